Source: an optimization exercise on an open RTL-to-GDS flow (aim: small area, a short achievable clock period and few clock cycles). Production flows keep margins and buffers that such runs may drop.
Where RTL was checked, it was by simulation tests only, not by an equivalence proof against the original.
Order is by start time. A run may have started before the one above it ended, and the first run may already hold edits.
Some runs may be left out. An edit can pass the tests and still lose a function that they never use.
For runs 6, 7, 17, 18, 23, 24 and 32, only the layout was checked, not whether the RTL still works.

==> flow/design.v <==
`timescale 1 ns / 100 ps
module mult1(clk, rst, start, ack, multiplicand, multiplier, product, done);
	input clk;
	input rst;
	input start;
	input ack;
	input [31:0] multiplicand;
	input [31:0] multiplier;
	output [63:0] product;
	output done;
localparam IDLE = 2'd0;
localparam ITER = 2'd1;
localparam FIN  = 2'd2;
localparam DONE = 2'd3;
reg [1:0]  state;
reg [2:0]  cnt;
reg [31:0] a_q;      
reg [31:0] b_q;      
reg [31:0] s_q;      
reg [31:0] c_q;      
reg [3:0]  sl_q;     
reg [3:0]  cl_q;     
reg        cy_q;     
assign done    = (state == DONE);
assign product = {s_q, b_q};
wire [35:0] p0 = {4'b0, a_q & {32{b_q[0]}}};
wire [35:0] p1 = {3'b0, a_q & {32{b_q[1]}}, 1'b0};
wire [35:0] p2 = {2'b0, a_q & {32{b_q[2]}}, 2'b0};
wire [35:0] p3 = {1'b0, a_q & {32{b_q[3]}}, 3'b0};
wire [35:0] sw = {4'b0, s_q};
wire [35:0] cw = {4'b0, c_q};
wire [35:0] s1 = sw ^ cw ^ p0;
wire [35:0] c1 = {(sw[34:0] & cw[34:0]) | (sw[34:0] & p0[34:0]) | (cw[34:0] & p0[34:0]), 1'b0};
wire [35:0] s2 = p1 ^ p2 ^ p3;
wire [35:0] c2 = {(p1[34:0] & p2[34:0]) | (p1[34:0] & p3[34:0]) | (p2[34:0] & p3[34:0]), 1'b0};
wire [35:0] s3 = s1 ^ c1 ^ s2;
wire [35:0] c3 = {(s1[34:0] & c1[34:0]) | (s1[34:0] & s2[34:0]) | (c1[34:0] & s2[34:0]), 1'b0};
wire [35:0] st = s3 ^ c3 ^ c2;
wire [35:0] ct = {(s3[34:0] & c3[34:0]) | (s3[34:0] & c2[34:0]) | (c3[34:0] & c2[34:0]), 1'b0};
wire [36:0] sum = {1'b0, s_q, sl_q} + {1'b0, c_q, cl_q} + {36'b0, cy_q};
wire [4:0]  lo  = {1'b0, sl_q} + {1'b0, cl_q} + {4'b0, cy_q};
always @(posedge clk or posedge rst)
	if (rst) begin
		state <= IDLE;
		cnt   <= 3'd0;
	end else begin
		case (state)
			IDLE: if (start) state <= ITER;
			ITER: if (cnt == 3'd7) state <= FIN;
			FIN:  state <= DONE;
			DONE: if (ack) state <= IDLE;
		endcase
		cnt <= (state == ITER) ? cnt + 3'd1 : 3'd0;
	end
always @(posedge clk or posedge rst)
	if (rst) begin
		s_q  <= 32'b0;
		c_q  <= 32'b0;
		sl_q <= 4'b0;
		cl_q <= 4'b0;
		cy_q <= 1'b0;
	end else begin
		case (state)
			IDLE: begin
				s_q  <= 32'b0;
				c_q  <= 32'b0;
				sl_q <= 4'b0;
				cl_q <= 4'b0;
				cy_q <= 1'b0;
			end
			ITER: begin
				s_q  <= st[35:4];
				c_q  <= ct[35:4];
				sl_q <= st[3:0];
				cl_q <= ct[3:0];
				cy_q <= lo[4];
			end
			default: begin
				s_q  <= sum[35:4];
				c_q  <= 32'b0;
				sl_q <= 4'b0;
				cl_q <= 4'b0;
				cy_q <= 1'b0;
			end
		endcase
	end
always @(posedge clk)
	case (state)
		IDLE: begin
			a_q <= multiplicand;
			b_q <= multiplier;
		end
		ITER, FIN: b_q <= {lo[3:0], b_q[31:4]};
		default: ;
	endcase
endmodule
==> flow/run.sh <==
#!/bin/bash
# synth_recipe.tcl (not shown) runs the flow's synth.tcl, then flattens the netlist and writes it again
# the make line also repeats each setting of config.mk as NAME=value (left out here)
make -C /OpenROAD-flow-scripts/flow DESIGN_CONFIG=/design/flow/config.mk WORK_HOME=/design/flow/orfs CLKGATE_MAP_FILE= SYNTH_SCRIPT=/design/flow/synth_recipe.tcl finish
==> flow/config.mk <==
export PLATFORM = sky130hd
export DESIGN_NAME = mult1
export DESIGN_NICKNAME = mult1
export VERILOG_FILES = /design/flow/design.v
export SDC_FILE = /design/flow/constraint.sdc
export NUM_CORES = 4
export LEC_CHECK = 0
export CAP_MARGIN = 20
export CORE_MARGIN = 2
export CORE_UTILIZATION = 40
export SLEW_MARGIN = 20
==> flow/constraint.sdc <==
create_clock -name core_clock -period 5.0 [get_ports {clk}]
set_input_delay 1.0000 -clock core_clock [delete_from_list [all_inputs] [get_ports {clk}]]
set_output_delay 1.0000 -clock core_clock [all_outputs]
set_load 0.01 [all_outputs]
==> results of run 1 <==
layout make-up:
class,instances,area [sq um]
Fill cell,2326,12700
Multi-Input combinational cell,657,5990
Sequential cell,139,3800
Timing Repair Buffer,141,1390
Clock buffer,17,425
Tap cell,330,413
Inverter,99,373
Clock inverter,15,185
Antenna cell,1,2.50
Yosys cell counts, types with 19 or more instances:
cell and instances:
o21ai_0 19, a21oi_1 26, mux2_2 30, dfrtp_1 75, nand2_1 113, ha_1 47
o22ai_1 22, clkbuf_1 28, fa_1 124, edfxtp_1 64, inv_1 98, and2_1 51
nor2_1 55
critical path: stages, from the launching register on:
cell and delay (ns):
edfxtp_1 0.81, buf_4 0.39, nand2_1 0.10, fa_1 0.49, inv_1 0.06, fa_1 0.52
inv_1 0.05, fa_1 0.47, inv_1 0.04, a221o_1 0.33
path summary, 6_finish.rpt:
| kind | slack, ns | start | to | cells after the start |
|---|---|---|---|---|
| max | 1.61 | b_q[1]$_DFFE_PP_ | s_q[25]$_DFF_PP0_ | 9 |
| min | 0.43 | cnt[0]$_DFF_PP0_ | cnt[0]$_DFF_PP0_ | 1 |
| max reg2reg | 1.61 | b_q[1]$_DFFE_PP_ | s_q[25]$_DFF_PP0_ | 9 |
| min reg2reg | 0.43 | cnt[0]$_DFF_PP0_ | cnt[0]$_DFF_PP0_ | 1 |
| max in group asynchronous | 2.99 | rst | cnt[1]$_DFF_PP0_ | 3 |
| min in group asynchronous | 1.04 | rst | s_q[11]$_DFF_PP0_ | 2 |
layer usage:
| layer | share of wire [%] | vias to the layer above | track usage [%] |
|---|---|---|---|
| li1 | - | 3380 | - |
| met1 | 45 | 3738 | 28.0 |
| met2 | 47 | 240 | 33.7 |
| met3 | 6.7 | 38 | 6.05 |
| met4 | 1.9 | 0 | 5.69 |
| met5 | 0 | - | 0 |
cell families after synthesis:
family | after synthesis | share of synthesized area, %
simple gates | 291 | 13.5
fa+ha+maj | 171 | 29.7
compound gates | 140 | 9.34
flops | 139 | 36.7
buf+inv | 135 | 5.43
mux | 32 | 3.46
xor+xnor | 23 | 1.95
flip-flops by register name (all words and copies together) (netlist names):
name,count
cnt,3
b_q,32
a_q,32
c_q,32
s_q,32
sl_q,4
cl_q,1
cy_q,1
state,2
through the flow:
step	util [%]	hold slack, ns	cell area, sq um	setup slack [ns]
2_1_floorplan	-	0.403	10400	2.09
3_3_place_gp	47.3	0.419	12000	1.76
3_5_place_dp	47.3	0.427	12000	1.68
4_1_cts	49.7	0.438	12600	1.66
5_1_grt	49.7	0.460	12600	1.52
6_report	49.7	0.435	12600	1.61
==> flow_summary_export.csv, run 1 <==
group,metric,value,unit
outcome,outcome,"no timing/DRC/antenna violations",
logic_synthesis,synthDominantCellAreaShare,24.0,%
setup_path,worstPathArrival,3.70,ns
global_routing,gr-total-overflow,0,
sta,drv_slew,0,
cts,ctsHoldBuffers,0,
sta,finalHoldViolations,0,
global_routing,antenna_found_initial,1,
floorplanning,initial_core_util,40.9,%
floorplanning,dieArea,27200,sq um
cts,cts_tree,"built",
place,io_buffers,132,
logic_synthesis,synth_top_area_cell,"fa_1",
drt,wl_per_cell,19.2,um
logic_synthesis,ys_ff_latch,139,
drt,vias_per_cell,5.29,
floorplanning,io_pins,133,
logic_synthesis,postSynthAreaPerCell,11.1,sq um
finish,areaGrowthSynthToFinish,21.5,%
sta,worst_pin_slew,1.10,ns
setup_path,start_kind,"flip-flop",
logic_synthesis,async_flop_share,54.0,%
finish,finalNonFillerCells,1399,
sta,tns,0,ns
drt,wl,26800,um
setup_path,critPathKind,"reg2reg",
cts,cts_buffers,17,
flow_run,cap_violations,0,
floorplanning,coreArea,25300,sq um
finish,nets,1294,
setup_path,crit_fanout,18,
sta,rsz0062_at_grt,"no",
cts,clockBufferDepth,2,
floorplanning,std_cell_rows,58,
drt,drc,0,
setup_path,endpoint_kind,"flip-flop",
setup_path,cp.required,5.31,ns
drt,ant_nets,0,
logic_synthesis,synth_edf_count,64,
cts,clk_latency,0.43,ns
drt,vias,7396,
finish,drive_above_1_share,8.15,%
drt,drt_iter0_markers,420,
logic_synthesis,ys_types,68,
logic_synthesis,synth_cells,931,
place,dp_hpwl,19900,um
cts,cts-htree-levels,4,
floorplanning,dieHeight,165,um
drt,firstDrtPassIters,4,
global_routing,gr-usage-all-layers,21.0,%
place,place_congestion,0.859,
cts,ctsResizeCount,0,
cts,path_clk_slew,0.07,ns
logic_synthesis,yosysWarnings,1,
sta,relSlewSlack,26.7,%
sta,skew,0.0109,ns
sta,fmax,295,MHz
sta,finalSetupViolCount,0,
logic_synthesis,synth_area_leaders,"fa_1, edfxtp_1, dfrtp_1",
cts,cts_root_buf,"clkbuf_16",
global_routing,grt_pass1_wl,43400,um
global_routing,grt_max_degree,45,
floorplanning,die_w,165,um
place,dp.cells,1366,
finish,layout_commonest_cell,"clkdlybuf4s50_1",
logic_synthesis,yosysSeqAreaShare,36.7,%
sta,period_share,67.7,%
worst_hold_path,min_path_type,"reg2reg",
logic_synthesis,synthesis.area,10400,sq um
sta,fin_crit,3.39,ns
cts,post_cts_buffers,0,
finish,final_cell_mix,"clkdlybuf4s50_1, fa_1, nand2_1, inv_1, dfrtp_1",
global_routing,grt_pass1_vias,7937,
cts,clock_sinks,139,
logic_synthesis,ys.flop_type,"dfrtp_1",
Testbench counts, summed over its fixed seeds: cycles 5,632.
Power of run 1 is not shown: the default activity estimate is doubtful for this run.
==> run 2, diff against run 1 <==
==> flow/design.v (replaced) <==
`timescale 1 ns / 100 ps
module mult1(clk, rst, start, ack, multiplicand, multiplier, product, done);
	input clk;
	input rst;
	input start;
	input ack;
	input [31:0] multiplicand;
	input [31:0] multiplier;
	output [63:0] product;
	output done;
reg        idle_q;   
reg        iter_q;   
reg        fin_q;    
reg        done_q;   
reg        first_q;  
reg [2:0]  cnt;
reg [31:0] a_q;      
reg [31:0] b_q;      
reg [31:0] s_q;      
reg [31:0] c_q;      
reg [3:0]  sl_q;     
reg [3:0]  cl_q;     
reg        cy_q;     
assign done    = done_q;
assign product = {a_q, b_q};
wire [31:0] sg = s_q & {32{~first_q}};
wire [31:0] cg = c_q & {32{~first_q}};
wire [35:0] p0 = {4'b0, a_q & {32{b_q[0]}}};
wire [35:0] p1 = {3'b0, a_q & {32{b_q[1]}}, 1'b0};
wire [35:0] p2 = {2'b0, a_q & {32{b_q[2]}}, 2'b0};
wire [35:0] p3 = {1'b0, a_q & {32{b_q[3]}}, 3'b0};
wire [35:0] sw = {4'b0, sg};
wire [35:0] cw = {4'b0, cg};
wire [35:0] s1 = sw ^ cw ^ p0;
wire [35:0] c1 = {(sw[34:0] & cw[34:0]) | (sw[34:0] & p0[34:0]) | (cw[34:0] & p0[34:0]), 1'b0};
wire [35:0] s2 = p1 ^ p2 ^ p3;
wire [35:0] c2 = {(p1[34:0] & p2[34:0]) | (p1[34:0] & p3[34:0]) | (p2[34:0] & p3[34:0]), 1'b0};
wire [35:0] s3 = s1 ^ c1 ^ s2;
wire [35:0] c3 = {(s1[34:0] & c1[34:0]) | (s1[34:0] & s2[34:0]) | (c1[34:0] & s2[34:0]), 1'b0};
wire [35:0] st = s3 ^ c3 ^ c2;
wire [35:0] ct = {(s3[34:0] & c3[34:0]) | (s3[34:0] & c2[34:0]) | (c3[34:0] & c2[34:0]), 1'b0};
wire [4:0]  lo  = {1'b0, sl_q} + {1'b0, cl_q} + {4'b0, cy_q};
wire [36:0] sum = {1'b0, s_q, sl_q} + {1'b0, c_q, cl_q} + {36'b0, cy_q};
wire a_nz = |multiplicand;
wire b_nz = |multiplier;
always @(posedge clk or posedge rst)
	if (rst) begin
		idle_q  <= 1'b1;
		iter_q  <= 1'b0;
		fin_q   <= 1'b0;
		done_q  <= 1'b0;
		first_q <= 1'b1;
		cnt     <= 3'd0;
	end else begin
		idle_q  <= (idle_q & ~start) | (done_q & ack);
		iter_q  <= (idle_q & start & a_nz & b_nz) | (iter_q & (cnt != 3'd7));
		fin_q   <= iter_q & (cnt == 3'd7);
		done_q  <= fin_q | (idle_q & start & ~(a_nz & b_nz)) | (done_q & ~ack);
		first_q <= idle_q;
		cnt     <= iter_q ? cnt + 3'd1 : 3'd0;
	end
always @(posedge clk) begin
	s_q  <= st[35:4];
	c_q  <= ct[35:4];
	sl_q <= st[3:0];
	cl_q <= ct[3:0];
	cy_q <= lo[4] & ~first_q;
end
always @(posedge clk)
	if (idle_q) begin
		a_q <= multiplicand & {32{b_nz}};
		b_q <= multiplier & {32{a_nz}};
	end else if (iter_q | fin_q) begin
		b_q <= {lo[3:0], b_q[31:4]};
		if (fin_q)
			a_q <= sum[35:4];
	end
endmodule
==> flow_summary_export.csv, run 2 <==
group,metric,value,unit
outcome,outcome,"no timing/DRC/antenna violations",
setup_path,critPathBufInv,2,
logic_synthesis,synth_cells,1080,
cts,clock_sinks,141,
setup_path,worstPathArrival,2.24,ns
logic_synthesis,yosysWarnings,1,
cts,ctsHoldBuffers,0,
sta,finalHoldViolations,0,
floorplanning,die_w,168,um
logic_synthesis,synth_common_cells,"inv_1, and2_1, fa_1",
logic_synthesis,synthesis.area,10800,sq um
floorplanning,dieArea,28200,sq um
setup_path,slowest_stage,"edfxtp_1",
global_routing,antenna_found_initial,0,
drt,vias,7985,
sta,relSlewSlack,34.0,%
setup_path,r2r_end,"s_q[0]$_DFF_P_",
finish,diodes,0,
setup_path,endpoint_kind,"output pin",
logic_synthesis,synth_top_area_cell,"fa_1",
setup_path,critical_path.endpoint,"product[3]",
setup_path,critPathKind,"reg2out",
logic_synthesis,ys_types,70,
setup_path,ff2ff_path_depth,7,
drt,wl,26900,um
setup_path,crit_fanout,19,
global_routing,grt_pass1_vias,8413,
finish,final_cell_mix,"inv_1, clkdlybuf4s50_1, and2_1, fa_1, nand2_1",
finish,drive_above_1_share,5.69,%
logic_synthesis,synth_area_leaders,"fa_1, edfxtp_1, dfxtp_1",
global_routing,grt_max_degree,88,
logic_synthesis,yosysSeqAreaShare,32.6,%
finish,reg_top3,"a_q x32, b_q x32, c_q x32",
cts,path_clk_slew,0.07,ns
sta,fin_crit,3.24,ns
cts,cts-htree-levels,4,
worst_hold_path,min_path_type,"reg2reg",
finish,nets,1432,
setup_path,crit_family,"buffers and inverters",
drt,drc,0,
floorplanning,dieHeight,168,um
place,place_congestion,0.825,
sta,fmax,309,MHz
global_routing,grt_pass1_wl,44100,um
floorplanning,coreArea,26700,sq um
cts,clk_latency,0.43,ns
place,io_buffers,132,
cts,cts_tree,"built",
floorplanning,io_pins,133,
logic_synthesis,synth_edf_count,64,
logic_synthesis,synthDominantCellAreaShare,22.9,%
place,dp_hpwl,20300,um
drt,wl_per_cell,17.3,um
sta,skew,0.0130,ns
setup_path,r2r_setup_slack,1.96,ns
cts,ctsResizeCount,0,
cts,post_cts_buffers,0,
drt,drt_iter0_markers,451,
setup_path,crit_chain,"buf_4 > clkdlybuf4s50_1",
setup_path,path_depth,2,
setup_path,cp.required,4.00,ns
cts,cts_root_buf,"clkbuf_16",
logic_synthesis,yosysMostFrequentCell,"inv_1",
global_routing,gr-usage-all-layers,19.9,%
finish,areaGrowthSynthToFinish,21.7,%
sta,rsz0062_at_grt,"no",
drt,ant_nets,0,
logic_synthesis,ys.flop_type,"dfxtp_1",
sta,period_share,64.7,%
floorplanning,initial_core_util,40.4,%
cts,cts_buffers,17,
global_routing,gr-total-overflow,0,
floorplanning,std_cell_rows,60,
cts,clockBufferDepth,2,
flow_run,cap_violations,0,
logic_synthesis,async_flop_share,5.67,%
worst_hold_path,min_from,"cnt[0]$_DFF_PP0_",
sta,tns,0,ns
logic_synthesis,postSynthAreaPerCell,9.96,sq um
sta,finalSetupViolCount,0,
sta,drv_slew,0,
setup_path,startpoint,"b_q[3]$_DFFE_PP_",
sta,worst_pin_slew,0.990,ns
logic_synthesis,ys_ff_latch,141,
setup_path,start_kind,"flip-flop",
setup_path,critPathMaxStageDelay,0.86,ns
drt,firstDrtPassIters,5,
finish,nFillCells,2471,
setup_path,r2r-start,"b_q[3]$_DFFE_PP_",
finish,layout_commonest_cell,"inv_1",
drt,vias_per_cell,5.14,
run 2: changes by cell type in the layout (fill, tap and decap cells not counted), moves of 31 or more:
cell	before	now
dfxtp_1	0	69
inv_1	97	155
dfrtp_1	75	6
o2bb2ai_1	0	31
nor2b_1	4	62
and2_1	51	129
run 2: worst min path at each step:
stage,to,slack [ns],cells past startpoint
after global placement,cnt[0]$_DFF_PP0_,0.42,1
after global routing,cnt[0]$_DFF_PP0_,0.46,1
after CTS,cnt[0]$_DFF_PP0_,0.44,1
final,cnt[0]$_DFF_PP0_,0.44,1
after detailed placement,cnt[0]$_DFF_PP0_,0.43,1
after floorplan,first_q$_DFF_PP1_,0.35,0
run 2: per-stage QoR:
| step | util [%] | instance area, sq um | std cells | setup slack, ns | hold slack (ns) |
|---|---|---|---|---|---|
| global placement | 46.7 | 12400 | 1521 | 1.36 | 0.423 |
| global route | 49.1 | 13100 | 1553 | 1.67 | 0.457 |
| finish | 49.1 | 13100 | 1553 | 1.76 | 0.438 |
| CTS | 49.1 | 13100 | 1553 | 1.71 | 0.436 |
| floorplan | - | 10800 | 1080 | 2.27 | 0.352 |
| detailed placement | 46.7 | 12400 | 1521 | 1.37 | 0.426 |
run 2: cell families (layout without fill, tap and decap cells):
kind of cell,Yosys count,in the layout,share of synthesized area (%)
flip-flops,141,141,32.6
AND/OR/NAND/NOR,373,373,19.0
multiplexers,1,1,0.0930
AO/OA/AOI/OAI,175,175,11.5
adder cells (fa/ha/maj),165,165,27.8
buffers and inverters,200,332,7.02
XOR/XNOR,25,25,2.03
run 2: cell type report:
type / instances / area [sq um] / share of cell area (%)
Clock inverter: 15 / 223 / 1.70
Tap cell: 341 / 427 / 3.26
Inverter: 156 / 586 / 4.47
Multi-Input combinational cell: 739 / 6510 / 49.7
Clock buffer: 17 / 425 / 3.25
Timing Repair Buffer: 144 / 1410 / 10.8
Sequential cell: 141 / 3510 / 26.8
run 2: routing by layer:
layer	up-vias	share of wire (%)	global-route usage, %
met5	-	0	0
met3	24	3.9	3.17
li1	3798	-	-
met4	0	1.3	5.10
met2	187	48	33.4
met1	3976	47	27.0
Testbench counts for the RTL of run 2, summed over its fixed seeds: cycles 5,119.
Power of run 2 is not shown: the default activity estimate is doubtful for this run.
==> run 3, diff against run 2 <==
--- a/flow/config.mk
+++ b/flow/config.mk
@@ -5,7 +5,9 @@
 export SDC_FILE = /design/flow/constraint.sdc
 export NUM_CORES = 4
 export LEC_CHECK = 0
+export ABC_CLOCK_PERIOD_IN_PS = 2500
 export CAP_MARGIN = 20
 export CORE_MARGIN = 2
 export CORE_UTILIZATION = 40
+export SETUP_SLACK_MARGIN = 2.5
 export SLEW_MARGIN = 20
==> flow_summary_export.csv, run 3 <==
group,metric,value,unit
sta,finalSetupViolCount,0,
global_routing,grt_pass1_vias,8715,
cts,ctsHoldBuffers,0,
floorplanning,die_w,168,um
global_routing,grt_max_degree,54,
logic_synthesis,synthDominantCellAreaShare,22.9,%
logic_synthesis,yosysWarnings,1,
drt,drt_iter0_markers,503,
setup_path,critPathBufInv,4,
sta,skew,0.0112,ns
setup_path,r2r-start,"first_q$_DFF_PP1_",
logic_synthesis,synth_common_cells,"inv_1, and2_1, fa_1",
outcome,outcome,"no timing/DRC/antenna violations",
logic_synthesis,synth_top_area_cell,"fa_1",
drt,ant_nets,0,
floorplanning,io_pins,133,
cts,clk_latency,0.45,ns
finish,areaGrowthSynthToFinish,35.0,%
finish,final_cell_mix,"inv_1, and2_1, fa_1, clkdlybuf4s50_1, nand2_1",
setup_path,critPathKind,"reg2reg",
sta,period_share,54.7,%
cts,cts-htree-levels,4,
finish,fin_area,14500,sq um
drt,vias,8408,
floorplanning,dieHeight,168,um
place,placed_area,12500,sq um
logic_synthesis,postSynthAreaPerCell,9.96,sq um
logic_synthesis,synth_edf_count,64,
finish,postLayoutCoreUtil,54.5,%
finish,reg_top3,"a_q x32, b_q x32, c_q x32",
sta,rsz0062_at_grt,"yes",
drt,wl,30800,um
sta,fin_ws,2.27,ns
sta,fmax,366,MHz
drt,wl_met2,14900,um
setup_path,crit_fanout,7,
global_routing,antenna_found_initial,1,
floorplanning,initial_core_util,40.4,%
logic_synthesis,ys_types,70,
logic_synthesis,yosysMostFrequentCell,"inv_1",
setup_path,startpoint,"first_q$_DFF_PP1_",
drt,met1Wirelength,14000,um
worst_hold_path,min_path_type,"reg2reg",
drt,drc,0,
setup_path,start_kind,"flip-flop",
logic_synthesis,async_flop_share,5.67,%
drt,met3WireLength,1390,um
logic_synthesis,synth_cells,1080,
place,place_congestion,0.814,
drt,top_layer,"met4",
global_routing,gr-usage-all-layers,21.6,%
place,io_buffers,132,
sta,tns,0,ns
worst_hold_path,min_from,"cnt[0]$_DFF_PP0_",
place,dp_hpwl,20300,um
setup_path,worstPathArrival,3.13,ns
finish,diodes,0,
cts,cts_root_buf,"clkbuf_16",
logic_synthesis,synthesis.area,10800,sq um
drt,firstDrtPassIters,6,
floorplanning,dieArea,28200,sq um
setup_path,crit_chain,"buf_12 > clkbuf_16 > nor2b_4 > fa_1 > inv_2 > fa_2 > inv_2 > fa_2",
sta,fin_crit,2.73,ns
logic_synthesis,ys.flop_type,"dfxtp_1",
finish,nFillCells,2328,
global_routing,gr-total-overflow,0,
finish,nets,1488,
finish,drive_above_1_share,20.3,%
drt,wl_per_cell,19.1,um
logic_synthesis,synth_area_leaders,"fa_1, edfxtp_1, dfxtp_1",
setup_path,slowest_stage,"dfstp_4",
sta,finalHoldViolations,0,
sta,worst_pin_slew,0.997,ns
setup_path,cp.required,5.39,ns
setup_path,crit_family,"adder cells",
logic_synthesis,yosysSeqAreaShare,32.6,%
drt,vias_per_cell,5.23,
cts,clock_sinks,141,
cts,cts_buffers,17,
setup_path,critPathMaxStageDelay,0.69,ns
finish,layout_commonest_cell,"inv_1",
logic_synthesis,ys_ff_latch,141,
cts,cts_tree,"built",
setup_path,endpoint_kind,"flip-flop",
cts,clockBufferDepth,2,
floorplanning,coreArea,26700,sq um
place,pre_cts_ws,1.36,ns
flow_run,cap_violations,0,
sta,drv_slew,0,
finish,multi_input_area,7160,sq um
cts,path_clk_slew,0.08,ns
finish,final-seq-area,3530,sq um
floorplanning,std_cell_rows,60,
sta,relSlewSlack,33.5,%
global_routing,grt_pass1_wl,47300,um
==> run 3: changes by cell type in the layout (fill, tap and decap cells not counted), sizes merged <==
cell and change:
buf +50, clkdlybuf4s50 -32, dlymetal6s2s +23, dlygate4sd2 +9
clkinv +5, clkbuf +4, bufinv -3, inv -2
nor2 +2
==> run 3: metal layers <==
layer	up-vias	track usage [%]
li1	3925	-
met1	4217	29.8
met2	233	35.8
met3	33	3.53
met4	0	5.22
met5	-	0
==> run 3: worst paths after layout <==
kind / slack (ns) / endpoint / cells past startpoint
min: 0.44 / cnt[0]$_DFF_PP0_ / 1
max in group asynchronous: 3.91 / first_q$_DFF_PP1_ / 2
min in group asynchronous: 0.80 / done_q$_DFF_PP0_ / 2
max: 2.27 / s_q[26]$_DFF_P_ / 8
min reg2reg: 0.44 / cnt[0]$_DFF_PP0_ / 1
max reg2reg: 2.27 / s_q[26]$_DFF_P_ / 8
==> run 3: timing repair <==
item | 4_1_cts | 5_1_grt
gates cloned | 5 | 5
endpoints found under the setup margin | 126 | 146
gates resized for setup | 93 | 129
pin swaps | 39 | 35
setup buffers | 31 | 16
==> run 3: per-stage QoR <==
stage,std cells,hold WS [ns]
3_5_place_dp,1520,0.429
6_report,1609,0.437
2_1_floorplan,1080,0.352
5_1_grt,1609,0.466
4_1_cts,1588,0.440
3_3_place_gp,1520,0.428
==> run 3: worst register-to-register path: cells and delay by family (launching register included) <==
kind	cells	cell delay, ns
adders and majority gates	3	1.54
and+or+nand+nor	1	0.05
DFF	1	0.69
buffers and inverters	4	0.40
==> run 3: cell families after synthesis <==
| kind of cell | count (synthesis) | share of synthesized area (%) |
|---|---|---|
| simple gates | 373 | 19.0 |
| buf+inv | 200 | 7.02 |
| compound gates | 175 | 11.5 |
| fa+ha+maj | 165 | 27.8 |
| flops | 141 | 32.6 |
| xor+xnor | 25 | 2.03 |
| mux | 1 | 0.0930 |
==> run 3: layout make-up <==
class / instances / share of cell area [%]
inverters: 156 / 4.03
repair buffers: 198 / 15.1
multi-input cells: 741 / 49.3
flip-flops and latches: 141 / 24.3
well taps: 341 / 2.94
clock inverters: 15 / 1.30
clock buffers: 17 / 2.93
Power of run 3 is not shown: the default activity estimate is doubtful for this run.
==> run 4, diff against run 3 <==
==> flow/config.mk (replaced) <==
export PLATFORM = sky130hd
export DESIGN_NAME = mult1
export DESIGN_NICKNAME = mult1
export VERILOG_FILES = /design/flow/design.v
export SDC_FILE = /design/flow/constraint.sdc
export NUM_CORES = 4
export LEC_CHECK = 0
export CAP_MARGIN = 20
export CORE_MARGIN = 2
export CORE_UTILIZATION = 40
export SETUP_SLACK_MARGIN = 1.5
export SLEW_MARGIN = 20
==> flow_summary_export.csv, run 4 <==
group,metric,value,unit
finish,areaGrowthSynthToFinish,21.7,%
setup_path,worstPathArrival,2.24,ns
cts,ctsResizeCount,0,
logic_synthesis,synth_edf_count,64,
floorplanning,io_pins,133,
finish,diodes,0,
worst_hold_path,min_path_type,"reg2reg",
logic_synthesis,ys.flop_type,"dfxtp_1",
setup_path,r2r-start,"b_q[3]$_DFFE_PP_",
setup_path,r2r_setup_slack,1.96,ns
finish,layout_commonest_cell,"inv_1",
cts,clockBufferDepth,2,
setup_path,cp.required,4.00,ns
global_routing,grt_pass1_vias,8413,
setup_path,endpoint_kind,"output pin",
logic_synthesis,yosysWarnings,1,
sta,fin_crit,3.24,ns
finish,nFillCells,2471,
outcome,outcome,"no timing/DRC/antenna violations",
global_routing,grt_max_degree,88,
cts,cts-htree-levels,4,
logic_synthesis,yosysMostFrequentCell,"inv_1",
cts,ctsHoldBuffers,0,
sta,fmax,309,MHz
floorplanning,std_cell_rows,60,
finish,nets,1432,
flow_run,cap_violations,0,
worst_hold_path,min_from,"cnt[0]$_DFF_PP0_",
finish,drive_above_1_share,5.69,%
cts,clk_latency,0.43,ns
floorplanning,dieArea,28200,sq um
setup_path,critPathKind,"reg2out",
cts,clock_sinks,141,
cts,cts_tree,"built",
finish,reg_top3,"a_q x32, b_q x32, c_q x32",
logic_synthesis,synthDominantCellAreaShare,22.9,%
cts,cts_root_buf,"clkbuf_16",
logic_synthesis,postSynthAreaPerCell,9.96,sq um
setup_path,startpoint,"b_q[3]$_DFFE_PP_",
logic_synthesis,ys_types,70,
cts,post_cts_buffers,0,
place,dp_hpwl,20300,um
floorplanning,initial_core_util,40.4,%
sta,relSlewSlack,34.0,%
setup_path,start_kind,"flip-flop",
logic_synthesis,ys_ff_latch,141,
sta,worst_pin_slew,0.990,ns
floorplanning,coreArea,26700,sq um
drt,ant_nets,0,
drt,wl_per_cell,17.3,um
sta,period_share,64.7,%
sta,drv_slew,0,
logic_synthesis,synth_top_area_cell,"fa_1",
drt,wl,26900,um
place,io_buffers,132,
logic_synthesis,synth_common_cells,"inv_1, and2_1, fa_1",
drt,vias,7985,
setup_path,crit_fanout,19,
global_routing,grt_pass1_wl,44100,um
logic_synthesis,synth_cells,1080,
cts,path_clk_slew,0.07,ns
drt,drt_iter0_markers,451,
logic_synthesis,synth_area_leaders,"fa_1, edfxtp_1, dfxtp_1",
sta,finalSetupViolCount,0,
floorplanning,die_w,168,um
logic_synthesis,async_flop_share,5.67,%
sta,tns,0,ns
sta,skew,0.0130,ns
sta,finalHoldViolations,0,
sta,rsz0062_at_grt,"no",
global_routing,gr-usage-all-layers,19.9,%
floorplanning,dieHeight,168,um
logic_synthesis,synthesis.area,10800,sq um
cts,cts_buffers,17,
drt,drc,0,
global_routing,antenna_found_initial,0,
drt,vias_per_cell,5.14,
drt,firstDrtPassIters,5,
finish,final_cell_mix,"inv_1, clkdlybuf4s50_1, and2_1, fa_1, nand2_1",
place,place_congestion,0.825,
logic_synthesis,yosysSeqAreaShare,32.6,%
global_routing,gr-total-overflow,0,
-- run 4: cell count changes in the layout (fill, tap and decap cells not counted), moves of 20 or more --
cell	delta
clkdlybuf4s50_1	+32
buf_4	-23
fa_2	-22
fa_1	+22
dlymetal6s2s_1	-23
nor2b_1	+20
-- run 4: area by class of cell --
| cell class | count | area, sq um | share of cell area (%) |
|---|---|---|---|
| multi-input cells | 739 | 6510 | 49.7 |
| flip-flops and latches | 141 | 3510 | 26.8 |
| repair buffers | 144 | 1410 | 10.8 |
| inverters | 156 | 586 | 4.47 |
| well taps | 341 | 427 | 3.26 |
| clock buffers | 17 | 425 | 3.25 |
| clock inverters | 15 | 223 | 1.70 |
-- run 4: final timing paths --
| path | to | depth (start not counted) |
|---|---|---|
| worst max-delay path | product[3] | 2 |
| worst min-delay path | cnt[0]$_DFF_PP0_ | 1 |
| worst max register to register | s_q[0]$_DFF_P_ | 7 |
| worst min register to register | cnt[0]$_DFF_PP0_ | 1 |
| max in group asynchronous | idle_q$_DFF_PP1_ | 2 |
| min in group asynchronous | iter_q$_DFF_PP0_ | 2 |
-- run 4: stage by stage --
stage	util [%]	hold WS, ns	std cells	setup slack, ns	instance area, sq um
floorplan	-	0.352	1080	2.27	10800
global placement	46.7	0.423	1521	1.36	12400
detailed placement	46.7	0.426	1521	1.37	12400
CTS	49.1	0.436	1553	1.71	13100
global route	49.1	0.457	1553	1.67	13100
finish	49.1	0.438	1553	1.76	13100
-- run 4: critical path, stage by stage (launching register included) --
cell and delay [ns]:
edfxtp_1 0.86, buf_4 0.36, clkdlybuf4s50_1 0.57
-- run 4: routing by layer --
layer  routed length, um  track usage [%]
met5                   0                0
met4                 355             5.10
met3                1050             3.17
met2               13000             33.4
met1               12500             27.0
-- run 4: logic make-up after synthesis --
group / synth area share [%]
mux: 0.0930
fa+ha+maj: 27.8
compound gates: 11.5
flops: 32.6
buf+inv: 7.02
xor+xnor: 2.03
simple gates: 19.0
Power of run 4 is not shown: the default activity estimate is doubtful for this run.
==> run 5, diff against run 4 <==
--- a/flow/config.mk
+++ b/flow/config.mk
@@ -8,5 +8,5 @@
 export CAP_MARGIN = 20
 export CORE_MARGIN = 2
 export CORE_UTILIZATION = 40
-export SETUP_SLACK_MARGIN = 1.5
+export SETUP_SLACK_MARGIN = 3.5
 export SLEW_MARGIN = 20
==> flow_summary_export.csv, run 5 <==
group,metric,value,unit
drt,vias_per_cell,5.23,
place,io_buffers,132,
floorplanning,dieArea,28200,sq um
finish,final_cell_mix,"inv_1, fa_1, nand2_1, and2_1",
global_routing,gr-total-overflow,0,
finish,areaGrowthSynthToFinish,48.2,%
setup_path,r2r_end,"s_q[20]$_DFF_P_",
outcome,outcome,"no timing/DRC/antenna violations",
floorplanning,io_pins,133,
logic_synthesis,synth_common_cells,"inv_1, and2_1, fa_1",
drt,ant_nets,0,
sta,finalSetupViolCount,0,
cts,cts_buffers,17,
global_routing,grt_pass1_vias,9255,
drt,firstDrtPassIters,4,
setup_path,critPathMaxStageDelay,0.69,ns
setup_path,slowest_stage,"dfstp_4",
finish,nFillCells,2210,
logic_synthesis,synth_area_leaders,"fa_1, edfxtp_1, dfxtp_1",
global_routing,grtUsageMet2,39.8,%
global_routing,grt_pass1_wl,52200,um
setup_path,startpoint,"first_q$_DFF_PP1_",
sta,period_share,53.8,%
global_routing,grt_max_degree,38,
setup_path,cp.required,5.38,ns
logic_synthesis,ys_ff_latch,141,
global_routing,antenna_found_initial,0,
finish,finalNonFillerCells,1713,
sta,skew,0.0120,ns
flow_run,cap_violations,0,
place,dp.cells,1520,
sta,timing.hold.ws,0.475,ns
logic_synthesis,yosysWarnings,1,
logic_synthesis,synth_edf_count,64,
worst_hold_path,holdPathStages,1,
logic_synthesis,ys.flop_type,"dfxtp_1",
setup_path,crit_fanout,7,
floorplanning,initial_core_util,40.4,%
logic_synthesis,postSynthAreaPerCell,9.96,sq um
finish,nets,1592,
drt,wl_per_cell,19.5,um
logic_synthesis,synthDominantCellAreaShare,22.9,%
logic_synthesis,ys_types,70,
setup_path,crit_chain,"buf_12 > clkbuf_16 > nor2b_4 > fa_1 > inv_1 > fa_1 > inv_1 > fa_2",
cts,cts_tree,"built",
floorplanning,std_cell_rows,60,
setup_path,critPathKind,"reg2reg",
sta,fmax,372,MHz
drt,drc,0,
place,place_congestion,0.817,
cts,cts-htree-levels,4,
setup_path,r2r_setup_slack,2.31,ns
sta,finalHoldViolations,0,
logic_synthesis,async_flop_share,5.67,%
setup_path,start_kind,"flip-flop",
logic_synthesis,yosysSeqAreaShare,32.6,%
place,dp_hpwl,20800,um
place,placed_area,13000,sq um
sta,worst_pin_slew,0.769,ns
finish,layout_commonest_cell,"inv_1",
cts,clk_latency,0.44,ns
drt,vias,8967,
setup_path,r2r-start,"first_q$_DFF_PP1_",
logic_synthesis,yosysMostFrequentCell,"inv_1",
cts,clockBufferDepth,2,
logic_synthesis,synthesis.area,10800,sq um
sta,drv_slew,0,
global_routing,grt_busiest_layer,"met2",
finish,fin_area,15900,sq um
floorplanning,die_w,168,um
sta,fin_crit,2.69,ns
floorplanning,dieHeight,168,um
setup_path,critical_path.endpoint,"s_q[20]$_DFF_P_",
global_routing,gr-usage-met1,32.3,%
sta,tns,0,ns
cts,cts_root_buf,"clkbuf_16",
global_routing,gr-usage-all-layers,24.2,%
floorplanning,coreArea,26700,sq um
finish,diodes,0,
setup_path,worstPathArrival,3.07,ns
drt,drt_iter0_markers,661,
finish,reg_top3,"a_q x32, b_q x32, c_q x32",
logic_synthesis,synth_cells,1080,
setup_path,ff2ff_path_depth,8,
cts,clock_sinks,141,
worst_hold_path,min_path_type,"reg2reg",
setup_path,endpoint_kind,"flip-flop",
finish,drive_above_1_share,41.5,%
drt,wl,33500,um
sta,rsz0062_at_grt,"yes",
global_routing,met3_usage,5.24,%
logic_synthesis,synth_top_area_cell,"fa_1",
sta,relSlewSlack,48.7,%
cts,path_clk_slew,0.07,ns
[run 5: stage by stage]
stage	worst slack [ns]	util, %
finish	2.31	59.8
detailed placement	1.26	48.8
global placement	1.26	48.8
global route	2.25	59.8
CTS	2.33	56.8
floorplan	2.50	-
[run 5: worst min-delay path by stage]
| stage | start | to | slack [ns] |
|---|---|---|---|
| detailed placement | cnt[0]$_DFF_PP0_ | cnt[0]$_DFF_PP0_ | 0.43 |
| floorplan | idle_q$_DFF_PP1_ | first_q$_DFF_PP1_ | 0.35 |
| global placement | cnt[0]$_DFF_PP0_ | cnt[0]$_DFF_PP0_ | 0.43 |
| CTS | cnt[0]$_DFF_PP0_ | cnt[0]$_DFF_PP0_ | 0.44 |
| finish | cnt[0]$_DFF_PP0_ | cnt[0]$_DFF_PP0_ | 0.48 |
| global route | cnt[0]$_DFF_PP0_ | cnt[0]$_DFF_PP0_ | 0.47 |
[run 5: routing by layer]
metal | up-vias | wire, um
li1 | 4135 | -
met2 | 288 | 16100
met5 | - | 0
met3 | 50 | 2120
met4 | 0 | 707
met1 | 4494 | 14500
[run 5: final cells by class]
cell class / instances / area, sq um / area share, %
well taps: 341 / 427 / 2.68
inverters: 156 / 588 / 3.69
repair buffers: 299 / 2880 / 18.1
multi-input cells: 744 / 7900 / 49.6
flip-flops and latches: 141 / 3540 / 22.2
clock inverters: 15 / 180 / 1.13
clock buffers: 17 / 425 / 2.67
[run 5: cell families (layout without fill, tap and decap cells)]
logic type               after synthesis  after routing  synth area share [%]
buffers and inverters                200            487                  7.02
AND/OR/NAND/NOR                      373            378                  19.0
multiplexers                           1              1                0.0930
flip-flops                           141            141                  32.6
XOR/XNOR                              25             25                  2.03
adder cells (fa/ha/maj)              165            165                  27.8
AO/OA/AOI/OAI                        175            175                  11.5
[run 5: worst max-delay path, delay by kind of cell (launching register included)]
| kind | cells | cell delay (ns) |
|---|---|---|
| fa+ha+maj | 3 | 1.46 |
| flops | 1 | 0.69 |
| buf+inv | 4 | 0.43 |
| simple gates | 1 | 0.05 |
[run 5: what timing repair did]
action | in CTS | in global routing
pin swaps | 79 | 59
setup endpoints to repair | 264 | 231
resized for setup | 591 | 159
gates cloned | 10 | 1
hold buffers | 0 | 0
hold endpoints to repair | 0 | 0
buffers inserted | 112 | 38
Power of run 5 is not shown: the default activity estimate is doubtful for this run.
==> run 6, diff against run 5 <==
--- a/flow/design.v
+++ b/flow/design.v
@@ -1,4 +1,10 @@
 `timescale 1 ns / 100 ps
+module mult1_fa(a, b, ci, s, co);
+	input a, b, ci;
+	output s, co;
+	assign s  = a ^ b ^ ci;
+	assign co = (a & b) | (a & ci) | (b & ci);
+endmodule
 module mult1(clk, rst, start, ack, multiplicand, multiplier, product, done);
 	input clk;
 	input rst;
@@ -25,20 +31,141 @@
 assign product = {a_q, b_q};
 wire [31:0] sg = s_q & {32{~first_q}};
 wire [31:0] cg = c_q & {32{~first_q}};
-wire [35:0] p0 = {4'b0, a_q & {32{b_q[0]}}};
-wire [35:0] p1 = {3'b0, a_q & {32{b_q[1]}}, 1'b0};
-wire [35:0] p2 = {2'b0, a_q & {32{b_q[2]}}, 2'b0};
-wire [35:0] p3 = {1'b0, a_q & {32{b_q[3]}}, 3'b0};
-wire [35:0] sw = {4'b0, sg};
-wire [35:0] cw = {4'b0, cg};
-wire [35:0] s1 = sw ^ cw ^ p0;
-wire [35:0] c1 = {(sw[34:0] & cw[34:0]) | (sw[34:0] & p0[34:0]) | (cw[34:0] & p0[34:0]), 1'b0};
-wire [35:0] s2 = p1 ^ p2 ^ p3;
-wire [35:0] c2 = {(p1[34:0] & p2[34:0]) | (p1[34:0] & p3[34:0]) | (p2[34:0] & p3[34:0]), 1'b0};
-wire [35:0] s3 = s1 ^ c1 ^ s2;
-wire [35:0] c3 = {(s1[34:0] & c1[34:0]) | (s1[34:0] & s2[34:0]) | (c1[34:0] & s2[34:0]), 1'b0};
-wire [35:0] st = s3 ^ c3 ^ c2;
-wire [35:0] ct = {(s3[34:0] & c3[34:0]) | (s3[34:0] & c2[34:0]) | (c3[34:0] & c2[34:0]), 1'b0};
+wire [31:0] pp0 = a_q & {32{b_q[0]}};
+wire [31:0] pp1 = a_q & {32{b_q[1]}};
+wire [31:0] pp2 = a_q & {32{b_q[2]}};
+wire [31:0] pp3 = a_q & {32{b_q[3]}};
+wire s1, k2, s3, k4, s5, k6, s7, k8, s9, k10, s11, k12, s13, k14, s15, k16, s17, k18, s19, k20, s21, k22, s23, k24, s25, k26, s27, k28, s29, k30, s31, k32, s33, k34, s35, k36, s37, k38, s39, k40, s41, k42, s43, k44, s45, k46, s47, k48, s49, k50, s51, k52, s53, k54, s55, k56, s57, k58, s59, k60, s61, k62, s63, k64, s65, k66, s67, k68, s69, k70, s71, k72, s73, k74, s75, k76, s77, k78, s79, k80, s81, k82, s83, k84, s85, k86, s87, k88, s89, k90, s91, k92, s93, k94, s95, k96, s97, k98, s99, k100, s101, k102, s103, k104, s105, k106, s107, k108, s109, k110, s111, k112, s113, k114, s115, k116, s117, k118, s119, k120, s121, k122, s123, k124, s125, k126, s127, k128, s129, k130, s131, k132, s133, k134, s135, k136, s137, k138, s139, k140, s141, k142, s143, k144, s145, k146, s147, k148, s149, k150, s151, k152, s153, k154, s155, k156, s157, k158, s159, k160, s161, k162, s163, k164, s165, k166, s167, k168, s169, k170, s171, k172, s173, k174, s175, k176, s177, k178, s179, k180, s181, k182, s183, k184, s185, k186, s187, k188, s189, k190, s191, k192, s193, k194, s195, k196, s197, k198, s199, k200, s201, k202, s203, k204, s205, k206, s207, k208, s209, k210, s211, k212, s213, k214, s215, k216, s217, k218, s219, k220, s221, k222, s223, k224, s225, k226, s227, k228, s229, k230, s231, k232, s233, k234, s235, k236, s237, k238, s239, k240, s241, k242, s243, k244, s245, k246, s247, k248, s249, k250, s251, k252, s253, k254, s255, k256;
+mult1_fa f2 (.a(cg[0]), .b(sg[0]), .ci(pp0[0]), .s(s1), .co(k2));
+mult1_fa f4 (.a(cg[1]), .b(sg[1]), .ci(pp0[1]), .s(s3), .co(k4));
+mult1_fa f6 (.a(pp1[0]), .b(k2), .ci(s3), .s(s5), .co(k6));
+mult1_fa f8 (.a(cg[2]), .b(sg[2]), .ci(pp0[2]), .s(s7), .co(k8));
+mult1_fa f10 (.a(pp1[1]), .b(pp2[0]), .ci(k4), .s(s9), .co(k10));
+mult1_fa f12 (.a(s7), .b(k6), .ci(s9), .s(s11), .co(k12));
+mult1_fa f14 (.a(cg[3]), .b(sg[3]), .ci(pp0[3]), .s(s13), .co(k14));
+mult1_fa f16 (.a(pp1[2]), .b(pp2[1]), .ci(pp3[0]), .s(s15), .co(k16));
+mult1_fa f18 (.a(k8), .b(s13), .ci(s15), .s(s17), .co(k18));
+mult1_fa f20 (.a(k10), .b(s17), .ci(k12), .s(s19), .co(k20));
+mult1_fa f22 (.a(cg[4]), .b(sg[4]), .ci(pp0[4]), .s(s21), .co(k22));
+mult1_fa f24 (.a(pp1[3]), .b(pp2[2]), .ci(pp3[1]), .s(s23), .co(k24));
+mult1_fa f26 (.a(k14), .b(k16), .ci(s21), .s(s25), .co(k26));
+mult1_fa f28 (.a(s23), .b(k18), .ci(s25), .s(s27), .co(k28));
+mult1_fa f30 (.a(cg[5]), .b(sg[5]), .ci(pp0[5]), .s(s29), .co(k30));
+mult1_fa f32 (.a(pp1[4]), .b(pp2[3]), .ci(pp3[2]), .s(s31), .co(k32));
+mult1_fa f34 (.a(k22), .b(k24), .ci(s29), .s(s33), .co(k34));
+mult1_fa f36 (.a(s31), .b(k26), .ci(s33), .s(s35), .co(k36));
+mult1_fa f38 (.a(cg[6]), .b(sg[6]), .ci(pp0[6]), .s(s37), .co(k38));
+mult1_fa f40 (.a(pp1[5]), .b(pp2[4]), .ci(pp3[3]), .s(s39), .co(k40));
+mult1_fa f42 (.a(k30), .b(k32), .ci(s37), .s(s41), .co(k42));
+mult1_fa f44 (.a(s39), .b(k34), .ci(s41), .s(s43), .co(k44));
+mult1_fa f46 (.a(cg[7]), .b(sg[7]), .ci(pp0[7]), .s(s45), .co(k46));
+mult1_fa f48 (.a(pp1[6]), .b(pp2[5]), .ci(pp3[4]), .s(s47), .co(k48));
+mult1_fa f50 (.a(k38), .b(k40), .ci(s45), .s(s49), .co(k50));
+mult1_fa f52 (.a(s47), .b(k42), .ci(s49), .s(s51), .co(k52));
+mult1_fa f54 (.a(cg[8]), .b(sg[8]), .ci(pp0[8]), .s(s53), .co(k54));
+mult1_fa f56 (.a(pp1[7]), .b(pp2[6]), .ci(pp3[5]), .s(s55), .co(k56));
+mult1_fa f58 (.a(k46), .b(k48), .ci(s53), .s(s57), .co(k58));
+mult1_fa f60 (.a(s55), .b(k50), .ci(s57), .s(s59), .co(k60));
+mult1_fa f62 (.a(cg[9]), .b(sg[9]), .ci(pp0[9]), .s(s61), .co(k62));
+mult1_fa f64 (.a(pp1[8]), .b(pp2[7]), .ci(pp3[6]), .s(s63), .co(k64));
+mult1_fa f66 (.a(k54), .b(k56), .ci(s61), .s(s65), .co(k66));
+mult1_fa f68 (.a(s63), .b(k58), .ci(s65), .s(s67), .co(k68));
+mult1_fa f70 (.a(cg[10]), .b(sg[10]), .ci(pp0[10]), .s(s69), .co(k70));
+mult1_fa f72 (.a(pp1[9]), .b(pp2[8]), .ci(pp3[7]), .s(s71), .co(k72));
+mult1_fa f74 (.a(k62), .b(k64), .ci(s69), .s(s73), .co(k74));
+mult1_fa f76 (.a(s71), .b(k66), .ci(s73), .s(s75), .co(k76));
+mult1_fa f78 (.a(cg[11]), .b(sg[11]), .ci(pp0[11]), .s(s77), .co(k78));
+mult1_fa f80 (.a(pp1[10]), .b(pp2[9]), .ci(pp3[8]), .s(s79), .co(k80));
+mult1_fa f82 (.a(k70), .b(k72), .ci(s77), .s(s81), .co(k82));
+mult1_fa f84 (.a(s79), .b(k74), .ci(s81), .s(s83), .co(k84));
+mult1_fa f86 (.a(cg[12]), .b(sg[12]), .ci(pp0[12]), .s(s85), .co(k86));
+mult1_fa f88 (.a(pp1[11]), .b(pp2[10]), .ci(pp3[9]), .s(s87), .co(k88));
+mult1_fa f90 (.a(k78), .b(k80), .ci(s85), .s(s89), .co(k90));
+mult1_fa f92 (.a(s87), .b(k82), .ci(s89), .s(s91), .co(k92));
+mult1_fa f94 (.a(cg[13]), .b(sg[13]), .ci(pp0[13]), .s(s93), .co(k94));
+mult1_fa f96 (.a(pp1[12]), .b(pp2[11]), .ci(pp3[10]), .s(s95), .co(k96));
+mult1_fa f98 (.a(k86), .b(k88), .ci(s93), .s(s97), .co(k98));
+mult1_fa f100 (.a(s95), .b(k90), .ci(s97), .s(s99), .co(k100));
+mult1_fa f102 (.a(cg[14]), .b(sg[14]), .ci(pp0[14]), .s(s101), .co(k102));
+mult1_fa f104 (.a(pp1[13]), .b(pp2[12]), .ci(pp3[11]), .s(s103), .co(k104));
+mult1_fa f106 (.a(k94), .b(k96), .ci(s101), .s(s105), .co(k106));
+mult1_fa f108 (.a(s103), .b(k98), .ci(s105), .s(s107), .co(k108));
+mult1_fa f110 (.a(cg[15]), .b(sg[15]), .ci(pp0[15]), .s(s109), .co(k110));
+mult1_fa f112 (.a(pp1[14]), .b(pp2[13]), .ci(pp3[12]), .s(s111), .co(k112));
+mult1_fa f114 (.a(k102), .b(k104), .ci(s109), .s(s113), .co(k114));
+mult1_fa f116 (.a(s111), .b(k106), .ci(s113), .s(s115), .co(k116));
+mult1_fa f118 (.a(cg[16]), .b(sg[16]), .ci(pp0[16]), .s(s117), .co(k118));
+mult1_fa f120 (.a(pp1[15]), .b(pp2[14]), .ci(pp3[13]), .s(s119), .co(k120));
+mult1_fa f122 (.a(k110), .b(k112), .ci(s117), .s(s121), .co(k122));
+mult1_fa f124 (.a(s119), .b(k114), .ci(s121), .s(s123), .co(k124));
+mult1_fa f126 (.a(cg[17]), .b(sg[17]), .ci(pp0[17]), .s(s125), .co(k126));
+mult1_fa f128 (.a(pp1[16]), .b(pp2[15]), .ci(pp3[14]), .s(s127), .co(k128));
+mult1_fa f130 (.a(k118), .b(k120), .ci(s125), .s(s129), .co(k130));
+mult1_fa f132 (.a(s127), .b(k122), .ci(s129), .s(s131), .co(k132));
+mult1_fa f134 (.a(cg[18]), .b(sg[18]), .ci(pp0[18]), .s(s133), .co(k134));
+mult1_fa f136 (.a(pp1[17]), .b(pp2[16]), .ci(pp3[15]), .s(s135), .co(k136));
+mult1_fa f138 (.a(k126), .b(k128), .ci(s133), .s(s137), .co(k138));
+mult1_fa f140 (.a(s135), .b(k130), .ci(s137), .s(s139), .co(k140));
+mult1_fa f142 (.a(cg[19]), .b(sg[19]), .ci(pp0[19]), .s(s141), .co(k142));
+mult1_fa f144 (.a(pp1[18]), .b(pp2[17]), .ci(pp3[16]), .s(s143), .co(k144));
+mult1_fa f146 (.a(k134), .b(k136), .ci(s141), .s(s145), .co(k146));
+mult1_fa f148 (.a(s143), .b(k138), .ci(s145), .s(s147), .co(k148));
+mult1_fa f150 (.a(cg[20]), .b(sg[20]), .ci(pp0[20]), .s(s149), .co(k150));
+mult1_fa f152 (.a(pp1[19]), .b(pp2[18]), .ci(pp3[17]), .s(s151), .co(k152));
+mult1_fa f154 (.a(k142), .b(k144), .ci(s149), .s(s153), .co(k154));
+mult1_fa f156 (.a(s151), .b(k146), .ci(s153), .s(s155), .co(k156));
+mult1_fa f158 (.a(cg[21]), .b(sg[21]), .ci(pp0[21]), .s(s157), .co(k158));
+mult1_fa f160 (.a(pp1[20]), .b(pp2[19]), .ci(pp3[18]), .s(s159), .co(k160));
+mult1_fa f162 (.a(k150), .b(k152), .ci(s157), .s(s161), .co(k162));
+mult1_fa f164 (.a(s159), .b(k154), .ci(s161), .s(s163), .co(k164));
+mult1_fa f166 (.a(cg[22]), .b(sg[22]), .ci(pp0[22]), .s(s165), .co(k166));
+mult1_fa f168 (.a(pp1[21]), .b(pp2[20]), .ci(pp3[19]), .s(s167), .co(k168));
+mult1_fa f170 (.a(k158), .b(k160), .ci(s165), .s(s169), .co(k170));
+mult1_fa f172 (.a(s167), .b(k162), .ci(s169), .s(s171), .co(k172));
+mult1_fa f174 (.a(cg[23]), .b(sg[23]), .ci(pp0[23]), .s(s173), .co(k174));
+mult1_fa f176 (.a(pp1[22]), .b(pp2[21]), .ci(pp3[20]), .s(s175), .co(k176));
+mult1_fa f178 (.a(k166), .b(k168), .ci(s173), .s(s177), .co(k178));
+mult1_fa f180 (.a(s175), .b(k170), .ci(s177), .s(s179), .co(k180));
+mult1_fa f182 (.a(cg[24]), .b(sg[24]), .ci(pp0[24]), .s(s181), .co(k182));
+mult1_fa f184 (.a(pp1[23]), .b(pp2[22]), .ci(pp3[21]), .s(s183), .co(k184));
+mult1_fa f186 (.a(k174), .b(k176), .ci(s181), .s(s185), .co(k186));
+mult1_fa f188 (.a(s183), .b(k178), .ci(s185), .s(s187), .co(k188));
+mult1_fa f190 (.a(cg[25]), .b(sg[25]), .ci(pp0[25]), .s(s189), .co(k190));
+mult1_fa f192 (.a(pp1[24]), .b(pp2[23]), .ci(pp3[22]), .s(s191), .co(k192));
+mult1_fa f194 (.a(k182), .b(k184), .ci(s189), .s(s193), .co(k194));
+mult1_fa f196 (.a(s191), .b(k186), .ci(s193), .s(s195), .co(k196));
+mult1_fa f198 (.a(cg[26]), .b(sg[26]), .ci(pp0[26]), .s(s197), .co(k198));
+mult1_fa f200 (.a(pp1[25]), .b(pp2[24]), .ci(pp3[23]), .s(s199), .co(k200));
+mult1_fa f202 (.a(k190), .b(k192), .ci(s197), .s(s201), .co(k202));
+mult1_fa f204 (.a(s199), .b(k194), .ci(s201), .s(s203), .co(k204));
+mult1_fa f206 (.a(cg[27]), .b(sg[27]), .ci(pp0[27]), .s(s205), .co(k206));
+mult1_fa f208 (.a(pp1[26]), .b(pp2[25]), .ci(pp3[24]), .s(s207), .co(k208));
+mult1_fa f210 (.a(k198), .b(k200), .ci(s205), .s(s209), .co(k210));
+mult1_fa f212 (.a(s207), .b(k202), .ci(s209), .s(s211), .co(k212));
+mult1_fa f214 (.a(cg[28]), .b(sg[28]), .ci(pp0[28]), .s(s213), .co(k214));
+mult1_fa f216 (.a(pp1[27]), .b(pp2[26]), .ci(pp3[25]), .s(s215), .co(k216));
+mult1_fa f218 (.a(k206), .b(k208), .ci(s213), .s(s217), .co(k218));
+mult1_fa f220 (.a(s215), .b(k210), .ci(s217), .s(s219), .co(k220));
+mult1_fa f222 (.a(cg[29]), .b(sg[29]), .ci(pp0[29]), .s(s221), .co(k222));
+mult1_fa f224 (.a(pp1[28]), .b(pp2[27]), .ci(pp3[26]), .s(s223), .co(k224));
+mult1_fa f226 (.a(k214), .b(k216), .ci(s221), .s(s225), .co(k226));
+mult1_fa f228 (.a(s223), .b(k218), .ci(s225), .s(s227), .co(k228));
+mult1_fa f230 (.a(cg[30]), .b(sg[30]), .ci(pp0[30]), .s(s229), .co(k230));
+mult1_fa f232 (.a(pp1[29]), .b(pp2[28]), .ci(pp3[27]), .s(s231), .co(k232));
+mult1_fa f234 (.a(k222), .b(k224), .ci(s229), .s(s233), .co(k234));
+mult1_fa f236 (.a(s231), .b(k226), .ci(s233), .s(s235), .co(k236));
+mult1_fa f238 (.a(cg[31]), .b(sg[31]), .ci(pp0[31]), .s(s237), .co(k238));
+mult1_fa f240 (.a(pp1[30]), .b(pp2[29]), .ci(pp3[28]), .s(s239), .co(k240));
+mult1_fa f242 (.a(k230), .b(k232), .ci(s237), .s(s241), .co(k242));
+mult1_fa f244 (.a(s239), .b(k234), .ci(s241), .s(s243), .co(k244));
+mult1_fa f246 (.a(pp1[31]), .b(pp2[30]), .ci(pp3[29]), .s(s245), .co(k246));
+mult1_fa f248 (.a(k238), .b(k240), .ci(s245), .s(s247), .co(k248));
+mult1_fa f250 (.a(k242), .b(s247), .ci(k244), .s(s249), .co(k250));
+mult1_fa f252 (.a(pp2[31]), .b(pp3[30]), .ci(k246), .s(s251), .co(k252));
+mult1_fa f254 (.a(k248), .b(s251), .ci(k250), .s(s253), .co(k254));
+mult1_fa f256 (.a(pp3[31]), .b(k252), .ci(k254), .s(s255), .co(k256));
+wire [35:0] st = {k256, s255, s253, s249, k236, k228, k220, k212, k204, k196, k188, k180, k172, k164, k156, k148, k140, k132, k124, k116, k108, k100, k92, k84, k76, k68, k60, k52, k44, k36, k28, k20, s19, s11, s5, s1};
+wire [35:0] ct = {1'b0, 1'b0, 1'b0, 1'b0, s243, s235, s227, s219, s211, s203, s195, s187, s179, s171, s163, s155, s147, s139, s131, s123, s115, s107, s99, s91, s83, s75, s67, s59, s51, s43, s35, s27, 1'b0, 1'b0, 1'b0, 1'b0};
 wire [4:0]  lo  = {1'b0, sl_q} + {1'b0, cl_q} + {4'b0, cy_q};
 wire [36:0] sum = {1'b0, s_q, sl_q} + {1'b0, c_q, cl_q} + {36'b0, cy_q};
 wire a_nz = |multiplicand;
--- a/flow/config.mk
+++ b/flow/config.mk
@@ -8,5 +8,7 @@
 export CAP_MARGIN = 20
 export CORE_MARGIN = 2
 export CORE_UTILIZATION = 40
-export SETUP_SLACK_MARGIN = 3.5
+export SETUP_SLACK_MARGIN = 2.5
 export SLEW_MARGIN = 20
+export SYNTH_HIERARCHICAL = 1
+export SYNTH_MINIMUM_KEEP_SIZE = 0
==> flow_summary_export.csv, run 6 <==
group,metric,value,unit
outcome,outcome,"no timing/DRC/antenna violations",
finish,nets,1343,
place,io_buffers,132,
logic_synthesis,ys.flop_type,"dfxtp_1",
logic_synthesis,synth_top_area_cell,"fa_1",
logic_synthesis,yosysMostFrequentCell,"and2_1",
logic_synthesis,yosysSeqAreaShare,33.7,%
floorplanning,dieArea,26700,sq um
setup_path,crit_chain,"nor2b_4 > fa_1 > fa_1 > fa_2 > fa_2 > fa_2 > fa_1",
logic_synthesis,synthDominantCellAreaShare,25.2,%
flow_run,cap_violations,0,
floorplanning,die_w,163,um
place,dp_hpwl,20800,um
logic_synthesis,yosys.area_share.simple,20.4,%
global_routing,gr-usage-all-layers,23.5,%
logic_synthesis,postSynthAreaPerCell,10.8,sq um
global_routing,grt_pass1_vias,8254,
finish,diodes,0,
logic_synthesis,synthMuxAreaShare,0.197,%
cts,cts_root_buf,"clkbuf_16",
setup_path,start_kind,"flip-flop",
drt,wl,30300,um
floorplanning,dieHeight,163,um
finish,reg_top3,"a_q x32, b_q x32, s_q x32",
sta,worst_pin_slew,0.976,ns
logic_synthesis,synth_xor_xnor_area_share,2.07,%
sta,fin_crit,3.26,ns
sta,period_share,65.3,%
cts,cts_buffers,17,
setup_path,cp.required,5.31,ns
logic_synthesis,synth_common_cells,"and2_1, fa_1, nand2_1",
finish,areaGrowthSynthToFinish,34.7,%
cts,clock_sinks,137,
drt,firstDrtPassIters,6,
finish,nFillCells,2182,
drt,ant_nets,0,
setup_path,critPathKind,"reg2reg",
logic_synthesis,synth_area_leaders,"fa_1, edfxtp_1, dfxtp_1",
worst_hold_path,min_path_type,"reg2reg",
setup_path,endpoint_kind,"flip-flop",
finish,drive_above_1_share,21.6,%
cts,clk_latency,0.43,ns
logic_synthesis,ys_ff_latch,137,
setup_path,slowest_stage,"dfstp_4",
place,place_congestion,0.888,
drt,drc,0,
global_routing,grt_pass1_wl,47200,um
cts,path_clk_slew,0.07,ns
sta,finalHoldViolations,0,
cts,cts-htree-levels,4,
global_routing,grt_max_degree,70,
logic_synthesis,synth_edf_count,64,
logic_synthesis,async_flop_share,5.84,%
logic_synthesis,yosysWarnings,7,
logic_synthesis,synth_top_family_by_area,"adder cells",
global_routing,gr-total-overflow,0,
drt,vias,7903,
sta,rsz0062_at_grt,"yes",
sta,tns,0,ns
setup_path,crit_fanout,5,
sta,relSlewSlack,34.9,%
setup_path,critPathMaxStageDelay,0.66,ns
finish,layout_commonest_cell,"and2_1",
cts,cts_tree,"built",
floorplanning,initial_core_util,40.6,%
logic_synthesis,synthesis.area,10200,sq um
sta,skew,0.0105,ns
logic_synthesis,ys_types,63,
cts,ctsHoldBuffers,0,
floorplanning,std_cell_rows,58,
logic_synthesis,synthAdderAreaFrac,29.1,%
cts,clockBufferDepth,2,
finish,final_cell_mix,"and2_1, clkdlybuf4s50_1, nand2_1, fa_1",
sta,finalSetupViolCount,0,
logic_synthesis,synth_cells,938,
finish,multi_input_area,7100,sq um
floorplanning,coreArea,25000,sq um
setup_path,worstPathArrival,3.57,ns
sta,drv_slew,0,
sta,fmax,306,MHz
drt,drt_iter0_markers,575,
drt,wl_per_cell,20.8,um
global_routing,antenna_found_initial,0,
finish,final-seq-area,3430,sq um
logic_synthesis,synth_compound_area_share,12.2,%
drt,vias_per_cell,5.42,
floorplanning,io_pins,133,
==> run 6: cell count changes in the layout (fill, tap and decap cells not counted), sizes merged, moves of 7 or more <==
cell	before	now
buf	253	65
a21oi	37	48
a21o	9	2
xor2	13	4
ha	42	32
o22ai	14	2
inv	168	26
xnor2	12	20
clkdlybuf4s50	4	90
a22o	0	8
==> run 6: cell type report <==
type	instances	area share, %
flip-flops and latches	137	25.1
well taps	330	3.02
multi-input cells	746	51.8
inverters	15	0.411
repair buffers	198	15.2
clock inverters	15	1.43
clock buffers	17	3.11
==> run 6: path summary, 6_finish.rpt <==
path | from | endpoint | slack (ns) | cells after the start
worst max-delay path | first_q$_DFF_PP1_ | s_q[30]$_DFF_P_ | 1.74 | 7
worst min-delay path | cnt[0]$_DFF_PP0_ | cnt[0]$_DFF_PP0_ | 0.42 | 1
worst max register to register | first_q$_DFF_PP1_ | s_q[30]$_DFF_P_ | 1.74 | 7
worst min register to register | cnt[0]$_DFF_PP0_ | cnt[0]$_DFF_PP0_ | 0.42 | 1
min in group asynchronous | rst | cnt[2]$_DFF_PP0_ | 0.82 | 2
max in group asynchronous | rst | idle_q$_DFF_PP1_ | 3.89 | 2
==> run 6: metrics by stage <==
stage | hold slack (ns) | setup WS [ns] | cell area (sq um) | util (%) | std cells
floorplan | 0.383 | 1.72 | 10200 | - | 941
global placement | 0.416 | 1.23 | 11800 | 47.2 | 1368
detailed placement | 0.422 | 1.14 | 11800 | 47.2 | 1368
CTS | 0.429 | 1.74 | 13200 | 52.9 | 1442
global route | 0.455 | 1.67 | 13700 | 54.7 | 1458
finish | 0.425 | 1.74 | 13700 | 54.7 | 1458
==> run 6: timing repair <==
action                                  4_1_cts  5_1_grt
endpoints found under the setup margin      135      135
buffers inserted                             36       16
gates resized for setup                     140      104
pin swaps                                    36       58
cloned                                        6        0
==> run 6: cells by family after synthesis <==
group	after synthesis
buffers and inverters	58
and+or+nand+nor	377
other	1
muxes	2
adders and majority gates	160
xor gates and xnor gates	24
DFF	137
AOI/OAI and AO/OA	179
==> run 6: critical path: cells and delay by family (launching register included) <==
kind / cells / cell delay (ns)
flip-flops: 1 / 0.66
adder cells (fa/ha/maj): 6 / 2.42
AND/OR/NAND/NOR: 1 / 0.05
==> run 6: modules after synthesis (local to each module, per instance) <==
module / cells inside / cell area (sq um)
mult1_fa: 1 / 20.0
mult1: 810 / 7600
==> run 6: per-layer routing <==
layer | GRT usage [%] | up-vias | share of wire (%)
met2 | 37.9 | 257 | 47
met5 | 0 | - | 0
met4 | 4.87 | 0 | 1.4
met1 | 33.1 | 3995 | 45
li1 | - | 3616 | -
met3 | 4.72 | 35 | 6.1
Power of run 6 is not shown: the default activity estimate is doubtful for this run.
==> run 7, diff against run 6 <==
--- a/flow/config.mk
+++ b/flow/config.mk
@@ -8,7 +8,7 @@
 export CAP_MARGIN = 20
 export CORE_MARGIN = 2
 export CORE_UTILIZATION = 40
-export SETUP_SLACK_MARGIN = 2.5
+export SETUP_SLACK_MARGIN = 2.0
 export SLEW_MARGIN = 20
 export SYNTH_HIERARCHICAL = 1
 export SYNTH_MINIMUM_KEEP_SIZE = 0
==> flow_summary_export.csv, run 7 <==
group,metric,value,unit
outcome,outcome,"no timing/DRC/antenna violations",
sta,rsz0062_at_grt,"yes",
cts,cts_buffers,17,
floorplanning,io_pins,133,
sta,worst_pin_slew,0.984,ns
drt,wl_per_cell,20.0,um
sta,skew,0.0119,ns
floorplanning,die_w,163,um
place,dp_hpwl,20800,um
logic_synthesis,synth_common_cells,"and2_1, fa_1, nand2_1",
worst_hold_path,holdPathStages,1,
logic_synthesis,ys_types,63,
sta,drv_slew,0,
global_routing,grt_pass1_wl,45000,um
logic_synthesis,yosysSeqAreaShare,33.7,%
logic_synthesis,ys_ff_latch,137,
sta,fmax,308,MHz
place,pre_cts_ws,1.14,ns
global_routing,grt_max_degree,70,
finish,reg_top3,"a_q x32, b_q x32, s_q x32",
sta,fin_ws,1.75,ns
global_routing,gr-total-overflow,0,
sta,fin_crit,3.25,ns
sta,finalSetupViolCount,0,
drt,vias_per_cell,5.41,
global_routing,antenna_found_initial,0,
setup_path,r2r-start,"first_q$_DFF_PP1_",
setup_path,slowest_stage,"dfstp_4",
setup_path,cp.required,5.30,ns
logic_synthesis,synthesis.area,10200,sq um
logic_synthesis,synth_edf_count,64,
cts,cts-htree-levels,4,
setup_path,endpoint_kind,"flip-flop",
setup_path,ff2ff_path_depth,7,
drt,drt_iter0_markers,501,
setup_path,worstPathArrival,3.55,ns
worst_hold_path,worstHoldEndpoint,"cnt[0]$_DFF_PP0_",
setup_path,critPathKind,"reg2reg",
global_routing,gr-usage-all-layers,22.3,%
drt,top_layer,"met4",
drt,wl_met2,13200,um
floorplanning,coreArea,25000,sq um
drt,met3WireLength,1630,um
sta,finalHoldViolations,0,
setup_path,r2r_setup_slack,1.75,ns
finish,final_cell_mix,"and2_1, clkdlybuf4s50_1, fa_1, nand2_1, dfxtp_1",
floorplanning,initial_core_util,40.6,%
drt,met1Wirelength,13000,um
finish,drive_above_1_share,7.80,%
setup_path,crit_chain,"nor2b_2 > fa_1 > fa_1 > fa_2 > fa_2 > fa_2 > fa_1",
sta,period_share,65.0,%
cts,clk_latency,0.43,ns
logic_synthesis,async_flop_share,5.84,%
logic_synthesis,synth_area_leaders,"fa_1, edfxtp_1, dfxtp_1",
place,placed_area,11800,sq um
cts,clockBufferDepth,2,
cts,cts_root_buf,"clkbuf_16",
sta,relSlewSlack,34.4,%
place,place_congestion,0.888,
setup_path,critPathMaxStageDelay,0.65,ns
global_routing,grt_pass1_vias,8057,
cts,path_clk_slew,0.07,ns
logic_synthesis,yosysWarnings,7,
flow_run,cap_violations,0,
worst_hold_path,min_path_type,"reg2reg",
floorplanning,std_cell_rows,58,
drt,ant_nets,0,
worst_hold_path,min_from,"cnt[0]$_DFF_PP0_",
sta,tns,0,ns
drt,wl,28300,um
finish,diodes,0,
finish,nets,1305,
finish,fin_area,12700,sq um
finish,layout_commonest_cell,"and2_1",
cts,cts_tree,"built",
logic_synthesis,postSynthAreaPerCell,10.8,sq um
logic_synthesis,synth_cells,938,
cts,clock_sinks,137,
drt,firstDrtPassIters,5,
floorplanning,dieArea,26700,sq um
setup_path,crit_fanout,5,
finish,areaGrowthSynthToFinish,24.4,%
logic_synthesis,yosysMostFrequentCell,"and2_1",
place,io_buffers,132,
logic_synthesis,ys.flop_type,"dfxtp_1",
drt,vias,7678,
logic_synthesis,synthDominantCellAreaShare,25.2,%
setup_path,r2r_end,"s_q[30]$_DFF_P_",
logic_synthesis,synth_top_area_cell,"fa_1",
floorplanning,dieHeight,163,um
drt,drc,0,
setup_path,start_kind,"flip-flop",
-- run 7: Yosys stat by module, one instance, submodules excluded --
module    cells  flip-flops and latches  cell area (sq um)  times used
mult1_fa      1                       0               20.0         128
mult1       810                     137               7600           1
-- run 7: layout make-up --
type	instances	area (sq um)
Multi-Input combinational cell	746	6570
Inverter	15	56.3
Tap cell	330	413
Sequential cell	137	3430
Fill cell	2297	12400
Clock inverter	15	195
Timing Repair Buffer	160	1560
Clock buffer	17	425
-- run 7: worst max-delay path by stage --
stage / slack [ns] / end / from
2_1_floorplan: 1.72 / s_q[30]$_DFF_P_ / first_q$_DFF_PP1_
6_report: 1.75 / s_q[30]$_DFF_P_ / first_q$_DFF_PP1_
3_3_place_gp: 1.23 / s_q[30]$_DFF_P_ / b_q[0]$_DFFE_PP_
4_1_cts: 1.74 / s_q[30]$_DFF_P_ / first_q$_DFF_PP1_
3_5_place_dp: 1.14 / s_q[30]$_DFF_P_ / b_q[0]$_DFFE_PP_
5_1_grt: 1.68 / s_q[30]$_DFF_P_ / a_q[29]$_DFFE_PP_
-- run 7: stage by stage --
step / hold WS, ns / instances / util, %
after detailed placement: 0.422 / 1368 / 47.2
after CTS: 0.429 / 1417 / 50.3
after floorplan: 0.383 / 941 / -
after global placement: 0.416 / 1368 / 47.2
after global routing: 0.455 / 1420 / 50.5
final: 0.424 / 1420 / 50.5
-- run 7: repair_timing --
action	in CTS	in global routing
resized for setup	3	8
buffers inserted	17	3
hold buffers	0	0
pin swaps	2	2
setup endpoints to repair	33	5
-- run 7: logic make-up after synthesis --
kind of cell | after synthesis | share of synthesized area [%]
XOR/XNOR | 24 | 2.07
buffers and inverters | 58 | 2.22
AO/OA/AOI/OAI | 179 | 12.2
other | 1 | 0.0369
flip-flops | 137 | 33.7
adder cells (fa/ha/maj) | 160 | 29.1
AND/OR/NAND/NOR | 377 | 20.4
multiplexers | 2 | 0.197
-- run 7: routing by layer --
metal / GRT usage, % / vias to the layer above
met3: 4.70 / 24
met4: 5.99 / 0
li1: - / 3535
met5: 0 / -
met1: 31.3 / 3895
met2: 35.2 / 224
-- run 7: worst max-delay path, delay by kind of cell (launching register included) --
kind | cells | cell delay (ns)
adders and majority gates | 6 | 2.42
DFF | 1 | 0.65
and+or+nand+nor | 1 | 0.05
Power of run 7 is not shown: the default activity estimate is doubtful for this run.
==> run 8, diff against run 7 <==
==> flow/design.v (replaced) <==
`timescale 1 ns / 100 ps
module mult1_fa(a, b, ci, s, co);
	input a, b, ci;
	output s, co;
	assign s  = a ^ b ^ ci;
	assign co = (a & b) | (a & ci) | (b & ci);
endmodule
module mult1_ha(a, b, s, co);
	input a, b;
	output s, co;
	assign s  = ~(a ^ b);
	assign co = a | b;
endmodule
module mult1(clk, rst, start, ack, multiplicand, multiplier, product, done);
	input clk;
	input rst;
	input start;
	input ack;
	input [31:0] multiplicand;
	input [31:0] multiplier;
	output [63:0] product;
	output done;
reg        idle_q;   
reg        iter_q;   
reg        fin_q;    
reg        done_q;   
reg        first_q;  
reg [2:0]  cnt;
reg [31:0] a_q;      
reg [31:0] b_q;      
reg [31:0] s_n;      
reg [31:0] c_n;      
reg [3:0]  sl_n;     
reg [3:0]  cl_n;     
reg        cy_q;     
assign done    = done_q;
assign product = {a_q, b_q};
wire [31:0] sg = s_n | {32{first_q}};
wire [31:0] cg = c_n | {32{first_q}};
wire [31:0] pp0 = ~(a_q & {32{b_q[0]}});
wire [31:0] pp1 = ~(a_q & {32{b_q[1]}});
wire [31:0] pp2 = ~(a_q & {32{b_q[2]}});
wire [31:0] pp3 = ~(a_q & {32{b_q[3]}});
wire s1, k2, s3, k4, s5, k6, s7, k8, s9, k10, s11, k12, s13, k14, s15, k16, s17, k18, s19, k20, s21, k22, s23, k24, s25, k26, s27, k28, s29, k30, s31, k32, s33, k34, s35, k36, s37, k38, s39, k40, s41, k42, s43, k44, s45, k46, s47, k48, s49, k50, s51, k52, s53, k54, s55, k56, s57, k58, s59, k60, s61, k62, s63, k64, s65, k66, s67, k68, s69, k70, s71, k72, s73, k74, s75, k76, s77, k78, s79, k80, s81, k82, s83, k84, s85, k86, s87, k88, s89, k90, s91, k92, s93, k94, s95, k96, s97, k98, s99, k100, s101, k102, s103, k104, s105, k106, s107, k108, s109, k110, s111, k112, s113, k114, s115, k116, s117, k118, s119, k120, s121, k122, s123, k124, s125, k126, s127, k128, s129, k130, s131, k132, s133, k134, s135, k136, s137, k138, s139, k140, s141, k142, s143, k144, s145, k146, s147, k148, s149, k150, s151, k152, s153, k154, s155, k156, s157, k158, s159, k160, s161, k162, s163, k164, s165, k166, s167, k168, s169, k170, s171, k172, s173, k174, s175, k176, s177, k178, s179, k180, s181, k182, s183, k184, s185, k186, s187, k188, s189, k190, s191, k192, s193, k194, s195, k196, s197, k198, s199, k200, s201, k202, s203, k204, s205, k206, s207, k208, s209, k210, s211, k212, s213, k214, s215, k216, s217, k218, s219, k220, s221, k222, s223, k224, s225, k226, s227, k228, s229, k230, s231, k232, s233, k234, s235, k236, s237, k238, s239, k240, s241, k242, s243, k244, s245, k246, s247, k248, s249, k250, s251, k252, s253, k254, s255, k256;
mult1_ha h2 (.a(sg[2]), .b(cg[2]), .s(s1), .co(k2));
mult1_fa f4 (.a(sg[3]), .b(cg[3]), .ci(pp0[3]), .s(s3), .co(k4));
mult1_ha h6 (.a(pp1[2]), .b(pp2[1]), .s(s5), .co(k6));
mult1_fa f8 (.a(sg[4]), .b(cg[4]), .ci(pp0[4]), .s(s7), .co(k8));
mult1_fa f10 (.a(pp1[3]), .b(pp2[2]), .ci(pp3[1]), .s(s9), .co(k10));
mult1_fa f12 (.a(sg[5]), .b(cg[5]), .ci(pp0[5]), .s(s11), .co(k12));
mult1_fa f14 (.a(pp1[4]), .b(pp2[3]), .ci(pp3[2]), .s(s13), .co(k14));
mult1_fa f16 (.a(sg[6]), .b(cg[6]), .ci(pp0[6]), .s(s15), .co(k16));
mult1_fa f18 (.a(pp1[5]), .b(pp2[4]), .ci(pp3[3]), .s(s17), .co(k18));
mult1_fa f20 (.a(sg[7]), .b(cg[7]), .ci(pp0[7]), .s(s19), .co(k20));
mult1_fa f22 (.a(pp1[6]), .b(pp2[5]), .ci(pp3[4]), .s(s21), .co(k22));
mult1_fa f24 (.a(sg[8]), .b(cg[8]), .ci(pp0[8]), .s(s23), .co(k24));
mult1_fa f26 (.a(pp1[7]), .b(pp2[6]), .ci(pp3[5]), .s(s25), .co(k26));
mult1_fa f28 (.a(sg[9]), .b(cg[9]), .ci(pp0[9]), .s(s27), .co(k28));
mult1_fa f30 (.a(pp1[8]), .b(pp2[7]), .ci(pp3[6]), .s(s29), .co(k30));
mult1_fa f32 (.a(sg[10]), .b(cg[10]), .ci(pp0[10]), .s(s31), .co(k32));
mult1_fa f34 (.a(pp1[9]), .b(pp2[8]), .ci(pp3[7]), .s(s33), .co(k34));
mult1_fa f36 (.a(sg[11]), .b(cg[11]), .ci(pp0[11]), .s(s35), .co(k36));
mult1_fa f38 (.a(pp1[10]), .b(pp2[9]), .ci(pp3[8]), .s(s37), .co(k38));
mult1_fa f40 (.a(sg[12]), .b(cg[12]), .ci(pp0[12]), .s(s39), .co(k40));
mult1_fa f42 (.a(pp1[11]), .b(pp2[10]), .ci(pp3[9]), .s(s41), .co(k42));
mult1_fa f44 (.a(sg[13]), .b(cg[13]), .ci(pp0[13]), .s(s43), .co(k44));
mult1_fa f46 (.a(pp1[12]), .b(pp2[11]), .ci(pp3[10]), .s(s45), .co(k46));
mult1_fa f48 (.a(sg[14]), .b(cg[14]), .ci(pp0[14]), .s(s47), .co(k48));
mult1_fa f50 (.a(pp1[13]), .b(pp2[12]), .ci(pp3[11]), .s(s49), .co(k50));
mult1_fa f52 (.a(sg[15]), .b(cg[15]), .ci(pp0[15]), .s(s51), .co(k52));
mult1_fa f54 (.a(pp1[14]), .b(pp2[13]), .ci(pp3[12]), .s(s53), .co(k54));
mult1_fa f56 (.a(sg[16]), .b(cg[16]), .ci(pp0[16]), .s(s55), .co(k56));
mult1_fa f58 (.a(pp1[15]), .b(pp2[14]), .ci(pp3[13]), .s(s57), .co(k58));
mult1_fa f60 (.a(sg[17]), .b(cg[17]), .ci(pp0[17]), .s(s59), .co(k60));
mult1_fa f62 (.a(pp1[16]), .b(pp2[15]), .ci(pp3[14]), .s(s61), .co(k62));
mult1_fa f64 (.a(sg[18]), .b(cg[18]), .ci(pp0[18]), .s(s63), .co(k64));
mult1_fa f66 (.a(pp1[17]), .b(pp2[16]), .ci(pp3[15]), .s(s65), .co(k66));
mult1_fa f68 (.a(sg[19]), .b(cg[19]), .ci(pp0[19]), .s(s67), .co(k68));
mult1_fa f70 (.a(pp1[18]), .b(pp2[17]), .ci(pp3[16]), .s(s69), .co(k70));
mult1_fa f72 (.a(sg[20]), .b(cg[20]), .ci(pp0[20]), .s(s71), .co(k72));
mult1_fa f74 (.a(pp1[19]), .b(pp2[18]), .ci(pp3[17]), .s(s73), .co(k74));
mult1_fa f76 (.a(sg[21]), .b(cg[21]), .ci(pp0[21]), .s(s75), .co(k76));
mult1_fa f78 (.a(pp1[20]), .b(pp2[19]), .ci(pp3[18]), .s(s77), .co(k78));
mult1_fa f80 (.a(sg[22]), .b(cg[22]), .ci(pp0[22]), .s(s79), .co(k80));
mult1_fa f82 (.a(pp1[21]), .b(pp2[20]), .ci(pp3[19]), .s(s81), .co(k82));
mult1_fa f84 (.a(sg[23]), .b(cg[23]), .ci(pp0[23]), .s(s83), .co(k84));
mult1_fa f86 (.a(pp1[22]), .b(pp2[21]), .ci(pp3[20]), .s(s85), .co(k86));
mult1_fa f88 (.a(sg[24]), .b(cg[24]), .ci(pp0[24]), .s(s87), .co(k88));
mult1_fa f90 (.a(pp1[23]), .b(pp2[22]), .ci(pp3[21]), .s(s89), .co(k90));
mult1_fa f92 (.a(sg[25]), .b(cg[25]), .ci(pp0[25]), .s(s91), .co(k92));
mult1_fa f94 (.a(pp1[24]), .b(pp2[23]), .ci(pp3[22]), .s(s93), .co(k94));
mult1_fa f96 (.a(sg[26]), .b(cg[26]), .ci(pp0[26]), .s(s95), .co(k96));
mult1_fa f98 (.a(pp1[25]), .b(pp2[24]), .ci(pp3[23]), .s(s97), .co(k98));
mult1_fa f100 (.a(sg[27]), .b(cg[27]), .ci(pp0[27]), .s(s99), .co(k100));
mult1_fa f102 (.a(pp1[26]), .b(pp2[25]), .ci(pp3[24]), .s(s101), .co(k102));
mult1_fa f104 (.a(sg[28]), .b(cg[28]), .ci(pp0[28]), .s(s103), .co(k104));
mult1_fa f106 (.a(pp1[27]), .b(pp2[26]), .ci(pp3[25]), .s(s105), .co(k106));
mult1_fa f108 (.a(sg[29]), .b(cg[29]), .ci(pp0[29]), .s(s107), .co(k108));
mult1_fa f110 (.a(pp1[28]), .b(pp2[27]), .ci(pp3[26]), .s(s109), .co(k110));
mult1_fa f112 (.a(sg[30]), .b(cg[30]), .ci(pp0[30]), .s(s111), .co(k112));
mult1_fa f114 (.a(pp1[29]), .b(pp2[28]), .ci(pp3[27]), .s(s113), .co(k114));
mult1_fa f116 (.a(sg[31]), .b(cg[31]), .ci(pp0[31]), .s(s115), .co(k116));
mult1_fa f118 (.a(pp1[30]), .b(pp2[29]), .ci(pp3[28]), .s(s117), .co(k118));
mult1_ha h120 (.a(pp1[31]), .b(pp2[30]), .s(s119), .co(k120));
mult1_ha h122 (.a(sg[1]), .b(cg[1]), .s(s121), .co(k122));
mult1_fa f124 (.a(s1), .b(pp0[2]), .ci(pp1[1]), .s(s123), .co(k124));
mult1_fa f126 (.a(k2), .b(s3), .ci(s5), .s(s125), .co(k126));
mult1_fa f128 (.a(k4), .b(k6), .ci(s7), .s(s127), .co(k128));
mult1_fa f130 (.a(k8), .b(k10), .ci(s11), .s(s129), .co(k130));
mult1_fa f132 (.a(k12), .b(k14), .ci(s15), .s(s131), .co(k132));
mult1_fa f134 (.a(k16), .b(k18), .ci(s19), .s(s133), .co(k134));
mult1_fa f136 (.a(k20), .b(k22), .ci(s23), .s(s135), .co(k136));
mult1_fa f138 (.a(k24), .b(k26), .ci(s27), .s(s137), .co(k138));
mult1_fa f140 (.a(k28), .b(k30), .ci(s31), .s(s139), .co(k140));
mult1_fa f142 (.a(k32), .b(k34), .ci(s35), .s(s141), .co(k142));
mult1_fa f144 (.a(k36), .b(k38), .ci(s39), .s(s143), .co(k144));
mult1_fa f146 (.a(k40), .b(k42), .ci(s43), .s(s145), .co(k146));
mult1_fa f148 (.a(k44), .b(k46), .ci(s47), .s(s147), .co(k148));
mult1_fa f150 (.a(k48), .b(k50), .ci(s51), .s(s149), .co(k150));
mult1_fa f152 (.a(k52), .b(k54), .ci(s55), .s(s151), .co(k152));
mult1_fa f154 (.a(k56), .b(k58), .ci(s59), .s(s153), .co(k154));
mult1_fa f156 (.a(k60), .b(k62), .ci(s63), .s(s155), .co(k156));
mult1_fa f158 (.a(k64), .b(k66), .ci(s67), .s(s157), .co(k158));
mult1_fa f160 (.a(k68), .b(k70), .ci(s71), .s(s159), .co(k160));
mult1_fa f162 (.a(k72), .b(k74), .ci(s75), .s(s161), .co(k162));
mult1_fa f164 (.a(k76), .b(k78), .ci(s79), .s(s163), .co(k164));
mult1_fa f166 (.a(k80), .b(k82), .ci(s83), .s(s165), .co(k166));
mult1_fa f168 (.a(k84), .b(k86), .ci(s87), .s(s167), .co(k168));
mult1_fa f170 (.a(k88), .b(k90), .ci(s91), .s(s169), .co(k170));
mult1_fa f172 (.a(k92), .b(k94), .ci(s95), .s(s171), .co(k172));
mult1_fa f174 (.a(k96), .b(k98), .ci(s99), .s(s173), .co(k174));
mult1_fa f176 (.a(k100), .b(k102), .ci(s103), .s(s175), .co(k176));
mult1_fa f178 (.a(k104), .b(k106), .ci(s107), .s(s177), .co(k178));
mult1_fa f180 (.a(k108), .b(k110), .ci(s111), .s(s179), .co(k180));
mult1_fa f182 (.a(k112), .b(k114), .ci(s115), .s(s181), .co(k182));
mult1_fa f184 (.a(k116), .b(k118), .ci(s119), .s(s183), .co(k184));
mult1_ha h186 (.a(k120), .b(pp2[31]), .s(s185), .co(k186));
mult1_ha h188 (.a(sg[0]), .b(cg[0]), .s(s187), .co(k188));
mult1_fa f190 (.a(s121), .b(pp0[1]), .ci(pp1[0]), .s(s189), .co(k190));
mult1_fa f192 (.a(k122), .b(s123), .ci(pp2[0]), .s(s191), .co(k192));
mult1_fa f194 (.a(k124), .b(s125), .ci(pp3[0]), .s(s193), .co(k194));
mult1_fa f196 (.a(k126), .b(s127), .ci(s9), .s(s195), .co(k196));
mult1_fa f198 (.a(k128), .b(s129), .ci(s13), .s(s197), .co(k198));
mult1_fa f200 (.a(k130), .b(s131), .ci(s17), .s(s199), .co(k200));
mult1_fa f202 (.a(k132), .b(s133), .ci(s21), .s(s201), .co(k202));
mult1_fa f204 (.a(k134), .b(s135), .ci(s25), .s(s203), .co(k204));
mult1_fa f206 (.a(k136), .b(s137), .ci(s29), .s(s205), .co(k206));
mult1_fa f208 (.a(k138), .b(s139), .ci(s33), .s(s207), .co(k208));
mult1_fa f210 (.a(k140), .b(s141), .ci(s37), .s(s209), .co(k210));
mult1_fa f212 (.a(k142), .b(s143), .ci(s41), .s(s211), .co(k212));
mult1_fa f214 (.a(k144), .b(s145), .ci(s45), .s(s213), .co(k214));
mult1_fa f216 (.a(k146), .b(s147), .ci(s49), .s(s215), .co(k216));
mult1_fa f218 (.a(k148), .b(s149), .ci(s53), .s(s217), .co(k218));
mult1_fa f220 (.a(k150), .b(s151), .ci(s57), .s(s219), .co(k220));
mult1_fa f222 (.a(k152), .b(s153), .ci(s61), .s(s221), .co(k222));
mult1_fa f224 (.a(k154), .b(s155), .ci(s65), .s(s223), .co(k224));
mult1_fa f226 (.a(k156), .b(s157), .ci(s69), .s(s225), .co(k226));
mult1_fa f228 (.a(k158), .b(s159), .ci(s73), .s(s227), .co(k228));
mult1_fa f230 (.a(k160), .b(s161), .ci(s77), .s(s229), .co(k230));
mult1_fa f232 (.a(k162), .b(s163), .ci(s81), .s(s231), .co(k232));
mult1_fa f234 (.a(k164), .b(s165), .ci(s85), .s(s233), .co(k234));
mult1_fa f236 (.a(k166), .b(s167), .ci(s89), .s(s235), .co(k236));
mult1_fa f238 (.a(k168), .b(s169), .ci(s93), .s(s237), .co(k238));
mult1_fa f240 (.a(k170), .b(s171), .ci(s97), .s(s239), .co(k240));
mult1_fa f242 (.a(k172), .b(s173), .ci(s101), .s(s241), .co(k242));
mult1_fa f244 (.a(k174), .b(s175), .ci(s105), .s(s243), .co(k244));
mult1_fa f246 (.a(k176), .b(s177), .ci(s109), .s(s245), .co(k246));
mult1_fa f248 (.a(k178), .b(s179), .ci(s113), .s(s247), .co(k248));
mult1_fa f250 (.a(k180), .b(s181), .ci(s117), .s(s249), .co(k250));
mult1_fa f252 (.a(k182), .b(s183), .ci(pp3[29]), .s(s251), .co(k252));
mult1_fa f254 (.a(k184), .b(s185), .ci(pp3[30]), .s(s253), .co(k254));
mult1_ha h256 (.a(k186), .b(pp3[31]), .s(s255), .co(k256));
wire [35:0] st = {k256, k254, k252, k250, k248, k246, k244, k242, k240, k238, k236, k234, k232, k230, k228, k226, k224, k222, k220, k218, k216, k214, k212, k210, k208, k206, k204, k202, k200, k198, k196, k194, k192, k190, k188, s187};
wire [35:0] ct = {1'b1, s255, s253, s251, s249, s247, s245, s243, s241, s239, s237, s235, s233, s231, s229, s227, s225, s223, s221, s219, s217, s215, s213, s211, s209, s207, s205, s203, s201, s199, s197, s195, s193, s191, s189, pp0[0]};
wire [4:0]  lo  = {1'b0, ~sl_n} + {1'b0, ~cl_n} + {4'b0, cy_q};
wire [36:0] sum = {1'b0, ~s_n, ~sl_n} + {1'b0, ~c_n, ~cl_n} + {36'b0, cy_q};
wire a_nz = |multiplicand;
wire b_nz = |multiplier;
always @(posedge clk or posedge rst)
	if (rst) begin
		idle_q  <= 1'b1;
		iter_q  <= 1'b0;
		fin_q   <= 1'b0;
		done_q  <= 1'b0;
		first_q <= 1'b1;
		cnt     <= 3'd0;
	end else begin
		idle_q  <= (idle_q & ~start) | (done_q & ack);
		iter_q  <= (idle_q & start & a_nz & b_nz) | (iter_q & (cnt != 3'd7));
		fin_q   <= iter_q & (cnt == 3'd7);
		done_q  <= fin_q | (idle_q & start & ~(a_nz & b_nz)) | (done_q & ~ack);
		first_q <= idle_q;
		cnt     <= iter_q ? cnt + 3'd1 : 3'd0;
	end
always @(posedge clk) begin
	s_n  <= st[35:4];
	c_n  <= ct[35:4];
	sl_n <= st[3:0];
	cl_n <= ct[3:0];
	cy_q <= lo[4] & ~first_q;
end
always @(posedge clk)
	if (idle_q) begin
		a_q <= multiplicand & {32{b_nz}};
		b_q <= multiplier & {32{a_nz}};
	end else if (iter_q | fin_q) begin
		b_q <= {lo[3:0], b_q[31:4]};
		if (fin_q)
			a_q <= sum[35:4];
	end
endmodule
==> flow_summary_export.csv, run 8 <==
group,metric,value,unit
floorplanning,die_w,166,um
global_routing,gr-total-overflow,0,
global_routing,grt_max_degree,70,
finish,layout_commonest_cell,"nand2_1",
drt,firstDrtPassIters,4,
drt,drt_iter0_markers,499,
place,dp.cells,1474,
logic_synthesis,synthDominantCellAreaShare,23.6,%
sta,skew,0.0150,ns
logic_synthesis,postSynthAreaPerCell,9.99,sq um
setup_path,slowest_stage,"fa_2",
logic_synthesis,synthesis.area,10400,sq um
logic_synthesis,synth_top_area_cell,"fa_1",
logic_synthesis,ys.flop_type,"dfxtp_1",
sta,relSlewSlack,39.1,%
global_routing,grt_pass1_wl,44100,um
sta,fin_crit,2.95,ns
place,io_buffers,132,
cts,cts_root_buf,"clkbuf_16",
outcome,outcome,"no timing/DRC/antenna violations",
worst_hold_path,min_path_type,"reg2reg",
drt,vias_per_cell,5.20,
setup_path,start_kind,"flip-flop",
setup_path,crit_family,"compound AO/OA/AOI/OAI gates",
setup_path,critPathMaxStageDelay,0.36,ns
setup_path,worstPathArrival,3.16,ns
sta,finalSetupViolCount,0,
logic_synthesis,async_flop_share,5.56,%
cts,cts-htree-levels,4,
setup_path,critPathKind,"reg2reg",
setup_path,crit_fanout,4,
sta,fmax,339,MHz
cts,path_clk_slew,0.07,ns
floorplanning,dieHeight,166,um
place,dp_hpwl,20500,um
sta,period_share,59.0,%
global_routing,antenna_found_initial,0,
setup_path,crit_chain,"inv_2 > fa_2 > inv_2 > fa_2 > nor2b_2 > o31a_1 > o31ai_4 > a21oi_4 > a311oi_4 > o41ai_4 > a21o_2 > a221o_1",
sta,rsz0062_at_grt,"yes",
global_routing,grt_pass1_vias,8367,
finish,final_cell_mix,"nand2_1, clkdlybuf4s50_1, fa_1, inv_1, dfxtp_1",
logic_synthesis,synth_common_cells,"nand2_1, fa_1, inv_1",
logic_synthesis,synth_edf_count,64,
finish,nFillCells,2455,
setup_path,endpoint_kind,"flip-flop",
setup_path,cp.required,5.20,ns
finish,areaGrowthSynthToFinish,22.9,%
floorplanning,std_cell_rows,59,
cts,clk_latency,0.45,ns
logic_synthesis,yosysMostFrequentCell,"nand2_1",
logic_synthesis,synth_area_leaders,"fa_1, edfxtp_1, dfxtp_1",
place,place_congestion,0.851,
sta,tns,0,ns
finish,reg_top3,"a_q x32, b_q x32, s_n x32",
finish,drive_above_1_share,11.9,%
drt,vias,7887,
finish,nets,1402,
cts,cts_tree,"built",
logic_synthesis,yosysWarnings,7,
cts,clockBufferDepth,2,
finish,finalNonFillerCells,1516,
finish,diodes,0,
floorplanning,initial_core_util,40.4,%
flow_run,cap_violations,0,
global_routing,gr-usage-all-layers,21.1,%
drt,wl,27200,um
drt,ant_nets,0,
sta,finalHoldViolations,0,
drt,drc,0,
sta,timing.hold.ws,0.461,ns
setup_path,critPathBufInv,2,
drt,wl_per_cell,17.9,um
logic_synthesis,ys_types,64,
worst_hold_path,holdPathStages,1,
logic_synthesis,synth_cells,1045,
cts,cts_buffers,17,
logic_synthesis,ys_ff_latch,144,
setup_path,ff2ff_path_depth,12,
floorplanning,coreArea,25800,sq um
logic_synthesis,yosysSeqAreaShare,34.2,%
sta,drv_slew,0,
cts,clock_sinks,144,
floorplanning,io_pins,133,
sta,worst_pin_slew,0.913,ns
setup_path,path_depth,12,
floorplanning,dieArea,27400,sq um
-- run 8: changes by cell type after synthesis, sizes merged, moves of 12 or more --
| cell | delta |
|---|---|
| nor2b | -59 |
| nand2 | +126 |
| and2 | -130 |
| a21oi | -12 |
| a21o | +27 |
| inv | +96 |
| or2 | +65 |
-- run 8: layer usage --
layer	routed length [um]	track usage, %	up-vias	share of wire [%]
met5	0	0	-	0
met4	296	5.41	0	1.1
met3	1270	4.07	24	4.7
met2	13100	34.6	202	48
met1	12600	28.9	3928	46
li1	-	-	3733	-
-- run 8: cell families (layout without fill, tap and decap cells) --
| group | after synthesis | count (layout) | synth area share, % |
|---|---|---|---|
| compound gates | 184 | 184 | 12.6 |
| xor+xnor | 28 | 28 | 2.35 |
| fa+ha+maj | 166 | 166 | 28.7 |
| buf+inv | 159 | 295 | 5.77 |
| flops | 144 | 144 | 34.2 |
| mux | 3 | 3 | 0.288 |
| other cells | 1 | 1 | 0.0359 |
| simple gates | 360 | 360 | 16.1 |
-- run 8: worst paths after layout --
path                                  start                end  slack [ns]
min                        cnt[0]$_DFF_PP0_   cnt[0]$_DFF_PP0_        0.46
max reg2reg                 cl_n[0]$_DFF_P_  a_q[30]$_DFFE_PP_        2.05
max                         cl_n[0]$_DFF_P_  a_q[30]$_DFFE_PP_        2.05
max in group asynchronous               rst   idle_q$_DFF_PP1_        3.90
min in group asynchronous               rst   cnt[2]$_DFF_PP0_        0.80
min reg2reg                cnt[0]$_DFF_PP0_   cnt[0]$_DFF_PP0_        0.46
-- run 8: final cells by class --
| type | instances | area (sq um) | area share, % |
|---|---|---|---|
| flip-flops and latches | 144 | 3570 | 27.8 |
| inverters | 112 | 420 | 3.28 |
| clock buffers | 17 | 425 | 3.32 |
| well taps | 335 | 419 | 3.27 |
| repair buffers | 151 | 1460 | 11.4 |
| clock inverters | 15 | 201 | 1.57 |
| multi-input cells | 742 | 6330 | 49.3 |
-- run 8: stage by stage --
step / util [%] / area, sq um / setup slack [ns]
final: 49.7 / 12800 / 2.05
after global routing: 49.7 / 12800 / 1.92
after CTS: 49.4 / 12800 / 1.91
after detailed placement: 46.7 / 12100 / 1.62
after global placement: 46.7 / 12100 / 1.59
after floorplan: - / 10400 / 2.11
-- run 8: per-module statistics from Yosys, one instance, submodules excluded --
module,cell area [sq um],cells,copies in the design,flops+latches
mult1_fa,20.0,1,121,0
mult1,7820,889,1,144
mult1_ha,27.5,5,7,0
-- run 8: timing repair --
| item | 4_1_cts | 5_1_grt |
|---|---|---|
| pin swaps | 9 | 9 |
| buffers inserted | 6 | 4 |
| resized for setup | 8 | 8 |
| setup endpoints to repair | 10 | 17 |
| hold buffers | 0 | 0 |
| cloned | 0 | 0 |
Testbench counts for the RTL of run 8, summed over its fixed seeds: cycles 5,119.
Power of run 8 is not shown: the default activity estimate is doubtful for this run.
==> run 9, diff against run 8 <==
--- a/flow/config.mk
+++ b/flow/config.mk
@@ -8,7 +8,7 @@
 export CAP_MARGIN = 20
 export CORE_MARGIN = 2
 export CORE_UTILIZATION = 40
-export SETUP_SLACK_MARGIN = 2.0
+export SETUP_SLACK_MARGIN = 2.5
 export SLEW_MARGIN = 20
 export SYNTH_HIERARCHICAL = 1
 export SYNTH_MINIMUM_KEEP_SIZE = 0
==> flow_summary_export.csv, run 9 <==
group,metric,value,unit
global_routing,grt_max_degree,50,
sta,fin_ws,1.95,ns
finish,reg_top3,"a_q x32, b_q x32, s_n x32",
global_routing,grt_pass1_vias,8700,
logic_synthesis,postSynthAreaPerCell,9.99,sq um
logic_synthesis,synth_edf_count,64,
finish,fin_area,14200,sq um
drt,drc,0,
setup_path,r2r_setup_slack,1.95,ns
finish,drive_above_1_share,24.6,%
finish,diodes,0,
sta,period_share,61.0,%
logic_synthesis,yosysWarnings,7,
drt,wl_per_cell,19.2,um
floorplanning,initial_core_util,40.4,%
floorplanning,dieArea,27400,sq um
global_routing,gr-usage-all-layers,22.9,%
worst_hold_path,min_path_type,"reg2reg",
setup_path,critPathMaxStageDelay,0.42,ns
setup_path,endpoint_kind,"flip-flop",
worst_hold_path,holdPathStages,1,
place,place_congestion,0.829,
drt,firstDrtPassIters,5,
global_routing,gr-total-overflow,0,
worst_hold_path,worstHoldEndpoint,"cnt[0]$_DFF_PP0_",
cts,clock_sinks,144,
setup_path,ff2ff_path_depth,12,
cts,cts_tree,"built",
worst_hold_path,min_from,"cnt[0]$_DFF_PP0_",
sta,finalSetupViolCount,0,
cts,clk_latency,0.44,ns
cts,cts_root_buf,"clkbuf_16",
sta,relSlewSlack,35.0,%
setup_path,start_kind,"flip-flop",
sta,drv_slew,0,
logic_synthesis,ys_ff_latch,144,
place,dp_hpwl,20300,um
floorplanning,io_pins,133,
finish,nets,1463,
sta,finalHoldViolations,0,
logic_synthesis,synthDominantCellAreaShare,23.6,%
global_routing,antenna_found_initial,0,
setup_path,crit_fanout,4,
setup_path,worstPathArrival,3.24,ns
drt,wl,30300,um
finish,layout_commonest_cell,"nand2_1",
cts,cts-htree-levels,4,
place,io_buffers,132,
logic_synthesis,yosysSeqAreaShare,34.2,%
global_routing,grt_pass1_wl,47600,um
floorplanning,coreArea,25800,sq um
sta,fmax,328,MHz
sta,worst_pin_slew,0.964,ns
logic_synthesis,synth_cells,1045,
outcome,outcome,"no timing/DRC/antenna violations",
cts,path_clk_slew,0.07,ns
sta,rsz0062_at_grt,"yes",
floorplanning,std_cell_rows,59,
logic_synthesis,yosysMostFrequentCell,"nand2_1",
place,pre_cts_ws,1.62,ns
cts,clockBufferDepth,2,
logic_synthesis,ys.flop_type,"dfxtp_1",
finish,areaGrowthSynthToFinish,36.0,%
drt,vias_per_cell,5.26,
place,placed_area,12100,sq um
setup_path,critPathKind,"reg2reg",
logic_synthesis,async_flop_share,5.56,%
logic_synthesis,synth_common_cells,"nand2_1, fa_1, inv_1",
sta,skew,0.0131,ns
finish,final_cell_mix,"nand2_1, clkdlybuf4s50_1, inv_1, fa_2, dfxtp_1",
flow_run,cap_violations,0,
finish,finalNonFillerCells,1577,
drt,vias,8298,
setup_path,cp.required,5.19,ns
logic_synthesis,synth_top_area_cell,"fa_1",
setup_path,r2r-start,"sl_n[0]$_DFF_P_",
setup_path,r2r_end,"a_q[26]$_DFFE_PP_",
sta,fin_crit,3.05,ns
floorplanning,die_w,166,um
logic_synthesis,ys_types,64,
sta,tns,0,ns
logic_synthesis,synth_area_leaders,"fa_1, edfxtp_1, dfxtp_1",
logic_synthesis,synthesis.area,10400,sq um
setup_path,slowest_stage,"o41a_1",
drt,drt_iter0_markers,648,
cts,cts_buffers,17,
place,dp.cells,1474,
setup_path,crit_chain,"inv_2 > fa_2 > inv_2 > fa_2 > nor2b_2 > o31a_1 > o31ai_4 > a21oi_4 > a311oi_4 > o41ai_4 > mux2i_1 > o41a_1",
drt,ant_nets,0,
floorplanning,dieHeight,166,um
==> run 9: layout make-up <==
type                            instances  area, sq um
Clock inverter                         15          196
Clock buffer                           17          425
Timing Repair Buffer                  212         2240
Sequential cell                       144         3570
Inverter                              112          420
Tap cell                              335          419
Multi-Input combinational cell        742         6920
Fill cell                            2294        11600
==> run 9: metrics by stage <==
stage / utilization, % / hold WS [ns]
global route: 54.9 / 0.461
CTS: 52.8 / 0.439
floorplan: - / 0.353
finish: 54.9 / 0.442
global placement: 46.7 / 0.422
detailed placement: 46.7 / 0.428
==> run 9: worst max-delay path by stage <==
| stage | from | endpoint | depth (start not counted) |
|---|---|---|---|
| final | sl_n[0]$_DFF_P_ | a_q[26]$_DFFE_PP_ | 12 |
| after global routing | sl_n[0]$_DFF_P_ | a_q[26]$_DFFE_PP_ | 12 |
| after CTS | sl_n[0]$_DFF_P_ | a_q[26]$_DFFE_PP_ | 12 |
| after detailed placement | multiplicand[13] | b_q[30]$_DFFE_PP_ | 6 |
| after global placement | multiplicand[13] | b_q[30]$_DFFE_PP_ | 6 |
| after floorplan | sl_n[0]$_DFF_P_ | a_q[26]$_DFFE_PP_ | 12 |
==> run 9: kinds of logic (layout without fill, tap and decap cells) <==
kind of cell               count (synthesis)  count (layout)  synth area share [%]
DFF                                      144             144                  34.2
adders and majority gates                166             166                  28.7
AOI/OAI and AO/OA                        184             184                  12.6
xor gates and xnor gates                  28              28                  2.35
muxes                                      3               3                 0.288
buffers and inverters                    159             356                  5.77
other                                      1               1                0.0359
and+or+nand+nor                          360             360                  16.1
==> run 9: repair_timing <==
item,CTS,global route
setup buffers,33,30
pin swaps,94,78
resized for setup,176,58
endpoints found under the setup margin,135,143
cloned,5,3
hold buffers,0,0
==> run 9: worst max-delay path, delay by kind of cell (launching register included) <==
family                     cells  cell delay [ns]
AOI/OAI and AO/OA              6             1.55
adders and majority gates      2             0.62
DFF                            1             0.32
muxes                          1             0.15
buffers and inverters          2             0.11
and+or+nand+nor                1             0.05
==> run 9: Yosys stat by module (local to each module, per instance) <==
| module | flops+latches | area [sq um] | cells inside | copies in the design |
|---|---|---|---|---|
| mult1_ha | 0 | 27.5 | 5 | 7 |
| mult1 | 144 | 7820 | 889 | 1 |
| mult1_fa | 0 | 20.0 | 1 | 121 |
==> run 9: layer usage <==
| metal | GRT usage [%] | wire (um) | vias up |
|---|---|---|---|
| met5 | 0 | 0 | - |
| met4 | 4.98 | 382 | 0 |
| met3 | 3.82 | 1470 | 31 |
| met2 | 38.5 | 14900 | 228 |
| met1 | 31.3 | 13600 | 4181 |
| li1 | - | - | 3858 |
Power of run 9 is not shown: the default activity estimate is doubtful for this run.
==> run 10, diff against run 9 <==
==> flow/flow/run.sh (new file) <==
#!/bin/bash
# The standard layout (standard.sh: the ORFS synthesis and flow), with one change:
# the port buffers that ORFS's buffer_ports inserts are the small sky130_fd_sc_hd__buf_1
# instead of the delay-cell buffer it picks by default. Every port still gets a buffer.
set -euo pipefail
export BUFFER_PORTS_ARGS="-buffer_cell sky130_fd_sc_hd__buf_1"
bash standard.sh finish > standard.log 2>&1
==> flow/standard.sh (new file) <==
#!/bin/bash
# synth_recipe.tcl (not shown) runs the flow's synth.tcl, then flattens the netlist and writes it again
# the make line also repeats each setting of config.mk as NAME=value (left out here)
make -C /OpenROAD-flow-scripts/flow DESIGN_CONFIG=/design/flow/config.mk WORK_HOME=/design/flow/orfs CLKGATE_MAP_FILE= SYNTH_SCRIPT=/design/flow/synth_recipe.tcl "${@:-finish}"
removed: flow/run.sh
==> flow_summary_export.csv, run 10 <==
group,metric,value,unit
drt,vias_per_cell,5.33,
finish,final_cell_mix,"nand2_1, buf_1, inv_1, fa_2, dfxtp_1",
setup_path,start_kind,"flip-flop",
outcome,outcome,"no timing/DRC/antenna violations",
floorplanning,coreArea,25800,sq um
drt,firstDrtPassIters,5,
global_routing,gr-usage-all-layers,22.7,%
finish,drive_above_1_share,22.4,%
logic_synthesis,yosysWarnings,7,
setup_path,cp.required,5.20,ns
logic_synthesis,synth_top_family_by_area,"adder cells",
floorplanning,dieArea,27400,sq um
logic_synthesis,synth_area_leaders,"fa_1, edfxtp_1, dfxtp_1",
finish,layout_commonest_cell,"nand2_1",
cts,clock_sinks,144,
logic_synthesis,postSynthAreaPerCell,9.99,sq um
setup_path,ff2ff_path_depth,12,
setup_path,r2r_end,"a_q[28]$_DFFE_PP_",
logic_synthesis,yosys.area_share.simple,16.1,%
setup_path,critPathKind,"reg2reg",
drt,ant_nets,0,
logic_synthesis,synth_common_cells,"nand2_1, fa_1, inv_1",
setup_path,r2r-start,"sl_n[0]$_DFF_P_",
sta,period_share,59.4,%
place,placed_area,11200,sq um
finish,nFillCells,2410,
logic_synthesis,ys.flop_type,"dfxtp_1",
global_routing,grt_pass1_wl,46600,um
worst_hold_path,min_path_type,"reg2reg",
setup_path,endpoint_kind,"flip-flop",
finish,reg_top3,"a_q x32, b_q x32, s_n x32",
sta,relSlewSlack,26.4,%
cts,cts-htree-levels,4,
global_routing,grt_max_degree,83,
global_routing,antenna_found_initial,0,
drt,wl,29600,um
setup_path,critical_path.endpoint,"a_q[28]$_DFFE_PP_",
finish,diodes,0,
place,place_congestion,0.883,
drt,drc,0,
flow_run,cap_violations,0,
sta,skew,0.0108,ns
setup_path,crit_fanout,3,
setup_path,r2r_setup_slack,2.03,ns
logic_synthesis,synth_compound_area_share,12.6,%
finish,multi_input_area,6820,sq um
floorplanning,initial_core_util,40.4,%
drt,drt_iter0_markers,696,
cts,clockBufferDepth,2,
sta,tns,0,ns
cts,clk_latency,0.44,ns
finish,nets,1425,
logic_synthesis,yosysMostFrequentCell,"nand2_1",
logic_synthesis,synth_xor_xnor_area_share,2.35,%
finish,areaGrowthSynthToFinish,23.0,%
logic_synthesis,synth_cells,1045,
setup_path,startpoint,"sl_n[0]$_DFF_P_",
logic_synthesis,ys_ff_latch,144,
floorplanning,std_cell_rows,59,
logic_synthesis,synth_edf_count,64,
worst_hold_path,min_from,"cnt[0]$_DFF_PP0_",
sta,finalHoldViolations,0,
finish,final-seq-area,3570,sq um
drt,wl_per_cell,19.2,um
global_routing,grt_pass1_vias,8405,
logic_synthesis,yosysSeqAreaShare,34.2,%
global_routing,gr-total-overflow,0,
floorplanning,io_pins,133,
logic_synthesis,async_flop_share,5.56,%
cts,cts_tree,"built",
logic_synthesis,synth_top_area_cell,"fa_1",
logic_synthesis,synthMuxAreaShare,0.288,%
logic_synthesis,synthDominantCellAreaShare,23.6,%
sta,finalSetupViolCount,0,
floorplanning,die_w,166,um
cts,cts_buffers,17,
sta,worst_pin_slew,1.10,ns
logic_synthesis,synthAdderAreaFrac,28.7,%
drt,vias,8196,
place,dp_hpwl,19900,um
sta,fin_crit,2.97,ns
sta,rsz0062_at_grt,"yes",
logic_synthesis,ys_types,64,
sta,drv_slew,0,
setup_path,worstPathArrival,3.17,ns
place,io_buffers,132,
cts,cts_root_buf,"clkbuf_16",
cts,path_clk_slew,0.07,ns
floorplanning,dieHeight,166,um
logic_synthesis,synthesis.area,10400,sq um
finish,postLayoutCoreUtil,49.7,%
finish,fin_area,12800,sq um
sta,fmax,337,MHz
-- run 10: per-module statistics from Yosys (local to each module, per instance) --
module / cells inside / flops+latches / area [sq um] / times used
mult1_ha: 5 / 0 / 27.5 / 7
mult1_fa: 1 / 0 / 20.0 / 121
mult1: 889 / 144 / 7820 / 1
-- run 10: metrics by stage --
step                setup slack [ns]  hold WS [ns]  cells
floorplan                       2.16         0.353   1045
global placement                2.03         0.420   1474
detailed placement              2.03         0.423   1474
CTS                             2.05         0.434   1531
global route                    1.92         0.460   1539
finish                          2.03         0.434   1539
-- run 10: worst min-delay path by stage --
stage | end | slack (ns) | depth (start not counted)
after floorplan | first_q$_DFF_PP1_ | 0.35 | 0
after global placement | cnt[0]$_DFF_PP0_ | 0.42 | 1
after detailed placement | cnt[0]$_DFF_PP0_ | 0.42 | 1
after CTS | cnt[0]$_DFF_PP0_ | 0.43 | 1
after global routing | cnt[0]$_DFF_PP0_ | 0.46 | 1
final | cnt[0]$_DFF_PP0_ | 0.43 | 1
-- run 10: cell families after synthesis --
family                   count (synthesis)
adder cells (fa/ha/maj)                166
AND/OR/NAND/NOR                        360
AO/OA/AOI/OAI                          184
multiplexers                             3
other                                    1
flip-flops                             144
XOR/XNOR                                28
buffers and inverters                  159
-- run 10: cell type report --
type	instances	share of cell area [%]
timing repair buffer	174	7.79
sequential	144	27.8
clock buffer	17	3.31
multi-input combinational	742	53.1
clock inverter	15	1.46
tap	335	3.26
inverter	112	3.27
-- run 10: critical path, cell delays in order (launching register included) --
cell      delay [ns]
dfxtp_2         0.32
inv_2           0.03
fa_2            0.39
inv_2           0.06
fa_2            0.20
nor2b_2         0.05
o31a_1          0.28
o31ai_4         0.24
o41ai_1         0.17
o211ai_1        0.30
a21oi_1         0.13
or3_1           0.32
a32o_1          0.24
-- run 10: timing repair --
item                                    CTS  global route
gates resized for setup                 150            47
hold buffers                              0             0
pin swaps                                94            63
setup buffers                            21             8
gates cloned                              4             0
endpoints found under the setup margin   86           117
-- run 10: layer usage --
metal / up-vias / routed length, um / track usage (%)
met5: - / 0 / 0
met4: 0 / 598 / 6.86
met3: 33 / 1570 / 3.92
met2: 255 / 14300 / 37.1
met1: 4127 / 13100 / 30.9
li1: 3781 / - / -
Power of run 10 is not shown: the default activity estimate is doubtful for this run.
==> run 11, diff against run 10 <==
--- a/flow/config.mk
+++ b/flow/config.mk
@@ -8,7 +8,7 @@
 export CAP_MARGIN = 20
 export CORE_MARGIN = 2
 export CORE_UTILIZATION = 40
-export SETUP_SLACK_MARGIN = 2.5
+export SETUP_SLACK_MARGIN = 2.0
 export SLEW_MARGIN = 20
 export SYNTH_HIERARCHICAL = 1
 export SYNTH_MINIMUM_KEEP_SIZE = 0
==> flow_summary_export.csv, run 11 <==
group,metric,value,unit
logic_synthesis,ys_types,64,
finish,reg_top3,"a_q x32, b_q x32, s_n x32",
outcome,outcome,"no timing/DRC/antenna violations",
cts,clk_latency,0.44,ns
place,place_congestion,0.849,
floorplanning,dieHeight,166,um
drt,vias_per_cell,5.23,
floorplanning,std_cell_rows,59,
logic_synthesis,synth_area_leaders,"fa_1, edfxtp_1, dfxtp_1",
logic_synthesis,synthesis.area,10400,sq um
floorplanning,die_w,166,um
cts,cts_buffers,17,
finish,final_cell_mix,"nand2_1, buf_1, fa_1, inv_1, dfxtp_1",
place,dp_hpwl,20000,um
finish,nFillCells,2496,
sta,period_share,59.1,%
finish,layout_commonest_cell,"nand2_1",
sta,fin_crit,2.95,ns
cts,clockBufferDepth,2,
sta,tns,0,ns
setup_path,crit_family,"compound AO/OA/AOI/OAI gates",
logic_synthesis,yosysWarnings,7,
cts,path_clk_slew,0.07,ns
logic_synthesis,ys_ff_latch,144,
floorplanning,dieArea,27400,sq um
setup_path,worstPathArrival,3.15,ns
floorplanning,io_pins,133,
logic_synthesis,async_flop_share,5.56,%
global_routing,grt_max_degree,65,
floorplanning,coreArea,25800,sq um
sta,timing.hold.ws,0.438,ns
place,pre_cts_ws,1.92,ns
logic_synthesis,postSynthAreaPerCell,9.99,sq um
finish,diodes,0,
floorplanning,initial_core_util,40.4,%
finish,areaGrowthSynthToFinish,14.5,%
finish,fin_area,11900,sq um
global_routing,gr-usage-all-layers,20.8,%
sta,skew,0.0153,ns
drt,wl_per_cell,17.6,um
setup_path,path_common_cell,"fa_2",
sta,relSlewSlack,31.7,%
setup_path,critPathBufInv,1,
sta,finalSetupViolCount,0,
logic_synthesis,synth_top_area_cell,"fa_1",
logic_synthesis,yosysMostFrequentCell,"nand2_1",
setup_path,cp.required,5.20,ns
global_routing,grt_pass1_wl,43600,um
drt,wl_met2,12500,um
drt,wl,26600,um
setup_path,start_kind,"flip-flop",
sta,drv_slew,0,
finish,nets,1397,
logic_synthesis,synth_cells,1045,
drt,top_layer,"met4",
drt,met1Wirelength,12300,um
setup_path,crit_fanout,3,
sta,fmax,338,MHz
cts,clock_sinks,144,
cts,cts_root_buf,"clkbuf_16",
drt,vias,7902,
cts,cts-htree-levels,4,
flow_run,cap_violations,0,
setup_path,critPathMaxStageDelay,0.39,ns
sta,worst_pin_slew,1.02,ns
logic_synthesis,synthDominantCellAreaShare,23.6,%
drt,drc,0,
logic_synthesis,synth_edf_count,64,
drt,firstDrtPassIters,5,
setup_path,slowest_stage,"fa_2",
setup_path,critPathKind,"reg2reg",
worst_hold_path,min_path_type,"reg2reg",
global_routing,grt_pass1_vias,8239,
logic_synthesis,ys.flop_type,"dfxtp_1",
logic_synthesis,yosysSeqAreaShare,34.2,%
sta,finalHoldViolations,0,
sta,fin_ws,2.05,ns
finish,drive_above_1_share,11.5,%
drt,met3WireLength,1430,um
global_routing,gr-total-overflow,0,
logic_synthesis,synth_common_cells,"nand2_1, fa_1, inv_1",
setup_path,endpoint_kind,"flip-flop",
place,io_buffers,132,
drt,drt_iter0_markers,521,
drt,ant_nets,0,
cts,cts_tree,"built",
global_routing,antenna_found_initial,0,
sta,rsz0062_at_grt,"yes",
setup_path,crit_chain,"fa_2 > inv_2 > fa_2 > nor2b_2 > o31a_1 > o31ai_4 > o41ai_4 > o211ai_1 > a21oi_1 > or3_1 > a32o_1",
place,placed_area,11200,sq um
cts,ctsHoldBuffers,0,
-- run 11: cell type report --
cell class / count / area, sq um / area share, %
clock buffers: 17 / 425 / 3.56
clock inverters: 15 / 194 / 1.62
inverters: 112 / 420 / 3.52
multi-input cells: 742 / 6310 / 52.9
flip-flops and latches: 144 / 3570 / 29.9
well taps: 335 / 419 / 3.51
repair buffers: 146 / 601 / 5.03
-- run 11: modules after synthesis, one instance, submodules excluded --
module	times used	cell area, sq um	flip-flops and latches	cells inside
mult1	1	7820	144	889
mult1_ha	7	27.5	0	5
mult1_fa	121	20.0	0	1
-- run 11: final timing paths --
| kind | slack [ns] | startpoint | depth (start not counted) | to |
|---|---|---|---|---|
| worst min register to register | 0.44 | cnt[0]$_DFF_PP0_ | 1 | cnt[0]$_DFF_PP0_ |
| worst max-delay path | 2.05 | cy_q$_DFF_P_ | 11 | a_q[28]$_DFFE_PP_ |
| worst min-delay path | 0.44 | cnt[0]$_DFF_PP0_ | 1 | cnt[0]$_DFF_PP0_ |
| min in group asynchronous | 0.47 | rst | 2 | done_q$_DFF_PP0_ |
| max in group asynchronous | 4.24 | rst | 2 | idle_q$_DFF_PP1_ |
| worst max register to register | 2.05 | cy_q$_DFF_P_ | 11 | a_q[28]$_DFFE_PP_ |
-- run 11: metrics by stage --
| stage | util, % | std cells |
|---|---|---|
| after floorplan | - | 1045 |
| after global placement | 43.5 | 1474 |
| after detailed placement | 43.5 | 1474 |
| after CTS | 46.1 | 1510 |
| after global routing | 46.2 | 1511 |
| final | 46.2 | 1511 |
-- run 11: worst register-to-register path, cell delays in order, from the launching register on --
cell and delay [ns]:
dfxtp_2 0.33, fa_2 0.39, inv_2 0.06, fa_2 0.20, nor2b_2 0.05, o31a_1 0.28
o31ai_4 0.29, o41ai_4 0.10, o211ai_1 0.29, a21oi_1 0.14, or3_1 0.32, a32o_1 0.25
-- run 11: layer usage --
metal | track usage, % | up-vias
li1 | - | 3718
met1 | 28.8 | 3927
met2 | 33.5 | 225
met3 | 3.75 | 32
met4 | 5.76 | 0
met5 | 0 | -
-- run 11: kinds of logic (layout without fill, tap and decap cells) --
logic type,count (synthesis),count (layout),synth area share (%)
xor+xnor,28,28,2.35
other cells,1,1,0.0359
mux,3,3,0.288
compound gates,184,184,12.6
simple gates,360,360,16.1
buf+inv,159,290,5.77
fa+ha+maj,166,166,28.7
flops,144,144,34.2
-- run 11: repair_timing --
| action | in CTS | in global routing |
|---|---|---|
| gates resized for setup | 8 | 6 |
| hold endpoints to repair | 0 | 0 |
| setup buffers | 4 | 1 |
| endpoints found under the setup margin | 6 | 47 |
| pin swaps | 8 | 10 |
Power of run 11 is not shown: the default activity estimate is doubtful for this run.
==> run 12, diff against run 11 <==
--- a/flow/config.mk
+++ b/flow/config.mk
@@ -7,7 +7,7 @@
 export LEC_CHECK = 0
 export CAP_MARGIN = 20
 export CORE_MARGIN = 2
-export CORE_UTILIZATION = 40
+export CORE_UTILIZATION = 55
 export SETUP_SLACK_MARGIN = 2.0
 export SLEW_MARGIN = 20
 export SYNTH_HIERARCHICAL = 1
==> flow_summary_export.csv, run 12 <==
group,metric,value,unit
cts,clk_latency,0.43,ns
setup_path,start_kind,"flip-flop",
finish,reg_top3,"a_q x32, b_q x32, s_n x32",
finish,nets,1402,
worst_hold_path,min_path_type,"reg2reg",
sta,fin_crit,3.03,ns
global_routing,grt_pass1_vias,8171,
finish,finalNonFillerCells,1415,
logic_synthesis,synth_common_cells,"nand2_1, fa_1, inv_1",
worst_hold_path,worstHoldEndpoint,"cnt[0]$_DFF_PP0_",
finish,diodes,0,
sta,relSlewSlack,33.2,%
setup_path,r2r-start,"cy_q$_DFF_P_",
logic_synthesis,ys.flop_type,"dfxtp_1",
cts,ctsHoldBuffers,0,
setup_path,critPathKind,"reg2reg",
logic_synthesis,yosysMostFrequentCell,"nand2_1",
cts,cts-htree-levels,4,
finish,areaGrowthSynthToFinish,13.7,%
sta,worst_pin_slew,1.00,ns
drt,drt_iter0_markers,490,
setup_path,r2r_setup_slack,1.97,ns
floorplanning,coreArea,18600,sq um
drt,drc,0,
cts,cts_root_buf,"clkbuf_16",
cts,cts_buffers,17,
logic_synthesis,postSynthAreaPerCell,9.99,sq um
logic_synthesis,ys_ff_latch,144,
finish,drive_above_1_share,12.2,%
finish,layout_commonest_cell,"nand2_1",
setup_path,worstPathArrival,3.21,ns
floorplanning,io_pins,133,
place,dp_hpwl,19300,um
cts,clockBufferDepth,2,
global_routing,grt_max_degree,83,
drt,firstDrtPassIters,5,
setup_path,crit_fanout,3,
sta,drv_slew,0,
logic_synthesis,synth_edf_count,64,
logic_synthesis,yosysSeqAreaShare,34.2,%
setup_path,cp.required,5.18,ns
drt,vias_per_cell,5.62,
sta,period_share,60.5,%
sta,skew,0.0105,ns
floorplanning,dieHeight,142,um
drt,ant_nets,0,
logic_synthesis,synth_top_area_cell,"fa_1",
sta,finalHoldViolations,0,
logic_synthesis,ys_types,64,
finish,final_cell_mix,"nand2_1, buf_1, fa_1, inv_1, dfxtp_1",
global_routing,gr-total-overflow,0,
logic_synthesis,synthesis.area,10400,sq um
logic_synthesis,yosysWarnings,7,
drt,vias,7955,
sta,rsz0062_at_grt,"yes",
logic_synthesis,async_flop_share,5.56,%
outcome,outcome,"no timing/DRC/antenna violations",
sta,tns,0,ns
logic_synthesis,synth_area_leaders,"fa_1, edfxtp_1, dfxtp_1",
global_routing,antenna_found_initial,0,
cts,path_clk_slew,0.07,ns
drt,wl,26700,um
floorplanning,std_cell_rows,50,
place,dp.cells,1373,
floorplanning,initial_core_util,56.0,%
cts,cts_tree,"built",
cts,clock_sinks,144,
sta,fmax,330,MHz
floorplanning,dieArea,20100,sq um
place,io_buffers,132,
setup_path,endpoint_kind,"flip-flop",
drt,wl_per_cell,18.9,um
worst_hold_path,min_from,"cnt[0]$_DFF_PP0_",
sta,finalSetupViolCount,0,
logic_synthesis,synthDominantCellAreaShare,23.6,%
setup_path,ff2ff_path_depth,11,
place,place_congestion,0.873,
setup_path,r2r_end,"a_q[28]$_DFFE_PP_",
global_routing,grt_pass1_wl,43400,um
logic_synthesis,synth_cells,1045,
flow_run,cap_violations,0,
floorplanning,die_w,142,um
global_routing,gr-usage-all-layers,28.2,%
worst_hold_path,holdPathStages,1,
## run 12: cell counts after synthesis
No cell type changed its count.
## run 12: cell families after synthesis
| kind of cell | after synthesis | synth area share [%] |
|---|---|---|
| other | 1 | 0.0359 |
| xor gates and xnor gates | 28 | 2.35 |
| AOI/OAI and AO/OA | 184 | 12.6 |
| buffers and inverters | 159 | 5.77 |
| adders and majority gates | 166 | 28.7 |
| and+or+nand+nor | 360 | 16.1 |
| DFF | 144 | 34.2 |
| muxes | 3 | 0.288 |
## run 12: worst max-delay path by stage
stage / slack (ns) / to / from
global route: 1.82 / a_q[28]$_DFFE_PP_ / cl_n[0]$_DFF_P_
floorplan: 2.11 / a_q[26]$_DFFE_PP_ / sl_n[0]$_DFF_P_
detailed placement: 1.90 / a_q[26]$_DFFE_PP_ / sl_n[0]$_DFF_P_
CTS: 1.87 / a_q[30]$_DFFE_PP_ / cy_q$_DFF_P_
global placement: 1.89 / a_q[26]$_DFFE_PP_ / sl_n[0]$_DFF_P_
finish: 1.97 / a_q[28]$_DFFE_PP_ / cy_q$_DFF_P_
## run 12: routing by layer
| layer | GRT usage [%] | vias to the layer above | part of all wire (%) |
|---|---|---|---|
| met2 | 45.7 | 222 | 48 |
| met5 | 0 | - | 0 |
| met4 | 8.26 | 0 | 2.1 |
| li1 | - | 3730 | - |
| met3 | 5.87 | 36 | 5.0 |
| met1 | 38.7 | 3967 | 45 |
## run 12: repair_timing
item / CTS / global route
pin swaps: 11 / 10
gates resized for setup: 12 / 7
setup endpoints to repair: 15 / 11
buffers inserted: 6 / 4
## run 12: area by class of cell
class / instances / area, sq um
Multi-Input combinational cell: 742 / 6340
Inverter: 112 / 420
Clock buffer: 17 / 425
Sequential cell: 144 / 3570
Clock inverter: 15 / 175
Tap cell: 234 / 293
Timing Repair Buffer: 151 / 642
Fill cell: 1639 / 6770
## run 12: Yosys stat by module (local to each module, per instance)
module / flops+latches / cells inside
mult1: 144 / 889
mult1_fa: 0 / 1
mult1_ha: 0 / 5
## run 12: per-stage QoR
stage                     util, %  hold slack, ns  worst slack [ns]  instance area, sq um
final                        63.7           0.437              1.97                 11900
after global routing         63.7           0.463              1.82                 11900
after CTS                    63.3           0.438              1.87                 11800
after detailed placement     59.6           0.428              1.90                 11100
after global placement       59.6           0.424              1.89                 11100
after floorplan                 -           0.353              2.11                 10400
## run 12: critical path: stages (launching register included)
cell and delay (ns):
dfxtp_2 0.32, fa_2 0.39, inv_2 0.08, fa_2 0.23, nor2b_2 0.05, o31a_1 0.29
o31ai_4 0.28, o41ai_2 0.12, o211ai_1 0.33, a21oi_2 0.11, or3_1 0.33, a32o_1 0.25
Power of run 12 is not shown: the default activity estimate is doubtful for this run.
==> run 13, diff against run 12 <==
==> flow/design.v (replaced) <==
`timescale 1 ns / 100 ps
module mult1_fa(a, b, ci, s, co);
	input a, b, ci;
	output s, co;
	assign s  = a ^ b ^ ci;
	assign co = (a & b) | (a & ci) | (b & ci);
endmodule
module mult1_ha(a, b, s, co);
	input a, b;
	output s, co;
	assign s  = a ^ b;
	assign co = a & b;
endmodule
module mult1_ha1(a, b, s, co);
	input a, b;
	output s, co;
	assign s  = ~(a ^ b);
	assign co = a | b;
endmodule
module mult1_row(a, one, two, neg, r);
	input [31:0] a;
	input one, two, neg;
	output [33:0] r;
	wire [32:0] m = ({1'b0, a} & {33{one}}) | ({a, 1'b0} & {33{two}});
	assign r = {~neg, m ^ {33{neg}}};
endmodule
module mult1_enc(b, one, two, neg);
	input [2:0] b;
	output one, two, neg;
	assign one = b[1] ^ b[0];
	assign two = (b[2] & ~b[1] & ~b[0]) | (~b[2] & b[1] & b[0]);
	assign neg = b[2];
endmodule
module mult1_add(a, b, ci, s, c8);
	input [39:0] a, b;
	input ci;
	output [39:0] s;
	output c8;
	wire [39:0] p0 = a ^ b;
	wire [39:0] g0 = a & b;
	wire gg1 = g0[1] | (p0[1] & g0[0]);
	wire pp1 = p0[1] & p0[0];
	wire gg2 = g0[3] | (p0[3] & g0[2]);
	wire pp2 = p0[3] & p0[2];
	wire gg3 = g0[5] | (p0[5] & g0[4]);
	wire pp3 = p0[5] & p0[4];
	wire gg4 = g0[7] | (p0[7] & g0[6]);
	wire pp4 = p0[7] & p0[6];
	wire gg5 = g0[9] | (p0[9] & g0[8]);
	wire pp5 = p0[9] & p0[8];
	wire gg6 = g0[11] | (p0[11] & g0[10]);
	wire pp6 = p0[11] & p0[10];
	wire gg7 = g0[13] | (p0[13] & g0[12]);
	wire pp7 = p0[13] & p0[12];
	wire gg8 = g0[15] | (p0[15] & g0[14]);
	wire pp8 = p0[15] & p0[14];
	wire gg9 = g0[17] | (p0[17] & g0[16]);
	wire pp9 = p0[17] & p0[16];
	wire gg10 = g0[19] | (p0[19] & g0[18]);
	wire pp10 = p0[19] & p0[18];
	wire gg11 = g0[21] | (p0[21] & g0[20]);
	wire pp11 = p0[21] & p0[20];
	wire gg12 = g0[23] | (p0[23] & g0[22]);
	wire pp12 = p0[23] & p0[22];
	wire gg13 = g0[25] | (p0[25] & g0[24]);
	wire pp13 = p0[25] & p0[24];
	wire gg14 = g0[27] | (p0[27] & g0[26]);
	wire pp14 = p0[27] & p0[26];
	wire gg15 = g0[29] | (p0[29] & g0[28]);
	wire pp15 = p0[29] & p0[28];
	wire gg16 = g0[31] | (p0[31] & g0[30]);
	wire pp16 = p0[31] & p0[30];
	wire gg17 = g0[33] | (p0[33] & g0[32]);
	wire pp17 = p0[33] & p0[32];
	wire gg18 = g0[35] | (p0[35] & g0[34]);
	wire pp18 = p0[35] & p0[34];
	wire gg19 = g0[37] | (p0[37] & g0[36]);
	wire pp19 = p0[37] & p0[36];
	wire gg20 = g0[39] | (p0[39] & g0[38]);
	wire pp20 = p0[39] & p0[38];
	wire gg21 = g0[2] | (p0[2] & gg1);
	wire pp21 = p0[2] & pp1;
	wire gg22 = gg2 | (pp2 & gg1);
	wire pp22 = pp2 & pp1;
	wire gg23 = g0[6] | (p0[6] & gg3);
	wire pp23 = p0[6] & pp3;
	wire gg24 = gg4 | (pp4 & gg3);
	wire pp24 = pp4 & pp3;
	wire gg25 = g0[10] | (p0[10] & gg5);
	wire pp25 = p0[10] & pp5;
	wire gg26 = gg6 | (pp6 & gg5);
	wire pp26 = pp6 & pp5;
	wire gg27 = g0[14] | (p0[14] & gg7);
	wire pp27 = p0[14] & pp7;
	wire gg28 = gg8 | (pp8 & gg7);
	wire pp28 = pp8 & pp7;
	wire gg29 = g0[18] | (p0[18] & gg9);
	wire pp29 = p0[18] & pp9;
	wire gg30 = gg10 | (pp10 & gg9);
	wire pp30 = pp10 & pp9;
	wire gg31 = g0[22] | (p0[22] & gg11);
	wire pp31 = p0[22] & pp11;
	wire gg32 = gg12 | (pp12 & gg11);
	wire pp32 = pp12 & pp11;
	wire gg33 = g0[26] | (p0[26] & gg13);
	wire pp33 = p0[26] & pp13;
	wire gg34 = gg14 | (pp14 & gg13);
	wire pp34 = pp14 & pp13;
	wire gg35 = g0[30] | (p0[30] & gg15);
	wire pp35 = p0[30] & pp15;
	wire gg36 = gg16 | (pp16 & gg15);
	wire pp36 = pp16 & pp15;
	wire gg37 = g0[34] | (p0[34] & gg17);
	wire pp37 = p0[34] & pp17;
	wire gg38 = gg18 | (pp18 & gg17);
	wire pp38 = pp18 & pp17;
	wire gg39 = g0[38] | (p0[38] & gg19);
	wire pp39 = p0[38] & pp19;
	wire gg40 = gg20 | (pp20 & gg19);
	wire pp40 = pp20 & pp19;
	wire gg41 = g0[4] | (p0[4] & gg22);
	wire pp41 = p0[4] & pp22;
	wire gg42 = gg3 | (pp3 & gg22);
	wire pp42 = pp3 & pp22;
	wire gg43 = gg23 | (pp23 & gg22);
	wire pp43 = pp23 & pp22;
	wire gg44 = gg24 | (pp24 & gg22);
	wire pp44 = pp24 & pp22;
	wire gg45 = g0[12] | (p0[12] & gg26);
	wire pp45 = p0[12] & pp26;
	wire gg46 = gg7 | (pp7 & gg26);
	wire pp46 = pp7 & pp26;
	wire gg47 = gg27 | (pp27 & gg26);
	wire pp47 = pp27 & pp26;
	wire gg48 = gg28 | (pp28 & gg26);
	wire pp48 = pp28 & pp26;
	wire gg49 = g0[20] | (p0[20] & gg30);
	wire pp49 = p0[20] & pp30;
	wire gg50 = gg11 | (pp11 & gg30);
	wire pp50 = pp11 & pp30;
	wire gg51 = gg31 | (pp31 & gg30);
	wire pp51 = pp31 & pp30;
	wire gg52 = gg32 | (pp32 & gg30);
	wire pp52 = pp32 & pp30;
	wire gg53 = g0[28] | (p0[28] & gg34);
	wire pp53 = p0[28] & pp34;
	wire gg54 = gg15 | (pp15 & gg34);
	wire pp54 = pp15 & pp34;
	wire gg55 = gg35 | (pp35 & gg34);
	wire pp55 = pp35 & pp34;
	wire gg56 = gg36 | (pp36 & gg34);
	wire pp56 = pp36 & pp34;
	wire gg57 = g0[36] | (p0[36] & gg38);
	wire pp57 = p0[36] & pp38;
	wire gg58 = gg19 | (pp19 & gg38);
	wire pp58 = pp19 & pp38;
	wire gg59 = gg39 | (pp39 & gg38);
	wire pp59 = pp39 & pp38;
	wire gg60 = gg40 | (pp40 & gg38);
	wire pp60 = pp40 & pp38;
	wire gg61 = g0[8] | (p0[8] & gg44);
	wire pp61 = p0[8] & pp44;
	wire gg62 = gg5 | (pp5 & gg44);
	wire pp62 = pp5 & pp44;
	wire gg63 = gg25 | (pp25 & gg44);
	wire pp63 = pp25 & pp44;
	wire gg64 = gg26 | (pp26 & gg44);
	wire pp64 = pp26 & pp44;
	wire gg65 = gg45 | (pp45 & gg44);
	wire pp65 = pp45 & pp44;
	wire gg66 = gg46 | (pp46 & gg44);
	wire pp66 = pp46 & pp44;
	wire gg67 = gg47 | (pp47 & gg44);
	wire pp67 = pp47 & pp44;
	wire gg68 = gg48 | (pp48 & gg44);
	wire pp68 = pp48 & pp44;
	wire gg69 = g0[24] | (p0[24] & gg52);
	wire pp69 = p0[24] & pp52;
	wire gg70 = gg13 | (pp13 & gg52);
	wire pp70 = pp13 & pp52;
	wire gg71 = gg33 | (pp33 & gg52);
	wire pp71 = pp33 & pp52;
	wire gg72 = gg34 | (pp34 & gg52);
	wire pp72 = pp34 & pp52;
	wire gg73 = gg53 | (pp53 & gg52);
	wire pp73 = pp53 & pp52;
	wire gg74 = gg54 | (pp54 & gg52);
	wire pp74 = pp54 & pp52;
	wire gg75 = gg55 | (pp55 & gg52);
	wire pp75 = pp55 & pp52;
	wire gg76 = gg56 | (pp56 & gg52);
	wire pp76 = pp56 & pp52;
	wire gg77 = g0[16] | (p0[16] & gg68);
	wire pp77 = p0[16] & pp68;
	wire gg78 = gg9 | (pp9 & gg68);
	wire pp78 = pp9 & pp68;
	wire gg79 = gg29 | (pp29 & gg68);
	wire pp79 = pp29 & pp68;
	wire gg80 = gg30 | (pp30 & gg68);
	wire pp80 = pp30 & pp68;
	wire gg81 = gg49 | (pp49 & gg68);
	wire pp81 = pp49 & pp68;
	wire gg82 = gg50 | (pp50 & gg68);
	wire pp82 = pp50 & pp68;
	wire gg83 = gg51 | (pp51 & gg68);
	wire pp83 = pp51 & pp68;
	wire gg84 = gg52 | (pp52 & gg68);
	wire pp84 = pp52 & pp68;
	wire gg85 = gg69 | (pp69 & gg68);
	wire pp85 = pp69 & pp68;
	wire gg86 = gg70 | (pp70 & gg68);
	wire pp86 = pp70 & pp68;
	wire gg87 = gg71 | (pp71 & gg68);
	wire pp87 = pp71 & pp68;
	wire gg88 = gg72 | (pp72 & gg68);
	wire pp88 = pp72 & pp68;
	wire gg89 = gg73 | (pp73 & gg68);
	wire pp89 = pp73 & pp68;
	wire gg90 = gg74 | (pp74 & gg68);
	wire pp90 = pp74 & pp68;
	wire gg91 = gg75 | (pp75 & gg68);
	wire pp91 = pp75 & pp68;
	wire gg92 = gg76 | (pp76 & gg68);
	wire pp92 = pp76 & pp68;
	wire gg93 = g0[32] | (p0[32] & gg92);
	wire pp93 = p0[32] & pp92;
	wire gg94 = gg17 | (pp17 & gg92);
	wire pp94 = pp17 & pp92;
	wire gg95 = gg37 | (pp37 & gg92);
	wire pp95 = pp37 & pp92;
	wire gg96 = gg38 | (pp38 & gg92);
	wire pp96 = pp38 & pp92;
	wire gg97 = gg57 | (pp57 & gg92);
	wire pp97 = pp57 & pp92;
	wire gg98 = gg58 | (pp58 & gg92);
	wire pp98 = pp58 & pp92;
	wire gg99 = gg59 | (pp59 & gg92);
	wire pp99 = pp59 & pp92;
	wire gg100 = gg60 | (pp60 & gg92);
	wire pp100 = pp60 & pp92;
	assign s = p0 ^ {(gg99 | (pp99 & ci)), (gg98 | (pp98 & ci)), (gg97 | (pp97 & ci)), (gg96 | (pp96 & ci)), (gg95 | (pp95 & ci)), (gg94 | (pp94 & ci)), (gg93 | (pp93 & ci)), (gg92 | (pp92 & ci)), (gg91 | (pp91 & ci)), (gg90 | (pp90 & ci)), (gg89 | (pp89 & ci)), (gg88 | (pp88 & ci)), (gg87 | (pp87 & ci)), (gg86 | (pp86 & ci)), (gg85 | (pp85 & ci)), (gg84 | (pp84 & ci)), (gg83 | (pp83 & ci)), (gg82 | (pp82 & ci)), (gg81 | (pp81 & ci)), (gg80 | (pp80 & ci)), (gg79 | (pp79 & ci)), (gg78 | (pp78 & ci)), (gg77 | (pp77 & ci)), (gg68 | (pp68 & ci)), (gg67 | (pp67 & ci)), (gg66 | (pp66 & ci)), (gg65 | (pp65 & ci)), (gg64 | (pp64 & ci)), (gg63 | (pp63 & ci)), (gg62 | (pp62 & ci)), (gg61 | (pp61 & ci)), (gg44 | (pp44 & ci)), (gg43 | (pp43 & ci)), (gg42 | (pp42 & ci)), (gg41 | (pp41 & ci)), (gg22 | (pp22 & ci)), (gg21 | (pp21 & ci)), (gg1 | (pp1 & ci)), (g0[0] | (p0[0] & ci)), ci};
	assign c8 = (gg44 | (pp44 & ci));
endmodule
module mult1(clk, rst, start, ack, multiplicand, multiplier, product, done);
	input clk;
	input rst;
	input start;
	input ack;
	input [31:0] multiplicand;
	input [31:0] multiplier;
	output [63:0] product;
	output done;
reg        idle_q;   
reg        iter_q;   
reg        fin_q;    
reg        done_q;   
reg        first_q;  
reg [1:0]  cnt;
reg [31:0] a_q;      
reg [31:0] b_q;      
reg [34:0] s_q;      
reg [33:0] c_q;      
reg [7:0]  sl_q;     
reg [7:0]  cl_q;     
reg        cy_q;     
reg        ng_q;     
assign done    = done_q;
assign product = {a_q, b_q};
wire last = (cnt == 2'd3);
wire [9:0] nb = idle_q ? {multiplier[9:2], 2'b00} : {b_q[17:16] & {2{cnt != 2'd2}}, b_q[15:9], 1'b0};
wire [3:0] one_d, two_d, neg_d;
mult1_enc e1 (.b(nb[3:1]), .one(one_d[0]), .two(two_d[0]), .neg(neg_d[0]));
mult1_enc e2 (.b(nb[5:3]), .one(one_d[1]), .two(two_d[1]), .neg(neg_d[1]));
mult1_enc e3 (.b(nb[7:5]), .one(one_d[2]), .two(two_d[2]), .neg(neg_d[2]));
mult1_enc e4 (.b(nb[9:7]), .one(one_d[3]), .two(two_d[3]), .neg(neg_d[3]));
reg [3:0] one_q, two_q, neg_q;
always @(posedge clk) begin
	one_q <= one_d;
	two_q <= two_d;
	neg_q <= neg_d;
end
wire neg1 = neg_q[0], neg2 = neg_q[1], neg3 = neg_q[2], neg4 = neg_q[3];
wire [33:0] r1, r2, r3, r4;
mult1_row w1 (.a(a_q), .one(one_q[0]), .two(two_q[0]), .neg(neg_q[0]), .r(r1));
mult1_row w2 (.a(a_q), .one(one_q[1]), .two(two_q[1]), .neg(neg_q[1]), .r(r2));
mult1_row w3 (.a(a_q), .one(one_q[2]), .two(two_q[2]), .neg(neg_q[2]), .r(r3));
mult1_row w4 (.a(a_q), .one(one_q[3]), .two(two_q[3]), .neg(neg_q[3]), .r(r4));
reg f0_q, f1_q, nf_q;
always @(posedge clk) begin
	f0_q <= idle_q & multiplier[0];
	f1_q <= idle_q & multiplier[1];
	nf_q <= ~idle_q;
end
wire [34:0] sx = {s_q[34] | ~nf_q, s_q[33:32] & {2{nf_q}}, (a_q & {32{f0_q}}) | (s_q[31:0] & {32{nf_q}})};
wire [33:0] cx = {c_q[33] & nf_q, (a_q & {32{f1_q}}) | (c_q[32:1] & {32{nf_q}}), c_q[0] & nf_q};
wire        n0 = ng_q & nf_q;
wire s1, k2, s3, k4, s5, k6, s7, k8, s9, k10, s11, k12, s13, k14, s15, k16, s17, k18, s19, k20, s21, k22, s23, k24, s25, k26, s27, k28, s29, k30, s31, k32, s33, k34, s35, k36, s37, k38, s39, k40, s41, k42, s43, k44, s45, k46, s47, k48, s49, k50, s51, k52, s53, k54, s55, k56, s57, k58, s59, k60, s61, k62, s63, k64, s65, k66, s67, k68, s69, k70, s71, k72, s73, k74, s75, k76, s77, k78, s79, k80, s81, k82, s83, k84, s85, k86, s87, k88, s89, k90, s91, k92, s93, k94, s95, k96, s97, k98, s99, k100, s101, k102, s103, k104, s105, k106, s107, k108, s109, k110, s111, k112, s113, k114, s115, k116, s117, k118, s119, k120, s121, k122, s123, k124, s125, k126, s127, k128, s129, k130, s131, k132, s133, k134, s135, k136, s137, k138, s139, k140, s141, k142, s143, k144, s145, k146, s147, k148, s149, k150, s151, k152, s153, k154, s155, k156, s157, k158, s159, k160, s161, k162, s163, k164, s165, k166, s167, k168, s169, k170, s171, k172, s173, k174, s175, k176, s177, k178, s179, k180, s181, k182, s183, k184, s185, k186, s187, k188, s189, k190, s191, k192, s193, k194, s195, k196, s197, k198, s199, k200, s201, k202, s203, k204, s205, k206, s207, k208, s209, k210, s211, k212, s213, k214, s215, k216, s217, k218, s219, k220, s221, k222, s223, k224, s225, k226, s227, k228, s229, k230, s231, k232, s233, k234, s235, k236, s237, k238, s239, k240, s241, k242, s243, k244, s245, k246, s247, k248, s249, k250, s251, k252, s253, k254, s255, k256, s257, k258, s259, k260, s261, k262, s263, k264, s265, k266, s267, k268, s269, k270, s271, k272, s273, k274, s275, k276, s277, k278, s279;
mult1_ha h2 (.a(neg2), .b(sx[4]), .s(s1), .co(k2));
mult1_ha h4 (.a(sx[5]), .b(cx[5]), .s(s3), .co(k4));
mult1_fa f6 (.a(neg3), .b(sx[6]), .ci(cx[6]), .s(s5), .co(k6));
mult1_ha h8 (.a(r1[4]), .b(r2[2]), .s(s7), .co(k8));
mult1_fa f10 (.a(sx[7]), .b(cx[7]), .ci(r1[5]), .s(s9), .co(k10));
mult1_ha h12 (.a(r2[3]), .b(r3[1]), .s(s11), .co(k12));
mult1_fa f14 (.a(sx[8]), .b(cx[8]), .ci(r1[6]), .s(s13), .co(k14));
mult1_fa f16 (.a(r2[4]), .b(r3[2]), .ci(r4[0]), .s(s15), .co(k16));
mult1_fa f18 (.a(sx[9]), .b(cx[9]), .ci(r1[7]), .s(s17), .co(k18));
mult1_fa f20 (.a(r2[5]), .b(r3[3]), .ci(r4[1]), .s(s19), .co(k20));
mult1_fa f22 (.a(sx[10]), .b(cx[10]), .ci(r1[8]), .s(s21), .co(k22));
mult1_fa f24 (.a(r2[6]), .b(r3[4]), .ci(r4[2]), .s(s23), .co(k24));
mult1_fa f26 (.a(sx[11]), .b(cx[11]), .ci(r1[9]), .s(s25), .co(k26));
mult1_fa f28 (.a(r2[7]), .b(r3[5]), .ci(r4[3]), .s(s27), .co(k28));
mult1_fa f30 (.a(sx[12]), .b(cx[12]), .ci(r1[10]), .s(s29), .co(k30));
mult1_fa f32 (.a(r2[8]), .b(r3[6]), .ci(r4[4]), .s(s31), .co(k32));
mult1_fa f34 (.a(sx[13]), .b(cx[13]), .ci(r1[11]), .s(s33), .co(k34));
mult1_fa f36 (.a(r2[9]), .b(r3[7]), .ci(r4[5]), .s(s35), .co(k36));
mult1_fa f38 (.a(sx[14]), .b(cx[14]), .ci(r1[12]), .s(s37), .co(k38));
mult1_fa f40 (.a(r2[10]), .b(r3[8]), .ci(r4[6]), .s(s39), .co(k40));
mult1_fa f42 (.a(sx[15]), .b(cx[15]), .ci(r1[13]), .s(s41), .co(k42));
mult1_fa f44 (.a(r2[11]), .b(r3[9]), .ci(r4[7]), .s(s43), .co(k44));
mult1_fa f46 (.a(sx[16]), .b(cx[16]), .ci(r1[14]), .s(s45), .co(k46));
mult1_fa f48 (.a(r2[12]), .b(r3[10]), .ci(r4[8]), .s(s47), .co(k48));
mult1_fa f50 (.a(sx[17]), .b(cx[17]), .ci(r1[15]), .s(s49), .co(k50));
mult1_fa f52 (.a(r2[13]), .b(r3[11]), .ci(r4[9]), .s(s51), .co(k52));
mult1_fa f54 (.a(sx[18]), .b(cx[18]), .ci(r1[16]), .s(s53), .co(k54));
mult1_fa f56 (.a(r2[14]), .b(r3[12]), .ci(r4[10]), .s(s55), .co(k56));
mult1_fa f58 (.a(sx[19]), .b(cx[19]), .ci(r1[17]), .s(s57), .co(k58));
mult1_fa f60 (.a(r2[15]), .b(r3[13]), .ci(r4[11]), .s(s59), .co(k60));
mult1_fa f62 (.a(sx[20]), .b(cx[20]), .ci(r1[18]), .s(s61), .co(k62));
mult1_fa f64 (.a(r2[16]), .b(r3[14]), .ci(r4[12]), .s(s63), .co(k64));
mult1_fa f66 (.a(sx[21]), .b(cx[21]), .ci(r1[19]), .s(s65), .co(k66));
mult1_fa f68 (.a(r2[17]), .b(r3[15]), .ci(r4[13]), .s(s67), .co(k68));
mult1_fa f70 (.a(sx[22]), .b(cx[22]), .ci(r1[20]), .s(s69), .co(k70));
mult1_fa f72 (.a(r2[18]), .b(r3[16]), .ci(r4[14]), .s(s71), .co(k72));
mult1_fa f74 (.a(sx[23]), .b(cx[23]), .ci(r1[21]), .s(s73), .co(k74));
mult1_fa f76 (.a(r2[19]), .b(r3[17]), .ci(r4[15]), .s(s75), .co(k76));
mult1_fa f78 (.a(sx[24]), .b(cx[24]), .ci(r1[22]), .s(s77), .co(k78));
mult1_fa f80 (.a(r2[20]), .b(r3[18]), .ci(r4[16]), .s(s79), .co(k80));
mult1_fa f82 (.a(sx[25]), .b(cx[25]), .ci(r1[23]), .s(s81), .co(k82));
mult1_fa f84 (.a(r2[21]), .b(r3[19]), .ci(r4[17]), .s(s83), .co(k84));
mult1_fa f86 (.a(sx[26]), .b(cx[26]), .ci(r1[24]), .s(s85), .co(k86));
mult1_fa f88 (.a(r2[22]), .b(r3[20]), .ci(r4[18]), .s(s87), .co(k88));
mult1_fa f90 (.a(sx[27]), .b(cx[27]), .ci(r1[25]), .s(s89), .co(k90));
mult1_fa f92 (.a(r2[23]), .b(r3[21]), .ci(r4[19]), .s(s91), .co(k92));
mult1_fa f94 (.a(sx[28]), .b(cx[28]), .ci(r1[26]), .s(s93), .co(k94));
mult1_fa f96 (.a(r2[24]), .b(r3[22]), .ci(r4[20]), .s(s95), .co(k96));
mult1_fa f98 (.a(sx[29]), .b(cx[29]), .ci(r1[27]), .s(s97), .co(k98));
mult1_fa f100 (.a(r2[25]), .b(r3[23]), .ci(r4[21]), .s(s99), .co(k100));
mult1_fa f102 (.a(sx[30]), .b(cx[30]), .ci(r1[28]), .s(s101), .co(k102));
mult1_fa f104 (.a(r2[26]), .b(r3[24]), .ci(r4[22]), .s(s103), .co(k104));
mult1_fa f106 (.a(sx[31]), .b(cx[31]), .ci(r1[29]), .s(s105), .co(k106));
mult1_fa f108 (.a(r2[27]), .b(r3[25]), .ci(r4[23]), .s(s107), .co(k108));
mult1_fa f110 (.a(sx[32]), .b(cx[32]), .ci(r1[30]), .s(s109), .co(k110));
mult1_fa f112 (.a(r2[28]), .b(r3[26]), .ci(r4[24]), .s(s111), .co(k112));
mult1_fa f114 (.a(sx[33]), .b(cx[33]), .ci(r1[31]), .s(s113), .co(k114));
mult1_fa f116 (.a(r2[29]), .b(r3[27]), .ci(r4[25]), .s(s115), .co(k116));
mult1_fa f118 (.a(sx[34]), .b(r1[32]), .ci(r2[30]), .s(s117), .co(k118));
mult1_ha1 g120 (.a(r3[28]), .b(r4[26]), .s(s119), .co(k120));
mult1_fa f122 (.a(r1[33]), .b(r2[31]), .ci(r3[29]), .s(s121), .co(k122));
mult1_ha h124 (.a(r2[32]), .b(r3[30]), .s(s123), .co(k124));
mult1_ha h126 (.a(neg1), .b(sx[2]), .s(s125), .co(k126));
mult1_ha h128 (.a(sx[3]), .b(cx[3]), .s(s127), .co(k128));
mult1_fa f130 (.a(cx[4]), .b(r1[2]), .ci(r2[0]), .s(s129), .co(k130));
mult1_fa f132 (.a(r1[3]), .b(r2[1]), .ci(k2), .s(s131), .co(k132));
mult1_fa f134 (.a(r3[0]), .b(k4), .ci(s5), .s(s133), .co(k134));
mult1_fa f136 (.a(k6), .b(k8), .ci(s11), .s(s135), .co(k136));
mult1_fa f138 (.a(k12), .b(k10), .ci(s13), .s(s137), .co(k138));
mult1_fa f140 (.a(k14), .b(s17), .ci(k16), .s(s139), .co(k140));
mult1_fa f142 (.a(k18), .b(s21), .ci(k20), .s(s141), .co(k142));
mult1_fa f144 (.a(k22), .b(s25), .ci(k24), .s(s143), .co(k144));
mult1_fa f146 (.a(k26), .b(s29), .ci(k28), .s(s145), .co(k146));
mult1_fa f148 (.a(k30), .b(s33), .ci(k32), .s(s147), .co(k148));
mult1_fa f150 (.a(k34), .b(s37), .ci(k36), .s(s149), .co(k150));
mult1_fa f152 (.a(k38), .b(s41), .ci(k40), .s(s151), .co(k152));
mult1_fa f154 (.a(k42), .b(s45), .ci(k44), .s(s153), .co(k154));
mult1_fa f156 (.a(k46), .b(s49), .ci(k48), .s(s155), .co(k156));
mult1_fa f158 (.a(k50), .b(s53), .ci(k52), .s(s157), .co(k158));
mult1_fa f160 (.a(k54), .b(s57), .ci(k56), .s(s159), .co(k160));
mult1_fa f162 (.a(k58), .b(s61), .ci(k60), .s(s161), .co(k162));
mult1_fa f164 (.a(k62), .b(s65), .ci(k64), .s(s163), .co(k164));
mult1_fa f166 (.a(k66), .b(s69), .ci(k68), .s(s165), .co(k166));
mult1_fa f168 (.a(k70), .b(s73), .ci(k72), .s(s167), .co(k168));
mult1_fa f170 (.a(k74), .b(s77), .ci(k76), .s(s169), .co(k170));
mult1_fa f172 (.a(k78), .b(s81), .ci(k80), .s(s171), .co(k172));
mult1_fa f174 (.a(k82), .b(s85), .ci(k84), .s(s173), .co(k174));
mult1_fa f176 (.a(k86), .b(s89), .ci(k88), .s(s175), .co(k176));
mult1_fa f178 (.a(k90), .b(s93), .ci(k92), .s(s177), .co(k178));
mult1_fa f180 (.a(k94), .b(s97), .ci(k96), .s(s179), .co(k180));
mult1_fa f182 (.a(k98), .b(s101), .ci(k100), .s(s181), .co(k182));
mult1_fa f184 (.a(k102), .b(s105), .ci(k104), .s(s183), .co(k184));
mult1_fa f186 (.a(k106), .b(s109), .ci(k108), .s(s185), .co(k186));
mult1_fa f188 (.a(k110), .b(s113), .ci(k112), .s(s187), .co(k188));
mult1_fa f190 (.a(k114), .b(s117), .ci(s119), .s(s189), .co(k190));
mult1_fa f192 (.a(r4[27]), .b(k118), .ci(k120), .s(s191), .co(k192));
mult1_fa f194 (.a(r4[28]), .b(s123), .ci(k122), .s(s193), .co(k194));
mult1_fa f196 (.a(r2[33]), .b(r3[31]), .ci(r4[29]), .s(s195), .co(k196));
mult1_ha h198 (.a(r3[32]), .b(r4[30]), .s(s197), .co(k198));
mult1_ha h200 (.a(n0), .b(sx[0]), .s(s199), .co(k200));
mult1_ha h202 (.a(sx[1]), .b(cx[1]), .s(s201), .co(k202));
mult1_fa f204 (.a(cx[2]), .b(r1[0]), .ci(s125), .s(s203), .co(k204));
mult1_fa f206 (.a(r1[1]), .b(k126), .ci(s127), .s(s205), .co(k206));
mult1_fa f208 (.a(k128), .b(s1), .ci(s129), .s(s207), .co(k208));
mult1_fa f210 (.a(s3), .b(k130), .ci(s131), .s(s209), .co(k210));
mult1_fa f212 (.a(s7), .b(k132), .ci(s133), .s(s211), .co(k212));
mult1_fa f214 (.a(s9), .b(k134), .ci(s135), .s(s213), .co(k214));
mult1_fa f216 (.a(s15), .b(k136), .ci(s137), .s(s215), .co(k216));
mult1_fa f218 (.a(s19), .b(k138), .ci(s139), .s(s217), .co(k218));
mult1_fa f220 (.a(s23), .b(k140), .ci(s141), .s(s219), .co(k220));
mult1_fa f222 (.a(s27), .b(k142), .ci(s143), .s(s221), .co(k222));
mult1_fa f224 (.a(s31), .b(k144), .ci(s145), .s(s223), .co(k224));
mult1_fa f226 (.a(s35), .b(k146), .ci(s147), .s(s225), .co(k226));
mult1_fa f228 (.a(s39), .b(k148), .ci(s149), .s(s227), .co(k228));
mult1_fa f230 (.a(s43), .b(k150), .ci(s151), .s(s229), .co(k230));
mult1_fa f232 (.a(s47), .b(k152), .ci(s153), .s(s231), .co(k232));
mult1_fa f234 (.a(s51), .b(k154), .ci(s155), .s(s233), .co(k234));
mult1_fa f236 (.a(s55), .b(k156), .ci(s157), .s(s235), .co(k236));
mult1_fa f238 (.a(s59), .b(k158), .ci(s159), .s(s237), .co(k238));
mult1_fa f240 (.a(s63), .b(k160), .ci(s161), .s(s239), .co(k240));
mult1_fa f242 (.a(s67), .b(k162), .ci(s163), .s(s241), .co(k242));
mult1_fa f244 (.a(s71), .b(k164), .ci(s165), .s(s243), .co(k244));
mult1_fa f246 (.a(s75), .b(k166), .ci(s167), .s(s245), .co(k246));
mult1_fa f248 (.a(s79), .b(k168), .ci(s169), .s(s247), .co(k248));
mult1_fa f250 (.a(s83), .b(k170), .ci(s171), .s(s249), .co(k250));
mult1_fa f252 (.a(s87), .b(k172), .ci(s173), .s(s251), .co(k252));
mult1_fa f254 (.a(s91), .b(k174), .ci(s175), .s(s253), .co(k254));
mult1_fa f256 (.a(s95), .b(k176), .ci(s177), .s(s255), .co(k256));
mult1_fa f258 (.a(s99), .b(k178), .ci(s179), .s(s257), .co(k258));
mult1_fa f260 (.a(s103), .b(k180), .ci(s181), .s(s259), .co(k260));
mult1_fa f262 (.a(s107), .b(k182), .ci(s183), .s(s261), .co(k262));
mult1_fa f264 (.a(s111), .b(k184), .ci(s185), .s(s263), .co(k264));
mult1_fa f266 (.a(s115), .b(k186), .ci(s187), .s(s265), .co(k266));
mult1_fa f268 (.a(k116), .b(k188), .ci(s189), .s(s267), .co(k268));
mult1_fa f270 (.a(s121), .b(k190), .ci(s191), .s(s269), .co(k270));
mult1_ha1 g272 (.a(s193), .b(k192), .s(s271), .co(k272));
mult1_fa f274 (.a(k124), .b(s195), .ci(k194), .s(s273), .co(k274));
mult1_ha1 g276 (.a(s197), .b(k196), .s(s275), .co(k276));
mult1_fa f278 (.a(r3[33]), .b(r4[31]), .ci(k198), .s(s277), .co(k278));
assign s279 = ~r4[32];
wire [42:0] st = {1'b0, r4[32], k278, k276, k274, k272, k270, k268, k266, k264, k262, k260, k258, k256, k254, k252, k250, k248, k246, k244, k242, k240, k238, k236, k234, k232, k230, k228, k226, k224, k222, k220, k218, k216, k214, k212, k210, k208, k206, k204, k202, k200, s199};
wire [42:0] ct = {1'b0, r4[33], s279, s277, s275, s273, s271, s269, s267, s265, s263, s261, s259, s257, s255, s253, s251, s249, s247, s245, s243, s241, s239, s237, s235, s233, s231, s229, s227, s225, s223, s221, s219, s217, s215, s213, s211, s209, s207, s205, s203, s201, cx[0]};
wire [39:0] sum;
wire        lo8;
mult1_add ad (.a({s_q[31:0], sl_q}), .b({c_q[31:0], cl_q}), .ci(cy_q), .s(sum), .c8(lo8));
wire [8:0]  lo  = {lo8, sum[7:0]};
wire a_nz = |multiplicand;
wire b_nz = |multiplier;
always @(posedge clk or posedge rst)
	if (rst) begin
		idle_q  <= 1'b1;
		iter_q  <= 1'b0;
		fin_q   <= 1'b0;
		done_q  <= 1'b0;
		first_q <= 1'b1;
		cnt     <= 2'd0;
	end else begin
		idle_q  <= (idle_q & ~start) | (done_q & ack);
		iter_q  <= (idle_q & start & a_nz & b_nz) | (iter_q & ~last);
		fin_q   <= iter_q & last;
		done_q  <= fin_q | (idle_q & start & ~(a_nz & b_nz)) | (done_q & ~ack);
		first_q <= idle_q;
		cnt     <= iter_q ? cnt + 2'd1 : 2'd0;
	end
always @(posedge clk) begin
	s_q  <= st[42:8];
	c_q  <= ct[41:8];
	sl_q <= st[7:0];
	cl_q <= ct[7:0];
	cy_q <= lo[8] & ~first_q;
	ng_q <= neg4;
end
always @(posedge clk)
	if (idle_q) begin
		a_q <= multiplicand & {32{b_nz}};
		b_q <= multiplier & {32{a_nz}};
	end else if (iter_q | fin_q) begin
		b_q <= {lo[7:0], b_q[31:8]};
		if (fin_q)
			a_q <= sum[39:8];
	end
endmodule
==> flow_summary_export.csv, run 13 <==
group,metric,value,unit
finish,fin_area,14200,sq um
cts,cts_tree,"built",
cts,clockBufferDepth,2,
finish,nets,1488,
logic_synthesis,synthAdderAreaFrac,25.0,%
setup_path,start_kind,"flip-flop",
finish,nFillCells,2042,
finish,layout_commonest_cell,"xnor2_1",
logic_synthesis,synth_top_family_by_area,"adder cells",
floorplanning,coreArea,23300,sq um
sta,tns,0,ns
sta,finalSetupViolCount,0,
cts,clk_latency,0.44,ns
setup_path,cp.required,5.32,ns
drt,ant_nets,0,
floorplanning,initial_core_util,55.4,%
sta,drv_slew,0,
place,placed_area,13500,sq um
finish,final_cell_mix,"xnor2_1, buf_1, fa_1, a22oi_1, nand2_1",
setup_path,r2r_setup_slack,2.10,ns
logic_synthesis,ys_types,55,
logic_synthesis,ys_ff_latch,172,
global_routing,gr-usage-all-layers,30.4,%
cts,cts_root_buf,"clkbuf_16",
drt,drt_iter0_markers,703,
place,place_congestion,0.875,
drt,wl_per_cell,23.1,um
setup_path,r2r-start,"two_q[2]$_DFF_P_",
logic_synthesis,yosysWarnings,7,
logic_synthesis,synth_cells,1146,
setup_path,crit_family,"adder cells",
logic_synthesis,yosysSeqAreaShare,32.0,%
flow_run,cap_violations,0,
cts,cts-htree-levels,4,
global_routing,gr-total-overflow,0,
floorplanning,dieHeight,157,um
floorplanning,dieArea,24700,sq um
setup_path,worstPathArrival,3.22,ns
sta,worst_pin_slew,1.01,ns
setup_path,critPathKind,"reg2reg",
outcome,outcome,"no timing/DRC/antenna violations",
setup_path,crit_chain,"a22oi_1 > xnor2_1 > fa_1 > fa_1 > fa_1",
finish,reg_top3,"c_q x34, s_q x34",
finish,drive_above_1_share,6.79,%
setup_path,critical_path.endpoint,"c_q[16]$_DFF_P_",
logic_synthesis,synth_top_area_cell,"fa_1",
setup_path,startpoint,"two_q[2]$_DFF_P_",
sta,fin_crit,2.90,ns
sta,period_share,58.0,%
setup_path,r2r_end,"c_q[16]$_DFF_P_",
drt,drc,0,
cts,path_clk_slew,0.08,ns
sta,relSlewSlack,33.0,%
logic_synthesis,synthMuxAreaShare,0,%
worst_hold_path,holdPathStages,1,
floorplanning,die_w,157,um
floorplanning,std_cell_rows,56,
logic_synthesis,synth_common_cells,"xnor2_1, fa_1, a22oi_1",
logic_synthesis,synth_compound_area_share,20.5,%
logic_synthesis,synth_edf_count,64,
worst_hold_path,min_path_type,"reg2reg",
global_routing,antenna_found_initial,1,
sta,fmax,345,MHz
logic_synthesis,yosysMostFrequentCell,"xnor2_1",
drt,vias,9622,
logic_synthesis,postSynthAreaPerCell,11.2,sq um
logic_synthesis,async_flop_share,4.07,%
floorplanning,io_pins,133,
drt,wl,36200,um
logic_synthesis,ys.flop_type,"dfxtp_1",
finish,diodes,0,
setup_path,endpoint_kind,"flip-flop",
place,dp_hpwl,25400,um
place,io_buffers,132,
cts,cts_buffers,17,
setup_path,ff2ff_path_depth,5,
global_routing,grt_pass1_wl,56200,um
setup_path,crit_fanout,32,
drt,firstDrtPassIters,5,
drt,vias_per_cell,6.12,
setup_path,critPathMaxStageDelay,0.93,ns
sta,rsz0062_at_grt,"no",
logic_synthesis,yosys.area_share.simple,6.40,%
sta,finalHoldViolations,0,
finish,areaGrowthSynthToFinish,10.1,%
cts,clock_sinks,172,
global_routing,grt_pass1_vias,9720,
logic_synthesis,synth_area_leaders,"fa_1, dfxtp_1, edfxtp_1",
logic_synthesis,synthesis.area,12900,sq um
logic_synthesis,synth_xor_xnor_area_share,11.5,%
logic_synthesis,synthDominantCellAreaShare,19.7,%
setup_path,path_common_cell,"fa_1",
setup_path,critPathBufInv,0,
setup_path,slowest_stage,"dfxtp_2",
setup_path,path_depth,5,
cts,ctsHoldBuffers,0,
sta,skew,0.0170,ns
global_routing,grt_max_degree,53,
==> run 13: changes by cell type in the layout (fill, tap and decap cells not counted), sizes merged, moves of 16 or more <==
cell,before,now
xnor2,20,153
a21o,29,13
o2bb2ai,29,55
dfxtp,72,101
o21ai,37,21
a22oi,1,124
or2,66,1
nand2,209,103
a22o,1,64
inv,118,35
==> run 13: metal layers <==
layer | vias to the layer above | share of wire [%] | global-route usage, %
li1 | 4354 | - | -
met1 | 4845 | 44 | 41.8
met2 | 381 | 48 | 50.3
met3 | 42 | 6.7 | 5.45
met4 | 0 | 1.6 | 7.53
met5 | - | 0 | 0
==> run 13: cell families after synthesis <==
family,after synthesis
AO/OA/AOI/OAI,336
XOR/XNOR,169
AND/OR/NAND/NOR,180
flip-flops,172
buffers and inverters,108
adder cells (fa/ha/maj),181
==> run 13: layout make-up <==
type                    count  area [sq um]  share of cell area, %
clock inverters            15           218                   1.53
repair buffers            153           691                   4.86
well taps                 319           399                   2.81
multi-input cells         866          8210                   57.8
clock buffers              17           425                   3.00
flip-flops and latches    172          4150                   29.2
inverters                  29           109                  0.767
==> run 13: repair_timing <==
action	CTS	global route
endpoints found under the setup margin	34	20
gates resized for setup	5	9
buffers inserted	1	2
pin swaps	1	2
==> run 13: metrics by stage <==
step	setup slack [ns]	util (%)	hold slack (ns)	std cells
finish	2.10	61.0	0.464	1571
global route	2.01	61.0	0.481	1571
floorplan	2.41	-	0.326	1146
detailed placement	1.74	57.8	0.456	1536
global placement	1.72	57.8	0.443	1535
CTS	2.01	60.7	0.468	1569
==> run 13: Yosys stat by module (local to each module, per instance) <==
| module | cells | flops+latches | area, sq um |
|---|---|---|---|
| mult1_ha1 | 5 | 0 | 27.5 |
| mult1_ha | 1 | 0 | 12.5 |
| mult1_fa | 1 | 0 | 20.0 |
| mult1_row | 77 | 0 | 609 |
| mult1_enc | 5 | 0 | 38.8 |
| mult1 | 469 | 172 | 5990 |
| mult1_add | 198 | 0 | 1580 |
==> run 13: worst min path at each step <==
stage,start,to,slack [ns]
finish,cnt[0]$_DFF_PP0_,cnt[0]$_DFF_PP0_,0.46
global route,rst,cnt[1]$_DFF_PP0_,0.48
CTS,rst,cnt[1]$_DFF_PP0_,0.47
detailed placement,cnt[0]$_DFF_PP0_,cnt[0]$_DFF_PP0_,0.46
global placement,cnt[0]$_DFF_PP0_,cnt[0]$_DFF_PP0_,0.44
floorplan,neg_q[3]$_DFF_P_,ng_q$_DFF_P_,0.33
Testbench counts for the RTL of run 13, summed over its fixed seeds: cycles 3,299.
Power of run 13 is not shown: default switching activity piles up to over one toggle a cycle in this logic, so the estimate is an artifact.
==> run 14, diff against run 13 <==
--- a/flow/config.mk
+++ b/flow/config.mk
@@ -8,7 +8,7 @@
 export CAP_MARGIN = 20
 export CORE_MARGIN = 2
 export CORE_UTILIZATION = 55
-export SETUP_SLACK_MARGIN = 2.0
+export SETUP_SLACK_MARGIN = 2.5
 export SLEW_MARGIN = 20
 export SYNTH_HIERARCHICAL = 1
 export SYNTH_MINIMUM_KEEP_SIZE = 0
==> flow_summary_export.csv, run 14 <==
group,metric,value,unit
outcome,outcome,"no timing/DRC/antenna violations",
cts,clk_latency,0.45,ns
logic_synthesis,yosys.area_share.simple,6.40,%
place,dp_hpwl,25900,um
global_routing,grt_pass1_vias,10500,
logic_synthesis,synth_top_area_cell,"fa_1",
sta,fmax,365,MHz
sta,skew,0.0151,ns
drt,ant_nets,0,
drt,drc,0,
cts,ctsHoldBuffers,0,
floorplanning,dieHeight,157,um
cts,cts-htree-levels,4,
setup_path,startpoint,"cl_q[5]$_DFF_P_",
sta,period_share,54.8,%
place,place_congestion,0.898,
logic_synthesis,postSynthAreaPerCell,11.2,sq um
finish,multi_input_area,9130,sq um
finish,final-seq-area,4190,sq um
cts,cts_root_buf,"clkbuf_16",
global_routing,grt_pass1_wl,62100,um
cts,clock_sinks,172,
place,io_buffers,132,
logic_synthesis,synth_edf_count,64,
sta,rsz0062_at_grt,"yes",
drt,firstDrtPassIters,7,
setup_path,r2r-start,"cl_q[5]$_DFF_P_",
finish,layout_commonest_cell,"buf_1",
logic_synthesis,synth_common_cells,"xnor2_1, fa_1, a22oi_1",
drt,vias_per_cell,6.18,
cts,cts_buffers,17,
finish,nets,1631,
sta,fin_crit,2.74,ns
logic_synthesis,synthMuxAreaShare,0,%
drt,wl_met2,20600,um
logic_synthesis,synth_area_leaders,"fa_1, dfxtp_1, edfxtp_1",
global_routing,antenna_found_initial,0,
drt,wl,41900,um
logic_synthesis,synthesis.area,12900,sq um
flow_run,cap_violations,0,
logic_synthesis,yosysMostFrequentCell,"xnor2_1",
logic_synthesis,synth_compound_area_share,20.5,%
logic_synthesis,synth_cells,1146,
global_routing,gr-usage-all-layers,34.1,%
drt,met1Wirelength,17500,um
global_routing,gr-total-overflow,0,
finish,drive_above_1_share,29.0,%
floorplanning,dieArea,24700,sq um
floorplanning,io_pins,133,
sta,finalHoldViolations,0,
logic_synthesis,ys_ff_latch,172,
drt,top_layer,"met4",
logic_synthesis,yosysWarnings,7,
global_routing,grt_max_degree,50,
setup_path,crit_fanout,5,
logic_synthesis,ys.flop_type,"dfxtp_1",
finish,nFillCells,1717,
logic_synthesis,synth_xor_xnor_area_share,11.5,%
cts,path_clk_slew,0.08,ns
logic_synthesis,synth_top_family_by_area,"adder cells",
drt,vias,10600,
sta,tns,0,ns
cts,cts_tree,"built",
setup_path,critPathKind,"reg2reg",
setup_path,start_kind,"flip-flop",
floorplanning,initial_core_util,55.4,%
cts,clockBufferDepth,2,
worst_hold_path,min_from,"cnt[0]$_DFF_PP0_",
logic_synthesis,ys_types,55,
floorplanning,coreArea,23300,sq um
drt,wl_per_cell,24.4,um
logic_synthesis,synthAdderAreaFrac,25.0,%
sta,relSlewSlack,30.7,%
floorplanning,die_w,157,um
logic_synthesis,synthDominantCellAreaShare,19.7,%
sta,finalSetupViolCount,0,
sta,worst_pin_slew,1.04,ns
floorplanning,std_cell_rows,56,
logic_synthesis,yosysSeqAreaShare,32.0,%
setup_path,worstPathArrival,2.94,ns
setup_path,cp.required,5.20,ns
finish,final_cell_mix,"buf_1, xnor2_1, nand2_1, buf_4, fa_1",
drt,drt_iter0_markers,863,
worst_hold_path,min_path_type,"reg2reg",
setup_path,endpoint_kind,"flip-flop",
finish,reg_top3,"c_q x34, s_q x34",
drt,met3WireLength,2630,um
sta,drv_slew,0,
finish,areaGrowthSynthToFinish,29.2,%
logic_synthesis,async_flop_share,4.07,%
run 14: cell counts after synthesis:
No cell type changed its count.
run 14: path summary, 6_finish.rpt:
check,to,slack [ns],cells past startpoint
hold reg to reg,cnt[0]$_DFF_PP0_,0.46,1
min in group asynchronous,cnt[0]$_DFF_PP0_,0.47,2
setup / recovery,a_q[29]$_DFFE_PP_,2.26,13
setup reg to reg,a_q[29]$_DFFE_PP_,2.26,13
hold / removal,cnt[0]$_DFF_PP0_,0.46,1
max in group asynchronous,first_q$_DFF_PP1_,4.22,2
run 14: repair_timing:
| action | in CTS | in global routing |
|---|---|---|
| pin swaps | 54 | 114 |
| setup buffers | 116 | 24 |
| endpoints found under the setup margin | 130 | 84 |
| resized for setup | 112 | 167 |
| cloned | 1 | 2 |
run 14: layout make-up:
class,instances,area share (%)
diodes,1,0.0150
clock buffers,17,2.55
clock inverters,15,1.27
inverters,29,0.668
multi-input cells,866,54.8
flip-flops and latches,172,25.1
well taps,319,2.40
repair buffers,296,13.2
run 14: cells by family after synthesis:
family | count (synthesis)
AO/OA/AOI/OAI | 336
XOR/XNOR | 169
adder cells (fa/ha/maj) | 181
buffers and inverters | 108
flip-flops | 172
AND/OR/NAND/NOR | 180
run 14: per-module statistics from Yosys (local to each module, per instance):
module / copies in the design / flip-flops and latches / cells / area (sq um)
mult1_row: 4 / 0 / 77 / 609
mult1: 1 / 172 / 469 / 5990
mult1_add: 1 / 0 / 198 / 1580
mult1_fa: 126 / 0 / 1 / 20.0
mult1_enc: 4 / 0 / 5 / 38.8
mult1_ha: 10 / 0 / 1 / 12.5
mult1_ha1: 3 / 0 / 5 / 27.5
run 14: metrics by stage:
stage | utilization (%) | std cells | setup slack [ns] | instance area, sq um | hold slack [ns]
after floorplan | - | 1146 | 2.52 | 12900 | 0.326
after global placement | 57.9 | 1539 | 1.66 | 13500 | 0.443
after CTS | 67.5 | 1688 | 2.27 | 15700 | 0.462
after detailed placement | 57.9 | 1539 | 1.72 | 13500 | 0.451
final | 71.6 | 1715 | 2.26 | 16700 | 0.464
after global routing | 71.6 | 1714 | 2.19 | 16700 | 0.492
run 14: worst max-delay path, stage by stage (launching register included):
cell	delay (ns)
dfxtp_1	0.38
ha_4	0.22
a21oi_1	0.17
o21ai_2	0.10
a31oi_2	0.24
o31ai_4	0.12
buf_6	0.16
a32oi_4	0.32
o31ai_4	0.08
buf_4	0.15
buf_12	0.13
a31oi_4	0.18
xnor2_1	0.10
o2bb2ai_1	0.13
run 14: per-layer routing:
layer | track usage (%) | vias up
li1 | - | 4657
met1 | 45.0 | 5372
met2 | 56.7 | 477
met3 | 6.91 | 90
met4 | 11.4 | 0
met5 | 0 | -
Power of run 14 is left out for the same reason.
==> run 15, diff against run 14 <==
--- a/flow/config.mk
+++ b/flow/config.mk
@@ -7,8 +7,8 @@
 export LEC_CHECK = 0
 export CAP_MARGIN = 20
 export CORE_MARGIN = 2
-export CORE_UTILIZATION = 55
-export SETUP_SLACK_MARGIN = 2.5
+export CORE_UTILIZATION = 65
+export SETUP_SLACK_MARGIN = 2.0
 export SLEW_MARGIN = 20
 export SYNTH_HIERARCHICAL = 1
 export SYNTH_MINIMUM_KEEP_SIZE = 0
==> flow_summary_export.csv, run 15 <==
group,metric,value,unit
cts,cts_buffers,17,
setup_path,slowest_stage,"dfxtp_2",
setup_path,critPathMaxStageDelay,0.91,ns
logic_synthesis,ys_ff_latch,172,
setup_path,cp.required,5.30,ns
cts,clockBufferDepth,2,
cts,path_clk_slew,0.07,ns
outcome,outcome,"no timing/DRC/antenna violations",
global_routing,gr-total-overflow,0,
sta,fin_crit,2.89,ns
sta,tns,0,ns
sta,period_share,57.8,%
global_routing,antenna_found_initial,0,
sta,finalHoldViolations,0,
place,place_congestion,0.937,
logic_synthesis,yosysMostFrequentCell,"xnor2_1",
setup_path,worstPathArrival,3.19,ns
drt,vias,9807,
finish,layout_commonest_cell,"xnor2_1",
setup_path,crit_chain,"a22oi_1 > xnor2_1 > fa_1 > fa_1 > fa_1",
logic_synthesis,async_flop_share,4.07,%
sta,worst_pin_slew,0.980,ns
flow_run,cap_violations,0,
finish,diodes,0,
logic_synthesis,postSynthAreaPerCell,11.2,sq um
drt,drt_iter0_markers,939,
logic_synthesis,yosysSeqAreaShare,32.0,%
sta,fmax,346,MHz
global_routing,grt_max_degree,69,
drt,ant_nets,0,
drt,firstDrtPassIters,7,
floorplanning,dieArea,21000,sq um
setup_path,path_common_cell,"fa_1",
cts,clock_sinks,172,
setup_path,critPathKind,"reg2reg",
cts,cts_root_buf,"clkbuf_16",
logic_synthesis,synth_cells,1146,
logic_synthesis,synth_area_leaders,"fa_1, dfxtp_1, edfxtp_1",
sta,drv_slew,0,
floorplanning,std_cell_rows,51,
drt,drc,0,
finish,final_cell_mix,"xnor2_1, buf_1, fa_1, a22oi_1, nand2_1",
floorplanning,die_w,145,um
floorplanning,initial_core_util,66.2,%
finish,drive_above_1_share,6.27,%
floorplanning,dieHeight,145,um
drt,wl_per_cell,23.8,um
cts,clk_latency,0.43,ns
place,dp_hpwl,24400,um
logic_synthesis,synth_common_cells,"xnor2_1, fa_1, a22oi_1",
sta,rsz0062_at_grt,"yes",
setup_path,crit_fanout,32,
logic_synthesis,ys.flop_type,"dfxtp_1",
sta,skew,0.0113,ns
setup_path,endpoint_kind,"flip-flop",
sta,fin_ws,2.11,ns
sta,relSlewSlack,34.5,%
cts,cts-htree-levels,4,
cts,cts_tree,"built",
setup_path,start_kind,"flip-flop",
global_routing,gr-usage-all-layers,35.2,%
drt,wl,35900,um
floorplanning,coreArea,19500,sq um
cts,ctsHoldBuffers,0,
sta,finalSetupViolCount,0,
global_routing,grt_pass1_wl,54800,um
drt,vias_per_cell,6.49,
global_routing,grt_pass1_vias,9731,
logic_synthesis,synth_edf_count,64,
place,io_buffers,132,
logic_synthesis,synthesis.area,12900,sq um
logic_synthesis,synth_top_area_cell,"fa_1",
worst_hold_path,min_path_type,"reg2reg",
logic_synthesis,ys_types,55,
logic_synthesis,synthDominantCellAreaShare,19.7,%
place,pre_cts_ws,1.84,ns
floorplanning,io_pins,133,
finish,areaGrowthSynthToFinish,8.86,%
logic_synthesis,yosysWarnings,7,
finish,postLayoutCoreUtil,72.1,%
finish,reg_top3,"c_q x34, s_q x34",
finish,nets,1482,
run 15: changes by cell type in the layout (fill, tap and decap cells not counted), moves of 12 or more:
cell,previous run,this run
buf_4,94,13
a22oi_1,67,124
a22oi_2,57,0
buf_6,42,0
fa_1,87,127
fa_2,40,0
xnor2_1,127,153
xnor2_2,26,0
buf_12,14,2
dfxtp_4,16,4
ha_1,42,54
run 15: area by class of cell:
type / count / area, sq um
clock buffer: 17 / 425
clock inverter: 14 / 183
fill: 1448 / 5430
inverter: 29 / 109
multi-input combinational: 866 / 8200
sequential: 172 / 4150
tap: 265 / 332
timing repair buffer: 147 / 633
run 15: worst paths after layout:
path,start,endpoint,slack [ns],cells after the start
setup / recovery,one_q[2]$_DFF_P_,c_q[19]$_DFF_P_,2.11,5
hold / removal,cnt[0]$_DFF_PP0_,cnt[0]$_DFF_PP0_,0.46,1
setup reg to reg,one_q[2]$_DFF_P_,c_q[19]$_DFF_P_,2.11,5
hold reg to reg,cnt[0]$_DFF_PP0_,cnt[0]$_DFF_PP0_,0.46,1
max in group asynchronous,rst,first_q$_DFF_PP1_,4.25,2
min in group asynchronous,rst,cnt[1]$_DFF_PP0_,0.47,2
run 15: kinds of logic after synthesis:
| family | after synthesis | synth area share (%) |
|---|---|---|
| flip-flops | 172 | 32.0 |
| buffers and inverters | 108 | 4.67 |
| AO/OA/AOI/OAI | 336 | 20.5 |
| adder cells (fa/ha/maj) | 181 | 25.0 |
| XOR/XNOR | 169 | 11.5 |
| AND/OR/NAND/NOR | 180 | 6.40 |
run 15: per-module statistics from Yosys (local to each module, per instance):
module	copies in the design	cell area [sq um]
mult1_ha1	3	27.5
mult1	1	5990
mult1_ha	10	12.5
mult1_fa	126	20.0
mult1_add	1	1580
mult1_row	4	609
mult1_enc	4	38.8
run 15: per-stage QoR:
| stage | instance area, sq um | instances | hold slack [ns] |
|---|---|---|---|
| floorplan | 12900 | 1146 | 0.326 |
| global placement | 13300 | 1476 | 0.446 |
| detailed placement | 13300 | 1476 | 0.449 |
| CTS | 14000 | 1508 | 0.460 |
| global route | 14000 | 1510 | 0.474 |
| finish | 14000 | 1510 | 0.457 |
run 15: routing by layer:
metal / GRT usage, % / vias up / part of all wire (%)
met4: 9.45 / 0 / 2.1
li1: - / 4350 / -
met5: 0 / - / 0
met2: 57.1 / 520 / 49
met3: 8.39 / 58 / 9.2
met1: 47.8 / 4879 / 40
run 15: timing repair:
| item | 4_1_cts | 5_1_grt |
|---|---|---|
| endpoints found under the setup margin | 43 | 25 |
| cloned | 0 | 0 |
| gates resized for setup | 5 | 6 |
| pin swaps | 1 | 4 |
| setup buffers | 1 | 2 |
run 15: worst max-delay path, delay by kind of cell (launching register included):
kind                     cells  cell delay (ns)
flip-flops                   1             0.91
adder cells (fa/ha/maj)      3             1.41
AO/OA/AOI/OAI                1             0.25
XOR/XNOR                     1             0.20
Power of run 15 is left out for the same reason.
==> run 16, diff against run 15 <==
--- a/flow/config.mk
+++ b/flow/config.mk
@@ -8,7 +8,7 @@
 export CAP_MARGIN = 20
 export CORE_MARGIN = 2
 export CORE_UTILIZATION = 65
-export SETUP_SLACK_MARGIN = 2.0
+export SETUP_SLACK_MARGIN = 1.7
 export SLEW_MARGIN = 20
 export SYNTH_HIERARCHICAL = 1
 export SYNTH_MINIMUM_KEEP_SIZE = 0
==> flow_summary_export.csv, run 16 <==
group,metric,value,unit
finish,final_cell_mix,"xnor2_1, buf_1, fa_1, a22oi_1, nand2_1",
logic_synthesis,yosysMostFrequentCell,"xnor2_1",
floorplanning,dieHeight,145,um
drt,firstDrtPassIters,6,
finish,nFillCells,1456,
sta,fmax,315,MHz
worst_hold_path,min_path_type,"reg2reg",
floorplanning,coreArea,19500,sq um
logic_synthesis,synthDominantCellAreaShare,19.7,%
place,place_congestion,0.937,
logic_synthesis,synth_common_cells,"xnor2_1, fa_1, a22oi_1",
sta,fin_crit,3.18,ns
logic_synthesis,synth_top_area_cell,"fa_1",
cts,clk_latency,0.43,ns
global_routing,gr-usage-all-layers,35.2,%
setup_path,crit_chain,"ha_1 > a211oi_2 > o21bai_2 > a21oi_2 > o31ai_4 > a32oi_2 > o31ai_4 > a41oi_1 > xnor2_1 > o2bb2ai_1",
setup_path,endpoint_kind,"flip-flop",
place,pre_cts_ws,1.84,ns
logic_synthesis,postSynthAreaPerCell,11.2,sq um
logic_synthesis,synth_area_leaders,"fa_1, dfxtp_1, edfxtp_1",
logic_synthesis,yosysSeqAreaShare,32.0,%
sta,drv_slew,0,
drt,wl_per_cell,23.7,um
setup_path,start_kind,"flip-flop",
finish,final-seq-area,4140,sq um
setup_path,critPathKind,"reg2reg",
logic_synthesis,async_flop_share,4.07,%
logic_synthesis,synth_cells,1146,
finish,reg_top3,"c_q x34, s_q x34",
sta,finalHoldViolations,0,
setup_path,critPathBufInv,0,
drt,ant_nets,0,
logic_synthesis,ys_ff_latch,172,
finish,drive_above_1_share,5.88,%
logic_synthesis,yosysWarnings,7,
setup_path,critPathMaxStageDelay,0.53,ns
setup_path,cp.required,5.15,ns
global_routing,grt_max_degree,69,
outcome,outcome,"no timing/DRC/antenna violations",
setup_path,worstPathArrival,3.33,ns
floorplanning,std_cell_rows,51,
global_routing,grt_pass1_vias,9738,
sta,period_share,63.6,%
place,io_buffers,132,
cts,post_cts_buffers,0,
flow_run,cap_violations,0,
setup_path,crit_family,"compound AO/OA/AOI/OAI gates",
setup_path,crit_fanout,9,
place,dp_hpwl,24400,um
logic_synthesis,ys_types,55,
drt,vias,9865,
sta,skew,0.0122,ns
global_routing,grt_pass1_wl,54800,um
cts,cts-htree-levels,4,
sta,fin_ws,1.82,ns
cts,clockBufferDepth,2,
finish,diodes,0,
finish,multi_input_area,8180,sq um
setup_path,slowest_stage,"o31ai_4",
logic_synthesis,synthesis.area,12900,sq um
sta,worst_pin_slew,1.16,ns
sta,rsz0062_at_grt,"no",
floorplanning,io_pins,133,
cts,clock_sinks,172,
cts,path_clk_slew,0.07,ns
logic_synthesis,synth_edf_count,64,
drt,vias_per_cell,6.55,
logic_synthesis,ys.flop_type,"dfxtp_1",
finish,nets,1479,
drt,drc,0,
sta,relSlewSlack,22.7,%
cts,cts_root_buf,"clkbuf_16",
global_routing,antenna_found_initial,0,
global_routing,gr-total-overflow,0,
drt,wl,35800,um
floorplanning,die_w,145,um
cts,cts_tree,"built",
setup_path,path_common_cell,"o31ai_4",
sta,finalSetupViolCount,0,
finish,areaGrowthSynthToFinish,8.20,%
sta,tns,0,ns
floorplanning,initial_core_util,66.2,%
cts,cts_buffers,17,
finish,layout_commonest_cell,"xnor2_1",
drt,drt_iter0_markers,855,
floorplanning,dieArea,21000,sq um
run 16: cell counts after synthesis:
No cell type changed its count.
run 16: layout make-up:
| type | count | area share [%] |
|---|---|---|
| Clock buffer | 17 | 3.05 |
| Clock inverter | 14 | 1.31 |
| Inverter | 29 | 0.780 |
| Multi-Input combinational cell | 866 | 58.6 |
| Sequential cell | 172 | 29.7 |
| Tap cell | 265 | 2.38 |
| Timing Repair Buffer | 144 | 4.20 |
run 16: cells by family (layout without fill, tap and decap cells):
kind of cell    count (synthesis)  after routing  share of synthesized area [%]
simple gates                  180            180                           6.40
flops                         172            172                           32.0
xor+xnor                      169            169                           11.5
fa+ha+maj                     181            181                           25.0
compound gates                336            336                           20.5
buf+inv                       108            204                           4.67
run 16: timing repair:
item	in CTS	in global routing
hold buffers	0	0
endpoints found under the hold margin	0	0
gates resized for setup	0	2
endpoints found under the setup margin	0	8
run 16: through the flow:
stage | hold WS (ns) | util (%) | std cells | area (sq um)
after CTS | 0.460 | 71.7 | 1507 | 13900
after floorplan | 0.326 | - | 1146 | 12900
after detailed placement | 0.449 | 68.5 | 1476 | 13300
final | 0.457 | 71.7 | 1507 | 13900
after global routing | 0.474 | 71.7 | 1507 | 13900
after global placement | 0.446 | 68.5 | 1476 | 13300
run 16: final timing paths:
path,startpoint,endpoint,slack [ns],cells after the start
min in group asynchronous,rst,cnt[1]$_DFF_PP0_,0.47,2
setup reg to reg,sl_q[0]$_DFF_P_,a_q[30]$_DFFE_PP_,1.82,10
setup / recovery,sl_q[0]$_DFF_P_,a_q[30]$_DFFE_PP_,1.82,10
hold reg to reg,cnt[0]$_DFF_PP0_,cnt[0]$_DFF_PP0_,0.46,1
hold / removal,cnt[0]$_DFF_PP0_,cnt[0]$_DFF_PP0_,0.46,1
max in group asynchronous,rst,first_q$_DFF_PP1_,4.25,2
run 16: Yosys stat by module, one instance, submodules excluded, a selection:
module	cell area [sq um]	cells inside
mult1	5990	469
mult1_add	1580	198
mult1_row	609	77
mult1_enc	38.8	5
mult1_fa	20.0	1
mult1_ha	12.5	1
run 16: per-layer routing:
metal  track usage [%]  share of wire [%]  vias up
met5                 0                  0        -
met2              57.1                 49      502
met4              9.35                2.0        0
met1              47.8                 40     4969
met3              8.39                9.1       53
li1                  -                  -     4341
Power of run 16 is left out for the same reason.
==> run 17, diff against run 16 <==
--- a/flow/design.v
+++ b/flow/design.v
@@ -264,9 +264,10 @@
 reg [7:0]  cl_q;     
 reg        cy_q;     
 reg        ng_q;     
+reg        sm_q;     
 assign done    = done_q;
 assign product = {a_q, b_q};
-wire last = (cnt == 2'd3);
+wire last = (cnt == 2'd3) | sm_q;
 wire [9:0] nb = idle_q ? {multiplier[9:2], 2'b00} : {b_q[17:16] & {2{cnt != 2'd2}}, b_q[15:9], 1'b0};
 wire [3:0] one_d, two_d, neg_d;
 mult1_enc e1 (.b(nb[3:1]), .one(one_d[0]), .two(two_d[0]), .neg(neg_d[0]));
@@ -451,9 +452,12 @@
 		done_q  <= 1'b0;
 		first_q <= 1'b1;
 		cnt     <= 2'd0;
+		sm_q    <= 1'b0;
 	end else begin
 		idle_q  <= (idle_q & ~start) | (done_q & ack);
 		iter_q  <= (idle_q & start & a_nz & b_nz) | (iter_q & ~last);
+		if (idle_q)
+			sm_q <= ~|multiplier[31:8];
 		fin_q   <= iter_q & last;
 		done_q  <= fin_q | (idle_q & start & ~(a_nz & b_nz)) | (done_q & ~ack);
 		first_q <= idle_q;
@@ -471,6 +475,9 @@
 	if (idle_q) begin
 		a_q <= multiplicand & {32{b_nz}};
 		b_q <= multiplier & {32{a_nz}};
+	end else if (fin_q & sm_q) begin
+		a_q <= {24'b0, sum[39:32]};
+		b_q <= sum[31:0];
 	end else if (iter_q | fin_q) begin
 		b_q <= {lo[7:0], b_q[31:8]};
 		if (fin_q)
--- a/flow/config.mk
+++ b/flow/config.mk
@@ -8,7 +8,7 @@
 export CAP_MARGIN = 20
 export CORE_MARGIN = 2
 export CORE_UTILIZATION = 65
-export SETUP_SLACK_MARGIN = 1.7
+export SETUP_SLACK_MARGIN = 2.0
 export SLEW_MARGIN = 20
 export SYNTH_HIERARCHICAL = 1
 export SYNTH_MINIMUM_KEEP_SIZE = 0
==> flow_summary_export.csv, run 17 <==
group,metric,value,unit
setup_path,critPathKind,"reg2reg",
drt,wl_per_cell,25.8,um
global_routing,grt_pass1_vias,10200,
setup_path,slowest_stage,"o31ai_4",
finish,areaGrowthSynthToFinish,11.0,%
sta,skew,0.0148,ns
setup_path,worstPathArrival,3.17,ns
sta,finalHoldViolations,0,
logic_synthesis,synthesis.area,13200,sq um
cts,clockBufferDepth,2,
cts,clock_sinks,173,
cts,ctsHoldBuffers,0,
logic_synthesis,ys_ff_latch,173,
setup_path,crit_fanout,8,
global_routing,grt_max_degree,64,
floorplanning,dieHeight,147,um
cts,clk_latency,0.45,ns
global_routing,gr-usage-all-layers,37.3,%
cts,cts_tree,"built",
logic_synthesis,yosysMostFrequentCell,"xnor2_1",
logic_synthesis,synth_top_area_cell,"fa_1",
worst_hold_path,min_path_type,"reg2reg",
sta,rsz0062_at_grt,"yes",
drt,vias_per_cell,6.64,
outcome,outcome,"no timing/DRC/antenna violations",
logic_synthesis,synth_area_leaders,"fa_1, dfxtp_1, edfxtp_1",
logic_synthesis,yosysWarnings,7,
floorplanning,dieArea,21500,sq um
setup_path,endpoint_kind,"flip-flop",
setup_path,crit_family,"compound AO/OA/AOI/OAI gates",
cts,cts-htree-levels,4,
sta,worst_pin_slew,1.14,ns
sta,relSlewSlack,24.3,%
setup_path,critPathBufInv,1,
place,dp_hpwl,27900,um
drt,wl,39800,um
global_routing,gr-total-overflow,0,
setup_path,cp.required,5.17,ns
sta,tns,0,ns
logic_synthesis,async_flop_share,4.62,%
sta,fin_crit,3.00,ns
cts,path_clk_slew,0.08,ns
flow_run,cap_violations,0,
finish,diodes,0,
logic_synthesis,synthDominantCellAreaShare,19.3,%
drt,firstDrtPassIters,5,
drt,vias,10200,
place,place_congestion,0.940,
logic_synthesis,synth_edf_count,64,
sta,period_share,59.9,%
floorplanning,coreArea,20100,sq um
floorplanning,initial_core_util,65.7,%
finish,layout_commonest_cell,"xnor2_1",
floorplanning,io_pins,133,
sta,fmax,334,MHz
global_routing,antenna_found_initial,1,
logic_synthesis,postSynthAreaPerCell,11.3,sq um
sta,finalSetupViolCount,0,
setup_path,crit_chain,"ha_4 > o21ai_4 > o21bai_2 > a21oi_4 > o31ai_4 > a32oi_4 > o31ai_4 > buf_12 > a31oi_1 > xnor2_2 > mux2i_1 > o22ai_1",
finish,final_cell_mix,"xnor2_1, buf_1, fa_1, a22oi_1, a22o_1",
drt,drc,0,
cts,cts_root_buf,"clkbuf_16",
finish,reg_top3,"c_q x34, s_q x34",
logic_synthesis,ys_types,59,
cts,cts_buffers,17,
logic_synthesis,synth_common_cells,"xnor2_1, fa_1, a22oi_1",
place,io_buffers,132,
logic_synthesis,ys.flop_type,"dfxtp_1",
finish,drive_above_1_share,9.20,%
setup_path,critPathMaxStageDelay,0.41,ns
setup_path,start_kind,"flip-flop",
floorplanning,die_w,147,um
logic_synthesis,synth_cells,1165,
floorplanning,std_cell_rows,52,
drt,drt_iter0_markers,1017,
finish,nets,1508,
global_routing,grt_pass1_wl,60200,um
logic_synthesis,yosysSeqAreaShare,31.4,%
setup_path,path_common_cell,"o31ai_4",
sta,drv_slew,0,
drt,ant_nets,0,
[run 17: cell count changes in the layout (fill, tap and decap cells not counted), sizes merged, moves of 2 or more]
| cell | delta |
|---|---|
| a22o | +24 |
| mux2i | +40 |
| o2bb2ai | -53 |
| bufinv | -2 |
| nand2 | -39 |
| buf | +10 |
| o22ai | +38 |
| nor3 | +2 |
| nor2b | +3 |
| o21ai | -3 |
| inv | +7 |
[run 17: area by class of cell]
type | count | area, sq um
fillers | 1521 | 5450
multi-input cells | 880 | 8720
inverters | 33 | 124
well taps | 270 | 338
flip-flops and latches | 173 | 4190
clock inverters | 15 | 188
clock buffers | 17 | 425
repair buffers | 154 | 677
[run 17: worst paths after layout]
check	cells after the start	slack (ns)	to	from
worst max-delay path	12	2.00	a_q[7]$_DFFE_PP_	sl_q[1]$_DFF_P_
worst min-delay path	1	0.46	cnt[0]$_DFF_PP0_	cnt[0]$_DFF_PP0_
worst max register to register	12	2.00	a_q[7]$_DFFE_PP_	sl_q[1]$_DFF_P_
worst min register to register	1	0.46	cnt[0]$_DFF_PP0_	cnt[0]$_DFF_PP0_
max in group asynchronous	2	4.23	first_q$_DFF_PP1_	rst
min in group asynchronous	2	0.47	cnt[0]$_DFF_PP0_	rst
[run 17: cell families (layout without fill, tap and decap cells)]
kind of cell	Yosys count	after routing	share of synthesized area (%)
AO/OA/AOI/OAI	344	344	19.9
XOR/XNOR	169	169	11.2
adder cells (fa/ha/maj)	181	181	24.4
buffers and inverters	112	219	4.60
flip-flops	173	173	31.4
multiplexers	40	40	3.03
AND/OR/NAND/NOR	146	146	5.45
[run 17: metrics by stage]
step / util, % / setup slack (ns) / hold WS (ns) / cell area [sq um] / instances
CTS: 71.5 / 2.00 / 0.462 / 14400 / 1538
detailed placement: 68.1 / 1.66 / 0.452 / 13700 / 1503
floorplan: - / 2.29 / 0.326 / 13200 / 1165
global route: 72.9 / 1.91 / 0.480 / 14700 / 1542
finish: 72.9 / 2.00 / 0.462 / 14700 / 1542
global placement: 68.0 / 1.69 / 0.448 / 13700 / 1502
[run 17: modules after synthesis, one instance, submodules excluded]
module / area [sq um] / flops+latches / cells inside
mult1_row: 609 / 0 / 77
mult1_add: 1580 / 0 / 198
mult1: 6300 / 173 / 488
mult1_enc: 38.8 / 0 / 5
mult1_ha: 12.5 / 0 / 1
mult1_fa: 20.0 / 0 / 1
mult1_ha1: 27.5 / 0 / 5
[run 17: metal layers]
layer  routed length, um  GRT usage [%]  share of wire [%]
met2               18200           57.5                 46
met3                4310           7.69                 11
met5                  11              0              0.028
met1               15800           52.7                 40
met4                1400           13.6                3.5
[run 17: worst reg2reg max path, delay by kind of cell, from the launching register on]
| family | cells | cell delay, ns |
|---|---|---|
| AOI/OAI and AO/OA | 8 | 1.52 |
| xor gates and xnor gates | 1 | 0.21 |
| adders and majority gates | 1 | 0.29 |
| buffers and inverters | 1 | 0.17 |
| DFF | 1 | 0.34 |
| muxes | 1 | 0.19 |
[run 17: what timing repair did]
action                     4_1_cts  5_1_grt
cloned                           0        0
setup endpoints to repair       34       44
pin swaps                        4       15
buffers inserted                 3        4
gates resized for setup          8       41
Power of run 17 is left out for the same reason.
==> run 18, diff against run 17 <==
--- a/flow/config.mk
+++ b/flow/config.mk
@@ -8,7 +8,7 @@
 export CAP_MARGIN = 20
 export CORE_MARGIN = 2
 export CORE_UTILIZATION = 65
-export SETUP_SLACK_MARGIN = 2.0
+export SETUP_SLACK_MARGIN = 2.2
 export SLEW_MARGIN = 20
 export SYNTH_HIERARCHICAL = 1
 export SYNTH_MINIMUM_KEEP_SIZE = 0
==> flow_summary_export.csv, run 18 <==
group,metric,value,unit
floorplanning,die_w,147,um
global_routing,grt_max_degree,64,
setup_path,ff2ff_path_depth,13,
logic_synthesis,yosys.area_share.simple,5.45,%
cts,cts-htree-levels,4,
setup_path,worstPathArrival,3.05,ns
sta,timing.hold.ws,0.462,ns
outcome,outcome,"no timing/DRC/antenna violations",
setup_path,cp.required,5.16,ns
logic_synthesis,synthDominantCellAreaShare,19.3,%
setup_path,path_common_cell,"o31ai_4",
logic_synthesis,ys_ff_latch,173,
drt,drt_iter0_markers,1058,
finish,nFillCells,1491,
logic_synthesis,synthesis.area,13200,sq um
logic_synthesis,synth_top_family_by_area,"adder cells",
global_routing,grt_pass1_wl,61000,um
logic_synthesis,yosysSeqAreaShare,31.4,%
setup_path,startpoint,"c_q[3]$_DFF_P_",
logic_synthesis,async_flop_share,4.62,%
cts,clk_latency,0.45,ns
logic_synthesis,synth_top_area_cell,"fa_1",
logic_synthesis,synth_cells,1165,
sta,rsz0062_at_grt,"yes",
sta,relSlewSlack,34.6,%
finish,layout_commonest_cell,"xnor2_1",
cts,ctsHoldBuffers,0,
drt,drc,0,
logic_synthesis,synthAdderAreaFrac,24.4,%
setup_path,start_kind,"flip-flop",
finish,multi_input_area,8810,sq um
cts,cts_root_buf,"clkbuf_16",
setup_path,slowest_stage,"dfxtp_2",
global_routing,gr-usage-met1,53.4,%
drt,wl_per_cell,26.1,um
setup_path,r2r_setup_slack,2.11,ns
drt,vias_per_cell,6.76,
global_routing,gr-total-overflow,0,
sta,finalSetupViolCount,0,
finish,diodes,0,
global_routing,grt_busiest_layer,"met2",
finish,final-seq-area,4200,sq um
floorplanning,dieHeight,147,um
setup_path,crit_fanout,8,
cts,cts_buffers,17,
global_routing,met3_usage,7.38,%
sta,drv_slew,0,
logic_synthesis,ys_types,59,
sta,fin_ws,2.11,ns
drt,ant_nets,0,
cts,path_clk_slew,0.08,ns
flow_run,cap_violations,0,
worst_hold_path,min_path_type,"reg2reg",
place,place_congestion,0.940,
logic_synthesis,synth_edf_count,64,
logic_synthesis,synthMuxAreaShare,3.03,%
floorplanning,dieArea,21500,sq um
finish,areaGrowthSynthToFinish,12.4,%
logic_synthesis,synth_common_cells,"xnor2_1, fa_1, a22oi_1",
logic_synthesis,yosysWarnings,7,
finish,nets,1512,
setup_path,crit_chain,"ha_4 > a21oi_1 > o21ai_0 > a31oi_2 > o31ai_4 > buf_6 > a32oi_4 > o31ai_4 > buf_12 > a41oi_4 > xnor2_2 > mux2i_1 > o22ai_1",
global_routing,grt_pass1_vias,10300,
floorplanning,std_cell_rows,52,
cts,clock_sinks,173,
cts,cts_tree,"built",
global_routing,gr-usage-all-layers,37.8,%
place,dp_hpwl,27900,um
setup_path,critPathKind,"reg2reg",
global_routing,antenna_found_initial,1,
sta,fmax,346,MHz
sta,worst_pin_slew,0.971,ns
logic_synthesis,synth_compound_area_share,19.9,%
global_routing,grtUsageMet2,58.7,%
setup_path,endpoint_kind,"flip-flop",
finish,postLayoutCoreUtil,73.8,%
sta,tns,0,ns
cts,clockBufferDepth,2,
sta,fin_crit,2.89,ns
logic_synthesis,yosysMostFrequentCell,"xnor2_1",
floorplanning,io_pins,133,
setup_path,critPathMaxStageDelay,0.38,ns
logic_synthesis,synth_area_leaders,"fa_1, dfxtp_1, edfxtp_1",
logic_synthesis,synth_xor_xnor_area_share,11.2,%
finish,final_cell_mix,"xnor2_1, buf_1, fa_1, a22oi_1, a22o_1",
place,pre_cts_ws,1.66,ns
place,io_buffers,132,
setup_path,r2r-start,"c_q[3]$_DFF_P_",
setup_path,critical_path.endpoint,"a_q[6]$_DFFE_PP_",
drt,vias,10500,
finish,drive_above_1_share,11.4,%
drt,wl,40400,um
drt,firstDrtPassIters,5,
sta,skew,0.0155,ns
floorplanning,initial_core_util,65.7,%
logic_synthesis,postSynthAreaPerCell,11.3,sq um
logic_synthesis,ys.flop_type,"dfxtp_1",
floorplanning,coreArea,20100,sq um
setup_path,r2r_end,"a_q[6]$_DFFE_PP_",
sta,period_share,57.8,%
finish,reg_top3,"c_q x34, s_q x34",
sta,finalHoldViolations,0,
[run 18: cell counts after synthesis]
No cell type changed its count.
[run 18: worst min-delay path by stage]
stage,from,to,slack [ns],cells after the start
2_1_floorplan,neg_q[3]$_DFF_P_,ng_q$_DFF_P_,0.33,0
3_3_place_gp,cnt[0]$_DFF_PP0_,cnt[0]$_DFF_PP0_,0.45,1
3_5_place_dp,cnt[0]$_DFF_PP0_,cnt[0]$_DFF_PP0_,0.45,1
4_1_cts,rst,cnt[0]$_DFF_PP0_,0.46,2
5_1_grt,cnt[0]$_DFF_PP0_,cnt[0]$_DFF_PP0_,0.48,1
6_report,cnt[0]$_DFF_PP0_,cnt[0]$_DFF_PP0_,0.46,1
[run 18: cells by family (layout without fill, tap and decap cells)]
| kind of cell | after synthesis | count (layout) |
|---|---|---|
| compound gates | 344 | 344 |
| xor+xnor | 169 | 169 |
| fa+ha+maj | 181 | 181 |
| buf+inv | 112 | 223 |
| flops | 173 | 173 |
| mux | 40 | 40 |
| simple gates | 146 | 146 |
[run 18: area by class of cell]
class                      count  share of cell area [%]
multi-input combinational    880                    59.4
sequential                   173                    28.3
timing repair buffer         158                    5.05
clock buffer                  17                    2.87
tap                          270                    2.28
clock inverter                15                    1.26
inverter                      33                   0.835
[run 18: stage by stage]
step           std cells  instance area (sq um)
2_1_floorplan       1165                  13200
3_3_place_gp        1502                  13700
3_5_place_dp        1503                  13700
4_1_cts             1541                  14700
5_1_grt             1546                  14800
6_report            1546                  14800
[run 18: layer usage]
layer / vias to the layer above / share of wire [%] / routed length [um]
li1: 4484 / - / -
met1: 5166 / 39 / 15700
met2: 708 / 46 / 18800
met3: 96 / 11 / 4510
met4: 2 / 3.5 / 1430
met5: - / 0.030 / 12
[run 18: timing repair]
action | 4_1_cts | 5_1_grt
pin swaps | 12 | 9
setup endpoints to repair | 102 | 60
hold endpoints to repair | 0 | 0
gates resized for setup | 54 | 32
buffers inserted | 6 | 5
[run 18: worst max-delay path: cells and delay by family, from the launching register on]
family          cells  cell delay (ns)
fa+ha+maj           1             0.23
xor+xnor            1             0.11
compound gates      8             1.37
mux                 1             0.18
buf+inv             2             0.31
flops               1             0.38
[run 18: per-module statistics from Yosys (local to each module, per instance), excerpt]
| module | cell area (sq um) | flip-flops and latches |
|---|---|---|
| mult1 | 6300 | 173 |
| mult1_add | 1580 | 0 |
| mult1_fa | 20.0 | 0 |
| mult1_ha | 12.5 | 0 |
| mult1_ha1 | 27.5 | 0 |
| mult1_row | 609 | 0 |
Power of run 18 is left out for the same reason.
==> run 19, diff against run 18 <==
--- a/flow/design.v
+++ b/flow/design.v
@@ -264,10 +264,9 @@
 reg [7:0]  cl_q;     
 reg        cy_q;     
 reg        ng_q;     
-reg        sm_q;     
 assign done    = done_q;
 assign product = {a_q, b_q};
-wire last = (cnt == 2'd3) | sm_q;
+wire last = (cnt == 2'd3);
 wire [9:0] nb = idle_q ? {multiplier[9:2], 2'b00} : {b_q[17:16] & {2{cnt != 2'd2}}, b_q[15:9], 1'b0};
 wire [3:0] one_d, two_d, neg_d;
 mult1_enc e1 (.b(nb[3:1]), .one(one_d[0]), .two(two_d[0]), .neg(neg_d[0]));
@@ -452,12 +451,9 @@
 		done_q  <= 1'b0;
 		first_q <= 1'b1;
 		cnt     <= 2'd0;
-		sm_q    <= 1'b0;
 	end else begin
 		idle_q  <= (idle_q & ~start) | (done_q & ack);
 		iter_q  <= (idle_q & start & a_nz & b_nz) | (iter_q & ~last);
-		if (idle_q)
-			sm_q <= ~|multiplier[31:8];
 		fin_q   <= iter_q & last;
 		done_q  <= fin_q | (idle_q & start & ~(a_nz & b_nz)) | (done_q & ~ack);
 		first_q <= idle_q;
@@ -475,9 +471,6 @@
 	if (idle_q) begin
 		a_q <= multiplicand & {32{b_nz}};
 		b_q <= multiplier & {32{a_nz}};
-	end else if (fin_q & sm_q) begin
-		a_q <= {24'b0, sum[39:32]};
-		b_q <= sum[31:0];
 	end else if (iter_q | fin_q) begin
 		b_q <= {lo[7:0], b_q[31:8]};
 		if (fin_q)
==> flow/flow/run.sh (replaced) <==
#!/bin/bash
# The standard layout (standard.sh: the ORFS synthesis and flow), with two changes:
# the port buffers that ORFS's buffer_ports inserts are the small sky130_fd_sc_hd__buf_1
# instead of the delay-cell buffer it picks by default (every port still gets a buffer),
# and after timing repair ORFS's power recovery downsizes cells off the critical paths.
set -euo pipefail
export BUFFER_PORTS_ARGS="-buffer_cell sky130_fd_sc_hd__buf_1"
export RECOVER_POWER=100
bash standard.sh finish > standard.log 2>&1
--- a/flow/config.mk
+++ b/flow/config.mk
@@ -8,7 +8,7 @@
 export CAP_MARGIN = 20
 export CORE_MARGIN = 2
 export CORE_UTILIZATION = 65
-export SETUP_SLACK_MARGIN = 2.2
+export SETUP_SLACK_MARGIN = 2.0
 export SLEW_MARGIN = 20
 export SYNTH_HIERARCHICAL = 1
 export SYNTH_MINIMUM_KEEP_SIZE = 0
==> flow_summary_export.csv, run 19 <==
group,metric,value,unit
logic_synthesis,synth_common_cells,"xnor2_1, fa_1, a22oi_1",
floorplanning,die_w,145,um
global_routing,antenna_found_initial,0,
floorplanning,dieArea,21000,sq um
setup_path,r2r_end,"a_q[23]$_DFFE_PP_",
finish,final_cell_mix,"xnor2_1, buf_1, fa_1, a22oi_1, nand2_1",
sta,drv_slew,181,
drt,drt_iter0_markers,878,
setup_path,critPathKind,"reg2reg",
drt,vias_per_cell,6.50,
place,place_congestion,0.937,
finish,finalNonFillerCells,1510,
floorplanning,std_cell_rows,51,
logic_synthesis,synth_area_leaders,"fa_1, dfxtp_1, edfxtp_1",
drt,drc,0,
cts,clk_latency,0.43,ns
global_routing,gr-total-overflow,0,
setup_path,worstPathArrival,3.98,ns
logic_synthesis,ys_ff_latch,172,
global_routing,grt_pass1_vias,9731,
setup_path,r2r_setup_slack,1.17,ns
cts,clockBufferDepth,2,
finish,layout_commonest_cell,"xnor2_1",
finish,diodes,0,
logic_synthesis,synth_edf_count,64,
logic_synthesis,postSynthAreaPerCell,11.2,sq um
finish,drive_above_1_share,4.82,%
drt,wl_per_cell,23.8,um
sta,tns,0,ns
sta,finalHoldViolations,0,
sta,fin_crit,3.83,ns
setup_path,ff2ff_path_depth,11,
global_routing,grt_pass1_wl,54800,um
sta,fmax,261,MHz
setup_path,start_kind,"flip-flop",
cts,ctsHoldBuffers,0,
cts,cts-htree-levels,4,
sta,worst_pin_slew,2.70,ns
place,dp.cells,1476,
logic_synthesis,ys_types,55,
cts,path_clk_slew,0.07,ns
sta,period_share,76.7,%
outcome,outcome,"finished with violations",
drt,wl,36000,um
setup_path,startpoint,"sl_q[0]$_DFF_P_",
finish,reg_top3,"c_q x34, s_q x34",
floorplanning,dieHeight,145,um
floorplanning,coreArea,19500,sq um
sta,skew,0.00980,ns
flow_run,cap_violations,5,
logic_synthesis,async_flop_share,4.07,%
logic_synthesis,yosysWarnings,7,
logic_synthesis,synthesis.area,12900,sq um
place,dp_hpwl,24400,um
global_routing,grt_max_degree,69,
outcome,so_faults,"capacitance limit, slew limit",
setup_path,cp.required,5.15,ns
sta,finalSetupViolCount,0,
logic_synthesis,synth_top_area_cell,"fa_1",
setup_path,endpoint_kind,"flip-flop",
floorplanning,io_pins,133,
global_routing,gr-usage-all-layers,35.2,%
drt,firstDrtPassIters,6,
floorplanning,initial_core_util,66.2,%
logic_synthesis,yosysMostFrequentCell,"xnor2_1",
logic_synthesis,synth_cells,1146,
setup_path,crit_fanout,6,
setup_path,critical_path.endpoint,"a_q[23]$_DFFE_PP_",
drt,ant_nets,0,
worst_hold_path,min_path_type,"reg2reg",
setup_path,r2r-start,"sl_q[0]$_DFF_P_",
cts,clock_sinks,172,
cts,cts_buffers,17,
sta,relSlewSlack,-80.1,%
cts,cts_root_buf,"clkbuf_16",
place,io_buffers,132,
logic_synthesis,ys.flop_type,"dfxtp_1",
logic_synthesis,synthDominantCellAreaShare,19.7,%
drt,vias,9819,
finish,areaGrowthSynthToFinish,8.00,%
logic_synthesis,yosysSeqAreaShare,32.0,%
sta,rsz0062_at_grt,"yes",
cts,cts_tree,"built",
finish,nets,1482,
[run 19: cell types whose count changed in the layout (fill, tap and decap cells not counted), sizes merged, moves of 3 or more]
cell and change:
nand2 +39, a22o -24, o2bb2ai +53, o21ai +3
o22ai -38, mux2i -40, buf -17, clkbuf +6
nor2b -3, inv -7
[run 19: area by class of cell]
| class | count | area [sq um] |
|---|---|---|
| inverters | 29 | 109 |
| repair buffers | 147 | 586 |
| flip-flops and latches | 172 | 4150 |
| clock buffers | 17 | 425 |
| fillers | 1462 | 5540 |
| well taps | 265 | 332 |
| clock inverters | 14 | 183 |
| multi-input cells | 866 | 8140 |
[run 19: repair_timing]
action	CTS	global route
endpoints found under the setup margin	43	25
buffers inserted	1	2
resized for setup	5	6
pin swaps	1	4
[run 19: metrics by stage]
step	hold WS (ns)	setup slack (ns)	utilization, %	cell area, sq um
after floorplan	0.326	2.41	-	12900
after global placement	0.446	1.78	68.5	13300
after detailed placement	0.449	1.84	68.5	13300
after CTS	0.460	2.03	71.9	14000
after global routing	0.474	1.00	71.5	13900
final	0.456	1.17	71.5	13900
[run 19: per-module statistics from Yosys (local to each module, per instance)]
module | cell area (sq um) | copies in the design | flip-flops and latches
mult1_fa | 20.0 | 126 | 0
mult1_ha1 | 27.5 | 3 | 0
mult1 | 5990 | 1 | 172
mult1_row | 609 | 4 | 0
mult1_enc | 38.8 | 4 | 0
mult1_add | 1580 | 1 | 0
mult1_ha | 12.5 | 10 | 0
[run 19: how the worst min path moves through the flow]
stage                     slack [ns]          endpoint              from  depth (start not counted)
after floorplan                 0.33      ng_q$_DFF_P_  neg_q[3]$_DFF_P_                          0
after global placement          0.45  cnt[0]$_DFF_PP0_  cnt[0]$_DFF_PP0_                          1
after detailed placement        0.45  cnt[0]$_DFF_PP0_  cnt[0]$_DFF_PP0_                          1
after CTS                       0.46  cnt[0]$_DFF_PP0_               rst                          2
after global routing            0.47  cnt[0]$_DFF_PP0_  cnt[0]$_DFF_PP0_                          1
final                           0.46  cnt[0]$_DFF_PP0_  cnt[0]$_DFF_PP0_                          1
[run 19: routing by layer]
layer  GRT usage, %  vias to the layer above  routed length (um)
met5              0                        -                   0
met4           9.45                        0                 716
met3           8.39                       49                3210
met2           57.1                      496               17500
met1           47.8                     4925               14600
li1               -                     4349                   -
[run 19: cell families (layout without fill, tap and decap cells)]
group | Yosys count | count (layout) | synth area share (%)
AO/OA/AOI/OAI | 336 | 336 | 20.5
adder cells (fa/ha/maj) | 181 | 181 | 25.0
AND/OR/NAND/NOR | 180 | 180 | 6.40
flip-flops | 172 | 172 | 32.0
XOR/XNOR | 169 | 169 | 11.5
buffers and inverters | 108 | 207 | 4.67
[run 19: worst max-delay path, cell delays in order, from the launching register on]
cell and delay [ns]:
dfxtp_1 0.33, ha_1 0.33, a211oi_1 0.38, o21bai_2 0.11, a21oi_1 0.45, o31ai_4 0.11
clkbuf_1 0.29, a32oi_1 0.60, o21ai_0 0.38, a41oi_1 0.33, xnor2_1 0.12, o2bb2ai_1 0.13
Testbench counts for the RTL of run 19, summed over its fixed seeds: cycles 3,299.
Power of run 19 is left out for the same reason.
==> run 20, diff against run 19 <==
--- a/flow/config.mk
+++ b/flow/config.mk
@@ -8,7 +8,7 @@
 export CAP_MARGIN = 20
 export CORE_MARGIN = 2
 export CORE_UTILIZATION = 65
-export SETUP_SLACK_MARGIN = 2.0
+export SETUP_SLACK_MARGIN = 2.3
 export SLEW_MARGIN = 20
 export SYNTH_HIERARCHICAL = 1
 export SYNTH_MINIMUM_KEEP_SIZE = 0
==> flow_summary_export.csv, run 20 <==
group,metric,value,unit
outcome,outcome,"finished with violations",
outcome,so_faults,"capacitance limit, slew limit",
setup_path,r2r_setup_slack,1.32,ns
worst_hold_path,worstHoldEndpoint,"cnt[0]$_DFF_PP0_",
global_routing,gr-usage-all-layers,35.8,%
floorplanning,dieHeight,145,um
logic_synthesis,ys.flop_type,"dfxtp_1",
cts,clockBufferDepth,2,
logic_synthesis,ys_ff_latch,172,
place,dp_hpwl,24400,um
sta,relSlewSlack,-76.9,%
worst_hold_path,min_from,"cnt[0]$_DFF_PP0_",
global_routing,grt_pass1_vias,9812,
cts,cts_tree,"built",
finish,final_cell_mix,"xnor2_1, buf_1, fa_1, a22oi_1, nand2_1",
logic_synthesis,synthesis.area,12900,sq um
drt,vias_per_cell,6.51,
finish,nets,1522,
logic_synthesis,yosysSeqAreaShare,32.0,%
logic_synthesis,synth_cells,1146,
floorplanning,coreArea,19500,sq um
logic_synthesis,synth_compound_area_share,20.5,%
sta,skew,0.0110,ns
floorplanning,io_pins,133,
drt,ant_nets,0,
logic_synthesis,postSynthAreaPerCell,11.2,sq um
sta,rsz0062_at_grt,"yes",
logic_synthesis,yosysWarnings,7,
setup_path,crit_fanout,6,
setup_path,r2r-start,"sl_q[0]$_DFF_P_",
sta,fmax,272,MHz
cts,path_clk_slew,0.07,ns
setup_path,ff2ff_path_depth,11,
logic_synthesis,synthMuxAreaShare,0,%
logic_synthesis,synth_edf_count,64,
worst_hold_path,holdPathStages,1,
flow_run,cap_violations,3,
finish,diodes,0,
logic_synthesis,yosys.area_share.simple,6.40,%
floorplanning,std_cell_rows,51,
finish,drive_above_1_share,8.79,%
sta,tns,0,ns
logic_synthesis,async_flop_share,4.07,%
logic_synthesis,synthAdderAreaFrac,25.0,%
drt,drt_iter0_markers,869,
floorplanning,die_w,145,um
place,place_congestion,0.937,
drt,firstDrtPassIters,8,
global_routing,grt_max_degree,69,
setup_path,critPathKind,"reg2reg",
logic_synthesis,synth_top_family_by_area,"adder cells",
finish,reg_top3,"c_q x34, s_q x34",
place,io_buffers,132,
sta,period_share,73.5,%
finish,layout_commonest_cell,"xnor2_1",
sta,finalSetupViolCount,0,
cts,cts_buffers,17,
logic_synthesis,synthDominantCellAreaShare,19.7,%
floorplanning,dieArea,21000,sq um
logic_synthesis,yosysMostFrequentCell,"xnor2_1",
cts,cts_root_buf,"clkbuf_16",
setup_path,cp.required,5.28,ns
global_routing,gr-total-overflow,0,
logic_synthesis,synth_xor_xnor_area_share,11.5,%
floorplanning,initial_core_util,66.2,%
logic_synthesis,synth_top_area_cell,"fa_1",
setup_path,endpoint_kind,"flip-flop",
drt,vias,10100,
global_routing,antenna_found_initial,0,
cts,cts-htree-levels,4,
sta,worst_pin_slew,2.65,ns
setup_path,r2r_end,"a_q[22]$_DFFE_PP_",
cts,clk_latency,0.43,ns
finish,areaGrowthSynthToFinish,11.7,%
logic_synthesis,ys_types,55,
global_routing,grt_pass1_wl,55600,um
worst_hold_path,min_path_type,"reg2reg",
logic_synthesis,synth_common_cells,"xnor2_1, fa_1, a22oi_1",
sta,fin_crit,3.68,ns
drt,drc,0,
logic_synthesis,synth_area_leaders,"fa_1, dfxtp_1, edfxtp_1",
sta,drv_slew,100,
setup_path,start_kind,"flip-flop",
drt,wl_per_cell,24.3,um
sta,finalHoldViolations,0,
setup_path,worstPathArrival,3.96,ns
cts,clock_sinks,172,
drt,wl,37600,um
## run 20: worst max path at each step
stage / from / to / slack, ns
floorplan: sl_q[0]$_DFF_P_ / a_q[30]$_DFFE_PP_ / 2.41
global placement: one_q[0]$_DFF_P_ / c_q[20]$_DFF_P_ / 1.78
CTS: cl_q[0]$_DFF_P_ / a_q[30]$_DFFE_PP_ / 2.29
detailed placement: one_q[1]$_DFF_P_ / c_q[26]$_DFF_P_ / 1.84
finish: sl_q[0]$_DFF_P_ / a_q[22]$_DFFE_PP_ / 1.32
global route: sl_q[0]$_DFF_P_ / a_q[30]$_DFFE_PP_ / 1.23
## run 20: layout make-up
class	instances	area [sq um]
sequential	172	4170
tap	265	332
clock inverter	14	183
inverter	29	109
timing repair buffer	187	945
clock buffer	17	425
multi-input combinational	866	8230
fill	1411	5070
## run 20: cells by family after synthesis
| kind of cell | Yosys count |
|---|---|
| adder cells (fa/ha/maj) | 181 |
| XOR/XNOR | 169 |
| buffers and inverters | 108 |
| AND/OR/NAND/NOR | 180 |
| flip-flops | 172 |
| AO/OA/AOI/OAI | 336 |
## run 20: through the flow
stage	cells	area (sq um)	utilization [%]	setup WS, ns	hold WS, ns
CTS	1511	14100	72.6	2.29	0.460
floorplan	1146	12900	-	2.41	0.326
global placement	1476	13300	68.5	1.78	0.446
detailed placement	1476	13300	68.5	1.84	0.449
global route	1550	14400	74.0	1.23	0.474
finish	1550	14400	74.0	1.32	0.456
## run 20: worst max-delay path, stage by stage (launching register included)
cell and delay [ns]:
dfxtp_1 0.33, ha_1 0.35, a211oi_1 0.43, o21bai_2 0.08, a21oi_1 0.25, o31ai_1 0.11
clkbuf_1 0.27, a32oi_1 0.64, o21ai_0 0.38, a2111o_1 0.48, nand3_1 0.09, o2bb2ai_1 0.11
## run 20: metal layers
metal | GRT usage, % | vias to the layer above | routed length [um]
li1 | - | 4431 | -
met1 | 48.1 | 5059 | 14900
met2 | 57.9 | 528 | 18300
met3 | 9.02 | 73 | 3460
met4 | 10.2 | 0 | 991
met5 | 0 | - | 0
## run 20: Yosys stat by module (local to each module, per instance)
module,times used,cells inside
mult1_add,1,198
mult1_ha,10,1
mult1_ha1,3,5
mult1_fa,126,1
mult1,1,469
mult1_row,4,77
mult1_enc,4,5
## run 20: what timing repair did
item	CTS	global route
pin swaps	6	8
cloned	0	0
gates resized for setup	30	25
setup buffers	4	39
setup endpoints to repair	84	43
hold buffers	0	0
Power of run 20 is left out for the same reason.
==> run 21, diff against run 20 <==
==> flow/flow/run.sh (replaced) <==
#!/bin/bash
# The standard layout (standard.sh: the ORFS synthesis and flow), with one change:
# the port buffers that ORFS's buffer_ports inserts are the small sky130_fd_sc_hd__buf_1
# instead of the delay-cell buffer it picks by default. Every port still gets a buffer.
set -euo pipefail
export BUFFER_PORTS_ARGS="-buffer_cell sky130_fd_sc_hd__buf_1"
bash standard.sh finish > standard.log 2>&1
--- a/flow/config.mk
+++ b/flow/config.mk
@@ -7,8 +7,8 @@
 export LEC_CHECK = 0
 export CAP_MARGIN = 20
 export CORE_MARGIN = 2
-export CORE_UTILIZATION = 65
-export SETUP_SLACK_MARGIN = 2.3
+export CORE_UTILIZATION = 75
+export SETUP_SLACK_MARGIN = 2.0
 export SLEW_MARGIN = 20
 export SYNTH_HIERARCHICAL = 1
 export SYNTH_MINIMUM_KEEP_SIZE = 0
==> flow_summary_export.csv, run 21 <==
group,metric,value,unit
outcome,outcome,"no timing/DRC/antenna violations",
finish,nets,1487,
global_routing,met3_usage,9.12,%
finish,drive_above_1_share,6.63,%
finish,reg_top3,"c_q x34, s_q x34",
floorplanning,dieHeight,135,um
floorplanning,io_pins,133,
global_routing,grt_pass1_vias,10100,
sta,fin_crit,2.95,ns
logic_synthesis,yosysWarnings,7,
drt,wl_per_cell,24.5,um
worst_hold_path,min_path_type,"reg2reg",
finish,fin_area,14000,sq um
sta,worst_pin_slew,1.00,ns
logic_synthesis,synth_top_area_cell,"fa_1",
sta,tns,0,ns
worst_hold_path,min_from,"cnt[0]$_DFF_PP0_",
cts,clk_latency,0.44,ns
cts,ctsHoldBuffers,0,
floorplanning,coreArea,16700,sq um
cts,cts_root_buf,"clkbuf_16",
worst_hold_path,holdPathStages,1,
drt,drt_iter0_markers,1206,
worst_hold_path,worstHoldEndpoint,"cnt[0]$_DFF_PP0_",
global_routing,gr-usage-met1,55.6,%
setup_path,r2r-start,"two_q[0]$_DFF_P_",
drt,wl,36100,um
sta,skew,0.00978,ns
place,dp_hpwl,24200,um
cts,path_clk_slew,0.07,ns
logic_synthesis,yosysMostFrequentCell,"xnor2_1",
setup_path,critPathKind,"reg2reg",
floorplanning,die_w,135,um
global_routing,antenna_found_initial,0,
drt,vias_per_cell,6.92,
global_routing,gr-total-overflow,0,
logic_synthesis,postSynthAreaPerCell,11.2,sq um
logic_synthesis,synth_edf_count,64,
drt,drc,0,
global_routing,grtUsageMet2,61.8,%
setup_path,start_kind,"flip-flop",
drt,firstDrtPassIters,7,
sta,rsz0062_at_grt,"yes",
sta,drv_slew,0,
cts,clock_sinks,172,
cts,cts_tree,"built",
setup_path,worstPathArrival,3.26,ns
sta,finalHoldViolations,0,
global_routing,grt_busiest_layer,"met2",
global_routing,gr-usage-all-layers,40.4,%
setup_path,cp.required,5.31,ns
global_routing,grt_max_degree,70,
setup_path,ff2ff_path_depth,5,
floorplanning,initial_core_util,77.2,%
drt,ant_nets,0,
setup_path,crit_fanout,32,
finish,nFillCells,992,
setup_path,r2r_end,"c_q[13]$_DFF_P_",
logic_synthesis,synthesis.area,12900,sq um
logic_synthesis,synthDominantCellAreaShare,19.7,%
place,io_buffers,132,
setup_path,r2r_setup_slack,2.05,ns
finish,areaGrowthSynthToFinish,8.37,%
drt,vias,10200,
place,placed_area,13300,sq um
logic_synthesis,synth_area_leaders,"fa_1, dfxtp_1, edfxtp_1",
logic_synthesis,ys.flop_type,"dfxtp_1",
logic_synthesis,ys_types,55,
sta,relSlewSlack,33.2,%
setup_path,endpoint_kind,"flip-flop",
floorplanning,dieArea,18300,sq um
logic_synthesis,ys_ff_latch,172,
flow_run,cap_violations,0,
logic_synthesis,synth_common_cells,"xnor2_1, fa_1, a22oi_1",
cts,cts_buffers,17,
place,place_congestion,0.954,
floorplanning,std_cell_rows,47,
finish,final_cell_mix,"xnor2_1, buf_1, fa_1, a22oi_1, nand2_1",
cts,clockBufferDepth,2,
finish,diodes,0,
sta,period_share,58.9,%
sta,finalSetupViolCount,0,
logic_synthesis,synth_cells,1146,
logic_synthesis,yosysSeqAreaShare,32.0,%
logic_synthesis,async_flop_share,4.07,%
sta,fmax,339,MHz
global_routing,grt_pass1_wl,55800,um
finish,layout_commonest_cell,"xnor2_1",
cts,cts-htree-levels,4,
-- run 21: cell types whose count changed in the layout (fill, tap and decap cells not counted), sizes merged --
cell and delta:
bufinv -2, buf -18, clkinv -1, clkbuf -13, clkinvlp +1, inv -1
-- run 21: worst max-delay path by stage --
| stage | to | cells after the start | from |
|---|---|---|---|
| after floorplan | a_q[30]$_DFFE_PP_ | 10 | sl_q[0]$_DFF_P_ |
| after global placement | c_q[6]$_DFF_P_ | 5 | one_q[0]$_DFF_P_ |
| after detailed placement | c_q[1]$_DFF_P_ | 5 | one_q[1]$_DFF_P_ |
| after CTS | c_q[1]$_DFF_P_ | 4 | neg_q[1]$_DFF_P_ |
| after global routing | a_q[30]$_DFFE_PP_ | 11 | sl_q[7]$_DFF_P_ |
| final | c_q[13]$_DFF_P_ | 5 | two_q[0]$_DFF_P_ |
-- run 21: per-module statistics from Yosys, one instance, submodules excluded --
module     area (sq um)  flip-flops and latches
mult1              5990                     172
mult1_add          1580                       0
mult1_row           609                       0
mult1_enc          38.8                       0
mult1_ha1          27.5                       0
mult1_fa           20.0                       0
mult1_ha           12.5                       0
-- run 21: routing by layer --
layer	wire, um	share of wire [%]	up-vias
met2	16600	46	774
met4	1550	4.3	0
li1	-	-	4351
met3	4250	12	130
met5	0	0	-
met1	13700	38	4925
-- run 21: area by class of cell --
cell class	instances	area [sq um]	area share, %
clock buffer	21	460	3.30
multi-input combinational	866	8210	58.7
sequential	172	4150	29.7
inverter	29	109	0.779
clock inverter	11	124	0.887
tap	220	275	1.97
timing repair buffer	152	646	4.62
-- run 21: timing repair --
| item | 4_1_cts | 5_1_grt |
|---|---|---|
| gates resized for setup | 7 | 11 |
| pin swaps | 2 | 4 |
| setup endpoints to repair | 68 | 36 |
| cloned | 0 | 0 |
| buffers inserted | 3 | 2 |
-- run 21: worst max-delay path: stages (launching register included) --
cell and delay [ns]:
dfxtp_2 0.84, a22oi_1 0.22, xnor2_1 0.26, fa_1 0.49, fa_1 0.57, fa_1 0.41
-- run 21: metrics by stage --
stage / hold slack [ns] / cells / util, % / setup WS (ns)
finish: 0.471 / 1471 / 83.7 / 2.05
floorplan: 0.326 / 1146 / - / 2.41
CTS: 0.470 / 1469 / 83.3 / 2.04
global route: 0.491 / 1471 / 83.7 / 1.98
global placement: 0.441 / 1434 / 79.6 / 1.72
detailed placement: 0.474 / 1434 / 79.6 / 1.79
-- run 21: kinds of logic after synthesis --
group,after synthesis,share of synthesized area [%]
AO/OA/AOI/OAI,336,20.5
buffers and inverters,108,4.67
XOR/XNOR,169,11.5
flip-flops,172,32.0
adder cells (fa/ha/maj),181,25.0
AND/OR/NAND/NOR,180,6.40
Power of run 21 is left out for the same reason.
==> run 22, diff against run 21 <==
--- a/flow/config.mk
+++ b/flow/config.mk
@@ -7,8 +7,8 @@
 export LEC_CHECK = 0
 export CAP_MARGIN = 20
 export CORE_MARGIN = 2
-export CORE_UTILIZATION = 75
-export SETUP_SLACK_MARGIN = 2.0
+export CORE_UTILIZATION = 65
+export SETUP_SLACK_MARGIN = 2.1
 export SLEW_MARGIN = 20
 export SYNTH_HIERARCHICAL = 1
 export SYNTH_MINIMUM_KEEP_SIZE = 0
==> flow_summary_export.csv, run 22 <==
group,metric,value,unit
logic_synthesis,synth_edf_count,64,
sta,timing.hold.ws,0.457,ns
cts,cts-htree-levels,4,
global_routing,gr-total-overflow,0,
logic_synthesis,ys_types,55,
cts,cts_tree,"built",
global_routing,gr-usage-all-layers,35.3,%
sta,drv_slew,0,
finish,nFillCells,1443,
logic_synthesis,synthDominantCellAreaShare,19.7,%
place,place_congestion,0.937,
finish,final_cell_mix,"xnor2_1, buf_1, fa_1, a22oi_1, nand2_1",
global_routing,antenna_found_initial,0,
setup_path,r2r_setup_slack,2.15,ns
logic_synthesis,synth_cells,1146,
floorplanning,dieHeight,145,um
setup_path,start_kind,"flip-flop",
floorplanning,std_cell_rows,51,
sta,fin_crit,2.85,ns
drt,wl_per_cell,23.7,um
logic_synthesis,ys.flop_type,"dfxtp_1",
logic_synthesis,postSynthAreaPerCell,11.2,sq um
flow_run,cap_violations,0,
drt,ant_nets,0,
worst_hold_path,worstHoldEndpoint,"cnt[0]$_DFF_PP0_",
drt,vias_per_cell,6.47,
setup_path,r2r-start,"neg_q[3]$_DFF_P_",
setup_path,crit_family,"adder cells",
setup_path,r2r_end,"c_q[4]$_DFF_P_",
finish,layout_commonest_cell,"xnor2_1",
global_routing,grt_pass1_vias,9722,
finish,areaGrowthSynthToFinish,9.10,%
sta,relSlewSlack,34.2,%
sta,tns,0,ns
floorplanning,initial_core_util,66.2,%
cts,path_clk_slew,0.07,ns
setup_path,slowest_stage,"dfxtp_2",
setup_path,crit_chain,"buf_4 > xnor2_1 > fa_1 > fa_1 > fa_1",
logic_synthesis,yosysMostFrequentCell,"xnor2_1",
drt,vias,9769,
sta,period_share,57.1,%
logic_synthesis,synth_top_area_cell,"fa_1",
sta,fmax,351,MHz
setup_path,endpoint_kind,"flip-flop",
drt,wl,35800,um
setup_path,critPathKind,"reg2reg",
place,dp_hpwl,24400,um
logic_synthesis,yosysWarnings,7,
worst_hold_path,min_from,"cnt[0]$_DFF_PP0_",
cts,clock_sinks,172,
place,io_buffers,132,
drt,drt_iter0_markers,891,
sta,rsz0062_at_grt,"yes",
sta,finalHoldViolations,0,
logic_synthesis,async_flop_share,4.07,%
logic_synthesis,ys_ff_latch,172,
drt,firstDrtPassIters,5,
outcome,outcome,"no timing/DRC/antenna violations",
cts,cts_buffers,17,
floorplanning,die_w,145,um
sta,finalSetupViolCount,0,
floorplanning,io_pins,133,
cts,clockBufferDepth,2,
finish,postLayoutCoreUtil,72.3,%
setup_path,cp.required,5.30,ns
logic_synthesis,synthesis.area,12900,sq um
setup_path,path_common_cell,"fa_1",
finish,diodes,0,
global_routing,grt_max_degree,69,
finish,nets,1483,
logic_synthesis,yosysSeqAreaShare,32.0,%
finish,reg_top3,"c_q x34, s_q x34",
setup_path,crit_fanout,20,
setup_path,worstPathArrival,3.16,ns
worst_hold_path,holdPathStages,1,
cts,clk_latency,0.43,ns
setup_path,critPathBufInv,1,
floorplanning,dieArea,21000,sq um
cts,cts_root_buf,"clkbuf_16",
global_routing,grt_pass1_wl,54900,um
sta,skew,0.0103,ns
worst_hold_path,min_path_type,"reg2reg",
setup_path,critPathMaxStageDelay,0.67,ns
floorplanning,coreArea,19500,sq um
logic_synthesis,synth_common_cells,"xnor2_1, fa_1, a22oi_1",
finish,drive_above_1_share,6.50,%
logic_synthesis,synth_area_leaders,"fa_1, dfxtp_1, edfxtp_1",
setup_path,startpoint,"neg_q[3]$_DFF_P_",
drt,drc,0,
sta,worst_pin_slew,0.984,ns
setup_path,ff2ff_path_depth,5,
## run 22: modules after synthesis (local to each module, per instance), excerpt
module / flops+latches / copies in the design / cells
mult1_ha1: 0 / 3 / 5
mult1_ha: 0 / 10 / 1
mult1_row: 0 / 4 / 77
mult1: 172 / 1 / 469
mult1_add: 0 / 1 / 198
mult1_fa: 0 / 126 / 1
## run 22: timing repair
item,4_1_cts,5_1_grt
buffers inserted,1,3
pin swaps,2,5
endpoints found under the setup margin,67,32
hold buffers,0,0
resized for setup,9,13
## run 22: kinds of logic (layout without fill, tap and decap cells)
logic type	count (synthesis)	count (layout)	share of synthesized area, %
DFF	172	172	32.0
xor gates and xnor gates	169	169	11.5
adders and majority gates	181	181	25.0
AOI/OAI and AO/OA	336	336	20.5
and+or+nand+nor	180	180	6.40
buffers and inverters	108	208	4.67
## run 22: area by class of cell
type | count | area [sq um] | share of cell area, %
Timing Repair Buffer | 148 | 641 | 4.55
Sequential cell | 172 | 4170 | 29.6
Inverter | 29 | 109 | 0.774
Tap cell | 265 | 332 | 2.36
Multi-Input combinational cell | 866 | 8210 | 58.4
Clock buffer | 17 | 425 | 3.02
Clock inverter | 14 | 183 | 1.30
## run 22: worst max path at each step
stage                     slack [ns]  depth (start not counted)           endpoint
after global placement          1.78                          5    c_q[20]$_DFF_P_
after global routing            2.04                         12  a_q[30]$_DFFE_PP_
after detailed placement        1.84                          6    c_q[26]$_DFF_P_
after floorplan                 2.41                         10  a_q[30]$_DFFE_PP_
final                           2.15                          5     c_q[4]$_DFF_P_
after CTS                       2.09                         11  a_q[30]$_DFFE_PP_
## run 22: stage by stage
| step | setup slack (ns) | cells | instance area (sq um) |
|---|---|---|---|
| 4_1_cts | 2.09 | 1508 | 14000 |
| 6_report | 2.15 | 1511 | 14100 |
| 5_1_grt | 2.04 | 1511 | 14100 |
| 3_5_place_dp | 1.84 | 1476 | 13300 |
| 2_1_floorplan | 2.41 | 1146 | 12900 |
| 3_3_place_gp | 1.78 | 1476 | 13300 |
## run 22: layer usage
layer	up-vias	global-route usage, %	share of wire (%)
met4	0	9.45	2.1
met1	4853	48.0	40
li1	4345	-	-
met2	511	57.1	49
met5	-	0	0
met3	60	8.39	9.3
## run 22: worst register-to-register path, cell delays in order, from the launching register on
cell and delay [ns]:
dfxtp_2 0.67, buf_4 0.50, xnor2_1 0.19, fa_1 0.41, fa_1 0.54, fa_1 0.43
Power of run 22 is left out for the same reason.
==> run 23, diff against run 22 <==
--- a/flow/design.v
+++ b/flow/design.v
@@ -17,12 +17,15 @@
 	assign s  = ~(a ^ b);
 	assign co = a | b;
 endmodule
-module mult1_row(a, one, two, neg, r);
+module mult1_row(a, onel, twol, negl, oneh, twoh, negh, r);
 	input [31:0] a;
-	input one, two, neg;
+	input onel, twol, negl, oneh, twoh, negh;
 	output [33:0] r;
-	wire [32:0] m = ({1'b0, a} & {33{one}}) | ({a, 1'b0} & {33{two}});
-	assign r = {~neg, m ^ {33{neg}}};
+	wire [32:0] one = {{16{oneh}}, {17{onel}}};
+	wire [32:0] two = {{16{twoh}}, {17{twol}}};
+	wire [32:0] neg = {{16{negh}}, {17{negl}}};
+	wire [32:0] m = ({1'b0, a} & one) | ({a, 1'b0} & two);
+	assign r = {~negh, m ^ neg};
 endmodule
 module mult1_enc(b, one, two, neg);
 	input [2:0] b;
@@ -274,17 +277,28 @@
 mult1_enc e3 (.b(nb[7:5]), .one(one_d[2]), .two(two_d[2]), .neg(neg_d[2]));
 mult1_enc e4 (.b(nb[9:7]), .one(one_d[3]), .two(two_d[3]), .neg(neg_d[3]));
 reg [3:0] one_q, two_q, neg_q;
+reg [3:0] one_r, two_r, neg_r;
 always @(posedge clk) begin
 	one_q <= one_d;
 	two_q <= two_d;
 	neg_q <= neg_d;
 end
+always @(posedge clk or posedge rst)
+	if (rst) begin
+		one_r <= 4'b0;
+		two_r <= 4'b0;
+		neg_r <= 4'b0;
+	end else begin
+		one_r <= one_d;
+		two_r <= two_d;
+		neg_r <= neg_d;
+	end
 wire neg1 = neg_q[0], neg2 = neg_q[1], neg3 = neg_q[2], neg4 = neg_q[3];
 wire [33:0] r1, r2, r3, r4;
-mult1_row w1 (.a(a_q), .one(one_q[0]), .two(two_q[0]), .neg(neg_q[0]), .r(r1));
-mult1_row w2 (.a(a_q), .one(one_q[1]), .two(two_q[1]), .neg(neg_q[1]), .r(r2));
-mult1_row w3 (.a(a_q), .one(one_q[2]), .two(two_q[2]), .neg(neg_q[2]), .r(r3));
-mult1_row w4 (.a(a_q), .one(one_q[3]), .two(two_q[3]), .neg(neg_q[3]), .r(r4));
+mult1_row w1 (.a(a_q), .onel(one_q[0]), .twol(two_q[0]), .negl(neg_q[0]), .oneh(one_r[0]), .twoh(two_r[0]), .negh(neg_r[0]), .r(r1));
+mult1_row w2 (.a(a_q), .onel(one_q[1]), .twol(two_q[1]), .negl(neg_q[1]), .oneh(one_r[1]), .twoh(two_r[1]), .negh(neg_r[1]), .r(r2));
+mult1_row w3 (.a(a_q), .onel(one_q[2]), .twol(two_q[2]), .negl(neg_q[2]), .oneh(one_r[2]), .twoh(two_r[2]), .negh(neg_r[2]), .r(r3));
+mult1_row w4 (.a(a_q), .onel(one_q[3]), .twol(two_q[3]), .negl(neg_q[3]), .oneh(one_r[3]), .twoh(two_r[3]), .negh(neg_r[3]), .r(r4));
 reg f0_q, f1_q, nf_q;
 always @(posedge clk) begin
 	f0_q <= idle_q & multiplier[0];
--- a/flow/config.mk
+++ b/flow/config.mk
@@ -8,7 +8,7 @@
 export CAP_MARGIN = 20
 export CORE_MARGIN = 2
 export CORE_UTILIZATION = 65
-export SETUP_SLACK_MARGIN = 2.1
+export SETUP_SLACK_MARGIN = 2.0
 export SLEW_MARGIN = 20
 export SYNTH_HIERARCHICAL = 1
 export SYNTH_MINIMUM_KEEP_SIZE = 0
==> flow_summary_export.csv, run 23 <==
group,metric,value,unit
global_routing,grt_pass1_vias,10300,
floorplanning,dieArea,22400,sq um
worst_hold_path,min_from,"cnt[0]$_DFF_PP0_",
finish,nets,1495,
outcome,outcome,"no timing/DRC/antenna violations",
logic_synthesis,postSynthAreaPerCell,11.9,sq um
sta,tns,0,ns
logic_synthesis,synthMuxAreaShare,0,%
logic_synthesis,synth_edf_count,64,
place,dp_hpwl,26100,um
logic_synthesis,yosysWarnings,7,
worst_hold_path,holdPathStages,1,
cts,path_clk_slew,0.08,ns
sta,fin_crit,2.95,ns
logic_synthesis,yosysSeqAreaShare,32.1,%
logic_synthesis,yosysMostFrequentCell,"xnor2_1",
drt,firstDrtPassIters,5,
logic_synthesis,synthDominantCellAreaShare,18.4,%
cts,cts-htree-levels,4,
logic_synthesis,synth_area_leaders,"fa_1, dfxtp_1, edfxtp_1",
sta,drv_slew,0,
sta,skew,0.0151,ns
finish,layout_commonest_cell,"xnor2_1",
cts,clock_sinks,184,
global_routing,antenna_found_initial,0,
setup_path,r2r_setup_slack,2.05,ns
logic_synthesis,yosys.area_share.simple,5.98,%
finish,final-seq-area,4440,sq um
setup_path,worstPathArrival,3.26,ns
global_routing,gr-total-overflow,0,
sta,rsz0062_at_grt,"yes",
place,place_congestion,0.914,
drt,vias_per_cell,6.48,
finish,reg_top3,"c_q x34, s_q x34",
finish,final_cell_mix,"xnor2_1, buf_1, fa_1, nand2_1, dfxtp_1",
drt,drt_iter0_markers,789,
sta,period_share,59.0,%
logic_synthesis,synth_common_cells,"xnor2_1, fa_1, nand2_1",
logic_synthesis,async_flop_share,10.3,%
setup_path,r2r-start,"one_r[2]$_DFF_PP0_",
sta,finalSetupViolCount,0,
logic_synthesis,synth_top_area_cell,"fa_1",
drt,wl_per_cell,24.2,um
floorplanning,die_w,150,um
sta,worst_pin_slew,1.10,ns
cts,cts_buffers,17,
floorplanning,dieHeight,150,um
worst_hold_path,min_path_type,"reg2reg",
cts,clockBufferDepth,2,
global_routing,gr-usage-all-layers,34.4,%
floorplanning,std_cell_rows,53,
finish,areaGrowthSynthToFinish,7.31,%
floorplanning,initial_core_util,66.0,%
setup_path,crit_fanout,15,
global_routing,grt_pass1_wl,57700,um
setup_path,endpoint_kind,"flip-flop",
setup_path,start_kind,"flip-flop",
cts,cts_tree,"built",
drt,vias,9939,
finish,nFillCells,1595,
logic_synthesis,synth_top_family_by_area,"adder cells",
setup_path,cp.required,5.31,ns
logic_synthesis,synth_compound_area_share,22.2,%
setup_path,ff2ff_path_depth,5,
setup_path,critPathKind,"reg2reg",
logic_synthesis,synth_xor_xnor_area_share,10.7,%
logic_synthesis,synth_cells,1162,
drt,ant_nets,0,
drt,drc,0,
setup_path,r2r_end,"c_q[19]$_DFF_P_",
worst_hold_path,worstHoldEndpoint,"cnt[0]$_DFF_PP0_",
logic_synthesis,synthesis.area,13800,sq um
global_routing,grt_max_degree,70,
sta,relSlewSlack,26.6,%
logic_synthesis,ys.flop_type,"dfxtp_1",
finish,multi_input_area,8610,sq um
finish,diodes,0,
floorplanning,io_pins,133,
logic_synthesis,synthAdderAreaFrac,23.3,%
flow_run,cap_violations,0,
logic_synthesis,ys_ff_latch,184,
floorplanning,coreArea,20900,sq um
sta,finalHoldViolations,0,
drt,wl,37100,um
finish,drive_above_1_share,12.8,%
logic_synthesis,ys_types,56,
cts,cts_root_buf,"clkbuf_16",
place,io_buffers,132,
sta,fmax,339,MHz
cts,clk_latency,0.44,ns
run 23: changes by cell type after synthesis, sizes merged:
cell | previous run | this run
dfrtp | 5 | 17
buf | 48 | 60
clkbuf | 31 | 23
run 23: stage by stage:
stage	setup slack (ns)	utilization [%]	instances	hold slack, ns	instance area (sq um)
4_1_cts	1.99	70.5	1531	0.462	14700
5_1_grt	1.98	70.8	1534	0.480	14800
6_report	2.05	70.8	1534	0.461	14800
2_1_floorplan	2.41	-	1162	0.326	13800
3_3_place_gp	1.73	67.2	1497	0.442	14000
3_5_place_dp	1.71	67.2	1497	0.449	14000
run 23: per-module statistics from Yosys, one instance, submodules excluded, excerpt:
| module | times used | flip-flops and latches | cells | area, sq um |
|---|---|---|---|---|
| mult1 | 1 | 184 | 481 | 6290 |
| mult1_add | 1 | 0 | 198 | 1580 |
| mult1_enc | 4 | 0 | 5 | 38.8 |
| mult1_fa | 126 | 0 | 1 | 20.0 |
| mult1_ha1 | 3 | 0 | 5 | 27.5 |
| mult1_row | 4 | 0 | 78 | 757 |
run 23: repair_timing:
action | in CTS | in global routing
hold buffers | 0 | 0
gates resized for setup | 5 | 10
buffers inserted | 2 | 2
endpoints found under the setup margin | 28 | 18
pin swaps | 1 | 3
run 23: logic make-up after synthesis:
kind of cell	count (synthesis)
AOI/OAI and AO/OA	336
DFF	184
adders and majority gates	181
and+or+nand+nor	180
xor gates and xnor gates	169
buffers and inverters	112
run 23: per-layer routing:
metal	global-route usage, %	share of wire, %	vias to the layer above
met5	0	0	-
met3	4.30	6.6	71
met4	12.2	2.9	0
met2	57.2	49	447
li1	-	-	4377
met1	46.9	42	5044
run 23: final cells by class:
type                       instances  share of cell area (%)
timing repair buffer             148                    4.36
clock buffer                      17                    2.88
sequential                       184                    30.0
tap                              275                    2.33
multi-input combinational        866                    58.2
clock inverter                    15                    1.48
inverter                          29                   0.736
run 23: worst max-delay path by stage:
stage                                    to  slack [ns]                from  cells past startpoint
final                       c_q[19]$_DFF_P_        2.05  one_r[2]$_DFF_PP0_                      5
after global routing      a_q[27]$_DFFE_PP_        1.98     sl_q[0]$_DFF_P_                     13
after CTS                 a_q[30]$_DFFE_PP_        1.99     sl_q[0]$_DFF_P_                     11
after detailed placement  b_q[28]$_DFFE_PP_        1.71    multiplicand[13]                      6
after global placement     b_q[0]$_DFFE_PP_        1.73    multiplicand[13]                      6
after floorplan           a_q[30]$_DFFE_PP_        2.41     sl_q[0]$_DFF_P_                     10
run 23: critical path: stages, from the launching register on:
cell and delay (ns):
dfrtp_1 0.95, a22oi_1 0.23, xnor2_1 0.20, fa_1 0.46, fa_1 0.52, fa_1 0.45
Power of run 23 is left out for the same reason.
==> run 24, diff against run 23 <==
--- a/flow/config.mk
+++ b/flow/config.mk
@@ -8,7 +8,7 @@
 export CAP_MARGIN = 20
 export CORE_MARGIN = 2
 export CORE_UTILIZATION = 65
-export SETUP_SLACK_MARGIN = 2.0
+export SETUP_SLACK_MARGIN = 2.4
 export SLEW_MARGIN = 20
 export SYNTH_HIERARCHICAL = 1
 export SYNTH_MINIMUM_KEEP_SIZE = 0
==> flow_summary_export.csv, run 24 <==
group,metric,value,unit
outcome,outcome,"no timing/DRC/antenna violations",
drt,wl,41000,um
global_routing,grt_max_degree,70,
logic_synthesis,synth_edf_count,64,
sta,fin_crit,2.80,ns
setup_path,crit_fanout,8,
logic_synthesis,ys_types,56,
place,place_congestion,0.914,
global_routing,gr-total-overflow,0,
drt,drt_iter0_markers,1058,
setup_path,start_kind,"flip-flop",
finish,nets,1600,
floorplanning,dieArea,22400,sq um
setup_path,r2r-start,"c_q[2]$_DFF_P_",
place,dp.cells,1497,
worst_hold_path,min_path_type,"reg2reg",
logic_synthesis,synthDominantCellAreaShare,18.4,%
finish,diodes,0,
logic_synthesis,yosysWarnings,7,
logic_synthesis,yosysSeqAreaShare,32.1,%
floorplanning,coreArea,20900,sq um
setup_path,crit_chain,"ha_4 > and3_1 > nand2_1 > o31ai_4 > buf_12 > a32oi_4 > o31ai_4 > buf_12 > a21oi_1 > xnor2_1 > o2bb2ai_1",
sta,fmax,358,MHz
logic_synthesis,ys_ff_latch,184,
cts,ctsHoldBuffers,0,
drt,wl_per_cell,25.0,um
drt,drc,0,
floorplanning,io_pins,133,
logic_synthesis,postSynthAreaPerCell,11.9,sq um
logic_synthesis,ys.flop_type,"dfxtp_1",
drt,met3WireLength,2950,um
cts,cts-htree-levels,4,
place,dp_hpwl,26100,um
floorplanning,std_cell_rows,53,
global_routing,antenna_found_initial,0,
sta,drv_slew,0,
worst_hold_path,min_from,"cnt[0]$_DFF_PP0_",
drt,firstDrtPassIters,5,
global_routing,grt_pass1_vias,10800,
finish,drive_above_1_share,26.8,%
setup_path,critPathMaxStageDelay,0.35,ns
setup_path,worstPathArrival,3.04,ns
drt,vias_per_cell,6.51,
setup_path,critPathKind,"reg2reg",
logic_synthesis,synth_common_cells,"xnor2_1, fa_1, nand2_1",
finish,finalNonFillerCells,1639,
floorplanning,die_w,150,um
sta,relSlewSlack,34.7,%
place,io_buffers,132,
logic_synthesis,synthesis.area,13800,sq um
global_routing,gr-usage-all-layers,36.2,%
setup_path,cp.required,5.25,ns
cts,clk_latency,0.44,ns
cts,cts_tree,"built",
logic_synthesis,synth_cells,1162,
logic_synthesis,yosysMostFrequentCell,"xnor2_1",
floorplanning,initial_core_util,66.0,%
drt,top_layer,"met4",
sta,finalSetupViolCount,0,
logic_synthesis,async_flop_share,10.3,%
setup_path,startpoint,"c_q[2]$_DFF_P_",
drt,wl_met2,20100,um
drt,met1Wirelength,16300,um
logic_synthesis,synth_top_area_cell,"fa_1",
drt,ant_nets,0,
sta,tns,0,ns
logic_synthesis,synth_area_leaders,"fa_1, dfxtp_1, edfxtp_1",
sta,period_share,55.9,%
cts,cts_buffers,17,
cts,path_clk_slew,0.08,ns
setup_path,slowest_stage,"dfxtp_1",
finish,nFillCells,1348,
sta,finalHoldViolations,0,
global_routing,grt_pass1_wl,60400,um
drt,vias,10700,
setup_path,endpoint_kind,"flip-flop",
cts,cts_root_buf,"clkbuf_16",
finish,final_cell_mix,"xnor2_1, buf_1, fa_1, nand2_1, buf_4",
finish,areaGrowthSynthToFinish,18.6,%
flow_run,cap_violations,0,
finish,layout_commonest_cell,"xnor2_1",
finish,reg_top3,"c_q x34, s_q x34",
cts,clock_sinks,184,
sta,skew,0.0168,ns
sta,worst_pin_slew,0.979,ns
sta,rsz0062_at_grt,"yes",
cts,clockBufferDepth,2,
floorplanning,dieHeight,150,um
[run 24: cell counts after synthesis]
No cell type changed its count.
[run 24: final timing paths]
check,end,slack [ns],depth (start not counted)
setup / recovery,a_q[25]$_DFFE_PP_,2.20,11
hold / removal,cnt[0]$_DFF_PP0_,0.46,1
setup reg to reg,a_q[25]$_DFFE_PP_,2.20,11
hold reg to reg,cnt[0]$_DFF_PP0_,0.46,1
max in group asynchronous,one_r[0]$_DFF_PP0_,3.80,2
min in group asynchronous,cnt[1]$_DFF_PP0_,0.64,2
[run 24: cells by family after synthesis]
kind of cell / Yosys count / synth area share [%]
xor+xnor: 169 / 10.7
flops: 184 / 32.1
buf+inv: 112 / 5.60
fa+ha+maj: 181 / 23.3
compound gates: 336 / 22.2
simple gates: 180 / 5.98
[run 24: stage by stage]
step	hold WS (ns)	instance area (sq um)	util [%]	setup slack [ns]
global placement	0.442	14000	67.2	1.73
floorplan	0.326	13800	-	2.41
global route	0.480	16300	78.3	2.07
CTS	0.462	15700	75.2	2.32
finish	0.457	16300	78.3	2.20
detailed placement	0.449	14000	67.2	1.71
[run 24: what timing repair did]
item	CTS	global route
buffers inserted	77	32
endpoints found under the hold margin	0	0
setup endpoints to repair	109	49
gates cloned	1	0
resized for setup	70	93
pin swaps	13	52
[run 24: per-module statistics from Yosys (local to each module, per instance)]
module / copies in the design / cells / flops+latches
mult1_ha1: 3 / 5 / 0
mult1_fa: 126 / 1 / 0
mult1_ha: 10 / 1 / 0
mult1_enc: 4 / 5 / 0
mult1_add: 1 / 198 / 0
mult1: 1 / 481 / 184
mult1_row: 4 / 78 / 0
[run 24: layer usage]
layer  track usage, %  vias up
met4             14.6        0
met5                0        -
met1             47.6     5362
li1                 -     4595
met3             5.03      137
met2             60.6      574
[run 24: worst max-delay path: cells and delay by family, from the launching register on]
| family | cells | cell delay, ns |
|---|---|---|
| AO/OA/AOI/OAI | 5 | 1.03 |
| flip-flops | 1 | 0.35 |
| buffers and inverters | 2 | 0.34 |
| AND/OR/NAND/NOR | 2 | 0.31 |
| adder cells (fa/ha/maj) | 1 | 0.30 |
| XOR/XNOR | 1 | 0.28 |
[run 24: area by class of cell]
cell class / instances / area, sq um / share of cell area [%]
flip-flops and latches: 184 / 4520 / 27.6
multi-input cells: 867 / 9110 / 55.7
clock buffers: 17 / 425 / 2.60
well taps: 275 / 344 / 2.10
repair buffers: 252 / 1630 / 9.96
clock inverters: 15 / 219 / 1.34
inverters: 29 / 109 / 0.666
Power of run 24 is left out for the same reason.
==> run 25, diff against run 24 <==
--- a/flow/design.v
+++ b/flow/design.v
@@ -17,15 +17,12 @@
 	assign s  = ~(a ^ b);
 	assign co = a | b;
 endmodule
-module mult1_row(a, onel, twol, negl, oneh, twoh, negh, r);
+module mult1_row(a, one, two, neg, r);
 	input [31:0] a;
-	input onel, twol, negl, oneh, twoh, negh;
+	input one, two, neg;
 	output [33:0] r;
-	wire [32:0] one = {{16{oneh}}, {17{onel}}};
-	wire [32:0] two = {{16{twoh}}, {17{twol}}};
-	wire [32:0] neg = {{16{negh}}, {17{negl}}};
-	wire [32:0] m = ({1'b0, a} & one) | ({a, 1'b0} & two);
-	assign r = {~negh, m ^ neg};
+	wire [32:0] m = ({1'b0, a} & {33{one}}) | ({a, 1'b0} & {33{two}});
+	assign r = {~neg, m ^ {33{neg}}};
 endmodule
 module mult1_enc(b, one, two, neg);
 	input [2:0] b;
@@ -277,28 +274,17 @@
 mult1_enc e3 (.b(nb[7:5]), .one(one_d[2]), .two(two_d[2]), .neg(neg_d[2]));
 mult1_enc e4 (.b(nb[9:7]), .one(one_d[3]), .two(two_d[3]), .neg(neg_d[3]));
 reg [3:0] one_q, two_q, neg_q;
-reg [3:0] one_r, two_r, neg_r;
 always @(posedge clk) begin
 	one_q <= one_d;
 	two_q <= two_d;
 	neg_q <= neg_d;
 end
-always @(posedge clk or posedge rst)
-	if (rst) begin
-		one_r <= 4'b0;
-		two_r <= 4'b0;
-		neg_r <= 4'b0;
-	end else begin
-		one_r <= one_d;
-		two_r <= two_d;
-		neg_r <= neg_d;
-	end
 wire neg1 = neg_q[0], neg2 = neg_q[1], neg3 = neg_q[2], neg4 = neg_q[3];
 wire [33:0] r1, r2, r3, r4;
-mult1_row w1 (.a(a_q), .onel(one_q[0]), .twol(two_q[0]), .negl(neg_q[0]), .oneh(one_r[0]), .twoh(two_r[0]), .negh(neg_r[0]), .r(r1));
-mult1_row w2 (.a(a_q), .onel(one_q[1]), .twol(two_q[1]), .negl(neg_q[1]), .oneh(one_r[1]), .twoh(two_r[1]), .negh(neg_r[1]), .r(r2));
-mult1_row w3 (.a(a_q), .onel(one_q[2]), .twol(two_q[2]), .negl(neg_q[2]), .oneh(one_r[2]), .twoh(two_r[2]), .negh(neg_r[2]), .r(r3));
-mult1_row w4 (.a(a_q), .onel(one_q[3]), .twol(two_q[3]), .negl(neg_q[3]), .oneh(one_r[3]), .twoh(two_r[3]), .negh(neg_r[3]), .r(r4));
+mult1_row w1 (.a(a_q), .one(one_q[0]), .two(two_q[0]), .neg(neg_q[0]), .r(r1));
+mult1_row w2 (.a(a_q), .one(one_q[1]), .two(two_q[1]), .neg(neg_q[1]), .r(r2));
+mult1_row w3 (.a(a_q), .one(one_q[2]), .two(two_q[2]), .neg(neg_q[2]), .r(r3));
+mult1_row w4 (.a(a_q), .one(one_q[3]), .two(two_q[3]), .neg(neg_q[3]), .r(r4));
 reg f0_q, f1_q, nf_q;
 always @(posedge clk) begin
 	f0_q <= idle_q & multiplier[0];
--- a/flow/config.mk
+++ b/flow/config.mk
@@ -8,7 +8,8 @@
 export CAP_MARGIN = 20
 export CORE_MARGIN = 2
 export CORE_UTILIZATION = 65
-export SETUP_SLACK_MARGIN = 2.4
+export CTS_BUF_LIST = sky130_fd_sc_hd__clkbuf_4 sky130_fd_sc_hd__clkbuf_8
+export SETUP_SLACK_MARGIN = 2.0
 export SLEW_MARGIN = 20
 export SYNTH_HIERARCHICAL = 1
 export SYNTH_MINIMUM_KEEP_SIZE = 0
==> flow_summary_export.csv, run 25 <==
group,metric,value,unit
logic_synthesis,ys.flop_type,"dfxtp_1",
logic_synthesis,synthesis.area,12900,sq um
floorplanning,coreArea,19500,sq um
logic_synthesis,synth_area_leaders,"fa_1, dfxtp_1, edfxtp_1",
setup_path,slowest_stage,"ha_1",
logic_synthesis,yosysWarnings,7,
setup_path,critPathKind,"reg2reg",
sta,finalHoldViolations,0,
place,dp_hpwl,24400,um
global_routing,gr-total-overflow,0,
finish,drive_above_1_share,6.19,%
floorplanning,std_cell_rows,51,
floorplanning,dieHeight,145,um
setup_path,crit_fanout,9,
global_routing,grt_busiest_layer,"met2",
sta,fmax,341,MHz
drt,drt_iter0_markers,975,
floorplanning,die_w,145,um
logic_synthesis,postSynthAreaPerCell,11.2,sq um
floorplanning,io_pins,133,
global_routing,grt_pass1_wl,54500,um
setup_path,crit_chain,"ha_1 > a211oi_2 > o21bai_2 > a21oi_4 > o31ai_4 > buf_12 > a32oi_4 > o31ai_4 > buf_12 > a41oi_1 > xnor2_1 > o2bb2ai_1",
finish,diodes,0,
setup_path,worstPathArrival,3.13,ns
drt,wl,35500,um
logic_synthesis,synth_edf_count,64,
setup_path,r2r-start,"sl_q[0]$_DFF_P_",
global_routing,grt_pass1_vias,9616,
finish,final_cell_mix,"xnor2_1, buf_1, fa_1, a22oi_1, nand2_1",
drt,wl_per_cell,23.6,um
global_routing,met3_usage,7.93,%
cts,cts_root_buf,"clkbuf_8",
outcome,outcome,"no timing/DRC/antenna violations",
worst_hold_path,min_path_type,"in2async",
setup_path,crit_family,"compound AO/OA/AOI/OAI gates",
place,io_buffers,132,
setup_path,endpoint_kind,"flip-flop",
drt,vias,9784,
global_routing,grt_max_degree,69,
logic_synthesis,ys_types,55,
global_routing,antenna_found_initial,0,
logic_synthesis,yosysSeqAreaShare,32.0,%
setup_path,critPathBufInv,2,
cts,cts_buffers,17,
sta,tns,0,ns
drt,vias_per_cell,6.48,
floorplanning,initial_core_util,66.2,%
cts,cts-htree-levels,4,
place,place_congestion,0.937,
finish,layout_commonest_cell,"xnor2_1",
logic_synthesis,synth_top_family_by_area,"adder cells",
logic_synthesis,synthMuxAreaShare,0,%
logic_synthesis,async_flop_share,4.07,%
sta,timing.hold.ws,0.423,ns
logic_synthesis,synth_common_cells,"xnor2_1, fa_1, a22oi_1",
setup_path,cp.required,5.20,ns
sta,period_share,58.6,%
global_routing,gr-usage-all-layers,35.0,%
logic_synthesis,synth_xor_xnor_area_share,11.5,%
global_routing,gr-usage-met1,48.2,%
logic_synthesis,synth_compound_area_share,20.5,%
cts,clk_latency,0.47,ns
logic_synthesis,synth_cells,1146,
logic_synthesis,ys_ff_latch,172,
flow_run,cap_violations,0,
cts,clock_sinks,172,
logic_synthesis,synthAdderAreaFrac,25.0,%
cts,clockBufferDepth,2,
sta,skew,0.0127,ns
logic_synthesis,synthDominantCellAreaShare,19.7,%
setup_path,startpoint,"sl_q[0]$_DFF_P_",
sta,fin_ws,2.07,ns
sta,rsz0062_at_grt,"yes",
setup_path,critPathMaxStageDelay,0.35,ns
drt,ant_nets,0,
finish,nFillCells,1480,
logic_synthesis,yosysMostFrequentCell,"xnor2_1",
sta,finalSetupViolCount,0,
cts,cts_tree,"built",
sta,relSlewSlack,33.2,%
logic_synthesis,yosys.area_share.simple,6.40,%
sta,worst_pin_slew,1.00,ns
sta,drv_slew,0,
cts,ctsHoldBuffers,0,
sta,fin_crit,2.93,ns
setup_path,start_kind,"flip-flop",
global_routing,grtUsageMet2,55.6,%
setup_path,path_depth,12,
place,pre_cts_ws,1.84,ns
cts,path_clk_slew,0.10,ns
floorplanning,dieArea,21000,sq um
drt,drc,0,
setup_path,ff2ff_path_depth,12,
finish,nets,1481,
finish,reg_top3,"c_q x34, s_q x34",
finish,areaGrowthSynthToFinish,7.32,%
drt,firstDrtPassIters,5,
logic_synthesis,synth_top_area_cell,"fa_1",
run 25: cell types whose count changed in the layout (fill, tap and decap cells not counted), sizes merged:
cell / delta
buf: -105
clkbuf: -1
inv: +1
clkinv: -3
clkinvlp: -1
dfrtp: -12
bufinv: +2
nor4: -1
run 25: repair_timing:
action,in CTS,in global routing
pin swaps,1,4
setup endpoints to repair,41,22
hold endpoints to repair,0,0
gates resized for setup,4,8
setup buffers,1,1
run 25: Yosys stat by module (local to each module, per instance):
module | copies in the design | cells | area (sq um) | flops+latches
mult1_ha | 10 | 1 | 12.5 | 0
mult1_add | 1 | 198 | 1580 | 0
mult1_fa | 126 | 1 | 20.0 | 0
mult1_enc | 4 | 5 | 38.8 | 0
mult1 | 1 | 469 | 5990 | 172
mult1_ha1 | 3 | 5 | 27.5 | 0
mult1_row | 4 | 77 | 609 | 0
run 25: layout make-up:
class                      instances  area (sq um)  share of cell area, %
multi-input combinational        866          8200                   59.3
sequential                       172          4150                   30.0
timing repair buffer             146           626                   4.52
tap                              265           332                   2.40
clock buffer                      17           234                   1.69
clock inverter                    14           183                   1.32
inverter                          29           109                  0.787
run 25: final timing paths:
kind | end | slack (ns)
max | a_q[30]$_DFFE_PP_ | 2.07
max in group asynchronous | first_q$_DFF_PP1_ | 4.30
min reg2reg | cnt[0]$_DFF_PP0_ | 0.46
max reg2reg | a_q[30]$_DFFE_PP_ | 2.07
min in group core_clock | cnt[0]$_DFF_PP0_ | 0.46
min | cnt[1]$_DFF_PP0_ | 0.42
run 25: stage by stage:
step                      std cells  utilization (%)  area (sq um)
after floorplan                1146                -         12900
after global placement         1476             68.5         13300
after detailed placement       1476             68.5         13300
after CTS                      1508             70.8         13800
after global routing           1509             71.1         13800
final                          1509             71.1         13800
run 25: kinds of logic (layout without fill, tap and decap cells):
| logic type | Yosys count | in the layout |
|---|---|---|
| fa+ha+maj | 181 | 181 |
| xor+xnor | 169 | 169 |
| buf+inv | 108 | 206 |
| compound gates | 336 | 336 |
| simple gates | 180 | 180 |
| flops | 172 | 172 |
run 25: metal layers:
| metal | wire (um) | vias up | part of all wire, % |
|---|---|---|---|
| met5 | 0 | - | 0 |
| met4 | 937 | 0 | 2.6 |
| met3 | 3010 | 61 | 8.5 |
| met2 | 17100 | 489 | 48 |
| met1 | 14500 | 4902 | 41 |
| li1 | - | 4332 | - |
Testbench counts for the RTL of run 25, summed over its fixed seeds: cycles 3,299.
Power of run 25 is left out for the same reason.
==> run 26, diff against run 25 <==
--- a/flow/config.mk
+++ b/flow/config.mk
@@ -9,7 +9,7 @@
 export CORE_MARGIN = 2
 export CORE_UTILIZATION = 65
 export CTS_BUF_LIST = sky130_fd_sc_hd__clkbuf_4 sky130_fd_sc_hd__clkbuf_8
-export SETUP_SLACK_MARGIN = 2.0
+export SETUP_SLACK_MARGIN = 2.2
 export SLEW_MARGIN = 20
 export SYNTH_HIERARCHICAL = 1
 export SYNTH_MINIMUM_KEEP_SIZE = 0
==> flow_summary_export.csv, run 26 <==
group,metric,value,unit
outcome,outcome,"no timing/DRC/antenna violations",
sta,relSlewSlack,33.8,%
floorplanning,io_pins,133,
logic_synthesis,yosysSeqAreaShare,32.0,%
floorplanning,std_cell_rows,51,
drt,drc,0,
finish,reg_top3,"c_q x34, s_q x34",
cts,cts_tree,"built",
logic_synthesis,ys_types,55,
global_routing,grt_pass1_wl,54600,um
finish,areaGrowthSynthToFinish,8.52,%
logic_synthesis,synth_top_family_by_area,"adder cells",
logic_synthesis,synthAdderAreaFrac,25.0,%
sta,drv_slew,0,
flow_run,cap_violations,0,
setup_path,critPathKind,"reg2reg",
sta,rsz0062_at_grt,"no",
floorplanning,initial_core_util,66.2,%
cts,clk_latency,0.47,ns
logic_synthesis,synth_xor_xnor_area_share,11.5,%
global_routing,grt_pass1_vias,9645,
drt,ant_nets,0,
drt,drt_iter0_markers,971,
global_routing,antenna_found_initial,0,
sta,skew,0.0155,ns
logic_synthesis,synthesis.area,12900,sq um
drt,vias,9834,
logic_synthesis,ys_ff_latch,172,
logic_synthesis,synth_area_leaders,"fa_1, dfxtp_1, edfxtp_1",
finish,layout_commonest_cell,"xnor2_1",
logic_synthesis,synthMuxAreaShare,0,%
drt,vias_per_cell,6.50,
logic_synthesis,yosysWarnings,7,
global_routing,grt_max_degree,69,
logic_synthesis,yosys.area_share.simple,6.40,%
logic_synthesis,yosysMostFrequentCell,"xnor2_1",
cts,cts_buffers,17,
logic_synthesis,async_flop_share,4.07,%
sta,finalSetupViolCount,0,
logic_synthesis,synthDominantCellAreaShare,19.7,%
sta,fin_crit,2.76,ns
place,io_buffers,132,
logic_synthesis,ys.flop_type,"dfxtp_1",
global_routing,gr-usage-all-layers,35.1,%
finish,drive_above_1_share,7.77,%
logic_synthesis,postSynthAreaPerCell,11.2,sq um
cts,clockBufferDepth,2,
sta,tns,0,ns
finish,diodes,0,
logic_synthesis,synth_common_cells,"xnor2_1, fa_1, a22oi_1",
setup_path,cp.required,5.19,ns
drt,firstDrtPassIters,5,
sta,fmax,362,MHz
cts,clock_sinks,172,
sta,period_share,55.3,%
floorplanning,die_w,145,um
floorplanning,coreArea,19500,sq um
place,place_congestion,0.937,
finish,nets,1485,
setup_path,start_kind,"flip-flop",
finish,final_cell_mix,"xnor2_1, buf_1, fa_1, a22oi_1, nand2_1",
floorplanning,dieHeight,145,um
drt,wl_per_cell,23.5,um
logic_synthesis,synth_top_area_cell,"fa_1",
logic_synthesis,synth_compound_area_share,20.5,%
setup_path,worstPathArrival,2.95,ns
setup_path,crit_fanout,9,
cts,cts_root_buf,"clkbuf_8",
setup_path,endpoint_kind,"flip-flop",
cts,cts-htree-levels,4,
logic_synthesis,synth_edf_count,64,
cts,ctsHoldBuffers,0,
sta,worst_pin_slew,0.990,ns
cts,path_clk_slew,0.10,ns
global_routing,gr-total-overflow,0,
drt,wl,35600,um
worst_hold_path,min_path_type,"in2async",
floorplanning,dieArea,21000,sq um
logic_synthesis,synth_cells,1146,
sta,finalHoldViolations,0,
place,dp_hpwl,24400,um
run 26: cells by family after synthesis:
| family | count (synthesis) |
|---|---|
| DFF | 172 |
| xor gates and xnor gates | 169 |
| AOI/OAI and AO/OA | 336 |
| and+or+nand+nor | 180 |
| buffers and inverters | 108 |
| adders and majority gates | 181 |
run 26: per-stage QoR:
stage	hold slack (ns)	instances	util, %	setup slack (ns)	instance area [sq um]
floorplan	0.326	1146	-	2.41	12900
global placement	0.446	1476	68.5	1.78	13300
finish	0.428	1513	71.9	2.24	14000
detailed placement	0.449	1476	68.5	1.84	13300
global route	0.435	1513	71.9	2.15	14000
CTS	0.406	1510	71.2	2.20	13900
run 26: worst max-delay path, stage by stage (launching register included):
cell and delay [ns]:
dfxtp_1 0.33, ha_1 0.33, nand2_1 0.10, nor2_1 0.41, and3_1 0.31, a32oi_4 0.17
o31ai_4 0.25, buf_12 0.16, a41oi_2 0.12, xnor2_1 0.15, o2bb2ai_1 0.13
run 26: per-layer routing:
layer	global-route usage (%)	vias up	wire length, um
met3	8.09	59	3070
met2	55.9	486	17400
met1	48.1	4947	14300
met4	10.7	0	830
li1	-	4342	-
met5	0	-	0
run 26: worst paths after layout:
kind / start / slack (ns) / to / cells past startpoint
worst max-delay path: s_q[7]$_DFF_P_ / 2.24 / a_q[30]$_DFFE_PP_ / 10
worst min-delay path: rst / 0.43 / cnt[1]$_DFF_PP0_ / 2
worst max register to register: s_q[7]$_DFF_P_ / 2.24 / a_q[30]$_DFFE_PP_ / 10
worst min register to register: cnt[0]$_DFF_PP0_ / 0.46 / cnt[0]$_DFF_PP0_ / 1
max in group asynchronous: rst / 4.29 / first_q$_DFF_PP1_ / 2
min in group core_clock: cnt[0]$_DFF_PP0_ / 0.46 / cnt[0]$_DFF_PP0_ / 1
run 26: modules after synthesis, one instance, submodules excluded:
| module | times used | cell area [sq um] | flops+latches | cells |
|---|---|---|---|---|
| mult1_ha | 10 | 12.5 | 0 | 1 |
| mult1_fa | 126 | 20.0 | 0 | 1 |
| mult1 | 1 | 5990 | 172 | 469 |
| mult1_row | 4 | 609 | 0 | 77 |
| mult1_ha1 | 3 | 27.5 | 0 | 5 |
| mult1_enc | 4 | 38.8 | 0 | 5 |
| mult1_add | 1 | 1580 | 0 | 198 |
run 26: cell type report:
| type | instances | area (sq um) |
|---|---|---|
| Fill cell | 1453 | 5470 |
| Clock buffer | 17 | 234 |
| Tap cell | 265 | 332 |
| Multi-Input combinational cell | 866 | 8300 |
| Clock inverter | 14 | 183 |
| Timing Repair Buffer | 150 | 659 |
| Sequential cell | 172 | 4180 |
| Inverter | 29 | 109 |
run 26: repair_timing:
action,in CTS,in global routing
gates cloned,0,0
pin swaps,6,4
setup buffers,3,3
resized for setup,19,21
setup endpoints to repair,76,48
Power of run 26 is left out for the same reason.
==> run 27, diff against run 26 <==
--- a/flow/config.mk
+++ b/flow/config.mk
@@ -9,7 +9,7 @@
 export CORE_MARGIN = 2
 export CORE_UTILIZATION = 65
 export CTS_BUF_LIST = sky130_fd_sc_hd__clkbuf_4 sky130_fd_sc_hd__clkbuf_8
-export SETUP_SLACK_MARGIN = 2.2
+export SETUP_SLACK_MARGIN = 2.1
 export SLEW_MARGIN = 20
 export SYNTH_HIERARCHICAL = 1
 export SYNTH_MINIMUM_KEEP_SIZE = 0
==> flow_summary_export.csv, run 27 <==
group,metric,value,unit
finish,reg_top3,"c_q x34, s_q x34",
cts,cts_tree,"built",
global_routing,antenna_found_initial,0,
finish,final-seq-area,4170,sq um
sta,relSlewSlack,34.6,%
sta,skew,0.0132,ns
sta,tns,0,ns
logic_synthesis,synthDominantCellAreaShare,19.7,%
sta,rsz0062_at_grt,"yes",
finish,diodes,0,
logic_synthesis,synthesis.area,12900,sq um
setup_path,r2r_setup_slack,2.16,ns
sta,finalSetupViolCount,0,
drt,drc,0,
setup_path,r2r_end,"a_q[30]$_DFFE_PP_",
global_routing,grt_pass1_vias,9620,
logic_synthesis,ys_ff_latch,172,
cts,path_clk_slew,0.10,ns
logic_synthesis,synth_common_cells,"xnor2_1, fa_1, a22oi_1",
floorplanning,io_pins,133,
drt,vias,9791,
finish,final_cell_mix,"xnor2_1, buf_1, fa_1, a22oi_1, nand2_1",
setup_path,start_kind,"flip-flop",
floorplanning,std_cell_rows,51,
finish,nFillCells,1473,
cts,cts-htree-levels,4,
cts,clk_latency,0.46,ns
cts,clockBufferDepth,2,
logic_synthesis,synth_edf_count,64,
finish,layout_commonest_cell,"xnor2_1",
logic_synthesis,yosysWarnings,7,
setup_path,r2r-start,"sl_q[0]$_DFF_P_",
global_routing,gr-total-overflow,0,
logic_synthesis,yosysSeqAreaShare,32.0,%
floorplanning,dieHeight,145,um
place,place_congestion,0.937,
logic_synthesis,synth_top_area_cell,"fa_1",
setup_path,endpoint_kind,"flip-flop",
floorplanning,coreArea,19500,sq um
logic_synthesis,async_flop_share,4.07,%
setup_path,slowest_stage,"dfxtp_1",
global_routing,gr-usage-all-layers,35.0,%
floorplanning,initial_core_util,66.2,%
global_routing,grt_pass1_wl,54500,um
logic_synthesis,synth_area_leaders,"fa_1, dfxtp_1, edfxtp_1",
sta,fin_crit,2.84,ns
place,dp_hpwl,24400,um
setup_path,critPathKind,"reg2reg",
finish,areaGrowthSynthToFinish,7.77,%
sta,finalHoldViolations,0,
cts,cts_root_buf,"clkbuf_8",
drt,vias_per_cell,6.48,
sta,worst_pin_slew,0.979,ns
drt,wl,35500,um
floorplanning,die_w,145,um
setup_path,worstPathArrival,3.04,ns
floorplanning,dieArea,21000,sq um
outcome,outcome,"no timing/DRC/antenna violations",
setup_path,critPathMaxStageDelay,0.34,ns
logic_synthesis,ys_types,55,
setup_path,crit_chain,"ha_1 > a211oi_2 > o21bai_2 > a21oi_4 > o31ai_4 > buf_12 > a32oi_4 > o31ai_4 > buf_12 > a41oi_1 > xnor2_1 > o2bb2ai_1",
drt,ant_nets,0,
sta,drv_slew,0,
cts,clock_sinks,172,
setup_path,cp.required,5.19,ns
place,io_buffers,132,
global_routing,grt_max_degree,69,
sta,fmax,352,MHz
drt,drt_iter0_markers,1100,
setup_path,ff2ff_path_depth,12,
cts,cts_buffers,17,
setup_path,crit_fanout,9,
worst_hold_path,min_path_type,"in2async",
sta,period_share,56.9,%
logic_synthesis,synth_cells,1146,
flow_run,cap_violations,0,
finish,multi_input_area,8220,sq um
logic_synthesis,postSynthAreaPerCell,11.2,sq um
drt,wl_per_cell,23.5,um
finish,nets,1484,
drt,firstDrtPassIters,5,
finish,drive_above_1_share,6.66,%
logic_synthesis,yosysMostFrequentCell,"xnor2_1",
logic_synthesis,ys.flop_type,"dfxtp_1",
[run 27: timing repair]
| item | CTS | global route |
|---|---|---|
| pin swaps | 2 | 5 |
| setup buffers | 1 | 4 |
| setup endpoints to repair | 66 | 33 |
| gates cloned | 0 | 0 |
| resized for setup | 8 | 16 |
| endpoints found under the hold margin | 0 | 0 |
| hold buffers | 0 | 0 |
[run 27: how the worst max path moves through the flow]
stage	depth (start not counted)	from	slack, ns	to
after floorplan	10	sl_q[0]$_DFF_P_	2.41	a_q[30]$_DFFE_PP_
after global placement	5	one_q[0]$_DFF_P_	1.78	c_q[20]$_DFF_P_
after detailed placement	6	one_q[1]$_DFF_P_	1.84	c_q[26]$_DFF_P_
after CTS	10	sl_q[0]$_DFF_P_	2.12	a_q[15]$_DFFE_PP_
after global routing	12	sl_q[0]$_DFF_P_	2.02	a_q[30]$_DFFE_PP_
final	12	sl_q[0]$_DFF_P_	2.16	a_q[30]$_DFFE_PP_
[run 27: per-stage QoR]
stage	utilization (%)	setup WS, ns	area [sq um]	std cells	hold WS (ns)
finish	71.4	2.16	13900	1512	0.426
global route	71.4	2.02	13900	1512	0.435
CTS	70.9	2.12	13800	1508	0.406
detailed placement	68.5	1.84	13300	1476	0.449
global placement	68.5	1.78	13300	1476	0.446
floorplan	-	2.41	12900	1146	0.326
[run 27: per-module statistics from Yosys, one instance, submodules excluded, a selection]
module	flops+latches	cells	copies in the design	cell area (sq um)
mult1	172	469	1	5990
mult1_add	0	198	1	1580
mult1_row	0	77	4	609
mult1_enc	0	5	4	38.8
mult1_ha1	0	5	3	27.5
mult1_ha	0	1	10	12.5
[run 27: cells by family (layout without fill, tap and decap cells)]
family                     Yosys count  count (layout)  synth area share [%]
AOI/OAI and AO/OA                  336             336                  20.5
xor gates and xnor gates           169             169                  11.5
adders and majority gates          181             181                  25.0
buffers and inverters              108             209                  4.67
DFF                                172             172                  32.0
and+or+nand+nor                    180             180                  6.40
[run 27: per-layer routing]
layer | vias to the layer above | share of wire [%] | GRT usage [%]
li1 | 4339 | - | -
met1 | 4900 | 40 | 48.2
met2 | 499 | 48 | 55.5
met3 | 53 | 9.0 | 8.09
met4 | 0 | 2.4 | 10.8
met5 | - | 0 | 0
[run 27: critical path: cells and delay by family, from the launching register on]
kind | cells | cell delay [ns]
adders and majority gates | 1 | 0.34
AOI/OAI and AO/OA | 8 | 1.49
buffers and inverters | 2 | 0.33
xor gates and xnor gates | 1 | 0.09
DFF | 1 | 0.34
[run 27: layout make-up]
class                   count  area share, %
multi-input cells         866           59.2
flip-flops and latches    172           30.0
repair buffers            149           4.66
well taps                 265           2.39
clock buffers              17           1.68
clock inverters            14           1.31
inverters                  29          0.783
Power of run 27 is left out for the same reason.
==> run 28, diff against run 27 <==
--- a/flow/config.mk
+++ b/flow/config.mk
@@ -9,7 +9,7 @@
 export CORE_MARGIN = 2
 export CORE_UTILIZATION = 65
 export CTS_BUF_LIST = sky130_fd_sc_hd__clkbuf_4 sky130_fd_sc_hd__clkbuf_8
-export SETUP_SLACK_MARGIN = 2.1
+export SETUP_SLACK_MARGIN = 2.3
 export SLEW_MARGIN = 20
 export SYNTH_HIERARCHICAL = 1
 export SYNTH_MINIMUM_KEEP_SIZE = 0
==> flow_summary_export.csv, run 28 <==
group,metric,value,unit
sta,finalHoldViolations,0,
logic_synthesis,ys_ff_latch,172,
worst_hold_path,min_path_type,"in2async",
cts,cts_root_buf,"clkbuf_8",
drt,vias_per_cell,6.48,
sta,relSlewSlack,33.5,%
cts,clockBufferDepth,2,
drt,firstDrtPassIters,5,
place,io_buffers,132,
global_routing,gr-total-overflow,0,
floorplanning,initial_core_util,66.2,%
setup_path,cp.required,5.32,ns
floorplanning,dieArea,21000,sq um
finish,layout_commonest_cell,"xnor2_1",
logic_synthesis,ys_types,55,
sta,drv_slew,0,
logic_synthesis,synthDominantCellAreaShare,19.7,%
logic_synthesis,synth_cells,1146,
drt,wl,36800,um
outcome,outcome,"no timing/DRC/antenna violations",
logic_synthesis,yosysSeqAreaShare,32.0,%
logic_synthesis,synthesis.area,12900,sq um
cts,cts_buffers,17,
finish,final_cell_mix,"xnor2_1, buf_1, fa_1, a22oi_1, nand2_1",
finish,reg_top3,"c_q x34, s_q x34",
sta,skew,0.0163,ns
logic_synthesis,async_flop_share,4.07,%
floorplanning,io_pins,133,
logic_synthesis,synth_area_leaders,"fa_1, dfxtp_1, edfxtp_1",
sta,fin_crit,2.77,ns
floorplanning,coreArea,19500,sq um
setup_path,crit_chain,"ha_4 > a211oi_4 > o21bai_2 > a21oi_4 > o31ai_4 > buf_12 > a32oi_4 > o31ai_4 > buf_12 > a311o_1 > nand3_1 > o2bb2ai_1",
setup_path,critPathMaxStageDelay,0.36,ns
global_routing,grt_pass1_vias,9721,
cts,cts-htree-levels,4,
global_routing,grt_pass1_wl,55000,um
setup_path,critPathKind,"reg2reg",
sta,worst_pin_slew,0.995,ns
drt,wl_per_cell,23.7,um
drt,ant_nets,0,
floorplanning,die_w,145,um
cts,clk_latency,0.47,ns
setup_path,crit_family,"compound AO/OA/AOI/OAI gates",
setup_path,slowest_stage,"dfxtp_4",
finish,nets,1523,
place,place_congestion,0.937,
sta,fmax,361,MHz
flow_run,cap_violations,0,
global_routing,gr-usage-all-layers,35.3,%
finish,areaGrowthSynthToFinish,11.6,%
global_routing,antenna_found_initial,0,
drt,drt_iter0_markers,959,
logic_synthesis,yosysMostFrequentCell,"xnor2_1",
floorplanning,std_cell_rows,51,
logic_synthesis,synth_edf_count,64,
logic_synthesis,ys.flop_type,"dfxtp_1",
logic_synthesis,postSynthAreaPerCell,11.2,sq um
setup_path,start_kind,"flip-flop",
logic_synthesis,synth_common_cells,"xnor2_1, fa_1, a22oi_1",
cts,ctsHoldBuffers,0,
cts,path_clk_slew,0.10,ns
sta,rsz0062_at_grt,"yes",
cts,clock_sinks,172,
sta,period_share,55.4,%
floorplanning,dieHeight,145,um
finish,diodes,0,
drt,drc,0,
setup_path,worstPathArrival,3.09,ns
setup_path,crit_fanout,9,
sta,finalSetupViolCount,0,
sta,tns,0,ns
drt,vias,10000,
setup_path,endpoint_kind,"flip-flop",
sta,timing.hold.ws,0.424,ns
global_routing,grt_max_degree,69,
finish,drive_above_1_share,11.3,%
cts,cts_tree,"built",
logic_synthesis,synth_top_area_cell,"fa_1",
place,dp_hpwl,24400,um
setup_path,critPathBufInv,2,
logic_synthesis,yosysWarnings,7,
run 28: cell counts after synthesis:
Identical to the previous run, type by type.
run 28: through the flow:
stage | setup slack [ns] | instances | util, % | instance area [sq um]
6_report | 2.23 | 1551 | 73.9 | 14400
3_3_place_gp | 1.78 | 1476 | 68.5 | 13300
4_1_cts | 2.31 | 1513 | 71.6 | 13900
3_5_place_dp | 1.84 | 1476 | 68.5 | 13300
2_1_floorplan | 2.41 | 1146 | - | 12900
5_1_grt | 2.16 | 1551 | 73.9 | 14400
run 28: final timing paths:
path / startpoint / to / slack, ns / cells past startpoint
setup reg to reg: cl_q[0]$_DFF_P_ / a_q[27]$_DFFE_PP_ / 2.23 / 12
max in group asynchronous: rst / first_q$_DFF_PP1_ / 4.29 / 2
min in group core_clock: cnt[0]$_DFF_PP0_ / cnt[0]$_DFF_PP0_ / 0.46 / 1
setup / recovery: cl_q[0]$_DFF_P_ / a_q[27]$_DFFE_PP_ / 2.23 / 12
hold reg to reg: cnt[0]$_DFF_PP0_ / cnt[0]$_DFF_PP0_ / 0.46 / 1
hold / removal: rst / cnt[1]$_DFF_PP0_ / 0.42 / 2
run 28: cell type report:
| cell class | count | area [sq um] |
|---|---|---|
| clock inverter | 14 | 183 |
| fill | 1405 | 5070 |
| clock buffer | 17 | 234 |
| sequential | 172 | 4180 |
| multi-input combinational | 866 | 8370 |
| tap | 265 | 332 |
| timing repair buffer | 188 | 988 |
| inverter | 29 | 109 |
run 28: cells by family after synthesis:
logic type | Yosys count | synth area share, %
compound gates | 336 | 20.5
fa+ha+maj | 181 | 25.0
simple gates | 180 | 6.40
flops | 172 | 32.0
xor+xnor | 169 | 11.5
buf+inv | 108 | 4.67
run 28: Yosys stat by module, one instance, submodules excluded:
module	cell area [sq um]	flops+latches	cells	copies in the design
mult1	5990	172	469	1
mult1_add	1580	0	198	1
mult1_row	609	0	77	4
mult1_enc	38.8	0	5	4
mult1_ha1	27.5	0	5	3
mult1_fa	20.0	0	1	126
mult1_ha	12.5	0	1	10
run 28: layer usage:
metal  vias to the layer above  track usage, %  share of wire (%)
li1                       4420               -                  -
met3                        78            8.13                9.1
met4                         0            11.4                2.9
met2                       546            56.5                 48
met5                         -               0                  0
met1                      4999            48.0                 40
run 28: timing repair:
item / in CTS / in global routing
pin swaps: 7 / 9
cloned: 0 / 0
resized for setup: 29 / 27
endpoints found under the setup margin: 82 / 40
setup buffers: 6 / 38
Power of run 28 is left out for the same reason.
==> run 29, diff against run 28 <==
--- a/flow/config.mk
+++ b/flow/config.mk
@@ -9,7 +9,7 @@
 export CORE_MARGIN = 2
 export CORE_UTILIZATION = 65
 export CTS_BUF_LIST = sky130_fd_sc_hd__clkbuf_4 sky130_fd_sc_hd__clkbuf_8
-export SETUP_SLACK_MARGIN = 2.3
+export SETUP_SLACK_MARGIN = 2.4
 export SLEW_MARGIN = 20
 export SYNTH_HIERARCHICAL = 1
 export SYNTH_MINIMUM_KEEP_SIZE = 0
==> flow_summary_export.csv, run 29 <==
group,metric,value,unit
floorplanning,die_w,145,um
sta,finalHoldViolations,0,
logic_synthesis,ys_ff_latch,172,
logic_synthesis,synthDominantCellAreaShare,19.7,%
drt,firstDrtPassIters,6,
worst_hold_path,min_path_type,"in2async",
global_routing,grt_max_degree,69,
logic_synthesis,synth_xor_xnor_area_share,11.5,%
setup_path,critPathMaxStageDelay,0.38,ns
setup_path,cp.required,5.21,ns
setup_path,critPathKind,"reg2reg",
outcome,outcome,"no timing/DRC/antenna violations",
setup_path,endpoint_kind,"flip-flop",
flow_run,cap_violations,0,
cts,ctsHoldBuffers,0,
sta,drv_slew,0,
logic_synthesis,synthesis.area,12900,sq um
setup_path,worstPathArrival,2.94,ns
logic_synthesis,postSynthAreaPerCell,11.2,sq um
logic_synthesis,synth_edf_count,64,
sta,worst_pin_slew,0.911,ns
place,place_congestion,0.937,
logic_synthesis,async_flop_share,4.07,%
sta,fin_crit,2.73,ns
finish,areaGrowthSynthToFinish,21.1,%
finish,nets,1607,
global_routing,grt_pass1_wl,58100,um
logic_synthesis,synth_top_area_cell,"fa_1",
finish,nFillCells,1201,
sta,fin_ws,2.27,ns
cts,cts_tree,"built",
setup_path,crit_fanout,5,
floorplanning,dieHeight,145,um
logic_synthesis,synthMuxAreaShare,0,%
logic_synthesis,synth_area_leaders,"fa_1, dfxtp_1, edfxtp_1",
sta,tns,0,ns
sta,skew,0.0128,ns
logic_synthesis,yosysMostFrequentCell,"xnor2_1",
logic_synthesis,ys_types,55,
setup_path,r2r_setup_slack,2.27,ns
floorplanning,coreArea,19500,sq um
finish,reg_top3,"c_q x34, s_q x34",
logic_synthesis,synth_common_cells,"xnor2_1, fa_1, a22oi_1",
drt,vias,10900,
setup_path,r2r-start,"s_q[0]$_DFF_P_",
cts,clk_latency,0.47,ns
global_routing,grt_pass1_vias,10200,
logic_synthesis,synth_top_family_by_area,"adder cells",
logic_synthesis,yosys.area_share.simple,6.40,%
place,dp_hpwl,24400,um
global_routing,antenna_found_initial,1,
logic_synthesis,ys.flop_type,"dfxtp_1",
drt,vias_per_cell,6.64,
sta,rsz0062_at_grt,"yes",
sta,fmax,366,MHz
sta,relSlewSlack,39.3,%
cts,cts-htree-levels,4,
sta,finalSetupViolCount,0,
setup_path,crit_chain,"ha_1 > a21oi_1 > o21ai_1 > a31oi_2 > o31ai_4 > buf_12 > a32oi_4 > o31ai_4 > buf_4 > buf_12 > a31oi_2 > xnor2_1 > o2bb2ai_1",
cts,cts_root_buf,"clkbuf_8",
finish,drive_above_1_share,21.2,%
floorplanning,io_pins,133,
finish,diodes,0,
drt,wl,42500,um
sta,period_share,54.7,%
place,dp.cells,1476,
floorplanning,dieArea,21000,sq um
place,pre_cts_ws,1.84,ns
logic_synthesis,synth_compound_area_share,20.5,%
setup_path,startpoint,"s_q[0]$_DFF_P_",
floorplanning,initial_core_util,66.2,%
drt,drt_iter0_markers,1178,
drt,wl_per_cell,26.0,um
setup_path,ff2ff_path_depth,13,
place,io_buffers,132,
setup_path,slowest_stage,"dfxtp_1",
global_routing,gr-total-overflow,0,
cts,path_clk_slew,0.10,ns
cts,clockBufferDepth,2,
floorplanning,std_cell_rows,51,
setup_path,start_kind,"flip-flop",
logic_synthesis,yosysWarnings,7,
finish,finalNonFillerCells,1635,
setup_path,r2r_end,"a_q[29]$_DFFE_PP_",
finish,layout_commonest_cell,"xnor2_1",
logic_synthesis,yosysSeqAreaShare,32.0,%
logic_synthesis,synthAdderAreaFrac,25.0,%
finish,final_cell_mix,"xnor2_1, buf_1, fa_1, a22oi_1, nand2_1",
cts,cts_buffers,17,
global_routing,gr-usage-all-layers,37.3,%
drt,ant_nets,0,
cts,clock_sinks,172,
logic_synthesis,synth_cells,1146,
drt,drc,0,
sta,timing.hold.ws,0.420,ns
-- run 29: cell counts after synthesis --
Identical to the previous run, type by type.
-- run 29: Yosys stat by module, one instance, submodules excluded --
module | cells | flip-flops and latches | area (sq um) | copies in the design
mult1_ha | 1 | 0 | 12.5 | 10
mult1_ha1 | 5 | 0 | 27.5 | 3
mult1_add | 198 | 0 | 1580 | 1
mult1 | 469 | 172 | 5990 | 1
mult1_row | 77 | 0 | 609 | 4
mult1_fa | 1 | 0 | 20.0 | 126
mult1_enc | 5 | 0 | 38.8 | 4
-- run 29: area by class of cell --
cell class	count	area, sq um	share of cell area, %
flip-flops and latches	172	4190	26.9
clock inverters	14	183	1.17
multi-input cells	867	8700	55.8
repair buffers	271	1860	11.9
well taps	265	332	2.12
inverters	29	109	0.697
clock buffers	17	234	1.50
-- run 29: logic make-up after synthesis --
kind of cell / after synthesis
adder cells (fa/ha/maj): 181
buffers and inverters: 108
flip-flops: 172
AO/OA/AOI/OAI: 336
AND/OR/NAND/NOR: 180
XOR/XNOR: 169
-- run 29: stage by stage --
stage | utilization [%] | instance area, sq um
finish | 80.2 | 15600
global route | 80.2 | 15600
CTS | 74.9 | 14600
detailed placement | 68.5 | 13300
global placement | 68.5 | 13300
floorplan | - | 12900
-- run 29: worst max-delay path by stage --
stage / endpoint / slack, ns
6_report: a_q[29]$_DFFE_PP_ / 2.27
2_1_floorplan: a_q[30]$_DFFE_PP_ / 2.41
5_1_grt: a_q[29]$_DFFE_PP_ / 2.21
3_5_place_dp: c_q[26]$_DFF_P_ / 1.84
4_1_cts: a_q[29]$_DFFE_PP_ / 2.35
3_3_place_gp: c_q[20]$_DFF_P_ / 1.78
-- run 29: metal layers --
metal / track usage [%] / part of all wire (%)
met1: 50.5 / 36
met2: 59.1 / 48
met3: 8.26 / 11
met4: 14.5 / 3.9
met5: 0 / 0.033
-- run 29: critical path: cells and delay by family (launching register included) --
family / cells / cell delay, ns
xor gates and xnor gates: 1 / 0.09
adders and majority gates: 1 / 0.24
DFF: 1 / 0.38
buffers and inverters: 3 / 0.44
AOI/OAI and AO/OA: 8 / 1.32
-- run 29: repair_timing --
item,CTS,global route
pin swaps,24,23
resized for setup,77,63
cloned,1,1
endpoints found under the setup margin,87,66
buffers inserted,46,80
Power of run 29 is left out for the same reason.
==> run 30, diff against run 29 <==
==> flow/flow/run.sh (replaced) <==
#!/bin/bash
# The standard layout (standard.sh: the ORFS synthesis and flow), with two changes:
# the port buffers that ORFS's buffer_ports inserts are the small sky130_fd_sc_hd__buf_1
# instead of the delay-cell buffer it picks by default (every port still gets a buffer),
# and clock tree synthesis adds no dummy load cells at the leaves.
set -euo pipefail
export BUFFER_PORTS_ARGS="-buffer_cell sky130_fd_sc_hd__buf_1"
export CTS_ARGS="-sink_clustering_enable -repair_clock_nets -dont_use_dummy_load -buf_list {sky130_fd_sc_hd__clkbuf_4 sky130_fd_sc_hd__clkbuf_8}"
bash standard.sh finish > standard.log 2>&1
--- a/flow/config.mk
+++ b/flow/config.mk
@@ -9,7 +9,7 @@
 export CORE_MARGIN = 2
 export CORE_UTILIZATION = 65
 export CTS_BUF_LIST = sky130_fd_sc_hd__clkbuf_4 sky130_fd_sc_hd__clkbuf_8
-export SETUP_SLACK_MARGIN = 2.4
+export SETUP_SLACK_MARGIN = 2.2
 export SLEW_MARGIN = 20
 export SYNTH_HIERARCHICAL = 1
 export SYNTH_MINIMUM_KEEP_SIZE = 0
==> flow_summary_export.csv, run 30 <==
group,metric,value,unit
logic_synthesis,synth_edf_count,64,
logic_synthesis,synth_common_cells,"xnor2_1, fa_1, a22oi_1",
setup_path,critPathKind,"reg2reg",
logic_synthesis,yosysSeqAreaShare,32.0,%
drt,drc,0,
cts,path_clk_slew,0.09,ns
logic_synthesis,synth_top_area_cell,"fa_1",
cts,cts_buffers,17,
setup_path,worstPathArrival,3.03,ns
logic_synthesis,yosysWarnings,7,
drt,drt_iter0_markers,944,
sta,fin_crit,2.73,ns
setup_path,start_kind,"flip-flop",
sta,relSlewSlack,34.3,%
floorplanning,dieHeight,145,um
setup_path,r2r_setup_slack,2.27,ns
finish,nFillCells,1480,
drt,vias_per_cell,6.57,
logic_synthesis,ys_ff_latch,172,
outcome,outcome,"no timing/DRC/antenna violations",
finish,final_cell_mix,"xnor2_1, buf_1, fa_1, a22oi_1, nand2_1",
global_routing,grt_max_degree,69,
sta,worst_pin_slew,0.983,ns
cts,cts_root_buf,"clkbuf_8",
drt,firstDrtPassIters,5,
drt,top_layer,"met4",
drt,vias,9842,
cts,clock_sinks,172,
sta,drv_slew,0,
place,dp_hpwl,24400,um
floorplanning,io_pins,133,
cts,clk_latency,0.46,ns
sta,rsz0062_at_grt,"no",
flow_run,cap_violations,0,
cts,clockBufferDepth,2,
floorplanning,dieArea,21000,sq um
sta,period_share,54.7,%
cts,ctsHoldBuffers,0,
place,place_congestion,0.937,
finish,diodes,0,
drt,ant_nets,0,
cts,cts_tree,"built",
logic_synthesis,synth_area_leaders,"fa_1, dfxtp_1, edfxtp_1",
drt,met1Wirelength,14300,um
drt,wl_met2,17000,um
logic_synthesis,async_flop_share,4.07,%
floorplanning,die_w,145,um
global_routing,grt_pass1_wl,54000,um
finish,layout_commonest_cell,"xnor2_1",
drt,wl,35600,um
sta,fmax,366,MHz
sta,skew,0.0345,ns
floorplanning,coreArea,19500,sq um
worst_hold_path,min_path_type,"in2async",
sta,finalSetupViolCount,0,
logic_synthesis,ys.flop_type,"dfxtp_1",
sta,tns,0,ns
logic_synthesis,postSynthAreaPerCell,11.2,sq um
place,io_buffers,132,
floorplanning,initial_core_util,66.2,%
global_routing,grt_pass1_vias,9610,
logic_synthesis,yosysMostFrequentCell,"xnor2_1",
finish,drive_above_1_share,6.97,%
global_routing,gr-usage-all-layers,34.7,%
cts,cts-htree-levels,4,
setup_path,crit_fanout,20,
drt,wl_per_cell,23.7,um
drt,met3WireLength,3290,um
floorplanning,std_cell_rows,51,
finish,nets,1485,
logic_synthesis,ys_types,55,
finish,multi_input_area,8320,sq um
setup_path,cp.required,5.30,ns
finish,final-seq-area,4180,sq um
logic_synthesis,synthDominantCellAreaShare,19.7,%
logic_synthesis,synthesis.area,12900,sq um
global_routing,antenna_found_initial,0,
logic_synthesis,synth_cells,1146,
setup_path,endpoint_kind,"flip-flop",
finish,areaGrowthSynthToFinish,7.47,%
sta,finalHoldViolations,0,
finish,reg_top3,"c_q x34, s_q x34",
global_routing,gr-total-overflow,0,
## run 30: changes by cell type in the layout (fill, tap and decap cells not counted), moves of 10 or more
| cell | change |
|---|---|
| a22oi_1 | +18 |
| buf_4 | -86 |
| a22oi_2 | -18 |
| buf_12 | -10 |
| fa_2 | -10 |
| fa_1 | +10 |
| dfxtp_1 | +10 |
## run 30: final timing paths
| path | from | to | depth (start not counted) |
|---|---|---|---|
| worst max-delay path | neg_q[3]$_DFF_P_ | c_q[2]$_DFF_P_ | 5 |
| worst min-delay path | rst | cnt[1]$_DFF_PP0_ | 2 |
| worst max register to register | neg_q[3]$_DFF_P_ | c_q[2]$_DFF_P_ | 5 |
| worst min register to register | cnt[0]$_DFF_PP0_ | cnt[0]$_DFF_PP0_ | 1 |
| max in group asynchronous | rst | first_q$_DFF_PP1_ | 2 |
| min in group core_clock | cnt[0]$_DFF_PP0_ | cnt[0]$_DFF_PP0_ | 1 |
## run 30: per-layer routing
metal	global-route usage (%)	vias up
li1	-	4325
met1	46.9	4947
met2	56.1	498
met3	8.62	72
met4	9.45	0
met5	0	-
## run 30: final cells by class
class                      instances  share of cell area, %
clock buffer                      17                   1.69
inverter                          29                  0.786
multi-input combinational        866                   60.1
sequential                       172                   30.1
tap                              265                   2.39
timing repair buffer             150                   4.93
## run 30: Yosys stat by module, one instance, submodules excluded
module	cell area, sq um	cells	times used
mult1	5990	469	1
mult1_add	1580	198	1
mult1_row	609	77	4
mult1_enc	38.8	5	4
mult1_ha1	27.5	5	3
mult1_fa	20.0	1	126
mult1_ha	12.5	1	10
## run 30: critical path, stage by stage (launching register included)
cell and delay (ns):
dfxtp_2 0.67, buf_6 0.37, xnor2_1 0.15, fa_1 0.43, fa_1 0.51, fa_1 0.43
## run 30: kinds of logic after synthesis
logic type | Yosys count | synth area share (%)
AOI/OAI and AO/OA | 336 | 20.5
and+or+nand+nor | 180 | 6.40
xor gates and xnor gates | 169 | 11.5
DFF | 172 | 32.0
adders and majority gates | 181 | 25.0
buffers and inverters | 108 | 4.67
## run 30: metrics by stage
step | instances | worst slack, ns | hold slack, ns | utilization (%) | instance area [sq um]
3_5_place_dp | 1476 | 1.84 | 0.449 | 68.5 | 13300
2_1_floorplan | 1146 | 2.41 | 0.326 | - | 12900
5_1_grt | 1499 | 2.17 | 0.451 | 71.2 | 13900
6_report | 1499 | 2.27 | 0.445 | 71.2 | 13900
4_1_cts | 1496 | 2.22 | 0.427 | 70.3 | 13700
3_3_place_gp | 1476 | 1.78 | 0.446 | 68.5 | 13300
## run 30: timing repair
item,CTS,global route
endpoints found under the setup margin,77,21
pin swaps,5,7
endpoints found under the hold margin,0,0
setup buffers,3,3
resized for setup,21,23
Power of run 30 is left out for the same reason.
==> run 31, diff against run 30 <==
--- a/flow/config.mk
+++ b/flow/config.mk
@@ -8,8 +8,7 @@
 export CAP_MARGIN = 20
 export CORE_MARGIN = 2
 export CORE_UTILIZATION = 65
-export CTS_BUF_LIST = sky130_fd_sc_hd__clkbuf_4 sky130_fd_sc_hd__clkbuf_8
-export SETUP_SLACK_MARGIN = 2.2
+export SETUP_SLACK_MARGIN = 2.3
 export SLEW_MARGIN = 20
 export SYNTH_HIERARCHICAL = 1
 export SYNTH_MINIMUM_KEEP_SIZE = 0
==> flow_summary_export.csv, run 31 <==
group,metric,value,unit
outcome,outcome,"no timing/DRC/antenna violations",
logic_synthesis,ys.flop_type,"dfxtp_1",
place,dp.cells,1476,
setup_path,slowest_stage,"dfxtp_4",
sta,drv_slew,0,
logic_synthesis,ys_ff_latch,172,
place,pre_cts_ws,1.84,ns
logic_synthesis,synth_compound_area_share,20.5,%
floorplanning,io_pins,133,
setup_path,critPathMaxStageDelay,0.37,ns
finish,diodes,0,
drt,wl_per_cell,23.8,um
finish,drive_above_1_share,10.3,%
setup_path,r2r-start,"sl_q[0]$_DFF_P_",
sta,rsz0062_at_grt,"yes",
logic_synthesis,synth_common_cells,"xnor2_1, fa_1, a22oi_1",
finish,areaGrowthSynthToFinish,10.5,%
cts,cts-htree-levels,4,
setup_path,critPathKind,"reg2reg",
global_routing,antenna_found_initial,0,
logic_synthesis,yosysWarnings,7,
drt,met3WireLength,3370,um
finish,reg_top3,"c_q x34, s_q x34",
place,place_congestion,0.937,
drt,firstDrtPassIters,6,
setup_path,crit_fanout,9,
drt,vias,9972,
setup_path,crit_chain,"ha_4 > a211oi_4 > o21bai_2 > a21oi_4 > o31ai_4 > buf_12 > a32oi_4 > o31ai_4 > buf_12 > a31oi_1 > xnor2_1 > o2bb2ai_1",
drt,wl,36700,um
sta,fmax,367,MHz
drt,ant_nets,0,
global_routing,grt_pass1_vias,9648,
global_routing,grt_max_degree,69,
setup_path,r2r_setup_slack,2.27,ns
logic_synthesis,synthAdderAreaFrac,25.0,%
logic_synthesis,async_flop_share,4.07,%
cts,clock_sinks,172,
logic_synthesis,postSynthAreaPerCell,11.2,sq um
setup_path,worstPathArrival,2.91,ns
logic_synthesis,synth_area_leaders,"fa_1, dfxtp_1, edfxtp_1",
cts,cts_tree,"built",
finish,final_cell_mix,"xnor2_1, buf_1, fa_1, a22oi_1, nand2_1",
logic_synthesis,synth_top_area_cell,"fa_1",
setup_path,cp.required,5.18,ns
floorplanning,dieHeight,145,um
finish,layout_commonest_cell,"xnor2_1",
logic_synthesis,synth_xor_xnor_area_share,11.5,%
setup_path,endpoint_kind,"flip-flop",
sta,fin_ws,2.27,ns
place,io_buffers,132,
worst_hold_path,min_path_type,"in2async",
cts,cts_root_buf,"clkbuf_8",
finish,nets,1524,
floorplanning,dieArea,21000,sq um
logic_synthesis,synthesis.area,12900,sq um
flow_run,cap_violations,0,
logic_synthesis,synth_edf_count,64,
drt,wl_met2,17600,um
logic_synthesis,synth_top_family_by_area,"adder cells",
sta,tns,0,ns
cts,clk_latency,0.47,ns
place,dp_hpwl,24400,um
logic_synthesis,synthMuxAreaShare,0,%
sta,fin_crit,2.73,ns
setup_path,r2r_end,"a_q[29]$_DFFE_PP_",
setup_path,ff2ff_path_depth,12,
global_routing,grt_pass1_wl,54300,um
floorplanning,die_w,145,um
logic_synthesis,yosysMostFrequentCell,"xnor2_1",
drt,drc,0,
drt,vias_per_cell,6.48,
drt,drt_iter0_markers,997,
sta,finalHoldViolations,0,
floorplanning,coreArea,19500,sq um
floorplanning,std_cell_rows,51,
global_routing,gr-total-overflow,0,
cts,cts_buffers,17,
sta,skew,0.0364,ns
logic_synthesis,yosysSeqAreaShare,32.0,%
cts,clockBufferDepth,2,
finish,postLayoutCoreUtil,73.2,%
drt,met1Wirelength,14700,um
floorplanning,initial_core_util,66.2,%
logic_synthesis,yosys.area_share.simple,6.40,%
sta,relSlewSlack,34.0,%
logic_synthesis,synthDominantCellAreaShare,19.7,%
sta,period_share,54.6,%
finish,finalNonFillerCells,1538,
sta,finalSetupViolCount,0,
drt,top_layer,"met4",
global_routing,gr-usage-all-layers,35.0,%
setup_path,start_kind,"flip-flop",
logic_synthesis,synth_cells,1146,
logic_synthesis,ys_types,55,
cts,path_clk_slew,0.09,ns
sta,worst_pin_slew,0.988,ns
==> run 31: cell count changes in the layout (fill, tap and decap cells not counted), moves of 2 or more <==
| cell | change |
|---|---|
| buf_4 | +35 |
| a21oi_1 | -2 |
| a21oi_2 | +2 |
| buf_12 | +2 |
| buf_8 | +2 |
| dfxtp_2 | -2 |
| dfxtp_4 | +2 |
| ha_1 | -2 |
| ha_4 | +2 |
==> run 31: cells by family (layout without fill, tap and decap cells) <==
logic type | Yosys count | count (layout)
AO/OA/AOI/OAI | 336 | 336
AND/OR/NAND/NOR | 180 | 180
flip-flops | 172 | 172
buffers and inverters | 108 | 235
adder cells (fa/ha/maj) | 181 | 181
XOR/XNOR | 169 | 169
==> run 31: layout make-up <==
cell class,count,area (sq um)
multi-input combinational,866,8390
fill,1422,5220
sequential,172,4180
timing repair buffer,189,1000
tap,265,332
clock buffer,17,234
inverter,29,109
==> run 31: critical path, delay by kind of cell, from the launching register on <==
kind / cells / cell delay, ns
flops: 1 / 0.37
fa+ha+maj: 1 / 0.25
compound gates: 8 / 1.42
buf+inv: 2 / 0.31
xor+xnor: 1 / 0.09
==> run 31: per-module statistics from Yosys (local to each module, per instance), a selection <==
| module | cells | flops+latches |
|---|---|---|
| mult1_ha | 1 | 0 |
| mult1_ha1 | 5 | 0 |
| mult1 | 469 | 172 |
| mult1_add | 198 | 0 |
| mult1_row | 77 | 0 |
| mult1_enc | 5 | 0 |
==> run 31: what timing repair did <==
action / CTS / global route
hold buffers: 0 / 0
pin swaps: 7 / 10
resized for setup: 27 / 30
buffers inserted: 6 / 39
setup endpoints to repair: 82 / 40
==> run 31: layer usage <==
metal	GRT usage [%]	up-vias
met5	0	-
met4	9.66	0
met3	7.90	71
met2	56.5	530
met1	47.8	4971
li1	-	4400
==> run 31: worst max-delay path by stage <==
| stage | to | slack, ns | cells past startpoint | startpoint |
|---|---|---|---|---|
| finish | a_q[29]$_DFFE_PP_ | 2.27 | 12 | sl_q[0]$_DFF_P_ |
| global route | a_q[27]$_DFFE_PP_ | 2.20 | 12 | sl_q[7]$_DFF_P_ |
| CTS | a_q[23]$_DFFE_PP_ | 2.30 | 11 | cl_q[0]$_DFF_P_ |
| detailed placement | c_q[26]$_DFF_P_ | 1.84 | 6 | one_q[1]$_DFF_P_ |
| global placement | c_q[20]$_DFF_P_ | 1.78 | 5 | one_q[0]$_DFF_P_ |
| floorplan | a_q[30]$_DFFE_PP_ | 2.41 | 10 | sl_q[0]$_DFF_P_ |
==> run 31: through the flow <==
step / instance area [sq um] / hold slack [ns]
after floorplan: 12900 / 0.326
after global placement: 13300 / 0.446
after detailed placement: 13300 / 0.449
after CTS: 13700 / 0.427
after global routing: 14200 / 0.451
final: 14200 / 0.438
Power of run 31 is left out for the same reason.
==> run 32, diff against run 31 <==
--- a/flow/design.v
+++ b/flow/design.v
@@ -264,9 +264,10 @@
 reg [7:0]  cl_q;     
 reg        cy_q;     
 reg        ng_q;     
+reg        sm_q;     
 assign done    = done_q;
 assign product = {a_q, b_q};
-wire last = (cnt == 2'd3);
+wire last = (cnt == 2'd3) | sm_q;
 wire [9:0] nb = idle_q ? {multiplier[9:2], 2'b00} : {b_q[17:16] & {2{cnt != 2'd2}}, b_q[15:9], 1'b0};
 wire [3:0] one_d, two_d, neg_d;
 mult1_enc e1 (.b(nb[3:1]), .one(one_d[0]), .two(two_d[0]), .neg(neg_d[0]));
@@ -451,9 +452,12 @@
 		done_q  <= 1'b0;
 		first_q <= 1'b1;
 		cnt     <= 2'd0;
+		sm_q    <= 1'b0;
 	end else begin
 		idle_q  <= (idle_q & ~start) | (done_q & ack);
 		iter_q  <= (idle_q & start & a_nz & b_nz) | (iter_q & ~last);
+		if (idle_q)
+			sm_q <= ~|multiplier[31:8];
 		fin_q   <= iter_q & last;
 		done_q  <= fin_q | (idle_q & start & ~(a_nz & b_nz)) | (done_q & ~ack);
 		first_q <= idle_q;
@@ -471,6 +475,9 @@
 	if (idle_q) begin
 		a_q <= multiplicand & {32{b_nz}};
 		b_q <= multiplier & {32{a_nz}};
+	end else if (fin_q & sm_q) begin
+		a_q <= {24'b0, sum[39:32]};
+		b_q <= sum[31:0];
 	end else if (iter_q | fin_q) begin
 		b_q <= {lo[7:0], b_q[31:8]};
 		if (fin_q)
--- a/flow/config.mk
+++ b/flow/config.mk
@@ -8,7 +8,7 @@
 export CAP_MARGIN = 20
 export CORE_MARGIN = 2
 export CORE_UTILIZATION = 65
-export SETUP_SLACK_MARGIN = 2.3
+export SETUP_SLACK_MARGIN = 2.2
 export SLEW_MARGIN = 20
 export SYNTH_HIERARCHICAL = 1
 export SYNTH_MINIMUM_KEEP_SIZE = 0
==> flow_summary_export.csv, run 32 <==
group,metric,value,unit
outcome,outcome,"no timing/DRC/antenna violations",
floorplanning,std_cell_rows,52,
logic_synthesis,synth_cells,1165,
drt,vias_per_cell,6.74,
setup_path,critPathKind,"reg2reg",
place,place_congestion,0.940,
cts,cts-htree-levels,4,
finish,reg_top3,"c_q x34, s_q x34",
floorplanning,io_pins,133,
logic_synthesis,synth_edf_count,64,
global_routing,gr-usage-all-layers,37.3,%
cts,clockBufferDepth,2,
sta,fin_crit,2.89,ns
cts,clock_sinks,173,
setup_path,worstPathArrival,3.06,ns
floorplanning,initial_core_util,65.7,%
setup_path,crit_fanout,5,
logic_synthesis,yosysSeqAreaShare,31.4,%
finish,nFillCells,1557,
logic_synthesis,synthesis.area,13200,sq um
global_routing,grt_pass1_vias,10200,
place,dp_hpwl,27900,um
global_routing,gr-total-overflow,0,
sta,timing.hold.ws,0.427,ns
sta,finalSetupViolCount,0,
logic_synthesis,ys_ff_latch,173,
cts,ctsHoldBuffers,0,
worst_hold_path,min_path_type,"in2async",
global_routing,grt_max_degree,64,
global_routing,grt_pass1_wl,60100,um
logic_synthesis,async_flop_share,4.62,%
floorplanning,coreArea,20100,sq um
sta,worst_pin_slew,0.987,ns
cts,cts_root_buf,"clkbuf_8",
logic_synthesis,postSynthAreaPerCell,11.3,sq um
drt,drc,0,
setup_path,ff2ff_path_depth,13,
cts,path_clk_slew,0.11,ns
logic_synthesis,synth_common_cells,"xnor2_1, fa_1, a22oi_1",
logic_synthesis,yosysWarnings,7,
logic_synthesis,synthDominantCellAreaShare,19.3,%
place,io_buffers,132,
drt,drt_iter0_markers,1028,
finish,areaGrowthSynthToFinish,9.88,%
logic_synthesis,synth_area_leaders,"fa_1, dfxtp_1, edfxtp_1",
finish,drive_above_1_share,10.5,%
floorplanning,dieArea,21500,sq um
logic_synthesis,yosysMostFrequentCell,"xnor2_1",
flow_run,cap_violations,0,
finish,layout_commonest_cell,"xnor2_1",
floorplanning,die_w,147,um
finish,nets,1515,
finish,final_cell_mix,"xnor2_1, buf_1, fa_1, a22oi_1, a22o_1",
sta,tns,0,ns
sta,fmax,347,MHz
cts,clk_latency,0.48,ns
logic_synthesis,ys.flop_type,"dfxtp_1",
sta,finalHoldViolations,0,
drt,wl,40200,um
drt,vias,10300,
setup_path,r2r-start,"sl_q[7]$_DFF_P_",
finish,diodes,0,
sta,skew,0.0402,ns
cts,cts_buffers,17,
setup_path,endpoint_kind,"flip-flop",
sta,relSlewSlack,33.5,%
setup_path,start_kind,"flip-flop",
cts,cts_tree,"built",
global_routing,antenna_found_initial,0,
drt,ant_nets,0,
finish,postLayoutCoreUtil,72.1,%
logic_synthesis,ys_types,59,
setup_path,startpoint,"sl_q[7]$_DFF_P_",
sta,drv_slew,0,
floorplanning,dieHeight,147,um
drt,firstDrtPassIters,5,
logic_synthesis,synth_top_area_cell,"fa_1",
sta,rsz0062_at_grt,"yes",
drt,wl_per_cell,26.2,um
sta,period_share,57.7,%
setup_path,cp.required,5.17,ns
-- run 32: changes by cell type after synthesis, sizes merged, moves of 6 or more --
| cell | delta |
|---|---|
| o2bb2ai | -53 |
| mux2i | +40 |
| clkbuf | +6 |
| buf | -6 |
| o22ai | +38 |
| a22o | +24 |
| nand2 | -39 |
-- run 32: through the flow --
stage                     setup WS [ns]  std cells  cell area [sq um]
after detailed placement           1.66       1503              13700
after global routing               2.08       1534              14500
final                              2.11       1534              14500
after CTS                          2.21       1525              14300
after global placement             1.69       1502              13700
after floorplan                    2.29       1165              13200
-- run 32: layout make-up --
type	instances	area, sq um	area share (%)
Clock buffer	17	234	1.61
Inverter	33	124	0.854
Multi-Input combinational cell	880	8830	60.9
Sequential cell	173	4210	29.0
Tap cell	270	338	2.33
Timing Repair Buffer	161	771	5.31
-- run 32: worst paths after layout --
kind                       slack [ns]                end
setup / recovery                 2.11  b_q[21]$_DFFE_PP_
hold / removal                   0.43   cnt[0]$_DFF_PP0_
setup reg to reg                 2.11  b_q[21]$_DFFE_PP_
hold reg to reg                  0.47   cnt[0]$_DFF_PP0_
max in group asynchronous        4.24  first_q$_DFF_PP1_
min in group core_clock          0.47   cnt[0]$_DFF_PP0_
-- run 32: Yosys stat by module, one instance, submodules excluded --
module | times used | cells | cell area, sq um
mult1_row | 4 | 77 | 609
mult1_ha | 10 | 1 | 12.5
mult1_ha1 | 3 | 5 | 27.5
mult1_add | 1 | 198 | 1580
mult1 | 1 | 488 | 6300
mult1_fa | 126 | 1 | 20.0
mult1_enc | 4 | 5 | 38.8
-- run 32: repair_timing --
action	CTS	global route
gates resized for setup	58	34
buffers inserted	5	9
setup endpoints to repair	101	84
pin swaps	10	14
-- run 32: routing by layer --
metal | global-route usage, % | vias to the layer above | share of wire, %
li1 | - | 4465 | -
met1 | 53.7 | 5153 | 40
met2 | 57.4 | 651 | 46
met3 | 7.19 | 70 | 11
met4 | 12.3 | 0 | 2.9
met5 | 0 | - | 0
-- run 32: cell families (layout without fill, tap and decap cells) --
| family | count (synthesis) | count (layout) | share of synthesized area (%) |
|---|---|---|---|
| AO/OA/AOI/OAI | 344 | 344 | 19.9 |
| adder cells (fa/ha/maj) | 181 | 181 | 24.4 |
| flip-flops | 173 | 173 | 31.4 |
| XOR/XNOR | 169 | 169 | 11.2 |
| AND/OR/NAND/NOR | 146 | 146 | 5.45 |
| buffers and inverters | 112 | 211 | 4.60 |
| multiplexers | 40 | 40 | 3.03 |
-- run 32: critical path: stages (launching register included) --
cell,delay [ns]
dfxtp_1,0.37
ha_4,0.23
a21oi_1,0.18
o21ai_2,0.10
a31oi_2,0.24
o31ai_4,0.10
buf_6,0.14
buf_4,0.13
a31oi_4,0.25
o21bai_1,0.14
a21oi_1,0.24
xnor2_2,0.16
mux2i_1,0.19
o22ai_1,0.13
Power of run 32 is left out for the same reason.
==> run 33, diff against run 32 <==
--- a/flow/design.v
+++ b/flow/design.v
@@ -264,10 +264,9 @@
 reg [7:0]  cl_q;     
 reg        cy_q;     
 reg        ng_q;     
-reg        sm_q;     
 assign done    = done_q;
 assign product = {a_q, b_q};
-wire last = (cnt == 2'd3) | sm_q;
+wire last = (cnt == 2'd3);
 wire [9:0] nb = idle_q ? {multiplier[9:2], 2'b00} : {b_q[17:16] & {2{cnt != 2'd2}}, b_q[15:9], 1'b0};
 wire [3:0] one_d, two_d, neg_d;
 mult1_enc e1 (.b(nb[3:1]), .one(one_d[0]), .two(two_d[0]), .neg(neg_d[0]));
@@ -452,12 +451,9 @@
 		done_q  <= 1'b0;
 		first_q <= 1'b1;
 		cnt     <= 2'd0;
-		sm_q    <= 1'b0;
 	end else begin
 		idle_q  <= (idle_q & ~start) | (done_q & ack);
 		iter_q  <= (idle_q & start & a_nz & b_nz) | (iter_q & ~last);
-		if (idle_q)
-			sm_q <= ~|multiplier[31:8];
 		fin_q   <= iter_q & last;
 		done_q  <= fin_q | (idle_q & start & ~(a_nz & b_nz)) | (done_q & ~ack);
 		first_q <= idle_q;
@@ -475,9 +471,6 @@
 	if (idle_q) begin
 		a_q <= multiplicand & {32{b_nz}};
 		b_q <= multiplier & {32{a_nz}};
-	end else if (fin_q & sm_q) begin
-		a_q <= {24'b0, sum[39:32]};
-		b_q <= sum[31:0];
 	end else if (iter_q | fin_q) begin
 		b_q <= {lo[7:0], b_q[31:8]};
 		if (fin_q)
--- a/flow/config.mk
+++ b/flow/config.mk
@@ -7,7 +7,7 @@
 export LEC_CHECK = 0
 export CAP_MARGIN = 20
 export CORE_MARGIN = 2
-export CORE_UTILIZATION = 65
+export CORE_UTILIZATION = 60
 export SETUP_SLACK_MARGIN = 2.2
 export SLEW_MARGIN = 20
 export SYNTH_HIERARCHICAL = 1
==> flow_summary_export.csv, run 33 <==
group,metric,value,unit
finish,drive_above_1_share,7.40,%
logic_synthesis,yosysMostFrequentCell,"xnor2_1",
logic_synthesis,ys.flop_type,"dfxtp_1",
setup_path,r2r_end,"a_q[27]$_DFFE_PP_",
sta,rsz0062_at_grt,"yes",
logic_synthesis,synthesis.area,12900,sq um
logic_synthesis,ys_ff_latch,172,
global_routing,antenna_found_initial,0,
drt,vias,9781,
finish,diodes,0,
setup_path,endpoint_kind,"flip-flop",
logic_synthesis,async_flop_share,4.07,%
drt,drc,0,
logic_synthesis,synth_common_cells,"xnor2_1, fa_1, a22oi_1",
logic_synthesis,synth_top_area_cell,"fa_1",
setup_path,critPathBufInv,2,
setup_path,worstPathArrival,3.03,ns
setup_path,cp.required,5.31,ns
sta,fmax,368,MHz
drt,wl_per_cell,24.1,um
cts,path_clk_slew,0.09,ns
floorplanning,dieArea,22700,sq um
sta,drv_slew,0,
cts,cts_buffers,17,
outcome,outcome,"no timing/DRC/antenna violations",
flow_run,cap_violations,0,
global_routing,gr-total-overflow,0,
place,io_buffers,132,
cts,ctsHoldBuffers,0,
setup_path,crit_chain,"ha_1 > a21oi_1 > o21ai_1 > a31oi_2 > o31ai_4 > buf_12 > a32oi_4 > o31ai_4 > buf_12 > a311o_1 > nand3_1 > o2bb2ai_1",
setup_path,r2r_setup_slack,2.28,ns
setup_path,start_kind,"flip-flop",
floorplanning,std_cell_rows,53,
sta,fin_crit,2.72,ns
drt,vias_per_cell,6.44,
finish,nets,1495,
cts,cts_root_buf,"clkbuf_8",
logic_synthesis,synth_cells,1146,
cts,clk_latency,0.48,ns
worst_hold_path,min_path_type,"in2async",
drt,firstDrtPassIters,6,
global_routing,grt_pass1_wl,55600,um
finish,reg_top3,"c_q x34, s_q x34",
setup_path,critPathMaxStageDelay,0.35,ns
sta,relSlewSlack,32.2,%
floorplanning,io_pins,133,
drt,drt_iter0_markers,977,
logic_synthesis,ys_types,55,
sta,finalSetupViolCount,0,
floorplanning,initial_core_util,61.1,%
setup_path,slowest_stage,"a32oi_4",
logic_synthesis,yosysWarnings,7,
global_routing,grt_pass1_vias,9692,
finish,layout_commonest_cell,"xnor2_1",
drt,ant_nets,0,
logic_synthesis,synthDominantCellAreaShare,19.7,%
setup_path,crit_fanout,9,
setup_path,r2r-start,"sl_q[5]$_DFF_P_",
global_routing,grt_max_degree,59,
floorplanning,dieHeight,151,um
sta,tns,0,ns
cts,clock_sinks,172,
cts,cts-htree-levels,4,
place,dp_hpwl,25400,um
finish,areaGrowthSynthToFinish,8.12,%
cts,cts_tree,"built",
sta,finalHoldViolations,0,
finish,final_cell_mix,"xnor2_1, buf_1, fa_1, a22oi_1, nand2_1",
floorplanning,die_w,151,um
setup_path,crit_family,"compound AO/OA/AOI/OAI gates",
sta,skew,0.0572,ns
sta,period_share,54.4,%
place,place_congestion,0.872,
logic_synthesis,yosysSeqAreaShare,32.0,%
setup_path,ff2ff_path_depth,12,
logic_synthesis,postSynthAreaPerCell,11.2,sq um
global_routing,gr-usage-all-layers,33.0,%
setup_path,critPathKind,"reg2reg",
finish,nFillCells,1696,
logic_synthesis,synth_edf_count,64,
floorplanning,coreArea,21100,sq um
sta,worst_pin_slew,1.02,ns
drt,wl,36600,um
logic_synthesis,synth_area_leaders,"fa_1, dfxtp_1, edfxtp_1",
cts,clockBufferDepth,2,
-- run 33: worst max-delay path by stage --
| stage | start | end | slack, ns | cells past startpoint |
|---|---|---|---|---|
| after CTS | two_q[1]$_DFF_P_ | c_q[1]$_DFF_P_ | 2.19 | 6 |
| after floorplan | sl_q[0]$_DFF_P_ | a_q[30]$_DFFE_PP_ | 2.41 | 10 |
| after global placement | multiplicand[13] | b_q[1]$_DFFE_PP_ | 1.74 | 6 |
| after detailed placement | multiplicand[14] | b_q[22]$_DFFE_PP_ | 1.65 | 6 |
| after global routing | sl_q[1]$_DFF_P_ | a_q[30]$_DFFE_PP_ | 2.19 | 12 |
| final | sl_q[5]$_DFF_P_ | a_q[27]$_DFFE_PP_ | 2.28 | 12 |
-- run 33: per-module statistics from Yosys, one instance, submodules excluded --
module | area [sq um] | flip-flops and latches
mult1 | 5990 | 172
mult1_add | 1580 | 0
mult1_row | 609 | 0
mult1_enc | 38.8 | 0
mult1_ha1 | 27.5 | 0
mult1_fa | 20.0 | 0
mult1_ha | 12.5 | 0
-- run 33: kinds of logic after synthesis --
group	Yosys count	synth area share, %
buffers and inverters	108	4.67
AOI/OAI and AO/OA	336	20.5
DFF	172	32.0
adders and majority gates	181	25.0
and+or+nand+nor	180	6.40
xor gates and xnor gates	169	11.5
-- run 33: through the flow --
stage	area [sq um]	std cells	hold slack (ns)	setup slack (ns)	util (%)
after CTS	13800	1515	0.436	2.19	65.2
final	13900	1519	0.447	2.28	66.1
after floorplan	12900	1146	0.326	2.41	-
after global placement	13400	1493	0.437	1.74	63.5
after detailed placement	13400	1493	0.441	1.65	63.5
after global routing	13900	1519	0.441	2.19	66.1
-- run 33: worst reg2reg max path, stage by stage (launching register included) --
cell and delay, ns:
dfxtp_1 0.32, ha_1 0.34, a21oi_1 0.14, o21ai_1 0.11, a31oi_2 0.26, o31ai_4 0.12, buf_12 0.15, a32oi_4 0.36
o31ai_4 0.10, buf_12 0.16, a311o_1 0.34, nand3_1 0.08, o2bb2ai_1 0.11
-- run 33: area by class of cell --
| type | instances | area, sq um | area share, % |
|---|---|---|---|
| Multi-Input combinational cell | 867 | 8340 | 59.8 |
| Sequential cell | 172 | 4180 | 30.0 |
| Timing Repair Buffer | 159 | 742 | 5.32 |
| Tap cell | 275 | 344 | 2.47 |
| Clock buffer | 17 | 234 | 1.68 |
| Inverter | 29 | 109 | 0.781 |
-- run 33: what timing repair did --
action,CTS,global route
endpoints found under the setup margin,77,62
buffers inserted,4,4
pin swaps,6,8
endpoints found under the hold margin,0,0
gates resized for setup,20,29
gates cloned,1,0
-- run 33: metal layers --
metal | vias to the layer above | track usage (%) | wire length, um
li1 | 4362 | - | -
met1 | 4924 | 44.6 | 15000
met2 | 444 | 55.1 | 18100
met3 | 51 | 6.09 | 2770
met4 | 0 | 8.41 | 670
met5 | - | 0 | 0
Testbench counts for the RTL of run 33, summed over its fixed seeds: cycles 3,299.
Power of run 33 is left out for the same reason.
==> run 34, diff against run 33 <==
--- a/flow/config.mk
+++ b/flow/config.mk
@@ -7,7 +7,8 @@
 export LEC_CHECK = 0
 export CAP_MARGIN = 20
 export CORE_MARGIN = 2
-export CORE_UTILIZATION = 60
+export CORE_UTILIZATION = 65
+export PLACE_DENSITY = 0.75
 export SETUP_SLACK_MARGIN = 2.2
 export SLEW_MARGIN = 20
 export SYNTH_HIERARCHICAL = 1
==> flow_summary_export.csv, run 34 <==
group,metric,value,unit
logic_synthesis,synth_edf_count,64,
logic_synthesis,synthMuxAreaShare,0,%
setup_path,startpoint,"s_q[10]$_DFF_P_",
drt,vias_per_cell,6.71,
setup_path,cp.required,5.19,ns
setup_path,critPathKind,"reg2reg",
finish,layout_commonest_cell,"xnor2_1",
setup_path,start_kind,"flip-flop",
finish,nets,1520,
cts,cts_tree,"built",
global_routing,grt_max_degree,58,
flow_run,cap_violations,0,
cts,clock_sinks,172,
finish,final_cell_mix,"xnor2_1, buf_1, fa_1, a22oi_1, nand2_1",
logic_synthesis,synth_common_cells,"xnor2_1, fa_1, a22oi_1",
floorplanning,io_pins,133,
global_routing,grt_pass1_vias,10100,
setup_path,r2r_end,"a_q[27]$_DFFE_PP_",
setup_path,r2r_setup_slack,2.17,ns
logic_synthesis,yosysSeqAreaShare,32.0,%
setup_path,crit_chain,"ha_1 > nand2_1 > o21ai_2 > a21oi_1 > o21ai_2 > a32oi_4 > buf_12 > o31ai_4 > buf_12 > buf_6 > a311o_1 > nand3_2 > o2bb2ai_2",
logic_synthesis,synth_top_family_by_area,"adder cells",
outcome,outcome,"no timing/DRC/antenna violations",
logic_synthesis,synth_area_leaders,"fa_1, dfxtp_1, edfxtp_1",
cts,cts_buffers,17,
finish,postLayoutCoreUtil,73.6,%
sta,skew,0.0515,ns
finish,final-seq-area,4180,sq um
global_routing,grt_pass1_wl,56200,um
sta,rsz0062_at_grt,"yes",
drt,wl_per_cell,24.6,um
floorplanning,dieArea,21000,sq um
global_routing,antenna_found_initial,0,
sta,fin_ws,2.17,ns
cts,clockBufferDepth,2,
logic_synthesis,yosys.area_share.simple,6.40,%
finish,reg_top3,"c_q x34, s_q x34",
setup_path,ff2ff_path_depth,13,
logic_synthesis,async_flop_share,4.07,%
setup_path,crit_fanout,7,
setup_path,endpoint_kind,"flip-flop",
logic_synthesis,ys_ff_latch,172,
setup_path,slowest_stage,"ha_1",
drt,vias,10300,
sta,worst_pin_slew,1.05,ns
cts,cts-htree-levels,4,
sta,drv_slew,0,
sta,tns,0,ns
logic_synthesis,synth_compound_area_share,20.5,%
logic_synthesis,ys_types,55,
logic_synthesis,ys.flop_type,"dfxtp_1",
floorplanning,std_cell_rows,51,
finish,areaGrowthSynthToFinish,11.1,%
drt,firstDrtPassIters,6,
global_routing,gr-usage-all-layers,35.8,%
place,dp_hpwl,24800,um
global_routing,gr-total-overflow,0,
logic_synthesis,synthDominantCellAreaShare,19.7,%
place,pre_cts_ws,1.41,ns
logic_synthesis,synth_cells,1146,
logic_synthesis,yosysMostFrequentCell,"xnor2_1",
place,io_buffers,132,
logic_synthesis,synth_top_area_cell,"fa_1",
floorplanning,initial_core_util,66.2,%
logic_synthesis,synthesis.area,12900,sq um
floorplanning,dieHeight,145,um
logic_synthesis,postSynthAreaPerCell,11.2,sq um
drt,ant_nets,0,
cts,cts_root_buf,"clkbuf_8",
drt,drc,0,
setup_path,worstPathArrival,3.02,ns
finish,drive_above_1_share,11.1,%
drt,drt_iter0_markers,1212,
logic_synthesis,synth_xor_xnor_area_share,11.5,%
setup_path,critPathMaxStageDelay,0.37,ns
logic_synthesis,synthAdderAreaFrac,25.0,%
sta,fin_crit,2.83,ns
floorplanning,coreArea,19500,sq um
sta,relSlewSlack,30.1,%
finish,nFillCells,1400,
cts,clk_latency,0.48,ns
setup_path,critical_path.endpoint,"a_q[27]$_DFFE_PP_",
sta,period_share,56.6,%
sta,finalHoldViolations,0,
drt,wl,37700,um
logic_synthesis,yosysWarnings,7,
finish,multi_input_area,8510,sq um
cts,path_clk_slew,0.11,ns
floorplanning,die_w,145,um
setup_path,r2r-start,"s_q[10]$_DFF_P_",
sta,fmax,354,MHz
place,place_congestion,0.891,
finish,diodes,0,
worst_hold_path,min_path_type,"in2async",
sta,finalSetupViolCount,0,
run 34: final cells by class:
type / count / area share [%]
Inverter: 29 / 0.760
Multi-Input combinational cell: 867 / 59.4
Tap cell: 265 / 2.31
Sequential cell: 172 / 29.2
Clock buffer: 17 / 1.63
Timing Repair Buffer: 184 / 6.76
run 34: kinds of logic after synthesis:
family	after synthesis
flip-flops	172
AND/OR/NAND/NOR	180
AO/OA/AOI/OAI	336
XOR/XNOR	169
buffers and inverters	108
adder cells (fa/ha/maj)	181
run 34: worst min path at each step:
stage                           from          endpoint  slack [ns]  depth (start not counted)
floorplan           neg_q[3]$_DFF_P_      ng_q$_DFF_P_        0.33                          0
global placement    cnt[0]$_DFF_PP0_  cnt[0]$_DFF_PP0_        0.44                          1
detailed placement  cnt[0]$_DFF_PP0_  cnt[0]$_DFF_PP0_        0.46                          1
CTS                              rst   fin_q$_DFF_PP0_        0.39                          2
global route                     rst  done_q$_DFF_PP0_        0.41                          2
finish                           rst  iter_q$_DFF_PP0_        0.40                          2
run 34: critical path: cells and delay by family, from the launching register on:
family                     cells  cell delay (ns)
DFF                            1             0.35
buffers and inverters          3             0.43
AOI/OAI and AO/OA              7             1.20
adders and majority gates      1             0.37
and+or+nand+nor                2             0.20
run 34: routing by layer:
layer / GRT usage, % / up-vias / routed length [um]
met5: 0 / - / 0
met4: 13.2 / 0 / 1160
met3: 7.90 / 87 / 3920
met2: 55.7 / 632 / 18100
met1: 49.5 / 5168 / 14500
li1: - / 4410 / -
run 34: through the flow:
step / hold slack (ns) / cells / cell area [sq um]
after floorplan: 0.326 / 1146 / 12900
after global placement: 0.440 / 1486 / 13400
after detailed placement: 0.465 / 1486 / 13400
after CTS: 0.391 / 1513 / 13800
after global routing: 0.414 / 1534 / 14300
final: 0.400 / 1534 / 14300
run 34: Yosys stat by module (local to each module, per instance):
module,flip-flops and latches,cell area (sq um)
mult1_fa,0,20.0
mult1,172,5990
mult1_ha,0,12.5
mult1_ha1,0,27.5
mult1_add,0,1580
mult1_enc,0,38.8
mult1_row,0,609
run 34: what timing repair did:
item,CTS,global route
hold buffers,0,0
gates cloned,1,0
resized for setup,24,54
pin swaps,7,20
setup buffers,9,21
setup endpoints to repair,108,52
Power of run 34 is left out for the same reason.
==> run 35, diff against run 34 <==
--- a/flow/config.mk
+++ b/flow/config.mk
@@ -8,7 +8,7 @@
 export CAP_MARGIN = 20
 export CORE_MARGIN = 2
 export CORE_UTILIZATION = 65
-export PLACE_DENSITY = 0.75
+export PLACE_DENSITY = 0.5
 export SETUP_SLACK_MARGIN = 2.2
 export SLEW_MARGIN = 20
 export SYNTH_HIERARCHICAL = 1
==> flow_summary_export.csv, run 35 <==
group,metric,value,unit
setup_path,cp.required,5.30,ns
drt,top_layer,"met4",
floorplanning,dieHeight,145,um
cts,cts_buffers,17,
logic_synthesis,synth_edf_count,64,
cts,clock_sinks,172,
logic_synthesis,synthesis.area,12900,sq um
sta,finalHoldViolations,0,
sta,relSlewSlack,34.3,%
finish,diodes,0,
logic_synthesis,synth_compound_area_share,20.5,%
global_routing,grt_pass1_wl,54000,um
setup_path,r2r-start,"neg_q[3]$_DFF_P_",
sta,skew,0.0345,ns
logic_synthesis,synth_top_family_by_area,"adder cells",
finish,final_cell_mix,"xnor2_1, buf_1, fa_1, a22oi_1, nand2_1",
sta,fmax,366,MHz
drt,drc,0,
place,place_congestion,0.937,
logic_synthesis,ys_ff_latch,172,
setup_path,slowest_stage,"dfxtp_2",
floorplanning,io_pins,133,
drt,firstDrtPassIters,5,
setup_path,ff2ff_path_depth,5,
finish,layout_commonest_cell,"xnor2_1",
sta,tns,0,ns
drt,ant_nets,0,
sta,timing.hold.ws,0.445,ns
place,dp_hpwl,24400,um
place,io_buffers,132,
floorplanning,coreArea,19500,sq um
cts,cts_tree,"built",
finish,areaGrowthSynthToFinish,7.47,%
cts,cts-htree-levels,4,
logic_synthesis,yosys.area_share.simple,6.40,%
drt,wl,35600,um
setup_path,critPathMaxStageDelay,0.67,ns
setup_path,startpoint,"neg_q[3]$_DFF_P_",
sta,rsz0062_at_grt,"no",
logic_synthesis,synthAdderAreaFrac,25.0,%
floorplanning,die_w,145,um
logic_synthesis,ys.flop_type,"dfxtp_1",
logic_synthesis,synthMuxAreaShare,0,%
flow_run,cap_violations,0,
setup_path,crit_chain,"buf_6 > xnor2_1 > fa_1 > fa_1 > fa_1",
drt,met3WireLength,3290,um
setup_path,critPathKind,"reg2reg",
sta,finalSetupViolCount,0,
drt,drt_iter0_markers,944,
finish,reg_top3,"c_q x34, s_q x34",
finish,nets,1485,
setup_path,crit_fanout,20,
sta,drv_slew,0,
outcome,outcome,"no timing/DRC/antenna violations",
floorplanning,std_cell_rows,51,
global_routing,grt_pass1_vias,9610,
floorplanning,initial_core_util,66.2,%
cts,clk_latency,0.46,ns
drt,wl_per_cell,23.7,um
floorplanning,dieArea,21000,sq um
global_routing,gr-usage-all-layers,34.7,%
logic_synthesis,synth_cells,1146,
logic_synthesis,synth_area_leaders,"fa_1, dfxtp_1, edfxtp_1",
cts,cts_root_buf,"clkbuf_8",
cts,path_clk_slew,0.09,ns
logic_synthesis,synthDominantCellAreaShare,19.7,%
logic_synthesis,synth_xor_xnor_area_share,11.5,%
logic_synthesis,yosysWarnings,7,
setup_path,worstPathArrival,3.03,ns
drt,wl_met2,17000,um
sta,worst_pin_slew,0.983,ns
setup_path,path_common_cell,"fa_1",
logic_synthesis,synth_common_cells,"xnor2_1, fa_1, a22oi_1",
sta,fin_crit,2.73,ns
logic_synthesis,yosysMostFrequentCell,"xnor2_1",
global_routing,gr-total-overflow,0,
global_routing,grt_max_degree,69,
setup_path,endpoint_kind,"flip-flop",
logic_synthesis,postSynthAreaPerCell,11.2,sq um
logic_synthesis,yosysSeqAreaShare,32.0,%
logic_synthesis,async_flop_share,4.07,%
setup_path,start_kind,"flip-flop",
drt,met1Wirelength,14300,um
logic_synthesis,ys_types,55,
drt,vias_per_cell,6.57,
cts,ctsHoldBuffers,0,
setup_path,r2r_end,"c_q[2]$_DFF_P_",
sta,period_share,54.7,%
setup_path,r2r_setup_slack,2.27,ns
global_routing,antenna_found_initial,0,
drt,vias,9842,
finish,postLayoutCoreUtil,71.2,%
finish,drive_above_1_share,6.97,%
logic_synthesis,synth_top_area_cell,"fa_1",
cts,clockBufferDepth,2,
worst_hold_path,min_path_type,"in2async",
[run 35: cell types whose count changed in the layout (fill, tap and decap cells not counted), moves of 2 or more]
cell	previous run	this run
ha_4	12	5
buf_8	2	0
o21ai_1	2	4
buf_4	41	13
buf_6	6	2
a21oi_2	5	2
ha_1	42	48
a21oi_1	19	22
o21ai_2	5	3
[run 35: cells by family after synthesis]
| family | after synthesis |
|---|---|
| and+or+nand+nor | 180 |
| xor gates and xnor gates | 169 |
| buffers and inverters | 108 |
| DFF | 172 |
| AOI/OAI and AO/OA | 336 |
| adders and majority gates | 181 |
[run 35: final cells by class]
| cell class | count | area, sq um |
|---|---|---|
| inverters | 29 | 109 |
| repair buffers | 150 | 683 |
| fillers | 1480 | 5610 |
| clock buffers | 17 | 234 |
| multi-input cells | 866 | 8320 |
| flip-flops and latches | 172 | 4180 |
| well taps | 265 | 332 |
[run 35: stage by stage]
stage	area, sq um	std cells	setup WS, ns
2_1_floorplan	12900	1146	2.41
3_3_place_gp	13300	1476	1.78
3_5_place_dp	13300	1476	1.84
4_1_cts	13700	1496	2.22
5_1_grt	13900	1499	2.17
6_report	13900	1499	2.27
[run 35: worst max path at each step]
stage	endpoint	slack, ns	cells after the start
after global routing	a_q[30]$_DFFE_PP_	2.17	12
after floorplan	a_q[30]$_DFFE_PP_	2.41	10
after detailed placement	c_q[26]$_DFF_P_	1.84	6
after CTS	c_q[4]$_DFF_P_	2.22	5
after global placement	c_q[20]$_DFF_P_	1.78	5
final	c_q[2]$_DFF_P_	2.27	5
[run 35: worst max-delay path, delay by kind of cell, from the launching register on]
kind	cells	cell delay, ns
adders and majority gates	3	1.37
DFF	1	0.67
buffers and inverters	1	0.37
xor gates and xnor gates	1	0.15
[run 35: per-layer routing]
layer | up-vias | global-route usage, %
met2 | 498 | 56.1
met3 | 72 | 8.62
li1 | 4325 | -
met5 | - | 0
met4 | 0 | 9.45
met1 | 4947 | 46.9
[run 35: Yosys stat by module, one instance, submodules excluded]
module	cells	area (sq um)	flops+latches	copies in the design
mult1_row	77	609	0	4
mult1_fa	1	20.0	0	126
mult1_enc	5	38.8	0	4
mult1_add	198	1580	0	1
mult1_ha1	5	27.5	0	3
mult1_ha	1	12.5	0	10
mult1	469	5990	172	1
[run 35: timing repair]
action / CTS / global route
hold endpoints to repair: 0 / 0
setup endpoints to repair: 77 / 21
pin swaps: 5 / 7
resized for setup: 21 / 23
buffers inserted: 3 / 3
Power of run 35 is left out for the same reason.
==> run 36, diff against run 35 <==
--- a/flow/config.mk
+++ b/flow/config.mk
@@ -8,8 +8,8 @@
 export CAP_MARGIN = 20
 export CORE_MARGIN = 2
 export CORE_UTILIZATION = 65
-export PLACE_DENSITY = 0.5
 export SETUP_SLACK_MARGIN = 2.2
 export SLEW_MARGIN = 20
 export SYNTH_HIERARCHICAL = 1
 export SYNTH_MINIMUM_KEEP_SIZE = 0
+export TNS_END_PERCENT = 20
==> flow_summary_export.csv, run 36 <==
group,metric,value,unit
outcome,outcome,"no timing/DRC/antenna violations",
setup_path,critPathBufInv,1,
finish,nFillCells,1489,
flow_run,cap_violations,0,
logic_synthesis,async_flop_share,4.07,%
sta,rsz0062_at_grt,"yes",
drt,wl_per_cell,23.6,um
sta,worst_pin_slew,0.988,ns
setup_path,slowest_stage,"dfxtp_2",
place,io_buffers,132,
drt,drc,0,
sta,finalHoldViolations,0,
floorplanning,die_w,145,um
cts,path_clk_slew,0.10,ns
finish,finalNonFillerCells,1498,
logic_synthesis,yosysWarnings,7,
drt,met3WireLength,3190,um
cts,cts_buffers,17,
finish,areaGrowthSynthToFinish,7.03,%
logic_synthesis,ys_types,55,
sta,skew,0.0356,ns
floorplanning,dieArea,21000,sq um
drt,top_layer,"met4",
cts,ctsHoldBuffers,0,
setup_path,crit_chain,"buf_4 > a22o_1 > fa_1 > fa_1 > fa_1",
sta,fmax,359,MHz
setup_path,endpoint_kind,"flip-flop",
cts,clock_sinks,172,
logic_synthesis,synth_common_cells,"xnor2_1, fa_1, a22oi_1",
logic_synthesis,synth_cells,1146,
sta,period_share,55.8,%
place,pre_cts_ws,1.84,ns
cts,clk_latency,0.46,ns
cts,cts_tree,"built",
sta,timing.hold.ws,0.444,ns
worst_hold_path,min_path_type,"in2async",
place,dp_hpwl,24400,um
setup_path,cp.required,5.32,ns
finish,diodes,0,
finish,layout_commonest_cell,"xnor2_1",
sta,drv_slew,0,
global_routing,grt_max_degree,69,
sta,finalSetupViolCount,0,
logic_synthesis,ys.flop_type,"dfxtp_1",
floorplanning,dieHeight,145,um
logic_synthesis,synth_top_area_cell,"fa_1",
floorplanning,initial_core_util,66.2,%
setup_path,start_kind,"flip-flop",
global_routing,gr-usage-all-layers,34.7,%
setup_path,critPathMaxStageDelay,0.60,ns
global_routing,grt_pass1_vias,9610,
drt,vias,9829,
cts,clockBufferDepth,2,
logic_synthesis,yosysMostFrequentCell,"xnor2_1",
drt,drt_iter0_markers,980,
cts,cts_root_buf,"clkbuf_8",
finish,drive_above_1_share,6.73,%
logic_synthesis,synthesis.area,12900,sq um
place,place_congestion,0.937,
finish,reg_top3,"c_q x34, s_q x34",
place,dp.cells,1476,
setup_path,path_common_cell,"fa_1",
drt,met1Wirelength,14200,um
sta,tns,0,ns
drt,wl,35400,um
logic_synthesis,postSynthAreaPerCell,11.2,sq um
setup_path,worstPathArrival,3.11,ns
drt,wl_met2,17000,um
global_routing,antenna_found_initial,0,
logic_synthesis,yosysSeqAreaShare,32.0,%
cts,cts-htree-levels,4,
finish,nets,1484,
logic_synthesis,ys_ff_latch,172,
drt,vias_per_cell,6.56,
global_routing,gr-total-overflow,0,
setup_path,crit_family,"adder cells",
setup_path,crit_fanout,17,
floorplanning,std_cell_rows,51,
logic_synthesis,synth_area_leaders,"fa_1, dfxtp_1, edfxtp_1",
floorplanning,io_pins,133,
setup_path,critPathKind,"reg2reg",
drt,firstDrtPassIters,6,
logic_synthesis,synthDominantCellAreaShare,19.7,%
global_routing,grt_pass1_wl,54000,um
floorplanning,coreArea,19500,sq um
drt,ant_nets,0,
sta,fin_ws,2.21,ns
sta,fin_crit,2.79,ns
sta,relSlewSlack,34.0,%
finish,final_cell_mix,"xnor2_1, buf_1, fa_1, a22oi_1, nand2_1",
logic_synthesis,synth_edf_count,64,
[run 36: cell types whose count changed in the layout (fill, tap and decap cells not counted), sizes merged]
| cell | change |
|---|---|
| buf | -1 |
[run 36: per-stage QoR]
| stage | area, sq um | utilization (%) |
|---|---|---|
| global placement | 13300 | 68.5 |
| CTS | 13700 | 70.3 |
| finish | 13800 | 70.9 |
| detailed placement | 13300 | 68.5 |
| global route | 13800 | 70.9 |
| floorplan | 12900 | - |
[run 36: worst reg2reg max path, stage by stage (launching register included)]
cell and delay (ns):
dfxtp_2 0.60, buf_4 0.35, a22o_1 0.24, fa_1 0.46, fa_1 0.56, fa_1 0.43
[run 36: worst paths after layout]
check,slack [ns],end,from,cells past startpoint
worst min register to register,0.46,cnt[0]$_DFF_PP0_,cnt[0]$_DFF_PP0_,1
worst max-delay path,2.21,c_q[4]$_DFF_P_,f1_q$_DFF_P_,5
worst max register to register,2.21,c_q[4]$_DFF_P_,f1_q$_DFF_P_,5
min in group core_clock,0.46,cnt[0]$_DFF_PP0_,cnt[0]$_DFF_PP0_,1
worst min-delay path,0.44,cnt[1]$_DFF_PP0_,rst,2
max in group asynchronous,4.27,first_q$_DFF_PP1_,rst,2
[run 36: timing repair]
item / CTS / global route
setup buffers: 3 / 2
pin swaps: 5 / 7
gates resized for setup: 20 / 19
endpoints found under the setup margin: 77 / 39
[run 36: logic make-up (layout without fill, tap and decap cells)]
family / Yosys count / after routing / share of synthesized area, %
AO/OA/AOI/OAI: 336 / 336 / 20.5
XOR/XNOR: 169 / 169 / 11.5
adder cells (fa/ha/maj): 181 / 181 / 25.0
buffers and inverters: 108 / 195 / 4.67
flip-flops: 172 / 172 / 32.0
AND/OR/NAND/NOR: 180 / 180 / 6.40
[run 36: cell type report]
type	count	area (sq um)	share of cell area [%]
Inverter	29	109	0.789
Sequential cell	172	4170	30.2
Multi-Input combinational cell	866	8300	60.1
Clock buffer	17	234	1.70
Timing Repair Buffer	149	652	4.72
Tap cell	265	332	2.40
[run 36: routing by layer]
metal | up-vias | GRT usage, %
met1 | 4927 | 46.9
met5 | - | 0
met3 | 70 | 8.62
met2 | 509 | 56.1
met4 | 0 | 9.45
li1 | 4323 | -
[run 36: Yosys stat by module, one instance, submodules excluded]
module     copies in the design  cell area, sq um
mult1_add                     1              1580
mult1_ha1                     3              27.5
mult1_ha                     10              12.5
mult1                         1              5990
mult1_row                     4               609
mult1_fa                    126              20.0
mult1_enc                     4              38.8
Power of run 36 is left out for the same reason.
==> run 37, diff against run 36 <==
--- a/flow/config.mk
+++ b/flow/config.mk
@@ -12,4 +12,4 @@
 export SLEW_MARGIN = 20
 export SYNTH_HIERARCHICAL = 1
 export SYNTH_MINIMUM_KEEP_SIZE = 0
-export TNS_END_PERCENT = 20
+export TNS_END_PERCENT = 50
==> flow_summary_export.csv, run 37 <==
group,metric,value,unit
outcome,outcome,"no timing/DRC/antenna violations",
drt,firstDrtPassIters,6,
logic_synthesis,synth_edf_count,64,
sta,tns,0,ns
drt,vias_per_cell,6.53,
sta,finalSetupViolCount,0,
global_routing,gr-usage-all-layers,34.7,%
sta,fmax,363,MHz
place,dp.cells,1476,
logic_synthesis,synth_area_leaders,"fa_1, dfxtp_1, edfxtp_1",
drt,ant_nets,0,
place,place_congestion,0.937,
logic_synthesis,synthesis.area,12900,sq um
logic_synthesis,ys_types,55,
setup_path,endpoint_kind,"flip-flop",
setup_path,critPathKind,"reg2reg",
logic_synthesis,postSynthAreaPerCell,11.2,sq um
place,dp_hpwl,24400,um
logic_synthesis,synthDominantCellAreaShare,19.7,%
global_routing,antenna_found_initial,0,
sta,drv_slew,0,
drt,wl_per_cell,23.6,um
worst_hold_path,min_path_type,"in2async",
flow_run,cap_violations,0,
global_routing,grt_pass1_wl,54000,um
setup_path,r2r-start,"neg_q[1]$_DFF_P_",
cts,cts_buffers,17,
logic_synthesis,synth_common_cells,"xnor2_1, fa_1, a22oi_1",
finish,drive_above_1_share,6.89,%
cts,clock_sinks,172,
place,placed_area,13300,sq um
floorplanning,io_pins,133,
global_routing,grt_pass1_vias,9610,
finish,reg_top3,"c_q x34, s_q x34",
setup_path,worstPathArrival,3.07,ns
sta,fin_crit,2.75,ns
cts,cts-htree-levels,4,
cts,clockBufferDepth,2,
finish,finalNonFillerCells,1498,
setup_path,crit_fanout,24,
logic_synthesis,ys.flop_type,"dfxtp_1",
floorplanning,die_w,145,um
sta,relSlewSlack,33.6,%
finish,postLayoutCoreUtil,71.1,%
drt,vias,9778,
sta,worst_pin_slew,0.994,ns
drt,drc,0,
cts,cts_root_buf,"clkbuf_8",
place,io_buffers,132,
drt,wl,35400,um
cts,cts_tree,"built",
setup_path,start_kind,"flip-flop",
finish,fin_area,13800,sq um
sta,period_share,55.1,%
cts,path_clk_slew,0.10,ns
setup_path,startpoint,"neg_q[1]$_DFF_P_",
sta,finalHoldViolations,0,
sta,rsz0062_at_grt,"yes",
floorplanning,dieHeight,145,um
logic_synthesis,yosysSeqAreaShare,32.0,%
cts,clk_latency,0.46,ns
finish,nFillCells,1482,
floorplanning,coreArea,19500,sq um
finish,final_cell_mix,"xnor2_1, buf_1, fa_1, a22oi_1, nand2_1",
floorplanning,initial_core_util,66.2,%
sta,skew,0.0349,ns
logic_synthesis,yosysMostFrequentCell,"xnor2_1",
logic_synthesis,async_flop_share,4.07,%
floorplanning,dieArea,21000,sq um
finish,diodes,0,
finish,layout_commonest_cell,"xnor2_1",
floorplanning,std_cell_rows,51,
setup_path,cp.required,5.32,ns
cts,ctsHoldBuffers,0,
finish,areaGrowthSynthToFinish,7.26,%
logic_synthesis,synth_cells,1146,
global_routing,gr-total-overflow,0,
logic_synthesis,yosysWarnings,7,
drt,drt_iter0_markers,922,
logic_synthesis,ys_ff_latch,172,
global_routing,grt_max_degree,69,
logic_synthesis,synth_top_area_cell,"fa_1",
finish,nets,1484,
==> run 37: cell types whose count changed in the layout (fill, tap and decap cells not counted) <==
cell     previous run  this run
o21ai_4             0         1
a21oi_2             1         2
buf_4              14        13
buf_6               1         2
a21oi_1            23        22
ha_4                4         5
dfxtp_2             5         4
o21ai_2             4         3
dfxtp_4            12        13
ha_1               49        48
==> run 37: final cells by class <==
| class | instances | area (sq um) | share of cell area, % |
|---|---|---|---|
| Timing Repair Buffer | 149 | 656 | 4.74 |
| Clock buffer | 17 | 234 | 1.69 |
| Inverter | 29 | 109 | 0.787 |
| Multi-Input combinational cell | 866 | 8320 | 60.2 |
| Tap cell | 265 | 332 | 2.40 |
| Sequential cell | 172 | 4180 | 30.2 |
==> run 37: per-layer routing <==
layer,up-vias,global-route usage [%],wire length [um]
met5,-,0,0
met4,0,9.45,966
met3,70,8.62,3130
met2,483,56.1,17100
met1,4897,46.9,14200
li1,4328,-,-
==> run 37: Yosys stat by module, one instance, submodules excluded <==
module	area [sq um]	cells	times used	flops+latches
mult1_add	1580	198	1	0
mult1_fa	20.0	1	126	0
mult1_ha	12.5	1	10	0
mult1_enc	38.8	5	4	0
mult1	5990	469	1	172
mult1_ha1	27.5	5	3	0
mult1_row	609	77	4	0
==> run 37: per-stage QoR <==
stage / hold slack (ns) / worst slack (ns)
2_1_floorplan: 0.326 / 2.41
3_3_place_gp: 0.446 / 1.78
3_5_place_dp: 0.449 / 1.84
4_1_cts: 0.427 / 2.22
5_1_grt: 0.451 / 2.17
6_report: 0.437 / 2.25
==> run 37: critical path: stages (launching register included) <==
cell and delay [ns]:
dfxtp_4 0.69, buf_4 0.35, xnor2_1 0.14, fa_1 0.45, fa_1 0.53, fa_1 0.43
==> run 37: worst paths after layout <==
| check | endpoint | slack (ns) | depth (start not counted) |
|---|---|---|---|
| min in group core_clock | cnt[0]$_DFF_PP0_ | 0.46 | 1 |
| max reg2reg | c_q[4]$_DFF_P_ | 2.25 | 5 |
| max in group asynchronous | first_q$_DFF_PP1_ | 4.28 | 2 |
| min | cnt[1]$_DFF_PP0_ | 0.44 | 2 |
| min reg2reg | cnt[0]$_DFF_PP0_ | 0.46 | 1 |
| max | c_q[4]$_DFF_P_ | 2.25 | 5 |
==> run 37: timing repair <==
item,CTS,global route
buffers inserted,3,2
pin swaps,5,7
endpoints found under the hold margin,0,0
endpoints found under the setup margin,77,21
resized for setup,21,23
==> run 37: cells by family after synthesis <==
logic type / count (synthesis) / share of synthesized area, %
AO/OA/AOI/OAI: 336 / 20.5
XOR/XNOR: 169 / 11.5
adder cells (fa/ha/maj): 181 / 25.0
buffers and inverters: 108 / 4.67
flip-flops: 172 / 32.0
AND/OR/NAND/NOR: 180 / 6.40
Power of run 37 is left out for the same reason.

-- separate check: timing with driven ports --
The results above use ideal ports. As a check the final layouts listed here were re-extracted and re-timed, cells and wires unchanged.
Step 1 assumes that a clkbuf_16 drives the clock port and a buf_2 every other input.
Step 2 adds t to the input delays and takes it off the output delays; t is the mean of the earliest and latest rising clock arrival at the registers after step 1. Input paths then give back, and output paths get back, about the clock's delay inside the block.
a / b / c = ideal / step 1 / step 2; a / b = the first two.
run | shift t [ns] | setup slack, ns | worst setup path after step 2
run 1 | 0.469 | 1.613 / 1.613 / 1.613 | register to register
run 2 | 0.477 | 1.763 / 1.715 / 1.386 | input to register
run 3 | 0.491 | 2.266 / 2.266 / 2.066 | input to register
run 4 | 0.477 | 1.763 / 1.715 / 1.386 | input to register
run 5 | 0.484 | 2.311 / 2.311 / 2.256 | input to register
run 6 | 0.473 | 1.736 / 1.736 / 1.736 | register to register
run 7 | 0.467 | 1.751 / 1.751 / 1.655 | input to register
run 8 | 0.492 | 2.048 / 2.048 / 1.667 | input to register
run 9 | 0.486 | 1.950 / 1.950 / 1.950 | register to register
run 10 | 0.489 | 2.030 / 2.030 / 2.030 | register to register
run 11 | 0.487 | 2.045 / 2.045 / 2.045 | register to register
run 12 | 0.473 | 1.973 / 1.973 / 1.973 | register to register
run 13 | 0.488 | 2.098 / 2.098 / 1.738 | input to register
run 14 | 0.494 | 2.260 / 2.260 / 2.104 | input to register
run 15 | 0.470 | 2.108 / 2.108 / 1.998 | input to register
run 16 | 0.470 | 1.821 / 1.821 / 1.821 | register to register
run 17 | 0.492 | 2.003 / 2.003 / 1.794 | input to register
run 18 | 0.494 | 2.112 / 2.112 / 1.867 | input to register
run 19 | 0.468 | 1.166 / 1.166 / 1.166 | register to register
run 20 | 0.473 | 1.324 / 1.324 / 1.235 | input to register
run 21 | 0.481 | 2.053 / 2.053 / 1.833 | input to register
run 22 | 0.473 | 2.147 / 2.147 / 2.005 | input to register
run 23 | 0.485 | 2.049 / 2.049 / 1.936 | input to register
run 24 | 0.484 | 2.203 / 2.203 / 2.104 | input to register
run 25 | 0.504 | 2.070 / 2.070 / 2.008 | input to register
run 26 | 0.502 | 2.236 / 2.236 / 1.950 | input to register
run 27 | 0.500 | 2.157 / 2.157 / 2.015 | input to register
run 28 | 0.505 | 2.230 / 2.230 / 1.996 | input to register
run 29 | 0.509 | 2.266 / 2.266 / 1.981 | input to register
run 30 | 0.489 | 2.267 / 2.267 / 1.953 | input to register
run 31 | 0.492 | 2.272 / 2.272 / 1.990 | input to register
run 32 | 0.506 | 2.114 / 2.114 / 1.747 | input to register
run 33 | 0.499 | 2.280 / 2.280 / 1.933 | input to register
run 34 | 0.499 | 2.172 / 2.172 / 1.897 | input to register
run 35 | 0.489 | 2.267 / 2.267 / 1.953 | input to register
run 36 | 0.486 | 2.211 / 2.211 / 1.969 | input to register
run 37 | 0.491 | 2.247 / 2.247 / 1.957 | input to register
The setup slack of run 8, which loses most, moves by 0.000 ns with the drivers and by -0.381 ns with both steps.
